Context: an optimization exercise on an open-source flow, tuned for small area, a short achievable clock period and few clock cycles. The choices shown serve that exercise and are no tape-out recipe. At most, simulation tests tie the RTL to the original design; equivalence was not proved. Order is by start time. A run may have started before the one above it ended, and the first run may already hold edits. Some runs may be left out. An edit can pass the tests and still lose a function that they never use. The RTL of runs 3 to 10, 12 to 14, 18, 22, 23, 28 to 32 and 36 was laid out without a check of its function. Power and IR drop assume default switching activity.

===== flow/run.sh =====
#!/bin/bash
# synth_recipe.tcl (not shown) runs the flow's synth.tcl, then flattens the netlist and writes it again
# the make line also repeats each setting of config.mk as NAME=value (left out here)
make -C /OpenROAD-flow-scripts/flow DESIGN_CONFIG=/design/flow/config.mk WORK_HOME=/design/flow/orfs CLKGATE_MAP_FILE= SYNTH_SCRIPT=/design/flow/synth_recipe.tcl finish

===== flow/config.mk =====
export PLATFORM = sky130hd
export DESIGN_NAME = stackMultiCycle
export DESIGN_NICKNAME = stackMultiCycle
export VERILOG_FILES = /design/flow/design.v
export SDC_FILE = /design/flow/constraint.sdc
export NUM_CORES = 4
export LEC_CHECK = 0
export CAP_MARGIN = 20
export CORE_MARGIN = 2
export CORE_UTILIZATION = 40
export SLEW_MARGIN = 20

===== flow/constraint.sdc =====
create_clock -name core_clock -period 4.0 [get_ports {clk}]
set_input_delay 0.8000 -clock core_clock [delete_from_list [all_inputs] [get_ports {clk}]]
set_output_delay 0.8000 -clock core_clock [all_outputs]
set_load 0.01 [all_outputs]

===== flow/design.v =====
`timescale 1ps/1ps
module mux2 (
    sel,
    inp1,
    inp2,
    out
    );
    parameter n = 8;
    input sel;
    input [n-1:0]inp1, inp2;
    output [n-1:0]out;
    assign out = sel ? inp2 : inp1;
endmodule
`timescale 1ps/1ps
module register (
    clk,
    rst,
    ld,
    clr,
    inp,
    out
    );
    parameter n = 8;
    input clk,
    rst,
    ld,
    clr;
    input [n-1:0]inp;
    output reg [n-1:0]out;
    always @(posedge clk, posedge rst) begin
        if (rst) out <= {(n){1'b0}};
        else begin
            if(clr) out <= {(n){1'b0}};
            else if(ld) out <= inp;
            else out <= out;
        end
    end
endmodule
`timescale 1ps/1ps
module Concatenator (
    inp,
    concatPart,
    out
    );
    parameter NINP = 5;
    parameter NCONCATPART = 3;
    input [NINP-1:0]inp;
    input [NCONCATPART-1:0] concatPart;
    output [NCONCATPART+NINP-1:0]out;
    assign out = {concatPart, inp};
endmodule
`timescale 1ps/1ps
module ALU (
    inp1,
    inp2,
    func,
    out
    );
    parameter n = 8;
    input [n-1:0]inp1, inp2;
    input [1:0]func;
    output [n-1:0]out;
    parameter  ADD = 3'b00, SUB = 3'b01, 
               AND = 3'b10, NOT = 3'b11;
    assign out = (func == ADD) ? inp1 + inp2 :
                 (func == SUB) ? inp1 - inp2 :
                 (func == AND) ? inp1 & inp2 :
                 ~inp1;         
endmodule
`timescale 1ps/1ps
module Stack (
    d_in,
    clk,
    rst,
    push,
    pop,
    tos,
    d_out
    );
    parameter WORD = 8, LENGTH = 64, POINTERL = 6;
    input [WORD-1:0]d_in;
    input clk,
    rst,
    push,
    pop,
    tos;
    output reg [WORD-1:0]d_out;
    reg [WORD-1:0]st[LENGTH-1:0];
    reg [POINTERL-1:0]stackPointer;
    always @(posedge clk, posedge rst) begin
        if (rst) stackPointer <= {(POINTERL){1'b0}};
        else begin
            if(push) begin 
                stackPointer = stackPointer + 1;
                st[stackPointer] <= d_in;
            end
            else if(pop) begin 
                d_out <= st[stackPointer];
                stackPointer = stackPointer - 1;
            end
            else if(tos) begin 
                d_out <= st[stackPointer];
            end
            else d_out <= d_out;
        end
    end
endmodule
`timescale 1ps/1ps
module DP(
    clk,
    rst,
	IorD,
    memRead,
    memWrite,
    IRWrite,
    SrcA,
    SrcB,
    LdA,
    LdB,
    AluOP,
    PCWrite,
    PCSrc,
    tos,
    Push,
    Pop,
    PCWriteCond,
    MtoS,
	OPC,
    mem_addr,
    mem_rdata,
    mem_wdata
    );
    output [4:0] mem_addr;
    input [7:0] mem_rdata;
    output [7:0] mem_wdata;
    input clk,
    rst;
    output [2:0]OPC;
    input IorD,
    memRead,
    memWrite,
    IRWrite,
    SrcA,
    SrcB,
    LdA,
    LdB,
    PCWrite,
    PCSrc,
    tos,
    Push,
    Pop,
    PCWriteCond,
    MtoS;
    input [1:0] AluOP;
   	wire[4:0] pcIn, pcOut, add;
   	wire[7:0] data, IRreg, MDRreg, pcEx, dIn, dOut, Aout, Bout, Zout, Ain, Bin, alu, aluReg;
   	wire zero, pcLd;
   	mux2 #(5) m1 (
    .sel(PCSrc),
    .inp1(alu),
    .inp2(IRreg[4:0]),
    .out(pcIn)
    );
   	register #(5) PC (
    .clk(clk),
    .rst(rst),
    .ld(pcLd),
    .clr(1'b0),
    .inp(pcIn),
    .out(pcOut)
    );
   	mux2 #(5) m2 (
    .sel(IorD),
    .inp1(pcOut),
    .inp2(IRreg[4:0]),
    .out(add)
    );
    assign mem_addr = add;
    assign mem_wdata = Aout;
    assign data = mem_rdata;
    register #(8) IR (
    .clk(clk),
    .rst(rst),
    .ld(IRWrite),
    .clr(1'b0),
    .inp(data),
    .out(IRreg)
    );
    register #(8) MDR (
    .clk(clk),
    .rst(rst),
    .ld(1'b1),
    .clr(1'b0),
    .inp(data),
    .out(MDRreg)
    );
    mux2 #(8) m3 (
    .sel(MtoS),
    .inp1(aluReg),
    .inp2(MDRreg),
    .out(dIn)
    );
    Stack stack (
    .d_in(dIn),
    .clk(clk),
    .rst(rst),
    .push(Push),
    .pop(Pop),
    .tos(tos),
    .d_out(dOut)
    );
    register #(8) A (
    .clk(clk),
    .rst(rst),
    .ld(LdA),
    .clr(1'b0),
    .inp(dOut),
    .out(Aout)
    );
    register #(8) B (
    .clk(clk),
    .rst(rst),
    .ld(LdB),
    .clr(1'b0),
    .inp(dOut),
    .out(Bout)
    );
    register #(8) Z (
    .clk(clk),
    .rst(rst),
    .ld(1'b1),
    .clr(1'b0),
    .inp(dOut),
    .out(Zout)
    );
    mux2 #(8) m4 (
    .sel(SrcA),
    .inp1(Aout),
    .inp2(pcEx),
    .out(Ain)
    );
    mux2 #(8) m5 (
    .sel(SrcB),
    .inp1(Bout),
    .inp2(8'b00000001),
    .out(Bin)
    );
    ALU Alu (
    .inp1(Ain),
    .inp2(Bin),
    .func(AluOP),
    .out(alu)
    );
    register #(8) AluOut (
    .clk(clk),
    .rst(rst),
    .ld(1'b1),
    .clr(1'b0),
    .inp(alu),
    .out(aluReg)
    );
    Concatenator extend (
    .inp(pcOut),
    .concatPart(3'b000),
    .out(pcEx)
    );
    assign pcLd = (zero & PCWriteCond)| PCWrite;
    assign zero = (Zout == 8'b00000000)?1'b1:1'b0;
    assign OPC = IRreg[7:5];
    endmodule
`timescale 1ps/1ps
module CU(
    clk,
    rst,
    OPC,
    IorD,
    memRead,
    memWrite,
    IRWrite,
    SrcA,
    SrcB,
    LdA,
    LdB,
    AluOP,
    PCWrite,
    PCSrc,
    tos,
    Push,
    Pop,
    PCWriteCond,
    MtoS
    );
    input clk,
    rst;
    input [2:0]OPC;
    output reg IorD,
    memRead,
    memWrite,
    IRWrite,
    SrcA,
    SrcB,
    LdA,
    LdB,
    PCWrite,
    PCSrc,
    tos,
    Push,
    Pop,
    PCWriteCond,
    MtoS;
    output reg [1:0] AluOP;
    reg [3:0]ps, ns;
    parameter  ADD  = 2'b00 , PUSH = 3'b100,
               JMP  = 3'b110, NOT  = 3'b011,
               JZ   = 3'b111, POP  = 3'b101,
               ADDO = 3'b000, SUBO = 3'b001,
               ANDO = 3'b010;
    always @(posedge clk, posedge rst)begin
      if(rst) ps <= 4'b0;
      else ps <= ns;
    end
    always @(*) begin
        IorD = 0;
        memRead = 0;
        memWrite = 0;
        IRWrite = 0;
        SrcA = 0;
        SrcB = 0;
        LdA = 0;
        LdB = 0;
        AluOP = 0;
        PCWrite = 0;
        PCSrc = 0;
        tos = 0;
        Push = 0;
        Pop = 0;
        PCWriteCond = 0;
        MtoS = 0;
        case(ps)
        0:  begin
            IorD = 0;
            memRead = 1;
            IRWrite = 1;
            SrcA = 1;
            SrcB = 1;
            AluOP = ADD;
            PCWrite = 1;
            PCSrc = 0;
            tos = 1;
            end
        1:;
        2:  begin
            PCSrc = 1;
            PCWrite = 1;
            end
        3:  begin
            PCSrc = 1;
            PCWriteCond = 1;
            end
        4:  begin
            IorD = 1;
            memRead = 1;
            end
        5:  begin
            MtoS = 1;
            Push = 1;
            end
        6:  Pop = 1;
        7:  LdA = 1;
        8:  begin
            memWrite = 1;
            IorD = 1;
            end
        9:  begin
            AluOP = OPC[1:0];
            SrcA = 0;
            end
        10: Pop = 1;
        11: LdB = 1;
        12: begin
            AluOP = OPC[1:0];
            SrcA = 0;
            SrcB = 0;
            end
        13: begin
            MtoS = 0;
            Push = 1;
            end
        endcase
    end
    always @(*)begin
        case(ps)
        0: ns = 4'b0001; 
        1:  begin
            if (OPC == JMP) ns = 4'b0010; 
            else if (OPC == JZ) ns = 4'b0011; 
            else if (OPC == PUSH) ns = 4'b0100; 
            else if (OPC == POP || OPC == NOT || OPC == ADDO || OPC == ANDO || OPC == SUBO) ns = 4'b0110; 
            else ns = 4'b0001;
            end
        2: ns = 4'b0; 
        3: ns = 4'b0; 
        4: ns = 4'b0101; 
        5: ns = 4'b0; 
        6: ns = 4'b0111; 
        7:  begin
            if (OPC == POP) ns = 4'b1000; 
            else if (OPC == NOT) ns = 4'b1001; 
            else ns = 4'b1010; 
            end
        8: ns = 4'b0; 
        9: ns = 4'b1101; 
        10: ns = 4'b1011; 
        11: ns = 4'b1100; 
        12: ns = 4'b1101; 
        13: ns = 4'b0; 
        default:ns=4'b0;
        endcase
    end
endmodule
`timescale 1ps/1ps
module stackMultiCycle(
	clk,
	rst,
	mem_addr,
	mem_rdata,
	mem_wdata,
	mem_we);
input clk,rst;
output [4:0] mem_addr;
input [7:0] mem_rdata;
output [7:0] mem_wdata;
output mem_we;
wire IorD,
    memRead,
    memWrite,
    IRWrite,
    SrcA,
    SrcB,
    LdA,
    LdB,
    PCWrite,
    PCSrc,
    tos,
    Push,
    Pop,
    PCWriteCond,
    MtoS;
wire[2:0] OPC;
wire[1:0] AluOP;
	DP dp(
    clk,
    rst,
	IorD,
    memRead,
    memWrite,
    IRWrite,
    SrcA,
    SrcB,
    LdA,
    LdB,
    AluOP,
    PCWrite,
    PCSrc,
    tos,
    Push,
    Pop,
    PCWriteCond,
    MtoS,
	OPC,
    mem_addr,
    mem_rdata,
    mem_wdata
    );
    assign mem_we = memWrite;
    CU cu(
    clk,
    rst,
    OPC,
    IorD,
    memRead,
    memWrite,
    IRWrite,
    SrcA,
    SrcB,
    LdA,
    LdB,
    AluOP,
    PCWrite,
    PCSrc,
    tos,
    Push,
    Pop,
    PCWriteCond,
    MtoS
    );
    endmodule

==> results by group, run 1 <==
STA
  • Relative slew margins: 0.206
  • Worst-Margin Slew: 1.19 ns
  • Final period utilization: 0.981
  • Skew final: about 0.014 ns
  • RSZ-0062 raised after global routing: false
  • Worst Hold Margin: around 0.44 ns
  • Final worst slack: about 0.076 ns
  • Final setup viols: 0
  • Period minus WS final: approximately 4 ns
  • Max Slew Vio Count: 0
  • Fmax: 255 MHz
  • Setup TNS: 0 ns
  • Fin. Hold Viols: 0

Clock tree
  • Clock tree root driver cell: clkbuf_16
  • Clock Pin Slew Worst Setup and Hold Paths: about 0.060 ns
  • CTS Hold Buffers Added: 0
  • CTS tree: built
  • Worst-Skew Late Latency: roughly 0.63 ns
  • Cts repair resizes: 3
  • H-tree Lvls: 2
  • Post CTS Setup Buffer Count: 0
  • Total CTS buffers: 60
  • Clock buffer depth: 3
  • Sink Count: just under 600

Routing
  • Residual DRC: 0
  • Final wirelength: between 80,000 and 90,000 µm
  • Vias: about 16,000
  • DR WL/cell: 34.3 µm
  • DRT antenna net count: 0
  • DR vias/cell: around 6.3
  • DRT iter0 DRCs: ~2,900
  • Drt pass-1 iters: 6

Cells and area
  • Area Growth Syn to Fin: 18.6%
  • Number of diodes: 0
  • Fin util: 0.481
  • Non-Filler Instances: about 2,600
  • Net count, final: approximately 1,800
  • Share of layout cells above drive strength 1: 0.174

Global route
  • Grt ovf: 0
  • Global Route Usage Sum: 0.294
  • Pin count of the biggest net entering global routing: between 60 and 70
  • Number of global-route vias before repair: 15,500
  • First-pass GRT wire length: about 120,000 µm
  • Initial antenna violation count: 1

Place
  • Hpwl dp: roughly 62,000 µm
  • Placed insts: ~2,500
  • DP Worst Slack: -0.232 ns
  • I/O Buffers: 23
  • Final Wtd Congestion: just over 1

Outcome
  • Status: finished clean

Yosys
  • Ys Warns: 6
  • Syn Std Cell Area: roughly 23,000 µm²
  • Seq/Total Area, Yosys: 0.732
  • Post-Syn Nets: between 1,500 and 2,000
  • Post-synth top flop: edfxtp_1
  • EDFF count, synth: 520
  • Distinct cells, synth: 70
  • Synth Area per Inst: between 10 and 15 µm²
  • Number of synthesized register bits: around 580
  • Post-synth ARST share: 0.108
  • Cells after Synth: around 1,600

Floorplan
  • Starting Density: 0.405
  • Core Region: 57,900 µm²
  • Die Ht: between 200 and 250 µm
  • Num rows: just under 90
  • I/O Pins: 24
  • Die area: 60,700 µm²
  • Die W: 246 µm

Setup path
  • Startpoint Class: flip-flop
  • Setup CP Type: flip-flop to flip-flop
  • Req. time, crit path: 4.37 ns
  • Worst EP arrival: roughly 4.3 ns
  • Crit end category: flip-flop
  • CP Max Fanout: 7

Flow run
  • Max-cap viol count: 0

Power
  • Leakage power: about 9.8 nW
  • Pwr dens: 779 nW/µm²
  • Max rail drop VDD: about 0.46 mV

Hold path
  • Worst hold path type: input pin to async pin
## worst paths after layout
| check | from | to | slack [ns] | cells after the start |
|---|---|---|---|---|
| hold reg to reg | dp.stack.d_out[7] | dp.Z.out[7] | 0.46 | 0 |
| max in group asynchronous | rst | dp.AluOut.out[3] | 2.56 | 3 |
| hold / removal | rst | dp.stack.stackPointer[4] | 0.44 | 2 |
| setup reg to reg | dp.stack.stackPointer[0] | dp.stack.d_out[1] | 0.08 | 11 |
| setup / recovery | dp.stack.stackPointer[0] | dp.stack.d_out[1] | 0.08 | 11 |
| min in group core_clock | dp.stack.d_out[7] | dp.Z.out[7] | 0.46 | 0 |
## worst max-delay path, cell delays in order (launching register included)
cell and delay, ns:
dfrtp_1 0.47, inv_1 0.16, ha_1 0.35, nand3b_1 0.34
nor2_1 0.28, buf_4 0.24, a22oi_1 0.44, nand2_1 0.20
nor4_2 0.50, nand4_1 0.25, buf_4 0.20, mux2_2 0.25
## Yosys cell counts (all sizes together), types with 4 or more instances
cell type / instances / area share
o22ai: 8 / 0.0021
dfrtp: 63 / 0.067
and3: 20 / 0.0055
a32oi: 10 / 0.0037
nor4: 16 / 0.0043
a2111oi: 4 / 0.0023
nand4: 27 / 0.0072
a211oi: 5 / 0.0018
mux2: 42 / 0.020
nor2b: 17 / 0.0045
nand2b: 7 / 0.0019
a22oi: 203 / 0.065
buf: 23 / 0.0051
nand2: 135 / 0.022
o221ai: 5 / 0.0019
xor2: 6 / 0.0022
ha: 21 / 0.011
a221o: 4 / 0.0017
inv: 35 / 0.0056
a21oi: 33 / 0.0070
a31oi: 6 / 0.0016
nor2: 154 / 0.025
mux2i: 16 / 0.0068
edfxtp: 520 / 0.66
a22o: 12 / 0.0045
nor3: 21 / 0.0045
xnor2: 7 / 0.0026
a221oi: 7 / 0.0026
nand3b: 9 / 0.0029
o21ai: 30 / 0.0064
nand3: 32 / 0.0068
clkbuf: 41 / 0.0066
## state kept, by name, indices dropped and copies added (netlist names)
name                   count
dp.MDR.out                 8
cu.ps                      4
dp.Z.out                   8
dp.B.out                   8
dp.stack.stackPointer      6
dp.stack.d_out             8
dp.IR.out                  8
dp.A.out                   8
dp.PC.out                  5
dp.AluOut.out              8
dp.stack.st              512
## final cells by class
class | count | area (µm²)
Sequential cell | 583 | 17200
Inverter | 36 | 135
Multi-Input combinational cell | 921 | 5940
Clock buffer | 75 | 1580
Timing Repair Buffer | 194 | 1650
Fill cell | 5038 | 30100
Tap cell | 765 | 957
Clock inverter | 35 | 402
## cells by family (layout without fill, tap and decap cells)
logic type      after synthesis  after routing  share of synthesized area
flops                       583            583                      0.732
simple gates                468            468                     0.0937
compound gates              359            359                      0.112
buf+inv                     100            340                     0.0174
mux                          58             58                     0.0270
fa+ha+maj                    23             23                     0.0129
xor+xnor                     13             13                    0.00485
## cells in the final DEF (no fill, tap or decap), types with 14 or more instances in the layout
| cell | synthesis | routed |
|---|---|---|
| nand2_1 | 135 | 135 |
| nor2b_1 | 17 | 17 |
| clkinv_1 | 1 | 14 |
| nand4_1 | 27 | 27 |
| and3_1 | 19 | 19 |
| clkbuf_16 | 0 | 61 |
| nand3_1 | 32 | 32 |
| a21oi_1 | 33 | 33 |
| clkbuf_1 | 41 | 14 |
| nor3_1 | 21 | 21 |
| a22oi_1 | 203 | 203 |
| dfrtp_1 | 63 | 63 |
| edfxtp_1 | 520 | 520 |
| inv_1 | 35 | 34 |
| o21ai_0 | 30 | 30 |
| clkdlybuf4s50_1 | 0 | 23 |
| nor2_1 | 154 | 148 |
| mux2i_1 | 16 | 16 |
| mux2_2 | 42 | 42 |
| buf_4 | 2 | 160 |
| ha_1 | 21 | 21 |
## metal layers
metal  share of wire  routed length [µm]  global-route usage  vias up
li1                -                   -                   -     6672
met1            0.37               33500               0.398     8202
met2            0.43               38800               0.429     1242
met3            0.13               11400              0.0759      264
met4           0.066                5880               0.171        2
met5         0.00016                  14                   0        -
## report_power, final
group / internal (mW) / switching (mW) / total [mW]
clock: 3.36 / 2.35 / 5.71
sequential: 8.14 / 0.389 / 8.53
combinational: 2.39 / 5.07 / 7.47
## metrics by stage
step                      total power [mW]  cell area (µm²)
after floorplan                       12.3            23500
after global placement                15.8            25800
after detailed placement              15.8            25800
after CTS                             21.5            27800
after global routing                  22.3            27900
final                                 21.7            27900
Testbench counts, summed over its fixed seeds: cycles 182,478.
==> inputs of run 2 (changes only) <==
==> flow/design.v (replaced) <==
`timescale 1ps/1ps
module ALU (
    input  [7:0] t,
    input  [7:0] n,
    input  [1:0] func,
    output [7:0] out
    );
    assign out = (func == 2'b00) ? t + n :
                 (func == 2'b01) ? t - n :
                 (func == 2'b10) ? t & n :
                 ~t;
endmodule
`timescale 1ps/1ps
module Stack #(parameter DEPTH = 61) (
    input            clk,
    input            rst,
    input            push,
    input            pop,
    input      [7:0] d_in,
    output reg [7:0] d_out
    );
    reg [7:0] st [0:DEPTH-1];
    reg [5:0] ptr;
    integer i;
    always @(posedge clk, posedge rst) begin
        if (rst) ptr <= 6'd61;
        else if (push) ptr <= ptr + 6'd1;
        else if (pop) ptr <= ptr - 6'd1;
    end
    always @(posedge clk) begin
        for (i = 0; i < DEPTH; i = i + 1)
            if (push && ptr == ((i + 63) % 64)) st[i] <= d_in;
    end
    always @(*) begin
        d_out = 8'd0;
        for (i = 0; i < DEPTH; i = i + 1)
            if (ptr == i) d_out = st[i];
    end
endmodule
`timescale 1ps/1ps
module stackMultiCycle(
	clk,
	rst,
	mem_addr,
	mem_rdata,
	mem_wdata,
	mem_we);
input clk,rst;
output [4:0] mem_addr;
input [7:0] mem_rdata;
output [7:0] mem_wdata;
output mem_we;
    reg  [4:0] pc;       
    reg  [7:0] ir;
    reg        ex;       
    reg  [7:0] t, n;     
    wire [2:0] op = ir[7:5];
    wire [4:0] a  = ir[4:0];
    wire is_alu  = ex & ~op[2] & ~(op[1] & op[0]);
    wire is_not  = ex & (op == 3'b011);
    wire is_push = ex & (op == 3'b100);
    wire is_pop  = ex & (op == 3'b101);
    wire is_jmp  = ex & (op == 3'b110);
    wire is_jz   = ex & (op == 3'b111);
    wire tz      = (t == 8'd0);
    wire data    = is_push | is_pop;
    wire sel_a   = data | is_jmp | (is_jz & tz);
    wire fetch   = ~data;
    assign mem_addr  = sel_a ? a : pc;
    assign mem_we    = is_pop;
    assign mem_wdata = t;
    wire [7:0] alu;
    ALU alu0 (.t(t), .n(n), .func(op[1:0]), .out(alu));
    wire [7:0] below;
    Stack stk (.clk(clk), .rst(rst), .push(is_push), .pop(is_pop | is_alu),
               .d_in(n), .d_out(below));
    always @(posedge clk, posedge rst) begin
        if (rst) begin
            pc <= 5'd0;
            ir <= 8'd0;
            ex <= 1'b0;
        end else begin
            ex <= fetch;
            if (fetch) begin
                ir <= mem_rdata;
                pc <= mem_addr + 5'd1;
            end
        end
    end
    always @(posedge clk) begin
        if (is_push) begin
            t <= mem_rdata;
            n <= t;
        end else if (is_pop | is_alu) begin
            t <= is_pop ? n : alu;
            n <= below;
        end else if (is_not) begin
            t <= alu;
        end
    end
endmodule
==> results by group, run 2 <==
Yosys
  • Distinct cells, synth: 100 (+43%)
  • Number of synthesized register bits: 524 (-10%)
  • Syn Std Cell Area: 23,700 µm² (+0.82%)
  • Post-synth top flop: edfxtp_1
  • Post-Syn Nets: 1,881 (+15%)
  • Ys Warns: 3 (-3)
  • Seq/Total Area, Yosys: 0.661 (-0.0714)
  • Cells after Synth: 1,848 (+15%)
  • Synth cell count leaders: edfxtp_1 (504), nor2_1 (231), nand2_1 (167)
  • Area share of the largest cell type after synthesis: 0.639 (-0.0257)
  • Synth Area per Inst: 12.8 µm² (-12%)
  • Post-synth ARST share: 0.0382 (-0.0699)
  • Cell taking the most area after synthesis: edfxtp_1
  • Most instantiated library cell after synthesis: edfxtp_1
  • Top cells by area, synth: edfxtp_1 (64%), nor2_1 (3.7%), nand2_1 (2.6%)
  • EDFF count, synth: 504 (-3.1%)

Cells and area
  • Net count, final: 2,019 (+10%)
  • Number of diodes: 0 (unchanged)
  • Most common cell after layout, fill and taps aside: edfxtp_1
  • Non-Filler Instances: 2,799 (+7.3%)
  • Share of layout cells above drive strength 1: 0.148 (-0.0255)
  • Area Growth Syn to Fin: 14.8%
  • Fin util: 0.462 (-0.0186)
  • Most frequent cells in the layout: edfxtp_1 (504), nor2_1 (231), nand2_1 (167), buf_4 (141), a21oi_1 (98)
  • Max reg flops: 488 (-4.7%)
  • Register name with the most flops: stk.st

Place
  • Final Wtd Congestion: 0.933 (-9.4%)
  • I/O Buffers: 23 (unchanged)
  • Hpwl dp: 52,700 µm (-15%)
  • Placed insts: 2,703 (+8.2%)

Routing
  • DR vias/cell: 6.26 (-0.23%)
  • Residual DRC: 0 (unchanged)
  • DRT iter0 DRCs: 2,429 (-16%)
  • Vias: 17,500 (+7.0%)
  • DRT antenna net count: 0 (unchanged)
  • Drt pass-1 iters: 6 (unchanged)
  • Final wirelength: 76,800 µm (-14%)
  • DR WL/cell: 27.4 µm (-20%)

Global route
  • Global Route Usage Sum: 0.251 (-0.0432)
  • Initial antenna violation count: 1 (unchanged)
  • Grt ovf: 0 (unchanged)
  • Number of global-route vias before repair: 16,900 (+9.0%)
  • First-pass GRT wire length: 114,000 µm (-7.1%)
  • Pin count of the biggest net entering global routing: 63 (-3.1%)

STA
  • Worst-Margin Slew: 1.01 ns (-0.174 ns)
  • Period minus WS final: 4.06 ns (+0.136 ns)
  • Relative slew margins: 0.323 (+0.117)
  • Final setup viols: 2 (+2)
  • Fmax: 246 MHz (-3.4%)
  • Skew final: 0.0260 ns (+0.0116 ns)
  • Max Slew Vio Count: 0 (unchanged)
  • Final period utilization: 1.02 (+0.0341)
  • Final worst slack: -0.0604 ns (-0.136 ns)
  • Fin. Hold Viols: 0 (unchanged)

Clock tree
  • H-tree Lvls: 2 (unchanged)
  • Total CTS buffers: 54 (-10%)
  • Clock tree root driver cell: clkbuf_16
  • Sink Count: 524 (-10%)
  • CTS tree: built
  • Worst-Skew Late Latency: 0.62 ns (about the same)
  • Clock Pin Slew Worst Setup and Hold Paths: 0.07 ns (about the same)
  • Post CTS Setup Buffer Count: 0 (unchanged)
  • Clock buffer depth: 3 (unchanged)

Power
  • Max rail drop VDD: 0.492 mV (+7.4%)
  • Pwr dens: 734 nW/µm² (-5.8%)
  • Leakage power: 9.16 nW (-6.7%)

Floorplan
  • Die Ht: 247 µm (+0.40%)
  • I/O Pins: 24 (unchanged)
  • Starting Density: 0.403 (-0.00280)
  • Die W: 247 µm (+0.40%)
  • Core Region: 58,800 µm² (+1.5%)
  • Die area: 61,200 µm² (+0.81%)
  • Num rows: 89 (+1.1%)

Outcome
  • Status: failed layout checks
  • Violated Checks: negative setup slack

Setup path
  • Max incr delay on CP: 0.67 ns (+0.17 ns)
  • CP max stage cell: nor4_1
  • CP top delay family: simple AND/OR/NAND/NOR gates
  • Req. time, crit path: 4.46 ns (+0.09 ns)
  • Crit end category: flip-flop
  • CP Buf/Inv Count: 1 (-2)
  • Worst-path cell chain: ha_2 > buf_4 > and3b_1 > nand2_2 > nand2_1 > o22ai_1 > or4_1 > nor4_1 > o211ai_1 > a31oi_1
  • Setup CP Type: flip-flop to flip-flop
  • Worst EP arrival: 4.52 ns (+0.22 ns)
  • Startpoint Class: flip-flop
  • CP Max Fanout: 13 (+6)

Hold path
  • Worst hold path type: flip-flop to flip-flop

Flow run
  • Max-cap viol count: 0 (unchanged)
## run 2: stage by stage
step	TNS (ns)	hold slack, ns	power, mW	cell area, µm²	setup slack [ns]
after global placement	-0.0423	0.452	14.9	25500	-0.0423
final	-0.0842	0.470	20.0	27200	-0.0604
after global routing	-0.0359	0.509	20.7	27200	-0.0359
after detailed placement	-0.0495	0.455	15.0	25500	-0.0371
after floorplan	0	0.433	11.8	23700	0.765
after CTS	0	0.469	19.9	27200	0.0180
## run 2: worst paths after layout
check                      startpoint  endpoint  slack (ns)  cells after the start
hold reg to reg                 ir[0]     ir[0]        0.47                      2
max in group asynchronous         rst     ir[6]        2.70                      2
setup / recovery           stk.ptr[0]      n[0]       -0.06                     10
hold / removal                  ir[0]     ir[0]        0.47                      2
setup reg to reg           stk.ptr[0]      n[0]       -0.06                     10
min in group asynchronous         rst     ir[5]        0.71                      2
## run 2: cell type report
type	count	area, µm²
clock buffers	65	1410
fillers	5263	31600
flip-flops and latches	524	15600
multi-input cells	1215	7460
well taps	773	967
clock inverters	31	272
inverters	24	90.1
repair buffers	167	1350
## run 2: cells by family (layout without fill, tap and decap cells)
family,after synthesis,in the layout,share of synthesized area
compound gates,491,491,0.146
xor+xnor,20,20,0.00740
fa+ha+maj,23,23,0.0128
buf+inv,109,287,0.0249
flops,524,524,0.661
mux,13,13,0.00787
simple gates,668,668,0.140
## run 2: what timing repair did
| item | 4_1_cts | 5_1_grt |
|---|---|---|
| setup endpoints to repair | 3 | 4 |
| hold buffers | 0 | 0 |
| gates cloned | 0 | 0 |
| resized for setup | 3 | 2 |
## run 2: routing by layer
metal	up-vias	global-route usage	routed length (µm)
met5	-	0	9
met2	1118	0.394	35100
met4	2	0.0903	2940
met1	8668	0.352	31200
li1	7559	-	-
met3	188	0.0411	7520
## run 2: worst register-to-register path: cells and delay by family, from the launching register on
kind            cells  cell delay, ns
simple gates        5            1.97
compound gates      3            0.68
flops               1            0.59
fa+ha+maj           1            0.42
buf+inv             1            0.25
## run 2: report_power, final
part / total (mW) / internal, mW / switching, mW
clock: 4.90 / 2.77 / 2.13
sequential: 7.52 / 7.16 / 0.360
combinational: 7.54 / 2.52 / 5.02
Testbench counts for the RTL of run 2, summed over its fixed seeds: cycles 61,910.
==> inputs of run 3 (changes only) <==
--- a/flow/design.v
+++ b/flow/design.v
@@ -17,7 +17,7 @@
     input            push,
     input            pop,
     input      [7:0] d_in,
-    output reg [7:0] d_out
+    output     [7:0] d_out
     );
     reg [7:0] st [0:DEPTH-1];
     reg [5:0] ptr;
@@ -31,11 +31,35 @@
         for (i = 0; i < DEPTH; i = i + 1)
             if (push && ptr == ((i + 63) % 64)) st[i] <= d_in;
     end
-    always @(*) begin
-        d_out = 8'd0;
-        for (i = 0; i < DEPTH; i = i + 1)
-            if (ptr == i) d_out = st[i];
-    end
+    wire [7:0] l0 [0:63];
+    wire [7:0] l1 [0:31];
+    wire [7:0] l2 [0:15];
+    wire [7:0] l3 [0:7];
+    wire [7:0] l4 [0:3];
+    wire [7:0] l5 [0:1];
+    genvar g;
+    generate
+        for (g = 0; g < 64; g = g + 1) begin : rd0
+            if (g < DEPTH) assign l0[g] = st[g];
+            else assign l0[g] = 8'd0;
+        end
+        for (g = 0; g < 32; g = g + 1) begin : rd1
+            assign l1[g] = ptr[0] ? l0[2*g+1] : l0[2*g];
+        end
+        for (g = 0; g < 16; g = g + 1) begin : rd2
+            assign l2[g] = ptr[1] ? l1[2*g+1] : l1[2*g];
+        end
+        for (g = 0; g < 8; g = g + 1) begin : rd3
+            assign l3[g] = ptr[2] ? l2[2*g+1] : l2[2*g];
+        end
+        for (g = 0; g < 4; g = g + 1) begin : rd4
+            assign l4[g] = ptr[3] ? l3[2*g+1] : l3[2*g];
+        end
+        for (g = 0; g < 2; g = g + 1) begin : rd5
+            assign l5[g] = ptr[4] ? l4[2*g+1] : l4[2*g];
+        end
+    endgenerate
+    assign d_out = ptr[5] ? l5[1] : l5[0];
 endmodule
 `timescale 1ps/1ps
 module stackMultiCycle(
==> results by group, run 3 <==
Outcome
  • Status: finished clean

Yosys
  • Post-synth top flop: edfxtp_1
  • Syn Std Cell Area: 21,700 µm² (-8.2%)
  • Synth cell count leaders: edfxtp_1 (504), mux4_2 (104), nor2_1 (104)
  • Top cells by area, synth: edfxtp_1 (70%), mux4_2 (11%), nor2_1 (1.8%)
  • EDFF count, synth: 504 (unchanged)
  • Distinct cells, synth: 63 (-37%)
  • Cells after Synth: 1,237 (-33%)
  • Area share of the largest cell type after synthesis: 0.696 (+0.0570)
  • Synth Area per Inst: 17.6 µm² (+37%)
  • Ys Warns: 3 (unchanged)
  • Most instantiated library cell after synthesis: edfxtp_1
  • Number of synthesized register bits: 524 (unchanged)
  • Post-Syn Nets: 1,271 (-32%)
  • Seq/Total Area, Yosys: 0.720 (+0.0589)
  • Cell taking the most area after synthesis: edfxtp_1
  • Post-synth ARST share: 0.0382 (unchanged)

Clock tree
  • Post CTS Setup Buffer Count: 0 (unchanged)
  • Total CTS buffers: 54 (unchanged)
  • Sink Count: 524 (unchanged)
  • Clock Pin Slew Worst Setup and Hold Paths: 0.06 ns (about the same)
  • Clock tree root driver cell: clkbuf_16
  • Worst-Skew Late Latency: 0.60 ns (-0.02 ns)
  • CTS Hold Buffers Added: 0 (unchanged)
  • H-tree Lvls: 2 (unchanged)
  • CTS tree: built
  • Cts repair resizes: 0 (-3)
  • Clock buffer depth: 3 (unchanged)

Floorplan
  • I/O Pins: 24 (unchanged)
  • Die W: 237 µm (-4.1%)
  • Core Region: 53,800 µm² (-8.5%)
  • Starting Density: 0.404 (+0.00127)
  • Die area: 56,200 µm² (-8.1%)
  • Die Ht: 237 µm (-4.1%)
  • Num rows: 85 (-4.5%)

Power
  • Combinational Power Share: 0.342 (-0.036)
  • Leakage power: 7.96 nW (-13%)
  • Internal: 12.3 mW (-1.4%)
  • Clock network power share: 0.254 (+0.009)
  • Pwr dens: 759 nW/µm² (+3.3%)
  • Psw: 6.41 mW (-15%)
  • Net Sw Frac: 0.343 (-0.0333)
  • Sequential power share: 0.404 (+0.027)
  • Max rail drop VDD: 0.388 mV (-21%)

STA
  • Max Slew Vio Count: 0 (unchanged)
  • Period minus WS final: 3.76 ns (-0.296 ns)
  • Final period utilization: 0.941 (-0.0740)
  • Setup TNS: 0 ns (+0.0842 ns)
  • Fin. Hold Viols: 0 (unchanged)
  • Worst-Margin Slew: 0.927 ns (-0.0859 ns)
  • Skew final: 0.0234 ns (-0.00267 ns)
  • Relative slew margins: 0.381 (+0.0580)
  • Final worst slack: 0.236 ns (+0.296 ns)
  • Final setup viols: 0 (-2)
  • Fmax: 266 MHz (+7.9%)
  • RSZ-0062 raised after global routing: false

Hold path
  • Worst hold path type: flip-flop to flip-flop

Routing
  • Residual DRC: 0 (unchanged)
  • DR vias/cell: 5.62 (-10%)
  • DR WL/cell: 25.1 µm (-8.6%)
  • Drt pass-1 iters: 5 (-1)
  • Vias: 11,500 (-34%)
  • DRT iter0 DRCs: 1,040 (-57%)
  • Final wirelength: 51,500 µm (-33%)
  • DRT antenna net count: 0 (unchanged)

Setup path
  • Reg2Reg Setup Slack: 0.95 ns (+1.01 ns)
  • Max incr delay on CP: 0.48 ns (-0.19 ns)
  • Critical Path Source: t[5]
  • CP max stage cell: edfxtp_1
  • Levels on crit path: 5 (-5)
  • Register-to-Register Path Depth: 4 (-6)
  • Req. time, crit path: 3.20 ns (-1.26 ns)
  • Crit path to: mem_addr[0]
  • Worst EP arrival: 2.96 ns (-1.56 ns)
  • Reg2reg start: ir[5]
  • Critical R2R Capture: stk.st[59][2]
  • Crit end category: output port
  • Setup CP Type: flip-flop to output port
  • CP top delay family: simple AND/OR/NAND/NOR gates
  • Worst-path cell chain: nor4_1 > a21oi_1 > nor2_2 > mux2_2 > clkdlybuf4s50_1
  • Startpoint Class: flip-flop
  • CP Max Fanout: 9 (-4)
  • CP Buf/Inv Count: 1 (unchanged)

Cells and area
  • Most frequent cells in the layout: edfxtp_1 (504), nor2_1 (104), mux4_2 (104), nand2_1 (94), buf_4 (58)
  • Share of layout cells above drive strength 1: 0.201 (+0.0531)
  • Net count, final: 1,349 (-33%)
  • Number of diodes: 0 (unchanged)
  • Register name with the most flops: stk.st
  • Most common cell after layout, fill and taps aside: edfxtp_1
  • Max reg flops: 488 (unchanged)
  • Area Growth Syn to Fin: 13.2%
  • Fillers: 4,585 (-13%)

Global route
  • Pin count of the biggest net entering global routing: 64 (+1.6%)
  • Initial antenna violation count: 2 (+1)
  • First-pass GRT wire length: 77,100 µm (-32%)
  • Number of global-route vias before repair: 11,600 (-31%)
  • Grt ovf: 0 (unchanged)
  • Global Route Usage Sum: 0.185 (-0.0661)

Place
  • DP Worst Slack: 0.829 ns (+0.866 ns)
  • Hpwl dp: 32,500 µm (-38%)
  • Final Wtd Congestion: 0.843 (-9.6%)
  • I/O Buffers: 23 (unchanged)

Flow run
  • Max-cap viol count: 0 (unchanged)
## run 3: cell count changes in the layout (fill, tap and decap cells not counted), sizes merged, moves of 37 or more
cell    before  now
a221oi      49    6
buf        144   62
o21ai       72   25
o22ai       59   11
nor2       243  106
nand2      180   94
a21oi       99   32
mux4         4  107
nor3        51   14
## run 3: tightest hold or removal path: stages (launching register included)
cell	delay, ns
dfrtp_1	0.34
nand2_1	0.05
nand2_1	0.05
## run 3: how the worst min path moves through the flow
stage	startpoint	end	slack [ns]	depth (start not counted)
5_1_grt	ir[4]	ir[4]	0.51	2
3_5_place_dp	ir[4]	ir[4]	0.46	2
3_3_place_gp	ir[4]	ir[4]	0.46	2
6_report	ir[4]	ir[4]	0.47	2
2_1_floorplan	ir[4]	ir[4]	0.43	2
4_1_cts	ir[4]	ir[4]	0.48	2
## run 3: power groups by stage
stage                     combinational, mW  sequential, mW  clock, mW
after floorplan                        4.06            7.79          0
after global placement                 6.34            7.65          0
after detailed placement               6.39            7.67          0
after CTS                              6.41            7.55       4.82
after global routing                   6.85            7.60       5.05
final                                  6.38            7.55       4.74
## run 3: layer usage
layer	GRT usage	wire, µm	share of wire	vias up
met5	0	66	0.0013	-
met4	0.0597	1350	0.026	4
met3	0.0302	3250	0.063	85
met2	0.286	23900	0.46	433
met1	0.269	22900	0.44	5951
li1	-	-	-	5069
## run 3: cell type report
class / instances / area (µm²) / share of cell area
clock buffers: 69 / 1450 / 0.0589
clock inverters: 29 / 200 / 0.00813
inverters: 23 / 86.3 / 0.00351
multi-input cells: 627 / 5620 / 0.228
flip-flops and latches: 524 / 15600 / 0.636
well taps: 696 / 871 / 0.0354
repair buffers: 85 / 746 / 0.0303
## run 3: kinds of logic (layout without fill, tap and decap cells)
logic type / after synthesis / in the layout / share of synthesized area
simple gates: 290 / 290 / 0.0595
fa+ha+maj: 24 / 24 / 0.0145
compound gates: 141 / 141 / 0.0429
buf+inv: 86 / 206 / 0.0222
flops: 524 / 524 / 0.720
mux: 157 / 157 / 0.135
xor+xnor: 15 / 15 / 0.00604
## run 3: per-stage QoR
step | hold slack [ns] | power, mW | instance area, µm² | util | instances
after CTS | 0.477 | 18.8 | 24600 | 0.457 | 2053
after global placement | 0.461 | 14.0 | 23000 | 0.427 | 1955
final | 0.472 | 18.7 | 24600 | 0.457 | 2053
after floorplan | 0.433 | 11.9 | 21700 | - | 1237
after detailed placement | 0.463 | 14.1 | 23000 | 0.427 | 1955
after global routing | 0.507 | 19.5 | 24600 | 0.457 | 2053
==> inputs of run 4 (changes only) <==
==> flow/design.v (replaced) <==
`timescale 1ps/1ps
module ALU (
    input  [7:0] t,
    input  [7:0] n,
    input  [1:0] func,
    output [7:0] out
    );
    assign out = (func == 2'b00) ? t + n :
                 (func == 2'b01) ? t - n :
                 (func == 2'b10) ? t & n :
                 ~t;
endmodule
`timescale 1ps/1ps
module Stack #(parameter DEPTH = 61) (
    input            clk,
    input            push,
    input            pop,
    input      [7:0] d_in,
    output     [7:0] d_out
    );
    reg [7:0] st [0:DEPTH-1];
    integer i;
    always @(posedge clk) begin
        if (push) begin
            st[0] <= d_in;
            for (i = 1; i < DEPTH; i = i + 1) st[i] <= st[i-1];
        end else if (pop) begin
            for (i = 0; i < DEPTH-1; i = i + 1) st[i] <= st[i+1];
        end
    end
    assign d_out = st[0];
endmodule
`timescale 1ps/1ps
module stackMultiCycle(
	clk,
	rst,
	mem_addr,
	mem_rdata,
	mem_wdata,
	mem_we);
input clk,rst;
output [4:0] mem_addr;
input [7:0] mem_rdata;
output [7:0] mem_wdata;
output mem_we;
    reg  [4:0] pc;       
    reg  [7:0] ir;
    reg        ex;       
    reg  [7:0] t, n;     
    wire [2:0] op = ir[7:5];
    wire [4:0] a  = ir[4:0];
    wire is_alu  = ex & ~op[2] & ~(op[1] & op[0]);
    wire is_not  = ex & (op == 3'b011);
    wire is_push = ex & (op == 3'b100);
    wire is_pop  = ex & (op == 3'b101);
    wire is_jmp  = ex & (op == 3'b110);
    wire is_jz   = ex & (op == 3'b111);
    wire tz      = (t == 8'd0);
    wire data    = is_push | is_pop;
    wire sel_a   = data | is_jmp | (is_jz & tz);
    wire fetch   = ~data;
    assign mem_addr  = sel_a ? a : pc;
    assign mem_we    = is_pop;
    assign mem_wdata = t;
    wire [7:0] alu;
    ALU alu0 (.t(t), .n(n), .func(op[1:0]), .out(alu));
    wire [7:0] below;
    Stack stk (.clk(clk), .push(is_push), .pop(is_pop | is_alu),
               .d_in(n), .d_out(below));
    always @(posedge clk, posedge rst) begin
        if (rst) begin
            pc <= 5'd0;
            ex <= 1'b0;
        end else begin
            ex <= fetch;
            if (fetch) pc <= mem_addr + 5'd1;
        end
    end
    always @(posedge clk) begin
        if (fetch) ir <= mem_rdata;
        if (is_push) begin
            t <= mem_rdata;
            n <= t;
        end else if (is_pop | is_alu) begin
            t <= is_pop ? n : alu;
            n <= below;
        end else if (is_not) begin
            t <= alu;
        end
    end
endmodule
==> results by group, run 4 <==
Floorplan
  • Starting Density: 0.405 (+0.000698)
  • Die W: 243 µm (+2.4%)
  • Num rows: 87 (+2.4%)
  • Die area: 59,000 µm² (+4.9%)
  • I/O Pins: 24 (unchanged)
  • Die Ht: 243 µm (+2.4%)
  • Core Region: 56,400 µm² (+4.8%)

Global route
  • Initial antenna violation count: 0 (-2)
  • Number of global-route vias before repair: 14,300 (+23%)
  • Pin count of the biggest net entering global routing: 244 (+280%)
  • First-pass GRT wire length: 66,100 µm (-14%)
  • Global Route Usage Sum: 0.130 (-0.0554)
  • Grt ovf: 0 (unchanged)

Routing
  • DR vias/cell: 4.83 (-14%)
  • DR WL/cell: 12.5 µm (-50%)
  • DRT iter0 DRCs: 1,326 (+28%)
  • Drt pass-1 iters: 5 (unchanged)
  • Vias: 14,800 (+28%)
  • DRT antenna net count: 0 (unchanged)
  • Final wirelength: 38,400 µm (-25%)
  • Residual DRC: 0 (unchanged)

Yosys
  • Syn Std Cell Area: 22,800 µm² (+5.0%)
  • Distinct cells, synth: 53 (-16%)
  • Number of synthesized register bits: 518 (-1.1%)
  • Cells after Synth: 2,286 (+85%)
  • Post-synth ARST share: 0.0116 (-0.0266)
  • Synth Area per Inst: 9.98 µm² (-43%)
  • Post-Syn Nets: 2,315 (+82%)
  • Post-synth top flop: edfxtp_1
  • Synth cell count leaders: nand2_1 (1,465), edfxtp_1 (512), buf_2 (68)
  • Seq/Total Area, Yosys: 0.680 (-0.0391)
  • Top cells by area, synth: edfxtp_1 (67%), nand2_1 (24%), buf_2 (1.5%)
  • Cell taking the most area after synthesis: edfxtp_1
  • EDFF count, synth: 512 (+1.6%)
  • Ys Warns: 3 (unchanged)
  • Most instantiated library cell after synthesis: nand2_1
  • Area share of the largest cell type after synthesis: 0.674 (-0.0224)

Clock tree
  • Total CTS buffers: 55 (+1.9%)
  • Clock tree root driver cell: clkbuf_16
  • Sink Count: 518 (-1.1%)
  • CTS tree: built
  • Post CTS Setup Buffer Count: 0 (unchanged)
  • Clock Pin Slew Worst Setup and Hold Paths: 0.06 ns (about the same)
  • Cts repair resizes: 0 (unchanged)
  • H-tree Lvls: 2 (unchanged)
  • Clock buffer depth: 3 (unchanged)
  • Worst-Skew Late Latency: 0.59 ns (about the same)
  • CTS Hold Buffers Added: 0 (unchanged)

Setup path
  • CP Max Fanout: 15 (+6)
  • Startpoint Class: flip-flop
  • Critical R2R Capture: stk.st[28][3]
  • Register-to-Register Path Depth: 7 (+3)
  • Worst-path cell chain: nor4_1 > nand2_1 > a31oi_4 > mux2_2 > clkdlybuf4s50_1
  • Req. time, crit path: 3.20 ns (about the same)
  • Reg2reg start: ir[6]
  • Crit path to: mem_addr[1]
  • Setup CP Type: flip-flop to output port
  • Reg2Reg Setup Slack: 0.88 ns (-0.07 ns)
  • Worst EP arrival: 2.97 ns (about the same)
  • Critical Path Source: t[5]
  • Crit end category: output port
  • Max incr delay on CP: 0.48 ns (about the same)
  • CP max stage cell: edfxtp_1

STA
  • Fin. Hold Viols: 0 (unchanged)
  • Setup TNS: 0 ns (unchanged)
  • Worst Hold Margin: 0.434 ns (-0.0377 ns)
  • Final period utilization: 0.942 (about the same)
  • Period minus WS final: 3.77 ns (+0.00276 ns)
  • Skew final: 0.0179 ns (-0.00546 ns)
  • RSZ-0062 raised after global routing: false
  • Fmax: 265 MHz (about the same)
  • Relative slew margins: 0.214 (-0.167)
  • Final setup viols: 0 (unchanged)
  • Worst-Margin Slew: 1.18 ns (+0.252 ns)
  • Max Slew Vio Count: 0 (unchanged)

Flow run
  • Max-cap viol count: 0 (unchanged)

Cells and area
  • Area Growth Syn to Fin: 11.2%
  • Net count, final: 2,296 (+70%)
  • Finished Cell Area: 25,400 µm² (+3.1%)
  • Share of layout cells above drive strength 1: 0.0463 (-0.155)
  • Most common cell after layout, fill and taps aside: nand2_1
  • Max reg flops: 488 (unchanged)
  • Number of diodes: 0 (unchanged)
  • Non-Filler Instances: 3,066 (+49%)
  • Register name with the most flops: stk.st
  • Most frequent cells in the layout: nand2_1 (1,464), edfxtp_1 (512), clkbuf_16 (55), o21ai_0 (30), clkdlybuf4s50_1 (23)

Power
  • Total power: 14.7 mW (-21%)
  • Leakage power: 10.8 nW (+35%)
  • Max rail drop VDD: 0.303 mV (-22%)
  • Pwr dens: 581 nW/µm² (-23%)

Place
  • Placed cell area: 23,700 µm² (+3.3%)
  • Final Wtd Congestion: 0.825 (-2.2%)
  • Hpwl dp: 21,400 µm (-34%)
  • Placed insts: 2,966 (+52%)
  • I/O Buffers: 23 (unchanged)

Hold path
  • Worst hold path type: input pin to async pin

Outcome
  • Status: finished clean
-- run 4: cell types whose count changed in the layout (fill, tap and decap cells not counted), moves of 12 or more --
| cell | previous run | this run |
|---|---|---|
| nand3_1 | 25 | 6 |
| mux4_2 | 104 | 0 |
| nand2_1 | 94 | 1464 |
| a22oi_1 | 19 | 2 |
| a21oi_1 | 32 | 20 |
| nor2_1 | 104 | 19 |
| mux2_2 | 17 | 4 |
| mux2i_1 | 33 | 6 |
| buf_4 | 58 | 11 |
-- run 4: per-stage QoR --
| step | util | setup slack, ns |
|---|---|---|
| global route | 0.450 | 0.0769 |
| finish | 0.450 | 0.233 |
| CTS | 0.450 | 0.196 |
| floorplan | - | -5.60 |
| detailed placement | 0.421 | 0.873 |
| global placement | 0.421 | 0.875 |
-- run 4: per-layer routing --
metal	up-vias	GRT usage	wire length (µm)
li1	7427	-	-
met1	7116	0.172	18600
met2	185	0.215	17600
met3	70	0.0213	1260
met4	0	0.0473	964
met5	-	0	0
-- run 4: kinds of logic (layout without fill, tap and decap cells) --
| logic type | after synthesis | after routing | synth area share |
|---|---|---|---|
| flip-flops | 518 | 518 | 0.680 |
| buffers and inverters | 139 | 163 | 0.0268 |
| multiplexers | 10 | 10 | 0.00461 |
| adder cells (fa/ha/maj) | 19 | 19 | 0.0111 |
| AO/OA/AOI/OAI | 85 | 85 | 0.0238 |
| AND/OR/NAND/NOR | 1509 | 1509 | 0.251 |
| XOR/XNOR | 6 | 6 | 0.00230 |
-- run 4: worst min-delay path by stage --
stage                  start            end  slack [ns]
6_report                 rst             ex        0.43
5_1_grt                  rst             ex        0.44
4_1_cts                  rst             ex        0.40
3_5_place_dp   stk.st[59][1]  stk.st[60][1]        0.44
3_3_place_gp   stk.st[59][3]  stk.st[60][3]        0.43
2_1_floorplan  stk.st[59][0]  stk.st[60][0]        0.43
-- run 4: cell type report --
class | count | area (µm²)
Clock buffer | 68 | 1430
Clock inverter | 32 | 211
Fill cell | 5326 | 31000
Inverter | 21 | 86.3
Multi-Input combinational cell | 1629 | 6710
Sequential cell | 518 | 15500
Tap cell | 756 | 946
Timing Repair Buffer | 42 | 464
-- run 4: critical path: cells and delay by family, from the launching register on --
family                 cells  cell delay (ns)
and+or+nand+nor            2             0.56
DFF                        1             0.48
AOI/OAI and AO/OA          1             0.44
buffers and inverters      1             0.48
muxes                      1             0.41
-- run 4: report_power, final --
part           switching, mW  leakage, nW  internal [mW]
Sequential             0.538         5.08           7.37
Combinational           1.34         4.90          0.798
Clock                   2.04        0.804           2.65
==> inputs of run 5 (changes only) <==
==> flow/design.v (replaced) <==
`timescale 1ps/1ps
module Stack #(parameter DEPTH = 62) (
    input            clk,
    input            hold,
    input            push,
    input            pop,
    input      [7:0] d_in,
    output     [7:0] d_out
    );
    reg  [7:0] e [0:DEPTH-1];
    wire [7:0] h = {8{hold}}, u = {8{push}}, p = {8{pop}};
    integer i;
    always @(posedge clk) begin
        e[0] <= (h & e[0]) | (u & d_in) | (p & e[1]);
        for (i = 1; i < DEPTH-1; i = i + 1)
            e[i] <= (h & e[i]) | (u & e[i-1]) | (p & e[i+1]);
        e[DEPTH-1] <= (h & e[DEPTH-1]) | (u & e[DEPTH-2]);
    end
    assign d_out = e[0];
endmodule
`timescale 1ps/1ps
module stackMultiCycle(
	clk,
	rst,
	mem_addr,
	mem_rdata,
	mem_wdata,
	mem_we);
input clk,rst;
output [4:0] mem_addr;
input [7:0] mem_rdata;
output [7:0] mem_wdata;
output mem_we;
    reg  [4:0] addr;     
    reg  [4:0] pc;       
    reg        we;       
    reg  [4:0] ja;       
    reg  [7:0] t;        
    reg dcyc;            
    reg d_push;          
    reg x_add, x_sub, x_and, x_not, x_jz;    
    reg s_hold, s_push, s_pop;               
    assign mem_addr  = addr;
    assign mem_we    = we;
    assign mem_wdata = t;
    wire [7:0] n;
    Stack stk (.clk(clk), .hold(s_hold), .push(s_push), .pop(s_pop),
               .d_in(t), .d_out(n));
    wire [2:0] op = mem_rdata[7:5];
    wire       taken = x_jz & (t == 8'd0);
    wire       fetch = ~dcyc & ~taken;           
    wire       i_alu  = ~op[2] & ~(op[1] & op[0]);
    wire       i_push = op == 3'b100;
    wire       i_pop  = op == 3'b101;
    wire       i_jmp  = op == 3'b110;
    wire       i_mem  = i_push | i_pop;
    wire [4:0] seq = addr + 5'd1;
    always @(posedge clk, posedge rst) begin
        if (rst) begin
            addr   <= 5'd0;
            pc     <= 5'd0;
            we     <= 1'b0;
            dcyc   <= 1'b0;
            d_push <= 1'b0;
            x_add  <= 1'b0;
            x_sub  <= 1'b0;
            x_and  <= 1'b0;
            x_not  <= 1'b0;
            x_jz   <= 1'b0;
            s_hold <= 1'b1;
            s_push <= 1'b0;
            s_pop  <= 1'b0;
        end else begin
            if (~dcyc) pc <= seq;
            if (dcyc) addr <= pc;
            else if (taken) addr <= ja;
            else if (i_mem | i_jmp) addr <= mem_rdata[4:0];
            else addr <= seq;
            we     <= fetch & i_pop;
            dcyc   <= fetch & i_mem;
            d_push <= fetch & i_push;
            x_add  <= fetch & (op == 3'b000);
            x_sub  <= fetch & (op == 3'b001);
            x_and  <= fetch & (op == 3'b010);
            x_not  <= fetch & (op == 3'b011);
            x_jz   <= fetch & (op == 3'b111);
            s_push <= fetch & i_push;
            s_pop  <= fetch & (i_pop | i_alu);
            s_hold <= ~(fetch & (i_push | i_pop | i_alu));
        end
    end
    always @(posedge clk) begin
        if (fetch) ja <= mem_rdata[4:0];
    end
    wire [7:0] sum  = t + n;
    wire [7:0] diff = t - n;
    wire       t_keep = ~(dcyc | x_add | x_sub | x_and | x_not);
    wire       d_pop  = dcyc & ~d_push;
    always @(posedge clk) begin
        t <= ({8{t_keep}} & t)
           | ({8{d_push}} & mem_rdata)
           | ({8{d_pop}}  & n)
           | ({8{x_add}}  & sum)
           | ({8{x_sub}}  & diff)
           | ({8{x_and}}  & (t & n))
           | ({8{x_not}}  & ~t);
    end
endmodule
==> results by group, run 5 <==
Floorplan
  • Die Ht: 225 µm (-7.2%)
  • Num rows: 81 (-6.9%)
  • I/O Pins: 24 (unchanged)
  • Die area: 50,800 µm² (-14%)
  • Die W: 225 µm (-7.2%)
  • Core Region: 48,600 µm² (-14%)
  • Starting Density: 0.403 (-0.00164)

Routing
  • DR vias/cell: 5.97 (+24%)
  • Vias: 14,700 (-0.76%)
  • Final wirelength: 35,600 µm (-7.2%)
  • DRT antenna net count: 0 (unchanged)
  • Residual DRC: 0 (unchanged)
  • DR WL/cell: 14.5 µm (+16%)
  • Drt pass-1 iters: 17 (+12)
  • DRT iter0 DRCs: 2,953 (+120%)

Outcome
  • Status: finished clean

Setup path
  • Setup CP Type: flip-flop to output port
  • Req. time, crit path: 3.20 ns (about the same)
  • Startpoint Class: flip-flop
  • CP Buf/Inv Count: 1 (unchanged)
  • Reg2Reg Setup Slack: 1.86 ns (+0.98 ns)
  • Worst-path cell chain: clkdlybuf4s50_1
  • CP max stage cell: dfxtp_1
  • Worst EP arrival: 1.85 ns (-1.12 ns)
  • Crit end category: output port
  • CP Max Fanout: 9 (-6)
  • Max incr delay on CP: 0.63 ns (+0.15 ns)
  • CP top delay family: flip-flops

Global route
  • Most Crowded Layer GR: met2
  • Number of global-route vias before repair: 13,200 (-7.6%)
  • Global Route Usage Sum: 0.135 (+0.00504)
  • Pin count of the biggest net entering global routing: 144 (-41%)
  • Grt ovf: 0 (unchanged)
  • Initial antenna violation count: 0 (unchanged)
  • First-pass GRT wire length: 60,100 µm (-9.2%)
  • Met3 usage: 0.0292 (+0.00786)
  • Met1 Resource Use GR: 0.172 (+0.000493)
  • M2 GR Usage: 0.228 (+0.0126)

STA
  • Final period utilization: 0.662 (-0.280)
  • Worst Hold Margin: 0.458 ns (+0.0241 ns)
  • Relative slew margins: 0.302 (+0.0877)
  • Fin. Hold Viols: 0 (unchanged)
  • Skew final: 0.0227 ns (+0.00485 ns)
  • Setup TNS: 0 ns (unchanged)
  • Max Slew Vio Count: 0 (unchanged)
  • Worst-Margin Slew: 1.05 ns (-0.132 ns)
  • RSZ-0062 raised after global routing: false
  • Final setup viols: 0 (unchanged)
  • Fmax: 378 MHz (+42%)
  • Period minus WS final: 2.65 ns (-1.12 ns)

Yosys
  • Compound-Gate Fraction of Synth Area: 0.274 (+0.250)
  • Synth cell count leaders: inv_1 (508), dfxtp_1 (504), a222oi_1 (497)
  • Area share of the largest cell type after synthesis: 0.515 (-0.159)
  • Top cells by area, synth: dfxtp_1 (51%), a222oi_1 (25%), inv_1 (9.7%)
  • Post-synth top flop: dfxtp_1
  • Seq/Total Area, Yosys: 0.548 (-0.133)
  • Ys Warns: 3 (unchanged)
  • Most instantiated library cell after synthesis: inv_1
  • Synth Area in XOR/XNOR: 0.00491 (+0.00261)
  • Number of synthesized register bits: 529 (+2.1%)
  • Cell taking the most area after synthesis: dfxtp_1
  • Mux cell area share after synthesis: 0.00568 (+0.00107)
  • Distinct cells, synth: 51 (-3.8%)
  • Synth Area per Inst: 10.4 µm² (+4.5%)
  • Post-Syn Nets: 1,907 (-18%)
  • Cells after Synth: 1,879 (-18%)
  • Syn Std Cell Area: 19,600 µm² (-14%)
  • Post-synth ARST share: 0.0378 (+0.0262)
  • Post-Synth Simple-Gate Area: 0.0207 (-0.230)
  • EDFF count, synth: 5 (-99%)
  • Main combinational cell family by area after synthesis: compound AO/OA/AOI/OAI gates
  • Post-Synth Adder-Cell Area: 0.0123 (+0.00118)

Clock tree
  • Cts repair resizes: 0 (unchanged)
  • Sink Count: 529 (+2.1%)
  • Total CTS buffers: 53 (-3.6%)
  • CTS Hold Buffers Added: 0 (unchanged)
  • CTS tree: built
  • Post CTS Setup Buffer Count: 0 (unchanged)
  • Clock tree root driver cell: clkbuf_16
  • Clock Pin Slew Worst Setup and Hold Paths: 0.06 ns (about the same)
  • Worst-Skew Late Latency: 0.59 ns (about the same)
  • Clock buffer depth: 3 (unchanged)
  • H-tree Lvls: 2 (unchanged)

Cells and area
  • Most common cell after layout, fill and taps aside: inv_1
  • Fillers: 4,597 (-14%)
  • Number of diodes: 0 (unchanged)
  • Share of layout cells above drive strength 1: 0.0609 (+0.0146)
  • Area Growth Syn to Fin: 11.6%
  • Max reg flops: 496 (+1.6%)
  • Net count, final: 1,825 (-21%)
  • Most frequent cells in the layout: inv_1 (508), dfxtp_1 (504), a222oi_1 (497), clkbuf_16 (53), clkdlybuf4s50_1 (23)
  • Register name with the most flops: stk.e

Power
  • Pwr dens: 537 nW/µm² (-7.5%)
  • Max rail drop VDD: 0.295 mV (-2.7%)
  • Leakage power: 11.6 nW (+7.6%)
  • Total power: 11.7 mW (-20%)

Flow run
  • Max-cap viol count: 0 (unchanged)

Place
  • Hpwl dp: 19,800 µm (-7.4%)
  • Final Wtd Congestion: 0.790 (-4.2%)
  • I/O Buffers: 23 (unchanged)

Hold path
  • Worst hold path type: flip-flop to flip-flop
-- run 5: layout make-up --
type	count	area [µm²]	area share
Clock buffer	81	1570	0.0718
Multi-Input combinational cell	664	6220	0.284
Timing Repair Buffer	39	438	0.0200
Inverter	510	1910	0.0875
Clock inverter	16	205	0.00938
Sequential cell	529	10800	0.491
Tap cell	622	778	0.0356
-- run 5: power by group --
part           switching [mW]  internal [mW]  total (mW)
clock                    1.99           2.96        4.95
sequential              0.224           5.39        5.62
combinational           0.716          0.461        1.18
-- run 5: logic make-up after synthesis --
kind of cell,Yosys count
buf+inv,686
flops,529
xor+xnor,11
compound gates,550
simple gates,74
fa+ha+maj,18
mux,11
-- run 5: layer usage --
layer / share of wire / vias to the layer above
met5: 0 / -
met4: 0.020 / 0
met3: 0.055 / 53
met2: 0.46 / 373
met1: 0.47 / 7229
li1: - / 7030
-- run 5: path summary, 6_finish.rpt --
kind                        from           end  depth (start not counted)
max                         t[1]  mem_wdata[1]                          1
min                        pc[1]       addr[1]                          2
max reg2reg                 t[0]          t[6]                          9
min reg2reg                pc[1]       addr[1]                          2
max in group asynchronous    rst        d_push                          2
min in group asynchronous    rst            we                          2
-- run 5: metrics by stage --
step,std cells,instance area [µm²],setup WS (ns),util
detailed placement,2364,20100,1.44,0.413
floorplan,1879,19600,2.10,-
CTS,2461,21900,1.30,0.450
finish,2461,21900,1.35,0.450
global placement,2364,20100,1.43,0.413
global route,2461,21900,1.23,0.450
-- run 5: worst min-delay path, stage by stage (launching register included) --
cell	delay [ns]
dfrtp_1	0.32
nand2_1	0.06
nand2_1	0.05
==> inputs of run 6 (changes only) <==
--- a/flow/config.mk
+++ b/flow/config.mk
@@ -7,5 +7,6 @@
 export LEC_CHECK = 0
 export CAP_MARGIN = 20
 export CORE_MARGIN = 2
-export CORE_UTILIZATION = 40
+export CORE_UTILIZATION = 60
+export SETUP_SLACK_MARGIN = 2.0
 export SLEW_MARGIN = 20
==> results by group, run 6 <==
Place
  • Final Wtd Congestion: 0.813 (+2.9%)
  • I/O Buffers: 23 (unchanged)
  • Hpwl dp: 19,000 µm (-4.2%)

STA
  • Final period utilization: 0.492 (-0.171)
  • Skew final: 0.0208 ns (-0.00199 ns)
  • Relative slew margins: 0.301 (-0.00109)
  • RSZ-0062 raised after global routing: true
  • Fin. Hold Viols: 0 (unchanged)
  • Max Slew Vio Count: 0 (unchanged)
  • Worst-Margin Slew: 1.05 ns (+0.00163 ns)
  • Final setup viols: 0 (unchanged)
  • Fmax: 509 MHz (+35%)
  • Period minus WS final: 1.97 ns (-0.683 ns)
  • Setup TNS: 0 ns (unchanged)

Outcome
  • Status: finished clean

Cells and area
  • Number of diodes: 0 (unchanged)
  • Register name with the most flops: stk.e
  • Net count, final: 1,854 (+1.6%)
  • Max reg flops: 496 (unchanged)
  • Fin util: 0.676 (+0.227)
  • Area Growth Syn to Fin: 11.7% (about the same)
  • Share of layout cells above drive strength 1: 0.0939 (+0.0330)
  • Fillers: 2,595 (-44%)
  • Most frequent cells in the layout: inv_1 (507), a222oi_1 (497), dfxtp_1 (493), clkbuf_16 (53), buf_4 (32)
  • Most common cell after layout, fill and taps aside: inv_1

Yosys
  • Synth cell count leaders: inv_1 (508), dfxtp_1 (504), a222oi_1 (497)
  • Top cells by area, synth: dfxtp_1 (51%), a222oi_1 (25%), inv_1 (9.7%)
  • Ys Warns: 3 (unchanged)
  • Syn Std Cell Area: 19,600 µm² (unchanged)
  • Post-Syn Nets: 1,907 (unchanged)
  • Seq/Total Area, Yosys: 0.548 (unchanged)
  • Cells after Synth: 1,879 (unchanged)
  • Most instantiated library cell after synthesis: inv_1
  • Distinct cells, synth: 51 (unchanged)
  • Cell taking the most area after synthesis: dfxtp_1
  • Post-synth ARST share: 0.0378 (unchanged)
  • Post-synth top flop: dfxtp_1
  • Number of synthesized register bits: 529 (unchanged)
  • Area share of the largest cell type after synthesis: 0.515 (unchanged)
  • Synth Area per Inst: 10.4 µm² (unchanged)
  • EDFF count, synth: 5 (unchanged)

Power
  • Max rail drop VDD: 0.390 mV (+32%)
  • Pwr dens: 535 nW/µm² (-0.36%)
  • Leakage power: 11.7 nW (+1.2%)

Routing
  • DRT iter0 DRCs: 2,858 (-3.2%)
  • DR WL/cell: 16.3 µm (+13%)
  • DRT antenna net count: 0 (unchanged)
  • Residual DRC: 0 (unchanged)
  • Drt pass-1 iters: 14 (-3)
  • Vias: 14,900 (+1.3%)
  • Final wirelength: 37,600 µm (+5.5%)
  • DR vias/cell: 6.46 (+8.2%)

Floorplan
  • Num rows: 66 (-19%)
  • Starting Density: 0.606 (+0.203)
  • Die W: 185 µm (-18%)
  • Die Ht: 185 µm (-18%)
  • I/O Pins: 24 (unchanged)
  • Die area: 34,100 µm² (-33%)
  • Core Region: 32,400 µm² (-33%)

Clock tree
  • Total CTS buffers: 53 (unchanged)
  • Sink Count: 529 (unchanged)
  • Clock tree root driver cell: clkbuf_16
  • H-tree Lvls: 2 (unchanged)
  • Worst-Skew Late Latency: 0.58 ns (about the same)
  • Clock buffer depth: 3 (unchanged)
  • CTS tree: built
  • CTS Hold Buffers Added: 0 (unchanged)
  • Clock Pin Slew Worst Setup and Hold Paths: 0.06 ns (about the same)

Global route
  • Grt ovf: 0 (unchanged)
  • Initial antenna violation count: 0 (unchanged)
  • Number of global-route vias before repair: 13,100 (-1.2%)
  • Pin count of the biggest net entering global routing: 260 (+81%)
  • Global Route Usage Sum: 0.211 (+0.0764)
  • First-pass GRT wire length: 61,600 µm (+2.6%)

Setup path
  • Worst EP arrival: 2.41 ns (+0.56 ns)
  • Crit end category: flip-flop
  • Setup CP Type: flip-flop to flip-flop
  • CP Max Fanout: 259 (+250)
  • Register-to-Register Path Depth: 3 (-6)
  • Req. time, crit path: 4.44 ns (+1.24 ns)
  • Startpoint Class: flip-flop

Hold path
  • Hold Path Stages: 2 (unchanged)
  • Worst hold path type: flip-flop to flip-flop

Flow run
  • Max-cap viol count: 0 (unchanged)
## run 6: cell counts after synthesis
Identical to the previous run, type by type.
## run 6: final timing paths
kind                         from           end  slack, ns
setup / recovery           d_push  stk.e[51][6]       2.03
hold / removal              pc[1]       addr[1]       0.45
setup reg to reg           d_push  stk.e[51][6]       2.03
hold reg to reg             pc[1]       addr[1]       0.45
max in group asynchronous     rst         s_pop       2.76
min in group asynchronous     rst       addr[4]       0.66
## run 6: layout make-up
class	count	area (µm²)	area share
sequential	529	10800	0.493
multi-input combinational	664	6260	0.286
inverter	510	1910	0.0874
clock buffer	81	1570	0.0718
timing repair buffer	68	706	0.0322
tap	442	553	0.0253
clock inverter	11	104	0.00474
## run 6: what timing repair did
item                                    4_1_cts  5_1_grt
cloned                                        0        0
pin swaps                                     0        3
endpoints found under the setup margin      466       43
buffers inserted                             19       10
endpoints found under the hold margin         0        0
resized for setup                            68       16
## run 6: critical path: stages, from the launching register on
cell and delay, ns:
dfrtp_4 0.59, buf_16 0.32, a222oi_1 0.57, inv_1 0.08
## run 6: metrics by stage
step                      cell area (µm²)  power (mW)  std cells  setup slack (ns)  hold WS [ns]
after floorplan                     19600        6.56       1879              2.10         0.427
after global placement              19900        6.90       2184              1.51         0.437
after detailed placement            19900        6.91       2184              1.49         0.444
after CTS                           21800        11.8       2295              1.96         0.458
after global routing                21900        12.2       2305              1.95         0.479
final                               21900        11.7       2305              2.03         0.454
## run 6: cells by family after synthesis
kind of cell / Yosys count / share of synthesized area
buffers and inverters: 686 / 0.135
AND/OR/NAND/NOR: 74 / 0.0207
XOR/XNOR: 11 / 0.00491
AO/OA/AOI/OAI: 550 / 0.274
adder cells (fa/ha/maj): 18 / 0.0123
flip-flops: 529 / 0.548
multiplexers: 11 / 0.00568
## run 6: per-layer routing
layer | vias to the layer above | routed length [µm] | track usage
li1 | 7089 | - | -
met1 | 7278 | 17400 | 0.288
met2 | 449 | 17200 | 0.345
met3 | 67 | 2150 | 0.0338
met4 | 0 | 821 | 0.0641
met5 | - | 0 | 0
## run 6: power breakdown
part / switching [mW] / internal (mW)
clock: 1.95 / 2.76
combinational: 0.889 / 0.552
sequential: 0.138 / 5.42
==> inputs of run 7 (changes only) <==
--- a/flow/design.v
+++ b/flow/design.v
@@ -38,8 +38,11 @@
     reg  [7:0] t;        
     reg dcyc;            
     reg d_push;          
-    reg x_add, x_sub, x_and, x_not, x_jz;    
-    reg s_hold, s_push, s_pop;               
+    reg x_add, x_sub, x_and, x_not, x_jz, x_push;   
+    reg s_hold, s_push, s_pop;                      
+    reg  [7:0] c_valid;
+    reg  [1:0] c_tag  [0:7];
+    reg  [7:0] c_data [0:7];
     assign mem_addr  = addr;
     assign mem_we    = we;
     assign mem_wdata = t;
@@ -47,54 +50,65 @@
     Stack stk (.clk(clk), .hold(s_hold), .push(s_push), .pop(s_pop),
                .d_in(t), .d_out(n));
     wire [2:0] op = mem_rdata[7:5];
+    wire [2:0] ci = mem_rdata[2:0];
+    wire       hit = c_valid[ci] & (c_tag[ci] == mem_rdata[4:3]);
     wire       taken = x_jz & (t == 8'd0);
     wire       fetch = ~dcyc & ~taken;           
     wire       i_alu  = ~op[2] & ~(op[1] & op[0]);
     wire       i_push = op == 3'b100;
     wire       i_pop  = op == 3'b101;
     wire       i_jmp  = op == 3'b110;
-    wire       i_mem  = i_push | i_pop;
+    wire       i_data = (i_push & ~hit) | i_pop;    
     wire [4:0] seq = addr + 5'd1;
     always @(posedge clk, posedge rst) begin
         if (rst) begin
-            addr   <= 5'd0;
-            pc     <= 5'd0;
-            we     <= 1'b0;
-            dcyc   <= 1'b0;
-            d_push <= 1'b0;
-            x_add  <= 1'b0;
-            x_sub  <= 1'b0;
-            x_and  <= 1'b0;
-            x_not  <= 1'b0;
-            x_jz   <= 1'b0;
-            s_hold <= 1'b1;
-            s_push <= 1'b0;
-            s_pop  <= 1'b0;
+            addr    <= 5'd0;
+            pc      <= 5'd0;
+            we      <= 1'b0;
+            dcyc    <= 1'b0;
+            d_push  <= 1'b0;
+            x_add   <= 1'b0;
+            x_sub   <= 1'b0;
+            x_and   <= 1'b0;
+            x_not   <= 1'b0;
+            x_jz    <= 1'b0;
+            x_push  <= 1'b0;
+            s_hold  <= 1'b1;
+            s_push  <= 1'b0;
+            s_pop   <= 1'b0;
+            c_valid <= 8'd0;
         end else begin
             if (~dcyc) pc <= seq;
             if (dcyc) addr <= pc;
             else if (taken) addr <= ja;
-            else if (i_mem | i_jmp) addr <= mem_rdata[4:0];
+            else if (i_data | i_jmp) addr <= mem_rdata[4:0];
             else addr <= seq;
             we     <= fetch & i_pop;
-            dcyc   <= fetch & i_mem;
-            d_push <= fetch & i_push;
+            dcyc   <= fetch & i_data;
+            d_push <= fetch & i_push & ~hit;
             x_add  <= fetch & (op == 3'b000);
             x_sub  <= fetch & (op == 3'b001);
             x_and  <= fetch & (op == 3'b010);
             x_not  <= fetch & (op == 3'b011);
             x_jz   <= fetch & (op == 3'b111);
+            x_push <= fetch & i_push & hit;
             s_push <= fetch & i_push;
             s_pop  <= fetch & (i_pop | i_alu);
             s_hold <= ~(fetch & (i_push | i_pop | i_alu));
+            if (dcyc) c_valid[ja[2:0]] <= 1'b1;
         end
     end
     always @(posedge clk) begin
         if (fetch) ja <= mem_rdata[4:0];
+        if (dcyc) begin
+            c_tag[ja[2:0]]  <= ja[4:3];
+            c_data[ja[2:0]] <= d_push ? mem_rdata : t;
+        end
     end
     wire [7:0] sum  = t + n;
     wire [7:0] diff = t - n;
-    wire       t_keep = ~(dcyc | x_add | x_sub | x_and | x_not);
+    wire [7:0] cval = c_data[ja[2:0]];
+    wire       t_keep = ~(dcyc | x_add | x_sub | x_and | x_not | x_push);
     wire       d_pop  = dcyc & ~d_push;
     always @(posedge clk) begin
         t <= ({8{t_keep}} & t)
@@ -103,6 +117,7 @@
            | ({8{x_add}}  & sum)
            | ({8{x_sub}}  & diff)
            | ({8{x_and}}  & (t & n))
-           | ({8{x_not}}  & ~t);
+           | ({8{x_not}}  & ~t)
+           | ({8{x_push}} & cval);
     end
 endmodule
==> results by group, run 7 <==
STA
  • Max Slew Vio Count: 0 (unchanged)
  • Relative slew margins: 0.388 (+0.0872)
  • Worst Hold Margin: 0.389 ns (-0.0644 ns)
  • Fmax: 481 MHz (-5.4%)
  • Worst-Margin Slew: 0.909 ns (-0.140 ns)
  • Final setup viols: 0 (unchanged)
  • Skew final: 0.0162 ns (-0.00459 ns)
  • Fin. Hold Viols: 0 (unchanged)
  • Final period utilization: 0.520 (+0.0280)
  • Final worst slack: 1.92 ns (-0.112 ns)
  • Setup TNS: 0 ns (unchanged)
  • Period minus WS final: 2.08 ns (+0.112 ns)
  • RSZ-0062 raised after global routing: true

Yosys
  • Number of synthesized register bits: 622 (+18%)
  • Seq/Total Area, Yosys: 0.581 (+0.0331)
  • Synth cell count leaders: inv_1 (511), dfxtp_1 (507), a222oi_1 (494)
  • Area share of the largest cell type after synthesis: 0.438 (-0.0763)
  • Most instantiated library cell after synthesis: inv_1
  • Cell taking the most area after synthesis: dfxtp_1
  • Synth Area per Inst: 11.3 µm² (+8.1%)
  • Syn Std Cell Area: 23,200 µm² (+18%)
  • Post-synth ARST share: 0.0482 (+0.0104)
  • Post-synth top flop: dfxtp_1
  • Cells after Synth: 2,053 (+9.3%)
  • Top cells by area, synth: dfxtp_1 (44%), a222oi_1 (21%), edfxtp_1 (11%)
  • Post-Syn Nets: 2,084 (+9.3%)
  • Distinct cells, synth: 56 (+9.8%)
  • Ys Warns: 3 (unchanged)
  • EDFF count, synth: 85 (+80)

Floorplan
  • Core Region: 37,800 µm² (+17%)
  • Starting Density: 0.612 (+0.00628)
  • Num rows: 71 (+7.6%)
  • I/O Pins: 24 (unchanged)
  • Die area: 40,200 µm² (+18%)
  • Die W: 200 µm (+8.5%)
  • Die Ht: 200 µm (+8.5%)

Power
  • Clock network power share: 0.388 (-0.015)
  • Max rail drop VDD: 0.488 mV (+25%)
  • Leakage power: 13.1 nW (+12%)
  • Net Sw Frac: 0.253 (-0.00196)
  • Sequential power share: 0.477 (+0.003)
  • Internal: 10.8 mW (+23%)
  • Psw: 3.64 mW (+22%)
  • Combinational Power Share: 0.134 (+0.011)
  • Pwr dens: 550 nW/µm² (+2.8%)

Routing
  • DR top layer: met4
  • Residual DRC: 0 (unchanged)
  • Final wirelength: 46,900 µm (+25%)
  • DRT antenna net count: 0 (unchanged)
  • Vias: 16,900 (+14%)
  • Drt pass-1 iters: 14 (unchanged)
  • DR vias/cell: 6.56 (+1.5%)
  • DRT iter0 DRCs: 3,099 (+8.4%)
  • M1 wire length: 20,900 µm (+20%)
  • Met2 wire len: 21,500 µm (+25%)
  • Met3 Routed Length: 3180 µm (+48%)
  • DR WL/cell: 18.2 µm (+11%)

Cells and area
  • Non-Filler Instances: 2,579 (+12%)
  • Finished Cell Area: 26,200 µm² (+20%)
  • Area Growth Syn to Fin: 13.2%
  • Net count, final: 2,053 (+11%)
  • Number of diodes: 0 (unchanged)
  • Register name with the most flops: stk.e
  • Most common cell after layout, fill and taps aside: inv_1
  • Area of the multi-input gates: 7220 µm² (+15%)
  • Fillers: 2,830 (+9.1%)
  • Share of layout cells above drive strength 1: 0.126 (+0.0323)
  • Most frequent cells in the layout: inv_1 (507), a222oi_1 (494), dfxtp_1 (492), edfxtp_1 (85), clkbuf_16 (64)
  • Storage cell area: 13,500 µm² (+25%)
  • Max reg flops: 496 (unchanged)

Clock tree
  • Clock tree root driver cell: clkbuf_16
  • CTS tree: built
  • Total CTS buffers: 61 (+15%)
  • H-tree Lvls: 2 (unchanged)
  • Worst-Skew Late Latency: 0.61 ns (+0.03 ns)
  • Clock Pin Slew Worst Setup and Hold Paths: 0.06 ns (about the same)
  • Sink Count: 622 (+18%)
  • Clock buffer depth: 3 (unchanged)

Place
  • Hpwl dp: 26,000 µm (+37%)
  • Placed insts: 2,432 (+11%)
  • I/O Buffers: 23 (unchanged)
  • Placed cell area: 23,700 µm² (+19%)
  • DP Worst Slack: 0.925 ns (-0.567 ns)
  • Final Wtd Congestion: 0.871 (+7.1%)

Setup path
  • Reg2reg start: t[0]
  • Crit end category: flip-flop
  • Worst EP arrival: 2.58 ns (+0.17 ns)
  • Reg2Reg Setup Slack: 1.92 ns (-0.11 ns)
  • Setup CP Type: flip-flop to flip-flop
  • CP Max Fanout: 5 (-98%)
  • Startpoint Class: flip-flop
  • Req. time, crit path: 4.50 ns (+0.06 ns)
  • Register-to-Register Path Depth: 7 (+4)
  • Critical R2R Capture: t[1]

Global route
  • First-pass GRT wire length: 75,000 µm (+22%)
  • Initial antenna violation count: 0 (unchanged)
  • Pin count of the biggest net entering global routing: 157 (-40%)
  • Grt ovf: 0 (unchanged)
  • Number of global-route vias before repair: 15,100 (+16%)
  • Global Route Usage Sum: 0.219 (+0.00812)

Hold path
  • Worst hold path type: input pin to async pin

Flow run
  • Max-cap viol count: 0 (unchanged)

Outcome
  • Status: finished clean
[run 7: changes by cell type in the layout (fill, tap and decap cells not counted), sizes merged, moves of 10 or more]
| cell | previous run | this run |
|---|---|---|
| edfxtp | 5 | 85 |
| buf | 53 | 81 |
| mux4 | 0 | 22 |
| mux2 | 1 | 19 |
| clkinv | 6 | 17 |
| dfrtp | 19 | 29 |
| o21ai | 11 | 21 |
[run 7: routing by layer]
layer,global-route usage,vias to the layer above
met5,0,-
met4,0.0762,0
met3,0.0414,94
met2,0.342,589
met1,0.308,8349
li1,-,7877
[run 7: worst max-delay path by stage]
stage	from	endpoint	slack (ns)	depth (start not counted)
5_1_grt	stk.e[0][0]	t[6]	1.87	9
6_report	t[0]	t[1]	1.92	7
3_5_place_dp	mem_rdata[1]	addr[2]	0.92	8
2_1_floorplan	mem_rdata[1]	addr[4]	1.64	8
4_1_cts	t[3]	mem_wdata[3]	1.89	1
3_3_place_gp	mem_rdata[1]	addr[2]	0.94	8
[run 7: through the flow]
stage	total power, mW	util
finish	14.4	0.692
global route	15.0	0.692
CTS	14.4	0.686
detailed placement	8.53	0.627
global placement	8.50	0.626
floorplan	8.01	-
[run 7: cell families after synthesis]
group / after synthesis / synth area share
adders and majority gates: 21 / 0.0120
AOI/OAI and AO/OA: 573 / 0.239
xor gates and xnor gates: 15 / 0.00567
and+or+nand+nor: 77 / 0.0156
buffers and inverters: 698 / 0.114
DFF: 622 / 0.581
muxes: 47 / 0.0332
[run 7: worst max-delay path, stage by stage (launching register included)]
cell and delay (ns):
dfxtp_4 0.40, inv_4 0.05, ha_4 0.16, inv_2 0.05, fa_2 0.42, a222oi_1 0.38, o2111ai_1 0.22, a221o_1 0.29
[run 7: what timing repair did]
action | CTS | global route
setup endpoints to repair | 100 | 278
pin swaps | 16 | 12
resized for setup | 106 | 29
hold buffers | 0 | 0
gates cloned | 0 | 0
buffers inserted | 24 | 13
[run 7: power groups by stage]
| stage | Combinational [mW] | Clock (mW) | Sequential, mW |
|---|---|---|---|
| after detailed placement | 1.46 | 0 | 7.07 |
| after floorplan | 1.10 | 0 | 6.91 |
| after CTS | 1.74 | 5.74 | 6.89 |
| after global placement | 1.43 | 0 | 7.07 |
| final | 1.94 | 5.59 | 6.88 |
| after global routing | 2.08 | 6.00 | 6.89 |
[run 7: final cells by class]
type / instances / share of cell area
clock inverter: 23 / 0.00850
tap: 511 / 0.0244
multi-input combinational: 733 / 0.276
sequential: 622 / 0.516
inverter: 513 / 0.0736
clock buffer: 86 / 0.0677
timing repair buffer: 91 / 0.0345
==> inputs of run 8 (changes only) <==
==> flow/design.v: back to that of run 5 <==
--- a/flow/config.mk
+++ b/flow/config.mk
@@ -8,5 +8,5 @@
 export CAP_MARGIN = 20
 export CORE_MARGIN = 2
 export CORE_UTILIZATION = 60
-export SETUP_SLACK_MARGIN = 2.0
+export SETUP_SLACK_MARGIN = 2.3
 export SLEW_MARGIN = 20
==> results by group, run 8 <==
Power
  • Total power: 12.6 mW (-12%)
  • Pwr dens: 555 nW/µm² (+0.90%)
  • Max rail drop VDD: 0.383 mV (-22%)
  • Leakage power: 12.1 nW (-8.1%)

Floorplan
  • Starting Density: 0.606 (-0.00628)
  • Die W: 185 µm (-7.8%)
  • Core Region: 32,400 µm² (-14%)
  • I/O Pins: 24 (unchanged)
  • Die Ht: 185 µm (-7.8%)
  • Num rows: 66 (-7.0%)
  • Die area: 34,100 µm² (-15%)

Place
  • I/O Buffers: 23 (unchanged)
  • Final Wtd Congestion: 0.777 (-11%)
  • Hpwl dp: 19,300 µm (-26%)
  • Placed insts: 2,182 (-10%)

STA
  • Fin. Hold Viols: 0 (unchanged)
  • Final period utilization: 0.477 (-0.0430)
  • Skew final: 0.0145 ns (-0.00162 ns)
  • Worst Hold Margin: 0.472 ns (+0.0832 ns)
  • Max Slew Vio Count: 0 (unchanged)
  • Period minus WS final: 1.91 ns (-0.172 ns)
  • Relative slew margins: 0.460 (+0.0723)
  • Fmax: 525 MHz (+9.0%)
  • Setup TNS: 0 ns (unchanged)
  • RSZ-0062 raised after global routing: true
  • Final setup viols: 0 (unchanged)
  • Worst-Margin Slew: 0.809 ns (-0.0998 ns)

Yosys
  • Top cells by area, synth: dfxtp_1 (51%), a222oi_1 (25%), inv_1 (9.7%)
  • Cell taking the most area after synthesis: dfxtp_1
  • Synth Area per Inst: 10.4 µm² (-7.5%)
  • Cells after Synth: 1,879 (-8.5%)
  • Synth cell count leaders: inv_1 (508), dfxtp_1 (504), a222oi_1 (497)
  • Most instantiated library cell after synthesis: inv_1
  • Syn Std Cell Area: 19,600 µm² (-15%)
  • Distinct cells, synth: 51 (-8.9%)
  • Post-synth ARST share: 0.0378 (-0.0104)
  • Post-Syn Nets: 1,907 (-8.5%)
  • EDFF count, synth: 5 (-94%)
  • Area share of the largest cell type after synthesis: 0.515 (+0.0763)
  • Ys Warns: 3 (unchanged)
  • Post-synth top flop: dfxtp_1
  • Number of synthesized register bits: 529 (-15%)
  • Seq/Total Area, Yosys: 0.548 (-0.0331)

Global route
  • M2 GR Usage: 0.354 (+0.0120)
  • Most Crowded Layer GR: met2
  • First-pass GRT wire length: 60,400 µm (-19%)
  • Number of global-route vias before repair: 13,000 (-14%)
  • Initial antenna violation count: 0 (unchanged)
  • Met3 usage: 0.0352 (-0.00623)
  • Global Route Usage Sum: 0.205 (-0.0138)
  • Met1 Resource Use GR: 0.266 (-0.0421)
  • Pin count of the biggest net entering global routing: 158 (+0.64%)
  • Grt ovf: 0 (unchanged)

Setup path
  • CP Buf/Inv Count: 3 (+1)
  • CP Max Fanout: 4 (-1)
  • Register-to-Register Path Depth: 9 (+2)
  • Startpoint Class: flip-flop
  • Critical Path Source: t[0]
  • Critical R2R Capture: t[4]
  • Worst-path cell chain: buf_6 > inv_4 > ha_4 > inv_2 > fa_2 > a21o_1 > a21oi_4 > xnor2_1 > a221o_1
  • Crit end category: flip-flop
  • CP max stage cell: dfxtp_4
  • CP top delay family: compound AO/OA/AOI/OAI gates
  • Setup CP Type: flip-flop to flip-flop
  • Reg2reg start: t[0]
  • Reg2Reg Setup Slack: 2.09 ns (+0.17 ns)
  • Max incr delay on CP: 0.34 ns (-0.08 ns)
  • Req. time, crit path: 4.45 ns (-0.05 ns)
  • Worst EP arrival: 2.36 ns (-0.22 ns)

Cells and area
  • Number of diodes: 0 (unchanged)
  • Share of layout cells above drive strength 1: 0.127 (+0.000708)
  • Area Growth Syn to Fin: 15.9%
  • Area of the multi-input gates: 6490 µm² (-10%)
  • Fin util: 0.702 (+0.00965)
  • Non-Filler Instances: 2,333 (-9.5%)
  • Net count, final: 1,877 (-8.6%)
  • Fillers: 2,500 (-12%)
  • Most frequent cells in the layout: inv_1 (505), a222oi_1 (497), dfxtp_1 (489), clkbuf_16 (58), buf_4 (35)
  • Register name with the most flops: stk.e
  • Max reg flops: 496 (unchanged)
  • Storage cell area: 10,800 µm² (-20%)
  • Most common cell after layout, fill and taps aside: inv_1

Hold path
  • Worst hold endpoint: stk.e[61][1]
  • Hold_sp: stk.e[61][1]
  • Hold Path Stages: 1
  • Worst hold path type: flip-flop to flip-flop

Clock tree
  • CTS tree: built
  • Sink Count: 529 (-15%)
  • CTS Hold Buffers Added: 0 (unchanged)
  • Total CTS buffers: 52 (-15%)
  • H-tree Lvls: 2 (unchanged)
  • Clock tree root driver cell: clkbuf_16
  • Clock Pin Slew Worst Setup and Hold Paths: 0.06 ns (about the same)
  • Worst-Skew Late Latency: 0.56 ns (-0.05 ns)
  • Clock buffer depth: 3 (unchanged)

Flow run
  • Max-cap viol count: 0 (unchanged)

Routing
  • Vias: 15,100 (-11%)
  • Drt pass-1 iters: 15 (+1)
  • Final wirelength: 39,600 µm (-15%)
  • DRT iter0 DRCs: 2,804 (-9.5%)
  • DR vias/cell: 6.47 (-1.3%)
  • DRT antenna net count: 0 (unchanged)
  • DR WL/cell: 17.0 µm (-6.5%)
  • Residual DRC: 0 (unchanged)

Outcome
  • Status: finished clean
## run 8: cell families (layout without fill, tap and decap cells)
kind of cell	after synthesis	after routing	synth area share
buffers and inverters	686	698	0.135
and+or+nand+nor	74	74	0.0207
AOI/OAI and AO/OA	550	550	0.274
DFF	529	529	0.548
muxes	11	11	0.00568
adders and majority gates	18	18	0.0123
xor gates and xnor gates	11	11	0.00491
## run 8: power breakdown
group / internal (mW) / total [mW] / switching [mW]
logic: 0.826 / 1.85 / 1.03
clock network: 3.24 / 5.18 / 1.94
registers: 5.42 / 5.57 / 0.148
## run 8: worst max path at each step
stage,endpoint,slack (ns),depth (start not counted)
4_1_cts,mem_addr[0],2.09,1
2_1_floorplan,t[7],2.30,5
6_report,t[4],2.09,9
5_1_grt,t[4],2.03,7
3_5_place_dp,addr[2],1.57,6
3_3_place_gp,addr[2],1.60,6
## run 8: final cells by class
cell class | instances | area share
multi-input cells | 664 | 0.286
flip-flops and latches | 529 | 0.476
clock inverters | 18 | 0.0133
clock buffers | 78 | 0.0696
repair buffers | 92 | 0.0473
inverters | 510 | 0.0843
well taps | 442 | 0.0243
## run 8: through the flow
stage	setup WS (ns)	cell area, µm²
floorplan	2.30	19700
global placement	1.60	20000
detailed placement	1.57	20000
CTS	2.09	22300
global route	2.03	22700
finish	2.09	22700
## run 8: worst register-to-register path, stage by stage, from the launching register on
cell     delay, ns
dfxtp_4       0.34
buf_6         0.12
inv_4         0.06
ha_4          0.13
inv_2         0.04
fa_2          0.34
a21o_1        0.19
a21oi_4       0.17
xnor2_1       0.09
a221o_1       0.29
## run 8: repair_timing
| action | CTS | global route |
|---|---|---|
| pin swaps | 20 | 21 |
| resized for setup | 117 | 33 |
| cloned | 0 | 4 |
| setup buffers | 33 | 18 |
| setup endpoints to repair | 510 | 366 |
## run 8: layer usage
metal	wire, µm	vias to the layer above
met2	19000	445
met3	2210	62
li1	-	7154
met5	0	-
met4	731	0
met1	17700	7436
==> inputs of run 9 (changes only) <==
==> flow/design.v (replaced) <==
`timescale 1ps/1ps
module Stack #(parameter DEPTH = 62) (
    input            clk,
    input            dn,       
    input      [7:0] d_in,     
    output     [7:0] c0,       
    output     [7:0] c1        
    );
    reg [7:0] c [0:DEPTH-1];
    integer i;
    always @(posedge clk) begin
        c[0] <= ~(dn ? d_in : c[1]);
        for (i = 1; i < DEPTH-1; i = i + 1)
            c[i] <= ~(dn ? c[i-1] : c[i+1]);
        c[DEPTH-1] <= ~c[DEPTH-2];
    end
    assign c0 = ~c[0];
    assign c1 = c[1];
endmodule
`timescale 1ps/1ps
module stackMultiCycle(
	clk,
	rst,
	mem_addr,
	mem_rdata,
	mem_wdata,
	mem_we);
input clk,rst;
output [4:0] mem_addr;
input [7:0] mem_rdata;
output [7:0] mem_wdata;
output mem_we;
    reg  [4:0] addr;     
    reg  [4:0] pc;       
    reg        we;       
    reg  [4:0] ja;       
    reg  [7:0] t;        
    reg dcyc;            
    reg d_push;          
    reg x_add, x_sub, x_and, x_not, x_jz, x_push;   
    reg s_hold, s_push, s_pop;                      
    reg o, dn;                                      
    reg [7:0] n;                                    
    reg  [7:0] c_valid;
    reg  [7:0] c_we;     
    reg  [1:0] c_tag  [0:7];
    reg  [7:0] c_data [0:7];
    assign mem_addr  = addr;
    assign mem_we    = we;
    assign mem_wdata = t;
    wire [7:0] c0, c1;
    Stack stk (.clk(clk), .dn(dn), .d_in(o ? t : n), .c0(c0), .c1(c1));
    wire [2:0] op = mem_rdata[7:5];
    wire [2:0] ci = mem_rdata[2:0];
    wire       hit = c_valid[ci] & (c_tag[ci] == mem_rdata[4:3]);
    wire       taken = x_jz & (t == 8'd0);
    wire       fetch = ~dcyc & ~taken;           
    wire       i_alu  = ~op[2] & ~(op[1] & op[0]);
    wire       i_push = op == 3'b100;
    wire       i_pop  = op == 3'b101;
    wire       i_jmp  = op == 3'b110;
    wire       i_data = (i_push & ~hit) | i_pop;    
    wire [4:0] seq = addr + 5'd1;
    integer k;
    always @(posedge clk, posedge rst) begin
        if (rst) begin
            addr    <= 5'd0;
            pc      <= 5'd0;
            we      <= 1'b0;
            dcyc    <= 1'b0;
            d_push  <= 1'b0;
            x_add   <= 1'b0;
            x_sub   <= 1'b0;
            x_and   <= 1'b0;
            x_not   <= 1'b0;
            x_jz    <= 1'b0;
            x_push  <= 1'b0;
            s_hold  <= 1'b1;
            o       <= 1'b0;
            dn      <= 1'b1;
            s_push  <= 1'b0;
            s_pop   <= 1'b0;
            c_valid <= 8'd0;
            c_we    <= 8'd0;
        end else begin
            if (~dcyc) pc <= seq;
            if (dcyc) addr <= pc;
            else if (taken) addr <= ja;
            else if (i_data | i_jmp) addr <= mem_rdata[4:0];
            else addr <= seq;
            we     <= fetch & i_pop;
            dcyc   <= fetch & i_data;
            d_push <= fetch & i_push & ~hit;
            x_add  <= fetch & (op == 3'b000);
            x_sub  <= fetch & (op == 3'b001);
            x_and  <= fetch & (op == 3'b010);
            x_not  <= fetch & (op == 3'b011);
            x_jz   <= fetch & (op == 3'b111);
            x_push <= fetch & i_push & hit;
            s_push <= fetch & i_push;
            s_pop  <= fetch & (i_pop | i_alu);
            s_hold <= ~(fetch & (i_push | i_pop | i_alu));
            o      <= o ^ s_hold;
            dn     <= (fetch & i_push) | (~(fetch & (i_push | i_pop | i_alu)) & ~(o ^ s_hold));
            c_valid <= c_valid | c_we;
            c_we    <= {8{fetch & i_data}} & (8'd1 << ci);
        end
    end
    always @(posedge clk) begin
        if (fetch) ja <= mem_rdata[4:0];
        for (k = 0; k < 8; k = k + 1)
            if (c_we[k]) begin
                c_tag[k]  <= ja[4:3];
                c_data[k] <= d_push ? mem_rdata : t;
            end
    end
    always @(posedge clk) begin
        if (s_push) n <= t;
        else if (s_pop) n <= o ? c1 : c0;
    end
    wire [7:0] sum  = t + n;
    wire [7:0] diff = t - n;
    wire [7:0] cval = c_data[ja[2:0]];
    wire       t_keep = ~(dcyc | x_add | x_sub | x_and | x_not | x_push);
    wire       d_pop  = dcyc & ~d_push;
    wire [7:0] t_early = ({8{t_keep}} & t)
                       | ({8{d_push}} & mem_rdata)
                       | ({8{d_pop}}  & n)
                       | ({8{x_and}}  & (t & n))
                       | ({8{x_not}}  & ~t)
                       | ({8{x_push}} & cval);
    wire       x_arith = x_add | x_sub;
    always @(posedge clk) begin
        t <= x_arith ? (x_sub ? diff : sum) : t_early;
    end
endmodule
--- a/flow/config.mk
+++ b/flow/config.mk
@@ -8,5 +8,8 @@
 export CAP_MARGIN = 20
 export CORE_MARGIN = 2
 export CORE_UTILIZATION = 60
-export SETUP_SLACK_MARGIN = 2.3
+export CTS_BUF_LIST = sky130_fd_sc_hd__clkbuf_8
+export CTS_CLUSTER_DIAMETER = 50
+export CTS_CLUSTER_SIZE = 20
+export SETUP_SLACK_MARGIN = 2.0
 export SLEW_MARGIN = 20
==> results by group, run 9 <==
Yosys
  • Number of synthesized register bits: 637 (+20%)
  • Top cells by area, synth: dfxtp_1 (47%), mux2i_1 (23%), edfxtp_1 (13%)
  • Ys Warns: 5 (+2)
  • Cells after Synth: 1,591 (-15%)
  • Post-Syn Nets: 1,612 (-15%)
  • Area share of the largest cell type after synthesis: 0.469 (-0.0452)
  • EDFF count, synth: 93 (+88)
  • Cell taking the most area after synthesis: dfxtp_1
  • Post-synth ARST share: 0.0628 (+0.0250)
  • Synth cell count leaders: dfxtp_1 (504), mux2i_1 (504), edfxtp_1 (93)
  • Post-synth top flop: dfxtp_1
  • Syn Std Cell Area: 21,500 µm² (+9.6%)
  • Synth Area per Inst: 13.5 µm² (+29%)
  • Distinct cells, synth: 60 (+18%)
  • Seq/Total Area, Yosys: 0.646 (+0.0981)

Routing
  • Final wirelength: 34,200 µm (-14%)
  • DRT iter0 DRCs: 567 (-80%)
  • Vias: 11,500 (-24%)
  • Drt pass-1 iters: 5 (-10)
  • DR WL/cell: 16.1 µm (-5.2%)
  • DR vias/cell: 5.43 (-16%)
  • DRT antenna net count: 0 (unchanged)
  • Residual DRC: 0 (unchanged)

STA
  • Relative slew margins: 0.325 (-0.135)
  • Period minus WS final: 2.33 ns (+0.426 ns)
  • Worst-Margin Slew: 1.01 ns (+0.203 ns)
  • Final setup viols: 0 (unchanged)
  • Fin. Hold Viols: 0 (unchanged)
  • Skew final: 0.0340 ns (+0.0195 ns)
  • Worst Hold Margin: 0.371 ns (-0.101 ns)
  • Setup TNS: 0 ns (unchanged)
  • Fmax: 429 MHz (-18%)
  • RSZ-0062 raised after global routing: true
  • Max Slew Vio Count: 0 (unchanged)
  • Final period utilization: 0.583 (+0.107)

Cells and area
  • Area Growth Syn to Fin: 10.5%
  • Register name with the most flops: stk.c
  • Max reg flops: 496 (unchanged)
  • Share of layout cells above drive strength 1: 0.137 (+0.0100)
  • Number of diodes: 0 (unchanged)
  • Most common cell after layout, fill and taps aside: mux2i_1
  • Most frequent cells in the layout: mux2i_1 (502), dfxtp_1 (496), edfxtp_1 (93), nand2_1 (63), clkbuf_8 (54)
  • Net count, final: 1,652 (-12%)

Global route
  • Number of global-route vias before repair: 11,600 (-11%)
  • Most Crowded Layer GR: met2
  • First-pass GRT wire length: 57,300 µm (-5.2%)
  • Initial antenna violation count: 0 (unchanged)
  • Pin count of the biggest net entering global routing: 79 (-50%)
  • M2 GR Usage: 0.288 (-0.0659)
  • Met3 usage: 0.0298 (-0.00536)
  • Grt ovf: 0 (unchanged)
  • Global Route Usage Sum: 0.183 (-0.0220)
  • Met1 Resource Use GR: 0.258 (-0.00750)

Setup path
  • Worst-path cell chain: buf_4 > or3_4 > nor2_4 > o31ai_2 > xor2_1 > or4b_4 > o211a_4 > a221o_1
  • Req. time, crit path: 4.52 ns (+0.07 ns)
  • CP Max Fanout: 13 (+9)
  • Setup CP Type: input pin to flip-flop
  • CP max stage cell: or4b_4
  • Max incr delay on CP: 0.60 ns (+0.26 ns)
  • Startpoint Class: input pin
  • Worst EP arrival: 2.86 ns (+0.50 ns)
  • Crit end category: flip-flop

Outcome
  • Status: finished clean

Clock tree
  • Worst-Skew Late Latency: 0.64 ns (+0.08 ns)
  • Clock tree root driver cell: clkbuf_8
  • Clock Pin Slew Worst Setup and Hold Paths: 0.10 ns (+0.04 ns)
  • Total CTS buffers: 47 (-9.6%)
  • Sink Count: 637 (+20%)
  • CTS tree: built
  • H-tree Lvls: 2 (unchanged)
  • Clock buffer depth: 3 (unchanged)

Place
  • Hpwl dp: 21,200 µm (+10%)
  • I/O Buffers: 23 (unchanged)
  • Final Wtd Congestion: 0.837 (+7.7%)

Flow run
  • Max-cap viol count: 0 (unchanged)

Floorplan
  • Die area: 37,400 µm² (+9.4%)
  • Die Ht: 193 µm (+4.6%)
  • I/O Pins: 24 (unchanged)
  • Die W: 193 µm (+4.6%)
  • Num rows: 69 (+4.5%)
  • Starting Density: 0.607 (+0.00161)
  • Core Region: 35,400 µm² (+9.3%)

Power
  • Pwr dens: 659 nW/µm² (+19%)
  • Max rail drop VDD: 0.458 mV (+20%)
  • Leakage power: 9.97 nW (-17%)

Hold path
  • Worst hold path type: input pin to flip-flop
run 9: metrics by stage:
stage	power [mW]	instances	setup WS, ns	util	cell area [µm²]
detailed placement	11.8	2007	0.382	0.627	22200
floorplan	10.9	1591	1.18	-	21500
finish	15.7	2126	1.67	0.671	23800
global placement	11.7	2007	0.451	0.627	22200
CTS	15.7	2122	1.71	0.667	23600
global route	16.5	2126	1.63	0.671	23800
run 9: per-layer routing:
layer | share of wire | up-vias | wire length (µm)
li1 | - | 5734 | -
met1 | 0.48 | 5549 | 16500
met2 | 0.45 | 195 | 15500
met3 | 0.041 | 67 | 1400
met4 | 0.025 | 0 | 868
met5 | 0 | - | 0
run 9: layout make-up:
| class | count | area [µm²] |
|---|---|---|
| Sequential cell | 637 | 13900 |
| Fill cell | 2598 | 11600 |
| Multi-Input combinational cell | 829 | 7330 |
| Clock buffer | 53 | 729 |
| Timing Repair Buffer | 73 | 689 |
| Tap cell | 461 | 577 |
| Clock inverter | 30 | 338 |
| Inverter | 43 | 161 |
run 9: worst max-delay path: cells and delay by family:
kind / cells / cell delay, ns
simple gates: 3 / 1.07
compound gates: 3 / 0.66
buf+inv: 1 / 0.17
xor+xnor: 1 / 0.15
run 9: cells by family (layout without fill, tap and decap cells):
logic type | after synthesis | in the layout | synth area share
and+or+nand+nor | 156 | 156 | 0.0347
muxes | 513 | 513 | 0.242
buffers and inverters | 125 | 199 | 0.0229
adders and majority gates | 11 | 11 | 0.00675
DFF | 637 | 637 | 0.646
xor gates and xnor gates | 18 | 18 | 0.00733
AOI/OAI and AO/OA | 131 | 131 | 0.0407
run 9: worst paths after layout:
| path | end | start | cells after the start | slack [ns] |
|---|---|---|---|---|
| setup / recovery | addr[2] | mem_rdata[0] | 8 | 1.67 |
| hold / removal | c_we[2] | mem_rdata[2] | 2 | 0.37 |
| setup reg to reg | addr[2] | c_tag[4][0] | 7 | 1.69 |
| hold reg to reg | stk.c[61][0] | stk.c[60][0] | 1 | 0.38 |
| max in group asynchronous | addr[2] | rst | 3 | 3.04 |
| min in group asynchronous | x_jz | rst | 3 | 0.58 |
run 9: repair_timing:
action / in CTS / in global routing
hold buffers: 0 / 0
endpoints found under the setup margin: 319 / 34
setup buffers: 32 / 4
gates resized for setup: 124 / 26
pin swaps: 22 / 15
run 9: power by group:
group / switching, mW / leakage (nW) / internal, mW
sequential: 0.680 / 5.56 / 7.60
clock: 2.14 / 0.549 / 1.52
combinational: 1.82 / 3.86 / 1.89
==> inputs of run 10 (changes only) <==
--- a/flow/config.mk
+++ b/flow/config.mk
@@ -8,8 +8,8 @@
 export CAP_MARGIN = 20
 export CORE_MARGIN = 2
 export CORE_UTILIZATION = 60
-export CTS_BUF_LIST = sky130_fd_sc_hd__clkbuf_8
-export CTS_CLUSTER_DIAMETER = 50
-export CTS_CLUSTER_SIZE = 20
+export CTS_BUF_LIST = sky130_fd_sc_hd__clkbuf_16
+export CTS_CLUSTER_DIAMETER = 60
+export CTS_CLUSTER_SIZE = 30
 export SETUP_SLACK_MARGIN = 2.0
 export SLEW_MARGIN = 20
==> results by group, run 10 <==
Power
  • Internal: 11.4 mW (+3.4%)
  • Leakage power: 10.0 nW (+0.49%)
  • Combinational Power Share: 0.230 (-0.007)
  • Clock network power share: 0.256 (+0.022)
  • Max rail drop VDD: 0.558 mV (+22%)
  • Psw: 4.73 mW (+1.9%)
  • Total power: 16.1 mW (+2.9%)
  • Pwr dens: 673 nW/µm² (+2.2%)
  • Sequential power share: 0.514 (-0.015)
  • Net Sw Frac: 0.294 (-0.00291)

Routing
  • DR vias/cell: 5.45 (+0.39%)
  • DR WL/cell: 16.2 µm (+0.49%)
  • Final wirelength: 34,100 µm (-0.36%)
  • DRT antenna net count: 0 (unchanged)
  • Drt pass-1 iters: 5 (unchanged)
  • Residual DRC: 0 (unchanged)
  • DRT iter0 DRCs: 563 (-0.71%)
  • Vias: 11,500 (-0.46%)

Setup path
  • Req. time, crit path: 4.44 ns (-0.08 ns)
  • Setup CP Type: input pin to flip-flop
  • Startpoint Class: input pin
  • CP Max Fanout: 7 (-6)
  • Crit end category: flip-flop
  • Worst-path cell chain: buf_12 > or3_4 > nor2_4 > o31ai_2 > xor2_1 > or4b_4 > buf_6 > o21ai_4 > inv_2 > and3_1
  • CP max stage cell: or4b_4
  • Max incr delay on CP: 0.57 ns (-0.03 ns)
  • Worst EP arrival: 2.85 ns (about the same)

Cells and area
  • Max reg flops: 496 (unchanged)
  • Non-Filler Instances: 2,108 (-0.85%)
  • Fillers: 2,579 (-0.73%)
  • Most common cell after layout, fill and taps aside: mux2i_1
  • Share of layout cells above drive strength 1: 0.124 (-0.0125)
  • Area of the multi-input gates: 7300 µm² (-0.48%)
  • Net count, final: 1,642 (-0.61%)
  • Storage cell area: 13,900 µm² (about the same)
  • Most frequent cells in the layout: mux2i_1 (502), dfxtp_1 (496), edfxtp_1 (93), nand2_1 (63), o21ai_0 (41)
  • Register name with the most flops: stk.c
  • Area Growth Syn to Fin: 11.3%
  • Number of diodes: 0 (unchanged)

Clock tree
  • CTS tree: built
  • Total CTS buffers: 37 (-21%)
  • Clock Pin Slew Worst Setup and Hold Paths: 0.09 ns (about the same)
  • Worst-Skew Late Latency: 0.57 ns (-0.07 ns)
  • Clock buffer depth: 3 (unchanged)
  • H-tree Lvls: 2 (unchanged)
  • Sink Count: 637 (unchanged)
  • CTS Hold Buffers Added: 0 (unchanged)
  • Clock tree root driver cell: clkbuf_16

STA
  • Final setup viols: 0 (unchanged)
  • Final period utilization: 0.602 (+0.0188)
  • Final worst slack: 1.59 ns (-0.0752 ns)
  • RSZ-0062 raised after global routing: true
  • Relative slew margins: 0.318 (-0.00718)
  • Worst-Margin Slew: 1.02 ns (+0.0108 ns)
  • Skew final: 0.0211 ns (-0.0129 ns)
  • Max Slew Vio Count: 0 (unchanged)
  • Fin. Hold Viols: 0 (unchanged)
  • Worst Hold Margin: 0.380 ns (+0.00922 ns)
  • Setup TNS: 0 ns (unchanged)
  • Period minus WS final: 2.41 ns (+0.0752 ns)
  • Fmax: 415 MHz (-3.1%)

Global route
  • Initial antenna violation count: 0 (unchanged)
  • Pin count of the biggest net entering global routing: 79 (unchanged)
  • First-pass GRT wire length: 57,300 µm (+0.13%)
  • Grt ovf: 0 (unchanged)
  • Number of global-route vias before repair: 11,600 (+0.095%)
  • Global Route Usage Sum: 0.184 (+0.000212)

Yosys
  • EDFF count, synth: 93 (unchanged)
  • Cells after Synth: 1,591 (unchanged)
  • Number of synthesized register bits: 637 (unchanged)
  • Area share of the largest cell type after synthesis: 0.469 (unchanged)
  • Post-synth top flop: dfxtp_1
  • Synth Area per Inst: 13.5 µm² (unchanged)
  • Ys Warns: 5 (unchanged)
  • Syn Std Cell Area: 21,500 µm² (unchanged)
  • Seq/Total Area, Yosys: 0.646 (unchanged)
  • Post-synth ARST share: 0.0628 (unchanged)
  • Post-Syn Nets: 1,612 (unchanged)
  • Top cells by area, synth: dfxtp_1 (47%), mux2i_1 (23%), edfxtp_1 (13%)
  • Distinct cells, synth: 60 (unchanged)
  • Cell taking the most area after synthesis: dfxtp_1
  • Synth cell count leaders: dfxtp_1 (504), mux2i_1 (504), edfxtp_1 (93)

Place
  • Placed insts: 2,007 (unchanged)
  • Final Wtd Congestion: 0.837 (unchanged)
  • Hpwl dp: 21,200 µm (unchanged)
  • I/O Buffers: 23 (unchanged)
  • DP Worst Slack: 0.382 ns (unchanged)

Floorplan
  • Starting Density: 0.607 (unchanged)
  • Die W: 193 µm (unchanged)
  • Num rows: 69 (unchanged)
  • Core Region: 35,400 µm² (unchanged)
  • I/O Pins: 24 (unchanged)
  • Die Ht: 193 µm (unchanged)
  • Die area: 37,400 µm² (unchanged)

Outcome
  • Status: finished clean

Flow run
  • Max-cap viol count: 0 (unchanged)

Hold path
  • Worst hold path type: flip-flop to flip-flop
==> run 10: kinds of logic (layout without fill, tap and decap cells) <==
kind of cell | after synthesis | in the layout | synth area share
flops | 637 | 637 | 0.646
buf+inv | 125 | 181 | 0.0229
fa+ha+maj | 11 | 11 | 0.00675
xor+xnor | 18 | 18 | 0.00733
compound gates | 131 | 131 | 0.0407
simple gates | 156 | 156 | 0.0347
mux | 513 | 513 | 0.242
==> run 10: final timing paths <==
check | startpoint | endpoint | slack (ns) | cells past startpoint
setup / recovery | mem_rdata[1] | c_we[6] | 1.59 | 10
hold / removal | stk.c[60][6] | stk.c[61][6] | 0.38 | 1
setup reg to reg | c_tag[6][0] | c_we[6] | 1.68 | 9
hold reg to reg | stk.c[60][6] | stk.c[61][6] | 0.38 | 1
max in group asynchronous | rst | x_sub | 2.96 | 3
min in group asynchronous | rst | x_jz | 0.67 | 3
==> run 10: power groups by stage <==
| stage | clock network [mW] | registers [mW] | logic, mW |
|---|---|---|---|
| 6_report | 4.12 | 8.28 | 3.71 |
| 5_1_grt | 4.49 | 8.41 | 4.05 |
| 4_1_cts | 4.27 | 8.29 | 3.57 |
| 3_5_place_dp | 0 | 8.50 | 3.26 |
| 3_3_place_gp | 0 | 8.48 | 3.17 |
| 2_1_floorplan | 0 | 8.14 | 2.79 |
==> run 10: worst max-delay path: cells and delay by family <==
| family | cells | cell delay (ns) |
|---|---|---|
| AND/OR/NAND/NOR | 4 | 1.27 |
| buffers and inverters | 3 | 0.34 |
| AO/OA/AOI/OAI | 2 | 0.29 |
| XOR/XNOR | 1 | 0.14 |
==> run 10: layer usage <==
metal  track usage  wire length [µm]  vias up
li1              -                 -     5710
met1         0.256             16300     5512
met2         0.291             15500      211
met3        0.0323              1550       59
met4        0.0645               837        0
met5             0                 0        -
==> run 10: cell type report <==
| type | count | share of cell area |
|---|---|---|
| Sequential cell | 637 | 0.582 |
| Clock buffer | 37 | 0.0387 |
| Clock inverter | 28 | 0.0132 |
| Multi-Input combinational cell | 829 | 0.305 |
| Tap cell | 461 | 0.0241 |
| Inverter | 43 | 0.00690 |
| Timing Repair Buffer | 73 | 0.0305 |
==> run 10: stage by stage <==
step,util,instance area (µm²)
after floorplan,-,21500
after global placement,0.627,22200
after detailed placement,0.627,22200
after CTS,0.673,23800
after global routing,0.676,23900
final,0.676,23900
==> run 10: repair_timing <==
item	CTS	global route
pin swaps	23	13
endpoints found under the hold margin	0	0
setup buffers	32	4
resized for setup	116	21
setup endpoints to repair	163	29
==> inputs of run 11 (changes only) <==
--- a/flow/design.v
+++ b/flow/design.v
@@ -42,7 +42,6 @@
     reg o, dn;                                      
     reg [7:0] n;                                    
     reg  [7:0] c_valid;
-    reg  [7:0] c_we;     
     reg  [1:0] c_tag  [0:7];
     reg  [7:0] c_data [0:7];
     assign mem_addr  = addr;
@@ -61,7 +60,6 @@
     wire       i_jmp  = op == 3'b110;
     wire       i_data = (i_push & ~hit) | i_pop;    
     wire [4:0] seq = addr + 5'd1;
-    integer k;
     always @(posedge clk, posedge rst) begin
         if (rst) begin
             addr    <= 5'd0;
@@ -81,7 +79,6 @@
             s_push  <= 1'b0;
             s_pop   <= 1'b0;
             c_valid <= 8'd0;
-            c_we    <= 8'd0;
         end else begin
             if (~dcyc) pc <= seq;
             if (dcyc) addr <= pc;
@@ -102,17 +99,15 @@
             s_hold <= ~(fetch & (i_push | i_pop | i_alu));
             o      <= o ^ s_hold;
             dn     <= (fetch & i_push) | (~(fetch & (i_push | i_pop | i_alu)) & ~(o ^ s_hold));
-            c_valid <= c_valid | c_we;
-            c_we    <= {8{fetch & i_data}} & (8'd1 << ci);
+            if (dcyc) c_valid[ja[2:0]] <= 1'b1;
         end
     end
     always @(posedge clk) begin
         if (fetch) ja <= mem_rdata[4:0];
-        for (k = 0; k < 8; k = k + 1)
-            if (c_we[k]) begin
-                c_tag[k]  <= ja[4:3];
-                c_data[k] <= d_push ? mem_rdata : t;
-            end
+        if (dcyc) begin
+            c_tag[ja[2:0]]  <= ja[4:3];
+            c_data[ja[2:0]] <= d_push ? mem_rdata : t;
+        end
     end
     always @(posedge clk) begin
         if (s_push) n <= t;
@@ -123,14 +118,14 @@
     wire [7:0] cval = c_data[ja[2:0]];
     wire       t_keep = ~(dcyc | x_add | x_sub | x_and | x_not | x_push);
     wire       d_pop  = dcyc & ~d_push;
-    wire [7:0] t_early = ({8{t_keep}} & t)
-                       | ({8{d_push}} & mem_rdata)
-                       | ({8{d_pop}}  & n)
-                       | ({8{x_and}}  & (t & n))
-                       | ({8{x_not}}  & ~t)
-                       | ({8{x_push}} & cval);
-    wire       x_arith = x_add | x_sub;
     always @(posedge clk) begin
-        t <= x_arith ? (x_sub ? diff : sum) : t_early;
+        t <= ({8{t_keep}} & t)
+           | ({8{d_push}} & mem_rdata)
+           | ({8{d_pop}}  & n)
+           | ({8{x_add}}  & sum)
+           | ({8{x_sub}}  & diff)
+           | ({8{x_and}}  & (t & n))
+           | ({8{x_not}}  & ~t)
+           | ({8{x_push}} & cval);
     end
 endmodule
--- a/flow/config.mk
+++ b/flow/config.mk
@@ -8,8 +8,5 @@
 export CAP_MARGIN = 20
 export CORE_MARGIN = 2
 export CORE_UTILIZATION = 60
-export CTS_BUF_LIST = sky130_fd_sc_hd__clkbuf_16
-export CTS_CLUSTER_DIAMETER = 60
-export CTS_CLUSTER_SIZE = 30
 export SETUP_SLACK_MARGIN = 2.0
 export SLEW_MARGIN = 20
==> results by group, run 11 <==
Yosys
  • Area share of the largest cell type after synthesis: 0.473 (+0.00362)
  • Post-Syn Nets: 1,554 (-3.6%)
  • Post-synth top flop: dfxtp_1
  • Synth Area per Inst: 14.1 µm² (+4.3%)
  • Syn Std Cell Area: 21,500 µm² (-0.17%)
  • Ys Warns: 3 (-2)
  • Number of synthesized register bits: 632 (-0.78%)
  • Distinct cells, synth: 56 (-6.7%)
  • Most instantiated library cell after synthesis: dfxtp_1
  • EDFF count, synth: 93 (unchanged)
  • Seq/Total Area, Yosys: 0.641 (-0.00540)
  • Cells after Synth: 1,523 (-4.3%)
  • Top cells by area, synth: dfxtp_1 (47%), mux2i_1 (23%), edfxtp_1 (13%)
  • Cell taking the most area after synthesis: dfxtp_1
  • Post-synth ARST share: 0.0506 (-0.0122)
  • Synth cell count leaders: dfxtp_1 (507), mux2i_1 (495), edfxtp_1 (93)

Power
  • Combinational Power Share: 0.229 (about the same)
  • Total power: 18.0 mW (+12%)
  • Sequential power share: 0.462 (-0.052)
  • Leakage power: 10.3 nW (+2.9%)
  • Psw: 5.05 mW (+6.8%)
  • Clock network power share: 0.309 (+0.053)
  • Internal: 12.9 mW (+14%)
  • Max rail drop VDD: 0.869 mV (+56%)
  • Net Sw Frac: 0.281 (-0.0128)
  • Pwr dens: 729 nW/µm² (+8.3%)

Setup path
  • Reg2Reg Setup Slack: 1.82 ns (+0.14 ns)
  • Startpoint Class: flip-flop
  • Reg2reg start: dcyc
  • Req. time, crit path: 4.22 ns (-0.22 ns)
  • CP Max Fanout: 17 (+10)
  • Critical Path Source: dcyc
  • Register-to-Register Path Depth: 3 (-6)
  • Setup CP Type: flip-flop to flip-flop
  • Worst EP arrival: 2.40 ns (-0.45 ns)
  • Critical R2R Capture: c_data[5][1]
  • Crit end category: flip-flop

Global route
  • First-pass GRT wire length: 57,300 µm (-0.13%)
  • Met1 Resource Use GR: 0.274 (+0.0177)
  • Met3 usage: 0.0391 (+0.00684)
  • Number of global-route vias before repair: 11,300 (-2.8%)
  • Most Crowded Layer GR: met2
  • Global Route Usage Sum: 0.192 (+0.00830)
  • Initial antenna violation count: 0 (unchanged)
  • Pin count of the biggest net entering global routing: 164 (+110%)
  • M2 GR Usage: 0.295 (+0.00404)
  • Grt ovf: 0 (unchanged)

STA
  • Setup TNS: 0 ns (unchanged)
  • Period minus WS final: 2.18 ns (-0.232 ns)
  • Final period utilization: 0.544 (-0.0579)
  • Relative slew margins: 0.291 (-0.0269)
  • Worst-Margin Slew: 1.06 ns (+0.0364 ns)
  • Final setup viols: 0 (unchanged)
  • RSZ-0062 raised after global routing: true
  • Skew final: 0.0151 ns (-0.00606 ns)
  • Max Slew Vio Count: 0 (unchanged)
  • Fin. Hold Viols: 0 (unchanged)
  • Fmax: 460 MHz (+11%)

Hold path
  • Worst hold endpoint: stk.c[61][7]
  • Hold_sp: stk.c[60][7]
  • Worst hold path type: flip-flop to flip-flop
  • Hold Path Stages: 1 (unchanged)

Routing
  • Residual DRC: 0 (unchanged)
  • DRT iter0 DRCs: 545 (-3.2%)
  • Final wirelength: 35,800 µm (+4.8%)
  • Vias: 11,400 (-1.2%)
  • DRT antenna net count: 0 (unchanged)
  • DR vias/cell: 5.42 (-0.63%)
  • DR WL/cell: 17.1 µm (+5.4%)
  • Drt pass-1 iters: 5 (unchanged)

Place
  • Final Wtd Congestion: 0.864 (+3.3%)
  • I/O Buffers: 23 (unchanged)
  • Hpwl dp: 20,700 µm (-2.3%)

Floorplan
  • Num rows: 69 (unchanged)
  • I/O Pins: 24 (unchanged)
  • Starting Density: 0.606 (-0.00106)
  • Die Ht: 193 µm (about the same)
  • Die area: 37,300 µm² (-0.17%)
  • Die W: 193 µm (about the same)
  • Core Region: 35,400 µm² (unchanged)

Flow run
  • Max-cap viol count: 0 (unchanged)

Cells and area
  • Number of diodes: 0 (unchanged)
  • Net count, final: 1,614 (-1.7%)
  • Fillers: 2,493 (-3.3%)
  • Share of layout cells above drive strength 1: 0.158 (+0.0333)
  • Register name with the most flops: stk.c
  • Most frequent cells in the layout: dfxtp_1 (497), mux2i_1 (495), edfxtp_1 (93), clkbuf_16 (64), nand2_1 (45)
  • Max reg flops: 496 (unchanged)
  • Area Growth Syn to Fin: 14.9%
  • Most common cell after layout, fill and taps aside: dfxtp_1

Clock tree
  • Clock Pin Slew Worst Setup and Hold Paths: 0.06 ns (-0.03 ns)
  • CTS tree: built
  • Sink Count: 632 (-0.78%)
  • Clock tree root driver cell: clkbuf_16
  • Total CTS buffers: 60 (+62%)
  • Clock buffer depth: 3 (unchanged)
  • Worst-Skew Late Latency: 0.61 ns (+0.04 ns)
  • H-tree Lvls: 2 (unchanged)

Outcome
  • Status: finished clean
==> run 11: cell count changes after synthesis, moves of 11 or more <==
cell / previous run / this run
a211oi_1: 16 / 1
a21oi_1: 21 / 7
o21ai_0: 45 / 24
clkbuf_1: 41 / 30
mux2_2: 5 / 19
mux4_2: 4 / 22
nand2_1: 64 / 45
==> run 11: logic make-up (layout without fill, tap and decap cells) <==
logic type | Yosys count | count (layout) | synth area share
adder cells (fa/ha/maj) | 21 | 21 | 0.0129
buffers and inverters | 123 | 235 | 0.0229
AND/OR/NAND/NOR | 96 | 96 | 0.0206
flip-flops | 632 | 632 | 0.641
AO/OA/AOI/OAI | 97 | 97 | 0.0316
XOR/XNOR | 18 | 18 | 0.00735
multiplexers | 536 | 536 | 0.264
==> run 11: power groups by stage <==
stage	logic, mW	registers (mW)	clock network [mW]
floorplan	2.98	8.16	0
global placement	3.47	8.45	0
detailed placement	3.56	8.48	0
CTS	3.92	8.31	5.71
global route	4.46	8.43	5.97
finish	4.11	8.31	5.56
==> run 11: final cells by class <==
| cell class | instances | area [µm²] | share of cell area |
|---|---|---|---|
| clock inverter | 20 | 181 | 0.00736 |
| clock buffer | 94 | 1810 | 0.0735 |
| multi-input combinational | 768 | 7410 | 0.301 |
| inverter | 44 | 170 | 0.00690 |
| sequential | 632 | 13800 | 0.559 |
| timing repair buffer | 77 | 716 | 0.0290 |
| tap | 461 | 577 | 0.0234 |
==> run 11: worst max path at each step <==
stage                   endpoint  slack [ns]  cells past startpoint
floorplan                addr[4]        1.64                      8
global placement         addr[1]        0.67                      8
detailed placement       addr[1]        0.68                      8
CTS                  c_tag[1][1]        1.86                      3
global route                t[6]        1.74                     10
finish              c_data[5][1]        1.82                      3
==> run 11: layer usage <==
layer | vias to the layer above | share of wire
li1 | 5581 | -
met1 | 5497 | 0.48
met2 | 211 | 0.45
met3 | 66 | 0.051
met4 | 0 | 0.022
met5 | - | 0
==> run 11: critical path: stages (launching register included) <==
cell and delay [ns]:
dfrtp_1 0.45, buf_4 0.27, nand2_1 0.20, nor2_1 0.86
==> run 11: timing repair <==
action,in CTS,in global routing
pin swaps,13,20
gates resized for setup,117,18
hold buffers,0,0
setup endpoints to repair,97,185
setup buffers,28,12
cloned,1,1
==> run 11: through the flow <==
step | utilization | setup slack, ns | instance area (µm²) | hold slack [ns] | cells
global placement | 0.624 | 0.669 | 22100 | 0.358 | 1938
finish | 0.697 | 1.82 | 24700 | 0.372 | 2096
global route | 0.697 | 1.74 | 24700 | 0.387 | 2096
floorplan | - | 1.64 | 21500 | 0.352 | 1523
CTS | 0.690 | 1.86 | 24400 | 0.374 | 2082
detailed placement | 0.624 | 0.678 | 22100 | 0.360 | 1939
Testbench counts for the RTL of run 11, summed over its fixed seeds: cycles 48,074.
==> inputs of run 12 (changes only) <==
==> flow/design.v (replaced) <==
`timescale 1ps/1ps
module ALU (
    input  [7:0] a,
    input  [7:0] b,
    input        cin,
    output [7:0] out
    );
    wire [8:0] g0 = {a & b, cin};
    wire [8:0] p0 = {a ^ b, 1'b0};
    wire [8:0] g1, p1, g2, p2, g3, p3, g4;
    genvar i;
    generate
        for (i = 0; i < 9; i = i + 1) begin : ks
            if (i >= 1) begin
                assign g1[i] = g0[i] | (p0[i] & g0[i-1]);
                assign p1[i] = p0[i] & p0[i-1];
            end else begin
                assign g1[i] = g0[i];
                assign p1[i] = p0[i];
            end
            if (i >= 2) begin
                assign g2[i] = g1[i] | (p1[i] & g1[i-2]);
                assign p2[i] = p1[i] & p1[i-2];
            end else begin
                assign g2[i] = g1[i];
                assign p2[i] = p1[i];
            end
            if (i >= 4) begin
                assign g3[i] = g2[i] | (p2[i] & g2[i-4]);
                assign p3[i] = p2[i] & p2[i-4];
            end else begin
                assign g3[i] = g2[i];
                assign p3[i] = p2[i];
            end
            if (i >= 8) assign g4[i] = g3[i] | (p3[i] & g3[i-8]);
            else assign g4[i] = g3[i];
        end
    endgenerate
    assign out = p0[8:1] ^ g4[7:0];
endmodule
`timescale 1ps/1ps
module Stack #(parameter DEPTH = 62) (
    input            clk,
    input            dn,       
    input      [7:0] d_in,     
    output     [7:0] c0,       
    output     [7:0] c1        
    );
    reg [7:0] c [0:DEPTH-1];
    integer i;
    always @(posedge clk) begin
        c[0] <= ~(dn ? d_in : c[1]);
        for (i = 1; i < DEPTH-1; i = i + 1)
            c[i] <= ~(dn ? c[i-1] : c[i+1]);
        c[DEPTH-1] <= ~c[DEPTH-2];
    end
    assign c0 = ~c[0];
    assign c1 = c[1];
endmodule
`timescale 1ps/1ps
module stackMultiCycle(
	clk,
	rst,
	mem_addr,
	mem_rdata,
	mem_wdata,
	mem_we);
input clk,rst;
output [4:0] mem_addr;
input [7:0] mem_rdata;
output [7:0] mem_wdata;
output mem_we;
    reg  [4:0] addr;     
    reg  [4:0] pc;       
    reg        we;       
    reg        d_push;   
    reg  [4:0] ja;       
    reg  [7:0] ir2;      
    reg  [7:0] t, n;     
    reg x_add, x_sub, x_and, x_not, x_jz, x_push;
    reg hit_r;           
    reg o;
    reg  [7:0] c_valid;
    reg  [7:0] c_we;     
    reg  [1:0] c_tag  [0:7];
    reg  [7:0] c_data [0:7];
    assign mem_addr  = addr;
    assign mem_we    = we;
    assign mem_wdata = t;
    wire dcyc     = we | d_push;
    wire taken    = x_jz & (t == 8'd0);
    wire miss     = x_push & ~hit_r;
    wire push_now = (x_push & hit_r) | d_push;
    wire pop_now  = x_add | x_sub | x_and | we;
    wire hold_now = ~(push_now | pop_now);
    wire       dec_ok = (~dcyc & ~taken & ~miss) | d_push;
    wire [7:0] ins    = d_push ? ir2 : mem_rdata;
    wire [2:0] op     = ins[7:5];
    wire       i_pop  = op == 3'b101;
    wire       i_push = op == 3'b100;
    wire       i_jmp  = op == 3'b110;
    wire [2:0] ci     = ins[2:0];
    wire       hit_m  = c_valid[ci] & (c_tag[ci] == ins[4:3]);
    wire       fill   = d_push & (ja[2:0] == ci);
    wire       hit    = fill ? (ja[4:3] == ins[4:3]) : hit_m;
    wire [4:0] seq = addr + 5'd1;
    integer k;
    always @(posedge clk, posedge rst) begin
        if (rst) begin
            addr    <= 5'd0;
            pc      <= 5'd0;
            we      <= 1'b0;
            d_push  <= 1'b0;
            x_add   <= 1'b0;
            x_sub   <= 1'b0;
            x_and   <= 1'b0;
            x_not   <= 1'b0;
            x_jz    <= 1'b0;
            x_push  <= 1'b0;
            o       <= 1'b0;
            c_valid <= 8'd0;
            c_we    <= 8'd0;
        end else begin
            if (~dcyc) pc <= seq;
            if (we) addr <= pc;
            else if (taken | miss) addr <= ja;
            else if (dec_ok & (i_pop | i_jmp)) addr <= ins[4:0];
            else if (d_push) addr <= pc;
            else addr <= seq;
            we      <= dec_ok & i_pop;
            d_push  <= miss;
            x_add   <= dec_ok & (op == 3'b000);
            x_sub   <= dec_ok & (op == 3'b001);
            x_and   <= dec_ok & (op == 3'b010);
            x_not   <= dec_ok & (op == 3'b011);
            x_jz    <= dec_ok & (op == 3'b111);
            x_push  <= dec_ok & i_push;
            o       <= o ^ hold_now;
            c_valid <= c_valid | c_we;
            c_we    <= ({8{dec_ok & i_pop}} & (8'd1 << ci))
                     | ({8{miss}} & (8'd1 << ja[2:0]));
        end
    end
    always @(posedge clk) begin
        hit_r <= hit;
        if (~dcyc) ir2 <= mem_rdata;
        if (dec_ok) ja <= ins[4:0];
        for (k = 0; k < 8; k = k + 1)
            if (c_we[k]) begin
                c_tag[k]  <= ja[4:3];
                c_data[k] <= d_push ? mem_rdata : t;
            end
    end
    wire [7:0] c0, c1;
    Stack stk (.clk(clk), .dn(push_now | (hold_now & ~o)), .d_in(o ? t : n),
               .c0(c0), .c1(c1));
    always @(posedge clk) begin
        n <= ({8{hold_now}} & n) | ({8{push_now}} & t)
           | ({8{pop_now}} & (o ? c1 : c0));
    end
    wire [7:0] sum, diff;
    ALU add0 (.a(t), .b(n),  .cin(1'b0), .out(sum));
    ALU sub0 (.a(t), .b(~n), .cin(1'b1), .out(diff));
    wire [7:0] cval = c_data[ja[2:0]];
    wire       t_keep = ~(dcyc | x_add | x_sub | x_and | x_not | (x_push & hit_r));
    always @(posedge clk) begin
        t <= ({8{t_keep}} & t)
           | ({8{d_push}} & mem_rdata)
           | ({8{we}}     & n)
           | ({8{x_add}}  & sum)
           | ({8{x_sub}}  & diff)
           | ({8{x_and}}  & (t & n))
           | ({8{x_not}}  & ~t)
           | ({8{x_push & hit_r}} & cval);
    end
endmodule
--- a/flow/config.mk
+++ b/flow/config.mk
@@ -8,5 +8,8 @@
 export CAP_MARGIN = 20
 export CORE_MARGIN = 2
 export CORE_UTILIZATION = 60
+export CTS_BUF_LIST = sky130_fd_sc_hd__clkbuf_8
+export CTS_CLUSTER_DIAMETER = 50
+export CTS_CLUSTER_SIZE = 20
 export SETUP_SLACK_MARGIN = 2.0
 export SLEW_MARGIN = 20
==> results by group, run 12 <==
Floorplan
  • Num rows: 70 (+1.4%)
  • I/O Pins: 24 (unchanged)
  • Starting Density: 0.607 (about the same)
  • Core Region: 36,500 µm² (+3.2%)
  • Die Ht: 196 µm (+1.6%)
  • Die W: 196 µm (+1.6%)
  • Die area: 38,500 µm² (+3.2%)

STA
  • Final setup viols: 0 (unchanged)
  • Worst-Margin Slew: 0.875 ns (-0.184 ns)
  • Fmax: 472 MHz (+2.7%)
  • Setup TNS: 0 ns (unchanged)
  • Max Slew Vio Count: 0 (unchanged)
  • Period minus WS final: 2.12 ns (-0.0567 ns)
  • Fin. Hold Viols: 0 (unchanged)
  • RSZ-0062 raised after global routing: true
  • Skew final: 0.0254 ns (+0.0103 ns)
  • Relative slew margins: 0.411 (+0.119)
  • Final period utilization: 0.530 (-0.0142)

Cells and area
  • Most common cell after layout, fill and taps aside: mux2i_1
  • Area Growth Syn to Fin: 18.3%
  • Fillers: 2,523 (+1.2%)
  • Share of layout cells above drive strength 1: 0.207 (+0.0491)
  • Number of diodes: 0 (unchanged)
  • Most frequent cells in the layout: mux2i_1 (507), dfxtp_1 (500), edfxtp_1 (93), buf_4 (73), clkbuf_8 (52)
  • Net count, final: 1,809 (+12%)
  • Max reg flops: 496 (unchanged)
  • Register name with the most flops: stk.c

Clock tree
  • H-tree Lvls: 2 (unchanged)
  • Sink Count: 641 (+1.4%)
  • Clock tree root driver cell: clkbuf_8
  • CTS tree: built
  • Clock Pin Slew Worst Setup and Hold Paths: 0.11 ns (+0.05 ns)
  • Worst-Skew Late Latency: 0.66 ns (+0.05 ns)
  • Total CTS buffers: 48 (-20%)
  • Clock buffer depth: 3 (unchanged)
  • CTS Hold Buffers Added: 0 (unchanged)

Routing
  • DR vias/cell: 5.56 (+2.7%)
  • Vias: 12,700 (+12%)
  • Final wirelength: 42,300 µm (+18%)
  • DR WL/cell: 18.5 µm (+8.6%)
  • DRT iter0 DRCs: 750 (+38%)
  • DRT antenna net count: 0 (unchanged)
  • Residual DRC: 0 (unchanged)
  • Drt pass-1 iters: 5 (unchanged)

Global route
  • Number of global-route vias before repair: 12,300 (+8.9%)
  • Global Route Usage Sum: 0.197 (+0.00519)
  • First-pass GRT wire length: 61,500 µm (+7.5%)
  • Pin count of the biggest net entering global routing: 62 (-62%)
  • Grt ovf: 0 (unchanged)
  • Initial antenna violation count: 0 (unchanged)

Yosys
  • Top cells by area, synth: dfxtp_1 (46%), mux2i_1 (23%), edfxtp_1 (13%)
  • Cells after Synth: 1,637 (+7.5%)
  • Post-Syn Nets: 1,666 (+7.2%)
  • Post-synth top flop: dfxtp_1
  • Seq/Total Area, Yosys: 0.629 (-0.0116)
  • Number of synthesized register bits: 641 (+1.4%)
  • Post-synth ARST share: 0.0546 (+0.00397)
  • Distinct cells, synth: 74 (+32%)
  • Area share of the largest cell type after synthesis: 0.463 (-0.00959)
  • Syn Std Cell Area: 22,200 µm² (+3.3%)
  • Synth Area per Inst: 13.5 µm² (-3.9%)
  • Synth cell count leaders: dfxtp_1 (513), mux2i_1 (511), edfxtp_1 (93)
  • Most instantiated library cell after synthesis: dfxtp_1
  • Ys Warns: 5 (+2)
  • Cell taking the most area after synthesis: dfxtp_1
  • EDFF count, synth: 93 (unchanged)

Power
  • Pwr dens: 728 nW/µm² (-0.22%)
  • Max rail drop VDD: 0.476 mV (-45%)
  • Clock network power share: 0.193 (-0.116)
  • Sequential power share: 0.438 (-0.024)
  • Net Sw Frac: 0.324 (+0.0434)
  • Combinational Power Share: 0.369 (+0.140)
  • Psw: 6.19 mW (+22%)
  • Leakage power: 12.2 nW (+18%)
  • Internal: 12.9 mW (-0.32%)
  • Total power: 19.1 mW (+6.1%)

Setup path
  • CP Max Fanout: 5 (-12)
  • Worst EP arrival: 2.67 ns (+0.27 ns)
  • Worst-path cell chain: buf_12 > mux2i_4 > buf_12 > buf_6 > mux2i_1 > nor2_1 > or4_1 > nand3_2 > o31ai_2
  • Startpoint Class: flip-flop
  • Setup CP Type: flip-flop to flip-flop
  • CP most frequent cell: buf_12
  • Req. time, crit path: 4.55 ns (+0.33 ns)
  • CP max stage cell: or4_1
  • Max incr delay on CP: 0.52 ns (-0.34 ns)
  • Crit end category: flip-flop

Place
  • Hpwl dp: 22,100 µm (+6.6%)
  • Final Wtd Congestion: 0.808 (-6.5%)
  • I/O Buffers: 23 (unchanged)

Flow run
  • Max-cap viol count: 0 (unchanged)

Hold path
  • Worst hold path type: flip-flop to flip-flop

Outcome
  • Status: finished clean
==> run 12: changes by cell type after synthesis, sizes merged, moves of 16 or more <==
cell,change
mux4,-19
a21oi,+30
nand2,-16
buf,+27
mux2i,+18
clkbuf,-21
nor2,+34
==> run 12: final cells by class <==
type / count / area, µm² / area share
sequential: 641 / 14000 / 0.534
multi-input combinational: 873 / 8120 / 0.310
timing repair buffer: 178 / 2310 / 0.0883
clock buffer: 52 / 716 / 0.0273
tap: 468 / 586 / 0.0223
clock inverter: 35 / 347 / 0.0132
inverter: 38 / 148 / 0.00563
==> run 12: power groups by stage <==
stage,Clock (mW),Sequential [mW],Combinational (mW)
6_report,3.67,8.36,7.05
5_1_grt,4.04,8.48,7.52
4_1_cts,3.81,8.37,5.34
3_5_place_dp,0,8.56,4.60
3_3_place_gp,0,8.55,4.51
2_1_floorplan,0,8.32,4.37
==> run 12: critical path, delay by kind of cell, from the launching register on <==
kind | cells | cell delay, ns
compound gates | 1 | 0.07
buf+inv | 3 | 0.36
flops | 1 | 0.42
mux | 2 | 0.47
simple gates | 3 | 0.70
==> run 12: timing repair <==
| action | 4_1_cts | 5_1_grt |
|---|---|---|
| cloned | 5 | 37 |
| pin swaps | 17 | 39 |
| gates resized for setup | 149 | 113 |
| setup buffers | 45 | 49 |
| setup endpoints to repair | 524 | 513 |
==> run 12: layer usage <==
layer / global-route usage / vias up / share of wire
met5: 0 / - / 0
met2: 0.311 / 247 / 0.47
met1: 0.270 / 6210 / 0.46
li1: - / 6174 / -
met3: 0.0468 / 81 / 0.047
met4: 0.0654 / 0 / 0.024
==> run 12: stage by stage <==
step | cells | setup WS, ns | util | hold slack, ns | cell area [µm²]
3_3_place_gp | 2062 | 0.922 | 0.622 | 0.360 | 22700
6_report | 2285 | 1.88 | 0.718 | 0.389 | 26200
2_1_floorplan | 1637 | 1.87 | - | 0.352 | 22600
4_1_cts | 2199 | 1.85 | 0.673 | 0.392 | 24600
5_1_grt | 2285 | 1.78 | 0.718 | 0.409 | 26200
3_5_place_dp | 2062 | 0.863 | 0.622 | 0.359 | 22700
==> run 12: kinds of logic (layout without fill, tap and decap cells) <==
family,count (synthesis),after routing,synth area share
mux,528,528,0.242
compound gates,161,161,0.0505
flops,641,641,0.629
simple gates,144,144,0.0322
xor+xnor,21,21,0.00830
buf+inv,123,303,0.0270
fa+ha+maj,19,19,0.0111
==> run 12: path summary, 6_finish.rpt <==
path,slack [ns],from,endpoint,depth (start not counted)
worst max-delay path,1.88,d_push,hit_r,9
worst min-delay path,0.39,stk.c[60][3],stk.c[61][3],1
worst max register to register,1.88,d_push,hit_r,9
worst min register to register,0.39,stk.c[60][3],stk.c[61][3],1
max in group asynchronous,3.10,rst,x_add,3
min in group asynchronous,0.54,rst,pc[4],3
==> inputs of run 13 (changes only) <==
--- a/flow/design.v
+++ b/flow/design.v
@@ -73,13 +73,14 @@
     reg  [4:0] addr;     
     reg  [4:0] pc;       
     reg        we;       
+    reg        dcyc;     
     reg        d_push;   
     reg  [4:0] ja;       
     reg  [7:0] ir2;      
     reg  [7:0] t, n;     
     reg x_add, x_sub, x_and, x_not, x_jz, x_push;
     reg hit_r;           
-    reg o;
+    reg o, dn_a, dn_h;
     reg  [7:0] c_valid;
     reg  [7:0] c_we;     
     reg  [1:0] c_tag  [0:7];
@@ -87,11 +88,11 @@
     assign mem_addr  = addr;
     assign mem_we    = we;
     assign mem_wdata = t;
-    wire dcyc     = we | d_push;
+    wire d_pop    = dcyc & ~d_push;
     wire taken    = x_jz & (t == 8'd0);
     wire miss     = x_push & ~hit_r;
     wire push_now = (x_push & hit_r) | d_push;
-    wire pop_now  = x_add | x_sub | x_and | we;
+    wire pop_now  = x_add | x_sub | x_and | d_pop;
     wire hold_now = ~(push_now | pop_now);
     wire       dec_ok = (~dcyc & ~taken & ~miss) | d_push;
     wire [7:0] ins    = d_push ? ir2 : mem_rdata;
@@ -104,12 +105,17 @@
     wire       fill   = d_push & (ja[2:0] == ci);
     wire       hit    = fill ? (ja[4:3] == ins[4:3]) : hit_m;
     wire [4:0] seq = addr + 5'd1;
+    wire       o_next = o ^ hold_now;
+    wire       i_alu  = ~op[2] & ~(op[1] & op[0]);
     integer k;
     always @(posedge clk, posedge rst) begin
         if (rst) begin
             addr    <= 5'd0;
             pc      <= 5'd0;
             we      <= 1'b0;
+            dcyc    <= 1'b0;
+            dn_a    <= 1'b1;
+            dn_h    <= 1'b0;
             d_push  <= 1'b0;
             x_add   <= 1'b0;
             x_sub   <= 1'b0;
@@ -122,12 +128,15 @@
             c_we    <= 8'd0;
         end else begin
             if (~dcyc) pc <= seq;
-            if (we) addr <= pc;
+            if (d_pop) addr <= pc;
             else if (taken | miss) addr <= ja;
             else if (dec_ok & (i_pop | i_jmp)) addr <= ins[4:0];
             else if (d_push) addr <= pc;
             else addr <= seq;
             we      <= dec_ok & i_pop;
+            dcyc    <= (dec_ok & i_pop) | miss;
+            dn_a    <= miss | (~o_next & ~(dec_ok & (i_pop | i_alu)));
+            dn_h    <= dec_ok & i_push & hit;
             d_push  <= miss;
             x_add   <= dec_ok & (op == 3'b000);
             x_sub   <= dec_ok & (op == 3'b001);
@@ -135,7 +144,7 @@
             x_not   <= dec_ok & (op == 3'b011);
             x_jz    <= dec_ok & (op == 3'b111);
             x_push  <= dec_ok & i_push;
-            o       <= o ^ hold_now;
+            o       <= o_next;
             c_valid <= c_valid | c_we;
             c_we    <= ({8{dec_ok & i_pop}} & (8'd1 << ci))
                      | ({8{miss}} & (8'd1 << ja[2:0]));
@@ -152,7 +161,7 @@
             end
     end
     wire [7:0] c0, c1;
-    Stack stk (.clk(clk), .dn(push_now | (hold_now & ~o)), .d_in(o ? t : n),
+    Stack stk (.clk(clk), .dn(dn_a | dn_h), .d_in(o ? t : n),
                .c0(c0), .c1(c1));
     always @(posedge clk) begin
         n <= ({8{hold_now}} & n) | ({8{push_now}} & t)
@@ -166,7 +175,7 @@
     always @(posedge clk) begin
         t <= ({8{t_keep}} & t)
            | ({8{d_push}} & mem_rdata)
-           | ({8{we}}     & n)
+           | ({8{d_pop}}  & n)
            | ({8{x_add}}  & sum)
            | ({8{x_sub}}  & diff)
            | ({8{x_and}}  & (t & n))
==> results by group, run 13 <==
Yosys
  • Synth Area per Inst: 13.4 µm² (-1.1%)
  • Seq/Total Area, Yosys: 0.632 (+0.00312)
  • Number of synthesized register bits: 644 (+0.47%)
  • Post-synth ARST share: 0.0590 (+0.00440)
  • Cells after Synth: 1,656 (+1.2%)
  • Post-Syn Nets: 1,684 (+1.1%)
  • Top cells by area, synth: dfxtp_1 (46%), mux2i_1 (23%), edfxtp_1 (13%)
  • Distinct cells, synth: 70 (-5.4%)
  • Synth cell count leaders: mux2i_1 (515), dfxtp_1 (513), edfxtp_1 (93)
  • EDFF count, synth: 93 (unchanged)
  • Syn Std Cell Area: 22,200 µm² (about the same)
  • Most instantiated library cell after synthesis: mux2i_1
  • Post-synth top flop: dfxtp_1
  • Area share of the largest cell type after synthesis: 0.463 (about the same)
  • Cell taking the most area after synthesis: dfxtp_1
  • Ys Warns: 5 (unchanged)

Cells and area
  • Fillers: 2,700 (+7.0%)
  • Finished Cell Area: 24,900 µm² (-4.9%)
  • Most common cell after layout, fill and taps aside: mux2i_1
  • Max reg flops: 496 (unchanged)
  • Most frequent cells in the layout: mux2i_1 (513), dfxtp_1 (501), edfxtp_1 (93), clkbuf_8 (54), nor2_1 (52)
  • Area Growth Syn to Fin: 12.4%
  • Number of diodes: 0 (unchanged)
  • Register name with the most flops: stk.c
  • Net count, final: 1,749 (-3.3%)
  • Share of layout cells above drive strength 1: 0.157 (-0.0501)

Clock tree
  • Total CTS buffers: 49 (+2.1%)
  • Worst-Skew Late Latency: 0.66 ns (about the same)
  • CTS Hold Buffers Added: 0 (unchanged)
  • Clock tree root driver cell: clkbuf_8
  • H-tree Lvls: 2 (unchanged)
  • CTS tree: built
  • Sink Count: 644 (+0.47%)
  • Clock Pin Slew Worst Setup and Hold Paths: 0.11 ns (about the same)
  • Clock buffer depth: 3 (unchanged)

Hold path
  • Worst hold path type: flip-flop to flip-flop
  • Hold Path Stages: 1 (unchanged)

Global route
  • Pin count of the biggest net entering global routing: 111 (+79%)
  • Grt ovf: 0 (unchanged)
  • Global Route Usage Sum: 0.198 (+0.00134)
  • Initial antenna violation count: 0 (unchanged)
  • First-pass GRT wire length: 62,200 µm (+1.1%)
  • Number of global-route vias before repair: 12,400 (+1.0%)

Power
  • Combinational Power Share: 0.309 (-0.060)
  • Leakage power: 11.5 nW (-5.4%)
  • Psw: 5.37 mW (-13%)
  • Sequential power share: 0.459 (+0.021)
  • Net Sw Frac: 0.320 (-0.00476)
  • Pwr dens: 674 nW/µm² (-7.4%)
  • Internal: 11.4 mW (-11%)
  • Max rail drop VDD: 0.488 mV (+2.4%)
  • Clock network power share: 0.232 (+0.039)

Floorplan
  • I/O Pins: 24 (unchanged)
  • Starting Density: 0.607 (about the same)
  • Die W: 196 µm (about the same)
  • Core Region: 36,500 µm² (unchanged)
  • Num rows: 70 (unchanged)
  • Die Ht: 196 µm (about the same)
  • Die area: 38,500 µm² (about the same)

STA
  • Relative slew margins: 0.323 (-0.0878)
  • Period minus WS final: 2.18 ns (+0.0646 ns)
  • Final period utilization: 0.546 (+0.0162)
  • Final setup viols: 0 (unchanged)
  • Skew final: 0.0250 ns (-0.000407 ns)
  • Worst-Margin Slew: 1.02 ns (+0.141 ns)
  • Fin. Hold Viols: 0 (unchanged)
  • Fmax: 458 MHz (-3.0%)
  • Setup TNS: 0 ns (unchanged)
  • RSZ-0062 raised after global routing: true
  • Max Slew Vio Count: 0 (unchanged)

Setup path
  • Register-to-Register Path Depth: 8 (-1)
  • Reg2Reg Setup Slack: 1.82 ns (-0.06 ns)
  • Setup CP Type: flip-flop to flip-flop
  • Crit end category: flip-flop
  • Reg2reg start: d_push
  • Critical R2R Capture: dn_h
  • Critical Path Source: d_push
  • Startpoint Class: flip-flop
  • Crit path to: dn_h
  • CP Max Fanout: 15 (+10)
  • Worst EP arrival: 2.73 ns (+0.06 ns)
  • Req. time, crit path: 4.55 ns (about the same)

Flow run
  • Max-cap viol count: 0 (unchanged)

Routing
  • Drt pass-1 iters: 7 (+2)
  • DRT iter0 DRCs: 673 (-10%)
  • DR vias/cell: 5.52 (-0.73%)
  • Residual DRC: 0 (unchanged)
  • Final wirelength: 37,400 µm (-12%)
  • DRT antenna net count: 0 (unchanged)
  • Vias: 12,300 (-3.2%)
  • DR WL/cell: 16.8 µm (-9.5%)

Place
  • Final Wtd Congestion: 0.855 (+5.8%)
  • I/O Buffers: 23 (unchanged)
  • Hpwl dp: 22,600 µm (+2.6%)
  • Placed cell area: 22,900 µm² (+0.60%)

Outcome
  • Status: finished clean
==> run 13: cell type report <==
class | instances | area [µm²] | area share
well taps | 468 | 586 | 0.0235
repair buffers | 98 | 987 | 0.0396
inverters | 40 | 165 | 0.00663
clock inverters | 36 | 409 | 0.0164
flip-flops and latches | 644 | 14100 | 0.564
clock buffers | 54 | 743 | 0.0298
multi-input cells | 888 | 7980 | 0.320
==> run 13: critical path, cell delays in order, from the launching register on <==
cell and delay (ns):
dfrtp_4 0.53, buf_6 0.14, buf_4 0.18, a31oi_1 0.34, a21oi_1 0.10, o32ai_2 0.28
xnor2_1 0.09, a41o_1 0.28, and2_1 0.14
==> run 13: per-layer routing <==
layer	routed length [µm]	up-vias	GRT usage
met2	16700	254	0.308
met1	17900	5900	0.280
met3	1830	70	0.0342
met4	955	0	0.0755
met5	0	-	0
li1	-	6080	-
==> run 13: power by group through the flow <==
stage               sequential [mW]  clock (mW)  combinational, mW
finish                         7.70        3.90               5.19
global route                   7.77        4.29               5.59
CTS                            7.70        4.04               5.02
detailed placement             7.92           0               4.35
global placement               7.93           0               4.29
floorplan                      7.68           0               3.67
==> run 13: kinds of logic (layout without fill, tap and decap cells) <==
group,after synthesis,in the layout,share of synthesized area
flip-flops,644,644,0.632
AND/OR/NAND/NOR,169,169,0.0371
XOR/XNOR,21,21,0.00830
AO/OA/AOI/OAI,148,148,0.0469
buffers and inverters,124,228,0.0223
multiplexers,532,532,0.243
adder cells (fa/ha/maj),18,18,0.0105
==> run 13: worst min path at each step <==
stage,from,to,slack (ns)
2_1_floorplan,stk.c[60][0],stk.c[61][0],0.35
3_3_place_gp,stk.c[60][1],stk.c[61][1],0.36
3_5_place_dp,stk.c[60][4],stk.c[61][4],0.36
4_1_cts,stk.c[60][6],stk.c[61][6],0.39
5_1_grt,stk.c[60][6],stk.c[61][6],0.41
6_report,stk.c[60][6],stk.c[61][6],0.39
==> run 13: timing repair <==
item / CTS / global route
pin swaps: 25 / 19
resized for setup: 140 / 31
endpoints found under the setup margin: 180 / 54
buffers inserted: 52 / 7
==> run 13: metrics by stage <==
stage / setup WS, ns / std cells / hold slack, ns / util / power [mW]
6_report: 1.82 / 2228 / 0.387 / 0.683 / 16.8
3_3_place_gp: 1.02 / 2078 / 0.360 / 0.626 / 12.2
4_1_cts: 1.82 / 2220 / 0.390 / 0.676 / 16.8
2_1_floorplan: 1.87 / 1656 / 0.352 / - / 11.4
3_5_place_dp: 0.911 / 2078 / 0.361 / 0.626 / 12.3
5_1_grt: 1.75 / 2228 / 0.406 / 0.683 / 17.6
==> inputs of run 14 (changes only) <==
--- a/flow/config.mk
+++ b/flow/config.mk
@@ -7,9 +7,9 @@
 export LEC_CHECK = 0
 export CAP_MARGIN = 20
 export CORE_MARGIN = 2
-export CORE_UTILIZATION = 60
+export CORE_UTILIZATION = 70
 export CTS_BUF_LIST = sky130_fd_sc_hd__clkbuf_8
 export CTS_CLUSTER_DIAMETER = 50
 export CTS_CLUSTER_SIZE = 20
-export SETUP_SLACK_MARGIN = 2.0
+export SETUP_SLACK_MARGIN = 1.8
 export SLEW_MARGIN = 20
==> results by group, run 14 <==
Outcome
  • Status: finished clean

Routing
  • DRT antenna net count: 0 (unchanged)
  • Vias: 12,200 (-0.80%)
  • Drt pass-1 iters: 7 (unchanged)
  • DR vias/cell: 5.72 (+3.5%)
  • Residual DRC: 0 (unchanged)
  • DRT iter0 DRCs: 673 (unchanged)
  • DR WL/cell: 16.8 µm (+0.32%)
  • Final wirelength: 35,900 µm (-3.9%)

STA
  • Final setup viols: 0 (unchanged)
  • Setup TNS: 0 ns (unchanged)
  • Period minus WS final: 2.17 ns (-0.0118 ns)
  • RSZ-0062 raised after global routing: true
  • Fmax: 460 MHz (+0.54%)
  • Fin. Hold Viols: 0 (unchanged)
  • Relative slew margins: 0.372 (+0.0493)
  • Max Slew Vio Count: 0 (unchanged)
  • Final period utilization: 0.543 (-0.00296)
  • Worst-Margin Slew: 0.942 ns (-0.0739 ns)
  • Skew final: 0.0173 ns (-0.00773 ns)

Cells and area
  • Register name with the most flops: stk.c
  • Most common cell after layout, fill and taps aside: mux2i_1
  • Share of layout cells above drive strength 1: 0.126 (-0.0304)
  • Fin util: 0.776 (+0.0930)
  • Number of diodes: 0 (unchanged)
  • Finished Cell Area: 24,300 µm² (-2.3%)
  • Max reg flops: 496 (unchanged)
  • Area Growth Syn to Fin: 9.81%
  • Net count, final: 1,734 (-0.86%)
  • Most frequent cells in the layout: mux2i_1 (512), dfxtp_1 (502), edfxtp_1 (93), nor2_1 (52), nand2_1 (50)

Yosys
  • Top cells by area, synth: dfxtp_1 (46%), mux2i_1 (23%), edfxtp_1 (13%)
  • Distinct cells, synth: 70 (unchanged)
  • Area share of the largest cell type after synthesis: 0.463 (unchanged)
  • Synth Area per Inst: 13.4 µm² (unchanged)
  • Cells after Synth: 1,656 (unchanged)
  • Post-synth top flop: dfxtp_1
  • Post-Syn Nets: 1,684 (unchanged)
  • EDFF count, synth: 93 (unchanged)
  • Post-synth ARST share: 0.0590 (unchanged)
  • Number of synthesized register bits: 644 (unchanged)
  • Seq/Total Area, Yosys: 0.632 (unchanged)
  • Ys Warns: 5 (unchanged)
  • Most instantiated library cell after synthesis: mux2i_1
  • Syn Std Cell Area: 22,200 µm² (unchanged)
  • Synth cell count leaders: mux2i_1 (515), dfxtp_1 (513), edfxtp_1 (93)
  • Cell taking the most area after synthesis: dfxtp_1

Setup path
  • Worst-path cell chain: buf_6 > ha_2 > a21oi_2 > o21ai_2 > o41ai_2 > mux2i_1 > or4_1
  • Req. time, crit path: 4.46 ns (-0.09 ns)
  • Max incr delay on CP: 0.51 ns (-0.02 ns)
  • Worst EP arrival: 2.63 ns (-0.10 ns)
  • Crit end category: flip-flop
  • Startpoint Class: flip-flop
  • CP Max Fanout: 7 (-8)
  • Setup CP Type: flip-flop to flip-flop
  • CP max stage cell: or4_1

Hold path
  • Worst hold path type: flip-flop to flip-flop

Place
  • Placed cell area: 22,800 µm² (-0.46%)
  • Hpwl dp: 22,500 µm (-0.76%)
  • Final Wtd Congestion: 0.888 (+3.9%)
  • I/O Buffers: 23 (unchanged)

Power
  • Clock network power share: 0.210 (-0.022)
  • Max rail drop VDD: 0.682 mV (+40%)
  • Sequential power share: 0.484 (+0.025)
  • Total power: 16.0 mW (-4.8%)
  • Leakage power: 11.4 nW (-1.6%)
  • Net Sw Frac: 0.318 (-0.00198)
  • Pwr dens: 657 nW/µm² (-2.5%)
  • Psw: 5.08 mW (-5.4%)
  • Combinational Power Share: 0.306 (-0.003)
  • Internal: 10.9 mW (-4.5%)

Floorplan
  • Starting Density: 0.706 (+0.0992)
  • Die W: 182 µm (-7.3%)
  • Die Ht: 182 µm (-7.3%)
  • Num rows: 65 (-7.1%)
  • I/O Pins: 24 (unchanged)
  • Core Region: 31,400 µm² (-14%)
  • Die area: 33,100 µm² (-14%)

Clock tree
  • Clock buffer depth: 3 (unchanged)
  • CTS tree: built
  • Clock Pin Slew Worst Setup and Hold Paths: 0.11 ns (about the same)
  • Sink Count: 644 (unchanged)
  • Worst-Skew Late Latency: 0.59 ns (-0.07 ns)
  • Total CTS buffers: 45 (-8.2%)
  • Clock tree root driver cell: clkbuf_8
  • H-tree Lvls: 2 (unchanged)

Global route
  • Initial antenna violation count: 0 (unchanged)
  • Number of global-route vias before repair: 12,100 (-2.0%)
  • Pin count of the biggest net entering global routing: 116 (+4.5%)
  • Global Route Usage Sum: 0.216 (+0.0176)
  • First-pass GRT wire length: 59,400 µm (-4.5%)
  • Grt ovf: 0 (unchanged)

Flow run
  • Max-cap viol count: 0 (unchanged)
[run 14: cell counts after synthesis]
Identical to the previous run, type by type.
[run 14: cells by family (layout without fill, tap and decap cells)]
group	count (synthesis)	after routing	synth area share
XOR/XNOR	21	21	0.00830
AO/OA/AOI/OAI	148	148	0.0469
adder cells (fa/ha/maj)	18	18	0.0105
AND/OR/NAND/NOR	169	169	0.0371
buffers and inverters	124	201	0.0223
flip-flops	644	644	0.632
multiplexers	532	532	0.243
[run 14: area by class of cell]
cell class                      count  area (µm²)
Multi-Input combinational cell    888        7870
Timing Repair Buffer               87         845
Inverter                           40         161
Tap cell                          402         503
Clock buffer                       49         674
Fill cell                        1989        7050
Sequential cell                   644       14100
Clock inverter                     25         244
[run 14: power groups by stage]
stage                     registers, mW  clock network, mW  logic (mW)
after floorplan                    7.67                  0        3.63
after CTS                          7.72               3.47        4.58
after global routing               7.81               3.70        5.23
final                              7.74               3.35        4.89
after detailed placement           7.90                  0        4.31
after global placement             7.89                  0        4.22
[run 14: per-layer routing]
metal  GRT usage  vias to the layer above  share of wire
li1            -                     6009              -
met1       0.294                     5868           0.45
met2       0.364                      262           0.47
met3      0.0337                       66          0.052
met4      0.0587                        0          0.021
met5           0                        -              0
[run 14: through the flow]
step	setup WS, ns	cells	hold WS (ns)
after CTS	1.56	2112	0.390
after floorplan	1.78	1656	0.352
final	1.83	2135	0.387
after detailed placement	0.921	2012	0.359
after global routing	1.76	2135	0.401
after global placement	1.02	2012	0.359
[run 14: path summary, 6_finish.rpt]
kind	startpoint	slack, ns	endpoint	cells past startpoint
max in group asynchronous	rst	2.97	d_push	3
setup reg to reg	t[2]	1.83	t[7]	7
setup / recovery	t[2]	1.83	t[7]	7
min in group asynchronous	rst	0.64	c_valid[4]	3
hold reg to reg	stk.c[60][2]	0.39	stk.c[61][2]	1
hold / removal	stk.c[60][2]	0.39	stk.c[61][2]	1
[run 14: timing repair]
action | CTS | global route
setup buffers | 26 | 23
resized for setup | 49 | 48
hold buffers | 0 | 0
cloned | 0 | 0
pin swaps | 6 | 26
endpoints found under the setup margin | 48 | 21
[run 14: worst max-delay path: cells and delay by family, from the launching register on]
family,cells,cell delay [ns]
buffers and inverters,1,0.14
and+or+nand+nor,1,0.51
muxes,1,0.12
DFF,1,0.40
AOI/OAI and AO/OA,3,0.57
adders and majority gates,1,0.32
==> inputs of run 15 (changes only) <==
==> flow/design.v (replaced) <==
`timescale 1ps/1ps
module ALU (
    input  [7:0] a,
    input  [7:0] b,
    input        cin,
    output [7:0] out
    );
    wire [8:0] g0 = {a & b, cin};
    wire [8:0] p0 = {a ^ b, 1'b0};
    wire [8:0] g1, p1, g2, p2, g3, p3, g4;
    genvar i;
    generate
        for (i = 0; i < 9; i = i + 1) begin : ks
            if (i >= 1) begin
                assign g1[i] = g0[i] | (p0[i] & g0[i-1]);
                assign p1[i] = p0[i] & p0[i-1];
            end else begin
                assign g1[i] = g0[i];
                assign p1[i] = p0[i];
            end
            if (i >= 2) begin
                assign g2[i] = g1[i] | (p1[i] & g1[i-2]);
                assign p2[i] = p1[i] & p1[i-2];
            end else begin
                assign g2[i] = g1[i];
                assign p2[i] = p1[i];
            end
            if (i >= 4) begin
                assign g3[i] = g2[i] | (p2[i] & g2[i-4]);
                assign p3[i] = p2[i] & p2[i-4];
            end else begin
                assign g3[i] = g2[i];
                assign p3[i] = p2[i];
            end
            if (i >= 8) assign g4[i] = g3[i] | (p3[i] & g3[i-8]);
            else assign g4[i] = g3[i];
        end
    endgenerate
    assign out = p0[8:1] ^ g4[7:0];
endmodule
`timescale 1ps/1ps
module Stack #(parameter DEPTH = 62) (
    input            clk,
    input            dn,       
    input      [7:0] d_in,     
    output     [7:0] c0,       
    output     [7:0] c1        
    );
    reg [7:0] c [0:DEPTH-1];
    integer i;
    always @(posedge clk) begin
        c[0] <= ~(dn ? d_in : c[1]);
        for (i = 1; i < DEPTH-1; i = i + 1)
            c[i] <= ~(dn ? c[i-1] : c[i+1]);
        c[DEPTH-1] <= ~c[DEPTH-2];
    end
    assign c0 = ~c[0];
    assign c1 = c[1];
endmodule
`timescale 1ps/1ps
module stackMultiCycle(
	clk,
	rst,
	mem_addr,
	mem_rdata,
	mem_wdata,
	mem_we);
input clk,rst;
output [4:0] mem_addr;
input [7:0] mem_rdata;
output [7:0] mem_wdata;
output mem_we;
    reg  [4:0] addr;     
    reg  [4:0] pc;       
    reg        we;       
    reg        dcyc;     
    reg        d_push;   
    reg  [4:0] ja;       
    reg  [7:0] t, n;     
    reg        tz;       
    reg x_add, x_sub, x_and, x_not, x_jz, x_push;
    reg hit_r;           
    reg p_add, p_sub, p_and, p_not, p_jz, p_push, p_pop, p_jmp, p_hit;
    reg [4:0] p_a;
    reg o, dn_a, dn_h;
    reg  [7:0] c_valid;
    reg  [7:0] c_we;     
    reg  [1:0] c_tag  [0:7];
    reg  [7:0] c_data [0:7];
    assign mem_addr  = addr;
    assign mem_we    = we;
    assign mem_wdata = t;
    wire d_pop    = dcyc & ~d_push;
    wire taken    = x_jz & tz;
    wire miss     = x_push & ~hit_r;
    wire hit_now  = x_push & hit_r;
    wire push_now = hit_now | d_push;
    wire pop_now  = x_add | x_sub | x_and | d_pop;
    wire hold_now = ~(push_now | pop_now);
    wire o_next   = o ^ hold_now;
    wire [2:0] op     = mem_rdata[7:5];
    wire       r_add  = op == 3'b000;
    wire       r_sub  = op == 3'b001;
    wire       r_and  = op == 3'b010;
    wire       r_not  = op == 3'b011;
    wire       r_push = op == 3'b100;
    wire       r_pop  = op == 3'b101;
    wire       r_jmp  = op == 3'b110;
    wire       r_jz   = op == 3'b111;
    wire [2:0] ci     = mem_rdata[2:0];
    wire       r_hit  = c_valid[ci] & (c_tag[ci] == mem_rdata[4:3]);
    wire       f_ok   = ~dcyc & ~taken & ~miss;    
    wire       p_fill = ja[2:0] == p_a[2:0];
    wire       p_hitf = p_fill ? (ja[4:3] == p_a[4:3]) : p_hit;
    wire [4:0] seq = addr + 5'd1;
    integer k;
    always @(posedge clk, posedge rst) begin
        if (rst) begin
            addr    <= 5'd0;
            pc      <= 5'd0;
            we      <= 1'b0;
            dcyc    <= 1'b0;
            d_push  <= 1'b0;
            x_add   <= 1'b0;
            x_sub   <= 1'b0;
            x_and   <= 1'b0;
            x_not   <= 1'b0;
            x_jz    <= 1'b0;
            x_push  <= 1'b0;
            o       <= 1'b0;
            dn_a    <= 1'b1;
            dn_h    <= 1'b0;
            c_valid <= 8'd0;
            c_we    <= 8'd0;
        end else begin
            if (~dcyc) pc <= seq;
            o       <= o_next;
            c_valid <= c_valid | c_we;
            if (d_push) begin
                addr   <= (p_pop | p_jmp) ? p_a : pc;
                we     <= p_pop;
                dcyc   <= p_pop;
                d_push <= 1'b0;
                x_add  <= p_add;
                x_sub  <= p_sub;
                x_and  <= p_and;
                x_not  <= p_not;
                x_jz   <= p_jz;
                x_push <= p_push;
                dn_a   <= ~o_next & ~(p_pop | p_add | p_sub | p_and);
                dn_h   <= p_push & p_hitf;
                c_we   <= {8{p_pop}} & (8'd1 << p_a[2:0]);
            end else begin
                if (d_pop) addr <= pc;
                else if (taken | miss) addr <= ja;
                else if (r_pop | r_jmp) addr <= mem_rdata[4:0];
                else addr <= seq;
                we     <= f_ok & r_pop;
                dcyc   <= (f_ok & r_pop) | miss;
                d_push <= miss;
                x_add  <= f_ok & r_add;
                x_sub  <= f_ok & r_sub;
                x_and  <= f_ok & r_and;
                x_not  <= f_ok & r_not;
                x_jz   <= f_ok & r_jz;
                x_push <= f_ok & r_push;
                dn_a   <= miss | (~o_next & ~(f_ok & (r_pop | r_add | r_sub | r_and)));
                dn_h   <= f_ok & r_push & r_hit;
                c_we   <= ({8{f_ok & r_pop}} & (8'd1 << ci))
                        | ({8{miss}} & (8'd1 << ja[2:0]));
            end
        end
    end
    always @(posedge clk) begin
        hit_r <= d_push ? p_hitf : r_hit;
        p_add <= r_add;
        p_sub <= r_sub;
        p_and <= r_and;
        p_not <= r_not;
        p_jz  <= r_jz;
        p_push <= r_push;
        p_pop <= r_pop;
        p_jmp <= r_jmp;
        p_hit <= r_hit;
        p_a   <= mem_rdata[4:0];
        if (d_push) ja <= p_a;
        else if (f_ok) ja <= mem_rdata[4:0];
        for (k = 0; k < 8; k = k + 1)
            if (c_we[k]) begin
                c_tag[k]  <= ja[4:3];
                c_data[k] <= d_push ? mem_rdata : t;
            end
    end
    wire [7:0] c0, c1;
    Stack stk (.clk(clk), .dn(dn_a | dn_h), .d_in(o ? t : n), .c0(c0), .c1(c1));
    wire [7:0] n_pop = o ? c1 : c0;
    always @(posedge clk) begin
        n <= ({8{hold_now}} & n) | ({8{push_now}} & t) | ({8{pop_now}} & n_pop);
    end
    wire [7:0] sum, diff;
    ALU add0 (.a(t), .b(n),  .cin(1'b0), .out(sum));
    ALU sub0 (.a(t), .b(~n), .cin(1'b1), .out(diff));
    wire [7:0] cval   = c_data[ja[2:0]];
    wire       t_keep = ~(dcyc | x_add | x_sub | x_and | x_not | hit_now);
    wire [7:0] t_or   = t | n;
    wire       z_sum  = ((t ^ n) ^ {t_or[6:0], 1'b0}) == 8'd0;    
    always @(posedge clk) begin
        t <= ({8{t_keep}}  & t)
           | ({8{d_push}}  & mem_rdata)
           | ({8{d_pop}}   & n)
           | ({8{x_add}}   & sum)
           | ({8{x_sub}}   & diff)
           | ({8{x_and}}   & (t & n))
           | ({8{x_not}}   & ~t)
           | ({8{hit_now}} & cval);
        tz <= (t_keep  & tz)
            | (d_push  & (mem_rdata == 8'd0))
            | (d_pop   & (n == 8'd0))
            | (x_add   & z_sum)
            | (x_sub   & (t == n))
            | (x_and   & ((t & n) == 8'd0))
            | (x_not   & (t == 8'hff))
            | (hit_now & (cval == 8'd0));
    end
endmodule
--- a/flow/config.mk
+++ b/flow/config.mk
@@ -11,5 +11,5 @@
 export CTS_BUF_LIST = sky130_fd_sc_hd__clkbuf_8
 export CTS_CLUSTER_DIAMETER = 50
 export CTS_CLUSTER_SIZE = 20
-export SETUP_SLACK_MARGIN = 1.8
+export SETUP_SLACK_MARGIN = 2.1
 export SLEW_MARGIN = 20
==> results by group, run 15 <==
Outcome
  • Status: finished clean

Setup path
  • CP max stage cell: or4_1
  • Reg2reg start: t[1]
  • Max incr delay on CP: 0.51 ns (about the same)
  • Req. time, crit path: 4.53 ns (+0.07 ns)
  • Worst-path cell chain: buf_6 > buf_6 > ha_4 > or4_1 > or4b_4 > nand4_1 > a2111oi_2 > o31ai_1
  • Worst EP arrival: 2.67 ns (+0.04 ns)
  • Critical Path Source: t[1]
  • Register-to-Register Path Depth: 8 (+1)
  • Startpoint Class: flip-flop
  • CP most frequent cell: buf_6
  • Crit path to: tz
  • Crit end category: flip-flop
  • Reg2Reg Setup Slack: 1.86 ns (+0.04 ns)
  • Setup CP Type: flip-flop to flip-flop
  • Critical R2R Capture: tz
  • CP Max Fanout: 4 (-3)

Routing
  • Final wirelength: 38,700 µm (+7.8%)
  • Residual DRC: 0 (unchanged)
  • Vias: 12,900 (+5.7%)
  • DRT iter0 DRCs: 837 (+24%)
  • Drt pass-1 iters: 7 (unchanged)
  • DR WL/cell: 17.1 µm (+1.8%)
  • DR vias/cell: 5.71 (-0.18%)
  • DRT antenna net count: 0 (unchanged)

Cells and area
  • Non-Filler Instances: 2,261 (+5.9%)
  • Most common cell after layout, fill and taps aside: dfxtp_1
  • Fillers: 2,075 (+4.3%)
  • Most frequent cells in the layout: dfxtp_1 (515), mux2i_1 (509), edfxtp_1 (85), nor2_1 (59)
  • Area Growth Syn to Fin: 10.4%
  • Number of diodes: 0 (unchanged)
  • Max reg flops: 496 (unchanged)
  • Net count, final: 1,818 (+4.8%)
  • Share of layout cells above drive strength 1: 0.151 (+0.0243)
  • Register name with the most flops: stk.c

Yosys
  • Cells after Synth: 1,742 (+5.2%)
  • Ys Warns: 5 (unchanged)
  • Number of synthesized register bits: 651 (+1.1%)
  • Synth Area per Inst: 13.1 µm² (-2.4%)
  • Syn Std Cell Area: 22,800 µm² (+2.6%)
  • EDFF count, synth: 85 (-8.6%)
  • Cell taking the most area after synthesis: dfxtp_1
  • Synth cell count leaders: dfxtp_1 (528), mux2i_1 (510), edfxtp_1 (85)
  • Most instantiated library cell after synthesis: dfxtp_1
  • Top cells by area, synth: dfxtp_1 (46%), mux2i_1 (22%), edfxtp_1 (11%)
  • Post-Syn Nets: 1,777 (+5.5%)
  • Distinct cells, synth: 67 (-4.3%)
  • Post-synth ARST share: 0.0584 (-0.000634)
  • Area share of the largest cell type after synthesis: 0.464 (+0.00128)
  • Seq/Total Area, Yosys: 0.618 (-0.0136)
  • Post-synth top flop: dfxtp_1

Clock tree
  • H-tree Lvls: 2 (unchanged)
  • Sink Count: 651 (+1.1%)
  • Total CTS buffers: 47 (+4.4%)
  • Clock tree root driver cell: clkbuf_8
  • CTS Hold Buffers Added: 0 (unchanged)
  • CTS tree: built
  • Clock Pin Slew Worst Setup and Hold Paths: 0.11 ns (about the same)
  • Clock buffer depth: 3 (unchanged)
  • Worst-Skew Late Latency: 0.61 ns (+0.02 ns)

Power
  • Pwr dens: 661 nW/µm² (+0.62%)
  • Leakage power: 11.8 nW (+3.8%)
  • Max rail drop VDD: 0.533 mV (-22%)

Place
  • Final Wtd Congestion: 0.920 (+3.6%)
  • I/O Buffers: 23 (unchanged)
  • Hpwl dp: 24,300 µm (+8.1%)
  • Placed insts: 2,123 (+5.5%)

Flow run
  • Max-cap viol count: 0 (unchanged)

STA
  • Final setup viols: 0 (unchanged)
  • Skew final: 0.0345 ns (+0.0172 ns)
  • Period minus WS final: 2.14 ns (-0.0351 ns)
  • RSZ-0062 raised after global routing: true
  • Setup TNS: 0 ns (unchanged)
  • Relative slew margins: 0.329 (-0.0432)
  • Fmax: 468 MHz (+1.6%)
  • Max Slew Vio Count: 0 (unchanged)
  • Final period utilization: 0.534 (-0.00877)
  • Worst-Margin Slew: 0.996 ns (+0.0543 ns)
  • Fin. Hold Viols: 0 (unchanged)

Global route
  • Pin count of the biggest net entering global routing: 143 (+23%)
  • Initial antenna violation count: 0 (unchanged)
  • Number of global-route vias before repair: 12,700 (+5.1%)
  • Grt ovf: 0 (unchanged)
  • Global Route Usage Sum: 0.230 (+0.0142)
  • First-pass GRT wire length: 63,800 µm (+7.4%)

Hold path
  • Hold_sp: stk.c[60][4]
  • Hold Path Stages: 1 (unchanged)
  • Worst hold path type: flip-flop to flip-flop

Floorplan
  • I/O Pins: 24 (unchanged)
  • Core Region: 32,300 µm² (+2.9%)
  • Die Ht: 184 µm (+1.3%)
  • Num rows: 66 (+1.5%)
  • Starting Density: 0.705 (-0.00146)
  • Die area: 34,000 µm² (+2.6%)
  • Die W: 184 µm (+1.3%)
## run 15: through the flow
step,power [mW],setup WS [ns],instance area [µm²],hold WS (ns),utilization
after CTS,16.5,1.91,25000,0.387,0.774
after floorplan,11.5,1.84,23000,0.352,-
final,16.6,1.86,25100,0.386,0.778
after global routing,17.3,1.86,25100,0.398,0.778
after detailed placement,12.4,1.03,23400,0.361,0.726
after global placement,12.3,1.10,23400,0.357,0.726
## run 15: layout make-up
type / instances / area, µm² / share of cell area
repair buffers: 92 / 830 / 0.0330
flip-flops and latches: 651 / 14100 / 0.562
clock buffers: 55 / 757 / 0.0301
multi-input cells: 954 / 8430 / 0.336
clock inverters: 30 / 289 / 0.0115
inverters: 37 / 148 / 0.00587
well taps: 442 / 553 / 0.0220
## run 15: kinds of logic after synthesis
group / synth area share
DFF: 0.618
muxes: 0.234
and+or+nand+nor: 0.0456
AOI/OAI and AO/OA: 0.0504
adders and majority gates: 0.0137
buffers and inverters: 0.0263
xor gates and xnor gates: 0.0115
## run 15: critical path: cells and delay by family, from the launching register on
family                     cells  cell delay [ns]
AOI/OAI and AO/OA              2             0.13
adders and majority gates      1             0.17
buffers and inverters          2             0.26
DFF                            1             0.38
and+or+nand+nor                3             1.12
## run 15: timing repair
item | CTS | global route
gates cloned | 0 | 0
resized for setup | 120 | 27
setup buffers | 46 | 7
pin swaps | 19 | 10
setup endpoints to repair | 103 | 30
## run 15: how the worst min path moves through the flow
stage and to:
6_report stk.c[61][4], 5_1_grt stk.c[61][4], 4_1_cts stk.c[61][4], 3_5_place_dp stk.c[61][5], 3_3_place_gp stk.c[61][5], 2_1_floorplan stk.c[61][0]
## run 15: routing by layer
layer | GRT usage | share of wire
met3 | 0.0458 | 0.062
met5 | 0 | 0
met2 | 0.373 | 0.47
met1 | 0.314 | 0.45
met4 | 0.0723 | 0.024
## run 15: power by group
| part | internal [mW] | switching (mW) |
|---|---|---|
| Clock | 1.48 | 2.14 |
| Combinational | 2.56 | 2.80 |
| Sequential | 7.19 | 0.433 |
| Total | 11.2 | 5.38 |
Testbench counts for the RTL of run 15, summed over its fixed seeds: cycles 48,074.
==> inputs of run 16 (changes only) <==
--- a/flow/config.mk
+++ b/flow/config.mk
@@ -7,9 +7,9 @@
 export LEC_CHECK = 0
 export CAP_MARGIN = 20
 export CORE_MARGIN = 2
-export CORE_UTILIZATION = 70
+export CORE_UTILIZATION = 80
 export CTS_BUF_LIST = sky130_fd_sc_hd__clkbuf_8
 export CTS_CLUSTER_DIAMETER = 50
 export CTS_CLUSTER_SIZE = 20
-export SETUP_SLACK_MARGIN = 2.1
+export SETUP_SLACK_MARGIN = 1.8
 export SLEW_MARGIN = 20
==> results by group, run 16 <==
Routing
  • Vias: 13,200 (+2.2%)
  • Drt pass-1 iters: 7 (unchanged)
  • Final wirelength: 42,800 µm (+11%)
  • DRT antenna net count: 0 (unchanged)
  • DRT iter0 DRCs: 1,217 (+45%)
  • DR WL/cell: 19.8 µm (+16%)
  • Residual DRC: 0 (unchanged)
  • DR vias/cell: 6.10 (+6.9%)

Place
  • Hpwl dp: 26,400 µm (+8.7%)
  • I/O Buffers: 23 (unchanged)
  • Final Wtd Congestion: 0.982 (+6.7%)
  • Placed insts: 2,061 (-2.9%)
  • DP Worst Slack: 1.03 ns (-0.00356 ns)

Clock tree
  • Total CTS buffers: 44 (-6.4%)
  • Worst-Skew Late Latency: 0.64 ns (+0.03 ns)
  • CTS tree: built
  • Clock buffer depth: 3 (unchanged)
  • CTS Hold Buffers Added: 0 (unchanged)
  • Sink Count: 651 (unchanged)
  • Clock Pin Slew Worst Setup and Hold Paths: 0.10 ns (about the same)
  • Clock tree root driver cell: clkbuf_8
  • H-tree Lvls: 2 (unchanged)

Yosys
  • Post-Syn Nets: 1,777 (unchanged)
  • Cells after Synth: 1,742 (unchanged)
  • Seq/Total Area, Yosys: 0.618 (unchanged)
  • Number of synthesized register bits: 651 (unchanged)
  • Synth Area in XOR/XNOR: 0.0115 (unchanged)
  • Post-synth ARST share: 0.0584 (unchanged)
  • Distinct cells, synth: 67 (unchanged)
  • Post-Synth Adder-Cell Area: 0.0137 (unchanged)
  • Synth Area per Inst: 13.1 µm² (unchanged)
  • Main combinational cell family by area after synthesis: multiplexers
  • Ys Warns: 5 (unchanged)
  • Area share of the largest cell type after synthesis: 0.464 (unchanged)
  • EDFF count, synth: 85 (unchanged)
  • Top cells by area, synth: dfxtp_1 (46%), mux2i_1 (22%), edfxtp_1 (11%)
  • Mux cell area share after synthesis: 0.234 (unchanged)
  • Most instantiated library cell after synthesis: dfxtp_1
  • Syn Std Cell Area: 22,800 µm² (unchanged)
  • Post-synth top flop: dfxtp_1
  • Compound-Gate Fraction of Synth Area: 0.0504 (unchanged)
  • Synth cell count leaders: dfxtp_1 (528), mux2i_1 (510), edfxtp_1 (85)
  • Post-Synth Simple-Gate Area: 0.0456 (unchanged)
  • Cell taking the most area after synthesis: dfxtp_1

Cells and area
  • Area Growth Syn to Fin: 7.80%
  • Net count, final: 1,793 (-1.4%)
  • Max reg flops: 496 (unchanged)
  • Register name with the most flops: stk.c
  • Most frequent cells in the layout: dfxtp_1 (516), mux2i_1 (510), edfxtp_1 (85), nor2_1 (61), nand2_1 (48)
  • Share of layout cells above drive strength 1: 0.103 (-0.0479)
  • Most common cell after layout, fill and taps aside: dfxtp_1
  • Non-Filler Instances: 2,161 (-4.4%)

Floorplan
  • Die Ht: 173 µm (-6.3%)
  • Die W: 173 µm (-6.3%)
  • Starting Density: 0.815 (+0.110)
  • Die area: 29,800 µm² (-12%)
  • Core Region: 27,900 µm² (-13%)
  • Num rows: 61 (-7.6%)
  • I/O Pins: 24 (unchanged)

STA
  • Final setup viols: 0 (unchanged)
  • Relative slew margins: 0.262 (-0.0674)
  • Final worst slack: 1.72 ns (-0.138 ns)
  • Fin. Hold Viols: 0 (unchanged)
  • Fmax: 440 MHz (-6.1%)
  • Final period utilization: 0.569 (+0.0345)
  • Setup TNS: 0 ns (unchanged)
  • Period minus WS final: 2.28 ns (+0.138 ns)
  • Worst-Margin Slew: 1.10 ns (+0.100 ns)
  • Max Slew Vio Count: 0 (unchanged)
  • Skew final: 0.0430 ns (+0.00844 ns)
  • Worst Hold Margin: 0.391 ns (+0.00515 ns)
  • RSZ-0062 raised after global routing: true

Power
  • Leakage power: 11.6 nW (-1.8%)
  • Pwr dens: 651 nW/µm² (-1.4%)
  • Clock network power share: 0.214 (-0.004)
  • Net Sw Frac: 0.325 (+0.00145)
  • Total power: 16.0 mW (-3.8%)
  • Combinational Power Share: 0.307 (-0.016)
  • Internal: 10.8 mW (-4.0%)
  • Psw: 5.20 mW (-3.3%)
  • Sequential power share: 0.480 (+0.021)
  • Max rail drop VDD: 0.545 mV (+2.1%)

Setup path
  • CP Max Fanout: 9 (+5)
  • Startpoint Class: flip-flop
  • Setup CP Type: flip-flop to flip-flop
  • Worst EP arrival: 2.76 ns (+0.09 ns)
  • Reg2Reg Setup Slack: 1.72 ns (-0.14 ns)
  • Crit end category: flip-flop
  • Req. time, crit path: 4.48 ns (-0.05 ns)

Global route
  • Number of global-route vias before repair: 13,500 (+5.7%)
  • Grt ovf: 0 (unchanged)
  • Initial antenna violation count: 1 (+1)
  • Global Route Usage Sum: 0.285 (+0.0552)
  • First-pass GRT wire length: 69,600 µm (+9.1%)
  • Pin count of the biggest net entering global routing: 66 (-54%)

Hold path
  • Worst hold path type: flip-flop to flip-flop

Outcome
  • Status: finished clean

Flow run
  • Max-cap viol count: 0 (unchanged)
run 16: cell counts after synthesis:
Identical to the previous run, type by type.
run 16: kinds of logic (layout without fill, tap and decap cells):
group / count (synthesis) / after routing
AOI/OAI and AO/OA: 165 / 165
xor gates and xnor gates: 30 / 30
adders and majority gates: 25 / 25
buffers and inverters: 137 / 176
DFF: 651 / 651
muxes: 526 / 526
other: 0 / 1
and+or+nand+nor: 208 / 209
run 16: worst paths after layout:
path,startpoint,to,cells past startpoint
worst min-delay path,stk.c[60][6],stk.c[61][6],1
worst max-delay path,t[1],t[6],8
worst min register to register,stk.c[60][6],stk.c[61][6],1
max in group asynchronous,rst,c_we[4],3
worst max register to register,t[1],t[6],8
min in group asynchronous,rst,pc[4],2
run 16: final cells by class:
| cell class | instances | area (µm²) |
|---|---|---|
| clock inverter | 24 | 270 |
| antenna | 1 | 2.50 |
| inverter | 37 | 139 |
| multi-input combinational | 955 | 8200 |
| timing repair buffer | 69 | 701 |
| sequential | 651 | 14100 |
| fill | 1308 | 3400 |
| clock buffer | 46 | 633 |
| tap | 378 | 473 |
run 16: layer usage:
layer	GRT usage	up-vias	wire (µm)
met4	0.0897	2	1190
met2	0.490	511	20900
met5	0	-	33
li1	-	6271	-
met3	0.0409	118	2950
met1	0.379	6278	17800
run 16: critical path: stages (launching register included):
cell	delay, ns
dfxtp_4	0.42
inv_1	0.14
ha_4	0.31
a21oi_1	0.24
o21bai_1	0.17
a2111oi_2	0.38
nor3_1	0.11
a211oi_1	0.24
o221ai_1	0.13
run 16: power by group through the flow:
| stage | registers, mW | clock network (mW) | logic, mW |
|---|---|---|---|
| floorplan | 7.59 | 0 | 3.65 |
| global placement | 7.81 | 0 | 4.34 |
| detailed placement | 7.84 | 0 | 4.42 |
| CTS | 7.64 | 3.44 | 4.68 |
| global route | 7.70 | 3.70 | 5.22 |
| finish | 7.66 | 3.42 | 4.90 |
run 16: metrics by stage:
| stage | area, µm² | util |
|---|---|---|
| after floorplan | 22800 | - |
| after global placement | 23300 | 0.833 |
| after detailed placement | 23300 | 0.833 |
| after CTS | 24400 | 0.873 |
| after global routing | 24500 | 0.878 |
| final | 24500 | 0.878 |
run 16: repair_timing:
| action | in CTS | in global routing |
|---|---|---|
| buffers inserted | 18 | 9 |
| pin swaps | 1 | 2 |
| endpoints found under the setup margin | 73 | 20 |
| gates cloned | 1 | 0 |
| endpoints found under the hold margin | 0 | 0 |
| resized for setup | 52 | 16 |
==> inputs of run 17 (changes only) <==
--- a/flow/config.mk
+++ b/flow/config.mk
@@ -7,9 +7,9 @@
 export LEC_CHECK = 0
 export CAP_MARGIN = 20
 export CORE_MARGIN = 2
-export CORE_UTILIZATION = 80
+export CORE_UTILIZATION = 70
 export CTS_BUF_LIST = sky130_fd_sc_hd__clkbuf_8
 export CTS_CLUSTER_DIAMETER = 50
 export CTS_CLUSTER_SIZE = 20
-export SETUP_SLACK_MARGIN = 1.8
+export SETUP_SLACK_MARGIN = 1.6
 export SLEW_MARGIN = 20
==> results by group, run 17 <==
Yosys
  • Seq/Total Area, Yosys: 0.618 (unchanged)
  • Most instantiated library cell after synthesis: dfxtp_1
  • Post-Synth Simple-Gate Area: 0.0456 (unchanged)
  • Main combinational cell family by area after synthesis: multiplexers
  • Synth Area per Inst: 13.1 µm² (unchanged)
  • Ys Warns: 5 (unchanged)
  • Post-synth ARST share: 0.0584 (unchanged)
  • Cell taking the most area after synthesis: dfxtp_1
  • Distinct cells, synth: 67 (unchanged)
  • Synth Area in XOR/XNOR: 0.0115 (unchanged)
  • Area share of the largest cell type after synthesis: 0.464 (unchanged)
  • Number of synthesized register bits: 651 (unchanged)
  • Post-Syn Nets: 1,777 (unchanged)
  • Syn Std Cell Area: 22,800 µm² (unchanged)
  • Post-synth top flop: dfxtp_1
  • Mux cell area share after synthesis: 0.234 (unchanged)
  • Top cells by area, synth: dfxtp_1 (46%), mux2i_1 (22%), edfxtp_1 (11%)
  • Compound-Gate Fraction of Synth Area: 0.0504 (unchanged)
  • Synth cell count leaders: dfxtp_1 (528), mux2i_1 (510), edfxtp_1 (85)
  • EDFF count, synth: 85 (unchanged)
  • Post-Synth Adder-Cell Area: 0.0137 (unchanged)
  • Cells after Synth: 1,742 (unchanged)

Setup path
  • CP Buf/Inv Count: 1 (unchanged)
  • CP top delay family: buffers and inverters
  • CP Max Fanout: 2 (-7)
  • Max incr delay on CP: 0.55 ns (+0.13 ns)
  • Levels on crit path: 1 (-7)
  • Critical R2R Capture: t[6]
  • Setup CP Type: flip-flop to output port
  • Worst-path cell chain: clkdlybuf4s50_1
  • CP max stage cell: clkdlybuf4s50_1
  • Startpoint Class: flip-flop
  • Reg2reg start: n[2]
  • Worst EP arrival: 1.53 ns (-1.23 ns)
  • Register-to-Register Path Depth: 8 (unchanged)
  • Crit end category: output port
  • Req. time, crit path: 3.20 ns (-1.28 ns)
  • Reg2Reg Setup Slack: 1.71 ns (about the same)

STA
  • Relative slew margins: 0.295 (+0.0331)
  • Skew final: 0.0234 ns (-0.0195 ns)
  • Max Slew Vio Count: 0 (unchanged)
  • Final period utilization: 0.582 (+0.0132)
  • Worst-Margin Slew: 1.06 ns (-0.0381 ns)
  • RSZ-0062 raised after global routing: true
  • Period minus WS final: 2.33 ns (+0.0527 ns)
  • Fin. Hold Viols: 0 (unchanged)
  • Setup TNS: 0 ns (unchanged)
  • Final setup viols: 0 (unchanged)
  • Final worst slack: 1.67 ns (-0.0527 ns)
  • Fmax: 430 MHz (-2.3%)

Cells and area
  • Area Growth Syn to Fin: 7.02%
  • Most common cell after layout, fill and taps aside: dfxtp_1
  • Storage cell area: 14,100 µm² (about the same)
  • Net count, final: 1,775 (-1.0%)
  • Max reg flops: 496 (unchanged)
  • Number of diodes: 0 (-1)
  • Register name with the most flops: stk.c
  • Most frequent cells in the layout: dfxtp_1 (517), mux2i_1 (510), edfxtp_1 (85), nor2_1 (61), clkbuf_8 (49)
  • Share of layout cells above drive strength 1: 0.0848 (-0.0179)
  • Fillers: 2,192 (+68%)
  • Finished Cell Area: 24,400 µm² (-0.72%)
  • Area of the multi-input gates: 8100 µm² (-1.3%)
  • Fin util: 0.754 (-0.124)

Clock tree
  • Clock tree root driver cell: clkbuf_8
  • Clock buffer depth: 3 (unchanged)
  • Clock Pin Slew Worst Setup and Hold Paths: 0.10 ns (about the same)
  • Sink Count: 651 (unchanged)
  • Total CTS buffers: 46 (+4.5%)
  • Worst-Skew Late Latency: 0.61 ns (-0.03 ns)
  • CTS Hold Buffers Added: 0 (unchanged)
  • CTS tree: built
  • H-tree Lvls: 2 (unchanged)

Global route
  • Initial antenna violation count: 0 (-1)
  • First-pass GRT wire length: 61,000 µm (-12%)
  • Grt ovf: 0 (unchanged)
  • Global Route Usage Sum: 0.219 (-0.0662)
  • Pin count of the biggest net entering global routing: 126 (+91%)
  • Number of global-route vias before repair: 12,400 (-8.0%)

Routing
  • Final wirelength: 37,000 µm (-14%)
  • Residual DRC: 0 (unchanged)
  • Vias: 12,600 (-4.4%)
  • DR vias/cell: 5.70 (-6.5%)
  • DRT iter0 DRCs: 880 (-28%)
  • Drt pass-1 iters: 6 (-1)
  • DRT antenna net count: 0 (unchanged)
  • DR WL/cell: 16.7 µm (-15%)

Floorplan
  • Die area: 34,000 µm² (+14%)
  • I/O Pins: 24 (unchanged)
  • Num rows: 66 (+8.2%)
  • Core Region: 32,300 µm² (+16%)
  • Die W: 184 µm (+6.7%)
  • Starting Density: 0.705 (-0.110)
  • Die Ht: 184 µm (+6.7%)

Flow run
  • Max-cap viol count: 0 (unchanged)

Outcome
  • Status: finished clean

Power
  • Max rail drop VDD: 0.537 mV (-1.4%)
  • Leakage power: 11.5 nW (-0.74%)
  • Pwr dens: 643 nW/µm² (-1.3%)

Hold path
  • Hold_sp: stk.c[60][2]
  • Hold Path Stages: 1 (unchanged)
  • Worst hold endpoint: stk.c[61][2]
  • Worst hold path type: flip-flop to flip-flop

Place
  • Placed cell area: 23,200 µm² (about the same)
  • DP Worst Slack: 1.02 ns (-0.0137 ns)
  • Final Wtd Congestion: 0.923 (-6.0%)
  • I/O Buffers: 23 (unchanged)
  • Hpwl dp: 24,000 µm (-8.9%)
-- run 17: cell counts after synthesis --
Identical to the previous run, type by type.
-- run 17: final cells by class --
cell class | count | area share
Multi-Input combinational cell | 954 | 0.332
Inverter | 37 | 0.00570
Timing Repair Buffer | 50 | 0.0199
Tap cell | 442 | 0.0227
Clock inverter | 28 | 0.0124
Sequential cell | 651 | 0.579
Clock buffer | 49 | 0.0277
-- run 17: cells by family after synthesis --
logic type / count (synthesis)
multiplexers: 526
adder cells (fa/ha/maj): 25
flip-flops: 651
AND/OR/NAND/NOR: 208
buffers and inverters: 137
AO/OA/AOI/OAI: 165
XOR/XNOR: 30
-- run 17: metrics by stage --
step                power, mW  instances  hold WS [ns]
floorplan                11.2       1742         0.352
global placement         12.1       2121         0.355
detailed placement       12.2       2121         0.365
CTS                      15.7       2206         0.387
global route             16.4       2211         0.402
finish                   15.7       2211         0.386
-- run 17: repair_timing --
action	4_1_cts	5_1_grt
endpoints found under the setup margin	17	11
cloned	0	0
buffers inserted	8	4
gates resized for setup	21	11
-- run 17: where the power goes --
group	internal, mW	total (mW)	switching (mW)
Sequential	7.18	7.66	0.477
Clock	1.41	3.50	2.09
Combinational	2.09	4.50	2.42
Total	10.7	15.7	4.98
-- run 17: per-layer routing --
| layer | GRT usage | share of wire | vias to the layer above |
|---|---|---|---|
| met2 | 0.351 | 0.46 | 324 |
| li1 | - | - | 6211 |
| met5 | 0 | 0 | - |
| met3 | 0.0449 | 0.062 | 70 |
| met4 | 0.0643 | 0.022 | 0 |
| met1 | 0.303 | 0.46 | 6001 |
-- run 17: how the worst max path moves through the flow --
stage / slack [ns] / to / start
floorplan: 1.70 / t[6] / t[1]
global placement: 1.08 / dn_h / mem_rdata[0]
detailed placement: 1.02 / dn_h / mem_rdata[0]
CTS: 1.44 / mem_wdata[0] / t[0]
global route: 1.50 / t[6] / t[1]
finish: 1.67 / mem_addr[4] / addr[4]
==> inputs of run 18 (changes only) <==
--- a/flow/design.v
+++ b/flow/design.v
@@ -83,6 +83,8 @@
     reg p_add, p_sub, p_and, p_not, p_jz, p_push, p_pop, p_jmp, p_hit;
     reg [4:0] p_a;
     reg o, dn_a, dn_h;
+    reg        b_v;
+    reg  [4:0] b_j, b_t;
     reg  [7:0] c_valid;
     reg  [7:0] c_we;     
     reg  [1:0] c_tag  [0:7];
@@ -112,7 +114,10 @@
     wire       f_ok   = ~dcyc & ~taken & ~miss;    
     wire       p_fill = ja[2:0] == p_a[2:0];
     wire       p_hitf = p_fill ? (ja[4:3] == p_a[4:3]) : p_hit;
-    wire [4:0] seq = addr + 5'd1;
+    wire [4:0] seq  = addr + 5'd1;
+    wire [4:0] nseq = (b_v & (seq == b_j)) ? b_t : seq;           
+    wire       b_ok = b_v & ~(we & (addr == b_j));                
+    wire [4:0] npc  = (b_ok & (pc == b_j)) ? b_t : pc;
     integer k;
     always @(posedge clk, posedge rst) begin
         if (rst) begin
@@ -132,12 +137,15 @@
             dn_h    <= 1'b0;
             c_valid <= 8'd0;
             c_we    <= 8'd0;
+            b_v     <= 1'b0;
         end else begin
+            if (f_ok & r_jmp) b_v <= 1'b1;
+            else b_v <= b_ok;
             if (~dcyc) pc <= seq;
             o       <= o_next;
             c_valid <= c_valid | c_we;
             if (d_push) begin
-                addr   <= (p_pop | p_jmp) ? p_a : pc;
+                addr   <= (p_pop | p_jmp) ? p_a : npc;
                 we     <= p_pop;
                 dcyc   <= p_pop;
                 d_push <= 1'b0;
@@ -151,10 +159,10 @@
                 dn_h   <= p_push & p_hitf;
                 c_we   <= {8{p_pop}} & (8'd1 << p_a[2:0]);
             end else begin
-                if (d_pop) addr <= pc;
+                if (d_pop) addr <= npc;
                 else if (taken | miss) addr <= ja;
                 else if (r_pop | r_jmp) addr <= mem_rdata[4:0];
-                else addr <= seq;
+                else addr <= nseq;
                 we     <= f_ok & r_pop;
                 dcyc   <= (f_ok & r_pop) | miss;
                 d_push <= miss;
@@ -183,6 +191,10 @@
         p_jmp <= r_jmp;
         p_hit <= r_hit;
         p_a   <= mem_rdata[4:0];
+        if (f_ok & r_jmp) begin
+            b_j <= addr;
+            b_t <= mem_rdata[4:0];
+        end
         if (d_push) ja <= p_a;
         else if (f_ok) ja <= mem_rdata[4:0];
         for (k = 0; k < 8; k = k + 1)
--- a/flow/config.mk
+++ b/flow/config.mk
@@ -11,5 +11,5 @@
 export CTS_BUF_LIST = sky130_fd_sc_hd__clkbuf_8
 export CTS_CLUSTER_DIAMETER = 50
 export CTS_CLUSTER_SIZE = 20
-export SETUP_SLACK_MARGIN = 1.6
+export SETUP_SLACK_MARGIN = 1.8
 export SLEW_MARGIN = 20
==> results by group, run 18 <==
Outcome
  • Status: finished clean

Cells and area
  • Share of layout cells above drive strength 1: 0.112 (+0.0276)
  • Most common cell after layout, fill and taps aside: dfxtp_1
  • Register name with the most flops: stk.c
  • Storage cell area: 14,400 µm² (+2.4%)
  • Fin util: 0.768 (+0.0138)
  • Area of the multi-input gates: 8670 µm² (+7.1%)
  • Net count, final: 1,838 (+3.5%)
  • Number of diodes: 0 (unchanged)
  • Max reg flops: 496 (unchanged)
  • Area Growth Syn to Fin: 8.99%
  • Fillers: 2,193 (+0.046%)
  • Most frequent cells in the layout: dfxtp_1 (513), mux2i_1 (502), edfxtp_1 (95), nand2_1 (59), clkbuf_8 (48)

Place
  • Hpwl dp: 26,100 µm (+8.4%)
  • I/O Buffers: 23 (unchanged)
  • Final Wtd Congestion: 0.945 (+2.4%)
  • DP Worst Slack: 0.932 ns (-0.0859 ns)

STA
  • Fmax: 457 MHz (+6.4%)
  • Final worst slack: 1.81 ns (+0.141 ns)
  • Period minus WS final: 2.19 ns (-0.141 ns)
  • Relative slew margins: 0.367 (+0.0723)
  • Skew final: 0.0218 ns (-0.00164 ns)
  • Setup TNS: 0 ns (unchanged)
  • Max Slew Vio Count: 0 (unchanged)
  • Final setup viols: 0 (unchanged)
  • Fin. Hold Viols: 0 (unchanged)
  • RSZ-0062 raised after global routing: true
  • Final period utilization: 0.547 (-0.0352)
  • Worst-Margin Slew: 0.949 ns (-0.108 ns)
  • Worst Hold Margin: 0.384 ns (-0.00208 ns)

Setup path
  • Critical R2R Capture: addr[1]
  • Reg2Reg Setup Slack: 1.84 ns (+0.13 ns)
  • Register-to-Register Path Depth: 7 (-1)
  • Reg2reg start: addr[0]
  • Crit end category: flip-flop
  • Critical Path Source: mem_rdata[6]
  • Setup CP Type: input pin to flip-flop
  • CP Max Fanout: 9 (+7)
  • Worst EP arrival: 2.74 ns (+1.21 ns)
  • Req. time, crit path: 4.56 ns (+1.36 ns)
  • Crit path to: addr[3]
  • Startpoint Class: input pin

Power
  • Leakage power: 11.9 nW (+3.7%)
  • Max rail drop VDD: 0.451 mV (-16%)
  • Pwr dens: 650 nW/µm² (+1.0%)
  • Total power: 16.6 mW (+6.0%)

Routing
  • DR WL/cell: 17.5 µm (+4.6%)
  • Residual DRC: 0 (unchanged)
  • DRT antenna net count: 0 (unchanged)
  • DRT iter0 DRCs: 848 (-3.6%)
  • Drt pass-1 iters: 7 (+1)
  • Final wirelength: 39,900 µm (+7.9%)
  • DR vias/cell: 5.77 (+1.3%)
  • Vias: 13,200 (+4.5%)

Yosys
  • Post-Synth Adder-Cell Area: 0.0133 (-0.000408)
  • Synth Area per Inst: 13.1 µm² (+0.29%)
  • Cells after Synth: 1,790 (+2.8%)
  • Post-Synth Simple-Gate Area: 0.0499 (+0.00430)
  • Post-synth ARST share: 0.0589 (+0.000541)
  • Most instantiated library cell after synthesis: dfxtp_1
  • Synth Area in XOR/XNOR: 0.0160 (+0.00441)
  • Seq/Total Area, Yosys: 0.614 (-0.00447)
  • Post-synth top flop: dfxtp_1
  • Ys Warns: 5 (unchanged)
  • Compound-Gate Fraction of Synth Area: 0.0519 (+0.00149)
  • Area share of the largest cell type after synthesis: 0.451 (-0.0138)
  • Number of synthesized register bits: 662 (+1.7%)
  • Main combinational cell family by area after synthesis: multiplexers
  • Post-Syn Nets: 1,825 (+2.7%)
  • Mux cell area share after synthesis: 0.231 (-0.00320)
  • Cell taking the most area after synthesis: dfxtp_1
  • Distinct cells, synth: 77 (+15%)
  • Synth cell count leaders: dfxtp_1 (528), mux2i_1 (503), edfxtp_1 (95)
  • Syn Std Cell Area: 23,500 µm² (+3.1%)
  • EDFF count, synth: 95 (+12%)
  • Top cells by area, synth: dfxtp_1 (45%), mux2i_1 (21%), edfxtp_1 (12%)

Clock tree
  • Sink Count: 662 (+1.7%)
  • Total CTS buffers: 47 (+2.2%)
  • H-tree Lvls: 2 (unchanged)
  • CTS tree: built
  • Clock tree root driver cell: clkbuf_8
  • CTS Hold Buffers Added: 0 (unchanged)
  • Worst-Skew Late Latency: 0.62 ns (about the same)
  • Clock buffer depth: 3 (unchanged)
  • Clock Pin Slew Worst Setup and Hold Paths: 0.11 ns (about the same)

Floorplan
  • Die area: 35,000 µm² (+3.0%)
  • Die Ht: 187 µm (+1.5%)
  • Core Region: 33,300 µm² (+3.1%)
  • Die W: 187 µm (+1.5%)
  • I/O Pins: 24 (unchanged)
  • Starting Density: 0.705 (about the same)
  • Num rows: 67 (+1.5%)

Hold path
  • Hold Path Stages: 1 (unchanged)
  • Worst hold path type: flip-flop to flip-flop

Global route
  • Initial antenna violation count: 0 (unchanged)
  • Grt ovf: 0 (unchanged)
  • First-pass GRT wire length: 67,100 µm (+9.9%)
  • Number of global-route vias before repair: 13,400 (+8.2%)
  • Pin count of the biggest net entering global routing: 80 (-37%)
  • Global Route Usage Sum: 0.232 (+0.0128)

Flow run
  • Max-cap viol count: 0 (unchanged)
==> run 18: cell types whose count changed in the layout (fill, tap and decap cells not counted), sizes merged, moves of 9 or more <==
cell,before,now
a21oi,41,32
buf,27,41
edfxtp,85,95
nand2,48,59
nand3,17,30
nor2,62,46
==> run 18: cell families (layout without fill, tap and decap cells) <==
kind of cell,count (synthesis),in the layout
flops,662,662
compound gates,168,168
mux,525,525
buf+inv,143,186
simple gates,226,226
fa+ha+maj,25,25
xor+xnor,41,41
==> run 18: worst min-delay path by stage <==
stage	start	endpoint	slack (ns)
after floorplan	stk.c[60][0]	stk.c[61][0]	0.35
after global placement	stk.c[60][6]	stk.c[61][6]	0.36
after detailed placement	stk.c[60][5]	stk.c[61][5]	0.36
after CTS	stk.c[60][2]	stk.c[61][2]	0.39
after global routing	stk.c[60][3]	stk.c[61][3]	0.40
final	stk.c[60][2]	stk.c[61][2]	0.38
==> run 18: worst max-delay path, stage by stage <==
cell	delay [ns]
clkdlybuf4s50_1	0.70
nor2b_2	0.34
o21a_1	0.31
a21oi_2	0.06
o41ai_1	0.33
a221o_1	0.20
==> run 18: cell type report <==
| class | instances | area share |
|---|---|---|
| Clock buffer | 48 | 0.0258 |
| Clock inverter | 31 | 0.0159 |
| Inverter | 43 | 0.00661 |
| Multi-Input combinational cell | 985 | 0.339 |
| Sequential cell | 662 | 0.565 |
| Tap cell | 448 | 0.0219 |
| Timing Repair Buffer | 64 | 0.0253 |
==> run 18: where the power goes <==
| group | internal, mW | switching, mW | leakage (nW) | total, mW |
|---|---|---|---|---|
| clock network | 1.69 | 2.08 | 0.558 | 3.77 |
| registers | 7.32 | 0.494 | 5.78 | 7.81 |
| logic | 2.36 | 2.67 | 5.57 | 5.03 |
==> run 18: repair_timing <==
item,CTS,global route
setup buffers,13,9
gates resized for setup,61,32
pin swaps,4,7
setup endpoints to repair,35,18
==> run 18: routing by layer <==
layer,vias to the layer above,track usage,part of all wire
met5,-,0,0
met2,307,0.393,0.48
met4,0,0.0873,0.033
met3,97,0.0385,0.050
li1,6429,-,-
met1,6337,0.302,0.44
==> run 18: per-stage QoR <==
step | instances | instance area, µm²
2_1_floorplan | 1790 | 23500
3_3_place_gp | 2180 | 24100
3_5_place_dp | 2180 | 24100
4_1_cts | 2272 | 25400
5_1_grt | 2281 | 25600
6_report | 2281 | 25600
==> inputs of run 19 (changes only) <==
--- a/flow/design.v
+++ b/flow/design.v
@@ -83,8 +83,6 @@
     reg p_add, p_sub, p_and, p_not, p_jz, p_push, p_pop, p_jmp, p_hit;
     reg [4:0] p_a;
     reg o, dn_a, dn_h;
-    reg        b_v;
-    reg  [4:0] b_j, b_t;
     reg  [7:0] c_valid;
     reg  [7:0] c_we;     
     reg  [1:0] c_tag  [0:7];
@@ -114,10 +112,7 @@
     wire       f_ok   = ~dcyc & ~taken & ~miss;    
     wire       p_fill = ja[2:0] == p_a[2:0];
     wire       p_hitf = p_fill ? (ja[4:3] == p_a[4:3]) : p_hit;
-    wire [4:0] seq  = addr + 5'd1;
-    wire [4:0] nseq = (b_v & (seq == b_j)) ? b_t : seq;           
-    wire       b_ok = b_v & ~(we & (addr == b_j));                
-    wire [4:0] npc  = (b_ok & (pc == b_j)) ? b_t : pc;
+    wire [4:0] seq = addr + 5'd1;
     integer k;
     always @(posedge clk, posedge rst) begin
         if (rst) begin
@@ -137,15 +132,12 @@
             dn_h    <= 1'b0;
             c_valid <= 8'd0;
             c_we    <= 8'd0;
-            b_v     <= 1'b0;
         end else begin
-            if (f_ok & r_jmp) b_v <= 1'b1;
-            else b_v <= b_ok;
             if (~dcyc) pc <= seq;
             o       <= o_next;
             c_valid <= c_valid | c_we;
             if (d_push) begin
-                addr   <= (p_pop | p_jmp) ? p_a : npc;
+                addr   <= (p_pop | p_jmp) ? p_a : pc;
                 we     <= p_pop;
                 dcyc   <= p_pop;
                 d_push <= 1'b0;
@@ -159,10 +151,10 @@
                 dn_h   <= p_push & p_hitf;
                 c_we   <= {8{p_pop}} & (8'd1 << p_a[2:0]);
             end else begin
-                if (d_pop) addr <= npc;
+                if (d_pop) addr <= pc;
                 else if (taken | miss) addr <= ja;
                 else if (r_pop | r_jmp) addr <= mem_rdata[4:0];
-                else addr <= nseq;
+                else addr <= seq;
                 we     <= f_ok & r_pop;
                 dcyc   <= (f_ok & r_pop) | miss;
                 d_push <= miss;
@@ -191,10 +183,6 @@
         p_jmp <= r_jmp;
         p_hit <= r_hit;
         p_a   <= mem_rdata[4:0];
-        if (f_ok & r_jmp) begin
-            b_j <= addr;
-            b_t <= mem_rdata[4:0];
-        end
         if (d_push) ja <= p_a;
         else if (f_ok) ja <= mem_rdata[4:0];
         for (k = 0; k < 8; k = k + 1)
==> results by group, run 19 <==
Outcome
  • Status: finished clean

Routing
  • DR vias/cell: 5.72 (-0.93%)
  • DRT iter0 DRCs: 766 (-9.7%)
  • Drt pass-1 iters: 5 (-2)
  • Final wirelength: 37,500 µm (-6.0%)
  • DR WL/cell: 17.0 µm (-3.1%)
  • DRT antenna net count: 0 (unchanged)
  • Residual DRC: 0 (unchanged)
  • Vias: 12,700 (-3.9%)

Yosys
  • Area share of the largest cell type after synthesis: 0.464 (+0.0138)
  • Ys Warns: 5 (unchanged)
  • Distinct cells, synth: 67 (-13%)
  • Post-synth top flop: dfxtp_1
  • Cells after Synth: 1,742 (-2.7%)
  • Seq/Total Area, Yosys: 0.618 (+0.00447)
  • Syn Std Cell Area: 22,800 µm² (-3.0%)
  • EDFF count, synth: 85 (-11%)
  • Cell taking the most area after synthesis: dfxtp_1
  • Top cells by area, synth: dfxtp_1 (46%), mux2i_1 (22%), edfxtp_1 (11%)
  • Number of synthesized register bits: 651 (-1.7%)
  • Post-synth ARST share: 0.0584 (-0.000541)
  • Synth Area per Inst: 13.1 µm² (-0.29%)
  • Synth cell count leaders: dfxtp_1 (528), mux2i_1 (510), edfxtp_1 (85)
  • Most instantiated library cell after synthesis: dfxtp_1
  • Post-Syn Nets: 1,777 (-2.6%)

Cells and area
  • Most common cell after layout, fill and taps aside: dfxtp_1
  • Net count, final: 1,775 (-3.4%)
  • Fin util: 0.761 (-0.00717)
  • Most frequent cells in the layout: dfxtp_1 (514), mux2i_1 (510), edfxtp_1 (85), nor2_1 (60), clkbuf_8 (56)
  • Finished Cell Area: 24,600 µm² (-3.9%)
  • Number of diodes: 0 (unchanged)
  • Non-Filler Instances: 2,213 (-3.0%)
  • Max reg flops: 496 (unchanged)
  • Area Growth Syn to Fin: 7.96%
  • Register name with the most flops: stk.c
  • Share of layout cells above drive strength 1: 0.102 (-0.0107)

Clock tree
  • Clock Pin Slew Worst Setup and Hold Paths: 0.11 ns (about the same)
  • Worst-Skew Late Latency: 0.61 ns (about the same)
  • CTS Hold Buffers Added: 0 (unchanged)
  • Total CTS buffers: 45 (-4.3%)
  • Sink Count: 651 (-1.7%)
  • H-tree Lvls: 2 (unchanged)
  • Clock buffer depth: 3 (unchanged)
  • Clock tree root driver cell: clkbuf_8
  • CTS tree: built

Setup path
  • CP Buf/Inv Count: 1 (unchanged)
  • Worst EP arrival: 1.35 ns (-1.39 ns)
  • Critical R2R Capture: t[5]
  • Worst-path cell chain: clkdlybuf4s15_1
  • Req. time, crit path: 3.20 ns (-1.36 ns)
  • Register-to-Register Path Depth: 8 (+1)
  • Crit end category: output port
  • Startpoint Class: flip-flop
  • Reg2Reg Setup Slack: 1.87 ns (+0.03 ns)
  • Setup CP Type: flip-flop to output port
  • CP max stage cell: dfxtp_4
  • CP Max Fanout: 7 (-2)
  • Max incr delay on CP: 0.43 ns (-0.27 ns)
  • CP top delay family: flip-flops
  • Reg2reg start: t[1]

STA
  • Fin. Hold Viols: 0 (unchanged)
  • RSZ-0062 raised after global routing: true
  • Final worst slack: 1.85 ns (+0.0393 ns)
  • Final period utilization: 0.537 (-0.00982)
  • Max Slew Vio Count: 0 (unchanged)
  • Final setup viols: 0 (unchanged)
  • Period minus WS final: 2.15 ns (-0.0393 ns)
  • Skew final: 0.0237 ns (+0.00192 ns)
  • Fmax: 466 MHz (+1.8%)
  • Worst-Margin Slew: 1.10 ns (+0.154 ns)
  • Relative slew margins: 0.257 (-0.110)
  • Worst Hold Margin: 0.379 ns (-0.00486 ns)
  • Setup TNS: 0 ns (unchanged)

Global route
  • Global Route Usage Sum: 0.224 (-0.00790)
  • Number of global-route vias before repair: 12,500 (-6.9%)
  • Pin count of the biggest net entering global routing: 124 (+55%)
  • First-pass GRT wire length: 62,100 µm (-7.5%)
  • Initial antenna violation count: 0 (unchanged)
  • Grt ovf: 0 (unchanged)

Place
  • Final Wtd Congestion: 0.965 (+2.2%)
  • Placed insts: 2,121 (-2.7%)
  • DP Worst Slack: 1.06 ns (+0.129 ns)
  • Hpwl dp: 24,300 µm (-6.9%)
  • I/O Buffers: 23 (unchanged)
  • Placed cell area: 23,200 µm² (-3.5%)

Hold path
  • Worst hold path type: flip-flop to flip-flop
  • Hold Path Stages: 1 (unchanged)
  • Hold_sp: stk.c[60][4]
  • Worst hold endpoint: stk.c[61][4]

Power
  • Leakage power: 11.5 nW (-3.2%)
  • Total power: 16.0 mW (-3.8%)
  • Pwr dens: 650 nW/µm² (about the same)
  • Max rail drop VDD: 0.576 mV (+28%)

Floorplan
  • Core Region: 32,300 µm² (-3.0%)
  • Num rows: 66 (-1.5%)
  • Die Ht: 184 µm (-1.5%)
  • Die area: 34,000 µm² (-2.9%)
  • Starting Density: 0.705 (about the same)
  • Die W: 184 µm (-1.5%)
  • I/O Pins: 24 (unchanged)

Flow run
  • Max-cap viol count: 0 (unchanged)
run 19: changes by cell type after synthesis, moves of 10 or more:
cell and delta:
buf_2 +40, buf_1 -31, nor2_1 +16, nand3_1 -12, nand2_1 -11, edfxtp_1 -10
run 19: layout make-up:
class | instances | area (µm²)
repair buffers | 51 | 483
inverters | 37 | 139
well taps | 442 | 553
fillers | 2120 | 7720
flip-flops and latches | 651 | 14100
multi-input cells | 954 | 8240
clock inverters | 22 | 272
clock buffers | 56 | 771
run 19: cells by family after synthesis:
logic type               Yosys count  share of synthesized area
flip-flops                       651                      0.618
multiplexers                     526                      0.234
AND/OR/NAND/NOR                  208                     0.0456
AO/OA/AOI/OAI                    165                     0.0504
buffers and inverters            137                     0.0263
XOR/XNOR                          30                     0.0115
adder cells (fa/ha/maj)           25                     0.0137
run 19: report_power, final:
group / switching [mW] / internal [mW]
sequential: 0.500 / 7.19
clock: 2.06 / 1.59
combinational: 2.49 / 2.16
total: 5.04 / 10.9
run 19: worst max path at each step:
stage,startpoint,end,slack [ns],cells after the start
5_1_grt,ja[1],tz,1.79,7
3_5_place_dp,mem_rdata[2],dn_h,1.06,6
2_1_floorplan,t[1],t[6],1.80,9
3_3_place_gp,mem_rdata[0],hit_r,1.14,7
6_report,t[1],mem_wdata[1],1.85,1
4_1_cts,t[2],t[6],1.80,8
run 19: repair_timing:
item | in CTS | in global routing
pin swaps | 1 | 3
setup endpoints to repair | 48 | 39
resized for setup | 52 | 26
buffers inserted | 13 | 1
run 19: layer usage:
layer  global-route usage  share of wire
met2                0.358           0.46
met4               0.0570          0.019
met3               0.0437          0.059
met1                0.315           0.46
met5                    0              0
Testbench counts for the RTL of run 19, summed over its fixed seeds: cycles 48,074.
==> inputs of run 20 (changes only) <==
==> flow/flow/run.sh (new file) <==
#!/bin/bash
# Standard layout with port buffers of a plain buffer cell. Each tool's
# output goes to standard.log.
set -euo pipefail
bash standard.sh "BUFFER_PORTS_ARGS=-buffer_cell sky130_fd_sc_hd__buf_4" finish > standard.log 2>&1
==> flow/standard.sh (new file) <==
#!/bin/bash
# synth_recipe.tcl (not shown) runs the flow's synth.tcl, then flattens the netlist and writes it again
# the make line also repeats each setting of config.mk as NAME=value (left out here)
make -C /OpenROAD-flow-scripts/flow DESIGN_CONFIG=/design/flow/config.mk WORK_HOME=/design/flow/orfs CLKGATE_MAP_FILE= SYNTH_SCRIPT=/design/flow/synth_recipe.tcl "${@:-finish}"
removed: flow/run.sh
==> results by group, run 20 <==
Outcome
  • Status: finished clean

Floorplan
  • Die W: 184 µm (unchanged)
  • Num rows: 66 (unchanged)
  • Starting Density: 0.705 (unchanged)
  • Core Region: 32,300 µm² (unchanged)
  • Die area: 34,000 µm² (unchanged)
  • I/O Pins: 24 (unchanged)
  • Die Ht: 184 µm (unchanged)

STA
  • Period minus WS final: 2.19 ns (+0.0397 ns)
  • Max Slew Vio Count: 0 (unchanged)
  • Final setup viols: 0 (unchanged)
  • Fmax: 457 MHz (-1.8%)
  • RSZ-0062 raised after global routing: true
  • Worst-Margin Slew: 1.06 ns (-0.0480 ns)
  • Fin. Hold Viols: 0 (unchanged)
  • Setup TNS: 0 ns (unchanged)
  • Skew final: 0.0368 ns (+0.0131 ns)
  • Worst Hold Margin: 0.294 ns (-0.0852 ns)
  • Final period utilization: 0.547 (+0.00993)
  • Relative slew margins: 0.289 (+0.0323)

Yosys
  • Syn Std Cell Area: 22,800 µm² (unchanged)
  • Main combinational cell family by area after synthesis: multiplexers
  • Post-synth top flop: dfxtp_1
  • Cell taking the most area after synthesis: dfxtp_1
  • Synth Area in XOR/XNOR: 0.0115 (unchanged)
  • Distinct cells, synth: 67 (unchanged)
  • Synth Area per Inst: 13.1 µm² (unchanged)
  • Post-synth ARST share: 0.0584 (unchanged)
  • Compound-Gate Fraction of Synth Area: 0.0504 (unchanged)
  • Seq/Total Area, Yosys: 0.618 (unchanged)
  • Area share of the largest cell type after synthesis: 0.464 (unchanged)
  • EDFF count, synth: 85 (unchanged)
  • Post-Syn Nets: 1,777 (unchanged)
  • Mux cell area share after synthesis: 0.234 (unchanged)
  • Ys Warns: 5 (unchanged)
  • Cells after Synth: 1,742 (unchanged)
  • Most instantiated library cell after synthesis: dfxtp_1
  • Post-Synth Simple-Gate Area: 0.0456 (unchanged)
  • Synth cell count leaders: dfxtp_1 (528), mux2i_1 (510), edfxtp_1 (85)
  • Number of synthesized register bits: 651 (unchanged)
  • Post-Synth Adder-Cell Area: 0.0137 (unchanged)
  • Top cells by area, synth: dfxtp_1 (46%), mux2i_1 (22%), edfxtp_1 (11%)

Cells and area
  • Max reg flops: 496 (unchanged)
  • Register name with the most flops: stk.c
  • Share of layout cells above drive strength 1: 0.101 (-0.000164)
  • Most frequent cells in the layout: dfxtp_1 (516), mux2i_1 (510), edfxtp_1 (85), nor2_1 (60), clkbuf_8 (49)
  • Fin util: 0.754 (-0.00725)
  • Storage cell area: 14,100 µm² (-0.12%)
  • Net count, final: 1,771 (-0.23%)
  • Fillers: 2,111 (-0.42%)
  • Area Growth Syn to Fin: 6.93%
  • Area of the multi-input gates: 8150 µm² (-1.0%)
  • Non-Filler Instances: 2,206 (-0.32%)
  • Number of diodes: 0 (unchanged)
  • Most common cell after layout, fill and taps aside: dfxtp_1

Clock tree
  • H-tree Lvls: 2 (unchanged)
  • Clock buffer depth: 3 (unchanged)
  • Clock tree root driver cell: clkbuf_8
  • CTS Hold Buffers Added: 0 (unchanged)
  • Clock Pin Slew Worst Setup and Hold Paths: 0.11 ns (about the same)
  • Worst-Skew Late Latency: 0.62 ns (about the same)
  • CTS tree: built
  • Sink Count: 651 (unchanged)
  • Total CTS buffers: 45 (unchanged)

Power
  • Pwr dens: 645 nW/µm² (-0.77%)
  • Max rail drop VDD: 0.545 mV (-5.4%)
  • Leakage power: 11.4 nW (-0.69%)

Routing
  • DRT antenna net count: 0 (unchanged)
  • Residual DRC: 0 (unchanged)
  • DR vias/cell: 5.71 (-0.23%)
  • Vias: 12,600 (-0.55%)
  • DR WL/cell: 17.0 µm (+0.30%)
  • DRT iter0 DRCs: 891 (+16%)
  • Drt pass-1 iters: 10 (+5)
  • Final wirelength: 37,500 µm (about the same)

Setup path
  • CP Max Fanout: 9 (+2)
  • CP max stage cell: dfxtp_1
  • Crit end category: output port
  • Max incr delay on CP: 0.59 ns (+0.16 ns)
  • Worst EP arrival: 1.39 ns (+0.04 ns)
  • Startpoint Class: flip-flop
  • CP Buf/Inv Count: 1 (unchanged)
  • Worst-path cell chain: buf_4
  • CP top delay family: flip-flops
  • Setup CP Type: flip-flop to output port
  • Req. time, crit path: 3.20 ns (about the same)

Global route
  • Number of global-route vias before repair: 12,500 (-0.080%)
  • Initial antenna violation count: 0 (unchanged)
  • First-pass GRT wire length: 61,700 µm (-0.69%)
  • Global Route Usage Sum: 0.222 (-0.00211)
  • Pin count of the biggest net entering global routing: 101 (-19%)
  • Grt ovf: 0 (unchanged)

Place
  • Placed insts: 2,121 (unchanged)
  • I/O Buffers: 23 (unchanged)
  • Final Wtd Congestion: 0.983 (+1.9%)
  • Hpwl dp: 24,700 µm (+1.7%)

Flow run
  • Max-cap viol count: 0 (unchanged)

Hold path
  • Worst hold path type: input pin to async pin
-- run 20: timing repair --
action                                  CTS  global route
endpoints found under the setup margin    8            21
pin swaps                                 0             2
gates resized for setup                  15            14
cloned                                    0             0
buffers inserted                          4             6
-- run 20: routing by layer --
metal | part of all wire | GRT usage
met1 | 0.47 | 0.306
met2 | 0.45 | 0.349
met3 | 0.055 | 0.0474
met4 | 0.028 | 0.0774
met5 | 0 | 0
-- run 20: area by class of cell --
cell class | count | area share
flip-flops and latches | 651 | 0.579
multi-input cells | 954 | 0.335
clock buffers | 49 | 0.0277
well taps | 442 | 0.0227
repair buffers | 47 | 0.0177
clock inverters | 26 | 0.0118
inverters | 37 | 0.00571
-- run 20: cells by family (layout without fill, tap and decap cells) --
logic type | Yosys count | in the layout
flip-flops | 651 | 651
multiplexers | 526 | 526
AND/OR/NAND/NOR | 208 | 208
AO/OA/AOI/OAI | 165 | 165
buffers and inverters | 137 | 159
XOR/XNOR | 30 | 30
adder cells (fa/ha/maj) | 25 | 25
-- run 20: final timing paths --
path / cells past startpoint / startpoint / to / slack (ns)
min: 3 / rst / addr[4] / 0.29
min reg2reg: 1 / stk.c[60][3] / stk.c[61][3] / 0.39
max in group asynchronous: 3 / rst / dcyc / 3.32
min in group core_clock: 1 / mem_rdata[4] / p_a[4] / 0.38
max: 1 / t[6] / mem_wdata[6] / 1.81
max reg2reg: 8 / t[2] / t[6] / 1.84
-- run 20: power breakdown --
group,internal (mW),switching [mW]
sequential,7.17,0.502
combinational,2.11,2.44
clock,1.40,2.08
-- run 20: through the flow --
step	cell area [µm²]	setup WS, ns	total power [mW]
final	24300	1.81	15.7
after global routing	24300	1.71	16.5
after CTS	24200	1.75	15.7
after detailed placement	23200	1.58	12.2
after global placement	23200	1.66	12.2
after floorplan	22800	1.80	11.2
==> inputs of run 21 (changes only) <==
==> flow/flow/run.sh (replaced) <==
#!/bin/bash
# Standard layout, with port buffers of a plain buffer cell and resizing not
# held to the same cell footprint. Each tool's output goes to standard.log.
set -euo pipefail
bash standard.sh MATCH_CELL_FOOTPRINT=0 "BUFFER_PORTS_ARGS=-buffer_cell sky130_fd_sc_hd__buf_4" finish > standard.log 2>&1
==> results by group, run 21 <==
Outcome
  • Status: finished clean

STA
  • Setup TNS: 0 ns (unchanged)
  • RSZ-0062 raised after global routing: true
  • Final worst slack: 1.84 ns (+0.0231 ns)
  • Period minus WS final: 2.16 ns (-0.0231 ns)
  • Final setup viols: 0 (unchanged)
  • Worst-Margin Slew: 1.12 ns (+0.0600 ns)
  • Skew final: 0.0405 ns (+0.00369 ns)
  • Relative slew margins: 0.249 (-0.0404)
  • Fin. Hold Viols: 0 (unchanged)
  • Final period utilization: 0.541 (-0.00577)
  • Max Slew Vio Count: 0 (unchanged)
  • Fmax: 462 MHz (+1.1%)

Clock tree
  • Clock Pin Slew Worst Setup and Hold Paths: 0.12 ns (about the same)
  • Worst-Skew Late Latency: 0.62 ns (about the same)
  • Clock tree root driver cell: clkbuf_8
  • Total CTS buffers: 45 (unchanged)
  • H-tree Lvls: 2 (unchanged)
  • CTS tree: built
  • Clock buffer depth: 3 (unchanged)
  • CTS Hold Buffers Added: 0 (unchanged)
  • Sink Count: 651 (unchanged)

Setup path
  • CP max stage cell: dfxtp_1
  • Reg2Reg Setup Slack: 1.85 ns (about the same)
  • Max incr delay on CP: 0.58 ns (about the same)
  • CP Buf/Inv Count: 1 (unchanged)
  • CP top delay family: flip-flops
  • Req. time, crit path: 3.20 ns (about the same)
  • Register-to-Register Path Depth: 8 (unchanged)
  • Startpoint Class: flip-flop
  • Reg2reg start: t[2]
  • Worst-path cell chain: buf_4
  • Setup CP Type: flip-flop to output port
  • Worst EP arrival: 1.36 ns (-0.03 ns)
  • Crit end category: output port
  • CP Max Fanout: 9 (unchanged)
  • Critical R2R Capture: t[6]

Yosys
  • Post-synth ARST share: 0.0584 (unchanged)
  • Seq/Total Area, Yosys: 0.618 (unchanged)
  • Ys Warns: 5 (unchanged)
  • Area share of the largest cell type after synthesis: 0.464 (unchanged)
  • Distinct cells, synth: 67 (unchanged)
  • Top cells by area, synth: dfxtp_1 (46%), mux2i_1 (22%), edfxtp_1 (11%)
  • Most instantiated library cell after synthesis: dfxtp_1
  • Cell taking the most area after synthesis: dfxtp_1
  • Post-Syn Nets: 1,777 (unchanged)
  • Number of synthesized register bits: 651 (unchanged)
  • Synth cell count leaders: dfxtp_1 (528), mux2i_1 (510), edfxtp_1 (85)
  • Post-synth top flop: dfxtp_1
  • Cells after Synth: 1,742 (unchanged)
  • EDFF count, synth: 85 (unchanged)
  • Synth Area per Inst: 13.1 µm² (unchanged)
  • Syn Std Cell Area: 22,800 µm² (unchanged)

Power
  • Internal: 10.7 mW (about the same)
  • Clock network power share: 0.222 (about the same)
  • Sequential power share: 0.489 (about the same)
  • Pwr dens: 645 nW/µm² (about the same)
  • Max rail drop VDD: 0.544 mV (about the same)
  • Net Sw Frac: 0.319 (-0.000365)
  • Leakage power: 11.5 nW (about the same)
  • Combinational Power Share: 0.289 (about the same)
  • Psw: 5.01 mW (-0.15%)

Floorplan
  • I/O Pins: 24 (unchanged)
  • Die W: 184 µm (unchanged)
  • Starting Density: 0.705 (unchanged)
  • Core Region: 32,300 µm² (unchanged)
  • Die area: 34,000 µm² (unchanged)
  • Num rows: 66 (unchanged)
  • Die Ht: 184 µm (unchanged)

Routing
  • Residual DRC: 0 (unchanged)
  • DRT antenna net count: 0 (unchanged)
  • DR WL/cell: 17.0 µm (unchanged)
  • Vias: 12,600 (unchanged)
  • Final wirelength: 37,500 µm (unchanged)
  • Drt pass-1 iters: 5 (-5)
  • DR vias/cell: 5.71 (unchanged)
  • DRT iter0 DRCs: 907 (+1.8%)

Global route
  • Met3 usage: 0.0474 (unchanged)
  • Met1 Resource Use GR: 0.306 (unchanged)
  • Global Route Usage Sum: 0.222 (about the same)
  • Grt ovf: 0 (unchanged)
  • First-pass GRT wire length: 61,700 µm (about the same)
  • Initial antenna violation count: 0 (unchanged)
  • Number of global-route vias before repair: 12,500 (+0.088%)
  • Most Crowded Layer GR: met2
  • Pin count of the biggest net entering global routing: 101 (unchanged)
  • M2 GR Usage: 0.349 (about the same)

Place
  • Placed cell area: 23,200 µm² (unchanged)
  • DP Worst Slack: 1.58 ns (unchanged)
  • I/O Buffers: 23 (unchanged)
  • Final Wtd Congestion: 0.983 (unchanged)
  • Hpwl dp: 24,700 µm (unchanged)

Cells and area
  • Most frequent cells in the layout: dfxtp_1 (516), mux2i_1 (510), edfxtp_1 (85), nor2_1 (60), clkbuf_8 (50)
  • Net count, final: 1,771 (unchanged)
  • Number of diodes: 0 (unchanged)
  • Max reg flops: 496 (unchanged)
  • Area Growth Syn to Fin: 6.96% (about the same)
  • Register name with the most flops: stk.c
  • Most common cell after layout, fill and taps aside: dfxtp_1
  • Finished Cell Area: 24,300 µm² (about the same)
  • Share of layout cells above drive strength 1: 0.101 (unchanged)

Hold path
  • Worst hold path type: input pin to async pin

Flow run
  • Max-cap viol count: 0 (unchanged)
==> run 21: cell counts after synthesis <==
No cell type changed its count.
==> run 21: power groups by stage <==
stage / Sequential (mW) / Combinational, mW / Clock (mW)
after floorplan: 7.59 / 3.65 / 0
after global placement: 7.80 / 4.37 / 0
after CTS: 7.66 / 4.44 / 3.58
final: 7.67 / 4.54 / 3.48
after global routing: 7.74 / 4.90 / 3.81
after detailed placement: 7.81 / 4.38 / 0
==> run 21: per-layer routing <==
metal	up-vias	share of wire
li1	6206	-
met3	82	0.064
met5	-	0
met4	0	0.029
met1	5969	0.46
met2	333	0.45
==> run 21: cell type report <==
cell class	count	area (µm²)
well taps	442	553
multi-input cells	954	8150
repair buffers	47	438
inverters	37	139
clock inverters	26	287
clock buffers	49	674
fillers	2109	7950
flip-flops and latches	651	14100
==> run 21: what timing repair did <==
action	4_1_cts	5_1_grt
pin swaps	0	2
setup endpoints to repair	8	21
resized for setup	15	14
buffers inserted	4	6
==> run 21: cell families (layout without fill, tap and decap cells) <==
logic type / count (synthesis) / in the layout / share of synthesized area
muxes: 526 / 526 / 0.234
buffers and inverters: 137 / 159 / 0.0263
DFF: 651 / 651 / 0.618
adders and majority gates: 25 / 25 / 0.0137
AOI/OAI and AO/OA: 165 / 165 / 0.0504
and+or+nand+nor: 208 / 208 / 0.0456
xor gates and xnor gates: 30 / 30 / 0.0115
==> run 21: worst max-delay path by stage <==
stage	start	end	slack, ns	cells after the start
global route	t[2]	t[6]	1.71	8
detailed placement	mem_rdata[1]	hit_r	1.58	7
global placement	mem_rdata[1]	hit_r	1.66	7
finish	t[6]	mem_wdata[6]	1.84	1
floorplan	t[1]	t[6]	1.80	9
CTS	t[2]	t[6]	1.75	8
==> run 21: through the flow <==
step | power (mW) | hold WS [ns] | std cells | utilization
6_report | 15.7 | 0.296 | 2206 | 0.754
4_1_cts | 15.7 | 0.306 | 2200 | 0.751
5_1_grt | 16.5 | 0.356 | 2206 | 0.754
2_1_floorplan | 11.2 | 0.352 | 1742 | -
3_3_place_gp | 12.2 | 0.358 | 2121 | 0.719
3_5_place_dp | 12.2 | 0.368 | 2121 | 0.719
==> run 21: worst register-to-register path, cell delays in order, from the launching register on <==
cell       delay [ns]
dfxtp_2          0.43
inv_1            0.08
ha_2             0.36
inv_1            0.13
o21bai_1         0.13
a2111oi_2        0.38
nor3_1           0.12
a211oi_1         0.25
o221ai_1         0.14
==> inputs of run 22 (changes only) <==
--- a/flow/design.v
+++ b/flow/design.v
@@ -197,9 +197,8 @@
     always @(posedge clk) begin
         n <= ({8{hold_now}} & n) | ({8{push_now}} & t) | ({8{pop_now}} & n_pop);
     end
-    wire [7:0] sum, diff;
-    ALU add0 (.a(t), .b(n),  .cin(1'b0), .out(sum));
-    ALU sub0 (.a(t), .b(~n), .cin(1'b1), .out(diff));
+    wire [7:0] arith;    
+    ALU add0 (.a(t), .b(n ^ {8{x_sub}}), .cin(x_sub), .out(arith));
     wire [7:0] cval   = c_data[ja[2:0]];
     wire       t_keep = ~(dcyc | x_add | x_sub | x_and | x_not | hit_now);
     wire [7:0] t_or   = t | n;
@@ -208,8 +207,7 @@
         t <= ({8{t_keep}}  & t)
            | ({8{d_push}}  & mem_rdata)
            | ({8{d_pop}}   & n)
-           | ({8{x_add}}   & sum)
-           | ({8{x_sub}}   & diff)
+           | ({8{x_add | x_sub}} & arith)
            | ({8{x_and}}   & (t & n))
            | ({8{x_not}}   & ~t)
            | ({8{hit_now}} & cval);
==> flow/run.sh (new file) <==
#!/bin/bash
# synth_recipe.tcl (not shown) runs the flow's synth.tcl, then flattens the netlist and writes it again
# the make line also repeats each setting of config.mk as NAME=value (left out here)
make -C /OpenROAD-flow-scripts/flow DESIGN_CONFIG=/design/flow/config.mk WORK_HOME=/design/flow/orfs CLKGATE_MAP_FILE= SYNTH_SCRIPT=/design/flow/synth_recipe.tcl finish
removed: flow/flow/run.sh
removed: flow/standard.sh
==> results by group, run 22 <==
Setup path
  • Startpoint Class: flip-flop
  • Req. time, crit path: 4.49 ns (+1.29 ns)
  • Setup CP Type: flip-flop to flip-flop
  • Reg2reg start: x_sub
  • CP Max Fanout: 7 (-2)
  • Crit end category: flip-flop
  • Critical Path Source: x_sub
  • Worst EP arrival: 2.69 ns (+1.33 ns)

Yosys
  • Cell taking the most area after synthesis: dfxtp_1
  • Top cells by area, synth: dfxtp_1 (47%), mux2i_1 (23%), edfxtp_1 (11%)
  • Number of synthesized register bits: 651 (unchanged)
  • Post-synth ARST share: 0.0584 (unchanged)
  • Post-Syn Nets: 1,736 (-2.3%)
  • Area share of the largest cell type after synthesis: 0.468 (+0.00316)
  • Seq/Total Area, Yosys: 0.623 (+0.00421)
  • Synth Area per Inst: 13.3 µm² (+1.7%)
  • Cells after Synth: 1,702 (-2.3%)
  • Most instantiated library cell after synthesis: dfxtp_1
  • Post-synth top flop: dfxtp_1
  • Ys Warns: 5 (unchanged)
  • EDFF count, synth: 85 (unchanged)
  • Synth cell count leaders: dfxtp_1 (528), mux2i_1 (513), edfxtp_1 (85)
  • Syn Std Cell Area: 22,600 µm² (-0.68%)
  • Distinct cells, synth: 60 (-10%)

Place
  • Hpwl dp: 23,500 µm (-4.9%)
  • Final Wtd Congestion: 0.908 (-7.7%)
  • Placed insts: 2,049 (-3.4%)
  • I/O Buffers: 23 (unchanged)

Floorplan
  • Die Ht: 184 µm (-0.33%)
  • Starting Density: 0.714 (+0.00966)
  • I/O Pins: 24 (unchanged)
  • Die W: 184 µm (-0.33%)
  • Die area: 33,700 µm² (-0.66%)
  • Num rows: 65 (-1.5%)
  • Core Region: 31,600 µm² (-2.0%)

Power
  • Pwr dens: 631 nW/µm² (-2.1%)
  • Total power: 15.4 mW (-1.8%)
  • Max rail drop VDD: 0.660 mV (+21%)
  • Leakage power: 11.6 nW (+1.2%)

Cells and area
  • Share of layout cells above drive strength 1: 0.0982 (-0.00330)
  • Fin util: 0.772 (+0.0177)
  • Area Growth Syn to Fin: 7.99%
  • Number of diodes: 0 (unchanged)
  • Non-Filler Instances: 2,154 (-2.4%)
  • Max reg flops: 496 (unchanged)
  • Net count, final: 1,755 (-0.90%)
  • Most frequent cells in the layout: dfxtp_1 (518), mux2i_1 (513), edfxtp_1 (85), nor2_1 (55), clkbuf_8 (49)
  • Register name with the most flops: stk.c
  • Fillers: 2,027 (-3.9%)
  • Most common cell after layout, fill and taps aside: dfxtp_1

Hold path
  • Worst hold path type: flip-flop to flip-flop
  • Hold_sp: stk.c[60][1]

Clock tree
  • Sink Count: 651 (unchanged)
  • Clock Pin Slew Worst Setup and Hold Paths: 0.10 ns (-0.02 ns)
  • H-tree Lvls: 2 (unchanged)
  • Total CTS buffers: 45 (unchanged)
  • CTS Hold Buffers Added: 0 (unchanged)
  • Worst-Skew Late Latency: 0.63 ns (about the same)
  • Clock buffer depth: 3 (unchanged)
  • Clock tree root driver cell: clkbuf_8
  • CTS tree: built

Global route
  • Grt ovf: 0 (unchanged)
  • Number of global-route vias before repair: 12,400 (-0.48%)
  • Global Route Usage Sum: 0.226 (+0.00404)
  • Initial antenna violation count: 0 (unchanged)
  • Pin count of the biggest net entering global routing: 132 (+31%)
  • First-pass GRT wire length: 62,300 µm (+0.93%)

Routing
  • Residual DRC: 0 (unchanged)
  • Vias: 12,600 (+0.27%)
  • DRT antenna net count: 0 (unchanged)
  • DR WL/cell: 17.4 µm (+2.1%)
  • Drt pass-1 iters: 8 (+3)
  • Final wirelength: 37,400 µm (-0.31%)
  • DR vias/cell: 5.86 (+2.7%)
  • DRT iter0 DRCs: 975 (+7.5%)

STA
  • RSZ-0062 raised after global routing: true
  • Worst-Margin Slew: 1.04 ns (-0.0792 ns)
  • Fin. Hold Viols: 0 (unchanged)
  • Period minus WS final: 2.20 ns (+0.0331 ns)
  • Max Slew Vio Count: 0 (unchanged)
  • Worst Hold Margin: 0.390 ns (+0.0934 ns)
  • Final period utilization: 0.549 (+0.00828)
  • Relative slew margins: 0.302 (+0.0534)
  • Setup TNS: 0 ns (unchanged)
  • Skew final: 0.0438 ns (+0.00325 ns)
  • Fmax: 455 MHz (-1.5%)
  • Final setup viols: 0 (unchanged)

Outcome
  • Status: finished clean

Flow run
  • Max-cap viol count: 0 (unchanged)
run 22: cell types whose count changed after synthesis, moves of 6 or more:
cell      change
xor2_1        +9
a221o_1       -6
nand2b_1      -6
xnor2_1       -8
nand2_1      -10
a21oi_1       -7
run 22: power breakdown:
group	switching (mW)	internal, mW	total [mW]
sequential	0.520	7.17	7.69
clock	2.08	1.40	3.48
combinational	2.24	2.00	4.25
run 22: final cells by class:
cell class,count,area (µm²),area share
Multi-Input combinational cell,923,8060,0.330
Inverter,34,128,0.00523
Timing Repair Buffer,66,633,0.0259
Sequential cell,651,14100,0.578
Tap cell,402,503,0.0206
Clock inverter,29,299,0.0123
Clock buffer,49,674,0.0276
run 22: worst paths after layout:
| kind | endpoint | slack [ns] | cells past startpoint |
|---|---|---|---|
| setup / recovery | t[6] | 1.80 | 8 |
| hold / removal | stk.c[61][1] | 0.39 | 1 |
| setup reg to reg | t[6] | 1.80 | 8 |
| hold reg to reg | stk.c[61][1] | 0.39 | 1 |
| max in group asynchronous | x_sub | 2.98 | 3 |
| min in group asynchronous | c_we[5] | 0.60 | 3 |
run 22: critical path, cell delays in order, from the launching register on:
cell      delay (ns)
dfrtp_4         0.55
xor2_1          0.17
ha_1            0.30
and3_4          0.19
a211oi_4        0.20
o21ai_2         0.11
o41ai_2         0.32
xor2_1          0.17
o21ai_1         0.06
run 22: metal layers:
metal / wire length, µm / vias to the layer above / global-route usage
met4: 919 / 0 / 0.0691
met2: 17000 / 367 / 0.358
met3: 2430 / 84 / 0.0475
li1: - / 6139 / -
met1: 17100 / 6034 / 0.315
met5: 0 / - / 0
run 22: through the flow:
step	instance area [µm²]	worst slack, ns
3_3_place_gp	23100	1.19
5_1_grt	24400	1.70
4_1_cts	24200	1.78
2_1_floorplan	22600	1.78
6_report	24400	1.80
3_5_place_dp	23100	1.09
run 22: logic make-up after synthesis:
kind of cell | count (synthesis) | synth area share
buf+inv | 128 | 0.0249
simple gates | 187 | 0.0418
mux | 533 | 0.240
xor+xnor | 31 | 0.0120
compound gates | 148 | 0.0449
flops | 651 | 0.623
fa+ha+maj | 24 | 0.0133
run 22: timing repair:
| action | 4_1_cts | 5_1_grt |
|---|---|---|
| setup endpoints to repair | 33 | 44 |
| cloned | 0 | 0 |
| resized for setup | 40 | 24 |
| buffers inserted | 14 | 13 |
| pin swaps | 4 | 11 |
==> inputs of run 23 (changes only) <==
==> flow/flow/run.sh (new file) <==
#!/bin/bash
# Standard layout, with port buffers of a plain buffer cell and resizing not
# held to the same cell footprint. Each tool's output goes to standard.log.
set -euo pipefail
bash standard.sh MATCH_CELL_FOOTPRINT=0 "BUFFER_PORTS_ARGS=-buffer_cell sky130_fd_sc_hd__buf_4" finish > standard.log 2>&1
==> flow/standard.sh (new file) <==
#!/bin/bash
# synth_recipe.tcl (not shown) runs the flow's synth.tcl, then flattens the netlist and writes it again
# the make line also repeats each setting of config.mk as NAME=value (left out here)
make -C /OpenROAD-flow-scripts/flow DESIGN_CONFIG=/design/flow/config.mk WORK_HOME=/design/flow/orfs CLKGATE_MAP_FILE= SYNTH_SCRIPT=/design/flow/synth_recipe.tcl "${@:-finish}"
removed: flow/run.sh
==> results by group, run 23 <==
Outcome
  • Status: finished clean

Place
  • Hpwl dp: 23,700 µm (+1.2%)
  • DP Worst Slack: 1.40 ns (+0.316 ns)
  • Placed insts: 2,045 (-0.20%)
  • Final Wtd Congestion: 0.912 (+0.48%)
  • I/O Buffers: 23 (unchanged)

Yosys
  • Cell taking the most area after synthesis: dfxtp_1
  • Ys Warns: 5 (unchanged)
  • Syn Std Cell Area: 22,600 µm² (unchanged)
  • Top cells by area, synth: dfxtp_1 (47%), mux2i_1 (23%), edfxtp_1 (11%)
  • Cells after Synth: 1,702 (unchanged)
  • Post-Syn Nets: 1,736 (unchanged)
  • Distinct cells, synth: 60 (unchanged)
  • Number of synthesized register bits: 651 (unchanged)
  • Area share of the largest cell type after synthesis: 0.468 (unchanged)
  • EDFF count, synth: 85 (unchanged)
  • Post-synth top flop: dfxtp_1
  • Synth Area per Inst: 13.3 µm² (unchanged)
  • Most instantiated library cell after synthesis: dfxtp_1
  • Synth cell count leaders: dfxtp_1 (528), mux2i_1 (513), edfxtp_1 (85)
  • Post-synth ARST share: 0.0584 (unchanged)
  • Seq/Total Area, Yosys: 0.623 (unchanged)

Floorplan
  • Starting Density: 0.714 (unchanged)
  • Die area: 33,700 µm² (unchanged)
  • I/O Pins: 24 (unchanged)
  • Die W: 184 µm (unchanged)
  • Num rows: 65 (unchanged)
  • Core Region: 31,600 µm² (unchanged)
  • Die Ht: 184 µm (unchanged)

Cells and area
  • Non-Filler Instances: 2,135 (-0.88%)
  • Register name with the most flops: stk.c
  • Most frequent cells in the layout: dfxtp_1 (519), mux2i_1 (513), edfxtp_1 (85), nor2_1 (55), clkbuf_8 (55)
  • Most common cell after layout, fill and taps aside: dfxtp_1
  • Area of the multi-input gates: 8040 µm² (-0.29%)
  • Fin util: 0.763 (-0.00902)
  • Number of diodes: 0 (unchanged)
  • Max reg flops: 496 (unchanged)
  • Share of layout cells above drive strength 1: 0.100 (+0.00223)
  • Fillers: 2,066 (+1.9%)
  • Storage cell area: 14,100 µm² (-0.16%)
  • Area Growth Syn to Fin: 6.73%
  • Net count, final: 1,737 (-1.0%)

Routing
  • Vias: 12,500 (-1.2%)
  • DRT iter0 DRCs: 1,018 (+4.4%)
  • Drt pass-1 iters: 8 (unchanged)
  • DRT antenna net count: 0 (unchanged)
  • DR vias/cell: 5.84 (-0.32%)
  • DR WL/cell: 17.0 µm (-1.9%)
  • Residual DRC: 0 (unchanged)
  • Final wirelength: 36,400 µm (-2.7%)

Clock tree
  • CTS tree: built
  • Sink Count: 651 (unchanged)
  • Clock buffer depth: 3 (unchanged)
  • Total CTS buffers: 45 (unchanged)
  • Worst-Skew Late Latency: 0.60 ns (-0.03 ns)
  • Clock tree root driver cell: clkbuf_8
  • Clock Pin Slew Worst Setup and Hold Paths: 0.11 ns (about the same)
  • H-tree Lvls: 2 (unchanged)

Setup path
  • Register-to-Register Path Depth: 6 (-2)
  • CP Max Fanout: 36 (+29)
  • Max incr delay on CP: 0.47 ns (-0.08 ns)
  • Worst EP arrival: 2.74 ns (+0.05 ns)
  • Setup CP Type: flip-flop to flip-flop
  • Startpoint Class: flip-flop
  • Crit end category: flip-flop
  • Worst-path cell chain: buf_6 > or3_1 > o22a_1 > nor4b_1 > nand3_1 > o31ai_2
  • CP max stage cell: edfxtp_1
  • Req. time, crit path: 4.50 ns (about the same)

STA
  • Skew final: 0.0227 ns (-0.0210 ns)
  • Final setup viols: 0 (unchanged)
  • Relative slew margins: 0.264 (-0.0385)
  • RSZ-0062 raised after global routing: true
  • Final period utilization: 0.558 (+0.00892)
  • Worst-Margin Slew: 1.09 ns (+0.0572 ns)
  • Fin. Hold Viols: 0 (unchanged)
  • Max Slew Vio Count: 0 (unchanged)
  • Setup TNS: 0 ns (unchanged)
  • Fmax: 448 MHz (-1.6%)
  • Period minus WS final: 2.23 ns (+0.0357 ns)
  • Final worst slack: 1.77 ns (-0.0357 ns)

Global route
  • Initial antenna violation count: 0 (unchanged)
  • First-pass GRT wire length: 60,900 µm (-2.2%)
  • Number of global-route vias before repair: 12,300 (-0.89%)
  • Global Route Usage Sum: 0.219 (-0.00687)
  • Pin count of the biggest net entering global routing: 108 (-18%)
  • Grt ovf: 0 (unchanged)

Power
  • Pwr dens: 630 nW/µm² (-0.20%)
  • Max rail drop VDD: 0.512 mV (-22%)
  • Leakage power: 11.4 nW (-1.3%)

Hold path
  • Worst hold path type: input pin to async pin

Flow run
  • Max-cap viol count: 0 (unchanged)
[run 23: area by class of cell]
| cell class | count | share of cell area |
|---|---|---|
| Clock inverter | 22 | 0.00866 |
| Sequential cell | 651 | 0.584 |
| Tap cell | 402 | 0.0209 |
| Multi-Input combinational cell | 923 | 0.333 |
| Timing Repair Buffer | 48 | 0.0166 |
| Inverter | 34 | 0.00529 |
| Clock buffer | 55 | 0.0314 |
[run 23: path summary, 6_finish.rpt]
kind	startpoint	to	slack [ns]
min in group core_clock	stk.c[60][6]	stk.c[61][6]	0.38
max in group asynchronous	rst	x_sub	3.29
hold reg to reg	stk.c[60][6]	stk.c[61][6]	0.38
setup / recovery	ja[0]	tz	1.77
hold / removal	rst	addr[1]	0.32
setup reg to reg	ja[0]	tz	1.77
[run 23: kinds of logic after synthesis]
kind of cell | after synthesis | share of synthesized area
DFF | 651 | 0.623
muxes | 533 | 0.240
and+or+nand+nor | 187 | 0.0418
AOI/OAI and AO/OA | 148 | 0.0449
buffers and inverters | 128 | 0.0249
xor gates and xnor gates | 31 | 0.0120
adders and majority gates | 24 | 0.0133
[run 23: through the flow]
step           hold slack, ns  total power, mW  instance area [µm²]
2_1_floorplan           0.352             10.9                22600
3_3_place_gp            0.359             11.7                23000
3_5_place_dp            0.363             11.8                23000
4_1_cts                 0.313             15.2                24100
5_1_grt                 0.351             15.9                24100
6_report                0.319             15.2                24100
[run 23: where the power goes]
group / internal (mW) / total [mW] / switching (mW)
clock network: 1.39 / 3.45 / 2.06
registers: 7.15 / 7.69 / 0.544
logic: 1.89 / 4.06 / 2.17
[run 23: worst max-delay path: cells and delay by family, from the launching register on]
family	cells	cell delay, ns
and+or+nand+nor	3	0.89
DFF	1	0.47
AOI/OAI and AO/OA	2	0.52
buffers and inverters	1	0.24
[run 23: layer usage]
layer / vias up / part of all wire / global-route usage / wire, µm
met4: 0 / 0.023 / 0.0586 / 850
met5: - / 0 / 0 / 0
met1: 5925 / 0.46 / 0.311 / 16700
li1: 6107 / - / - / -
met3: 80 / 0.065 / 0.0400 / 2370
met2: 361 / 0.45 / 0.350 / 16400
[run 23: repair_timing]
action | in CTS | in global routing
setup endpoints to repair | 21 | 9
hold buffers | 0 | 0
pin swaps | 1 | 1
hold endpoints to repair | 0 | 0
buffers inserted | 9 | 4
resized for setup | 13 | 9
==> inputs of run 24 (changes only) <==
--- a/flow/design.v
+++ b/flow/design.v
@@ -197,8 +197,9 @@
     always @(posedge clk) begin
         n <= ({8{hold_now}} & n) | ({8{push_now}} & t) | ({8{pop_now}} & n_pop);
     end
-    wire [7:0] arith;    
-    ALU add0 (.a(t), .b(n ^ {8{x_sub}}), .cin(x_sub), .out(arith));
+    wire [7:0] sum, diff;
+    ALU add0 (.a(t), .b(n),  .cin(1'b0), .out(sum));
+    ALU sub0 (.a(t), .b(~n), .cin(1'b1), .out(diff));
     wire [7:0] cval   = c_data[ja[2:0]];
     wire       t_keep = ~(dcyc | x_add | x_sub | x_and | x_not | hit_now);
     wire [7:0] t_or   = t | n;
@@ -207,7 +208,8 @@
         t <= ({8{t_keep}}  & t)
            | ({8{d_push}}  & mem_rdata)
            | ({8{d_pop}}   & n)
-           | ({8{x_add | x_sub}} & arith)
+           | ({8{x_add}}   & sum)
+           | ({8{x_sub}}   & diff)
            | ({8{x_and}}   & (t & n))
            | ({8{x_not}}   & ~t)
            | ({8{hit_now}} & cval);
==> flow/run.sh (new file) <==
#!/bin/bash
# synth_recipe.tcl (not shown) runs the flow's synth.tcl, then flattens the netlist and writes it again
# the make line also repeats each setting of config.mk as NAME=value (left out here)
make -C /OpenROAD-flow-scripts/flow DESIGN_CONFIG=/design/flow/config.mk WORK_HOME=/design/flow/orfs CLKGATE_MAP_FILE= SYNTH_SCRIPT=/design/flow/synth_recipe.tcl finish
--- a/flow/config.mk
+++ b/flow/config.mk
@@ -11,5 +11,6 @@
 export CTS_BUF_LIST = sky130_fd_sc_hd__clkbuf_8
 export CTS_CLUSTER_DIAMETER = 50
 export CTS_CLUSTER_SIZE = 20
+export PLACE_DENSITY = 0.8
 export SETUP_SLACK_MARGIN = 1.8
 export SLEW_MARGIN = 20
removed: flow/flow/run.sh
removed: flow/standard.sh
==> results by group, run 24 <==
Setup path
  • Worst EP arrival: 1.37 ns (-1.37 ns)
  • Req. time, crit path: 3.20 ns (-1.30 ns)
  • Reg2Reg Setup Slack: 1.84 ns (+0.07 ns)
  • Crit end category: output port
  • Startpoint Class: flip-flop
  • CP Buf/Inv Count: 1 (unchanged)
  • Max incr delay on CP: 0.44 ns (-0.03 ns)
  • CP max stage cell: dfrtp_1
  • CP top delay family: flip-flops
  • Setup CP Type: flip-flop to output port
  • CP Max Fanout: 3 (-92%)
  • Worst-path cell chain: dlygate4sd2_1

Routing
  • Drt pass-1 iters: 5 (-3)
  • Final wirelength: 38,300 µm (+5.3%)
  • DRT antenna net count: 0 (unchanged)
  • DRT iter0 DRCs: 777 (-24%)
  • Vias: 12,800 (+2.8%)
  • DR vias/cell: 5.75 (-1.6%)
  • DR WL/cell: 17.2 µm (+0.89%)
  • Residual DRC: 0 (unchanged)

Global route
  • Initial antenna violation count: 0 (unchanged)
  • Number of global-route vias before repair: 12,400 (+1.0%)
  • Grt ovf: 0 (unchanged)
  • Global Route Usage Sum: 0.222 (+0.00293)
  • First-pass GRT wire length: 61,400 µm (+0.72%)
  • Pin count of the biggest net entering global routing: 163 (+51%)

Floorplan
  • Die W: 184 µm (+0.33%)
  • Die Ht: 184 µm (+0.33%)
  • I/O Pins: 24 (unchanged)
  • Starting Density: 0.705 (-0.00966)
  • Core Region: 32,300 µm² (+2.1%)
  • Num rows: 66 (+1.5%)
  • Die area: 34,000 µm² (+0.67%)

Clock tree
  • Clock buffer depth: 3 (unchanged)
  • Sink Count: 651 (unchanged)
  • Total CTS buffers: 44 (-2.2%)
  • CTS Hold Buffers Added: 0 (unchanged)
  • CTS tree: built
  • H-tree Lvls: 2 (unchanged)
  • Clock tree root driver cell: clkbuf_8
  • Worst-Skew Late Latency: 0.63 ns (+0.03 ns)
  • Clock Pin Slew Worst Setup and Hold Paths: 0.11 ns (about the same)

Flow run
  • Max-cap viol count: 0 (unchanged)

Yosys
  • Syn Std Cell Area: 22,800 µm² (+0.68%)
  • Post-synth top flop: dfxtp_1
  • Distinct cells, synth: 67 (+12%)
  • Area share of the largest cell type after synthesis: 0.464 (-0.00316)
  • Ys Warns: 5 (unchanged)
  • Top cells by area, synth: dfxtp_1 (46%), mux2i_1 (22%), edfxtp_1 (11%)
  • Most instantiated library cell after synthesis: dfxtp_1
  • Post-synth ARST share: 0.0584 (unchanged)
  • Synth cell count leaders: dfxtp_1 (528), mux2i_1 (510), edfxtp_1 (85)
  • Seq/Total Area, Yosys: 0.618 (-0.00421)
  • Synth Area per Inst: 13.1 µm² (-1.6%)
  • Cell taking the most area after synthesis: dfxtp_1
  • Cells after Synth: 1,742 (+2.4%)
  • EDFF count, synth: 85 (unchanged)
  • Number of synthesized register bits: 651 (unchanged)
  • Post-Syn Nets: 1,777 (+2.4%)

Cells and area
  • Most common cell after layout, fill and taps aside: dfxtp_1
  • Share of layout cells above drive strength 1: 0.111 (+0.0104)
  • Most frequent cells in the layout: dfxtp_1 (513), mux2i_1 (510), edfxtp_1 (85), nor2_1 (60), clkbuf_8 (49)
  • Register name with the most flops: stk.c
  • Max reg flops: 496 (unchanged)
  • Number of diodes: 0 (unchanged)
  • Net count, final: 1,796 (+3.4%)
  • Area Growth Syn to Fin: 8.20%

STA
  • Final setup viols: 0 (unchanged)
  • Relative slew margins: 0.263 (-0.000390)
  • Fin. Hold Viols: 0 (unchanged)
  • Final period utilization: 0.543 (-0.0156)
  • Setup TNS: 0 ns (unchanged)
  • Fmax: 461 MHz (+2.9%)
  • Skew final: 0.0590 ns (+0.0363 ns)
  • Period minus WS final: 2.17 ns (-0.0622 ns)
  • Worst Hold Margin: 0.386 ns (+0.0664 ns)
  • Worst-Margin Slew: 1.09 ns (+0.000578 ns)
  • RSZ-0062 raised after global routing: true
  • Max Slew Vio Count: 0 (unchanged)

Place
  • I/O Buffers: 23 (unchanged)
  • Final Wtd Congestion: 0.927 (+1.6%)
  • Hpwl dp: 24,300 µm (+2.3%)

Power
  • Leakage power: 11.6 nW (+1.4%)
  • Max rail drop VDD: 0.446 mV (-13%)
  • Internal: 10.7 mW (+2.2%)
  • Clock network power share: 0.204 (-0.023)
  • Combinational Power Share: 0.309 (+0.042)
  • Psw: 5.09 mW (+6.7%)
  • Sequential power share: 0.487 (-0.019)
  • Net Sw Frac: 0.323 (+0.00936)
  • Pwr dens: 640 nW/µm² (+1.5%)

Outcome
  • Status: finished clean

Hold path
  • Worst hold path type: flip-flop to flip-flop
-- run 24: cell types whose count changed after synthesis, sizes merged, moves of 5 or more --
cell,change
a21o,+5
a21oi,+7
a221o,+6
a222oi,-5
clkbuf,+5
nand2,+10
nand2b,+6
nor2,+5
or3,+5
xnor2,+8
xor2,-9
-- run 24: area by class of cell --
class	count	area, µm²
Sequential cell	651	14100
Multi-Input combinational cell	954	8260
Fill cell	2164	7670
Timing Repair Buffer	73	706
Clock buffer	49	674
Tap cell	442	553
Clock inverter	23	171
Inverter	37	143
-- run 24: final timing paths --
| path | start | to | cells after the start |
|---|---|---|---|
| worst max-delay path | addr[1] | mem_addr[1] | 1 |
| worst min-delay path | stk.c[60][4] | stk.c[61][4] | 1 |
| worst max register to register | t[0] | t[6] | 9 |
| worst min register to register | stk.c[60][4] | stk.c[61][4] | 1 |
| max in group asynchronous | rst | c_we[5] | 3 |
| min in group asynchronous | rst | c_we[0] | 2 |
-- run 24: timing repair --
item / in CTS / in global routing
cloned: 0 / 1
pin swaps: 1 / 10
endpoints found under the setup margin: 36 / 187
buffers inserted: 16 / 21
gates resized for setup: 48 / 42
-- run 24: per-stage QoR --
step	worst slack [ns]	instances	instance area, µm²	utilization	total power [mW]
6_report	1.83	2229	24600	0.763	15.7
3_3_place_gp	1.14	2119	23200	0.720	12.1
4_1_cts	1.61	2207	24300	0.752	15.5
2_1_floorplan	1.80	1742	22800	-	11.2
5_1_grt	1.75	2229	24600	0.763	16.5
3_5_place_dp	1.08	2119	23200	0.720	12.2
-- run 24: power groups by stage --
stage	Clock (mW)	Sequential, mW	Combinational, mW
2_1_floorplan	0	7.59	3.65
3_3_place_gp	0	7.82	4.30
3_5_place_dp	0	7.83	4.36
4_1_cts	3.31	7.66	4.53
5_1_grt	3.56	7.73	5.20
6_report	3.21	7.67	4.87
-- run 24: cell families (layout without fill, tap and decap cells) --
kind of cell    after synthesis  in the layout  synth area share
flops                       651            651             0.618
mux                         526            526             0.234
simple gates                208            208            0.0456
compound gates              165            165            0.0504
buf+inv                     137            182            0.0263
xor+xnor                     30             30            0.0115
fa+ha+maj                    25             25            0.0137
-- run 24: per-layer routing --
layer / share of wire / track usage
met1: 0.46 / 0.307
met2: 0.45 / 0.353
met3: 0.068 / 0.0488
met4: 0.026 / 0.0666
met5: 0 / 0
Testbench counts for the RTL of run 24, summed over its fixed seeds: cycles 48,074.
==> inputs of run 25 (changes only) <==
--- a/flow/config.mk
+++ b/flow/config.mk
@@ -11,6 +11,6 @@
 export CTS_BUF_LIST = sky130_fd_sc_hd__clkbuf_8
 export CTS_CLUSTER_DIAMETER = 50
 export CTS_CLUSTER_SIZE = 20
-export PLACE_DENSITY = 0.8
-export SETUP_SLACK_MARGIN = 1.8
+export PLACE_DENSITY = 0.9
+export SETUP_SLACK_MARGIN = 2.0
 export SLEW_MARGIN = 20
==> results by group, run 25 <==
Outcome
  • Status: finished clean

Global route
  • Global Route Usage Sum: 0.241 (+0.0185)
  • Grt ovf: 0 (unchanged)
  • Number of global-route vias before repair: 13,300 (+7.1%)
  • Initial antenna violation count: 0 (unchanged)
  • First-pass GRT wire length: 66,400 µm (+8.3%)
  • Pin count of the biggest net entering global routing: 138 (-15%)

Setup path
  • CP Max Fanout: 4 (+1)
  • Max incr delay on CP: 0.38 ns (-0.06 ns)
  • CP max stage cell: dfxtp_4
  • Worst-path cell chain: buf_12 > clkinvlp_4 > buf_4 > buf_6 > ha_4 > o21bai_4 > a21oi_2 > o21ai_2 > xnor2_1 > a221o_1 > a221o_1
  • Levels on crit path: 11 (+10)
  • Crit path to: t[5]
  • Crit end category: flip-flop
  • Reg2reg start: t[0]
  • Startpoint Class: flip-flop
  • Critical Path Source: t[0]
  • Setup CP Type: flip-flop to flip-flop
  • CP most frequent cell: a221o_1
  • Register-to-Register Path Depth: 11 (+2)
  • Worst EP arrival: 2.64 ns (+1.27 ns)
  • Req. time, crit path: 4.50 ns (+1.30 ns)
  • Critical R2R Capture: t[5]
  • CP Buf/Inv Count: 4 (+3)
  • Reg2Reg Setup Slack: 1.86 ns (+0.02 ns)
  • CP top delay family: compound AO/OA/AOI/OAI gates

Floorplan
  • Die area: 34,000 µm² (unchanged)
  • Die Ht: 184 µm (unchanged)
  • I/O Pins: 24 (unchanged)
  • Core Region: 32,300 µm² (unchanged)
  • Num rows: 66 (unchanged)
  • Starting Density: 0.705 (unchanged)
  • Die W: 184 µm (unchanged)

Yosys
  • Top cells by area, synth: dfxtp_1 (46%), mux2i_1 (22%), edfxtp_1 (11%)
  • Number of synthesized register bits: 651 (unchanged)
  • Post-Syn Nets: 1,777 (unchanged)
  • Cells after Synth: 1,742 (unchanged)
  • Post-synth top flop: dfxtp_1
  • Post-synth ARST share: 0.0584 (unchanged)
  • EDFF count, synth: 85 (unchanged)
  • Syn Std Cell Area: 22,800 µm² (unchanged)
  • Cell taking the most area after synthesis: dfxtp_1
  • Seq/Total Area, Yosys: 0.618 (unchanged)
  • Synth cell count leaders: dfxtp_1 (528), mux2i_1 (510), edfxtp_1 (85)
  • Most instantiated library cell after synthesis: dfxtp_1
  • Ys Warns: 5 (unchanged)
  • Synth Area per Inst: 13.1 µm² (unchanged)
  • Distinct cells, synth: 67 (unchanged)
  • Area share of the largest cell type after synthesis: 0.464 (unchanged)

Cells and area
  • Most common cell after layout, fill and taps aside: dfxtp_1
  • Max reg flops: 496 (unchanged)
  • Share of layout cells above drive strength 1: 0.137 (+0.0267)
  • Number of diodes: 0 (unchanged)
  • Area Growth Syn to Fin: 9.78%
  • Net count, final: 1,805 (+0.50%)
  • Most frequent cells in the layout: dfxtp_1 (514), mux2i_1 (510), edfxtp_1 (85), nor2_1 (58), clkbuf_8 (50)
  • Fin util: 0.774 (+0.0112)
  • Register name with the most flops: stk.c

STA
  • Final period utilization: 0.534 (-0.00839)
  • Worst-Margin Slew: 0.989 ns (-0.105 ns)
  • Fin. Hold Viols: 0 (unchanged)
  • Period minus WS final: 2.14 ns (-0.0336 ns)
  • Setup TNS: 0 ns (unchanged)
  • Final setup viols: 0 (unchanged)
  • Final worst slack: 1.86 ns (+0.0336 ns)
  • Relative slew margins: 0.341 (+0.0776)
  • Skew final: 0.0299 ns (-0.0291 ns)
  • Max Slew Vio Count: 0 (unchanged)
  • Fmax: 468 MHz (+1.6%)
  • RSZ-0062 raised after global routing: true

Routing
  • Drt pass-1 iters: 8 (+3)
  • DRT iter0 DRCs: 960 (+24%)
  • DRT antenna net count: 0 (unchanged)
  • Final wirelength: 40,700 µm (+6.1%)
  • DR vias/cell: 5.89 (+2.4%)
  • Vias: 13,200 (+2.9%)
  • DR WL/cell: 18.2 µm (+5.7%)
  • Residual DRC: 0 (unchanged)

Clock tree
  • Sink Count: 651 (unchanged)
  • Worst-Skew Late Latency: 0.62 ns (about the same)
  • Clock Pin Slew Worst Setup and Hold Paths: 0.10 ns (about the same)
  • Clock tree root driver cell: clkbuf_8
  • Clock buffer depth: 3 (unchanged)
  • H-tree Lvls: 2 (unchanged)
  • Total CTS buffers: 46 (+4.5%)
  • CTS tree: built
  • CTS Hold Buffers Added: 0 (unchanged)

Power
  • Max rail drop VDD: 0.655 mV (+47%)
  • Pwr dens: 666 nW/µm² (+4.2%)
  • Total power: 16.6 mW (+5.7%)
  • Leakage power: 11.7 nW (+0.87%)

Hold path
  • Worst hold path type: flip-flop to flip-flop
  • Hold Path Stages: 1 (unchanged)

Flow run
  • Max-cap viol count: 0 (unchanged)

Place
  • DP Worst Slack: 1.05 ns (-0.0313 ns)
  • Final Wtd Congestion: 0.956 (+3.1%)
  • I/O Buffers: 23 (unchanged)
  • Hpwl dp: 25,200 µm (+3.6%)
[run 25: worst register-to-register path: stages (launching register included)]
cell	delay, ns
dfxtp_4	0.38
buf_12	0.11
clkinvlp_4	0.15
buf_4	0.18
buf_6	0.11
ha_4	0.17
o21bai_4	0.14
a21oi_2	0.07
o21ai_2	0.10
xnor2_1	0.10
a221o_1	0.29
a221o_1	0.25
[run 25: worst min path at each step]
stage | startpoint | end | slack [ns]
after CTS | stk.c[60][2] | stk.c[61][2] | 0.39
after detailed placement | stk.c[60][4] | stk.c[61][4] | 0.37
after global routing | stk.c[60][2] | stk.c[61][2] | 0.41
final | stk.c[60][2] | stk.c[61][2] | 0.39
after global placement | stk.c[60][7] | stk.c[61][7] | 0.36
after floorplan | stk.c[60][0] | stk.c[61][0] | 0.35
[run 25: logic make-up (layout without fill, tap and decap cells)]
logic type      Yosys count  count (layout)  synth area share
flops                   651             651             0.618
buf+inv                 137             192            0.0263
xor+xnor                 30              30            0.0115
simple gates            208             208            0.0456
mux                     526             526             0.234
fa+ha+maj                25              25            0.0137
compound gates          165             165            0.0504
[run 25: layer usage]
metal,wire [µm],up-vias,track usage
li1,-,6290,-
met1,17500,6340,0.320
met2,19500,430,0.398
met3,2220,128,0.0371
met4,1440,0,0.0970
met5,0,-,0
[run 25: timing repair]
| action | in CTS | in global routing |
|---|---|---|
| buffers inserted | 39 | 7 |
| endpoints found under the hold margin | 0 | 0 |
| pin swaps | 11 | 11 |
| resized for setup | 129 | 32 |
| endpoints found under the setup margin | 89 | 56 |
[run 25: power by group]
group | total (mW) | internal [mW] | switching (mW)
sequential | 7.66 | 7.20 | 0.468
combinational | 5.25 | 2.48 | 2.77
clock | 3.73 | 1.62 | 2.11
[run 25: metrics by stage]
stage,std cells,area [µm²],hold WS [ns]
after floorplan,1742,22800,0.352
after global routing,2239,25000,0.405
after global placement,2118,23300,0.358
after CTS,2232,24800,0.392
after detailed placement,2118,23300,0.367
final,2239,25000,0.389
[run 25: area by class of cell]
type / instances / area (µm²)
tap: 442 / 553
inverter: 37 / 143
multi-input combinational: 954 / 8410
sequential: 651 / 14100
clock buffer: 50 / 688
clock inverter: 25 / 358
timing repair buffer: 80 / 708
fill: 1948 / 7310
==> inputs of run 26 (changes only) <==
--- a/flow/config.mk
+++ b/flow/config.mk
@@ -11,6 +11,6 @@
 export CTS_BUF_LIST = sky130_fd_sc_hd__clkbuf_8
 export CTS_CLUSTER_DIAMETER = 50
 export CTS_CLUSTER_SIZE = 20
-export PLACE_DENSITY = 0.9
-export SETUP_SLACK_MARGIN = 2.0
+export PLACE_DENSITY = 0.95
+export SETUP_SLACK_MARGIN = 1.9
 export SLEW_MARGIN = 20
==> results by group, run 26 <==
Outcome
  • Status: finished clean

Clock tree
  • Clock buffer depth: 3 (unchanged)
  • H-tree Lvls: 2 (unchanged)
  • Sink Count: 651 (unchanged)
  • Clock tree root driver cell: clkbuf_8
  • Clock Pin Slew Worst Setup and Hold Paths: 0.11 ns (about the same)
  • Worst-Skew Late Latency: 0.62 ns (about the same)
  • Total CTS buffers: 44 (-4.3%)
  • CTS Hold Buffers Added: 0 (unchanged)
  • CTS tree: built

Routing
  • Drt pass-1 iters: 8 (unchanged)
  • Vias: 13,100 (-0.53%)
  • DRT antenna net count: 0 (unchanged)
  • Residual DRC: 0 (unchanged)
  • DR WL/cell: 17.8 µm (-1.9%)
  • Final wirelength: 39,800 µm (-2.2%)
  • DR vias/cell: 5.88 (-0.17%)
  • DRT iter0 DRCs: 1,122 (+17%)

Global route
  • Initial antenna violation count: 3 (+3)
  • Pin count of the biggest net entering global routing: 125 (-9.4%)
  • M2 GR Usage: 0.392 (-0.00602)
  • Number of global-route vias before repair: 13,400 (+0.25%)
  • Most Crowded Layer GR: met2
  • Global Route Usage Sum: 0.236 (-0.00451)
  • Grt ovf: 0 (unchanged)
  • First-pass GRT wire length: 65,300 µm (-1.7%)
  • Met1 Resource Use GR: 0.302 (-0.0172)
  • Met3 usage: 0.0480 (+0.0109)

STA
  • Relative slew margins: 0.349 (+0.00814)
  • Final setup viols: 0 (unchanged)
  • Max Slew Vio Count: 0 (unchanged)
  • RSZ-0062 raised after global routing: true
  • Worst Hold Margin: 0.372 ns (-0.0164 ns)
  • Final period utilization: 0.537 (+0.00257)
  • Setup TNS: 0 ns (unchanged)
  • Fmax: 466 MHz (-0.48%)
  • Skew final: 0.0431 ns (+0.0132 ns)
  • Worst-Margin Slew: 0.977 ns (-0.0122 ns)
  • Final worst slack: 1.85 ns (-0.0103 ns)
  • Period minus WS final: 2.15 ns (+0.0103 ns)
  • Fin. Hold Viols: 0 (unchanged)

Setup path
  • Req. time, crit path: 4.48 ns (-0.02 ns)
  • Worst-path cell chain: buf_6 > clkinvlp_4 > ha_4 > nor2b_1 > o211ai_1 > a311o_1 > a21oi_1 > o21a_1 > o221ai_1
  • Max incr delay on CP: 0.37 ns (about the same)
  • Startpoint Class: flip-flop
  • CP Max Fanout: 4 (unchanged)
  • CP max stage cell: dfxtp_4
  • Reg2Reg Setup Slack: 1.85 ns (about the same)
  • Worst EP arrival: 2.63 ns (about the same)
  • Setup CP Type: flip-flop to flip-flop
  • Crit end category: flip-flop

Yosys
  • Most instantiated library cell after synthesis: dfxtp_1
  • Cells after Synth: 1,742 (unchanged)
  • Number of synthesized register bits: 651 (unchanged)
  • EDFF count, synth: 85 (unchanged)
  • Top cells by area, synth: dfxtp_1 (46%), mux2i_1 (22%), edfxtp_1 (11%)
  • Synth Area per Inst: 13.1 µm² (unchanged)
  • Seq/Total Area, Yosys: 0.618 (unchanged)
  • Post-synth top flop: dfxtp_1
  • Synth cell count leaders: dfxtp_1 (528), mux2i_1 (510), edfxtp_1 (85)
  • Syn Std Cell Area: 22,800 µm² (unchanged)
  • Post-synth ARST share: 0.0584 (unchanged)
  • Cell taking the most area after synthesis: dfxtp_1
  • Ys Warns: 5 (unchanged)
  • Distinct cells, synth: 67 (unchanged)
  • Post-Syn Nets: 1,777 (unchanged)
  • Area share of the largest cell type after synthesis: 0.464 (unchanged)

Place
  • Final Wtd Congestion: 0.952 (-0.45%)
  • DP Worst Slack: 0.976 ns (-0.0766 ns)
  • I/O Buffers: 23 (unchanged)
  • Hpwl dp: 25,200 µm (about the same)

Power
  • Max rail drop VDD: 0.651 mV (-0.63%)
  • Internal: 11.0 mW (-2.6%)
  • Clock network power share: 0.216 (-0.008)
  • Net Sw Frac: 0.322 (+0.000850)
  • Total power: 16.2 mW (-2.5%)
  • Sequential power share: 0.472 (+0.012)
  • Psw: 5.22 mW (-2.2%)
  • Pwr dens: 657 nW/µm² (-1.5%)
  • Combinational Power Share: 0.312 (-0.003)
  • Leakage power: 11.6 nW (-1.0%)

Cells and area
  • Most frequent cells in the layout: dfxtp_1 (514), mux2i_1 (510), edfxtp_1 (85), nor2_1 (59), nand2_1 (48)
  • Area Growth Syn to Fin: 8.64%
  • Most common cell after layout, fill and taps aside: dfxtp_1
  • Fillers: 1,882 (-3.4%)
  • Max reg flops: 496 (unchanged)
  • Net count, final: 1,794 (-0.61%)
  • Register name with the most flops: stk.c
  • Fin util: 0.766 (-0.00802)
  • Share of layout cells above drive strength 1: 0.123 (-0.0149)
  • Storage cell area: 14,100 µm² (about the same)
  • Area of the multi-input gates: 8320 µm² (-1.1%)

Flow run
  • Max-cap viol count: 0 (unchanged)

Floorplan
  • I/O Pins: 24 (unchanged)
  • Die Ht: 184 µm (unchanged)
  • Die area: 34,000 µm² (unchanged)
  • Die W: 184 µm (unchanged)
  • Num rows: 66 (unchanged)
  • Starting Density: 0.705 (unchanged)
  • Core Region: 32,300 µm² (unchanged)

Hold path
  • Worst hold path type: flip-flop to flip-flop
-- run 26: cell counts after synthesis --
Identical to the previous run, type by type.
-- run 26: worst paths after layout --
check | start | to | depth (start not counted)
max in group asynchronous | rst | dn_a | 3
worst min register to register | stk.c[60][7] | stk.c[61][7] | 1
worst max-delay path | t[0] | t[6] | 9
worst max register to register | t[0] | t[6] | 9
worst min-delay path | stk.c[60][7] | stk.c[61][7] | 1
min in group asynchronous | rst | d_push | 2
-- run 26: area by class of cell --
class	count	area share
multi-input combinational	954	0.336
antenna	2	0.000202
timing repair buffer	71	0.0250
clock buffer	46	0.0256
tap	442	0.0224
clock inverter	28	0.0134
inverter	37	0.00577
sequential	651	0.571
-- run 26: what timing repair did --
item                                    in CTS  in global routing
pin swaps                                    4                  9
endpoints found under the setup margin      48                 43
gates resized for setup                     84                 42
buffers inserted                            30                  8
-- run 26: layer usage --
layer	share of wire	wire [µm]	vias up
li1	-	-	6245
met1	0.42	16500	6206
met2	0.48	19000	500
met3	0.070	2780	165
met4	0.038	1510	2
met5	0.00048	19	-
-- run 26: cell families (layout without fill, tap and decap cells) --
logic type | count (synthesis) | count (layout) | synth area share
AO/OA/AOI/OAI | 165 | 165 | 0.0504
flip-flops | 651 | 651 | 0.618
adder cells (fa/ha/maj) | 25 | 25 | 0.0137
AND/OR/NAND/NOR | 208 | 208 | 0.0456
other | 0 | 2 | 0
buffers and inverters | 137 | 182 | 0.0263
multiplexers | 526 | 526 | 0.234
XOR/XNOR | 30 | 30 | 0.0115
-- run 26: power groups by stage --
stage	combinational, mW	clock (mW)	sequential [mW]
2_1_floorplan	3.66	0	7.60
3_3_place_gp	4.23	0	7.83
3_5_place_dp	4.32	0	7.86
4_1_cts	4.77	3.58	7.62
5_1_grt	5.39	3.83	7.70
6_report	5.06	3.51	7.66
-- run 26: stage by stage --
step / cell area [µm²] / instances
global route: 24700 / 2230
global placement: 23200 / 2117
CTS: 24600 / 2221
detailed placement: 23200 / 2117
floorplan: 22800 / 1742
finish: 24700 / 2231
-- run 26: critical path, delay by kind of cell, from the launching register on --
| family | cells | cell delay, ns |
|---|---|---|
| and+or+nand+nor | 1 | 0.17 |
| DFF | 1 | 0.37 |
| buffers and inverters | 2 | 0.29 |
| adders and majority gates | 1 | 0.32 |
| AOI/OAI and AO/OA | 5 | 0.86 |
==> inputs of run 27 (changes only) <==
--- a/flow/config.mk
+++ b/flow/config.mk
@@ -11,6 +11,6 @@
 export CTS_BUF_LIST = sky130_fd_sc_hd__clkbuf_8
 export CTS_CLUSTER_DIAMETER = 50
 export CTS_CLUSTER_SIZE = 20
-export PLACE_DENSITY = 0.95
+export PLACE_DENSITY = 0.9
 export SETUP_SLACK_MARGIN = 1.9
 export SLEW_MARGIN = 20
==> results by group, run 27 <==
Floorplan
  • Die area: 34,000 µm² (unchanged)
  • I/O Pins: 24 (unchanged)
  • Starting Density: 0.705 (unchanged)
  • Die W: 184 µm (unchanged)
  • Num rows: 66 (unchanged)
  • Die Ht: 184 µm (unchanged)
  • Core Region: 32,300 µm² (unchanged)

Global route
  • First-pass GRT wire length: 65,100 µm (-0.37%)
  • Global Route Usage Sum: 0.235 (-0.00140)
  • Initial antenna violation count: 0 (-3)
  • Pin count of the biggest net entering global routing: 172 (+38%)
  • Grt ovf: 0 (unchanged)
  • Number of global-route vias before repair: 13,100 (-1.8%)

Routing
  • Residual DRC: 0 (unchanged)
  • Final wirelength: 40,100 µm (+0.72%)
  • Vias: 13,000 (-0.93%)
  • DRT iter0 DRCs: 812 (-28%)
  • DRT antenna net count: 0 (unchanged)
  • DR WL/cell: 18.0 µm (+0.68%)
  • Drt pass-1 iters: 7 (-1)
  • DR vias/cell: 5.82 (-0.97%)

Yosys
  • Distinct cells, synth: 67 (unchanged)
  • Syn Std Cell Area: 22,800 µm² (unchanged)
  • Ys Warns: 5 (unchanged)
  • Post-Syn Nets: 1,777 (unchanged)
  • Post-synth top flop: dfxtp_1
  • Top cells by area, synth: dfxtp_1 (46%), mux2i_1 (22%), edfxtp_1 (11%)
  • Synth Area per Inst: 13.1 µm² (unchanged)
  • Post-synth ARST share: 0.0584 (unchanged)
  • Area share of the largest cell type after synthesis: 0.464 (unchanged)
  • Seq/Total Area, Yosys: 0.618 (unchanged)
  • Cells after Synth: 1,742 (unchanged)
  • Most instantiated library cell after synthesis: dfxtp_1
  • EDFF count, synth: 85 (unchanged)
  • Number of synthesized register bits: 651 (unchanged)
  • Synth cell count leaders: dfxtp_1 (528), mux2i_1 (510), edfxtp_1 (85)
  • Cell taking the most area after synthesis: dfxtp_1

Cells and area
  • Area of the multi-input gates: 8290 µm² (-0.33%)
  • Max reg flops: 496 (unchanged)
  • Fillers: 1,989 (+5.7%)
  • Most frequent cells in the layout: dfxtp_1 (515), mux2i_1 (510), edfxtp_1 (85), nor2_1 (60), clkbuf_8 (49)
  • Area Growth Syn to Fin: 8.76%
  • Most common cell after layout, fill and taps aside: dfxtp_1
  • Number of diodes: 0 (-2)
  • Share of layout cells above drive strength 1: 0.121 (-0.00188)
  • Storage cell area: 14,100 µm² (about the same)
  • Net count, final: 1,798 (+0.22%)
  • Register name with the most flops: stk.c

STA
  • Fmax: 471 MHz (+1.2%)
  • RSZ-0062 raised after global routing: true
  • Final period utilization: 0.530 (-0.00661)
  • Relative slew margins: 0.304 (-0.0448)
  • Period minus WS final: 2.12 ns (-0.0265 ns)
  • Fin. Hold Viols: 0 (unchanged)
  • Final setup viols: 0 (unchanged)
  • Worst-Margin Slew: 1.04 ns (+0.0672 ns)
  • Skew final: 0.0379 ns (-0.00523 ns)
  • Max Slew Vio Count: 0 (unchanged)
  • Setup TNS: 0 ns (unchanged)

Setup path
  • Req. time, crit path: 3.20 ns (-1.28 ns)
  • Register-to-Register Path Depth: 6 (-3)
  • Critical Path Source: t[4]
  • CP Max Fanout: 3 (-1)
  • Crit end category: output port
  • Setup CP Type: flip-flop to output port
  • Worst EP arrival: 1.32 ns (-1.31 ns)
  • Reg2Reg Setup Slack: 1.90 ns (+0.05 ns)
  • Startpoint Class: flip-flop
  • Reg2reg start: ja[1]

Outcome
  • Status: finished clean

Clock tree
  • Clock tree root driver cell: clkbuf_8
  • Worst-Skew Late Latency: 0.63 ns (about the same)
  • Total CTS buffers: 46 (+4.5%)
  • Clock Pin Slew Worst Setup and Hold Paths: 0.11 ns (about the same)
  • H-tree Lvls: 2 (unchanged)
  • CTS tree: built
  • Sink Count: 651 (unchanged)
  • Clock buffer depth: 3 (unchanged)

Place
  • Hpwl dp: 24,900 µm (-1.0%)
  • Final Wtd Congestion: 0.901 (-5.3%)
  • I/O Buffers: 23 (unchanged)

Hold path
  • Worst hold path type: flip-flop to flip-flop
  • Hold_sp: stk.c[60][4]
  • Hold Path Stages: 1 (unchanged)

Power
  • Total power: 16.3 mW (+0.42%)
  • Max rail drop VDD: 0.523 mV (-20%)
  • Leakage power: 11.6 nW (+0.27%)
  • Pwr dens: 659 nW/µm² (+0.31%)

Flow run
  • Max-cap viol count: 0 (unchanged)
==> run 27: cell counts after synthesis <==
Identical to the previous run, type by type.
==> run 27: area by class of cell <==
type | instances | share of cell area
clock buffers | 49 | 0.0272
clock inverters | 26 | 0.0128
inverters | 37 | 0.00576
multi-input cells | 954 | 0.335
flip-flops and latches | 651 | 0.570
well taps | 442 | 0.0223
repair buffers | 73 | 0.0264
==> run 27: what timing repair did <==
item,in CTS,in global routing
pin swaps,3,11
cloned,0,1
gates resized for setup,72,41
setup buffers,29,9
hold buffers,0,0
setup endpoints to repair,44,50
==> run 27: metal layers <==
metal	track usage	vias to the layer above	wire length, µm	part of all wire
met2	0.393	419	19400	0.48
met1	0.307	6180	16700	0.42
li1	-	6277	-	-
met4	0.0874	0	1340	0.033
met5	0	-	0	0
met3	0.0409	120	2640	0.066
==> run 27: critical path, stage by stage (launching register included) <==
cell             delay (ns)
dfxtp_4                0.37
buf_12                 0.12
clkdlybuf4s15_1        0.22
==> run 27: logic make-up (layout without fill, tap and decap cells) <==
logic type      count (synthesis)  count (layout)  synth area share
flops                         651             651             0.618
mux                           526             526             0.234
simple gates                  208             208            0.0456
compound gates                165             165            0.0504
buf+inv                       137             185            0.0263
xor+xnor                       30              30            0.0115
fa+ha+maj                      25              25            0.0137
==> run 27: where the power goes <==
part | internal [mW] | switching, mW | total (mW)
registers | 7.19 | 0.471 | 7.66
clock network | 1.48 | 2.11 | 3.59
logic | 2.37 | 2.68 | 5.05
total | 11.0 | 5.26 | 16.3
==> run 27: path summary, 6_finish.rpt <==
check,endpoint
min in group asynchronous,we
worst max-delay path,mem_wdata[4]
worst min-delay path,stk.c[61][4]
max in group asynchronous,d_push
worst min register to register,stk.c[61][4]
worst max register to register,tz
==> run 27: through the flow <==
stage / hold WS [ns] / std cells / worst slack [ns] / instance area, µm² / utilization
floorplan: 0.352 / 1742 / 1.84 / 22800 / -
global placement: 0.357 / 2118 / 1.12 / 23200 / 0.719
detailed placement: 0.363 / 2118 / 1.08 / 23200 / 0.719
CTS: 0.392 / 2222 / 1.77 / 24600 / 0.760
global route: 0.401 / 2232 / 1.81 / 24800 / 0.767
finish: 0.387 / 2232 / 1.88 / 24800 / 0.767
==> inputs of run 28 (changes only) <==
--- a/flow/design.v
+++ b/flow/design.v
@@ -197,9 +197,8 @@
     always @(posedge clk) begin
         n <= ({8{hold_now}} & n) | ({8{push_now}} & t) | ({8{pop_now}} & n_pop);
     end
-    wire [7:0] sum, diff;
-    ALU add0 (.a(t), .b(n),  .cin(1'b0), .out(sum));
-    ALU sub0 (.a(t), .b(~n), .cin(1'b1), .out(diff));
+    wire [7:0] arith;    
+    ALU add0 (.a(t), .b(n ^ {8{x_sub}}), .cin(x_sub), .out(arith));
     wire [7:0] cval   = c_data[ja[2:0]];
     wire       t_keep = ~(dcyc | x_add | x_sub | x_and | x_not | hit_now);
     wire [7:0] t_or   = t | n;
@@ -208,8 +207,7 @@
         t <= ({8{t_keep}}  & t)
            | ({8{d_push}}  & mem_rdata)
            | ({8{d_pop}}   & n)
-           | ({8{x_add}}   & sum)
-           | ({8{x_sub}}   & diff)
+           | ({8{x_add | x_sub}} & arith)
            | ({8{x_and}}   & (t & n))
            | ({8{x_not}}   & ~t)
            | ({8{hit_now}} & cval);
==> results by group, run 28 <==
Outcome
  • Status: finished clean

Clock tree
  • Clock buffer depth: 3 (unchanged)
  • H-tree Lvls: 2 (unchanged)
  • CTS tree: built
  • Clock Pin Slew Worst Setup and Hold Paths: 0.11 ns (about the same)
  • Worst-Skew Late Latency: 0.59 ns (-0.04 ns)
  • Sink Count: 651 (unchanged)
  • Clock tree root driver cell: clkbuf_8
  • Total CTS buffers: 45 (-2.2%)

Cells and area
  • Non-Filler Instances: 2,168 (-2.9%)
  • Net count, final: 1,774 (-1.3%)
  • Register name with the most flops: stk.c
  • Area Growth Syn to Fin: 8.68% (about the same)
  • Fin util: 0.776 (+0.00994)
  • Max reg flops: 496 (unchanged)
  • Share of layout cells above drive strength 1: 0.115 (-0.00566)
  • Finished Cell Area: 24,600 µm² (-0.75%)
  • Fillers: 1,860 (-6.5%)
  • Area of the multi-input gates: 8140 µm² (-1.8%)
  • Most frequent cells in the layout: dfxtp_1 (518), mux2i_1 (513), edfxtp_1 (85), nor2_1 (54)
  • Most common cell after layout, fill and taps aside: dfxtp_1
  • Storage cell area: 14,100 µm² (about the same)

Routing
  • DR WL/cell: 18.1 µm (+0.93%)
  • DRT antenna net count: 0 (unchanged)
  • Drt pass-1 iters: 8 (+1)
  • Final wirelength: 39,300 µm (-2.0%)
  • Vias: 13,000 (-0.28%)
  • DRT iter0 DRCs: 1,106 (+36%)
  • Residual DRC: 0 (unchanged)
  • DR vias/cell: 5.98 (+2.7%)

Hold path
  • Hold Path Stages: 1 (unchanged)
  • Worst hold path type: flip-flop to flip-flop
  • Hold_sp: stk.c[60][5]

Yosys
  • Cell taking the most area after synthesis: dfxtp_1
  • Number of synthesized register bits: 651 (unchanged)
  • Post-synth ARST share: 0.0584 (unchanged)
  • Distinct cells, synth: 60 (-10%)
  • Top cells by area, synth: dfxtp_1 (47%), mux2i_1 (23%), edfxtp_1 (11%)
  • Seq/Total Area, Yosys: 0.623 (+0.00421)
  • Synth cell count leaders: dfxtp_1 (528), mux2i_1 (513), edfxtp_1 (85)
  • Synth Area per Inst: 13.3 µm² (+1.7%)
  • EDFF count, synth: 85 (unchanged)
  • Area share of the largest cell type after synthesis: 0.468 (+0.00316)
  • Post-synth top flop: dfxtp_1
  • Most instantiated library cell after synthesis: dfxtp_1
  • Ys Warns: 5 (unchanged)
  • Syn Std Cell Area: 22,600 µm² (-0.68%)
  • Cells after Synth: 1,702 (-2.3%)
  • Post-Syn Nets: 1,736 (-2.3%)

Flow run
  • Max-cap viol count: 0 (unchanged)

STA
  • Fmax: 449 MHz (-4.7%)
  • Skew final: 0.0318 ns (-0.00606 ns)
  • Setup TNS: 0 ns (unchanged)
  • RSZ-0062 raised after global routing: true
  • Fin. Hold Viols: 0 (unchanged)
  • Worst-Margin Slew: 1.00 ns (-0.0407 ns)
  • Final period utilization: 0.557 (+0.0264)
  • Relative slew margins: 0.331 (+0.0271)
  • Period minus WS final: 2.23 ns (+0.105 ns)
  • Max Slew Vio Count: 0 (unchanged)
  • Final worst slack: 1.77 ns (-0.105 ns)
  • Final setup viols: 0 (unchanged)

Floorplan
  • Starting Density: 0.714 (+0.00966)
  • Die area: 33,700 µm² (-0.66%)
  • Core Region: 31,600 µm² (-2.0%)
  • Die W: 184 µm (-0.33%)
  • Num rows: 65 (-1.5%)
  • I/O Pins: 24 (unchanged)
  • Die Ht: 184 µm (-0.33%)

Place
  • Final Wtd Congestion: 0.930 (+3.3%)
  • Placed cell area: 23,100 µm² (-0.57%)
  • Hpwl dp: 23,800 µm (-4.3%)
  • I/O Buffers: 23 (unchanged)
  • DP Worst Slack: 0.935 ns (-0.149 ns)
  • Placed insts: 2,047 (-3.4%)

Global route
  • Number of global-route vias before repair: 12,900 (-2.0%)
  • Grt ovf: 0 (unchanged)
  • Initial antenna violation count: 0 (unchanged)
  • Pin count of the biggest net entering global routing: 151 (-12%)
  • Global Route Usage Sum: 0.232 (-0.00250)
  • First-pass GRT wire length: 64,100 µm (-1.4%)

Setup path
  • Setup CP Type: flip-flop to flip-flop
  • Worst-path cell chain: xor2_1 > ha_1 > nand2_2 > o311ai_4 > o21ai_1 > xnor2_1 > o221ai_1
  • CP Max Fanout: 6 (+3)
  • Reg2Reg Setup Slack: 1.77 ns (-0.13 ns)
  • Crit path to: t[7]
  • Max incr delay on CP: 0.56 ns (+0.19 ns)
  • Register-to-Register Path Depth: 7 (+1)
  • Critical R2R Capture: t[7]
  • Critical Path Source: x_sub
  • Crit end category: flip-flop
  • Worst EP arrival: 2.67 ns (+1.35 ns)
  • Req. time, crit path: 4.44 ns (+1.24 ns)
  • Reg2reg start: x_sub
  • Startpoint Class: flip-flop
  • CP max stage cell: dfrtp_4

Power
  • Pwr dens: 632 nW/µm² (-4.0%)
  • Max rail drop VDD: 0.622 mV (+19%)
  • Leakage power: 11.6 nW (+0.20%)
==> run 28: changes by cell type after synthesis, moves of 5 or more <==
cell      before  now
a21o_1         5    0
a21oi_1       41   34
a221o_1       14    8
a222oi_1       3    8
buf_2         58   53
clkbuf_1      36   31
nand2_1       48   38
nand2b_1      15    9
nor2_1        62   57
o21ai_0       29   34
xnor2_1       18   10
xor2_1        12   21
==> run 28: logic make-up (layout without fill, tap and decap cells) <==
logic type,Yosys count,in the layout,synth area share
multiplexers,533,533,0.240
XOR/XNOR,31,31,0.0120
AO/OA/AOI/OAI,148,148,0.0449
AND/OR/NAND/NOR,187,187,0.0418
adder cells (fa/ha/maj),24,24,0.0133
flip-flops,651,651,0.623
buffers and inverters,128,191,0.0249
other,0,1,0
==> run 28: report_power, final <==
group          internal, mW  switching, mW  total (mW)  leakage, nW
Combinational          2.17           2.40        4.57         5.48
Sequential             7.17          0.481        7.65         5.68
Clock                  1.25           2.06        3.31        0.471
==> run 28: per-stage QoR <==
stage,hold WS (ns),total power [mW]
after floorplan,0.352,11.0
after global placement,0.358,11.7
after detailed placement,0.362,11.8
after CTS,0.385,15.3
after global routing,0.400,16.2
final,0.387,15.5
==> run 28: worst min path at each step <==
stage | endpoint | slack, ns
after floorplan | stk.c[61][0] | 0.35
after global placement | stk.c[61][0] | 0.36
after detailed placement | stk.c[61][2] | 0.36
after CTS | stk.c[61][5] | 0.39
after global routing | stk.c[61][4] | 0.40
final | stk.c[61][5] | 0.39
==> run 28: what timing repair did <==
item / CTS / global route
setup endpoints to repair: 37 / 27
buffers inserted: 34 / 14
hold endpoints to repair: 0 / 0
gates resized for setup: 72 / 26
hold buffers: 0 / 0
pin swaps: 16 / 17
==> run 28: area by class of cell <==
type / instances / area share
Tap cell: 402 / 0.0205
Clock inverter: 24 / 0.00932
Antenna cell: 1 / 0.000102
Multi-Input combinational cell: 923 / 0.332
Inverter: 34 / 0.00520
Timing Repair Buffer: 85 / 0.0319
Sequential cell: 651 / 0.575
Clock buffer: 48 / 0.0269
==> run 28: worst max-delay path: cells and delay by family (launching register included) <==
family / cells / cell delay [ns]
and+or+nand+nor: 1 / 0.11
xor gates and xnor gates: 2 / 0.37
adders and majority gates: 1 / 0.43
DFF: 1 / 0.56
AOI/OAI and AO/OA: 3 / 0.60
==> run 28: layer usage <==
layer | global-route usage | share of wire | vias up
li1 | - | - | 6177
met1 | 0.312 | 0.43 | 6199
met2 | 0.375 | 0.46 | 473
met3 | 0.0513 | 0.077 | 110
met4 | 0.0803 | 0.028 | 0
met5 | 0 | 0 | -
==> inputs of run 29 (changes only) <==
--- a/flow/design.v
+++ b/flow/design.v
@@ -82,7 +82,7 @@
     reg hit_r;           
     reg p_add, p_sub, p_and, p_not, p_jz, p_push, p_pop, p_jmp, p_hit;
     reg [4:0] p_a;
-    reg o, dn_a, dn_h;
+    reg o, dn;
     reg  [7:0] c_valid;
     reg  [7:0] c_we;     
     reg  [1:0] c_tag  [0:7];
@@ -128,8 +128,7 @@
             x_jz    <= 1'b0;
             x_push  <= 1'b0;
             o       <= 1'b0;
-            dn_a    <= 1'b1;
-            dn_h    <= 1'b0;
+            dn      <= 1'b1;
             c_valid <= 8'd0;
             c_we    <= 8'd0;
         end else begin
@@ -147,8 +146,8 @@
                 x_not  <= p_not;
                 x_jz   <= p_jz;
                 x_push <= p_push;
-                dn_a   <= ~o_next & ~(p_pop | p_add | p_sub | p_and);
-                dn_h   <= p_push & p_hitf;
+                dn     <= (~o_next & ~(p_pop | p_add | p_sub | p_and))
+                        | (p_push & p_hitf);
                 c_we   <= {8{p_pop}} & (8'd1 << p_a[2:0]);
             end else begin
                 if (d_pop) addr <= pc;
@@ -164,8 +163,8 @@
                 x_not  <= f_ok & r_not;
                 x_jz   <= f_ok & r_jz;
                 x_push <= f_ok & r_push;
-                dn_a   <= miss | (~o_next & ~(f_ok & (r_pop | r_add | r_sub | r_and)));
-                dn_h   <= f_ok & r_push & r_hit;
+                dn     <= miss | (~o_next & ~(f_ok & (r_pop | r_add | r_sub | r_and)))
+                        | (f_ok & r_push & r_hit);
                 c_we   <= ({8{f_ok & r_pop}} & (8'd1 << ci))
                         | ({8{miss}} & (8'd1 << ja[2:0]));
             end
@@ -192,13 +191,14 @@
             end
     end
     wire [7:0] c0, c1;
-    Stack stk (.clk(clk), .dn(dn_a | dn_h), .d_in(o ? t : n), .c0(c0), .c1(c1));
+    Stack stk (.clk(clk), .dn(dn), .d_in(o ? t : n), .c0(c0), .c1(c1));
     wire [7:0] n_pop = o ? c1 : c0;
     always @(posedge clk) begin
         n <= ({8{hold_now}} & n) | ({8{push_now}} & t) | ({8{pop_now}} & n_pop);
     end
-    wire [7:0] arith;    
-    ALU add0 (.a(t), .b(n ^ {8{x_sub}}), .cin(x_sub), .out(arith));
+    wire [7:0] sum, diff;
+    ALU add0 (.a(t), .b(n),  .cin(1'b0), .out(sum));
+    ALU sub0 (.a(t), .b(~n), .cin(1'b1), .out(diff));
     wire [7:0] cval   = c_data[ja[2:0]];
     wire       t_keep = ~(dcyc | x_add | x_sub | x_and | x_not | hit_now);
     wire [7:0] t_or   = t | n;
@@ -207,7 +207,8 @@
         t <= ({8{t_keep}}  & t)
            | ({8{d_push}}  & mem_rdata)
            | ({8{d_pop}}   & n)
-           | ({8{x_add | x_sub}} & arith)
+           | ({8{x_add}}   & sum)
+           | ({8{x_sub}}   & diff)
            | ({8{x_and}}   & (t & n))
            | ({8{x_not}}   & ~t)
            | ({8{hit_now}} & cval);
==> results by group, run 29 <==
Outcome
  • Status: finished clean

Setup path
  • CP max stage cell: or4_4
  • Worst-path cell chain: buf_6 > mux2_4 > nand2_1 > a21oi_1 > o32a_1 > or4_4 > o41ai_2
  • CP Buf/Inv Count: 1 (+1)
  • Crit end category: flip-flop
  • Reg2Reg Setup Slack: 1.72 ns (-0.05 ns)
  • Worst EP arrival: 2.81 ns (+0.14 ns)
  • Req. time, crit path: 4.54 ns (+0.10 ns)
  • Crit path to: tz
  • CP top delay family: compound AO/OA/AOI/OAI gates
  • Critical Path Source: ja[0]
  • Register-to-Register Path Depth: 7 (unchanged)
  • Critical R2R Capture: tz
  • CP Max Fanout: 6 (unchanged)
  • Startpoint Class: flip-flop
  • Reg2reg start: ja[0]
  • Max incr delay on CP: 0.55 ns (about the same)
  • Levels on crit path: 7 (unchanged)
  • Setup CP Type: flip-flop to flip-flop

Routing
  • Drt pass-1 iters: 8 (unchanged)
  • Residual DRC: 0 (unchanged)
  • DR vias/cell: 5.86 (-1.9%)
  • Met3 Routed Length: 2920 µm (-3.7%)
  • Met2 wire len: 19,500 µm (+6.9%)
  • DRT iter0 DRCs: 992 (-10%)
  • DR top layer: met4
  • Final wirelength: 41,900 µm (+6.7%)
  • DR WL/cell: 18.5 µm (+1.9%)
  • M1 wire length: 17,900 µm (+5.4%)
  • DRT antenna net count: 0 (unchanged)
  • Vias: 13,300 (+2.7%)

Cells and area
  • Net count, final: 1,834 (+3.4%)
  • Fillers: 1,895 (+1.9%)
  • Storage cell area: 14,100 µm² (about the same)
  • Most frequent cells in the layout: dfxtp_1 (514), mux2i_1 (498), edfxtp_1 (85), buf_4 (62), nand2_1 (59)
  • Share of layout cells above drive strength 1: 0.136 (+0.0208)
  • Most common cell after layout, fill and taps aside: dfxtp_1
  • Fin util: 0.777 (+0.00103)
  • Area Growth Syn to Fin: 10.4%
  • Max reg flops: 496 (unchanged)
  • Register name with the most flops: stk.c
  • Non-Filler Instances: 2,270 (+4.7%)
  • Area of the multi-input gates: 8420 µm² (+3.4%)
  • Finished Cell Area: 25,100 µm² (+2.2%)

Power
  • Leakage power: 10.6 nW (-8.8%)
  • Max rail drop VDD: 0.446 mV (-28%)
  • Pwr dens: 646 nW/µm² (+2.2%)

Clock tree
  • Clock Pin Slew Worst Setup and Hold Paths: 0.11 ns (about the same)
  • CTS Hold Buffers Added: 0 (unchanged)
  • Clock buffer depth: 3 (unchanged)
  • Total CTS buffers: 45 (unchanged)
  • H-tree Lvls: 2 (unchanged)
  • Clock tree root driver cell: clkbuf_8
  • Sink Count: 650 (-0.15%)
  • CTS tree: built
  • Worst-Skew Late Latency: 0.61 ns (+0.02 ns)

STA
  • Worst Hold Margin: 0.383 ns (-0.00391 ns)
  • Period minus WS final: 2.28 ns (+0.0494 ns)
  • Skew final: 0.0325 ns (+0.000682 ns)
  • Final setup viols: 0 (unchanged)
  • RSZ-0062 raised after global routing: true
  • Max Slew Vio Count: 0 (unchanged)
  • Final period utilization: 0.569 (+0.0123)
  • Relative slew margins: 0.342 (+0.0104)
  • Fin. Hold Viols: 0 (unchanged)
  • Worst-Margin Slew: 0.977 ns (-0.0260 ns)
  • Fmax: 439 MHz (-2.2%)
  • Setup TNS: 0 ns (unchanged)

Floorplan
  • Die area: 33,900 µm² (+0.59%)
  • Die W: 184 µm (+0.30%)
  • Num rows: 66 (+1.5%)
  • Core Region: 32,300 µm² (+2.1%)
  • Die Ht: 184 µm (+0.30%)
  • I/O Pins: 24 (unchanged)
  • Starting Density: 0.704 (-0.0102)

Place
  • Placed cell area: 23,400 µm² (+1.3%)
  • Hpwl dp: 26,200 µm (+10%)
  • Placed insts: 2,137 (+4.4%)
  • I/O Buffers: 23 (unchanged)
  • Final Wtd Congestion: 0.993 (+6.7%)

Yosys
  • EDFF count, synth: 85 (unchanged)
  • Ys Warns: 5 (unchanged)
  • Cell taking the most area after synthesis: dfxtp_1
  • Top cells by area, synth: dfxtp_1 (46%), mux2i_1 (22%), edfxtp_1 (11%)
  • Most instantiated library cell after synthesis: dfxtp_1
  • Post-synth top flop: dfxtp_1
  • Synth cell count leaders: dfxtp_1 (528), mux2i_1 (499), edfxtp_1 (85)
  • Seq/Total Area, Yosys: 0.618 (-0.00487)
  • Post-synth ARST share: 0.0569 (-0.00145)
  • Synth Area per Inst: 13.0 µm² (-2.3%)
  • Distinct cells, synth: 68 (+13%)
  • Cells after Synth: 1,752 (+2.9%)
  • Area share of the largest cell type after synthesis: 0.465 (-0.00283)
  • Post-Syn Nets: 1,787 (+2.9%)
  • Syn Std Cell Area: 22,700 µm² (+0.61%)
  • Number of synthesized register bits: 650 (-0.15%)

Flow run
  • Max-cap viol count: 0 (unchanged)

Global route
  • Number of global-route vias before repair: 13,600 (+5.5%)
  • Global Route Usage Sum: 0.250 (+0.0178)
  • Initial antenna violation count: 2 (+2)
  • Grt ovf: 0 (unchanged)
  • Pin count of the biggest net entering global routing: 68 (-55%)
  • First-pass GRT wire length: 68,500 µm (+6.8%)

Hold path
  • Worst hold path type: flip-flop to flip-flop
## run 29: cell count changes in the layout (fill, tap and decap cells not counted), moves of 9 or more
cell	delta
a21oi_1	-12
buf_4	+14
ha_1	-9
mux2i_1	-15
nand2_1	+23
o211ai_1	+10
o21ai_0	+11
## run 29: where the power goes
part	internal (mW)	total [mW]	leakage [nW]	switching, mW
clock	1.38	3.44	0.498	2.06
sequential	7.13	7.55	5.67	0.426
combinational	2.41	5.22	4.44	2.81
total	10.9	16.2	10.6	5.30
## run 29: worst register-to-register path, stage by stage, from the launching register on
cell and delay (ns):
edfxtp_1 0.43, buf_6 0.16, mux2_4 0.31, nand2_1 0.08, a21oi_1 0.08, o32a_1 0.39
or4_4 0.55, o41ai_2 0.20
## run 29: cell families (layout without fill, tap and decap cells)
family,count (synthesis),in the layout,share of synthesized area
flops,650,650,0.618
mux,518,518,0.232
simple gates,221,221,0.0481
compound gates,168,168,0.0532
buf+inv,142,216,0.0246
xor+xnor,28,28,0.0108
fa+ha+maj,25,25,0.0138
other cells,0,2,0
## run 29: per-layer routing
| layer | vias up | global-route usage |
|---|---|---|
| met4 | 0 | 0.116 |
| met3 | 143 | 0.0510 |
| li1 | 6371 | - |
| met1 | 6292 | 0.331 |
| met2 | 502 | 0.399 |
| met5 | - | 0 |
## run 29: worst min-delay path by stage
stage / from / to / slack [ns] / cells past startpoint
final: stk.c[60][5] / stk.c[61][5] / 0.38 / 1
after global routing: stk.c[60][5] / stk.c[61][5] / 0.38 / 1
after CTS: stk.c[60][5] / stk.c[61][5] / 0.38 / 1
after detailed placement: stk.c[60][2] / stk.c[61][2] / 0.37 / 1
after global placement: stk.c[60][5] / stk.c[61][5] / 0.36 / 1
after floorplan: stk.c[60][0] / stk.c[61][0] / 0.35 / 1
## run 29: what timing repair did
item | 4_1_cts | 5_1_grt
gates cloned | 0 | 1
setup buffers | 47 | 9
setup endpoints to repair | 63 | 27
pin swaps | 10 | 11
gates resized for setup | 83 | 44
## run 29: cell type report
type                       count  share of cell area
clock inverter                26              0.0107
antenna                        2            0.000199
timing repair buffer         102              0.0371
multi-input combinational    960               0.336
tap                          442              0.0220
sequential                   650               0.562
clock buffer                  48              0.0263
inverter                      40             0.00618
## run 29: stage by stage
step	power [mW]	worst slack, ns
2_1_floorplan	11.1	1.81
3_3_place_gp	12.0	0.844
3_5_place_dp	12.1	0.666
4_1_cts	16.1	1.71
5_1_grt	16.9	1.68
6_report	16.2	1.72
==> inputs of run 30 (changes only) <==
==> flow/flow/run.sh (new file) <==
#!/bin/bash
# Standard layout, with port buffers of a plain buffer cell and resizing not
# held to the same cell footprint. Each tool's output goes to standard.log.
set -euo pipefail
bash standard.sh MATCH_CELL_FOOTPRINT=0 "BUFFER_PORTS_ARGS=-buffer_cell sky130_fd_sc_hd__buf_4" finish > standard.log 2>&1
==> flow/standard.sh (new file) <==
#!/bin/bash
# synth_recipe.tcl (not shown) runs the flow's synth.tcl, then flattens the netlist and writes it again
# the make line also repeats each setting of config.mk as NAME=value (left out here)
make -C /OpenROAD-flow-scripts/flow DESIGN_CONFIG=/design/flow/config.mk WORK_HOME=/design/flow/orfs CLKGATE_MAP_FILE= SYNTH_SCRIPT=/design/flow/synth_recipe.tcl "${@:-finish}"
removed: flow/run.sh
==> results by group, run 30 <==
Clock tree
  • Clock Pin Slew Worst Setup and Hold Paths: 0.12 ns (about the same)
  • Worst-Skew Late Latency: 0.62 ns (about the same)
  • CTS Hold Buffers Added: 0 (unchanged)
  • Clock tree root driver cell: clkbuf_8
  • Sink Count: 650 (unchanged)
  • H-tree Lvls: 2 (unchanged)
  • Total CTS buffers: 44 (-2.2%)
  • CTS tree: built
  • Clock buffer depth: 3 (unchanged)

Routing
  • Residual DRC: 0 (unchanged)
  • DR vias/cell: 5.91 (+0.86%)
  • DR WL/cell: 18.8 µm (+1.9%)
  • Vias: 13,200 (-0.87%)
  • DRT iter0 DRCs: 1,108 (+12%)
  • DRT antenna net count: 0 (unchanged)
  • Final wirelength: 42,000 µm (+0.14%)
  • Drt pass-1 iters: 7 (-1)

Yosys
  • Synth Area per Inst: 13.0 µm² (unchanged)
  • Seq/Total Area, Yosys: 0.618 (unchanged)
  • Cell taking the most area after synthesis: dfxtp_1
  • Ys Warns: 5 (unchanged)
  • EDFF count, synth: 85 (unchanged)
  • Post-synth top flop: dfxtp_1
  • Post-synth ARST share: 0.0569 (unchanged)
  • Area share of the largest cell type after synthesis: 0.465 (unchanged)
  • Distinct cells, synth: 68 (unchanged)
  • Number of synthesized register bits: 650 (unchanged)
  • Top cells by area, synth: dfxtp_1 (46%), mux2i_1 (22%), edfxtp_1 (11%)
  • Most instantiated library cell after synthesis: dfxtp_1
  • Synth cell count leaders: dfxtp_1 (528), mux2i_1 (499), edfxtp_1 (85)
  • Post-Syn Nets: 1,787 (unchanged)
  • Syn Std Cell Area: 22,700 µm² (unchanged)
  • Cells after Synth: 1,752 (unchanged)

STA
  • Skew final: 0.0548 ns (+0.0223 ns)
  • RSZ-0062 raised after global routing: true
  • Period minus WS final: 2.24 ns (-0.0406 ns)
  • Final period utilization: 0.559 (-0.0102)
  • Worst-Margin Slew: 1.20 ns (+0.224 ns)
  • Max Slew Vio Count: 0 (unchanged)
  • Final setup viols: 0 (unchanged)
  • Setup TNS: 0 ns (unchanged)
  • Fmax: 447 MHz (+1.8%)
  • Fin. Hold Viols: 0 (unchanged)
  • Relative slew margins: 0.191 (-0.151)

Cells and area
  • Net count, final: 1,795 (-2.1%)
  • Most frequent cells in the layout: dfxtp_1 (515), mux2i_1 (499), edfxtp_1 (85), nand2_1 (59), buf_4 (54)
  • Non-Filler Instances: 2,231 (-1.7%)
  • Max reg flops: 496 (unchanged)
  • Fin util: 0.763 (-0.0142)
  • Number of diodes: 0 (-2)
  • Register name with the most flops: stk.c
  • Finished Cell Area: 24,600 µm² (-1.8%)
  • Fillers: 1,973 (+4.1%)
  • Most common cell after layout, fill and taps aside: dfxtp_1
  • Share of layout cells above drive strength 1: 0.117 (-0.0190)
  • Area Growth Syn to Fin: 8.37%

Floorplan
  • Die area: 33,900 µm² (unchanged)
  • Core Region: 32,300 µm² (unchanged)
  • Die Ht: 184 µm (unchanged)
  • Num rows: 66 (unchanged)
  • I/O Pins: 24 (unchanged)
  • Die W: 184 µm (unchanged)
  • Starting Density: 0.704 (unchanged)

Global route
  • Initial antenna violation count: 0 (-2)
  • Number of global-route vias before repair: 13,400 (-1.4%)
  • Pin count of the biggest net entering global routing: 91 (+34%)
  • Grt ovf: 0 (unchanged)
  • First-pass GRT wire length: 68,200 µm (-0.41%)
  • Global Route Usage Sum: 0.249 (-0.00127)

Setup path
  • Worst EP arrival: 2.73 ns (-0.08 ns)
  • Setup CP Type: flip-flop to flip-flop
  • CP Max Fanout: 13 (+7)
  • Startpoint Class: flip-flop
  • Max incr delay on CP: 0.52 ns (-0.03 ns)
  • Req. time, crit path: 4.50 ns (-0.04 ns)
  • CP max stage cell: or4_1
  • Worst-path cell chain: buf_4 > mux2i_1 > o2bb2ai_1 > a211oi_2 > nor2_1 > or4_1 > o41ai_2
  • Crit end category: flip-flop

Place
  • Final Wtd Congestion: 0.944 (-4.9%)
  • Placed insts: 2,130 (-0.33%)
  • Hpwl dp: 26,600 µm (+1.3%)
  • Placed cell area: 23,300 µm² (-0.46%)
  • I/O Buffers: 23 (unchanged)

Flow run
  • Max-cap viol count: 0 (unchanged)

Power
  • Leakage power: 10.4 nW (-2.3%)
  • Total power: 15.8 mW (-2.4%)
  • Max rail drop VDD: 0.427 mV (-4.3%)
  • Pwr dens: 642 nW/µm² (-0.59%)

Outcome
  • Status: finished clean

Hold path
  • Worst hold path type: input pin to async pin
[run 30: cell counts after synthesis]
Identical to the previous run, type by type.
[run 30: cells by family (layout without fill, tap and decap cells)]
group,count (synthesis),in the layout,synth area share
and+or+nand+nor,221,221,0.0481
AOI/OAI and AO/OA,168,168,0.0532
muxes,518,518,0.232
buffers and inverters,142,179,0.0246
DFF,650,650,0.618
xor gates and xnor gates,28,28,0.0108
adders and majority gates,25,25,0.0138
[run 30: what timing repair did]
item	CTS	global route
buffers inserted	18	8
endpoints found under the hold margin	0	0
gates resized for setup	36	22
endpoints found under the setup margin	46	29
pin swaps	4	3
[run 30: metrics by stage]
step	hold WS, ns	setup WS (ns)
6_report	0.299	1.76
5_1_grt	0.317	1.67
4_1_cts	0.289	1.73
3_5_place_dp	0.360	1.14
3_3_place_gp	0.358	1.15
2_1_floorplan	0.352	1.81
[run 30: critical path: cells and delay by family (launching register included)]
kind / cells / cell delay, ns
muxes: 1 / 0.22
DFF: 1 / 0.47
and+or+nand+nor: 2 / 0.63
AOI/OAI and AO/OA: 3 / 0.60
buffers and inverters: 1 / 0.22
[run 30: routing by layer]
layer | global-route usage | share of wire | wire [µm]
met1 | 0.330 | 0.43 | 18000
met2 | 0.411 | 0.48 | 20000
met3 | 0.0435 | 0.062 | 2620
met4 | 0.0941 | 0.032 | 1330
met5 | 0 | 0 | 0
[run 30: area by class of cell]
type	instances	area [µm²]	share of cell area
Multi-Input combinational cell	960	8340	0.339
Timing Repair Buffer	64	582	0.0236
Inverter	40	153	0.00619
Clock inverter	26	245	0.00995
Sequential cell	650	14100	0.572
Tap cell	442	553	0.0224
Clock buffer	49	674	0.0274
[run 30: where the power goes]
part           internal [mW]  switching [mW]  leakage [nW]
sequential              7.12           0.474          5.66
clock                   1.32            2.05         0.491
combinational           2.23            2.63          4.20
total                   10.7            5.15          10.4
[run 30: final timing paths]
path	from	slack [ns]	end	cells after the start
min reg2reg	stk.c[60][1]	0.38	stk.c[61][1]	1
max reg2reg	ja[0]	1.76	tz	7
min	rst	0.30	c_valid[7]	3
max	ja[0]	1.76	tz	7
max in group asynchronous	rst	3.28	x_add	3
min in group core_clock	mem_rdata[3]	0.35	p_a[3]	1
==> inputs of run 31 (changes only) <==
--- a/flow/design.v
+++ b/flow/design.v
@@ -80,6 +80,8 @@
     reg        tz;       
     reg x_add, x_sub, x_and, x_not, x_jz, x_push;
     reg hit_r;           
+    reg [7:0] cv;        
+    reg cvz;             
     reg p_add, p_sub, p_and, p_not, p_jz, p_push, p_pop, p_jmp, p_hit;
     reg [4:0] p_a;
     reg o, dn;
@@ -170,8 +172,12 @@
             end
         end
     end
+    wire [2:0] cv_i    = d_push ? p_a[2:0] : ci;
+    wire [7:0] cv_next = (d_push & p_fill) ? mem_rdata : c_data[cv_i];
     always @(posedge clk) begin
         hit_r <= d_push ? p_hitf : r_hit;
+        cv    <= cv_next;
+        cvz   <= cv_next == 8'd0;
         p_add <= r_add;
         p_sub <= r_sub;
         p_and <= r_and;
@@ -199,7 +205,7 @@
     wire [7:0] sum, diff;
     ALU add0 (.a(t), .b(n),  .cin(1'b0), .out(sum));
     ALU sub0 (.a(t), .b(~n), .cin(1'b1), .out(diff));
-    wire [7:0] cval   = c_data[ja[2:0]];
+    wire [7:0] cval   = cv;
     wire       t_keep = ~(dcyc | x_add | x_sub | x_and | x_not | hit_now);
     wire [7:0] t_or   = t | n;
     wire       z_sum  = ((t ^ n) ^ {t_or[6:0], 1'b0}) == 8'd0;    
@@ -219,6 +225,6 @@
             | (x_sub   & (t == n))
             | (x_and   & ((t & n) == 8'd0))
             | (x_not   & (t == 8'hff))
-            | (hit_now & (cval == 8'd0));
+            | (hit_now & cvz);
     end
 endmodule
==> results by group, run 31 <==
Yosys
  • Top cells by area, synth: dfxtp_1 (47%), mux2i_1 (22%), edfxtp_1 (11%)
  • Synth Area per Inst: 12.9 µm² (-0.39%)
  • Cells after Synth: 1,773 (+1.2%)
  • EDFF count, synth: 85 (unchanged)
  • Area share of the largest cell type after synthesis: 0.469 (+0.00416)
  • Number of synthesized register bits: 659 (+1.4%)
  • Most instantiated library cell after synthesis: dfxtp_1
  • Cell taking the most area after synthesis: dfxtp_1
  • Synth cell count leaders: dfxtp_1 (537), mux2i_1 (498), edfxtp_1 (85)
  • Seq/Total Area, Yosys: 0.621 (+0.00294)
  • Distinct cells, synth: 70 (+2.9%)
  • Post-Syn Nets: 1,808 (+1.2%)
  • Post-synth top flop: dfxtp_1
  • Syn Std Cell Area: 22,900 µm² (+0.80%)
  • Post-synth ARST share: 0.0561 (-0.000777)
  • Ys Warns: 5 (unchanged)

Outcome
  • Status: finished clean

Cells and area
  • Share of layout cells above drive strength 1: 0.127 (+0.00996)
  • Non-Filler Instances: 2,264 (+1.5%)
  • Finished Cell Area: 24,900 µm² (+1.2%)
  • Register name with the most flops: stk.c
  • Storage cell area: 14,300 µm² (+1.3%)
  • Area Growth Syn to Fin: 8.79%
  • Max reg flops: 496 (unchanged)
  • Number of diodes: 0 (unchanged)
  • Most frequent cells in the layout: dfxtp_1 (523), mux2i_1 (498), edfxtp_1 (85), nand2_1 (75), buf_4 (60)
  • Fillers: 2,003 (+1.5%)
  • Net count, final: 1,829 (+1.9%)
  • Area of the multi-input gates: 8330 µm² (-0.15%)
  • Most common cell after layout, fill and taps aside: dfxtp_1

Clock tree
  • Sink Count: 659 (+1.4%)
  • CTS tree: built
  • Worst-Skew Late Latency: 0.62 ns (about the same)
  • Clock tree root driver cell: clkbuf_8
  • Total CTS buffers: 46 (+4.5%)
  • H-tree Lvls: 2 (unchanged)
  • Clock Pin Slew Worst Setup and Hold Paths: 0.11 ns (about the same)
  • CTS Hold Buffers Added: 0 (unchanged)
  • Clock buffer depth: 3 (unchanged)

Floorplan
  • I/O Pins: 24 (unchanged)
  • Num rows: 66 (unchanged)
  • Die Ht: 185 µm (+0.39%)
  • Starting Density: 0.708 (+0.00385)
  • Core Region: 32,400 µm² (+0.26%)
  • Die W: 185 µm (+0.39%)
  • Die area: 34,200 µm² (+0.78%)

Setup path
  • Crit end category: flip-flop
  • Setup CP Type: flip-flop to flip-flop
  • Req. time, crit path: 4.53 ns (+0.03 ns)
  • Reg2reg start: d_push
  • Worst EP arrival: 3.02 ns (+0.29 ns)
  • CP Max Fanout: 6 (-7)
  • Reg2Reg Setup Slack: 1.51 ns (-0.26 ns)
  • Register-to-Register Path Depth: 8 (+1)
  • Startpoint Class: flip-flop
  • Critical R2R Capture: cvz

Routing
  • Vias: 13,300 (+0.58%)
  • Final wirelength: 40,100 µm (-4.6%)
  • DRT antenna net count: 0 (unchanged)
  • Residual DRC: 0 (unchanged)
  • DRT iter0 DRCs: 972 (-12%)
  • DR WL/cell: 17.7 µm (-6.0%)
  • Drt pass-1 iters: 7 (unchanged)
  • DR vias/cell: 5.86 (-0.88%)

STA
  • Max Slew Vio Count: 0 (unchanged)
  • Final setup viols: 0 (unchanged)
  • Fin. Hold Viols: 0 (unchanged)
  • Skew final: 0.0293 ns (-0.0254 ns)
  • Worst-Margin Slew: 1.09 ns (-0.110 ns)
  • RSZ-0062 raised after global routing: true
  • Relative slew margins: 0.265 (+0.0740)
  • Final period utilization: 0.623 (+0.0645)
  • Period minus WS final: 2.49 ns (+0.258 ns)
  • Setup TNS: 0 ns (unchanged)
  • Fmax: 401 MHz (-10%)

Power
  • Leakage power: 10.6 nW (+2.3%)
  • Pwr dens: 645 nW/µm² (+0.45%)
  • Max rail drop VDD: 0.411 mV (-3.6%)

Place
  • I/O Buffers: 23 (unchanged)
  • Placed cell area: 23,400 µm² (+0.62%)
  • Final Wtd Congestion: 0.965 (+2.2%)
  • Hpwl dp: 25,700 µm (-3.4%)
  • Placed insts: 2,147 (+0.80%)

Global route
  • Global Route Usage Sum: 0.234 (-0.0152)
  • First-pass GRT wire length: 65,100 µm (-4.5%)
  • Grt ovf: 0 (unchanged)
  • Number of global-route vias before repair: 13,000 (-2.9%)
  • Pin count of the biggest net entering global routing: 97 (+6.6%)
  • Initial antenna violation count: 1 (+1)

Flow run
  • Max-cap viol count: 0 (unchanged)

Hold path
  • Worst hold path type: input pin to async pin
run 31: stage by stage:
| stage | hold WS, ns | total power, mW | utilization | setup slack (ns) |
|---|---|---|---|---|
| 6_report | 0.283 | 16.1 | 0.770 | 1.51 |
| 5_1_grt | 0.320 | 16.8 | 0.770 | 1.44 |
| 4_1_cts | 0.270 | 15.8 | 0.760 | 1.42 |
| 3_5_place_dp | 0.363 | 12.3 | 0.724 | 0.702 |
| 3_3_place_gp | 0.358 | 12.2 | 0.724 | 0.842 |
| 2_1_floorplan | 0.352 | 11.4 | - | 1.37 |
run 31: how the worst max path moves through the flow:
stage	startpoint	endpoint	slack (ns)	cells past startpoint
6_report	d_push	cvz	1.51	8
2_1_floorplan	mem_rdata[1]	cvz	1.37	8
5_1_grt	d_push	cvz	1.44	8
3_5_place_dp	mem_rdata[1]	cvz	0.70	8
4_1_cts	d_push	cvz	1.42	8
3_3_place_gp	mem_rdata[1]	cvz	0.84	8
run 31: critical path, stage by stage, from the launching register on:
cell and delay [ns]:
dfrtp_2 0.42, mux2i_4 0.34, buf_12 0.16, mux2_4 0.30
o221ai_2 0.16, o221ai_2 0.12, a22o_1 0.20, or4_4 0.51
nor4b_2 0.20
run 31: per-layer routing:
layer  wire length (µm)  up-vias  GRT usage
met1              18100     6382      0.327
met4               1150        2     0.0768
met3               2500      103     0.0436
met5                 10        -          0
met2              18300      410      0.370
li1                   -     6372          -
run 31: report_power, final:
part	switching, mW	leakage, nW	internal [mW]
Combinational	2.53	4.38	2.34
Sequential	0.595	5.74	7.29
Clock	2.08	0.479	1.24
Total	5.20	10.6	10.9
run 31: kinds of logic (layout without fill, tap and decap cells):
family | Yosys count | count (layout) | synth area share
buf+inv | 143 | 192 | 0.0249
simple gates | 229 | 229 | 0.0481
flops | 659 | 659 | 0.621
xor+xnor | 28 | 28 | 0.0107
mux | 514 | 514 | 0.228
fa+ha+maj | 25 | 25 | 0.0136
compound gates | 175 | 175 | 0.0535
run 31: what timing repair did:
action / CTS / global route
setup endpoints to repair: 78 / 67
cloned: 0 / 1
gates resized for setup: 41 / 33
endpoints found under the hold margin: 0 / 0
pin swaps: 10 / 10
buffers inserted: 20 / 20
run 31: final cells by class:
cell class / instances / share of cell area
clock buffers: 48 / 0.0265
clock inverters: 28 / 0.00908
inverters: 40 / 0.00697
multi-input cells: 971 / 0.334
flip-flops and latches: 659 / 0.572
well taps: 442 / 0.0222
repair buffers: 76 / 0.0287
==> inputs of run 32 (changes only) <==
==> flow/run.sh (new file) <==
#!/bin/bash
# synth_recipe.tcl (not shown) runs the flow's synth.tcl, then flattens the netlist and writes it again
# the make line also repeats each setting of config.mk as NAME=value (left out here)
make -C /OpenROAD-flow-scripts/flow DESIGN_CONFIG=/design/flow/config.mk WORK_HOME=/design/flow/orfs CLKGATE_MAP_FILE= SYNTH_SCRIPT=/design/flow/synth_recipe.tcl finish
removed: flow/flow/run.sh
removed: flow/standard.sh
==> results by group, run 32 <==
Floorplan
  • Die Ht: 185 µm (unchanged)
  • Core Region: 32,400 µm² (unchanged)
  • I/O Pins: 24 (unchanged)
  • Num rows: 66 (unchanged)
  • Die area: 34,200 µm² (unchanged)
  • Die W: 185 µm (unchanged)
  • Starting Density: 0.708 (unchanged)

Routing
  • Residual DRC: 0 (unchanged)
  • DRT antenna net count: 0 (unchanged)
  • Vias: 13,200 (-0.44%)
  • Final wirelength: 41,100 µm (+2.5%)
  • Drt pass-1 iters: 7 (unchanged)
  • DR WL/cell: 18.1 µm (+2.0%)
  • DRT iter0 DRCs: 1,022 (+5.1%)
  • DR vias/cell: 5.81 (-0.92%)

Cells and area
  • Most frequent cells in the layout: dfxtp_1 (524), mux2i_1 (498), edfxtp_1 (85), nand2_1 (75), clkbuf_8 (54)
  • Fillers: 1,985 (-0.90%)
  • Most common cell after layout, fill and taps aside: dfxtp_1
  • Max reg flops: 496 (unchanged)
  • Net count, final: 1,838 (+0.49%)
  • Fin util: 0.777 (+0.00711)
  • Area of the multi-input gates: 8350 µm² (+0.24%)
  • Register name with the most flops: stk.c
  • Number of diodes: 0 (unchanged)
  • Share of layout cells above drive strength 1: 0.134 (+0.00742)
  • Area Growth Syn to Fin: 9.79%
  • Storage cell area: 14,300 µm² (+0.11%)

Global route
  • Global Route Usage Sum: 0.241 (+0.00698)
  • First-pass GRT wire length: 66,700 µm (+2.3%)
  • Number of global-route vias before repair: 13,000 (+0.40%)
  • Initial antenna violation count: 0 (-1)
  • Pin count of the biggest net entering global routing: 81 (-16%)
  • Grt ovf: 0 (unchanged)

Yosys
  • Synth Area per Inst: 12.9 µm² (unchanged)
  • Top cells by area, synth: dfxtp_1 (47%), mux2i_1 (22%), edfxtp_1 (11%)
  • Syn Std Cell Area: 22,900 µm² (unchanged)
  • Most instantiated library cell after synthesis: dfxtp_1
  • Area share of the largest cell type after synthesis: 0.469 (unchanged)
  • Synth cell count leaders: dfxtp_1 (537), mux2i_1 (498), edfxtp_1 (85)
  • Ys Warns: 5 (unchanged)
  • Number of synthesized register bits: 659 (unchanged)
  • Seq/Total Area, Yosys: 0.621 (unchanged)
  • Post-Syn Nets: 1,808 (unchanged)
  • Cells after Synth: 1,773 (unchanged)
  • Post-synth top flop: dfxtp_1
  • Distinct cells, synth: 70 (unchanged)
  • Post-synth ARST share: 0.0561 (unchanged)
  • Cell taking the most area after synthesis: dfxtp_1
  • EDFF count, synth: 85 (unchanged)

Place
  • Hpwl dp: 26,200 µm (+2.1%)
  • I/O Buffers: 23 (unchanged)
  • Final Wtd Congestion: 0.948 (-1.8%)

Power
  • Max rail drop VDD: 0.442 mV (+7.5%)
  • Net Sw Frac: 0.321 (-0.00219)
  • Internal: 11.1 mW (+2.5%)
  • Leakage power: 10.7 nW (+0.84%)
  • Psw: 5.28 mW (+1.5%)
  • Sequential power share: 0.479 (-0.011)
  • Combinational Power Share: 0.302 (about the same)
  • Clock network power share: 0.219 (+0.013)
  • Pwr dens: 653 nW/µm² (+1.2%)

Setup path
  • Worst-path cell chain: mux2i_4 > buf_12 > mux2_1 > o22ai_1 > or3_1 > o22ai_1 > or4_4 > nor4b_2
  • CP most frequent cell: o22ai_1
  • CP top delay family: simple AND/OR/NAND/NOR gates
  • Req. time, crit path: 4.50 ns (-0.03 ns)
  • Worst EP arrival: 3.00 ns (-0.02 ns)
  • Max incr delay on CP: 0.55 ns (+0.04 ns)
  • Startpoint Class: flip-flop
  • CP Buf/Inv Count: 1 (unchanged)
  • Crit end category: flip-flop
  • CP max stage cell: or4_4
  • Setup CP Type: flip-flop to flip-flop
  • CP Max Fanout: 5 (-1)

Clock tree
  • Sink Count: 659 (unchanged)
  • Clock buffer depth: 3 (unchanged)
  • Clock tree root driver cell: clkbuf_8
  • H-tree Lvls: 2 (unchanged)
  • CTS tree: built
  • CTS Hold Buffers Added: 0 (unchanged)
  • Clock Pin Slew Worst Setup and Hold Paths: 0.10 ns (about the same)
  • Worst-Skew Late Latency: 0.58 ns (-0.04 ns)
  • Total CTS buffers: 47 (+2.2%)

STA
  • Fin. Hold Viols: 0 (unchanged)
  • Final setup viols: 0 (unchanged)
  • Worst-Margin Slew: 1.15 ns (+0.0633 ns)
  • Fmax: 400 MHz (-0.24%)
  • Final period utilization: 0.625 (+0.00153)
  • Skew final: 0.0276 ns (-0.00177 ns)
  • Relative slew margins: 0.230 (-0.0345)
  • Setup TNS: 0 ns (unchanged)
  • Max Slew Vio Count: 0 (unchanged)
  • Period minus WS final: 2.50 ns (+0.00611 ns)
  • RSZ-0062 raised after global routing: true

Flow run
  • Max-cap viol count: 0 (unchanged)

Outcome
  • Status: finished clean

Hold path
  • Worst hold path type: flip-flop to flip-flop
[run 32: cell counts after synthesis]
Identical to the previous run, type by type.
[run 32: layout make-up]
| type | count | share of cell area |
|---|---|---|
| clock buffer | 54 | 0.0295 |
| clock inverter | 25 | 0.0113 |
| inverter | 40 | 0.00691 |
| multi-input combinational | 971 | 0.332 |
| sequential | 659 | 0.568 |
| tap | 442 | 0.0220 |
| timing repair buffer | 84 | 0.0307 |
[run 32: final timing paths]
kind	startpoint	endpoint	slack, ns	depth (start not counted)
setup / recovery	d_push	cvz	1.50	8
hold / removal	stk.c[60][3]	stk.c[61][3]	0.39	1
setup reg to reg	d_push	cvz	1.50	8
hold reg to reg	stk.c[60][3]	stk.c[61][3]	0.39	1
max in group asynchronous	rst	addr[4]	2.97	3
min in group asynchronous	rst	c_valid[6]	0.65	3
[run 32: timing repair]
| action | in CTS | in global routing |
|---|---|---|
| resized for setup | 95 | 43 |
| pin swaps | 10 | 24 |
| cloned | 0 | 0 |
| endpoints found under the setup margin | 121 | 61 |
| buffers inserted | 30 | 13 |
| endpoints found under the hold margin | 0 | 0 |
[run 32: worst reg2reg max path, stage by stage (launching register included)]
cell,delay [ns]
dfrtp_4,0.51
mux2i_4,0.37
buf_12,0.15
mux2_1,0.31
o22ai_1,0.10
or3_1,0.13
o22ai_1,0.10
or4_4,0.55
nor4b_2,0.20
[run 32: cells by family (layout without fill, tap and decap cells)]
logic type                 after synthesis  in the layout  share of synthesized area
and+or+nand+nor                        229            229                     0.0481
buffers and inverters                  143            203                     0.0249
AOI/OAI and AO/OA                      175            175                     0.0535
DFF                                    659            659                      0.621
adders and majority gates               25             25                     0.0136
muxes                                  514            514                      0.228
xor gates and xnor gates                28             28                     0.0107
[run 32: power groups by stage]
stage	registers, mW	clock network (mW)	logic (mW)
floorplan	7.70	0	3.68
global placement	8.00	0	4.20
detailed placement	8.02	0	4.31
CTS	7.86	3.68	4.65
global route	7.93	3.91	5.29
finish	7.88	3.60	4.95
[run 32: metrics by stage]
stage                     total power [mW]  instance area [µm²]  std cells  hold slack (ns)  setup slack, ns
after global placement                12.2                23600       2153            0.358            0.532
final                                 16.4                25200       2275            0.386             1.50
after CTS                             16.2                25000       2262            0.385             1.52
after detailed placement              12.3                23600       2153            0.362            0.467
after global routing                  17.1                25200       2275            0.399             1.39
after floorplan                       11.4                23100       1773            0.352             1.37
[run 32: routing by layer]
metal	global-route usage	wire, µm
met3	0.0438	2600
met5	0	0
met4	0.0660	1040
met2	0.384	18700
met1	0.340	18700
==> inputs of run 33 (changes only) <==
--- a/flow/design.v
+++ b/flow/design.v
@@ -81,7 +81,6 @@
     reg x_add, x_sub, x_and, x_not, x_jz, x_push;
     reg hit_r;           
     reg [7:0] cv;        
-    reg cvz;             
     reg p_add, p_sub, p_and, p_not, p_jz, p_push, p_pop, p_jmp, p_hit;
     reg [4:0] p_a;
     reg o, dn;
@@ -177,7 +176,6 @@
     always @(posedge clk) begin
         hit_r <= d_push ? p_hitf : r_hit;
         cv    <= cv_next;
-        cvz   <= cv_next == 8'd0;
         p_add <= r_add;
         p_sub <= r_sub;
         p_and <= r_and;
@@ -225,6 +223,6 @@
             | (x_sub   & (t == n))
             | (x_and   & ((t & n) == 8'd0))
             | (x_not   & (t == 8'hff))
-            | (hit_now & cvz);
+            | (hit_now & (cv == 8'd0));
     end
 endmodule
==> results by group, run 33 <==
STA
  • Max Slew Vio Count: 0 (unchanged)
  • Final worst slack: 1.85 ns (+0.346 ns)
  • Period minus WS final: 2.15 ns (-0.346 ns)
  • RSZ-0062 raised after global routing: true
  • Final period utilization: 0.538 (-0.0865)
  • Fin. Hold Viols: 0 (unchanged)
  • Relative slew margins: 0.205 (-0.0255)
  • Worst Hold Margin: 0.379 ns (-0.00702 ns)
  • Skew final: 0.0429 ns (+0.0153 ns)
  • Worst-Margin Slew: 1.18 ns (+0.0257 ns)
  • Final setup viols: 0 (unchanged)
  • Fmax: 464 MHz (+16%)
  • Setup TNS: 0 ns (unchanged)

Yosys
  • Top cells by area, synth: dfxtp_1 (47%), mux2i_1 (21%), edfxtp_1 (11%)
  • Most instantiated library cell after synthesis: dfxtp_1
  • Syn Std Cell Area: 23,000 µm² (+0.24%)
  • Compound-Gate Fraction of Synth Area: 0.0509 (-0.00258)
  • Post-Synth Simple-Gate Area: 0.0573 (+0.00920)
  • Ys Warns: 5 (unchanged)
  • Synth Area per Inst: 12.8 µm² (-1.4%)
  • Mux cell area share after synthesis: 0.222 (-0.00616)
  • Seq/Total Area, Yosys: 0.618 (-0.00236)
  • Synth Area in XOR/XNOR: 0.0106 (-0.0000801)
  • Post-Synth Adder-Cell Area: 0.0136 (-0.0000327)
  • Area share of the largest cell type after synthesis: 0.467 (-0.00199)
  • EDFF count, synth: 85 (unchanged)
  • Cells after Synth: 1,802 (+1.6%)
  • Distinct cells, synth: 69 (-1.4%)
  • Main combinational cell family by area after synthesis: multiplexers
  • Post-synth ARST share: 0.0562 (+0.0000853)
  • Cell taking the most area after synthesis: dfxtp_1
  • Post-Syn Nets: 1,837 (+1.6%)
  • Post-synth top flop: dfxtp_1
  • Number of synthesized register bits: 658 (-0.15%)
  • Synth cell count leaders: dfxtp_1 (536), mux2i_1 (492), nand2_1 (89)

Clock tree
  • Worst-Skew Late Latency: 0.60 ns (+0.02 ns)
  • Total CTS buffers: 44 (-6.4%)
  • H-tree Lvls: 2 (unchanged)
  • Clock tree root driver cell: clkbuf_8
  • Sink Count: 658 (-0.15%)
  • CTS Hold Buffers Added: 0 (unchanged)
  • CTS tree: built
  • Clock Pin Slew Worst Setup and Hold Paths: 0.11 ns (about the same)
  • Clock buffer depth: 3 (unchanged)

Setup path
  • Req. time, crit path: 4.24 ns (-0.26 ns)
  • Crit end category: flip-flop
  • Setup CP Type: flip-flop to flip-flop
  • Worst-path cell chain: buf_4 > buf_4 > o21ai_0
  • CP Max Fanout: 8 (+3)
  • Max incr delay on CP: 0.92 ns (+0.37 ns)
  • CP most frequent cell: buf_4
  • Startpoint Class: flip-flop
  • Worst EP arrival: 2.39 ns (-0.61 ns)
  • CP max stage cell: o21ai_0

Place
  • DP Worst Slack: 0.766 ns (+0.299 ns)
  • Hpwl dp: 25,900 µm (-1.1%)
  • I/O Buffers: 23 (unchanged)
  • Final Wtd Congestion: 0.971 (+2.5%)

Routing
  • Final wirelength: 40,800 µm (-0.65%)
  • Vias: 13,700 (+3.7%)
  • DR top layer: met4
  • DR WL/cell: 17.9 µm (-1.1%)
  • DRT antenna net count: 0 (unchanged)
  • Residual DRC: 0 (unchanged)
  • DRT iter0 DRCs: 1,431 (+40%)
  • Drt pass-1 iters: 7 (unchanged)
  • Met3 Routed Length: 3040 µm (+17%)
  • M1 wire length: 17,200 µm (-7.9%)
  • DR vias/cell: 6.00 (+3.3%)
  • Met2 wire len: 19,100 µm (+1.8%)

Flow run
  • Max-cap viol count: 0 (unchanged)

Cells and area
  • Max reg flops: 496 (unchanged)
  • Number of diodes: 0 (unchanged)
  • Most frequent cells in the layout: dfxtp_1 (522), mux2i_1 (491), nand2_1 (88), edfxtp_1 (85), clkbuf_8 (51)
  • Fillers: 2,046 (+3.1%)
  • Area Growth Syn to Fin: 8.23%
  • Register name with the most flops: stk.c
  • Share of layout cells above drive strength 1: 0.105 (-0.0289)
  • Most common cell after layout, fill and taps aside: dfxtp_1
  • Net count, final: 1,850 (+0.65%)

Power
  • Leakage power: 10.6 nW (-1.1%)
  • Max rail drop VDD: 0.593 mV (+34%)
  • Pwr dens: 636 nW/µm² (-2.6%)

Floorplan
  • I/O Pins: 24 (unchanged)
  • Starting Density: 0.708 (about the same)
  • Die W: 185 µm (+0.12%)
  • Num rows: 66 (unchanged)
  • Die Ht: 185 µm (+0.12%)
  • Die area: 34,300 µm² (+0.24%)
  • Core Region: 32,500 µm² (+0.26%)

Hold path
  • Worst hold path type: flip-flop to flip-flop

Global route
  • First-pass GRT wire length: 66,900 µm (+0.39%)
  • Pin count of the biggest net entering global routing: 139 (+72%)
  • Global Route Usage Sum: 0.239 (-0.00119)
  • Initial antenna violation count: 0 (unchanged)
  • Number of global-route vias before repair: 13,500 (+3.9%)
  • Grt ovf: 0 (unchanged)

Outcome
  • Status: finished clean
==> run 33: changes by cell type in the layout (fill, tap and decap cells not counted), moves of 7 or more <==
| cell | change |
|---|---|
| a221o_1 | -10 |
| nand3_1 | +14 |
| mux2i_1 | -7 |
| nor3_1 | +10 |
| inv_1 | +9 |
| nand2_1 | +13 |
| buf_4 | -14 |
| dfrtp_1 | +7 |
| dfrtp_2 | -7 |
==> run 33: repair_timing <==
item	in CTS	in global routing
pin swaps	2	2
setup endpoints to repair	51	64
gates cloned	2	1
resized for setup	64	33
buffers inserted	24	7
==> run 33: where the power goes <==
group	total (mW)	internal (mW)	switching, mW
Clock	3.38	1.36	2.03
Sequential	7.67	7.26	0.410
Combinational	4.76	2.17	2.59
==> run 33: metrics by stage <==
| stage | power (mW) | util | cell area (µm²) | instances |
|---|---|---|---|---|
| 4_1_cts | 15.7 | 0.761 | 24700 | 2277 |
| 2_1_floorplan | 11.2 | - | 23000 | 1802 |
| 6_report | 15.8 | 0.766 | 24900 | 2285 |
| 5_1_grt | 16.5 | 0.766 | 24900 | 2285 |
| 3_5_place_dp | 12.2 | 0.723 | 23500 | 2177 |
| 3_3_place_gp | 12.0 | 0.723 | 23500 | 2177 |
==> run 33: kinds of logic (layout without fill, tap and decap cells) <==
group           Yosys count  count (layout)
compound gates          172             172
simple gates            269             269
fa+ha+maj                25              25
mux                     505             505
buf+inv                 146             187
flops                   658             658
xor+xnor                 27              27
==> run 33: area by class of cell <==
cell class | instances | area (µm²) | share of cell area
sequential | 658 | 14300 | 0.573
multi-input combinational | 998 | 8300 | 0.334
clock buffer | 51 | 702 | 0.0282
timing repair buffer | 71 | 666 | 0.0268
tap | 442 | 553 | 0.0222
clock inverter | 23 | 223 | 0.00896
inverter | 41 | 161 | 0.00649
timing repair inverter | 1 | 7.51 | 0.000302
==> run 33: per-layer routing <==
| metal | track usage | vias up |
|---|---|---|
| met5 | 0 | - |
| li1 | - | 6476 |
| met3 | 0.0393 | 142 |
| met4 | 0.0816 | 0 |
| met2 | 0.395 | 582 |
| met1 | 0.324 | 6501 |
==> run 33: worst max-delay path, delay by kind of cell, from the launching register on <==
| family | cells | cell delay, ns |
|---|---|---|
| flops | 1 | 0.55 |
| compound gates | 1 | 0.92 |
| buf+inv | 2 | 0.32 |
==> run 33: final timing paths <==
kind / slack, ns / from / cells past startpoint / to
max: 1.85 / d_push / 3 / c_data[3][7]
min: 0.38 / stk.c[60][2] / 1 / stk.c[61][2]
max reg2reg: 1.85 / d_push / 3 / c_data[3][7]
min reg2reg: 0.38 / stk.c[60][2] / 1 / stk.c[61][2]
max in group asynchronous: 3.02 / rst / 3 / d_push
min in group asynchronous: 0.61 / rst / 3 / pc[1]
Testbench counts for the RTL of run 33, summed over its fixed seeds: cycles 48,074.
==> inputs of run 34 (changes only) <==
==> flow/flow/run.sh (new file) <==
#!/bin/bash
# Standard layout, with port buffers of a plain buffer cell and resizing not
# held to the same cell footprint. Each tool's output goes to standard.log.
set -euo pipefail
bash standard.sh MATCH_CELL_FOOTPRINT=0 "BUFFER_PORTS_ARGS=-buffer_cell sky130_fd_sc_hd__buf_4" finish > standard.log 2>&1
==> flow/standard.sh (new file) <==
#!/bin/bash
# synth_recipe.tcl (not shown) runs the flow's synth.tcl, then flattens the netlist and writes it again
# the make line also repeats each setting of config.mk as NAME=value (left out here)
make -C /OpenROAD-flow-scripts/flow DESIGN_CONFIG=/design/flow/config.mk WORK_HOME=/design/flow/orfs CLKGATE_MAP_FILE= SYNTH_SCRIPT=/design/flow/synth_recipe.tcl "${@:-finish}"
removed: flow/run.sh
==> results by group, run 34 <==
Yosys
  • Top cells by area, synth: dfxtp_1 (47%), mux2i_1 (21%), edfxtp_1 (11%)
  • Synth Area per Inst: 12.8 µm² (unchanged)
  • Post-synth ARST share: 0.0562 (unchanged)
  • Cells after Synth: 1,802 (unchanged)
  • Cell taking the most area after synthesis: dfxtp_1
  • EDFF count, synth: 85 (unchanged)
  • Seq/Total Area, Yosys: 0.618 (unchanged)
  • Synth cell count leaders: dfxtp_1 (536), mux2i_1 (492), nand2_1 (89)
  • Area share of the largest cell type after synthesis: 0.467 (unchanged)
  • Syn Std Cell Area: 23,000 µm² (unchanged)
  • Number of synthesized register bits: 658 (unchanged)
  • Most instantiated library cell after synthesis: dfxtp_1
  • Post-synth top flop: dfxtp_1
  • Ys Warns: 5 (unchanged)
  • Post-Syn Nets: 1,837 (unchanged)
  • Distinct cells, synth: 69 (unchanged)

Place
  • I/O Buffers: 23 (unchanged)
  • Hpwl dp: 26,100 µm (+0.91%)
  • Final Wtd Congestion: 0.958 (-1.4%)
  • Placed cell area: 23,400 µm² (-0.12%)

Routing
  • Drt pass-1 iters: 8 (+1)
  • DRT antenna net count: 0 (unchanged)
  • DRT iter0 DRCs: 1,213 (-15%)
  • Residual DRC: 0 (unchanged)
  • DR vias/cell: 5.98 (-0.29%)
  • DR WL/cell: 18.3 µm (+2.2%)
  • Final wirelength: 41,500 µm (+1.6%)
  • Vias: 13,600 (-0.86%)

STA
  • Worst-Margin Slew: 1.08 ns (-0.105 ns)
  • Period minus WS final: 2.06 ns (-0.0953 ns)
  • Fmax: 486 MHz (+4.6%)
  • Setup TNS: 0 ns (unchanged)
  • Final period utilization: 0.515 (-0.0238)
  • RSZ-0062 raised after global routing: true
  • Worst Hold Margin: 0.381 ns (+0.00172 ns)
  • Relative slew margins: 0.275 (+0.0706)
  • Fin. Hold Viols: 0 (unchanged)
  • Final setup viols: 0 (unchanged)
  • Skew final: 0.0281 ns (-0.0148 ns)
  • Max Slew Vio Count: 0 (unchanged)

Global route
  • Initial antenna violation count: 0 (unchanged)
  • Number of global-route vias before repair: 13,500 (-0.21%)
  • Pin count of the biggest net entering global routing: 70 (-50%)
  • First-pass GRT wire length: 67,800 µm (+1.4%)
  • Global Route Usage Sum: 0.244 (+0.00424)
  • Grt ovf: 0 (unchanged)

Setup path
  • Startpoint Class: flip-flop
  • Setup CP Type: flip-flop to output port
  • Worst EP arrival: 1.26 ns (-1.13 ns)
  • CP Buf/Inv Count: 1 (-1)
  • Req. time, crit path: 3.20 ns (-1.04 ns)
  • Worst-path cell chain: buf_4
  • CP max stage cell: dfxtp_2
  • Crit end category: output port
  • CP Max Fanout: 8 (unchanged)
  • CP top delay family: flip-flops
  • Max incr delay on CP: 0.48 ns (-0.44 ns)

Power
  • Max rail drop VDD: 0.488 mV (-18%)
  • Pwr dens: 647 nW/µm² (+1.8%)
  • Leakage power: 10.5 nW (-0.40%)
  • Total power: 16.0 mW (+1.4%)

Clock tree
  • Sink Count: 658 (unchanged)
  • Clock buffer depth: 3 (unchanged)
  • Total CTS buffers: 45 (+2.3%)
  • Worst-Skew Late Latency: 0.63 ns (+0.03 ns)
  • Clock tree root driver cell: clkbuf_8
  • CTS tree: built
  • H-tree Lvls: 2 (unchanged)
  • Clock Pin Slew Worst Setup and Hold Paths: 0.12 ns (about the same)

Flow run
  • Max-cap viol count: 0 (unchanged)

Cells and area
  • Most common cell after layout, fill and taps aside: dfxtp_1
  • Area Growth Syn to Fin: 7.76%
  • Number of diodes: 0 (unchanged)
  • Max reg flops: 496 (unchanged)
  • Net count, final: 1,834 (-0.86%)
  • Finished Cell Area: 24,800 µm² (-0.43%)
  • Register name with the most flops: stk.c
  • Share of layout cells above drive strength 1: 0.109 (+0.00348)
  • Most frequent cells in the layout: dfxtp_1 (523), mux2i_1 (492), nand2_1 (88), edfxtp_1 (85), clkbuf_8 (50)

Floorplan
  • Die area: 34,300 µm² (unchanged)
  • I/O Pins: 24 (unchanged)
  • Die W: 185 µm (unchanged)
  • Core Region: 32,500 µm² (unchanged)
  • Starting Density: 0.708 (unchanged)
  • Num rows: 66 (unchanged)
  • Die Ht: 185 µm (unchanged)

Hold path
  • Worst hold path type: input pin to async pin

Outcome
  • Status: finished clean
run 34: cell counts after synthesis:
No cell type changed its count.
run 34: final timing paths:
check,startpoint,to,slack (ns),cells after the start
worst min-delay path,rst,c_we[1],0.38,2
worst min register to register,stk.c[60][2],stk.c[61][2],0.38,1
worst max register to register,d_push,cv[7],1.95,7
min in group core_clock,stk.c[60][2],stk.c[61][2],0.38,1
worst max-delay path,t[5],mem_wdata[5],1.94,1
max in group asynchronous,rst,c_valid[4],2.87,3
run 34: repair_timing:
item | 4_1_cts | 5_1_grt
endpoints found under the setup margin | 316 | 36
gates resized for setup | 25 | 24
setup buffers | 9 | 8
gates cloned | 1 | 0
hold buffers | 0 | 0
pin swaps | 1 | 4
run 34: cell families after synthesis:
group           count (synthesis)  share of synthesized area
flops                         658                      0.618
fa+ha+maj                      25                     0.0136
xor+xnor                       27                     0.0106
compound gates                172                     0.0509
buf+inv                       146                     0.0269
mux                           505                      0.222
simple gates                  269                     0.0573
run 34: through the flow:
stage	util	setup slack (ns)	instances
finish	0.763	1.94	2272
global route	0.763	1.77	2272
CTS	0.758	1.90	2264
detailed placement	0.722	0.975	2176
global placement	0.722	1.20	2176
floorplan	-	1.89	1802
run 34: final cells by class:
class / count / area, µm²
clock buffer: 50 / 688
clock inverter: 28 / 310
fill: 1968 / 7690
inverter: 41 / 161
multi-input combinational: 998 / 8290
sequential: 658 / 14200
tap: 442 / 553
timing repair buffer: 54 / 509
timing repair inverter: 1 / 5.00
run 34: report_power, final:
part | internal, mW | switching [mW] | total, mW
Combinational | 2.12 | 2.43 | 4.55
Clock | 1.49 | 2.12 | 3.61
Sequential | 7.26 | 0.613 | 7.87
run 34: per-layer routing:
metal / wire, µm / GRT usage / vias to the layer above
met5: 0 / 0 / -
met4: 1460 / 0.0908 / 0
li1: - / - / 6434
met2: 19400 / 0.398 / 517
met1: 17700 / 0.330 / 6498
met3: 2830 / 0.0385 / 134
==> inputs of run 35 (changes only) <==
--- a/flow/config.mk
+++ b/flow/config.mk
@@ -12,5 +12,5 @@
 export CTS_CLUSTER_DIAMETER = 50
 export CTS_CLUSTER_SIZE = 20
 export PLACE_DENSITY = 0.9
-export SETUP_SLACK_MARGIN = 1.9
+export SETUP_SLACK_MARGIN = 2.0
 export SLEW_MARGIN = 20
==> results by group, run 35 <==
Yosys
  • Cells after Synth: 1,802 (unchanged)
  • Seq/Total Area, Yosys: 0.618 (unchanged)
  • Post-synth ARST share: 0.0562 (unchanged)
  • EDFF count, synth: 85 (unchanged)
  • Distinct cells, synth: 69 (unchanged)
  • Cell taking the most area after synthesis: dfxtp_1
  • Post-synth top flop: dfxtp_1
  • Synth Area per Inst: 12.8 µm² (unchanged)
  • Area share of the largest cell type after synthesis: 0.467 (unchanged)
  • Most instantiated library cell after synthesis: dfxtp_1
  • Number of synthesized register bits: 658 (unchanged)
  • Post-Syn Nets: 1,837 (unchanged)
  • Syn Std Cell Area: 23,000 µm² (unchanged)
  • Ys Warns: 5 (unchanged)
  • Synth cell count leaders: dfxtp_1 (536), mux2i_1 (492), nand2_1 (89)
  • Top cells by area, synth: dfxtp_1 (47%), mux2i_1 (21%), edfxtp_1 (11%)

Floorplan
  • Core Region: 32,500 µm² (unchanged)
  • I/O Pins: 24 (unchanged)
  • Starting Density: 0.708 (unchanged)
  • Die area: 34,300 µm² (unchanged)
  • Num rows: 66 (unchanged)
  • Die W: 185 µm (unchanged)
  • Die Ht: 185 µm (unchanged)

Cells and area
  • Net count, final: 1,849 (+0.82%)
  • Share of layout cells above drive strength 1: 0.121 (+0.0125)
  • Finished Cell Area: 24,900 µm² (+0.50%)
  • Max reg flops: 496 (unchanged)
  • Most frequent cells in the layout: dfxtp_1 (522), mux2i_1 (491), nand2_1 (88), edfxtp_1 (85), buf_4 (53)
  • Area Growth Syn to Fin: 8.30%
  • Register name with the most flops: stk.c
  • Fin util: 0.767 (+0.00382)
  • Most common cell after layout, fill and taps aside: dfxtp_1
  • Fillers: 1,924 (-2.2%)
  • Number of diodes: 0 (unchanged)

Setup path
  • CP Max Fanout: 17 (+9)
  • Setup CP Type: flip-flop to flip-flop
  • Register-to-Register Path Depth: 9 (+2)
  • Worst EP arrival: 2.69 ns (+1.43 ns)
  • Req. time, crit path: 4.47 ns (+1.27 ns)
  • Crit end category: flip-flop
  • Startpoint Class: flip-flop
  • Reg2Reg Setup Slack: 1.79 ns (-0.16 ns)

Routing
  • Vias: 13,800 (+1.6%)
  • Final wirelength: 43,200 µm (+4.1%)
  • Drt pass-1 iters: 6 (-2)
  • DRT antenna net count: 0 (unchanged)
  • Residual DRC: 0 (unchanged)
  • Met3 Routed Length: 3380 µm (+20%)
  • M1 wire length: 18,100 µm (+2.1%)
  • DR top layer: met4
  • DR WL/cell: 18.9 µm (+3.6%)
  • DRT iter0 DRCs: 1,492 (+23%)
  • Met2 wire len: 20,200 µm (+4.2%)
  • DR vias/cell: 6.05 (+1.2%)

Place
  • Placed cell area: 23,400 µm² (-0.12%)
  • Hpwl dp: 25,900 µm (-0.92%)
  • DP Worst Slack: 1.35 ns (+0.372 ns)
  • Final Wtd Congestion: 0.931 (-2.8%)
  • I/O Buffers: 23 (unchanged)

Outcome
  • Status: finished clean

STA
  • Max Slew Vio Count: 0 (unchanged)
  • Relative slew margins: 0.266 (-0.00885)
  • RSZ-0062 raised after global routing: true
  • Fmax: 452 MHz (-7.1%)
  • Final period utilization: 0.554 (+0.0391)
  • Fin. Hold Viols: 0 (unchanged)
  • Final worst slack: 1.79 ns (-0.156 ns)
  • Setup TNS: 0 ns (unchanged)
  • Worst-Margin Slew: 1.09 ns (+0.0131 ns)
  • Skew final: 0.0413 ns (+0.0133 ns)
  • Final setup viols: 0 (unchanged)
  • Period minus WS final: 2.21 ns (+0.156 ns)

Clock tree
  • Clock tree root driver cell: clkbuf_8
  • CTS tree: built
  • Worst-Skew Late Latency: 0.61 ns (-0.02 ns)
  • CTS Hold Buffers Added: 0 (unchanged)
  • Total CTS buffers: 45 (unchanged)
  • Sink Count: 658 (unchanged)
  • Clock buffer depth: 3 (unchanged)
  • Clock Pin Slew Worst Setup and Hold Paths: 0.11 ns (about the same)
  • H-tree Lvls: 2 (unchanged)

Power
  • Clock network power share: 0.207 (-0.018)
  • Pwr dens: 635 nW/µm² (-1.9%)
  • Sequential power share: 0.495 (+0.004)
  • Max rail drop VDD: 0.517 mV (+6.0%)
  • Net Sw Frac: 0.330 (+0.00810)
  • Internal: 10.6 mW (-2.6%)
  • Combinational Power Share: 0.298 (+0.014)
  • Leakage power: 10.6 nW (+0.36%)
  • Psw: 5.22 mW (+1.0%)

Global route
  • Grt ovf: 0 (unchanged)
  • Number of global-route vias before repair: 13,400 (-0.84%)
  • Initial antenna violation count: 0 (unchanged)
  • Global Route Usage Sum: 0.238 (-0.00561)
  • Pin count of the biggest net entering global routing: 110 (+57%)
  • First-pass GRT wire length: 66,700 µm (-1.7%)

Flow run
  • Max-cap viol count: 0 (unchanged)

Hold path
  • Worst hold path type: input pin to async pin
## run 35: changes by cell type in the layout (fill, tap and decap cells not counted), moves of 3 or more
| cell | previous run | this run |
|---|---|---|
| clkbuf_8 | 50 | 46 |
| buf_6 | 1 | 4 |
| bufinv_16 | 4 | 0 |
| clkinv_8 | 1 | 4 |
| dfxtp_4 | 5 | 8 |
| buf_4 | 44 | 53 |
## run 35: worst paths after layout
| kind | startpoint | endpoint |
|---|---|---|
| max | d_push | cv[7] |
| min | rst | addr[2] |
| max reg2reg | d_push | cv[7] |
| min reg2reg | stk.c[60][3] | stk.c[61][3] |
| max in group asynchronous | rst | dn |
| min in group core_clock | stk.c[60][3] | stk.c[61][3] |
## run 35: cells by family (layout without fill, tap and decap cells)
group,Yosys count,after routing,share of synthesized area
DFF,658,658,0.618
muxes,505,505,0.222
and+or+nand+nor,269,269,0.0573
AOI/OAI and AO/OA,172,172,0.0509
buffers and inverters,146,184,0.0269
xor gates and xnor gates,27,27,0.0106
adders and majority gates,25,25,0.0136
## run 35: area by class of cell
cell class                 instances  area, µm²  share of cell area
inverter                          41        166             0.00669
timing repair buffer              70        678              0.0272
clock buffer                      46        633              0.0254
sequential                       658      14300               0.573
tap                              442        553              0.0222
clock inverter                    27        228             0.00915
multi-input combinational        998       8370               0.336
## run 35: power groups by stage
stage | registers [mW] | logic [mW] | clock network, mW
2_1_floorplan | 7.66 | 3.57 | 0
5_1_grt | 7.86 | 5.01 | 3.58
4_1_cts | 7.76 | 4.44 | 3.33
6_report | 7.81 | 4.71 | 3.27
3_3_place_gp | 7.89 | 4.10 | 0
3_5_place_dp | 7.92 | 4.21 | 0
## run 35: routing by layer
layer / GRT usage / up-vias
li1: - / 6461
met1: 0.330 / 6588
met2: 0.390 / 604
met3: 0.0330 / 150
met4: 0.0771 / 0
met5: 0 / -
## run 35: critical path, cell delays in order, from the launching register on
cell and delay (ns):
dfrtp_4 0.56, buf_4 0.17, mux2i_4 0.20, buf_4 0.16, buf_6 0.15, and3_1 0.17
a31oi_1 0.20, o22ai_1 0.14, o22ai_1 0.19, a21oi_1 0.13
## run 35: timing repair
| item | CTS | global route |
|---|---|---|
| pin swaps | 2 | 7 |
| endpoints found under the setup margin | 81 | 40 |
| setup buffers | 18 | 13 |
| gates cloned | 0 | 4 |
| resized for setup | 42 | 38 |
## run 35: stage by stage
stage	cells	hold WS, ns	power, mW
2_1_floorplan	1802	0.352	11.2
6_report	2282	0.205	15.8
3_5_place_dp	2173	0.364	12.1
5_1_grt	2282	0.230	16.4
4_1_cts	2264	0.379	15.5
3_3_place_gp	2173	0.358	12.0
==> inputs of run 36 (changes only) <==
--- a/flow/design.v
+++ b/flow/design.v
@@ -84,6 +84,8 @@
     reg p_add, p_sub, p_and, p_not, p_jz, p_push, p_pop, p_jmp, p_hit;
     reg [4:0] p_a;
     reg o, dn;
+    reg        b_v;
+    reg  [4:0] b_j, b_t;
     reg  [7:0] c_valid;
     reg  [7:0] c_we;     
     reg  [1:0] c_tag  [0:7];
@@ -113,7 +115,10 @@
     wire       f_ok   = ~dcyc & ~taken & ~miss;    
     wire       p_fill = ja[2:0] == p_a[2:0];
     wire       p_hitf = p_fill ? (ja[4:3] == p_a[4:3]) : p_hit;
-    wire [4:0] seq = addr + 5'd1;
+    wire [4:0] seq  = addr + 5'd1;
+    wire [4:0] nseq = (b_v & (seq == b_j)) ? b_t : seq;           
+    wire       b_ok = b_v & ~(we & (addr == b_j));                
+    wire [4:0] npc  = (b_ok & (pc == b_j)) ? b_t : pc;
     integer k;
     always @(posedge clk, posedge rst) begin
         if (rst) begin
@@ -132,12 +137,15 @@
             dn      <= 1'b1;
             c_valid <= 8'd0;
             c_we    <= 8'd0;
+            b_v     <= 1'b0;
         end else begin
+            if (f_ok & r_jmp) b_v <= 1'b1;
+            else b_v <= b_ok;
             if (~dcyc) pc <= seq;
             o       <= o_next;
             c_valid <= c_valid | c_we;
             if (d_push) begin
-                addr   <= (p_pop | p_jmp) ? p_a : pc;
+                addr   <= (p_pop | p_jmp) ? p_a : npc;
                 we     <= p_pop;
                 dcyc   <= p_pop;
                 d_push <= 1'b0;
@@ -151,10 +159,10 @@
                         | (p_push & p_hitf);
                 c_we   <= {8{p_pop}} & (8'd1 << p_a[2:0]);
             end else begin
-                if (d_pop) addr <= pc;
+                if (d_pop) addr <= npc;
                 else if (taken | miss) addr <= ja;
                 else if (r_pop | r_jmp) addr <= mem_rdata[4:0];
-                else addr <= seq;
+                else addr <= nseq;
                 we     <= f_ok & r_pop;
                 dcyc   <= (f_ok & r_pop) | miss;
                 d_push <= miss;
@@ -186,6 +194,10 @@
         p_jmp <= r_jmp;
         p_hit <= r_hit;
         p_a   <= mem_rdata[4:0];
+        if (f_ok & r_jmp) begin
+            b_j <= addr;
+            b_t <= mem_rdata[4:0];
+        end
         if (d_push) ja <= p_a;
         else if (f_ok) ja <= mem_rdata[4:0];
         for (k = 0; k < 8; k = k + 1)
--- a/flow/config.mk
+++ b/flow/config.mk
@@ -12,5 +12,5 @@
 export CTS_CLUSTER_DIAMETER = 50
 export CTS_CLUSTER_SIZE = 20
 export PLACE_DENSITY = 0.9
-export SETUP_SLACK_MARGIN = 2.0
+export SETUP_SLACK_MARGIN = 1.9
 export SLEW_MARGIN = 20
==> results by group, run 36 <==
Cells and area
  • Most frequent cells in the layout: dfxtp_1 (521), mux2i_1 (493), edfxtp_1 (95), nand2_1 (84), buf_4 (58)
  • Non-Filler Instances: 2,345 (+2.8%)
  • Most common cell after layout, fill and taps aside: dfxtp_1
  • Share of layout cells above drive strength 1: 0.139 (+0.0174)
  • Area Growth Syn to Fin: 9.80%
  • Register name with the most flops: stk.c
  • Fillers: 2,073 (+7.7%)
  • Net count, final: 1,907 (+3.1%)
  • Fin util: 0.778 (+0.0108)
  • Number of diodes: 0 (unchanged)
  • Max reg flops: 496 (unchanged)

Yosys
  • Seq/Total Area, Yosys: 0.615 (-0.00329)
  • Post-Syn Nets: 1,884 (+2.6%)
  • Most instantiated library cell after synthesis: dfxtp_1
  • Synth Area in XOR/XNOR: 0.0168 (+0.00622)
  • Synth Area per Inst: 12.8 µm² (+0.22%)
  • EDFF count, synth: 95 (+12%)
  • Cells after Synth: 1,849 (+2.6%)
  • Cell taking the most area after synthesis: dfxtp_1
  • Post-Synth Adder-Cell Area: 0.0132 (-0.000376)
  • Number of synthesized register bits: 669 (+1.7%)
  • Mux cell area share after synthesis: 0.217 (-0.00518)
  • Post-synth top flop: dfxtp_1
  • Synth cell count leaders: dfxtp_1 (536), mux2i_1 (494), edfxtp_1 (95)
  • Main combinational cell family by area after synthesis: multiplexers
  • Post-synth ARST share: 0.0568 (+0.000570)
  • Compound-Gate Fraction of Synth Area: 0.0577 (+0.00680)
  • Area share of the largest cell type after synthesis: 0.454 (-0.0129)
  • Distinct cells, synth: 78 (+13%)
  • Top cells by area, synth: dfxtp_1 (45%), mux2i_1 (21%), edfxtp_1 (12%)
  • Ys Warns: 5 (unchanged)
  • Post-Synth Simple-Gate Area: 0.0570 (-0.000309)
  • Syn Std Cell Area: 23,600 µm² (+2.8%)

STA
  • Relative slew margins: 0.365 (+0.0989)
  • Final setup viols: 0 (unchanged)
  • Final period utilization: 0.567 (+0.0132)
  • Skew final: 0.0282 ns (-0.0131 ns)
  • Worst-Margin Slew: 0.942 ns (-0.147 ns)
  • Fin. Hold Viols: 0 (unchanged)
  • Setup TNS: 0 ns (unchanged)
  • Period minus WS final: 2.27 ns (+0.0529 ns)
  • Fmax: 441 MHz (-2.3%)
  • Max Slew Vio Count: 0 (unchanged)
  • RSZ-0062 raised after global routing: true

Setup path
  • Req. time, crit path: 4.49 ns (+0.02 ns)
  • CP top delay family: flip-flops
  • Reg2reg start: addr[0]
  • Critical R2R Capture: addr[3]
  • Startpoint Class: flip-flop
  • Worst-path cell chain: buf_6 > ha_4 > xor2_4 > xor2_1 > nand4bb_4 > buf_6 > mux2i_1 > nor2_1 > a211o_1
  • Max incr delay on CP: 0.48 ns (-0.08 ns)
  • CP Buf/Inv Count: 2 (-1)
  • Levels on crit path: 9 (unchanged)
  • CP most frequent cell: buf_6
  • Worst EP arrival: 2.76 ns (+0.07 ns)
  • Register-to-Register Path Depth: 9 (unchanged)
  • CP max stage cell: dfrtp_2
  • Reg2Reg Setup Slack: 1.73 ns (-0.05 ns)
  • Crit end category: flip-flop
  • CP Max Fanout: 4 (-13)
  • Setup CP Type: flip-flop to flip-flop

Hold path
  • Worst hold path type: input pin to async pin

Place
  • I/O Buffers: 23 (unchanged)
  • Final Wtd Congestion: 0.944 (+1.5%)
  • Hpwl dp: 27,000 µm (+4.1%)
  • Placed insts: 2,234 (+2.8%)

Clock tree
  • Clock buffer depth: 3 (unchanged)
  • Clock tree root driver cell: clkbuf_8
  • Clock Pin Slew Worst Setup and Hold Paths: 0.12 ns (about the same)
  • CTS Hold Buffers Added: 0 (unchanged)
  • CTS tree: built
  • Total CTS buffers: 46 (+2.2%)
  • Sink Count: 669 (+1.7%)
  • Worst-Skew Late Latency: 0.64 ns (+0.03 ns)
  • H-tree Lvls: 2 (unchanged)

Floorplan
  • Die area: 35,200 µm² (+2.8%)
  • Num rows: 67 (+1.5%)
  • Die W: 188 µm (+1.4%)
  • Core Region: 33,400 µm² (+2.8%)
  • I/O Pins: 24 (unchanged)
  • Die Ht: 188 µm (+1.4%)
  • Starting Density: 0.708 (about the same)

Global route
  • Pin count of the biggest net entering global routing: 90 (-18%)
  • Grt ovf: 0 (unchanged)
  • Global Route Usage Sum: 0.237 (-0.000842)
  • Number of global-route vias before repair: 13,800 (+2.7%)
  • Initial antenna violation count: 0 (unchanged)
  • First-pass GRT wire length: 68,900 µm (+3.3%)

Power
  • Max rail drop VDD: 0.480 mV (-7.2%)
  • Leakage power: 10.9 nW (+3.5%)
  • Pwr dens: 659 nW/µm² (+3.8%)

Routing
  • DRT antenna net count: 0 (unchanged)
  • Residual DRC: 0 (unchanged)
  • DR vias/cell: 5.96 (-1.5%)
  • Final wirelength: 43,600 µm (+1.1%)
  • DRT iter0 DRCs: 1,197 (-20%)
  • Drt pass-1 iters: 6 (unchanged)
  • Vias: 14,000 (+1.2%)
  • DR WL/cell: 18.6 µm (-1.6%)

Flow run
  • Max-cap viol count: 0 (unchanged)

Outcome
  • Status: finished clean
[run 36: changes by cell type after synthesis, moves of 10 or more]
cell      previous run  this run
buf_2               43        11
buf_1               16        45
o21ai_1              0        14
xor2_1               9        22
edfxtp_1            85        95
[run 36: cells by family (layout without fill, tap and decap cells)]
family                   Yosys count  after routing
AO/OA/AOI/OAI                    196            196
XOR/XNOR                          42             42
adder cells (fa/ha/maj)           25             25
buffers and inverters            136            184
flip-flops                       669            669
multiplexers                     510            510
AND/OR/NAND/NOR                  271            271
[run 36: worst max path at each step]
stage                  from       to  slack, ns
3_3_place_gp   mem_rdata[0]    cv[0]       1.36
3_5_place_dp   mem_rdata[0]    cv[0]       1.33
6_report            addr[0]  addr[3]       1.73
4_1_cts                n[4]     t[7]       1.70
2_1_floorplan          n[1]     t[7]       1.88
5_1_grt             addr[0]  addr[3]       1.71
[run 36: layout make-up]
type	count	area (µm²)	area share
clock buffers	52	716	0.0276
clock inverters	21	243	0.00936
inverters	33	133	0.00511
multi-input cells	1044	8930	0.344
flip-flops and latches	669	14600	0.562
well taps	448	561	0.0216
repair buffers	78	779	0.0300
[run 36: stage by stage]
stage | setup WS, ns | hold WS, ns | cell area (µm²) | power, mW
after global placement | 1.36 | 0.358 | 24200 | 12.7
after CTS | 1.70 | 0.298 | 25400 | 16.5
final | 1.73 | 0.294 | 25900 | 17.1
after floorplan | 1.88 | 0.352 | 23700 | 11.8
after detailed placement | 1.33 | 0.362 | 24200 | 12.8
after global routing | 1.71 | 0.342 | 25900 | 17.8
[run 36: power breakdown]
| part | switching [mW] | internal (mW) |
|---|---|---|
| combinational | 2.88 | 2.58 |
| clock | 2.17 | 1.40 |
| sequential | 0.604 | 7.47 |
| total | 5.65 | 11.5 |
[run 36: worst min-delay path, delay by kind of cell]
kind                   cells  cell delay [ns]
buffers and inverters      3             0.57
[run 36: what timing repair did]
| item | in CTS | in global routing |
|---|---|---|
| gates resized for setup | 39 | 71 |
| setup endpoints to repair | 37 | 87 |
| cloned | 0 | 2 |
| pin swaps | 8 | 26 |
| setup buffers | 8 | 28 |
[run 36: per-layer routing]
layer / wire (µm) / global-route usage
met1: 18500 / 0.308
met2: 20300 / 0.390
met3: 2940 / 0.0464
met4: 1840 / 0.101
met5: 0 / 0

[what the ideal ports hide]
The results above use ideal ports. As a check the final layouts listed here were re-extracted and re-timed, cells and wires unchanged.
Step 1: set_driving_cell puts a clkbuf_16 on clk and a buf_2 on each other input, an assumption about the parent block.
Step 2 adds t to the input delays and takes it off the output delays; t is the mean of the earliest and latest rising clock arrival at the registers after step 1. Input paths then give back, and output paths get back, about the clock's delay inside the block.
Slacks: ideal ports / drivers / drivers and shift; pairs: ideal ports / drivers.
| run | shift t [ns] | setup WS [ns] | hold slack, ns | latest minus earliest clock arrival (ns) | slew at the worst register clock pin (ns) |
|---|---|---|---|---|---|
| run 1 | 0.675 | 0.076 / 0.076 / 0.076 | 0.438 / 0.412 / 0.461 | 0.015 / 0.016 | 0.06 / 0.06 |
| run 2 | 0.669 | -0.060 / -0.060 / -0.060 | 0.470 / 0.470 / 0.470 | 0.026 / 0.026 | 0.07 / 0.07 |
| run 3 | 0.648 | 0.236 / 0.178 / 0.826 | 0.472 / 0.472 / 0.472 | 0.024 / 0.024 | 0.07 / 0.07 |
| run 4 | 0.640 | 0.233 / 0.177 / 0.817 | 0.434 / 0.401 / 0.459 | 0.018 / 0.018 | 0.06 / 0.06 |
| run 5 | 0.641 | 1.351 / 1.294 / 1.405 | 0.458 / 0.458 / 0.458 | 0.029 / 0.029 | 0.06 / 0.06 |
| run 6 | 0.629 | 2.034 / 1.992 / 1.508 | 0.454 / 0.454 / 0.454 | 0.026 / 0.026 | 0.06 / 0.06 |
| run 7 | 0.653 | 1.922 / 1.888 / 1.396 | 0.389 / 0.356 / 0.465 | 0.019 / 0.018 | 0.06 / 0.06 |
| run 8 | 0.610 | 2.094 / 2.052 / 1.761 | 0.472 / 0.472 / 0.472 | 0.022 / 0.022 | 0.06 / 0.06 |
| run 9 | 0.669 | 1.668 / 1.682 / 1.013 | 0.371 / 0.363 / 0.384 | 0.034 / 0.034 | 0.12 / 0.12 |
| run 10 | 0.605 | 1.592 / 1.594 / 0.990 | 0.380 / 0.380 / 0.380 | 0.025 / 0.025 | 0.10 / 0.10 |
| run 11 | 0.653 | 1.824 / 1.824 / 1.326 | 0.372 / 0.372 / 0.372 | 0.021 / 0.021 | 0.07 / 0.07 |
| run 12 | 0.699 | 1.881 / 1.832 / 1.261 | 0.389 / 0.389 / 0.389 | 0.033 / 0.033 | 0.12 / 0.12 |
| run 13 | 0.701 | 1.816 / 1.816 / 1.222 | 0.387 / 0.384 / 0.387 | 0.030 / 0.030 | 0.12 / 0.12 |
| run 14 | 0.627 | 1.828 / 1.805 / 1.297 | 0.387 / 0.387 / 0.387 | 0.019 / 0.019 | 0.11 / 0.11 |
| run 15 | 0.649 | 1.863 / 1.863 / 1.534 | 0.386 / 0.386 / 0.386 | 0.037 / 0.037 | 0.11 / 0.11 |
| run 16 | 0.664 | 1.725 / 1.725 / 1.286 | 0.391 / 0.391 / 0.391 | 0.048 / 0.048 | 0.12 / 0.12 |
| run 17 | 0.640 | 1.672 / 1.624 / 1.100 | 0.386 / 0.386 / 0.386 | 0.029 / 0.028 | 0.11 / 0.11 |
| run 18 | 0.661 | 1.813 / 1.776 / 1.153 | 0.384 / 0.384 / 0.384 | 0.030 / 0.030 | 0.12 / 0.12 |
| run 19 | 0.641 | 1.852 / 1.804 / 1.295 | 0.379 / 0.379 / 0.379 | 0.025 / 0.026 | 0.11 / 0.11 |
| run 20 | 0.651 | 1.813 / 1.765 / 1.596 | 0.294 / 0.269 / 0.387 | 0.038 / 0.038 | 0.12 / 0.12 |
| run 21 | 0.651 | 1.836 / 1.788 / 1.599 | 0.296 / 0.271 / 0.386 | 0.041 / 0.041 | 0.12 / 0.12 |
| run 22 | 0.655 | 1.803 / 1.757 / 1.459 | 0.390 / 0.390 / 0.390 | 0.044 / 0.044 | 0.12 / 0.12 |
| run 23 | 0.631 | 1.767 / 1.767 / 1.571 | 0.319 / 0.294 / 0.379 | 0.028 / 0.028 | 0.12 / 0.12 |
| run 24 | 0.649 | 1.829 / 1.780 / 1.221 | 0.386 / 0.386 / 0.386 | 0.061 / 0.061 | 0.12 / 0.12 |
| run 25 | 0.649 | 1.863 / 1.823 / 1.442 | 0.389 / 0.389 / 0.389 | 0.043 / 0.043 | 0.12 / 0.12 |
| run 26 | 0.644 | 1.852 / 1.852 / 1.344 | 0.372 / 0.372 / 0.372 | 0.050 / 0.050 | 0.12 / 0.12 |
| run 27 | 0.652 | 1.879 / 1.832 / 1.390 | 0.387 / 0.387 / 0.387 | 0.040 / 0.040 | 0.12 / 0.12 |
| run 28 | 0.624 | 1.773 / 1.773 / 1.374 | 0.387 / 0.387 / 0.387 | 0.032 / 0.032 | 0.12 / 0.12 |
| run 29 | 0.651 | 1.724 / 1.724 / 1.235 | 0.383 / 0.383 / 0.383 | 0.045 / 0.044 | 0.12 / 0.12 |
| run 30 | 0.641 | 1.765 / 1.765 / 1.342 | 0.299 / 0.284 / 0.383 | 0.056 / 0.056 | 0.12 / 0.12 |
| run 31 | 0.651 | 1.506 / 1.506 / 0.960 | 0.283 / 0.259 / 0.385 | 0.039 / 0.040 | 0.12 / 0.12 |
| run 32 | 0.621 | 1.500 / 1.500 / 1.067 | 0.386 / 0.386 / 0.386 | 0.032 / 0.032 | 0.11 / 0.11 |
| run 33 | 0.630 | 1.846 / 1.846 / 1.323 | 0.379 / 0.379 / 0.379 | 0.044 / 0.044 | 0.12 / 0.12 |
| run 34 | 0.657 | 1.941 / 1.895 / 1.489 | 0.381 / 0.359 / 0.381 | 0.035 / 0.036 | 0.12 / 0.12 |
| run 35 | 0.637 | 1.785 / 1.785 / 1.417 | 0.205 / 0.182 / 0.381 | 0.049 / 0.049 | 0.12 / 0.12 |
| run 36 | 0.668 | 1.732 / 1.732 / 1.425 | 0.294 / 0.269 / 0.388 | 0.035 / 0.036 | 0.12 / 0.12 |
For run 18, which loses most, drivers alone change the setup slack by -0.037 ns; drivers and shift together by -0.660 ns.
